Context: an optimization exercise on an open-source flow, tuned for small area and a short achievable clock period. The choices shown serve that exercise and are no tape-out recipe.
RTL that was checked went through simulation tests only; none was proved equivalent to the original.
The runs stand in the order in which they began. Some may have run side by side, so a run need not build on the results above it, and the first need not be the original design.
The series may have gaps, and a smaller design here may also do less where the tests do not look.
Function not checked in runs 2 to 17, 22 to 28, 38, 39, 41 and 42: the RTL went through the layout flow alone.
The clock port is modelled as an ideal driver; clocking choices that lean on that would not hold on a real chip.
Power and IR drop assume default switching activity.

## config.mk

```make
export PLATFORM = sky130hd
export DESIGN_NAME = pe
export DESIGN_NICKNAME = pe
export VERILOG_FILES = /design/flow/design.v
export SDC_FILE = /design/flow/constraint.sdc
export NUM_CORES = 4
export LEC_CHECK = 0
export CAP_MARGIN = 20
export CORE_MARGIN = 2
export CORE_UTILIZATION = 40
export SLEW_MARGIN = 20
```

## design.v

```verilog
`default_nettype none
`timescale 1ns / 1ps
module pe #(
    parameter IN_PRECISION = 16,
    parameter OUT_PRECISION = 32,       
    parameter REG_SIZE = 4
) (
    input wire clk,                     
    input wire rst,                     
    input wire [IN_PRECISION-1:0] act,  
    input wire [IN_PRECISION-1:0] wgt,  
    input wire store,                   
    input wire reuse,                   
    input wire [REG_SIZE-1:0] addr,     
    input wire update_out,              
    output reg [OUT_PRECISION-1:0] out  
);
    reg [OUT_PRECISION-1:0] regfile [REG_SIZE-1:0];
    reg start_new_dot_product; 
    wire addr_ok = (addr < REG_SIZE);
    wire [OUT_PRECISION-1:0] reg_wgt = addr_ok ? regfile[addr] : {OUT_PRECISION{1'b0}};
    always @(posedge clk) begin
        if (rst) begin
            for (int i=0; i<REG_SIZE; i=i+1) begin
                regfile[i] <= 0;
            end
            out <= 0;
            start_new_dot_product <= 0;
        end 
        else begin
            if (store && addr_ok) begin
                regfile[addr] <= wgt;
            end 
            if (start_new_dot_product) begin
                if (reuse) begin                                 
                    regfile[0] <= act * reg_wgt;
                end else begin                                   
                    regfile[0] <= act * wgt;    
                end
                start_new_dot_product <= 0;
            end 
            else begin
                if (reuse) begin                                     
                    regfile[0] <= regfile[0] + act * reg_wgt;
                end else begin                                       
                    regfile[0] <= regfile[0] + act * wgt;
                end
            end
            if (update_out) begin
                out <= regfile[0];
                start_new_dot_product <= 1;  
            end
        end
    end
endmodule
```

## run.sh

```bash
#!/bin/bash
# synth_recipe.tcl (not shown) runs the flow's synth.tcl, then flattens the netlist and writes it again
# the make line also repeats each setting of config.mk as NAME=value (left out here)
make -C /OpenROAD-flow-scripts/flow DESIGN_CONFIG=/design/flow/config.mk WORK_HOME=/design/flow/orfs CLKGATE_MAP_FILE= SYNTH_SCRIPT=/design/flow/synth_recipe.tcl finish
```

## constraint.sdc

```tcl
create_clock -name core_clock -period 11.0 [get_ports {clk}]
set_input_delay 2.2000 -clock core_clock [delete_from_list [all_inputs] [get_ports {clk}]]
set_output_delay 2.2000 -clock core_clock [all_outputs]
set_load 0.01 [all_outputs]
```

==> flow_summary_export.csv, run 1 <==
group,metric,value,unit
outcome,status,"finished clean",
critical_path,critPathMaxFanout,21,
synthesis,synthDistinctLibCells,73,
floorplanning,design.core.area,70000,µm²
placement,hpwl,71000,µm
global_routing,overflow,0,
sta,fin_skew,0.0103,ns
critical_path,setup.worst_path.start_class,"input pin",
synthesis,avgSynthCellArea,8.82,µm²
critical_path,crit_required,11.17,ns
detailed_routing,drt_iter0_drc,1494,
layout,nets,4239,
detailed_routing,viasPerCell,5.16,
synthesis,synth_area_leaders,"fa_1 (35%), ha_1 (10%), edfxtp_1 (8.5%)",
critical_path,cp.arrival,10.66,ns
global_routing,grt_max_degree,50,
critical_path,cpPeakStageDelay,0.54,ns
clock_tree,root_buffer,"clkbuf_16",
clock_tree,cts.sinks,113,
sta,drv_slew,0,
clock_tree,cts_made_buffers,17,
sta,fin_crit_sh,95.4,%
synthesis,netlist_area,28300,µm²
global_routing,antenna_found_initial,4,
synthesis,synth_enable_flop_cells,80,
synthesis,synth.most_common_cell,"inv_1",
sta,fin_setup_tns,0,ns
sta,setup_viol,0,
floorplanning,ios,73,
floorplanning,dieArea,72800,µm²
detailed_routing,drt_wl_total,86100,µm
floorplanning,initial_core_util,40.4,%
detailed_routing,routedWlPerCell,19.5,µm
floorplanning,die_x,270,µm
floorplanning,die_h,270,µm
placement,dpl.cell_count,4382,
placement,place.gp.congestion,0.884,
synthesis,syn_inst,3205,
layout,area_growth,15.8,%
clock_tree,cts_hold_buf,0,
clock_tree,cts_buffer_depth,2,
placement,numPortBuffers,72,
global_routing,grt_pass1_wl,138000,µm
sta,period_needed,10.49,ns
clock_tree,h-tree-depth,4,
synthesis,yosysTopAreaCellShare,35.4,%
sta,worst_pin_slew,1.11,ns
flow_run,drv_cap,0,
clock_tree,cts_tree,"yes",
synthesis,synth_async_sr_flop_share,0,%
critical_path,reg2reg_to,"regfile[0][28]$_SDFFCE_PP0P_",
detailed_routing,remaining_drc_errors,0,
sta,max_freq,95.3,MHz
sta,fin_ws,0.509,ns
layout,instances_no_fill,4422,
critical_path,crit_slowest_cell,"fa_1",
placement,place_ws,-0.543,ns
critical_path,worstSetupPathType,"in -> reg",
synthesis,ys_seq_area_share,10.8,%
critical_path,reg2reg_depth,32,
floorplanning,num_rows,97,
global_routing,first_global_vias,24000,
min_path,worst_hold_path.endpoint,"out[12]$_SDFFE_PP0P_",
sta,hold_viol,0,
detailed_routing,dr.pass1.iters,6,
sta,rsz0062_at_grt,"no",
min_path,min_from,"out[12]$_SDFFE_PP0P_",
min_path,min_path_cells,2,
synthesis,ys_ff_latch,113,
clock_tree,insertion_delay,0.46,ns
critical_path,r2r_slack,2.11,ns
layout,nFillCells,6806,
min_path,min_path_type,"reg -> reg",
critical_path,worst_path_most_repeated_cell,"fa_1",
critical_path,cp-end-kind,"register",
clock_tree,clkTransAtPathRegs,0.06,ns
synthesis,synth_commonest_cells,"inv_1 (601), fa_1 (500), nand2_1 (476)",
layout,drive_gt1_share,11.9,%
critical_path,regToRegStartpoint,"regfile[0][3]$_DFFE_PP_",
synthesis,synth_top_flop_cell,"edfxtp_1",
synthesis,yosysWarnings,1,
global_routing,grt_usage,24.5,%
detailed_routing,dr_total_vias,22800,
detailed_routing,ant_nets,0,
synthesis,synth_area_leader_cell,"fa_1",
sta,max_slew_margin,26.3,%
[worst max-delay path, delay by kind of cell]
family | cells | cell delay (ns)
AND/OR/NAND/NOR | 7 | 1.48
buffers and inverters | 8 | 1.36
AO/OA/AOI/OAI | 10 | 1.96
adder cells (fa/ha/maj) | 8 | 3.66
[logic make-up after synthesis]
family	synth area share, %
adder cells (fa/ha/maj)	45.7
AND/OR/NAND/NOR	17.1
multiplexers	3.59
XOR/XNOR	3.72
AO/OA/AOI/OAI	8.70
flip-flops	10.8
other	0.0133
buffers and inverters	10.3
[flip-flops by register name, summed over array words and instances (netlist names)]
register / count
start_new_dot_product: 1
out: 32
regfile: 80
[area by class of cell]
type / instances / area [µm²] / share of cell area [%]
multi-input cells: 2347 / 22500 / 68.7
inverters: 602 / 2260 / 6.91
flip-flops and latches: 113 / 3060 / 9.36
clock buffers: 18 / 439 / 1.34
clock inverters: 14 / 104 / 0.317
well taps: 940 / 1180 / 3.59
repair buffers: 385 / 3200 / 9.77
diodes: 3 / 7.51 / 0.0229
[cells in the final DEF (no fill, tap or decap), types with 7 or more instances in the layout]
master / count
a211o_1: 7
nand2b_1: 21
o31ai_1: 11
xnor2_1: 93
conb_1: 32
o211ai_1: 11
o22ai_1: 9
and2_1: 139
clkdlybuf4s50_1: 58
o21bai_1: 11
nand3_1: 35
dfxtp_1: 33
nor3_1: 20
edfxtp_1: 80
o21ai_0: 60
buf_2: 12
a21o_1: 45
nor2b_1: 13
clkbuf_16: 18
a211oi_1: 23
ha_1: 232
nor2_1: 138
mux4_2: 25
mux2i_1: 43
inv_1: 601
or3_1: 12
buf_12: 13
o21a_1: 23
xor2_1: 27
nand2_1: 476
fa_1: 497
a21oi_1: 90
buf_4: 299
and3_1: 150
[per-stage QoR]
step | utilization (%) | hold slack (ns) | cell area [µm²]
final | 46.7 | 0.489 | 32700
after global routing | 46.7 | 0.513 | 32700
after CTS | 46.6 | 0.495 | 32600
after detailed placement | 45.8 | 0.481 | 32100
after global placement | 45.8 | 0.474 | 32100
after floorplan | - | 0.531 | 28400
[metal layers]
layer	vias up	GRT usage [%]	part of all wire [%]
met2	676	39.3	46
li1	10600	-	-
met3	94	5.96	8.3
met1	11400	33.3	44
met5	-	0	0.015
met4	2	5.98	2.1
[how the worst max path moves through the flow]
| stage | start | endpoint | slack [ns] | cells after the start |
|---|---|---|---|---|
| 6_report | addr[3] | regfile[0][28]$_SDFFCE_PP0P_ | 0.51 | 33 |
| 5_1_grt | addr[3] | regfile[0][31]$_SDFFCE_PP0P_ | 0.09 | 35 |
| 4_1_cts | addr[1] | regfile[0][29]$_SDFFCE_PP0P_ | 0.009 | 35 |
| 3_5_place_dp | addr[1] | regfile[0][29]$_SDFFCE_PP0P_ | -0.54 | 35 |
| 3_3_place_gp | addr[1] | regfile[0][29]$_SDFFCE_PP0P_ | -0.46 | 35 |
| 2_1_floorplan | addr[0] | regfile[0][29]$_SDFFCE_PP0P_ | 0.04 | 36 |
[what timing repair did]
| action | CTS | global route |
|---|---|---|
| cloned | 0 | 1 |
| setup endpoints to repair | 3 | 11 |
| resized for setup | 3 | 17 |
| pin swaps | 0 | 6 |
| setup buffers | 0 | 4 |
Power of run 1 is left out: the tool's default activity adds up to more than one toggle a clock period on the data nets, which glitch-free logic cannot reach.
==> run 2: changes to the inputs <==
==> design.v (replaced) <==
`default_nettype none
`timescale 1ns / 1ps
module pe (
    input wire clk,
    input wire rst,
    input wire [15:0] act,
    input wire [15:0] wgt,
    input wire store,
    input wire reuse,
    input wire [3:0] addr,
    input wire update_out,
    output reg [31:0] out
);
    reg [31:0] acc_s;             
    reg [15:0] r1, r2, r3;        
    reg start;
    wire [31:0] acc = acc_s;
    wire a0 = addr == 4'd0;
    wire a1 = addr == 4'd1;
    wire a2 = addr == 4'd2;
    wire a3 = addr == 4'd3;
    wire sw = ~rst & ~reuse;
    wire s0 = ~rst & reuse & a0;
    wire s1 = ~rst & reuse & a1;
    wire s2 = ~rst & reuse & a2;
    wire s3 = ~rst & reuse & a3;
    wire [31:0] B;
    assign B[15:0] = ({16{sw}} & wgt) | ({16{s0}} & acc[15:0]) | ({16{s1}} & r1)
                   | ({16{s2}} & r2) | ({16{s3}} & r3);
    assign B[31:16] = {16{s0}} & acc[31:16];
    wire keep = ~rst & ~start;
    wire [31:0] acc_s_g = {32{keep}} & acc_s;
    wire [17:0] ax = {1'b0, act, 1'b0};
    wire [7:0] one, two, neg;
    genvar g;
    generate for (g = 0; g < 8; g = g + 1) begin : enc
        assign one[g] = ax[2*g+1] ^ ax[2*g];
        assign two[g] = (ax[2*g+2] & ~ax[2*g+1] & ~ax[2*g]) | (~ax[2*g+2] & ax[2*g+1] & ax[2*g]);
        assign neg[g] = ax[2*g+2];
    end endgenerate
    wire [32:0] Bx = {B, 1'b0};
    wire [31:0] pp0;
    wire [29:0] pp1;
    wire [27:0] pp2;
    wire [25:0] pp3;
    wire [23:0] pp4;
    wire [21:0] pp5;
    wire [19:0] pp6;
    wire [17:0] pp7;
    generate for (g = 0; g < 32; g = g + 1) begin : pp
        if (g < 32) pe_bsel b0 (.one(one[0]), .two(two[0]), .neg(neg[0]), .b1(Bx[g+1]), .b0(Bx[g]), .p(pp0[g]));
        if (g < 30) pe_bsel b1 (.one(one[1]), .two(two[1]), .neg(neg[1]), .b1(Bx[g+1]), .b0(Bx[g]), .p(pp1[g]));
        if (g < 28) pe_bsel b2 (.one(one[2]), .two(two[2]), .neg(neg[2]), .b1(Bx[g+1]), .b0(Bx[g]), .p(pp2[g]));
        if (g < 26) pe_bsel b3 (.one(one[3]), .two(two[3]), .neg(neg[3]), .b1(Bx[g+1]), .b0(Bx[g]), .p(pp3[g]));
        if (g < 24) pe_bsel b4 (.one(one[4]), .two(two[4]), .neg(neg[4]), .b1(Bx[g+1]), .b0(Bx[g]), .p(pp4[g]));
        if (g < 22) pe_bsel b5 (.one(one[5]), .two(two[5]), .neg(neg[5]), .b1(Bx[g+1]), .b0(Bx[g]), .p(pp5[g]));
        if (g < 20) pe_bsel b6 (.one(one[6]), .two(two[6]), .neg(neg[6]), .b1(Bx[g+1]), .b0(Bx[g]), .p(pp6[g]));
        if (g < 18) pe_bsel b7 (.one(one[7]), .two(two[7]), .neg(neg[7]), .b1(Bx[g+1]), .b0(Bx[g]), .p(pp7[g]));
    end endgenerate
    wire [15:0] pp8 = {16{act[15]}} & B[15:0];
    wire fs1, fc1;
    pe_fa u0 (.a(acc_s_g[0]), .b(neg[0]), .c(pp0[0]), .s(fs1), .co(fc1));
    wire fs2, fc2;
    pe_fa u1 (.a(acc_s_g[1]), .b(pp0[1]), .c(fc1), .s(fs2), .co(fc2));
    wire fs3, fc3;
    pe_fa u2 (.a(acc_s_g[2]), .b(neg[1]), .c(pp0[2]), .s(fs3), .co(fc3));
    wire fs4, fc4;
    pe_fa u3 (.a(pp1[0]), .b(fs3), .c(fc2), .s(fs4), .co(fc4));
    wire fs5, fc5;
    pe_fa u4 (.a(acc_s_g[3]), .b(pp0[3]), .c(pp1[1]), .s(fs5), .co(fc5));
    wire fs6, fc6;
    pe_fa u5 (.a(fc3), .b(fs5), .c(fc4), .s(fs6), .co(fc6));
    wire fs7, fc7;
    pe_fa u6 (.a(acc_s_g[4]), .b(neg[2]), .c(pp0[4]), .s(fs7), .co(fc7));
    wire fs8, fc8;
    pe_fa u7 (.a(pp1[2]), .b(pp2[0]), .c(fc5), .s(fs8), .co(fc8));
    wire hs1, hc1;
    pe_ha u8 (.a(fs7), .b(fs8), .s(hs1), .co(hc1));
    wire fs9, fc9;
    pe_fa u9 (.a(acc_s_g[5]), .b(pp0[5]), .c(pp1[3]), .s(fs9), .co(fc9));
    wire fs10, fc10;
    pe_fa u10 (.a(pp2[1]), .b(fc7), .c(fs9), .s(fs10), .co(fc10));
    wire fs11, fc11;
    pe_fa u11 (.a(fc8), .b(fs10), .c(hc1), .s(fs11), .co(fc11));
    wire fs12, fc12;
    pe_fa u12 (.a(acc_s_g[6]), .b(neg[3]), .c(pp0[6]), .s(fs12), .co(fc12));
    wire fs13, fc13;
    pe_fa u13 (.a(pp1[4]), .b(pp2[2]), .c(pp3[0]), .s(fs13), .co(fc13));
    wire fs14, fc14;
    pe_fa u14 (.a(fc9), .b(fs12), .c(fs13), .s(fs14), .co(fc14));
    wire hs2, hc2;
    pe_ha u15 (.a(fc10), .b(fs14), .s(hs2), .co(hc2));
    wire fs15, fc15;
    pe_fa u16 (.a(acc_s_g[7]), .b(pp0[7]), .c(pp1[5]), .s(fs15), .co(fc15));
    wire fs16, fc16;
    pe_fa u17 (.a(pp2[3]), .b(pp3[1]), .c(fc12), .s(fs16), .co(fc16));
    wire fs17, fc17;
    pe_fa u18 (.a(fc13), .b(fs15), .c(fc14), .s(fs17), .co(fc17));
    wire fs18, fc18;
    pe_fa u19 (.a(fs16), .b(hc2), .c(fs17), .s(fs18), .co(fc18));
    wire fs19, fc19;
    pe_fa u20 (.a(acc_s_g[8]), .b(neg[4]), .c(pp0[8]), .s(fs19), .co(fc19));
    wire fs20, fc20;
    pe_fa u21 (.a(pp1[6]), .b(pp2[4]), .c(pp3[2]), .s(fs20), .co(fc20));
    wire fs21, fc21;
    pe_fa u22 (.a(pp4[0]), .b(fc15), .c(fs19), .s(fs21), .co(fc21));
    wire fs22, fc22;
    pe_fa u23 (.a(fs20), .b(fc16), .c(fs21), .s(fs22), .co(fc22));
    wire hs3, hc3;
    pe_ha u24 (.a(fc17), .b(fs22), .s(hs3), .co(hc3));
    wire fs23, fc23;
    pe_fa u25 (.a(acc_s_g[9]), .b(pp0[9]), .c(pp1[7]), .s(fs23), .co(fc23));
    wire fs24, fc24;
    pe_fa u26 (.a(pp2[5]), .b(pp3[3]), .c(pp4[1]), .s(fs24), .co(fc24));
    wire fs25, fc25;
    pe_fa u27 (.a(fc19), .b(fc20), .c(fs23), .s(fs25), .co(fc25));
    wire fs26, fc26;
    pe_fa u28 (.a(fs24), .b(fc21), .c(fs25), .s(fs26), .co(fc26));
    wire hs4, hc4;
    pe_ha u29 (.a(fc22), .b(fs26), .s(hs4), .co(hc4));
    wire fs27, fc27;
    pe_fa u30 (.a(acc_s_g[10]), .b(neg[5]), .c(pp0[10]), .s(fs27), .co(fc27));
    wire fs28, fc28;
    pe_fa u31 (.a(pp1[8]), .b(pp2[6]), .c(pp3[4]), .s(fs28), .co(fc28));
    wire fs29, fc29;
    pe_fa u32 (.a(pp4[2]), .b(pp5[0]), .c(fc23), .s(fs29), .co(fc29));
    wire fs30, fc30;
    pe_fa u33 (.a(fc24), .b(fs27), .c(fs28), .s(fs30), .co(fc30));
    wire fs31, fc31;
    pe_fa u34 (.a(fc25), .b(fs29), .c(fs30), .s(fs31), .co(fc31));
    wire hs5, hc5;
    pe_ha u35 (.a(fc26), .b(fs31), .s(hs5), .co(hc5));
    wire fs32, fc32;
    pe_fa u36 (.a(acc_s_g[11]), .b(pp0[11]), .c(pp1[9]), .s(fs32), .co(fc32));
    wire fs33, fc33;
    pe_fa u37 (.a(pp2[7]), .b(pp3[5]), .c(pp4[3]), .s(fs33), .co(fc33));
    wire fs34, fc34;
    pe_fa u38 (.a(pp5[1]), .b(fc27), .c(fc28), .s(fs34), .co(fc34));
    wire fs35, fc35;
    pe_fa u39 (.a(fs32), .b(fs33), .c(fc29), .s(fs35), .co(fc35));
    wire fs36, fc36;
    pe_fa u40 (.a(fc30), .b(fs34), .c(fs35), .s(fs36), .co(fc36));
    wire hs6, hc6;
    pe_ha u41 (.a(fc31), .b(hc5), .s(hs6), .co(hc6));
    wire fs37, fc37;
    pe_fa u42 (.a(acc_s_g[12]), .b(neg[6]), .c(pp0[12]), .s(fs37), .co(fc37));
    wire fs38, fc38;
    pe_fa u43 (.a(pp1[10]), .b(pp2[8]), .c(pp3[6]), .s(fs38), .co(fc38));
    wire fs39, fc39;
    pe_fa u44 (.a(pp4[4]), .b(pp5[2]), .c(pp6[0]), .s(fs39), .co(fc39));
    wire fs40, fc40;
    pe_fa u45 (.a(fc32), .b(fc33), .c(fs37), .s(fs40), .co(fc40));
    wire fs41, fc41;
    pe_fa u46 (.a(fs38), .b(fs39), .c(fc34), .s(fs41), .co(fc41));
    wire fs42, fc42;
    pe_fa u47 (.a(fs40), .b(fc35), .c(fs41), .s(fs42), .co(fc42));
    wire hs7, hc7;
    pe_ha u48 (.a(fc36), .b(fs42), .s(hs7), .co(hc7));
    wire fs43, fc43;
    pe_fa u49 (.a(acc_s_g[13]), .b(pp0[13]), .c(pp1[11]), .s(fs43), .co(fc43));
    wire fs44, fc44;
    pe_fa u50 (.a(pp2[9]), .b(pp3[7]), .c(pp4[5]), .s(fs44), .co(fc44));
    wire fs45, fc45;
    pe_fa u51 (.a(pp5[3]), .b(pp6[1]), .c(fc37), .s(fs45), .co(fc45));
    wire fs46, fc46;
    pe_fa u52 (.a(fc38), .b(fc39), .c(fs43), .s(fs46), .co(fc46));
    wire fs47, fc47;
    pe_fa u53 (.a(fs44), .b(fc40), .c(fs45), .s(fs47), .co(fc47));
    wire fs48, fc48;
    pe_fa u54 (.a(fs46), .b(fc41), .c(fs47), .s(fs48), .co(fc48));
    wire hs8, hc8;
    pe_ha u55 (.a(fc42), .b(fs48), .s(hs8), .co(hc8));
    wire fs49, fc49;
    pe_fa u56 (.a(acc_s_g[14]), .b(neg[7]), .c(pp0[14]), .s(fs49), .co(fc49));
    wire fs50, fc50;
    pe_fa u57 (.a(pp1[12]), .b(pp2[10]), .c(pp3[8]), .s(fs50), .co(fc50));
    wire fs51, fc51;
    pe_fa u58 (.a(pp4[6]), .b(pp5[4]), .c(pp6[2]), .s(fs51), .co(fc51));
    wire fs52, fc52;
    pe_fa u59 (.a(pp7[0]), .b(fc43), .c(fc44), .s(fs52), .co(fc52));
    wire fs53, fc53;
    pe_fa u60 (.a(fs49), .b(fs50), .c(fs51), .s(fs53), .co(fc53));
    wire fs54, fc54;
    pe_fa u61 (.a(fc45), .b(fc46), .c(fs52), .s(fs54), .co(fc54));
    wire fs55, fc55;
    pe_fa u62 (.a(fs53), .b(fc47), .c(fs54), .s(fs55), .co(fc55));
    wire hs9, hc9;
    pe_ha u63 (.a(fc48), .b(fs55), .s(hs9), .co(hc9));
    wire fs56, fc56;
    pe_fa u64 (.a(acc_s_g[15]), .b(pp0[15]), .c(pp1[13]), .s(fs56), .co(fc56));
    wire fs57, fc57;
    pe_fa u65 (.a(pp2[11]), .b(pp3[9]), .c(pp4[7]), .s(fs57), .co(fc57));
    wire fs58, fc58;
    pe_fa u66 (.a(pp5[5]), .b(pp6[3]), .c(pp7[1]), .s(fs58), .co(fc58));
    wire fs59, fc59;
    pe_fa u67 (.a(fc49), .b(fc50), .c(fc51), .s(fs59), .co(fc59));
    wire fs60, fc60;
    pe_fa u68 (.a(fs56), .b(fs57), .c(fs58), .s(fs60), .co(fc60));
    wire fs61, fc61;
    pe_fa u69 (.a(fc52), .b(fc53), .c(fs59), .s(fs61), .co(fc61));
    wire fs62, fc62;
    pe_fa u70 (.a(fs60), .b(fc54), .c(fs61), .s(fs62), .co(fc62));
    wire hs10, hc10;
    pe_ha u71 (.a(fc55), .b(fs62), .s(hs10), .co(hc10));
    wire fs63, fc63;
    pe_fa u72 (.a(acc_s_g[16]), .b(pp8[0]), .c(pp0[16]), .s(fs63), .co(fc63));
    wire fs64, fc64;
    pe_fa u73 (.a(pp1[14]), .b(pp2[12]), .c(pp3[10]), .s(fs64), .co(fc64));
    wire fs65, fc65;
    pe_fa u74 (.a(pp4[8]), .b(pp5[6]), .c(pp6[4]), .s(fs65), .co(fc65));
    wire fs66, fc66;
    pe_fa u75 (.a(pp7[2]), .b(fc56), .c(fc57), .s(fs66), .co(fc66));
    wire fs67, fc67;
    pe_fa u76 (.a(fc58), .b(fs63), .c(fs64), .s(fs67), .co(fc67));
    wire fs68, fc68;
    pe_fa u77 (.a(fs65), .b(fc59), .c(fc60), .s(fs68), .co(fc68));
    wire fs69, fc69;
    pe_fa u78 (.a(fs66), .b(fs67), .c(fc61), .s(fs69), .co(fc69));
    wire fs70, fc70;
    pe_fa u79 (.a(fs68), .b(fc62), .c(fs69), .s(fs70), .co(fc70));
    wire fs71, fc71;
    pe_fa u80 (.a(acc_s_g[17]), .b(pp8[1]), .c(pp0[17]), .s(fs71), .co(fc71));
    wire fs72, fc72;
    pe_fa u81 (.a(pp1[15]), .b(pp2[13]), .c(pp3[11]), .s(fs72), .co(fc72));
    wire fs73, fc73;
    pe_fa u82 (.a(pp4[9]), .b(pp5[7]), .c(pp6[5]), .s(fs73), .co(fc73));
    wire fs74, fc74;
    pe_fa u83 (.a(pp7[3]), .b(fc63), .c(fc64), .s(fs74), .co(fc74));
    wire fs75, fc75;
    pe_fa u84 (.a(fc65), .b(fs71), .c(fs72), .s(fs75), .co(fc75));
    wire fs76, fc76;
    pe_fa u85 (.a(fs73), .b(fc66), .c(fc67), .s(fs76), .co(fc76));
    wire fs77, fc77;
    pe_fa u86 (.a(fs74), .b(fs75), .c(fc68), .s(fs77), .co(fc77));
    wire fs78, fc78;
    pe_fa u87 (.a(fs76), .b(fc69), .c(fs77), .s(fs78), .co(fc78));
    wire fs79, fc79;
    pe_fa u88 (.a(acc_s_g[18]), .b(pp8[2]), .c(pp0[18]), .s(fs79), .co(fc79));
    wire fs80, fc80;
    pe_fa u89 (.a(pp1[16]), .b(pp2[14]), .c(pp3[12]), .s(fs80), .co(fc80));
    wire fs81, fc81;
    pe_fa u90 (.a(pp4[10]), .b(pp5[8]), .c(pp6[6]), .s(fs81), .co(fc81));
    wire fs82, fc82;
    pe_fa u91 (.a(pp7[4]), .b(fc71), .c(fc72), .s(fs82), .co(fc82));
    wire fs83, fc83;
    pe_fa u92 (.a(fc73), .b(fs79), .c(fs80), .s(fs83), .co(fc83));
    wire fs84, fc84;
    pe_fa u93 (.a(fs81), .b(fc74), .c(fc75), .s(fs84), .co(fc84));
    wire fs85, fc85;
    pe_fa u94 (.a(fs82), .b(fs83), .c(fc76), .s(fs85), .co(fc85));
    wire fs86, fc86;
    pe_fa u95 (.a(fs84), .b(fc77), .c(fs85), .s(fs86), .co(fc86));
    wire fs87, fc87;
    pe_fa u96 (.a(acc_s_g[19]), .b(pp8[3]), .c(pp0[19]), .s(fs87), .co(fc87));
    wire fs88, fc88;
    pe_fa u97 (.a(pp1[17]), .b(pp2[15]), .c(pp3[13]), .s(fs88), .co(fc88));
    wire fs89, fc89;
    pe_fa u98 (.a(pp4[11]), .b(pp5[9]), .c(pp6[7]), .s(fs89), .co(fc89));
    wire fs90, fc90;
    pe_fa u99 (.a(pp7[5]), .b(fc79), .c(fc80), .s(fs90), .co(fc90));
    wire fs91, fc91;
    pe_fa u100 (.a(fc81), .b(fs87), .c(fs88), .s(fs91), .co(fc91));
    wire fs92, fc92;
    pe_fa u101 (.a(fs89), .b(fc82), .c(fc83), .s(fs92), .co(fc92));
    wire fs93, fc93;
    pe_fa u102 (.a(fs90), .b(fs91), .c(fc84), .s(fs93), .co(fc93));
    wire fs94, fc94;
    pe_fa u103 (.a(fs92), .b(fc85), .c(fs93), .s(fs94), .co(fc94));
    wire fs95, fc95;
    pe_fa u104 (.a(acc_s_g[20]), .b(pp8[4]), .c(pp0[20]), .s(fs95), .co(fc95));
    wire fs96, fc96;
    pe_fa u105 (.a(pp1[18]), .b(pp2[16]), .c(pp3[14]), .s(fs96), .co(fc96));
    wire fs97, fc97;
    pe_fa u106 (.a(pp4[12]), .b(pp5[10]), .c(pp6[8]), .s(fs97), .co(fc97));
    wire fs98, fc98;
    pe_fa u107 (.a(pp7[6]), .b(fc87), .c(fc88), .s(fs98), .co(fc98));
    wire fs99, fc99;
    pe_fa u108 (.a(fc89), .b(fs95), .c(fs96), .s(fs99), .co(fc99));
    wire fs100, fc100;
    pe_fa u109 (.a(fs97), .b(fc90), .c(fc91), .s(fs100), .co(fc100));
    wire fs101, fc101;
    pe_fa u110 (.a(fs98), .b(fs99), .c(fc92), .s(fs101), .co(fc101));
    wire fs102, fc102;
    pe_fa u111 (.a(fs100), .b(fc93), .c(fs101), .s(fs102), .co(fc102));
    wire fs103, fc103;
    pe_fa u112 (.a(acc_s_g[21]), .b(pp8[5]), .c(pp0[21]), .s(fs103), .co(fc103));
    wire fs104, fc104;
    pe_fa u113 (.a(pp1[19]), .b(pp2[17]), .c(pp3[15]), .s(fs104), .co(fc104));
    wire fs105, fc105;
    pe_fa u114 (.a(pp4[13]), .b(pp5[11]), .c(pp6[9]), .s(fs105), .co(fc105));
    wire fs106, fc106;
    pe_fa u115 (.a(pp7[7]), .b(fc95), .c(fc96), .s(fs106), .co(fc106));
    wire fs107, fc107;
    pe_fa u116 (.a(fc97), .b(fs103), .c(fs104), .s(fs107), .co(fc107));
    wire fs108, fc108;
    pe_fa u117 (.a(fs105), .b(fc98), .c(fc99), .s(fs108), .co(fc108));
    wire fs109, fc109;
    pe_fa u118 (.a(fs106), .b(fs107), .c(fc100), .s(fs109), .co(fc109));
    wire fs110, fc110;
    pe_fa u119 (.a(fs108), .b(fc101), .c(fs109), .s(fs110), .co(fc110));
    wire fs111, fc111;
    pe_fa u120 (.a(acc_s_g[22]), .b(pp8[6]), .c(pp0[22]), .s(fs111), .co(fc111));
    wire fs112, fc112;
    pe_fa u121 (.a(pp1[20]), .b(pp2[18]), .c(pp3[16]), .s(fs112), .co(fc112));
    wire fs113, fc113;
    pe_fa u122 (.a(pp4[14]), .b(pp5[12]), .c(pp6[10]), .s(fs113), .co(fc113));
    wire fs114, fc114;
    pe_fa u123 (.a(pp7[8]), .b(fc103), .c(fc104), .s(fs114), .co(fc114));
    wire fs115, fc115;
    pe_fa u124 (.a(fc105), .b(fs111), .c(fs112), .s(fs115), .co(fc115));
    wire fs116, fc116;
    pe_fa u125 (.a(fs113), .b(fc106), .c(fc107), .s(fs116), .co(fc116));
    wire fs117, fc117;
    pe_fa u126 (.a(fs114), .b(fs115), .c(fc108), .s(fs117), .co(fc117));
    wire fs118, fc118;
    pe_fa u127 (.a(fs116), .b(fc109), .c(fs117), .s(fs118), .co(fc118));
    wire fs119, fc119;
    pe_fa u128 (.a(acc_s_g[23]), .b(pp8[7]), .c(pp0[23]), .s(fs119), .co(fc119));
    wire fs120, fc120;
    pe_fa u129 (.a(pp1[21]), .b(pp2[19]), .c(pp3[17]), .s(fs120), .co(fc120));
    wire fs121, fc121;
    pe_fa u130 (.a(pp4[15]), .b(pp5[13]), .c(pp6[11]), .s(fs121), .co(fc121));
    wire fs122, fc122;
    pe_fa u131 (.a(pp7[9]), .b(fc111), .c(fc112), .s(fs122), .co(fc122));
    wire fs123, fc123;
    pe_fa u132 (.a(fc113), .b(fs119), .c(fs120), .s(fs123), .co(fc123));
    wire fs124, fc124;
    pe_fa u133 (.a(fs121), .b(fc114), .c(fc115), .s(fs124), .co(fc124));
    wire fs125, fc125;
    pe_fa u134 (.a(fs122), .b(fs123), .c(fc116), .s(fs125), .co(fc125));
    wire fs126, fc126;
    pe_fa u135 (.a(fs124), .b(fc117), .c(fs125), .s(fs126), .co(fc126));
    wire fs127, fc127;
    pe_fa u136 (.a(acc_s_g[24]), .b(pp8[8]), .c(pp0[24]), .s(fs127), .co(fc127));
    wire fs128, fc128;
    pe_fa u137 (.a(pp1[22]), .b(pp2[20]), .c(pp3[18]), .s(fs128), .co(fc128));
    wire fs129, fc129;
    pe_fa u138 (.a(pp4[16]), .b(pp5[14]), .c(pp6[12]), .s(fs129), .co(fc129));
    wire fs130, fc130;
    pe_fa u139 (.a(pp7[10]), .b(fc119), .c(fc120), .s(fs130), .co(fc130));
    wire fs131, fc131;
    pe_fa u140 (.a(fc121), .b(fs127), .c(fs128), .s(fs131), .co(fc131));
    wire fs132, fc132;
    pe_fa u141 (.a(fs129), .b(fc122), .c(fc123), .s(fs132), .co(fc132));
    wire fs133, fc133;
    pe_fa u142 (.a(fs130), .b(fs131), .c(fc124), .s(fs133), .co(fc133));
    wire fs134, fc134;
    pe_fa u143 (.a(fs132), .b(fc125), .c(fs133), .s(fs134), .co(fc134));
    wire fs135, fc135;
    pe_fa u144 (.a(acc_s_g[25]), .b(pp8[9]), .c(pp0[25]), .s(fs135), .co(fc135));
    wire fs136, fc136;
    pe_fa u145 (.a(pp1[23]), .b(pp2[21]), .c(pp3[19]), .s(fs136), .co(fc136));
    wire fs137, fc137;
    pe_fa u146 (.a(pp4[17]), .b(pp5[15]), .c(pp6[13]), .s(fs137), .co(fc137));
    wire fs138, fc138;
    pe_fa u147 (.a(pp7[11]), .b(fc127), .c(fc128), .s(fs138), .co(fc138));
    wire fs139, fc139;
    pe_fa u148 (.a(fc129), .b(fs135), .c(fs136), .s(fs139), .co(fc139));
    wire fs140, fc140;
    pe_fa u149 (.a(fs137), .b(fc130), .c(fc131), .s(fs140), .co(fc140));
    wire fs141, fc141;
    pe_fa u150 (.a(fs138), .b(fs139), .c(fc132), .s(fs141), .co(fc141));
    wire fs142, fc142;
    pe_fa u151 (.a(fs140), .b(fc133), .c(fs141), .s(fs142), .co(fc142));
    wire fs143, fc143;
    pe_fa u152 (.a(acc_s_g[26]), .b(pp8[10]), .c(pp0[26]), .s(fs143), .co(fc143));
    wire fs144, fc144;
    pe_fa u153 (.a(pp1[24]), .b(pp2[22]), .c(pp3[20]), .s(fs144), .co(fc144));
    wire fs145, fc145;
    pe_fa u154 (.a(pp4[18]), .b(pp5[16]), .c(pp6[14]), .s(fs145), .co(fc145));
    wire fs146, fc146;
    pe_fa u155 (.a(pp7[12]), .b(fc135), .c(fc136), .s(fs146), .co(fc146));
    wire fs147, fc147;
    pe_fa u156 (.a(fc137), .b(fs143), .c(fs144), .s(fs147), .co(fc147));
    wire fs148, fc148;
    pe_fa u157 (.a(fs145), .b(fc138), .c(fc139), .s(fs148), .co(fc148));
    wire fs149, fc149;
    pe_fa u158 (.a(fs146), .b(fs147), .c(fc140), .s(fs149), .co(fc149));
    wire fs150, fc150;
    pe_fa u159 (.a(fs148), .b(fc141), .c(fs149), .s(fs150), .co(fc150));
    wire fs151, fc151;
    pe_fa u160 (.a(acc_s_g[27]), .b(pp8[11]), .c(pp0[27]), .s(fs151), .co(fc151));
    wire fs152, fc152;
    pe_fa u161 (.a(pp1[25]), .b(pp2[23]), .c(pp3[21]), .s(fs152), .co(fc152));
    wire fs153, fc153;
    pe_fa u162 (.a(pp4[19]), .b(pp5[17]), .c(pp6[15]), .s(fs153), .co(fc153));
    wire fs154, fc154;
    pe_fa u163 (.a(pp7[13]), .b(fc143), .c(fc144), .s(fs154), .co(fc154));
    wire fs155, fc155;
    pe_fa u164 (.a(fc145), .b(fs151), .c(fs152), .s(fs155), .co(fc155));
    wire fs156, fc156;
    pe_fa u165 (.a(fs153), .b(fc146), .c(fc147), .s(fs156), .co(fc156));
    wire fs157, fc157;
    pe_fa u166 (.a(fs154), .b(fs155), .c(fc148), .s(fs157), .co(fc157));
    wire fs158, fc158;
    pe_fa u167 (.a(fs156), .b(fc149), .c(fs157), .s(fs158), .co(fc158));
    wire fs159, fc159;
    pe_fa u168 (.a(acc_s_g[28]), .b(pp8[12]), .c(pp0[28]), .s(fs159), .co(fc159));
    wire fs160, fc160;
    pe_fa u169 (.a(pp1[26]), .b(pp2[24]), .c(pp3[22]), .s(fs160), .co(fc160));
    wire fs161, fc161;
    pe_fa u170 (.a(pp4[20]), .b(pp5[18]), .c(pp6[16]), .s(fs161), .co(fc161));
    wire fs162, fc162;
    pe_fa u171 (.a(pp7[14]), .b(fc151), .c(fc152), .s(fs162), .co(fc162));
    wire fs163, fc163;
    pe_fa u172 (.a(fc153), .b(fs159), .c(fs160), .s(fs163), .co(fc163));
    wire fs164, fc164;
    pe_fa u173 (.a(fs161), .b(fc154), .c(fc155), .s(fs164), .co(fc164));
    wire fs165, fc165;
    pe_fa u174 (.a(fs162), .b(fs163), .c(fc156), .s(fs165), .co(fc165));
    wire fs166, fc166;
    pe_fa u175 (.a(fs164), .b(fc157), .c(fs165), .s(fs166), .co(fc166));
    wire fs167, fc167;
    pe_fa u176 (.a(acc_s_g[29]), .b(pp8[13]), .c(pp0[29]), .s(fs167), .co(fc167));
    wire fs168, fc168;
    pe_fa u177 (.a(pp1[27]), .b(pp2[25]), .c(pp3[23]), .s(fs168), .co(fc168));
    wire fs169, fc169;
    pe_fa u178 (.a(pp4[21]), .b(pp5[19]), .c(pp6[17]), .s(fs169), .co(fc169));
    wire fs170, fc170;
    pe_fa u179 (.a(pp7[15]), .b(fc159), .c(fc160), .s(fs170), .co(fc170));
    wire fs171, fc171;
    pe_fa u180 (.a(fc161), .b(fs167), .c(fs168), .s(fs171), .co(fc171));
    wire fs172, fc172;
    pe_fa u181 (.a(fs169), .b(fc162), .c(fc163), .s(fs172), .co(fc172));
    wire fs173, fc173;
    pe_fa u182 (.a(fs170), .b(fs171), .c(fc164), .s(fs173), .co(fc173));
    wire fs174, fc174;
    pe_fa u183 (.a(fs172), .b(fc165), .c(fs173), .s(fs174), .co(fc174));
    wire fs175, fc175;
    pe_fa u184 (.a(acc_s_g[30]), .b(pp8[14]), .c(pp0[30]), .s(fs175), .co(fc175));
    wire fs176, fc176;
    pe_fa u185 (.a(pp1[28]), .b(pp2[26]), .c(pp3[24]), .s(fs176), .co(fc176));
    wire fs177, fc177;
    pe_fa u186 (.a(pp4[22]), .b(pp5[20]), .c(pp6[18]), .s(fs177), .co(fc177));
    wire fs178, fc178;
    pe_fa u187 (.a(pp7[16]), .b(fc167), .c(fc168), .s(fs178), .co(fc178));
    wire fs179, fc179;
    pe_fa u188 (.a(fc169), .b(fs175), .c(fs176), .s(fs179), .co(fc179));
    wire fs180, fc180;
    pe_fa u189 (.a(fs177), .b(fc170), .c(fc171), .s(fs180), .co(fc180));
    wire fs181, fc181;
    pe_fa u190 (.a(fs178), .b(fs179), .c(fc172), .s(fs181), .co(fc181));
    wire fs182, fc182;
    pe_fa u191 (.a(fs180), .b(fc173), .c(fs181), .s(fs182), .co(fc182));
    wire fs183, fc183;
    pe_fa u192 (.a(acc_s_g[31]), .b(pp8[15]), .c(pp0[31]), .s(fs183), .co(fc183));
    wire fs184, fc184;
    pe_fa u193 (.a(pp1[29]), .b(pp2[27]), .c(pp3[25]), .s(fs184), .co(fc184));
    wire fs185, fc185;
    pe_fa u194 (.a(pp4[23]), .b(pp5[21]), .c(pp6[19]), .s(fs185), .co(fc185));
    wire fs186, fc186;
    pe_fa u195 (.a(pp7[17]), .b(fc175), .c(fc176), .s(fs186), .co(fc186));
    wire fs187, fc187;
    pe_fa u196 (.a(fc177), .b(fs183), .c(fs184), .s(fs187), .co(fc187));
    wire fs188, fc188;
    pe_fa u197 (.a(fs185), .b(fc178), .c(fc179), .s(fs188), .co(fc188));
    wire fs189, fc189;
    pe_fa u198 (.a(fs186), .b(fs187), .c(fc180), .s(fs189), .co(fc189));
    wire fs190, fc190;
    pe_fa u199 (.a(fs188), .b(fc181), .c(fs189), .s(fs190), .co(fc190));
    wire [31:0] row_a = {fc182, fc174, fc166, fc158, fc150, fc142, fc134, fc126, fc118, fc110, fc102, fc94, fc86, fc78, fc70, hc10, hc9, hc8, hc7, hc6, fs36, hc4, hc3, hs3, fs18, hs2, fs11, hs1, fs6, fs4, fs2, fs1};
    wire [31:0] row_b = {fs190, fs182, fs174, fs166, fs158, fs150, fs142, fs134, fs126, fs118, fs110, fs102, fs94, fs86, fs78, fs70, hs10, hs9, hs8, hs7, hs6, hs5, hs4, fc18, 1'b0, fc11, 1'b0, fc6, 1'b0, 1'b0, 1'b0, 1'b0};
    always @(posedge clk) begin
        acc_s <= row_a + row_b;
        if (rst) begin
            r1 <= 16'd0;
            r2 <= 16'd0;
            r3 <= 16'd0;
            out <= 32'd0;
            start <= 1'b0;
        end else begin
            if (store && a1) r1 <= wgt;
            if (store && a2) r2 <= wgt;
            if (store && a3) r3 <= wgt;
            if (update_out) out <= acc;
            start <= update_out;
        end
    end
endmodule
module pe_bsel (input wire one, input wire two, input wire neg, input wire b1, input wire b0, output wire p);
    assign p = ((one & b1) | (two & b0)) ^ neg;
endmodule
module pe_fa (input wire a, input wire b, input wire c, output wire s, output wire co);
    assign s = a ^ b ^ c;
    assign co = (a & b) | (a & c) | (b & c);
endmodule
module pe_ha (input wire a, input wire b, output wire s, output wire co);
    assign s = a ^ b;
    assign co = a & b;
endmodule
--- a/config.mk
+++ b/config.mk
@@ -9,3 +9,4 @@
 export CORE_MARGIN = 2
 export CORE_UTILIZATION = 40
 export SLEW_MARGIN = 20
+export SYNTH_HIERARCHICAL = 1
==> run 2 against run 1 <==
Against the previous run: still clean on timing, DRC and antenna; first-iteration DRC count decreased by 38%; setup slack gained 1.1 ns; die area shrank 49%; area after synthesis down 49%; clock-buffer cell count increased by 2; critical endpoint is now acc_s[30]$_DFF_P_; largest cell class unchanged.
==> flow_summary_export.csv, run 2 <==
group,metric,value,unit
floorplanning,design.core.area,35400,µm²
min_path,min_path_cells,2,
min_path,min_path_type,"reg -> reg",
critical_path,cp-end-kind,"register",
synthesis,synth_area_leaders,"fa_1 (27%), a22oi_2 (17%), dfxtp_1 (16%)",
detailed_routing,dr.pass1.iters,8,
clock_tree,cts_made_buffers,17,
critical_path,reg2reg_depth,18,
layout,nets,1716,
detailed_routing,viasPerCell,5.77,
global_routing,first_global_vias,11900,
floorplanning,die_h,193,µm
flow_run,drv_cap,0,
placement,numPortBuffers,72,
global_routing,antenna_found_initial,0,
synthesis,synth_area_leader_cell,"fa_1",
clock_tree,cts.sinks,113,
synthesis,synth_async_sr_flop_share,0,%
critical_path,crit_required,11.29,ns
synthesis,synth_enable_flop_cells,0,
clock_tree,h-tree-depth,4,
detailed_routing,drt_wl_total,44800,µm
sta,fin_crit_sh,85.1,%
placement,place.gp.congestion,0.939,
critical_path,worst_path_most_repeated_cell,"fa_1",
global_routing,grt_usage,24.5,%
clock_tree,cts_hold_buf,0,
clock_tree,insertion_delay,0.41,ns
synthesis,synth.most_common_cell,"xnor2_1",
floorplanning,ios,73,
critical_path,crit_slowest_cell,"inv_1",
synthesis,avgSynthCellArea,10.6,µm²
floorplanning,die_x,193,µm
clock_tree,cts_buffer_depth,2,
critical_path,cp_num_cells,20,
synthesis,synth_commonest_cells,"xnor2_1 (217), a22oi_2 (200), fa_1 (190)",
critical_path,critPathBufInv,3,
global_routing,overflow,0,
synthesis,yosysWarnings,7,
floorplanning,num_rows,69,
critical_path,critPathMaxFanout,18,
sta,rsz0062_at_grt,"no",
synthesis,yosysTopAreaCellShare,26.5,%
layout,final_cell_mix,"xnor2_1 (217), a22oi_2 (200), fa_1 (190)",
sta,drv_slew,0,
critical_path,cp.arrival,9.66,ns
critical_path,worstSetupPathType,"in -> reg",
sta,max_slew_margin,23.7,%
detailed_routing,routedWlPerCell,23.3,µm
sta,setup_viol,0,
global_routing,grt_pass1_wl,71600,µm
detailed_routing,ant_nets,0,
critical_path,path_delay_family,"adder cells",
synthesis,ys_seq_area_share,15.8,%
layout,drive_gt1_share,21.4,%
layout,reg.largest.list,"acc_s (32), out (32)",
layout,diodes,0,
sta,fin_setup_tns,0,ns
detailed_routing,remaining_drc_errors,0,
sta,worst_pin_slew,1.14,ns
floorplanning,initial_core_util,40.5,%
global_routing,grt_max_degree,83,
clock_tree,clkTransAtPathRegs,0.05,ns
detailed_routing,drt_iter0_drc,929,
detailed_routing,dr_total_vias,11100,
synthesis,netlist_area,14300,µm²
critical_path,cpPeakStageDelay,0.81,ns
synthesis,syn_inst,1353,
clock_tree,cts_tree,"yes",
clock_tree,cts_setup_buffers,0,
clock_tree,root_buffer,"clkbuf_16",
clock_tree,cts_resized,0,
critical_path,setup.worst_path.start_class,"input pin",
layout,area_growth,14.9,%
synthesis,ys_ff_latch,113,
critical_path,path_cells,"clkdlybuf4s50_1 > nor4b_4 > buf_4 > and3b_1 > a222oi_1 > inv_1 > a22oi_2 > xnor2_1 > fa_1 > fa_1 > fa_1 > fa_1 > fa_1 > ha_1 > nand4_1 > a211oi_1 > nor3_1 > a21oi_1 > nor4b_1 > a311oi_1",
sta,fin_skew,0.0112,ns
layout,final_common_cell,"xnor2_1",
sta,holdWs,0.454,ns
synthesis,synth_top_flop_cell,"dfxtp_1",
synthesis,synthDistinctLibCells,57,
sta,period_needed,9.37,ns
outcome,status,"finished clean",
sta,hold_viol,0,
sta,max_freq,107,MHz
placement,hpwl,33500,µm
floorplanning,dieArea,37400,µm²
## run 2: cells by family (layout without fill, tap and decap cells)
logic type                 Yosys count  after routing  synth area share (%)
xor gates and xnor gates           231            231                  14.1
and+or+nand+nor                    310            310                  10.5
AOI/OAI and AO/OA                  356            356                  24.6
adders and majority gates          226            226                  29.7
muxes                               49             49                  3.42
DFF                                113            113                  15.8
buffers and inverters               67            167                  1.95
other                                1              8                0.0261
## run 2: final timing paths
check / startpoint / endpoint / slack, ns
worst max-delay path: addr[3] / acc_s[30]$_DFF_P_ / 1.63
worst min-delay path: r1[6]$_SDFFE_PP0P_ / r1[6]$_SDFFE_PP0P_ / 0.45
worst max register to register: acc_s[14]$_DFF_P_ / acc_s[30]$_DFF_P_ / 4.35
worst min register to register: r1[6]$_SDFFE_PP0P_ / r1[6]$_SDFFE_PP0P_ / 0.45
## run 2: area by class of cell
type | count | area, µm²
clock inverter | 10 | 87.6
tap | 461 | 577
clock buffer | 20 | 467
fill | 3379 | 18900
multi-input combinational | 1180 | 12000
sequential | 113 | 2260
inverter | 22 | 82.6
timing repair buffer | 115 | 1010
## run 2: metrics by stage
stage               setup slack, ns  cell area (µm²)  std cells  util [%]
finish                         1.63            16500       1921      46.6
global route                   1.44            16500       1921      46.6
CTS                            1.76            16400       1920      46.5
detailed placement             1.36            15900       1890      44.9
global placement               1.44            15900       1890      44.9
floorplan                      1.55            14400       1360         -
## run 2: worst reg2reg max path, delay by kind of cell (launching register included)
kind | cells | cell delay, ns
adders and majority gates | 6 | 2.74
xor gates and xnor gates | 1 | 0.20
buffers and inverters | 1 | 0.54
muxes | 1 | 0.15
AOI/OAI and AO/OA | 6 | 2.17
and+or+nand+nor | 3 | 0.35
DFF | 1 | 0.38
## run 2: per-layer routing
metal  up-vias  GRT usage [%]  part of all wire, %
li1       4970              -                    -
met1      5673           32.9                   44
met2       369           41.3                   49
met3        76           2.49                  4.4
met4         0           8.06                  2.9
met5         -              0                    0
## run 2: Yosys stat by module, one instance, submodules excluded
module | cells | times used
pe_bsel | 2 | 200
pe_fa | 1 | 190
pe_ha | 1 | 10
pe | 753 | 1
Power of run 2 is not shown: the default activity estimate is doubtful for this run.
## Run 3: large edit since run 2, in outline
design.v: 490 -> 525 lines; modules unchanged: 3
  pe: edited, 477 -> 512 lines, shown in part
==> module pe, changes in run 3, first 27 of 678 lines <==
@@ -9,10 +9,11 @@
     input wire update_out,
     output reg [31:0] out
 );
-    reg [31:0] acc_s;             
+    reg [31:0] acc_s;
+    reg [31:0] acc_c;
     reg [15:0] r1, r2, r3;        
     reg start;
-    wire [31:0] acc = acc_s;
+    wire [31:0] acc = acc_s + acc_c;
     wire a0 = addr == 4'd0;
     wire a1 = addr == 4'd1;
     wire a2 = addr == 4'd2;
@@ -28,6 +29,7 @@
     assign B[31:16] = {16{s0}} & acc[31:16];
     wire keep = ~rst & ~start;
     wire [31:0] acc_s_g = {32{keep}} & acc_s;
+    wire [31:0] acc_c_g = {32{keep}} & acc_c;
     wire [17:0] ax = {1'b0, act, 1'b0};
     wire [7:0] one, two, neg;
     genvar g;
@@ -57,409 +59,442 @@
     end endgenerate
     wire [15:0] pp8 = {16{act[15]}} & B[15:0];
     wire fs1, fc1;
-    pe_fa u0 (.a(acc_s_g[0]), .b(neg[0]), .c(pp0[0]), .s(fs1), .co(fc1));
==> run 3 against run 2 <==
Against the previous run: still clean on timing, DRC and antenna; register-to-register slack improved by 0.21 ns; first-iteration DRC count rose by 15%; clock skew rose by 0.0064 ns; clock-buffer cell count fell by 3; fmax rose by 27%; cell count rose by 9.6%; utilization fell by 0.15 points; largest cell class unchanged.
==> flow_summary_export.csv, run 3 <==
group,metric,value,unit
synthesis,synth_area_leader_cell,"fa_1",
layout,final_common_cell,"xnor2_1",
detailed_routing,remaining_drc_errors,0,
critical_path,cp-end-kind,"register",
global_routing,first_global_vias,12700,
synthesis,yosysTopAreaCellShare,27.7,%
clock_tree,clkTransAtPathRegs,0.07,ns
clock_tree,cts_resized,0,
clock_tree,cts_buffer_depth,2,
floorplanning,initial_core_util,40.5,%
placement,place_ws,3.23,ns
sta,max_slew_margin,23.3,%
sta,setup_viol,0,
floorplanning,design.core.area,38600,µm²
min_path,min_path_type,"reg -> reg",
detailed_routing,dr_total_vias,12100,
synthesis,synth.most_common_cell,"xnor2_1",
critical_path,critPathMaxFanout,15,
layout,final_cell_mix,"xnor2_1 (217), fa_1 (216), a22oi_2 (200)",
global_routing,antenna_found_initial,0,
sta,worst_pin_slew,1.15,ns
placement,hpwl,34800,µm
global_routing,grt_max_degree,90,
detailed_routing,routedWlPerCell,23.9,µm
pwr,ir_drop,103,µV
detailed_routing,drt_iter0_drc,1069,
placement,place.gp.congestion,0.889,
layout,nets,1863,
critical_path,worst_path_most_repeated_cell,"fa_1",
detailed_routing,ant_nets,0,
synthesis,synth_top_flop_cell,"dfxtp_1",
sta,fin_ws,3.64,ns
clock_tree,cts_setup_buffers,0,
pwr,cellPowerDensity,248,nW/µm²
synthesis,ys_ff_latch,145,
synthesis,synth_area_leaders,"fa_1 (28%), dfxtp_1 (19%), a22oi_2 (16%)",
critical_path,crit_required,11.34,ns
sta,fin_skew,0.0177,ns
sta,fin_setup_tns,0,ns
global_routing,grt_usage,25.4,%
critical_path,worstSetupPathType,"in -> reg",
sta,fin_crit_sh,66.9,%
detailed_routing,dr.pass1.iters,5,
floorplanning,ios,73,
critical_path,path_delay_family,"adder cells",
sta,rsz0062_at_grt,"no",
synthesis,synth_enable_flop_cells,0,
layout,reg.largest.list,"acc_c (32), acc_s (32), out (32)",
outcome,status,"finished clean",
critical_path,path_cells,"clkdlybuf4s50_1 > nor2b_1 > nor2b_1 > buf_4 > a222oi_1 > nand3_1 > buf_4 > and2_1 > fa_1 > fa_1 > fa_1 > fa_1 > fa_1 > fa_1",
global_routing,grt_pass1_wl,77900,µm
critical_path,critPathBufInv,3,
synthesis,synth_commonest_cells,"xnor2_1 (217), fa_1 (216), a22oi_2 (200)",
synthesis,ys_seq_area_share,18.6,%
detailed_routing,drt_wl_total,50400,µm
sta,hold_viol,0,
pwr,p_leak,6.11,nW
clock_tree,cts_tree,"yes",
floorplanning,dieArea,40700,µm²
sta,drv_slew,0,
placement,numPortBuffers,72,
clock_tree,cts.sinks,145,
clock_tree,insertion_delay,0.46,ns
detailed_routing,viasPerCell,5.76,
clock_tree,h-tree-depth,4,
floorplanning,die_h,202,µm
critical_path,cpPeakStageDelay,0.60,ns
global_routing,overflow,0,
clock_tree,cts_hold_buf,0,
layout,final_util,46.4,%
critical_path,setup.worst_path.start_class,"input pin",
synthesis,avgSynthCellArea,10.6,µm²
layout,drive_gt1_share,20.7,%
sta,max_freq,136,MHz
critical_path,cp.arrival,7.70,ns
layout,area_growth,14.7,%
floorplanning,num_rows,72,
floorplanning,die_x,202,µm
synthesis,synthDistinctLibCells,60,
clock_tree,root_buffer,"clkbuf_16",
synthesis,yosysWarnings,7,
clock_tree,cts_made_buffers,17,
synthesis,synth_async_sr_flop_share,0,%
flow_run,drv_cap,0,
synthesis,syn_inst,1470,
sta,period_needed,7.36,ns
synthesis,netlist_area,15600,µm²
critical_path,crit_slowest_cell,"clkdlybuf4s50_1",
## run 3: modules after synthesis (local to each module, per instance)
module | flip-flops and latches | times used | cells inside
pe_ha | 0 | 1 | 1
pe_fa | 0 | 215 | 1
pe | 145 | 1 | 854
pe_bsel | 0 | 200 | 2
## run 3: path summary, 6_finish.rpt
check                 startpoint                  end  slack, ns  cells past startpoint
max                      addr[1]    acc_c[31]$_DFF_P_       3.64                     14
min          r3[12]$_SDFFE_PP0P_  r3[12]$_SDFFE_PP0P_       0.46                      2
max reg2reg    acc_s[10]$_DFF_P_    acc_c[24]$_DFF_P_       4.56                     16
min reg2reg  r3[12]$_SDFFE_PP0P_  r3[12]$_SDFFE_PP0P_       0.46                      2
## run 3: layout make-up
cell class | instances | area, µm²
Antenna cell | 1 | 2.50
Clock buffer | 17 | 425
Clock inverter | 15 | 148
Fill cell | 3581 | 20700
Inverter | 22 | 82.6
Multi-Input combinational cell | 1263 | 12700
Sequential cell | 145 | 2900
Tap cell | 518 | 648
Timing Repair Buffer | 125 | 1070
## run 3: kinds of logic (layout without fill, tap and decap cells)
family / Yosys count / in the layout / share of synthesized area (%)
AOI/OAI and AO/OA: 382 / 382 / 23.5
and+or+nand+nor: 367 / 367 / 11.3
adders and majority gates: 248 / 248 / 30.2
xor gates and xnor gates: 236 / 236 / 13.2
DFF: 145 / 145 / 18.6
buffers and inverters: 69 / 179 / 1.69
muxes: 22 / 22 / 1.45
other: 1 / 9 / 0.0240
## run 3: through the flow
stage               std cells  hold WS (ns)  instance area, µm²  power (mW)
floorplan                1477         0.433               15700        2.89
global placement         2073         0.441               17400        3.77
detailed placement       2073         0.446               17400        3.84
CTS                      2105         0.456               17900        4.47
global route             2105         0.477               17900        4.86
finish                   2106         0.457               17900        4.45
## run 3: worst register-to-register path: stages (launching register included)
cell and delay (ns):
dfxtp_1 0.33, ha_1 0.41, nand3_2 0.14, or3_4 0.40, o31ai_2 0.44, o21bai_1 0.20, nor3_1 0.40, a31oi_1 0.18
xor2_1 0.21, nor2_1 0.89, a22oi_2 0.20, xnor2_1 0.25, fa_1 0.48, fa_1 0.42, fa_1 0.42, fa_1 0.53
fa_1 0.41
## run 3: routing by layer
| metal | share of wire (%) | track usage, % |
|---|---|---|
| met1 | 45 | 35.9 |
| met4 | 2.8 | 9.48 |
| met2 | 45 | 38.5 |
| met5 | 0 | 0 |
| met3 | 7.3 | 5.13 |
## run 3: where the power goes
part           leakage (nW)  internal, mW  total (mW)  switching [mW]
Combinational          4.64          1.27        3.01            1.74
Sequential             1.20         0.738       0.846           0.108
Clock                 0.272         0.318       0.596           0.278
==> run 4: changes to the inputs <==
--- a/config.mk
+++ b/config.mk
@@ -7,6 +7,7 @@
 export LEC_CHECK = 0
 export CAP_MARGIN = 20
 export CORE_MARGIN = 2
-export CORE_UTILIZATION = 40
+export CORE_UTILIZATION = 55
+export SETUP_SLACK_MARGIN = 3
 export SLEW_MARGIN = 20
 export SYNTH_HIERARCHICAL = 1
==> run 4 against run 3 <==
Against the previous run: setup slack improved by 0.0081 ns; sequential share of layout area rose by 0.12 points; cell count decreased by 6.8%; clock power up 3.4%; global-route usage increased by 7.3 points; sequential power barely moved; flip-flop and latch count did not move; highest routed layer unchanged.
==> flow_summary_export.csv, run 4 <==
group,metric,value,unit
critical_path,cp.arrival,7.66,ns
floorplanning,dieArea,29800,µm²
synthesis,yosysWarnings,7,
global_routing,grt_usage,32.7,%
detailed_routing,drt_iter0_drc,954,
critical_path,crit_required,11.31,ns
sta,period_needed,7.35,ns
synthesis,netlist_area,15600,µm²
clock_tree,cts_hold_buf,0,
sta,holdWs,0.456,ns
global_routing,antenna_found_initial,1,
sta,hold_viol,0,
layout,nets,1859,
synthesis,ys_seq_area_share,18.6,%
detailed_routing,dr_total_vias,12100,
pwr,p_leak,6.12,nW
min_path,min_path_type,"reg -> reg",
floorplanning,die_h,173,µm
sta,fin_skew,0.0181,ns
synthesis,synth_area_leaders,"fa_1 (28%), dfxtp_1 (19%), a22oi_2 (16%)",
detailed_routing,routedWlPerCell,24.3,µm
min_path,min_path_cells,2,
layout,final_common_cell,"xnor2_1",
floorplanning,ios,73,
clock_tree,cts_setup_buffers,0,
placement,numPortBuffers,72,
clock_tree,cts_made_buffers,17,
floorplanning,initial_core_util,56.1,%
clock_tree,clkTransAtPathRegs,0.06,ns
sta,setup_viol,0,
sta,worst_pin_slew,1.16,ns
layout,register_area,2900,µm²
critical_path,path_cells,"clkdlybuf4s50_1 > nor2_1 > nand3b_1 > nand2b_1 > nor2_1 > a221o_1 > a221o_1 > buf_4 > and2_1 > fa_1 > fa_1 > fa_1 > fa_1 > fa_1 > fa_1",
global_routing,grt_pass1_wl,75400,µm
clock_tree,h-tree-depth,4,
detailed_routing,ant_nets,0,
clock_tree,cts.sinks,145,
detailed_routing,remaining_drc_errors,0,
global_routing,grt_max_degree,72,
synthesis,synthDistinctLibCells,60,
clock_tree,cts_tree,"yes",
sta,rsz0062_at_grt,"no",
clock_tree,cts_resized,0,
synthesis,synth_area_leader_cell,"fa_1",
layout,nFillCells,2375,
synthesis,yosysTopAreaCellShare,27.7,%
sta,fin_crit_sh,66.8,%
critical_path,reg2reg_depth,17,
sta,max_freq,136,MHz
global_routing,first_global_vias,12800,
synthesis,ys_ff_latch,145,
clock_tree,cts_buffer_depth,2,
synthesis,synth_enable_flop_cells,0,
critical_path,path_delay_family,"adder cells",
clock_tree,insertion_delay,0.44,ns
critical_path,cp-end-kind,"register",
placement,place_ws,3.21,ns
critical_path,critPathBufInv,2,
detailed_routing,drt_wl_total,47800,µm
detailed_routing,viasPerCell,6.18,
sta,max_slew_margin,22.5,%
floorplanning,die_x,173,µm
outcome,status,"finished clean",
placement,place.gp.congestion,0.899,
synthesis,synth_commonest_cells,"xnor2_1 (217), fa_1 (216), a22oi_2 (200)",
layout,area_growth,13.8,%
floorplanning,design.core.area,27900,µm²
placement,hpwl,33500,µm
sta,drv_slew,0,
synthesis,synth_top_flop_cell,"dfxtp_1",
synthesis,avgSynthCellArea,10.6,µm²
sta,fin_ws,3.65,ns
critical_path,crit_slowest_cell,"nand2b_1",
sta,fin_setup_tns,0,ns
flow_run,drv_cap,0,
clock_tree,root_buffer,"clkbuf_16",
layout,multiInputGateArea,12700,µm²
layout,final_util,63.9,%
pwr,cellPowerDensity,247,nW/µm²
layout,final_cell_mix,"xnor2_1 (217), fa_1 (216), a22oi_2 (200)",
critical_path,worstSetupPathType,"in -> reg",
synthesis,synth.most_common_cell,"xnor2_1",
critical_path,critPathMaxFanout,20,
global_routing,overflow,0,
floorplanning,num_rows,61,
pwr,finalPower,4.39,mW
detailed_routing,dr.pass1.iters,5,
critical_path,cp_num_cells,15,
critical_path,setup.worst_path.start_class,"input pin",
pwr,ir_drop,110,µV
layout,drive_gt1_share,20.5,%
layout,reg.largest.list,"acc_c (32), acc_s (32), out (32)",
critical_path,cpPeakStageDelay,0.83,ns
synthesis,synth_async_sr_flop_share,0,%
synthesis,syn_inst,1470,
critical_path,worst_path_most_repeated_cell,"fa_1",
## run 4: metal layers
metal | vias to the layer above | global-route usage, % | wire, µm
met2 | 435 | 53.8 | 23100
met4 | 0 | 9.54 | 1130
met3 | 68 | 5.39 | 2890
met5 | - | 0 | 0
met1 | 6278 | 44.7 | 20700
li1 | 5348 | - | -
## run 4: power breakdown
| group | total (mW) | internal (mW) | switching [mW] |
|---|---|---|---|
| Sequential | 0.849 | 0.739 | 0.110 |
| Combinational | 2.93 | 1.27 | 1.66 |
| Clock | 0.616 | 0.350 | 0.266 |
## run 4: per-module statistics from Yosys (local to each module, per instance)
module	times used	cell area, µm²
pe	1	7070
pe_ha	1	12.5
pe_fa	215	20.0
pe_bsel	200	21.3
## run 4: cell families after synthesis
group	after synthesis	synth area share, %
compound gates	382	23.5
simple gates	367	11.3
fa+ha+maj	248	30.2
xor+xnor	236	13.2
flops	145	18.6
buf+inv	69	1.69
mux	22	1.45
other cells	1	0.0240
## run 4: through the flow
stage / area, µm² / cells
2_1_floorplan: 15700 / 1477
3_3_place_gp: 17100 / 1927
3_5_place_dp: 17200 / 1928
4_1_cts: 17800 / 1960
5_1_grt: 17800 / 1961
6_report: 17800 / 1962
## run 4: final timing paths
check | start | endpoint | slack, ns
worst max-delay path | addr[2] | acc_c[22]$_DFF_P_ | 3.65
worst min-delay path | r1[7]$_SDFFE_PP0P_ | r1[7]$_SDFFE_PP0P_ | 0.46
worst max register to register | acc_s[9]$_DFF_P_ | acc_c[25]$_DFF_P_ | 4.63
worst min register to register | r1[7]$_SDFFE_PP0P_ | r1[7]$_SDFFE_PP0P_ | 0.46
## run 4: final cells by class
type | count | area share, %
Timing Repair Buffer | 121 | 5.96
Multi-Input combinational cell | 1263 | 71.2
Antenna cell | 1 | 0.0141
Clock inverter | 13 | 0.914
Tap cell | 378 | 2.66
Clock buffer | 19 | 2.49
Sequential cell | 145 | 16.3
Inverter | 22 | 0.464
## run 4: worst min-delay path, cell delays in order, from the launching register on
cell and delay (ns):
dfxtp_1 0.31, nand2_1 0.05, a21oi_1 0.05
==> run 5: changes to the inputs <==
--- a/config.mk
+++ b/config.mk
@@ -8,6 +8,6 @@
 export CAP_MARGIN = 20
 export CORE_MARGIN = 2
 export CORE_UTILIZATION = 55
-export SETUP_SLACK_MARGIN = 3
+export SETUP_SLACK_MARGIN = 5
 export SLEW_MARGIN = 20
 export SYNTH_HIERARCHICAL = 1
==> run 5 against run 4 <==
Against the previous run: sequential share of layout area fell by 1.5 points; global-route usage is 4.5 points higher; non-clock buffer count up 91; via count up 7.0%; wire length increased by 15%; highest routed layer is now met5.
==> flow_summary_export.csv, run 5 <==
group,metric,value,unit
outcome,status,"finished clean",
synthesis,netlist_area,15600,µm²
clock_tree,cts.sinks,145,
layout,final_common_cell,"a22oi_2",
sta,holdWs,0.455,ns
sta,rsz0062_at_grt,"yes",
detailed_routing,remaining_drc_errors,0,
synthesis,synth_commonest_cells,"xnor2_1 (217), fa_1 (216), a22oi_2 (200)",
detailed_routing,ant_nets,0,
sta,setup_viol,0,
synthesis,synth_area_leader_cell,"fa_1",
placement,hpwl,34200,µm
critical_path,setup.worst_path.start_class,"input pin",
synthesis,avgSynthCellArea,10.6,µm²
synthesis,ys_seq_area_share,18.6,%
critical_path,worst_path_most_repeated_cell,"fa_2",
synthesis,synth_area_leaders,"fa_1 (28%), dfxtp_1 (19%), a22oi_2 (16%)",
global_routing,grt_max_degree,65,
pwr,p_leak,6.85,nW
floorplanning,ios,73,
floorplanning,die_x,173,µm
synthesis,ys_ff_latch,145,
global_routing,first_global_vias,13300,
pwr,seqPwrFrac,17.9,%
global_routing,antenna_found_initial,1,
detailed_routing,dr.pass1.iters,6,
min_path,worst_hold_path.endpoint,"r1[4]$_SDFFE_PP0P_",
critical_path,reg2reg_depth,17,
layout,nets,1951,
pwr,finalPower,4.72,mW
floorplanning,die_h,173,µm
min_path,min_path_type,"reg -> reg",
sta,max_freq,164,MHz
critical_path,cp.arrival,6.44,ns
sta,worst_pin_slew,0.833,ns
detailed_routing,drt_iter0_drc,1476,
synthesis,syn_inst,1470,
synthesis,synth_enable_flop_cells,0,
critical_path,worstSetupPathType,"in -> reg",
min_path,min_path_cells,2,
critical_path,reg2reg_to,"acc_c[31]$_DFF_P_",
sta,hold_viol,0,
layout,reg.largest.list,"acc_c (32), acc_s (32), out (32)",
synthesis,synthDistinctLibCells,60,
synthesis,yosysTopAreaCellShare,27.7,%
pwr,p_sw,2.26,mW
detailed_routing,dr_total_vias,13000,
synthesis,yosysWarnings,7,
critical_path,crit_slowest_cell,"fa_2",
pwr,p_clk_share,12.4,%
critical_path,r2r_slack,5.09,ns
sta,fin_crit_sh,55.6,%
detailed_routing,routedWlPerCell,26.6,µm
critical_path,regToRegStartpoint,"acc_s[9]$_DFF_P_",
synthesis,synth.most_common_cell,"xnor2_1",
floorplanning,design.core.area,27900,µm²
global_routing,grt_pass1_wl,83300,µm
pwr,ir_drop,119,µV
critical_path,crit_required,11.33,ns
critical_path,critPathMaxFanout,9,
clock_tree,cts_buffer_depth,2,
layout,area_growth,25.0,%
critical_path,cp-end-kind,"register",
sta,max_slew_margin,44.3,%
clock_tree,insertion_delay,0.44,ns
placement,dpl.cell_count,1928,
pwr,cellPowerDensity,242,nW/µm²
min_path,min_from,"r1[4]$_SDFFE_PP0P_",
placement,place.gp.congestion,0.869,
layout,diodes,0,
synthesis,synth_top_flop_cell,"dfxtp_1",
pwr,power_switching_share,47.9,%
detailed_routing,viasPerCell,6.32,
sta,period_needed,6.11,ns
pwr,p_comb_share,69.7,%
placement,numPortBuffers,72,
layout,drive_gt1_share,34.3,%
critical_path,cpPeakStageDelay,0.57,ns
detailed_routing,drt_wl_total,54700,µm
clock_tree,cts_hold_buf,0,
layout,instances_no_fill,2053,
clock_tree,cts_made_buffers,17,
flow_run,drv_cap,0,
critical_path,path_cells,"buf_16 > nand3b_1 > buf_6 > nor2b_4 > buf_6 > a222oi_1 > nand3_4 > buf_12 > buf_4 > a22oi_2 > xnor2_2 > fa_1 > fa_2 > fa_2 > fa_2 > fa_2",
global_routing,grt_usage,37.2,%
floorplanning,num_rows,61,
global_routing,overflow,0,
synthesis,synth_async_sr_flop_share,0,%
sta,fin_setup_tns,0,ns
clock_tree,cts_tree,"yes",
floorplanning,initial_core_util,56.1,%
sta,fin_skew,0.0116,ns
floorplanning,dieArea,29800,µm²
clock_tree,root_buffer,"clkbuf_16",
sta,drv_slew,0,
clock_tree,h-tree-depth,4,
layout,final_cell_mix,"a22oi_2 (201), xnor2_1 (199), dfxtp_1 (145)",
pwr,p_int,2.46,mW
clock_tree,clkTransAtPathRegs,0.07,ns
==> run 5: cell count changes in the layout (fill, tap and decap cells not counted), moves of 8 or more <==
cell,change
buf_12,+18
buf_4,+41
buf_6,+32
fa_1,-101
fa_2,+101
nor2_1,-8
xnor2_1,-18
xnor2_2,+18
==> run 5: how the worst max path moves through the flow <==
stage	to	startpoint	depth (start not counted)
3_3_place_gp	acc_c[31]$_DFF_P_	addr[1]	13
6_report	acc_c[20]$_DFF_P_	rst	16
2_1_floorplan	acc_c[18]$_DFF_P_	rst	12
5_1_grt	acc_c[20]$_DFF_P_	addr[2]	17
3_5_place_dp	acc_c[31]$_DFF_P_	addr[1]	13
4_1_cts	acc_c[17]$_DFF_P_	rst	16
==> run 5: through the flow <==
stage / instance area, µm² / setup WS (ns) / utilization, %
final: 19500 / 4.89 / 70.2
after global routing: 19500 / 4.80 / 70.2
after CTS: 19000 / 5.00 / 68.2
after detailed placement: 17400 / 3.37 / 62.3
after global placement: 17400 / 3.41 / 62.3
after floorplan: 15900 / 4.27 / -
==> run 5: cells by family (layout without fill, tap and decap cells) <==
group	count (synthesis)	count (layout)	share of synthesized area, %
compound gates	382	382	23.5
buf+inv	69	266	1.69
xor+xnor	236	236	13.2
simple gates	367	368	11.3
other cells	1	8	0.0240
flops	145	145	18.6
fa+ha+maj	248	248	30.2
mux	22	22	1.45
==> run 5: layer usage <==
metal	wire, µm	share of wire (%)	global-route usage, %
met5	12	0.022	0.641
met1	23000	42	51.3
met4	1980	3.6	13.0
met3	5150	9.4	10.0
met2	24600	45	56.8
==> run 5: area by class of cell <==
cell class	count	area [µm²]
clock buffers	17	425
clock inverters	15	144
repair buffers	212	2200
inverters	22	82.6
flip-flops and latches	145	2900
multi-input cells	1264	13300
fillers	2054	8310
well taps	378	473
==> run 5: power by group through the flow <==
stage	clock (mW)	sequential, mW	combinational [mW]
after CTS	0.589	0.845	3.18
after global placement	0	0.854	2.96
after floorplan	0	0.828	2.13
final	0.587	0.845	3.29
after detailed placement	0	0.854	3.06
after global routing	0.613	0.861	3.64
==> run 5: Yosys stat by module, one instance, submodules excluded <==
| module | flops+latches | cells |
|---|---|---|
| pe_fa | 0 | 1 |
| pe_ha | 0 | 1 |
| pe | 145 | 854 |
| pe_bsel | 0 | 2 |
==> run 5: repair_timing <==
| action | CTS | global route |
|---|---|---|
| resized for setup | 125 | 57 |
| setup buffers | 56 | 30 |
| pin swaps | 60 | 61 |
| setup endpoints to repair | 46 | 32 |
| cloned | 7 | 0 |
==> run 5: critical path: cells and delay by family <==
family	cells	cell delay, ns
fa+ha+maj	5	2.23
compound gates	2	0.73
buf+inv	5	0.70
simple gates	3	0.42
xor+xnor	1	0.15
## Run 6: large edit since run 5, in outline
design.v: 525 -> 491 lines; modules unchanged: 3
  pe: edited, 512 -> 478 lines, shown in part
==> module pe, changes in run 6, first 21 of 709 lines <==
@@ -9,28 +9,22 @@
     input wire update_out,
     output reg [31:0] out
 );
-    reg [31:0] acc_s;
-    reg [31:0] acc_c;
+    reg [31:0] acc;               
     reg [15:0] r1, r2, r3;        
     reg start;
-    wire [31:0] acc = acc_s + acc_c;
+    reg [15:0] act_r;
+    reg [15:0] bm_r;              
+    reg s0_r;                     
+    reg keep_r;                   
     wire a0 = addr == 4'd0;
     wire a1 = addr == 4'd1;
     wire a2 = addr == 4'd2;
     wire a3 = addr == 4'd3;
-    wire sw = ~rst & ~reuse;
-    wire s0 = ~rst & reuse & a0;
-    wire s1 = ~rst & reuse & a1;
--- a/config.mk
+++ b/config.mk
@@ -8,6 +8,6 @@
 export CAP_MARGIN = 20
 export CORE_MARGIN = 2
 export CORE_UTILIZATION = 55
-export SETUP_SLACK_MARGIN = 5
+export SETUP_SLACK_MARGIN = 0
 export SLEW_MARGIN = 20
 export SYNTH_HIERARCHICAL = 1
==> run 6 against run 5 <==
Against the previous run: fmax is 11% lower; area after synthesis is 4.9% lower; register-to-register slack worse by 0.99 ns.
==> flow_summary_export.csv, run 6 <==
group,metric,value,unit
outcome,status,"finished clean",
synthesis,netlist_area,14900,µm²
critical_path,critPathMaxFanout,30,
sta,max_freq,145,MHz
critical_path,cpPeakStageDelay,0.70,ns
synthesis,synth_xor_area_share,13.5,%
layout,instances_no_fill,1803,
global_routing,overflow,0,
floorplanning,dieArea,28400,µm²
detailed_routing,dr.pass1.iters,5,
clock_tree,clkTransAtPathRegs,0.08,ns
placement,dpl.cell_count,1770,
critical_path,r2r_slack,4.10,ns
detailed_routing,viasPerCell,6.20,
clock_tree,cts_made_buffers,17,
floorplanning,num_rows,60,
critical_path,critPathBufInv,2,
clock_tree,cts.sinks,147,
clock_tree,h-tree-depth,4,
detailed_routing,routedWlPerCell,23.5,µm
synthesis,synthDistinctLibCells,58,
detailed_routing,drt_iter0_drc,1046,
global_routing,grt_usage,31.1,%
critical_path,crit_slowest_cell,"dfxtp_2",
critical_path,worstSetupPathType,"reg -> reg",
synthesis,synth_area_leader_cell,"fa_1",
clock_tree,insertion_delay,0.45,ns
global_routing,grt_pass1_wl,67600,µm
sta,drv_slew,0,
clock_tree,root_buffer,"clkbuf_16",
flow_run,drv_cap,0,
synthesis,synth_mux_area_share,2.42,%
clock_tree,cts_resized,0,
synthesis,syn_inst,1363,
critical_path,cp.arrival,7.22,ns
clock_tree,cts_hold_buf,0,
sta,holdWs,0.393,ns
floorplanning,design.core.area,26700,µm²
clock_tree,cts_buffer_depth,2,
placement,numPortBuffers,72,
floorplanning,ios,73,
synthesis,synth.most_common_cell,"xnor2_1",
critical_path,path_delay_family,"adder cells",
clock_tree,cts_tree,"yes",
clock_tree,cts_setup_buffers,0,
detailed_routing,drt_wl_total,42400,µm
synthesis,synth_top_flop_cell,"dfxtp_1",
detailed_routing,ant_nets,0,
synthesis,synth_async_sr_flop_share,0,%
critical_path,cp-end-kind,"register",
synthesis,synth-simple-area-share,10.5,%
sta,max_slew_margin,27.3,%
synthesis,ys_ff_latch,147,
layout,final_cell_mix,"xnor2_1 (212), a22oi_2 (200), fa_1 (193)",
global_routing,antenna_found_initial,0,
layout,nets,1712,
synthesis,avgSynthCellArea,10.9,µm²
sta,fin_crit_sh,62.7,%
sta,fin_setup_tns,0,ns
layout,nFillCells,2259,
floorplanning,die_x,168,µm
global_routing,first_global_vias,11200,
sta,setup_viol,0,
layout,multiInputGateArea,11900,µm²
critical_path,crit_required,11.33,ns
sta,fin_skew,0.0346,ns
critical_path,startpoint,"act_r[1]$_DFF_P_",
layout,drive_gt1_share,21.5,%
sta,worst_pin_slew,1.09,ns
placement,place.gp.congestion,0.900,
floorplanning,die_h,168,µm
layout,reg.largest.list,"acc (32), out (32)",
synthesis,yosysWarnings,7,
synthesis,ys_seq_area_share,19.8,%
sta,rsz0062_at_grt,"no",
synthesis,synth_enable_flop_cells,0,
synthesis,synth_compound_area_share,24.0,%
floorplanning,initial_core_util,55.6,%
synthesis,synth_top_family_by_area,"adder cells",
layout,final_common_cell,"xnor2_1",
critical_path,worst_path_most_repeated_cell,"fa_1",
synthesis,synth-adder-area-share,28.5,%
critical_path,path_cells,"buf_4 > nand3b_1 > o21ai_4 > buf_4 > a22oi_2 > xnor2_1 > fa_1 > fa_1 > fa_1 > fa_1 > fa_1 > ha_1 > a21oi_1 > o21ai_0 > nor3_1 > o21ai_0 > a31o_2 > a211o_1",
global_routing,grt_max_degree,99,
min_path,min_from,"start$_SDFF_PP0_",
min_path,min_path_type,"reg -> reg",
synthesis,yosysTopAreaCellShare,26.0,%
synthesis,synth_commonest_cells,"xnor2_1 (212), a22oi_2 (200), fa_1 (193)",
placement,hpwl,30300,µm
detailed_routing,dr_total_vias,11200,
layout,area_growth,13.3,%
critical_path,setup.worst_path.start_class,"register",
detailed_routing,remaining_drc_errors,0,
sta,period_needed,6.90,ns
sta,hold_viol,0,
layout,register_area,2950,µm²
critical_path,regToRegStartpoint,"act_r[1]$_DFF_P_",
synthesis,synth_area_leaders,"fa_1 (26%), dfxtp_1 (20%), a22oi_2 (17%)",
run 6: cell types whose count changed after synthesis, sizes merged, moves of 8 or more:
cell    change
buf         +8
nor2b       -8
nor2       -32
mux2       +11
clkbuf     -14
nand2       -9
a21o        -8
inv        -16
and2       -12
a21oi       +8
fa         -23
nor3b      +11
run 6: kinds of logic after synthesis:
kind of cell | after synthesis
fa+ha+maj | 223
mux | 34
simple gates | 316
other cells | 1
flops | 147
compound gates | 365
xor+xnor | 230
buf+inv | 47
run 6: worst paths after layout:
kind | to | cells after the start
max | out[29]$_SDFFE_PP0P_ | 18
min | keep_r$_DFF_P_ | 1
max reg2reg | out[29]$_SDFFE_PP0P_ | 18
min reg2reg | keep_r$_DFF_P_ | 1
run 6: layer usage:
layer	GRT usage, %	part of all wire [%]	wire length, µm	up-vias
met3	6.14	7.3	3090	39
met4	6.41	1.5	632	0
met1	47.8	48	20300	5674
met2	45.5	43	18400	436
li1	-	-	-	5031
met5	0	0	0	-
run 6: Yosys stat by module (local to each module, per instance):
module | cells | flops+latches
pe | 763 | 147
pe_bsel | 2 | 0
pe_fa | 1 | 0
pe_ha | 1 | 0
run 6: cell type report:
type	instances	area share, %
multi-input combinational	1176	70.7
timing repair buffer	100	5.48
clock inverter	15	1.09
antenna	1	0.0148
tap	341	2.53
sequential	147	17.5
inverter	6	0.134
clock buffer	17	2.52
run 6: metrics by stage:
step / cell area [µm²] / setup slack, ns / util (%)
after detailed placement: 16200 / 4.16 / 60.8
final: 16900 / 4.10 / 63.1
after global placement: 16200 / 4.26 / 60.7
after floorplan: 14900 / 2.22 / -
after global routing: 16900 / 3.83 / 63.1
after CTS: 16900 / 4.11 / 63.1
Power of run 6 is not shown: the default activity estimate is doubtful for this run.
==> run 7: changes to the inputs <==
--- a/config.mk
+++ b/config.mk
@@ -8,6 +8,6 @@
 export CAP_MARGIN = 20
 export CORE_MARGIN = 2
 export CORE_UTILIZATION = 55
-export SETUP_SLACK_MARGIN = 0
+export SETUP_SLACK_MARGIN = 5
 export SLEW_MARGIN = 20
 export SYNTH_HIERARCHICAL = 1
==> run 7 against run 6 <==
Against the previous run: die area did not move; flip-flop and latch count did not move; largest cell class unchanged; hold slack got worse by 0.0027 ns; critical path type unchanged; highest routed layer unchanged; register-to-register slack improved by 1.0 ns; synthesized cell count did not move.
==> flow_summary_export.csv, run 7 <==
group,metric,value,unit
floorplanning,ios,73,
sta,fin_setup_tns,0,ns
synthesis,avgSynthCellArea,10.9,µm²
outcome,status,"finished clean",
synthesis,synth.most_common_cell,"xnor2_1",
clock_tree,cts_tree,"yes",
layout,final_cell_mix,"xnor2_1 (211), a22oi_2 (200), fa_1 (193)",
sta,setup_viol,0,
critical_path,path_delay_family,"adder cells",
critical_path,crit_required,11.33,ns
critical_path,critPathMaxFanout,32,
layout,drive_gt1_share,25.4,%
detailed_routing,dr_total_vias,11600,
detailed_routing,viasPerCell,6.27,
synthesis,netlist_area,14900,µm²
synthesis,ys_seq_area_share,19.8,%
clock_tree,insertion_delay,0.44,ns
layout,diodes,0,
sta,fin_crit_sh,53.3,%
min_path,min_path_type,"reg -> reg",
critical_path,worstSetupPathType,"reg -> reg",
global_routing,first_global_vias,11500,
sta,rsz0062_at_grt,"yes",
floorplanning,initial_core_util,55.6,%
critical_path,cp.arrival,6.19,ns
clock_tree,clkTransAtPathRegs,0.07,ns
synthesis,syn_inst,1363,
flow_run,drv_cap,0,
critical_path,path_cells,"buf_12 > mux2_4 > buf_4 > a22oi_2 > xnor2_1 > fa_1 > fa_1 > fa_1 > fa_1 > fa_1 > ha_1 > a21oi_1 > o211ai_1 > a221oi_1 > o21ai_1 > a31o_2 > a211o_1",
sta,period_needed,5.86,ns
global_routing,grt_max_degree,94,
floorplanning,die_h,168,µm
sta,fin_skew,0.0181,ns
synthesis,synth_area_leader_cell,"fa_1",
layout,area_growth,18.8,%
layout,multiInputGateArea,12200,µm²
clock_tree,cts_hold_buf,0,
synthesis,synthDistinctLibCells,58,
placement,place.gp.congestion,0.889,
synthesis,synth_top_flop_cell,"dfxtp_1",
critical_path,setup.worst_path.start_class,"register",
detailed_routing,drt_wl_total,45000,µm
floorplanning,die_x,168,µm
sta,worst_pin_slew,0.950,ns
placement,hpwl,30400,µm
synthesis,synth_async_sr_flop_share,0,%
critical_path,critPathBufInv,2,
synthesis,synth_commonest_cells,"xnor2_1 (212), a22oi_2 (200), fa_1 (193)",
critical_path,cpPeakStageDelay,0.51,ns
layout,register_area,2970,µm²
detailed_routing,drt_iter0_drc,1126,
sta,max_freq,171,MHz
synthesis,ys_ff_latch,147,
global_routing,antenna_found_initial,0,
floorplanning,num_rows,60,
synthesis,synth_enable_flop_cells,0,
floorplanning,dieArea,28400,µm²
sta,drv_slew,0,
clock_tree,cts_made_buffers,17,
clock_tree,cts_buffer_depth,2,
sta,max_slew_margin,36.7,%
clock_tree,cts.sinks,147,
detailed_routing,routedWlPerCell,24.3,µm
critical_path,cp-end-kind,"register",
synthesis,yosysWarnings,7,
layout,nets,1760,
critical_path,crit_slowest_cell,"fa_1",
detailed_routing,dr.pass1.iters,6,
synthesis,synth_area_leaders,"fa_1 (26%), dfxtp_1 (20%), a22oi_2 (17%)",
layout,final_common_cell,"xnor2_1",
detailed_routing,ant_nets,0,
global_routing,overflow,0,
sta,hold_viol,0,
synthesis,yosysTopAreaCellShare,26.0,%
layout,reg.largest.list,"acc (32), out (32)",
clock_tree,h-tree-depth,4,
critical_path,worst_path_most_repeated_cell,"fa_1",
floorplanning,design.core.area,26700,µm²
global_routing,grt_pass1_wl,70500,µm
clock_tree,root_buffer,"clkbuf_16",
layout,nFillCells,2128,
global_routing,grt_usage,32.5,%
detailed_routing,remaining_drc_errors,0,
placement,numPortBuffers,72,
run 7: cell counts after synthesis:
No cell type changed its count.
run 7: worst paths after layout:
| kind | start | end | slack [ns] | depth (start not counted) |
|---|---|---|---|---|
| worst max register to register | s0_r$_DFF_P_ | out[29]$_SDFFE_PP0P_ | 5.14 | 17 |
| worst max-delay path | s0_r$_DFF_P_ | out[29]$_SDFFE_PP0P_ | 5.14 | 17 |
| worst min register to register | start$_SDFF_PP0_ | keep_r$_DFF_P_ | 0.39 | 1 |
| worst min-delay path | start$_SDFF_PP0_ | keep_r$_DFF_P_ | 0.39 | 1 |
run 7: kinds of logic (layout without fill, tap and decap cells):
kind of cell               after synthesis  in the layout  share of synthesized area, %
adders and majority gates              223            223                          28.5
xor gates and xnor gates               230            232                          13.5
DFF                                    147            147                          19.8
buffers and inverters                   47            182                          1.20
muxes                                   34             34                          2.42
AOI/OAI and AO/OA                      365            367                          24.0
and+or+nand+nor                        316            316                          10.5
other                                    1              8                        0.0252
run 7: per-stage QoR:
stage	hold slack (ns)	instances	util, %	cell area [µm²]	setup slack [ns]
2_1_floorplan	0.363	1370	-	15100	5.03
3_3_place_gp	0.372	1761	60.7	16200	4.24
3_5_place_dp	0.378	1762	60.8	16200	4.17
4_1_cts	0.391	1816	64.5	17200	4.99
5_1_grt	0.406	1850	66.1	17700	4.95
6_report	0.390	1850	66.1	17700	5.14
run 7: cell type report:
class,instances,share of cell area (%)
Tap cell,341,2.42
Clock inverter,15,1.06
Multi-Input combinational cell,1180,69.0
Timing Repair Buffer,144,8.25
Clock buffer,17,2.41
Inverter,6,0.128
Sequential cell,147,16.8
run 7: repair_timing:
item,4_1_cts,5_1_grt
setup endpoints to repair,28,21
pin swaps,4,5
gates cloned,4,1
buffers inserted,18,33
resized for setup,42,25
run 7: per-layer routing:
metal	wire length [µm]	up-vias	GRT usage (%)
met4	990	0	7.72
li1	-	5127	-
met5	0	-	0
met2	19800	476	47.5
met3	3180	70	5.50
met1	21000	5921	50.2
run 7: Yosys stat by module (local to each module, per instance):
module | area (µm²) | cells | copies in the design
pe_ha | 12.5 | 1 | 7
pe_fa | 20.0 | 1 | 193
pe_bsel | 21.3 | 2 | 200
pe | 6670 | 763 | 1
Power of run 7 is not shown: the default activity estimate is doubtful for this run.
==> run 8: changes to the inputs <==
--- a/design.v
+++ b/design.v
@@ -11,30 +11,29 @@
     input wire update_out,
     output reg [31:0] out
 );
-    reg [31:0] acc;               
+    reg [31:0] accg;              
+    reg [31:0] bm_r;              
+    reg [15:0] pp8_r;             
+    reg [7:0] one, two, neg;      
     reg [15:0] r1, r2, r3;        
     reg start;
-    reg [15:0] act_r;
-    reg [15:0] bm_r;              
-    reg s0_r;                     
-    reg keep_r;                   
+    wire [31:0] acc_next;
     wire a0 = addr == 4'd0;
     wire a1 = addr == 4'd1;
     wire a2 = addr == 4'd2;
     wire a3 = addr == 4'd3;
     wire [15:0] bm = ({16{~reuse}} & wgt) | ({16{reuse & a1}} & r1)
                    | ({16{reuse & a2}} & r2) | ({16{reuse & a3}} & r3);
-    wire [31:0] B = s0_r ? acc : {16'd0, bm_r};
-    wire [31:0] acc_s_g = {32{keep_r}} & acc;
-    wire [17:0] ax = {1'b0, act_r, 1'b0};
-    wire [7:0] one, two, neg;
+    wire [31:0] bsel = rst ? 32'd0 : (reuse & a0) ? acc_next : {16'd0, bm};
+    wire keep = ~rst & ~start;
+    wire [17:0] ax = {1'b0, act, 1'b0};
+    wire [7:0] one_d, two_d;
     genvar g;
     generate for (g = 0; g < 8; g = g + 1) begin : enc
-        assign one[g] = ax[2*g+1] ^ ax[2*g];
-        assign two[g] = (ax[2*g+2] & ~ax[2*g+1] & ~ax[2*g]) | (~ax[2*g+2] & ax[2*g+1] & ax[2*g]);
-        assign neg[g] = ax[2*g+2];
+        assign one_d[g] = ax[2*g+1] ^ ax[2*g];
+        assign two_d[g] = (ax[2*g+2] & ~ax[2*g+1] & ~ax[2*g]) | (~ax[2*g+2] & ax[2*g+1] & ax[2*g]);
     end endgenerate
-    wire [32:0] Bx = {B, 1'b0};
+    wire [32:0] Bx = {bm_r, 1'b0};
     wire [31:0] pp0;
     wire [29:0] pp1;
     wire [27:0] pp2;
@@ -53,7 +52,8 @@
         if (g < 20) pe_bsel b6 (.one(one[6]), .two(two[6]), .neg(neg[6]), .b1(Bx[g+1]), .b0(Bx[g]), .p(pp6[g]));
         if (g < 18) pe_bsel b7 (.one(one[7]), .two(two[7]), .neg(neg[7]), .b1(Bx[g+1]), .b0(Bx[g]), .p(pp7[g]));
     end endgenerate
-    wire [15:0] pp8 = {16{act_r[15]}} & B[15:0];
+    wire [31:0] acc_s_g = accg;
+    wire [15:0] pp8 = pp8_r;
     wire fs1, fc1;
     pe_fa u0 (.a(neg[0]), .b(acc_s_g[0]), .c(pp0[0]), .s(fs1), .co(fc1));
     wire fs2, fc2;
@@ -199,7 +199,7 @@
     wire hs7, hc7;
     pe_ha u71 (.a(fc58), .b(fs65), .s(hs7), .co(hc7));
     wire fs66, fc66;
-    pe_fa u72 (.a(acc_s_g[16]), .b(pp8[0]), .c(pp0[16]), .s(fs66), .co(fc66));
+    pe_fa u72 (.a(pp8[0]), .b(acc_s_g[16]), .c(pp0[16]), .s(fs66), .co(fc66));
     wire fs67, fc67;
     pe_fa u73 (.a(pp1[14]), .b(pp2[12]), .c(pp3[10]), .s(fs67), .co(fc67));
     wire fs68, fc68;
@@ -215,7 +215,7 @@
     wire fs73, fc73;
     pe_fa u79 (.a(fs71), .b(fs72), .c(fc65), .s(fs73), .co(fc73));
     wire fs74, fc74;
-    pe_fa u80 (.a(acc_s_g[17]), .b(pp8[1]), .c(pp0[17]), .s(fs74), .co(fc74));
+    pe_fa u80 (.a(pp8[1]), .b(acc_s_g[17]), .c(pp0[17]), .s(fs74), .co(fc74));
     wire fs75, fc75;
     pe_fa u81 (.a(pp1[15]), .b(pp2[13]), .c(pp3[11]), .s(fs75), .co(fc75));
     wire fs76, fc76;
@@ -231,7 +231,7 @@
     wire fs81, fc81;
     pe_fa u87 (.a(fs79), .b(fs80), .c(fc72), .s(fs81), .co(fc81));
     wire fs82, fc82;
-    pe_fa u88 (.a(acc_s_g[18]), .b(pp8[2]), .c(pp0[18]), .s(fs82), .co(fc82));
+    pe_fa u88 (.a(pp8[2]), .b(acc_s_g[18]), .c(pp0[18]), .s(fs82), .co(fc82));
     wire fs83, fc83;
     pe_fa u89 (.a(pp1[16]), .b(pp2[14]), .c(pp3[12]), .s(fs83), .co(fc83));
     wire fs84, fc84;
@@ -247,7 +247,7 @@
     wire fs89, fc89;
     pe_fa u95 (.a(fs87), .b(fc80), .c(fs88), .s(fs89), .co(fc89));
     wire fs90, fc90;
-    pe_fa u96 (.a(acc_s_g[19]), .b(pp8[3]), .c(pp0[19]), .s(fs90), .co(fc90));
+    pe_fa u96 (.a(pp8[3]), .b(acc_s_g[19]), .c(pp0[19]), .s(fs90), .co(fc90));
     wire fs91, fc91;
     pe_fa u97 (.a(pp1[17]), .b(pp2[15]), .c(pp3[13]), .s(fs91), .co(fc91));
     wire fs92, fc92;
@@ -263,7 +263,7 @@
     wire fs97, fc97;
     pe_fa u103 (.a(fs95), .b(fc88), .c(fs96), .s(fs97), .co(fc97));
     wire fs98, fc98;
-    pe_fa u104 (.a(acc_s_g[20]), .b(pp8[4]), .c(pp0[20]), .s(fs98), .co(fc98));
+    pe_fa u104 (.a(pp8[4]), .b(acc_s_g[20]), .c(pp0[20]), .s(fs98), .co(fc98));
     wire fs99, fc99;
     pe_fa u105 (.a(pp1[18]), .b(pp2[16]), .c(pp3[14]), .s(fs99), .co(fc99));
     wire fs100, fc100;
@@ -279,7 +279,7 @@
     wire fs105, fc105;
     pe_fa u111 (.a(fs103), .b(fc96), .c(fs104), .s(fs105), .co(fc105));
     wire fs106, fc106;
-    pe_fa u112 (.a(acc_s_g[21]), .b(pp8[5]), .c(pp0[21]), .s(fs106), .co(fc106));
+    pe_fa u112 (.a(pp8[5]), .b(acc_s_g[21]), .c(pp0[21]), .s(fs106), .co(fc106));
     wire fs107, fc107;
     pe_fa u113 (.a(pp1[19]), .b(pp2[17]), .c(pp3[15]), .s(fs107), .co(fc107));
     wire fs108, fc108;
@@ -295,7 +295,7 @@
     wire fs113, fc113;
     pe_fa u119 (.a(fs111), .b(fc104), .c(fs112), .s(fs113), .co(fc113));
     wire fs114, fc114;
-    pe_fa u120 (.a(acc_s_g[22]), .b(pp8[6]), .c(pp0[22]), .s(fs114), .co(fc114));
+    pe_fa u120 (.a(pp8[6]), .b(acc_s_g[22]), .c(pp0[22]), .s(fs114), .co(fc114));
     wire fs115, fc115;
     pe_fa u121 (.a(pp1[20]), .b(pp2[18]), .c(pp3[16]), .s(fs115), .co(fc115));
     wire fs116, fc116;
@@ -311,7 +311,7 @@
     wire fs121, fc121;
     pe_fa u127 (.a(fs119), .b(fc112), .c(fs120), .s(fs121), .co(fc121));
     wire fs122, fc122;
-    pe_fa u128 (.a(acc_s_g[23]), .b(pp8[7]), .c(pp0[23]), .s(fs122), .co(fc122));
+    pe_fa u128 (.a(pp8[7]), .b(acc_s_g[23]), .c(pp0[23]), .s(fs122), .co(fc122));
     wire fs123, fc123;
     pe_fa u129 (.a(pp1[21]), .b(pp2[19]), .c(pp3[17]), .s(fs123), .co(fc123));
     wire fs124, fc124;
@@ -327,7 +327,7 @@
     wire fs129, fc129;
     pe_fa u135 (.a(fs127), .b(fc120), .c(fs128), .s(fs129), .co(fc129));
     wire fs130, fc130;
-    pe_fa u136 (.a(acc_s_g[24]), .b(pp8[8]), .c(pp0[24]), .s(fs130), .co(fc130));
+    pe_fa u136 (.a(pp8[8]), .b(acc_s_g[24]), .c(pp0[24]), .s(fs130), .co(fc130));
     wire fs131, fc131;
     pe_fa u137 (.a(pp1[22]), .b(pp2[20]), .c(pp3[18]), .s(fs131), .co(fc131));
     wire fs132, fc132;
@@ -343,7 +343,7 @@
     wire fs137, fc137;
     pe_fa u143 (.a(fs135), .b(fc128), .c(fs136), .s(fs137), .co(fc137));
     wire fs138, fc138;
-    pe_fa u144 (.a(acc_s_g[25]), .b(pp8[9]), .c(pp0[25]), .s(fs138), .co(fc138));
+    pe_fa u144 (.a(pp8[9]), .b(acc_s_g[25]), .c(pp0[25]), .s(fs138), .co(fc138));
     wire fs139, fc139;
     pe_fa u145 (.a(pp1[23]), .b(pp2[21]), .c(pp3[19]), .s(fs139), .co(fc139));
     wire fs140, fc140;
@@ -359,7 +359,7 @@
     wire fs145, fc145;
     pe_fa u151 (.a(fs143), .b(fc136), .c(fs144), .s(fs145), .co(fc145));
     wire fs146, fc146;
-    pe_fa u152 (.a(acc_s_g[26]), .b(pp8[10]), .c(pp0[26]), .s(fs146), .co(fc146));
+    pe_fa u152 (.a(pp8[10]), .b(acc_s_g[26]), .c(pp0[26]), .s(fs146), .co(fc146));
     wire fs147, fc147;
     pe_fa u153 (.a(pp1[24]), .b(pp2[22]), .c(pp3[20]), .s(fs147), .co(fc147));
     wire fs148, fc148;
@@ -375,7 +375,7 @@
     wire fs153, fc153;
     pe_fa u159 (.a(fs151), .b(fc144), .c(fs152), .s(fs153), .co(fc153));
     wire fs154, fc154;
-    pe_fa u160 (.a(acc_s_g[27]), .b(pp8[11]), .c(pp0[27]), .s(fs154), .co(fc154));
+    pe_fa u160 (.a(pp8[11]), .b(acc_s_g[27]), .c(pp0[27]), .s(fs154), .co(fc154));
     wire fs155, fc155;
     pe_fa u161 (.a(pp1[25]), .b(pp2[23]), .c(pp3[21]), .s(fs155), .co(fc155));
     wire fs156, fc156;
@@ -391,7 +391,7 @@
     wire fs161, fc161;
     pe_fa u167 (.a(fs159), .b(fc152), .c(fs160), .s(fs161), .co(fc161));
     wire fs162, fc162;
-    pe_fa u168 (.a(acc_s_g[28]), .b(pp8[12]), .c(pp0[28]), .s(fs162), .co(fc162));
+    pe_fa u168 (.a(pp8[12]), .b(acc_s_g[28]), .c(pp0[28]), .s(fs162), .co(fc162));
     wire fs163, fc163;
     pe_fa u169 (.a(pp1[26]), .b(pp2[24]), .c(pp3[22]), .s(fs163), .co(fc163));
     wire fs164, fc164;
@@ -407,7 +407,7 @@
     wire fs169, fc169;
     pe_fa u175 (.a(fs167), .b(fc160), .c(fs168), .s(fs169), .co(fc169));
     wire fs170, fc170;
-    pe_fa u176 (.a(acc_s_g[29]), .b(pp8[13]), .c(pp0[29]), .s(fs170), .co(fc170));
+    pe_fa u176 (.a(pp8[13]), .b(acc_s_g[29]), .c(pp0[29]), .s(fs170), .co(fc170));
     wire fs171, fc171;
     pe_fa u177 (.a(pp1[27]), .b(pp2[25]), .c(pp3[23]), .s(fs171), .co(fc171));
     wire fs172, fc172;
@@ -423,7 +423,7 @@
     wire fs177, fc177;
     pe_fa u183 (.a(fs175), .b(fc168), .c(fs176), .s(fs177), .co(fc177));
     wire fs178, fc178;
-    pe_fa u184 (.a(acc_s_g[30]), .b(pp8[14]), .c(pp0[30]), .s(fs178), .co(fc178));
+    pe_fa u184 (.a(pp8[14]), .b(acc_s_g[30]), .c(pp0[30]), .s(fs178), .co(fc178));
     wire fs179, fc179;
     pe_fa u185 (.a(pp1[28]), .b(pp2[26]), .c(pp3[24]), .s(fs179), .co(fc179));
     wire fs180, fc180;
@@ -439,7 +439,7 @@
     wire fs185, fc185;
     pe_fa u191 (.a(fs183), .b(fc176), .c(fs184), .s(fs185), .co(fc185));
     wire fs186, fc186;
-    pe_fa u192 (.a(acc_s_g[31]), .b(pp8[15]), .c(pp0[31]), .s(fs186), .co(fc186));
+    pe_fa u192 (.a(pp8[15]), .b(acc_s_g[31]), .c(pp0[31]), .s(fs186), .co(fc186));
     wire fs187, fc187;
     pe_fa u193 (.a(pp1[29]), .b(pp2[27]), .c(pp3[25]), .s(fs187), .co(fc187));
     wire fs188, fc188;
@@ -456,13 +456,14 @@
     pe_fa u199 (.a(fs191), .b(fc184), .c(fs192), .s(fs193), .co(fc193));
     wire [31:0] row_a = {fc185, fc177, fc169, fc161, fc153, fc145, fc137, fc129, fc121, fc113, fc105, fc97, fc89, fc81, fs81, hc7, hc6, hc5, hc4, hs4, fs39, hs3, fs28, hs2, fs19, fs15, hs1, fs9, fs6, fs4, fs2, fs1};
     wire [31:0] row_b = {fs193, fs185, fs177, fs169, fs161, fs153, fs145, fs137, fs129, fs121, fs113, fs105, fs97, fs89, fc73, fs73, hs7, hs6, hs5, fc39, 1'b0, fc28, 1'b0, fc19, 1'b0, 1'b0, fc9, 1'b0, 1'b0, 1'b0, 1'b0, 1'b0};
-    wire [31:0] acc_next = row_a + row_b;
+    assign acc_next = row_a + row_b;
     always @(posedge clk) begin
-        act_r <= act;
-        bm_r <= rst ? 16'd0 : bm;
-        s0_r <= ~rst & reuse & a0;
-        keep_r <= ~rst & ~start;
-        acc <= acc_next;
+        bm_r <= bsel;
+        pp8_r <= {16{act[15]}} & bsel[15:0];
+        one <= one_d;
+        two <= two_d;
+        neg <= {act[15], act[13], act[11], act[9], act[7], act[5], act[3], act[1]};
+        accg <= {32{keep}} & acc_next;
         if (rst) begin
             r1 <= 16'd0;
             r2 <= 16'd0;
==> run 8 against run 7 <==
Against the previous run: fmax grew 0.74%; critical path depth fell by 2; non-clock buffer count down 29; synthesized cell count up 7.3%; hold slack better by 0.063 ns; cell area is 1.0% higher; clock-buffer cell count is 2 higher; first-iteration DRC count fell by 7.0%; cell count rose by 5.7%.
==> flow_summary_export.csv, run 8 <==
group,metric,value,unit
outcome,status,"finished clean",
detailed_routing,drt_iter0_drc,1047,
critical_path,worstSetupPathType,"reg -> reg",
synthesis,synth.most_common_cell,"xnor2_1",
layout,reg.largest.list,"accg (32), bm_r (32), out (32)",
critical_path,cp-end-kind,"register",
global_routing,grt_pass1_wl,75500,µm
layout,final_cell_mix,"xnor2_1 (212), a22oi_2 (200), fa_1 (193)",
clock_tree,h-tree-depth,4,
critical_path,reg2reg_depth,15,
sta,worst_pin_slew,0.969,ns
synthesis,syn_inst,1463,
sta,hold_viol,0,
layout,nets,1822,
sta,holdWs,0.453,ns
critical_path,worst_path_most_repeated_cell,"fa_1",
placement,place.gp.congestion,0.914,
sta,rsz0062_at_grt,"yes",
critical_path,endpoint,"out[31]$_SDFFE_PP0P_",
global_routing,grt_usage,33.1,%
floorplanning,ios,73,
sta,setup_viol,0,
sta,fin_setup_tns,0,ns
critical_path,crit_slowest_cell,"nor4_1",
critical_path,startpoint,"two[0]$_DFF_P_",
synthesis,yosysTopAreaCellShare,24.4,%
global_routing,antenna_found_initial,0,
min_path,min_path_type,"reg -> reg",
floorplanning,design.core.area,28500,µm²
synthesis,synth_area_leaders,"fa_1 (24%), dfxtp_1 (23%), a22oi_2 (16%)",
placement,hpwl,34700,µm
clock_tree,cts_buffer_depth,2,
critical_path,regToRegStartpoint,"two[0]$_DFF_P_",
sta,max_slew_margin,35.4,%
floorplanning,die_h,174,µm
sta,fin_skew,0.0180,ns
clock_tree,cts.sinks,185,
clock_tree,clkTransAtPathRegs,0.08,ns
sta,fin_ws,5.18,ns
synthesis,synth_async_sr_flop_share,0,%
synthesis,netlist_area,15800,µm²
layout,final_util,62.5,%
critical_path,critPathBufInv,1,
critical_path,cp_num_cells,15,
global_routing,overflow,0,
synthesis,ys_seq_area_share,23.4,%
floorplanning,num_rows,62,
clock_tree,root_buffer,"clkbuf_16",
synthesis,synth_top_flop_cell,"dfxtp_1",
detailed_routing,routedWlPerCell,25.0,µm
critical_path,critPathMaxFanout,32,
clock_tree,insertion_delay,0.45,ns
flow_run,drv_cap,0,
detailed_routing,viasPerCell,6.25,
critical_path,setup.worst_path.start_class,"register",
floorplanning,initial_core_util,55.4,%
critical_path,path_delay_family,"adder cells",
critical_path,cpPeakStageDelay,0.53,ns
synthesis,avgSynthCellArea,10.8,µm²
critical_path,cp.arrival,6.17,ns
synthesis,synth_commonest_cells,"xnor2_1 (212), a22oi_2 (200), fa_1 (193)",
placement,numPortBuffers,72,
critical_path,reg2reg_to,"out[31]$_SDFFE_PP0P_",
critical_path,path_cells,"buf_4 > a22oi_2 > xnor2_1 > fa_1 > fa_1 > fa_1 > fa_1 > fa_1 > ha_1 > nand2_1 > nor4_1 > o21ai_1 > a211oi_1 > nor3_1 > o31ai_1",
layout,drive_gt1_share,19.7,%
synthesis,ys_ff_latch,185,
layout,area_growth,12.8,%
sta,drv_slew,0,
critical_path,r2r_slack,5.18,ns
detailed_routing,dr.pass1.iters,5,
detailed_routing,dr_total_vias,12200,
sta,max_freq,172,MHz
sta,period_needed,5.82,ns
synthesis,yosysWarnings,7,
clock_tree,cts_setup_buffers,0,
layout,final_common_cell,"xnor2_1",
floorplanning,die_x,174,µm
global_routing,first_global_vias,12200,
floorplanning,dieArea,30100,µm²
synthesis,synthDistinctLibCells,67,
critical_path,crit_required,11.35,ns
min_path,min_path_cells,2,
clock_tree,cts_tree,"yes",
clock_tree,cts_made_buffers,17,
synthesis,synth_area_leader_cell,"fa_1",
detailed_routing,ant_nets,0,
placement,place_ws,5.14,ns
sta,fin_crit_sh,52.9,%
detailed_routing,remaining_drc_errors,0,
synthesis,synth_enable_flop_cells,0,
detailed_routing,drt_wl_total,48800,µm
global_routing,grt_max_degree,83,
-- run 8: changes by cell type after synthesis, sizes merged, moves of 9 or more --
cell and delta:
a221oi +10, a222oi -16, o21ai +12, o22ai +9, a21oi -13, nor3 +17
nand2b +18, mux2 -14, a22oi +14, nor2 +40, and2 -48, inv +13
dfxtp +38, a31oi +9
-- run 8: final cells by class --
type	count	area, µm²
tap	384	480
clock inverter	13	195
clock buffer	19	433
antenna	1	2.50
timing repair buffer	115	1050
fill	2442	10700
multi-input combinational	1219	11900
sequential	185	3720
inverter	20	75.1
-- run 8: per-module statistics from Yosys (local to each module, per instance) --
module / cells inside / copies in the design
pe: 863 / 1
pe_bsel: 2 / 200
pe_fa: 1 / 193
pe_ha: 1 / 7
-- run 8: timing repair --
action | 4_1_cts | 5_1_grt
resized for setup | 0 | 12
setup endpoints to repair | 0 | 12
hold buffers | 0 | 0
-- run 8: kinds of logic (layout without fill, tap and decap cells) --
family	Yosys count	count (layout)	synth area share [%]
DFF	185	185	23.4
muxes	17	17	1.12
and+or+nand+nor	350	350	10.6
other	1	9	0.0237
xor gates and xnor gates	225	225	12.5
buffers and inverters	66	167	1.65
AOI/OAI and AO/OA	396	396	23.9
adders and majority gates	223	223	26.8
-- run 8: worst min-delay path by stage --
stage	start	to	slack, ns
after global placement	r2[6]$_SDFFE_PP0P_	r2[6]$_SDFFE_PP0P_	0.44
final	r2[2]$_SDFFE_PP0P_	r2[2]$_SDFFE_PP0P_	0.45
after floorplan	r2[1]$_SDFFE_PP0P_	r2[1]$_SDFFE_PP0P_	0.43
after global routing	r2[11]$_SDFFE_PP0P_	r2[11]$_SDFFE_PP0P_	0.47
after CTS	r2[8]$_SDFFE_PP0P_	r2[8]$_SDFFE_PP0P_	0.45
after detailed placement	r2[8]$_SDFFE_PP0P_	r2[8]$_SDFFE_PP0P_	0.44
-- run 8: per-layer routing --
layer / global-route usage (%) / wire, µm / vias up
li1: - / - / 5409
met1: 50.3 / 22800 / 6257
met2: 48.6 / 21300 / 510
met3: 6.78 / 3860 / 56
met4: 7.88 / 852 / 0
met5: 0 / 0 / -
-- run 8: per-stage QoR --
step,cells,cell area (µm²)
floorplan,1470,15800
global placement,1922,17200
detailed placement,1922,17200
CTS,1954,17800
global route,1955,17800
finish,1956,17800
-- run 8: tightest hold or removal path, stage by stage, from the launching register on --
cell and delay [ns]:
dfxtp_1 0.31, nand2_1 0.05, a21oi_1 0.05
Power of run 8 is not shown: default switching activity piles up to over one toggle a cycle in this logic, so the estimate is an artifact.
==> run 9: changes to the inputs <==
--- a/config.mk
+++ b/config.mk
@@ -8,6 +8,6 @@
 export CAP_MARGIN = 20
 export CORE_MARGIN = 2
 export CORE_UTILIZATION = 55
-export SETUP_SLACK_MARGIN = 5
+export SETUP_SLACK_MARGIN = 0
 export SLEW_MARGIN = 20
 export SYNTH_HIERARCHICAL = 1
==> run 9 against run 8 <==
Against the previous run: global-route usage is the same; synthesized cell count is the same; via count is essentially flat; die area is the same; non-clock buffer count is the same; hold slack is essentially flat; setup slack lost 0.22 ns; clock-buffer cell count is the same; cell area shrank 0.19%; cell count is essentially flat; sequential share of layout area is essentially flat; wire length shrank 0.14%; critical endpoint is now accg[30]$_DFF_P_; largest cell class unchanged.
==> flow_summary_export.csv, run 9 <==
group,metric,value,unit
sta,fin_skew,0.0139,ns
sta,fin_crit_sh,54.9,%
synthesis,yosysTopAreaCellShare,24.4,%
global_routing,overflow,0,
detailed_routing,drt_wl_total,48800,µm
critical_path,endpoint,"accg[30]$_DFF_P_",
synthesis,ys_seq_area_share,23.4,%
layout,nets,1822,
sta,max_freq,166,MHz
clock_tree,cts_tree,"yes",
detailed_routing,remaining_drc_errors,0,
clock_tree,cts.sinks,185,
synthesis,netlist_area,15800,µm²
clock_tree,cts_setup_buffers,0,
global_routing,antenna_found_initial,0,
synthesis,synth.most_common_cell,"xnor2_1",
clock_tree,root_buffer,"clkbuf_16",
detailed_routing,dr_total_vias,12200,
critical_path,reg2reg_to,"accg[30]$_DFF_P_",
clock_tree,insertion_delay,0.44,ns
synthesis,synth_area_leader_cell,"fa_1",
floorplanning,initial_core_util,55.4,%
global_routing,grt_usage,33.1,%
sta,period_needed,6.03,ns
synthesis,synth_compound_area_share,23.9,%
clock_tree,cts_buffer_depth,2,
sta,fin_setup_tns,0,ns
critical_path,cp-end-kind,"register",
synthesis,synth_mux_area_share,1.12,%
layout,final_util,62.4,%
synthesis,syn_inst,1463,
synthesis,ys_ff_latch,185,
layout,drive_gt1_share,19.4,%
critical_path,r2r_slack,4.97,ns
clock_tree,clkTransAtPathRegs,0.08,ns
sta,max_slew_margin,23.2,%
sta,rsz0062_at_grt,"no",
detailed_routing,viasPerCell,6.26,
critical_path,setup.worst_path.start_class,"register",
layout,final_cell_mix,"xnor2_1 (212), a22oi_2 (200), fa_1 (193)",
synthesis,synth_commonest_cells,"xnor2_1 (212), a22oi_2 (200), fa_1 (193)",
layout,instances_no_fill,1955,
critical_path,regToRegStartpoint,"two[1]$_DFF_P_",
flow_run,drv_cap,0,
layout,final_common_cell,"xnor2_1",
floorplanning,dieArea,30100,µm²
outcome,status,"finished clean",
synthesis,synthDistinctLibCells,67,
floorplanning,design.core.area,28500,µm²
layout,reg.largest.list,"accg (32), bm_r (32), out (32)",
critical_path,cp.arrival,6.32,ns
synthesis,avgSynthCellArea,10.8,µm²
floorplanning,die_x,174,µm
floorplanning,num_rows,62,
synthesis,yosysWarnings,7,
synthesis,synth_top_flop_cell,"dfxtp_1",
min_path,min_from,"r2[2]$_SDFFE_PP0P_",
critical_path,critPathMaxFanout,30,
synthesis,synth-simple-area-share,10.6,%
placement,dpl.cell_count,1922,
clock_tree,cts_hold_buf,0,
sta,hold_viol,0,
critical_path,startpoint,"two[1]$_DFF_P_",
synthesis,synth_area_leaders,"fa_1 (24%), dfxtp_1 (23%), a22oi_2 (16%)",
clock_tree,cts_made_buffers,17,
global_routing,grt_max_degree,83,
global_routing,grt_pass1_wl,75500,µm
floorplanning,die_h,174,µm
floorplanning,ios,73,
clock_tree,cts_resized,0,
detailed_routing,ant_nets,0,
critical_path,worstSetupPathType,"reg -> reg",
detailed_routing,routedWlPerCell,24.9,µm
synthesis,synth-adder-area-share,26.8,%
layout,diodes,0,
sta,worst_pin_slew,1.15,ns
global_routing,first_global_vias,12200,
critical_path,reg2reg_depth,14,
sta,setup_viol,0,
min_path,min_path_type,"reg -> reg",
layout,area_growth,12.6,%
detailed_routing,drt_iter0_drc,968,
synthesis,synth_async_sr_flop_share,0,%
placement,place.gp.congestion,0.914,
critical_path,crit_required,11.29,ns
synthesis,synth_top_family_by_area,"adder cells",
synthesis,synth_xor_area_share,12.5,%
synthesis,synth_enable_flop_cells,0,
placement,hpwl,34700,µm
placement,numPortBuffers,72,
clock_tree,h-tree-depth,4,
detailed_routing,dr.pass1.iters,5,
sta,drv_slew,0,
## run 9: worst min path at each step
stage	endpoint	cells after the start	slack (ns)
after detailed placement	r2[8]$_SDFFE_PP0P_	2	0.44
after global routing	r2[11]$_SDFFE_PP0P_	2	0.47
after global placement	r2[6]$_SDFFE_PP0P_	2	0.44
after CTS	r2[8]$_SDFFE_PP0P_	2	0.45
after floorplan	r2[1]$_SDFFE_PP0P_	2	0.43
final	r2[2]$_SDFFE_PP0P_	2	0.45
## run 9: layout make-up
| class | instances | area, µm² |
|---|---|---|
| inverters | 20 | 75.1 |
| multi-input cells | 1219 | 11900 |
| well taps | 384 | 480 |
| fillers | 2448 | 10700 |
| repair buffers | 115 | 1040 |
| flip-flops and latches | 185 | 3710 |
| clock inverters | 13 | 195 |
| clock buffers | 19 | 433 |
## run 9: metrics by stage
| stage | hold WS, ns | cell area [µm²] | setup WS, ns |
|---|---|---|---|
| finish | 0.453 | 17800 | 4.97 |
| floorplan | 0.431 | 15800 | 5.35 |
| detailed placement | 0.443 | 17200 | 5.14 |
| global route | 0.470 | 17800 | 4.76 |
| global placement | 0.438 | 17200 | 5.17 |
| CTS | 0.454 | 17800 | 5.11 |
## run 9: modules after synthesis, one instance, submodules excluded
module | area [µm²] | cells
pe | 7610 | 863
pe_bsel | 21.3 | 2
pe_ha | 12.5 | 1
pe_fa | 20.0 | 1
## run 9: layer usage
| metal | routed length [µm] | GRT usage, % |
|---|---|---|
| met1 | 22600 | 50.3 |
| met2 | 21300 | 48.6 |
| met3 | 4070 | 6.78 |
| met4 | 815 | 7.88 |
| met5 | 0 | 0 |
## run 9: worst max-delay path, cell delays in order, from the launching register on
cell and delay (ns):
dfxtp_2 1.09, a22oi_2 0.14, xnor2_1 0.31, fa_1 0.46, fa_1 0.41, fa_1 0.40
fa_1 0.51, fa_1 0.42, ha_1 0.48, nand2_1 0.16, o21ai_0 0.49, a31oi_1 0.15
o21ai_0 0.55, o21a_1 0.24, nor3_1 0.05
## run 9: cells by family after synthesis
logic type | Yosys count
AOI/OAI and AO/OA | 396
and+or+nand+nor | 350
adders and majority gates | 223
other | 1
DFF | 185
xor gates and xnor gates | 225
muxes | 17
buffers and inverters | 66
Power of run 9 is left out for the same reason.
==> run 10: changes to the inputs <==
==> flow/run.sh (new file) <==
#!/bin/bash
# Layout flow: the standard synthesis unchanged, then the standard layout with a
# tighter timing-repair target (repair_timing -setup_margin) and small port buffers.
set -euo pipefail
bash standard.sh synth > synth.log 2>&1
bash standard.sh SETUP_SLACK_MARGIN=9  finish > layout.log 2>&1
==> standard.sh (new file) <==
#!/bin/bash
# synth_recipe.tcl (not shown) runs the flow's synth.tcl, then flattens the netlist and writes it again
# the make line also repeats each setting of config.mk as NAME=value (left out here)
make -C /OpenROAD-flow-scripts/flow DESIGN_CONFIG=/design/flow/config.mk WORK_HOME=/design/flow/orfs CLKGATE_MAP_FILE= SYNTH_SCRIPT=/design/flow/synth_recipe.tcl "${@:-finish}"
--- a/config.mk
+++ b/config.mk
@@ -8,6 +8,6 @@
 export CAP_MARGIN = 20
 export CORE_MARGIN = 2
 export CORE_UTILIZATION = 55
-export SETUP_SLACK_MARGIN = 0
+export SETUP_SLACK_MARGIN = 5
 export SLEW_MARGIN = 20
 export SYNTH_HIERARCHICAL = 1
removed: run.sh
==> run 10 against run 9 <==
Against the previous run: global-route usage up 5.5 points; synthesized cell count unchanged; utilization up 19 points; sequential share of layout area down 3.9 points; clock-buffer cell count down 1; area after synthesis unchanged; flip-flop and latch count unchanged; setup slack better by 1.0 ns; via count up 14%; non-clock buffer count up 224; hold slack better by 0.0059 ns; wire length up 25%; largest cell class unchanged.
==> flow_summary_export.csv, run 10 <==
group,metric,value,unit
clock_tree,cts_buffer_depth,2,
sta,drv_slew,0,
synthesis,netlist_area,15800,µm²
detailed_routing,drt-met1-wl,24900,µm
flow_run,drv_cap,0,
sta,hold_viol,0,
floorplanning,num_rows,62,
detailed_routing,routedWlPerCell,28.0,µm
sta,period_needed,5.03,ns
global_routing,grt_max_degree,39,
synthesis,synth_commonest_cells,"xnor2_1 (212), a22oi_2 (200), fa_1 (193)",
sta,rsz0062_at_grt,"yes",
detailed_routing,wl_met3,4880,µm
synthesis,yosysWarnings,7,
clock_tree,root_buffer,"clkbuf_16",
synthesis,ys_ff_latch,185,
detailed_routing,dr_total_vias,14000,
critical_path,cp.arrival,5.37,ns
sta,setup_viol,0,
clock_tree,h-tree-depth,4,
layout,reg.largest.list,"accg (32), bm_r (32), out (32)",
clock_tree,cts_made_buffers,17,
detailed_routing,ant_nets,0,
min_path,min_path_cells,2,
layout,diodes,0,
floorplanning,ios,73,
detailed_routing,route.met2.wl,28100,µm
detailed_routing,remaining_drc_errors,0,
clock_tree,cts.sinks,185,
critical_path,r2r_slack,5.97,ns
clock_tree,cts_tree,"yes",
clock_tree,clkTransAtPathRegs,0.08,ns
min_path,worst_hold_path.endpoint,"r2[5]$_SDFFE_PP0P_",
layout,nets,2048,
detailed_routing,routed.top_layer,"met4",
outcome,status,"finished clean",
detailed_routing,viasPerCell,6.41,
synthesis,synth_async_sr_flop_share,0,%
synthesis,ys_seq_area_share,23.4,%
detailed_routing,dr.pass1.iters,5,
synthesis,syn_inst,1463,
synthesis,synth.most_common_cell,"xnor2_1",
synthesis,synth_area_leaders,"fa_1 (24%), dfxtp_1 (23%), a22oi_2 (16%)",
synthesis,avgSynthCellArea,10.8,µm²
clock_tree,insertion_delay,0.47,ns
critical_path,worstSetupPathType,"reg -> reg",
sta,fin_setup_tns,0,ns
global_routing,overflow,0,
critical_path,regToRegStartpoint,"one[0]$_DFF_P_",
sta,max_freq,199,MHz
detailed_routing,drt_iter0_drc,1488,
global_routing,first_global_vias,13700,
floorplanning,dieArea,30100,µm²
sta,max_slew_margin,27.5,%
global_routing,grt_pass1_wl,87700,µm
synthesis,yosysTopAreaCellShare,24.4,%
placement,place.gp.congestion,0.882,
global_routing,grt_usage,38.6,%
layout,final_common_cell,"a22oi_2",
sta,worst_pin_slew,1.09,ns
critical_path,critPathMaxFanout,6,
layout,area_growth,46.3,%
synthesis,synth_enable_flop_cells,0,
floorplanning,die_x,174,µm
floorplanning,design.core.area,28500,µm²
min_path,min_path_type,"reg -> reg",
critical_path,reg2reg_depth,16,
critical_path,cp-end-kind,"register",
critical_path,setup.worst_path.start_class,"register",
detailed_routing,drt_wl_total,61000,µm
layout,final_cell_mix,"a22oi_2 (200), xnor2_1 (182), buf_4 (160)",
critical_path,reg2reg_to,"out[21]$_SDFFE_PP0P_",
floorplanning,die_h,174,µm
sta,holdWs,0.459,ns
min_path,min_from,"r2[5]$_SDFFE_PP0P_",
synthesis,synth_top_flop_cell,"dfxtp_1",
layout,drive_gt1_share,53.5,%
global_routing,antenna_found_initial,0,
sta,fin_skew,0.0194,ns
clock_tree,cts_hold_buf,0,
synthesis,synth_area_leader_cell,"fa_1",
placement,numPortBuffers,72,
synthesis,synthDistinctLibCells,67,
placement,hpwl,34900,µm
floorplanning,initial_core_util,55.4,%
critical_path,crit_required,11.34,ns
sta,fin_crit_sh,45.7,%
run 10: cell counts after synthesis:
Identical to the previous run, type by type.
run 10: routing by layer:
layer	track usage [%]	up-vias
met5	0	-
li1	-	5880
met4	15.1	0
met3	6.27	194
met1	54.3	7116
met2	60.2	793
run 10: kinds of logic (layout without fill, tap and decap cells):
group / after synthesis / count (layout) / share of synthesized area [%]
buf+inv: 66 / 391 / 1.65
other cells: 1 / 8 / 0.0237
mux: 17 / 17 / 1.12
compound gates: 396 / 396 / 23.9
simple gates: 350 / 352 / 10.6
xor+xnor: 225 / 225 / 12.5
fa+ha+maj: 223 / 223 / 26.8
flops: 185 / 185 / 23.4
run 10: worst max-delay path by stage:
stage	start	cells after the start	to	slack [ns]
global placement	one[0]$_DFF_P_	14	out[31]$_SDFFE_PP0P_	5.55
CTS	one[0]$_DFF_P_	14	out[31]$_SDFFE_PP0P_	6.01
detailed placement	neg[4]$_DFF_P_	12	out[28]$_SDFFE_PP0P_	5.54
floorplan	one[1]$_DFF_P_	14	out[28]$_SDFFE_PP0P_	6.20
global route	one[0]$_DFF_P_	15	accg[29]$_DFF_P_	5.85
finish	one[0]$_DFF_P_	16	out[21]$_SDFFE_PP0P_	5.97
run 10: per-module statistics from Yosys, one instance, submodules excluded:
module   cells  flops+latches  area (µm²)
pe_bsel      2              0        21.3
pe_ha        1              0        12.5
pe         863            185        7610
pe_fa        1              0        20.0
run 10: area by class of cell:
cell class | instances | area [µm²]
Multi-Input combinational cell | 1221 | 14100
Fill cell | 1690 | 5410
Sequential cell | 185 | 3920
Timing Repair Buffer | 339 | 3910
Tap cell | 384 | 480
Clock buffer | 18 | 439
Clock inverter | 14 | 148
Inverter | 20 | 104
run 10: through the flow:
step / util, % / setup slack, ns / area (µm²) / instances
2_1_floorplan: - / 6.20 / 16900 / 1470
3_3_place_gp: 62.0 / 5.55 / 17700 / 1881
3_5_place_dp: 62.0 / 5.54 / 17700 / 1881
4_1_cts: 75.4 / 6.01 / 21500 / 2081
5_1_grt: 81.1 / 5.85 / 23100 / 2181
6_report: 81.1 / 5.97 / 23100 / 2181
run 10: repair_timing:
item,in CTS,in global routing
pin swaps,117,96
setup endpoints to repair,217,208
gates cloned,9,3
resized for setup,558,166
buffers inserted,159,97
run 10: worst max-delay path, stage by stage (launching register included):
cell	delay [ns]
dfxtp_4	0.41
buf_8	0.16
buf_6	0.11
a22oi_2	0.20
xnor2_2	0.14
fa_2	0.48
fa_2	0.38
fa_2	0.36
fa_1	0.49
fa_1	0.53
ha_4	0.34
nand4_1	0.20
buf_4	0.21
nor4_4	0.36
or3_4	0.25
xnor2_4	0.17
o22ai_1	0.12
Power of run 10 is left out for the same reason.
==> run 11: changes to the inputs <==
==> flow/run.sh (replaced) <==
#!/bin/bash
# Layout flow: the standard synthesis unchanged, then the standard layout with a
# tighter timing-repair target (repair_timing -setup_margin) and small port buffers.
set -euo pipefail
bash standard.sh synth > synth.log 2>&1
bash standard.sh SETUP_SLACK_MARGIN=7  finish > layout.log 2>&1
==> run 11 against run 10 <==
Against the previous run: still clean; area after synthesis stayed put; critical path depth is 1 lower; cell area down 5.5%; fmax up 0.42%; clock skew is 0.0073 ns lower; critical path type unchanged; highest routed layer unchanged.
==> flow_summary_export.csv, run 11 <==
group,metric,value,unit
outcome,status,"finished clean",
layout,nFillCells,1883,
detailed_routing,ant_nets,0,
synthesis,synth_area_leaders,"fa_1 (24%), dfxtp_1 (23%), a22oi_2 (16%)",
critical_path,cp.arrival,5.30,ns
sta,worst_pin_slew,1.18,ns
floorplanning,die_h,174,µm
clock_tree,clkTransAtPathRegs,0.07,ns
sta,fin_skew,0.0121,ns
clock_tree,cts_made_buffers,17,
sta,max_slew_margin,21.0,%
global_routing,overflow,0,
placement,numPortBuffers,72,
detailed_routing,drt_iter0_drc,1594,
synthesis,syn_inst,1463,
layout,drive_gt1_share,43.0,%
global_routing,first_global_vias,13500,
synthesis,synth_commonest_cells,"xnor2_1 (212), a22oi_2 (200), fa_1 (193)",
synthesis,synth_enable_flop_cells,0,
global_routing,antenna_found_initial,0,
placement,hpwl,35000,µm
synthesis,synthDistinctLibCells,67,
floorplanning,initial_core_util,55.4,%
clock_tree,insertion_delay,0.46,ns
detailed_routing,dr_total_vias,13700,
synthesis,synth_area_leader_cell,"fa_1",
sta,drv_slew,0,
floorplanning,design.core.area,28500,µm²
clock_tree,cts_buffer_depth,2,
layout,diodes,0,
layout,multiInputGateArea,13500,µm²
sta,fin_crit_sh,45.5,%
sta,max_freq,200,MHz
layout,nets,2021,
sta,setup_viol,0,
clock_tree,cts_tree,"yes",
global_routing,grt_max_degree,87,
synthesis,avgSynthCellArea,10.8,µm²
synthesis,ys_ff_latch,185,
synthesis,yosysWarnings,7,
placement,dpl_cell_area,17500,µm²
layout,register_area,3880,µm²
layout,final_cell_area,21900,µm²
clock_tree,root_buffer,"clkbuf_16",
sta,hold_viol,0,
critical_path,cp-end-kind,"register",
critical_path,critPathMaxFanout,5,
sta,period_needed,5.01,ns
synthesis,synth_async_sr_flop_share,0,%
placement,place.gp.congestion,0.914,
sta,rsz0062_at_grt,"yes",
clock_tree,cts.sinks,185,
clock_tree,cts_hold_buf,0,
layout,reg.largest.list,"accg (32), bm_r (32), out (32)",
synthesis,ys_seq_area_share,23.4,%
detailed_routing,routedWlPerCell,27.0,µm
global_routing,grt_pass1_wl,85700,µm
floorplanning,ios,73,
layout,final_cell_mix,"a22oi_2 (200), xnor2_1 (188), buf_4 (156)",
floorplanning,die_x,174,µm
critical_path,crit_required,11.29,ns
detailed_routing,drt_wl_total,58200,µm
layout,final_common_cell,"a22oi_2",
sta,fin_setup_tns,0,ns
flow_run,drv_cap,0,
min_path,min_path_type,"reg -> reg",
synthesis,yosysTopAreaCellShare,24.4,%
clock_tree,h-tree-depth,4,
synthesis,synth.most_common_cell,"xnor2_1",
global_routing,grt_usage,38.0,%
detailed_routing,dr.pass1.iters,6,
detailed_routing,viasPerCell,6.37,
floorplanning,dieArea,30100,µm²
synthesis,netlist_area,15800,µm²
floorplanning,num_rows,62,
critical_path,worstSetupPathType,"reg -> reg",
layout,area_growth,38.2,%
critical_path,setup.worst_path.start_class,"register",
synthesis,synth_top_flop_cell,"dfxtp_1",
detailed_routing,remaining_drc_errors,0,
## run 11: cell counts after synthesis
Identical to the previous run, type by type.
## run 11: layout make-up
type	instances	share of cell area (%)
clock buffers	17	1.95
flip-flops and latches	185	17.7
inverters	20	0.360
well taps	384	2.20
clock inverters	15	0.956
repair buffers	314	15.2
multi-input cells	1219	61.6
## run 11: what timing repair did
item	in CTS	in global routing
gates resized for setup	202	73
setup endpoints to repair	97	93
pin swaps	70	30
endpoints found under the hold margin	0	0
buffers inserted	172	65
cloned	0	1
## run 11: metal layers
metal  vias to the layer above  global-route usage (%)  routed length, µm
met3                       154                    6.56               4970
met1                      6914                    55.0              24600
li1                       5815                       -                  -
met5                         -                       0                  0
met2                       848                    56.4              26000
met4                         0                    16.4               2730
## run 11: final timing paths
path                                    startpoint  cells past startpoint  slack [ns]            endpoint
worst min-delay path            r2[5]$_SDFFE_PP0P_                      2        0.45  r2[5]$_SDFFE_PP0P_
worst max register to register      one[0]$_DFF_P_                     15        5.99    accg[30]$_DFF_P_
worst max-delay path                one[0]$_DFF_P_                     15        5.99    accg[30]$_DFF_P_
worst min register to register  r2[5]$_SDFFE_PP0P_                      2        0.45  r2[5]$_SDFFE_PP0P_
## run 11: critical path, cell delays in order (launching register included)
cell	delay [ns]
dfxtp_4	0.39
buf_6	0.15
buf_6	0.12
a22oi_2	0.23
xnor2_2	0.15
fa_2	0.47
fa_2	0.35
fa_1	0.46
fa_1	0.50
fa_2	0.70
nand4_1	0.27
nor2_4	0.25
o311ai_4	0.13
a311oi_2	0.40
o21a_1	0.21
nor3_1	0.05
## run 11: logic make-up (layout without fill, tap and decap cells)
| family | count (synthesis) | count (layout) | synth area share (%) |
|---|---|---|---|
| other cells | 1 | 8 | 0.0237 |
| xor+xnor | 225 | 225 | 12.5 |
| fa+ha+maj | 223 | 223 | 26.8 |
| flops | 185 | 185 | 23.4 |
| buf+inv | 66 | 366 | 1.65 |
| compound gates | 396 | 396 | 23.9 |
| mux | 17 | 17 | 1.12 |
| simple gates | 350 | 350 | 10.6 |
## run 11: per-module statistics from Yosys (local to each module, per instance)
module / cells inside / area (µm²) / flops+latches / times used
pe: 863 / 7610 / 185 / 1
pe_bsel: 2 / 21.3 / 0 / 200
pe_fa: 1 / 20.0 / 0 / 193
pe_ha: 1 / 12.5 / 0 / 7
## run 11: per-stage QoR
stage / hold WS, ns / util (%) / cells / setup WS (ns)
after floorplan: 0.431 / - / 1470 / 6.19
after global placement: 0.437 / 61.2 / 1884 / 5.55
after detailed placement: 0.443 / 61.2 / 1884 / 5.50
after CTS: 0.454 / 73.4 / 2088 / 6.05
after global routing: 0.471 / 76.6 / 2154 / 5.88
final: 0.449 / 76.6 / 2154 / 5.99
Power of run 11 is left out for the same reason.
==> run 12: changes to the inputs <==
==> flow/run.sh (replaced) <==
#!/bin/bash
# Layout flow: the standard synthesis unchanged; after the floorplan every
# combinational cell is set to its smallest drive strength (downsize.tcl), then the standard flow's
# standard layout continues, with timing repair upsizing what the timing needs.
set -euo pipefail
here=$(pwd)
bash standard.sh synth > synth.log 2>&1
bash standard.sh floorplan > floorplan.log 2>&1
odb=$(ls $here/orfs/results/*/pe/base/2_floorplan.odb)
DS_ODB=$odb openroad -no_init -exit flow/downsize.tcl > downsize.log 2>&1
bash standard.sh  finish > layout.log 2>&1
==> flow/downsize.tcl (new file) <==
# Set every combinational standard cell to the smallest drive strength of the same
# function; timing repair later in the flow upsizes the cells that need it.
# Flip-flops, tap cells and port buffers are left alone.
set odb_file $::env(DS_ODB)
read_db $odb_file
set db [ord::get_db]
set block [ord::get_db_block]
set skip {dfxtp dfxbp dfrtp dfrbp dfstp dfsbp edfxtp sdfxtp tapvpwrvgnd conb clkbuf clkinv}
set n 0
foreach inst [$block getInsts] {
  set m [$inst getMaster]
  set name [$m getName]
  if {![regexp {^sky130_fd_sc_hd__(\w+)_(\d+)$} $name -> base drive]} { continue }
  if {[lsearch -exact $skip $base] >= 0} { continue }
  set best ""
  set best_area [expr {[$m getWidth] * [$m getHeight]}]
  foreach d {0 1 2} {
    if {$d >= $drive} { break }
    set cand [$db findMaster "sky130_fd_sc_hd__${base}_$d"]
    if {$cand eq "NULL" || $cand eq ""} { continue }
    set a [expr {[$cand getWidth] * [$cand getHeight]}]
    if {$a < $best_area} { set best $cand; set best_area $a }
  }
  if {$best ne ""} {
    $inst swapMaster $best
    incr n
  }
}
puts "downsized $n instances"
write_db $odb_file
==> run 12 against run 11 <==
Against the previous run: critical path depth rose by 1; global-route usage shrank 6.2 points; flip-flop and latch count did not move; cell count decreased by 10%; clock-buffer cell count is the same; non-clock buffer count shrank 220; critical endpoint is now accg[29]$_DFF_P_; largest cell class unchanged; highest routed layer unchanged.
==> flow_summary_export.csv, run 12 <==
group,metric,value,unit
outcome,status,"finished clean",
min_path,min_path_cells,2,
placement,numPortBuffers,72,
clock_tree,cts_tree,"yes",
placement,place_ws,4.72,ns
sta,fin_ws,5.31,ns
synthesis,synth_top_flop_cell,"dfxtp_1",
detailed_routing,dr_total_vias,12000,
detailed_routing,routedWlPerCell,24.0,µm
critical_path,r2r_slack,5.31,ns
layout,drive_gt1_share,5.74,%
floorplanning,design.core.area,28500,µm²
sta,fin_crit_sh,51.8,%
critical_path,reg2reg_to,"accg[29]$_DFF_P_",
clock_tree,root_buffer,"clkbuf_16",
layout,final_util,57.9,%
sta,fin_skew,0.0194,ns
floorplanning,die_h,174,µm
placement,hpwl,33700,µm
placement,place.gp.congestion,0.905,
global_routing,grt_max_degree,94,
sta,fin_setup_tns,0,ns
global_routing,grt_usage,31.8,%
synthesis,synth_area_leaders,"fa_1 (24%), dfxtp_1 (23%), a22oi_2 (16%)",
synthesis,netlist_area,15800,µm²
global_routing,overflow,0,
sta,hold_viol,0,
sta,max_slew_margin,33.0,%
critical_path,regToRegStartpoint,"one[0]$_DFF_P_",
clock_tree,h-tree-depth,4,
sta,max_freq,176,MHz
sta,holdWs,0.451,ns
synthesis,yosysWarnings,7,
sta,setup_viol,0,
synthesis,ys_ff_latch,185,
min_path,worst_hold_path.endpoint,"r2[1]$_SDFFE_PP0P_",
sta,worst_pin_slew,1.01,ns
critical_path,reg2reg_depth,16,
detailed_routing,dr.pass1.iters,8,
clock_tree,cts.sinks,185,
floorplanning,ios,73,
synthesis,synthDistinctLibCells,67,
floorplanning,dieArea,30100,µm²
layout,reg.largest.list,"accg (32), bm_r (32), out (32)",
detailed_routing,ant_nets,0,
clock_tree,insertion_delay,0.46,ns
layout,final_common_cell,"a22oi_1",
critical_path,crit_required,11.30,ns
clock_tree,cts_hold_buf,0,
synthesis,yosysTopAreaCellShare,24.4,%
floorplanning,initial_core_util,55.4,%
critical_path,cp-end-kind,"register",
layout,nets,1801,
sta,drv_slew,0,
synthesis,ys_seq_area_share,23.4,%
synthesis,synth_async_sr_flop_share,0,%
synthesis,avgSynthCellArea,10.8,µm²
synthesis,synth.most_common_cell,"xnor2_1",
detailed_routing,remaining_drc_errors,0,
synthesis,synth_commonest_cells,"xnor2_1 (212), a22oi_2 (200), fa_1 (193)",
global_routing,grt_pass1_wl,73600,µm
sta,period_needed,5.69,ns
sta,rsz0062_at_grt,"no",
detailed_routing,viasPerCell,6.20,
clock_tree,cts_buffer_depth,2,
layout,final_cell_mix,"a22oi_1 (214), xnor2_1 (212), fa_1 (193)",
synthesis,synth_enable_flop_cells,0,
detailed_routing,drt_wl_total,46500,µm
flow_run,drv_cap,0,
layout,diodes,0,
min_path,min_from,"r2[1]$_SDFFE_PP0P_",
critical_path,worstSetupPathType,"reg -> reg",
synthesis,synth_area_leader_cell,"fa_1",
floorplanning,num_rows,62,
floorplanning,die_x,174,µm
synthesis,syn_inst,1463,
global_routing,first_global_vias,12000,
critical_path,setup.worst_path.start_class,"register",
min_path,min_path_type,"reg -> reg",
layout,area_growth,4.48,%
clock_tree,clkTransAtPathRegs,0.07,ns
detailed_routing,drt_iter0_drc,1459,
critical_path,critPathMaxFanout,32,
critical_path,cp.arrival,5.99,ns
clock_tree,cts_made_buffers,17,
global_routing,antenna_found_initial,0,
run 12: layout make-up:
cell class	instances	area [µm²]
fill	2555	12000
multi-input combinational	1219	10800
sequential	185	3740
timing repair buffer	94	878
tap	384	480
clock buffer	17	425
clock inverter	15	138
inverter	20	75.1
run 12: worst max-delay path: stages, from the launching register on:
cell,delay (ns)
dfxtp_1,0.31
buf_4,0.39
a22oi_1,0.19
xnor2_1,0.17
fa_1,0.40
fa_1,0.42
fa_1,0.39
fa_1,0.41
fa_1,0.39
ha_1,0.28
ha_1,0.25
a311oi_1,0.46
o31a_1,0.29
nor4_1,0.12
o31ai_1,0.65
nand3_1,0.19
nor3b_1,0.19
run 12: logic make-up (layout without fill, tap and decap cells):
group | Yosys count | after routing | share of synthesized area [%]
buffers and inverters | 66 | 146 | 1.65
AND/OR/NAND/NOR | 350 | 350 | 10.6
other | 1 | 8 | 0.0237
XOR/XNOR | 225 | 225 | 12.5
adder cells (fa/ha/maj) | 223 | 223 | 26.8
multiplexers | 17 | 17 | 1.12
AO/OA/AOI/OAI | 396 | 396 | 23.9
flip-flops | 185 | 185 | 23.4
run 12: Yosys stat by module (local to each module, per instance):
module | flip-flops and latches | copies in the design | area (µm²)
pe_ha | 0 | 7 | 12.5
pe_fa | 0 | 193 | 20.0
pe | 185 | 1 | 7610
pe_bsel | 0 | 200 | 21.3
run 12: how the worst max path moves through the flow:
stage,from,end,slack [ns],cells past startpoint
floorplan,one[0]$_DFF_P_,out[28]$_SDFFE_PP0P_,5.35,15
global placement,one[2]$_DFF_P_,out[25]$_SDFFE_PP0P_,4.82,13
detailed placement,one[2]$_DFF_P_,out[25]$_SDFFE_PP0P_,4.72,14
CTS,bm_r[11]$_DFF_P_,out[28]$_SDFFE_PP0P_,5.00,14
global route,one[0]$_DFF_P_,out[28]$_SDFFE_PP0P_,5.06,15
finish,one[0]$_DFF_P_,accg[29]$_DFF_P_,5.31,16
run 12: metal layers:
layer,vias to the layer above,track usage [%],part of all wire [%]
li1,5362,-,-
met1,6029,47.7,46
met2,556,47.1,44
met3,39,7.46,8.7
met4,0,6.72,1.2
met5,-,0,0
run 12: per-stage QoR:
step	std cells	instance area, µm²
2_1_floorplan	1470	15800
3_3_place_gp	1902	15900
6_report	1934	16500
3_5_place_dp	1902	15900
4_1_cts	1934	16500
5_1_grt	1934	16500
run 12: what timing repair did:
action | CTS | global route
pin swaps | 0 | 0
hold endpoints to repair | 0 | 0
endpoints found under the setup margin | 13 | 24
buffers inserted | 0 | 0
resized for setup | 7 | 23
Power of run 12 is left out for the same reason.
==> run 13: changes to the inputs <==
--- a/flow/run.sh
+++ b/flow/run.sh
@@ -8,4 +8,4 @@
 bash standard.sh floorplan > floorplan.log 2>&1
 odb=$(ls $here/orfs/results/*/pe/base/2_floorplan.odb)
 DS_ODB=$odb openroad -no_init -exit flow/downsize.tcl > downsize.log 2>&1
-bash standard.sh  finish > layout.log 2>&1
+bash standard.sh 'BUFFER_PORTS_ARGS=-buffer_cell sky130_fd_sc_hd__buf_2' finish > layout.log 2>&1
==> run 13 against run 12 <==
Against the previous run: largest cell class unchanged; critical path depth decreased by 3; sequential share of layout area rose by 0.40 points; critical endpoint is now out[25]$_SDFFE_PP0P_; clock skew shrank 0.0042 ns; global-route usage shrank 0.50 points; area after synthesis stayed put; clock-buffer cell count stayed put.
==> flow_summary_export.csv, run 13 <==
group,metric,value,unit
detailed_routing,drt_wl_total,46000,µm
critical_path,crit_required,11.31,ns
critical_path,critPathMaxFanout,16,
detailed_routing,dr.pass1.iters,6,
critical_path,cp.arrival,6.12,ns
floorplanning,design.core.area,28500,µm²
clock_tree,cts_setup_buffers,0,
global_routing,grt_usage,31.3,%
global_routing,antenna_found_initial,0,
synthesis,synth_commonest_cells,"xnor2_1 (212), a22oi_2 (200), fa_1 (193)",
detailed_routing,dr_total_vias,11900,
critical_path,cp-end-kind,"register",
detailed_routing,ant_nets,0,
sta,hold_viol,0,
critical_path,reg2reg_to,"out[25]$_SDFFE_PP0P_",
outcome,status,"finished clean",
floorplanning,ios,73,
clock_tree,cts_hold_buf,0,
synthesis,synth_enable_flop_cells,0,
min_path,min_from,"r2[1]$_SDFFE_PP0P_",
clock_tree,clkTransAtPathRegs,0.07,ns
global_routing,overflow,0,
synthesis,synthDistinctLibCells,67,
global_routing,first_global_vias,12000,
detailed_routing,routedWlPerCell,23.8,µm
clock_tree,cts_made_buffers,17,
sta,fin_crit_sh,52.8,%
sta,max_slew_margin,37.4,%
layout,final_common_cell,"a22oi_1",
synthesis,yosysWarnings,7,
layout,nFillCells,2627,
placement,place.gp.congestion,0.928,
placement,dpl.cell_count,1902,
synthesis,ys_seq_area_share,23.4,%
sta,worst_pin_slew,0.940,ns
sta,period_needed,5.81,ns
synthesis,synth_async_sr_flop_share,0,%
synthesis,avgSynthCellArea,10.8,µm²
layout,reg.largest.list,"accg (32), bm_r (32), out (32)",
synthesis,synth_area_leader_cell,"fa_1",
clock_tree,cts.sinks,185,
sta,rsz0062_at_grt,"yes",
sta,drv_slew,0,
sta,fin_setup_tns,0,ns
layout,diodes,0,
floorplanning,dieArea,30100,µm²
layout,drive_gt1_share,9.87,%
synthesis,netlist_area,15800,µm²
floorplanning,die_h,174,µm
detailed_routing,drt_iter0_drc,1281,
flow_run,drv_cap,0,
detailed_routing,viasPerCell,6.15,
critical_path,setup.worst_path.start_class,"register",
layout,area_growth,2.47,%
clock_tree,cts_buffer_depth,2,
floorplanning,die_x,174,µm
synthesis,ys_ff_latch,185,
layout,final_cell_mix,"a22oi_1 (214), xnor2_1 (212), fa_1 (193)",
critical_path,r2r_slack,5.19,ns
detailed_routing,remaining_drc_errors,0,
sta,setup_viol,0,
layout,instances_no_fill,1934,
placement,numPortBuffers,72,
clock_tree,root_buffer,"clkbuf_16",
clock_tree,cts_tree,"yes",
min_path,min_path_cells,2,
placement,hpwl,33500,µm
clock_tree,h-tree-depth,4,
sta,fin_skew,0.0152,ns
floorplanning,initial_core_util,55.4,%
layout,nets,1801,
min_path,worst_hold_path.endpoint,"r2[1]$_SDFFE_PP0P_",
critical_path,regToRegStartpoint,"bm_r[1]$_DFF_P_",
global_routing,grt_max_degree,63,
floorplanning,num_rows,62,
clock_tree,insertion_delay,0.45,ns
synthesis,yosysTopAreaCellShare,24.4,%
synthesis,synth_top_flop_cell,"dfxtp_1",
critical_path,worstSetupPathType,"reg -> reg",
synthesis,synth.most_common_cell,"xnor2_1",
min_path,min_path_type,"reg -> reg",
synthesis,synth_area_leaders,"fa_1 (24%), dfxtp_1 (23%), a22oi_2 (16%)",
synthesis,syn_inst,1463,
critical_path,reg2reg_depth,13,
global_routing,grt_pass1_wl,72200,µm
sta,max_freq,172,MHz
[run 13: cell type report]
type | instances | area, µm² | area share (%)
multi-input combinational | 1219 | 10800 | 66.5
tap | 384 | 480 | 2.96
clock inverter | 15 | 181 | 1.12
timing repair buffer | 94 | 528 | 3.26
inverter | 20 | 75.1 | 0.463
sequential | 185 | 3730 | 23.0
clock buffer | 17 | 425 | 2.62
[run 13: what timing repair did]
item / 4_1_cts / 5_1_grt
endpoints found under the setup margin: 14 / 25
gates resized for setup: 7 / 16
pin swaps: 0 / 0
hold endpoints to repair: 0 / 0
[run 13: metal layers]
| layer | share of wire, % | track usage [%] |
|---|---|---|
| met1 | 45 | 45.5 |
| met4 | 2.0 | 8.40 |
| met5 | 0 | 0 |
| met2 | 44 | 45.9 |
| met3 | 8.9 | 9.04 |
[run 13: critical path, cell delays in order, from the launching register on]
cell and delay (ns):
dfxtp_1 0.93, a22oi_1 0.24, xnor2_1 0.19, fa_1 0.41, fa_1 0.41, fa_1 0.39, fa_1 0.54, fa_1 0.44
ha_1 0.39, a21oi_1 0.26, o21ai_0 0.20, or3_1 0.45, o311ai_1 0.62, o22ai_1 0.18
[run 13: cell families (layout without fill, tap and decap cells)]
logic type	count (synthesis)	after routing	share of synthesized area, %
buffers and inverters	66	146	1.65
other	1	8	0.0237
DFF	185	185	23.4
adders and majority gates	223	223	26.8
and+or+nand+nor	350	350	10.6
AOI/OAI and AO/OA	396	396	23.9
muxes	17	17	1.12
xor gates and xnor gates	225	225	12.5
[run 13: metrics by stage]
step / hold slack [ns] / setup slack [ns] / util [%] / instance area, µm²
2_1_floorplan: 0.431 / 5.35 / - / 15800
3_3_place_gp: 0.432 / 4.75 / 54.5 / 15600
3_5_place_dp: 0.442 / 4.71 / 54.6 / 15600
4_1_cts: 0.453 / 5.02 / 56.7 / 16200
5_1_grt: 0.470 / 4.95 / 56.8 / 16200
6_report: 0.450 / 5.19 / 56.8 / 16200
[run 13: Yosys stat by module, one instance, submodules excluded]
module | cell area (µm²) | copies in the design
pe_ha | 12.5 | 7
pe | 7610 | 1
pe_fa | 20.0 | 193
pe_bsel | 21.3 | 200
[run 13: how the worst max path moves through the flow]
stage	slack [ns]	startpoint	endpoint	depth (start not counted)
2_1_floorplan	5.35	one[0]$_DFF_P_	out[28]$_SDFFE_PP0P_	15
6_report	5.19	bm_r[1]$_DFF_P_	out[25]$_SDFFE_PP0P_	13
3_3_place_gp	4.75	one[1]$_DFF_P_	out[25]$_SDFFE_PP0P_	13
3_5_place_dp	4.71	one[1]$_DFF_P_	out[25]$_SDFFE_PP0P_	13
5_1_grt	4.95	one[1]$_DFF_P_	out[28]$_SDFFE_PP0P_	14
4_1_cts	5.02	bm_r[13]$_DFF_P_	out[28]$_SDFFE_PP0P_	14
Power of run 13 is left out for the same reason.
==> run 14: changes to the inputs <==
--- a/flow/run.sh
+++ b/flow/run.sh
@@ -8,4 +8,4 @@
 bash standard.sh floorplan > floorplan.log 2>&1
 odb=$(ls $here/orfs/results/*/pe/base/2_floorplan.odb)
 DS_ODB=$odb openroad -no_init -exit flow/downsize.tcl > downsize.log 2>&1
-bash standard.sh 'BUFFER_PORTS_ARGS=-buffer_cell sky130_fd_sc_hd__buf_2' finish > layout.log 2>&1
+bash standard.sh 'BUFFER_PORTS_ARGS=-buffer_cell sky130_fd_sc_hd__buf_2' SETUP_SLACK_MARGIN=7 finish > layout.log 2>&1
==> run 14 against run 13 <==
Against the previous run: still clean on timing, DRC and antenna; non-clock buffer count rose by 102; clock-buffer cell count did not move; setup slack improved by 0.78 ns; area after synthesis did not move; via count rose by 7.9%; clock skew rose by 0.00068 ns; largest cell class unchanged.
==> flow_summary_export.csv, run 14 <==
group,metric,value,unit
outcome,status,"finished clean",
global_routing,first_global_vias,12600,
layout,register_area,3830,µm²
synthesis,avgSynthCellArea,10.8,µm²
layout,drive_gt1_share,30.5,%
synthesis,synth.most_common_cell,"xnor2_1",
detailed_routing,routedWlPerCell,25.2,µm
placement,numPortBuffers,72,
clock_tree,root_buffer,"clkbuf_16",
clock_tree,cts_tree,"yes",
floorplanning,initial_core_util,55.4,%
global_routing,grt_usage,34.0,%
sta,setup_viol,0,
sta,drv_slew,0,
global_routing,antenna_found_initial,1,
synthesis,synth_async_sr_flop_share,0,%
layout,final_cell_area,19000,µm²
floorplanning,dieArea,30100,µm²
floorplanning,die_h,174,µm
floorplanning,design.core.area,28500,µm²
flow_run,drv_cap,0,
critical_path,cp.arrival,5.34,ns
detailed_routing,drt_iter0_drc,1457,
layout,reg.largest.list,"accg (32), bm_r (32), out (32)",
sta,holdWs,0.451,ns
clock_tree,h-tree-depth,4,
sta,rsz0062_at_grt,"yes",
synthesis,ys_seq_area_share,23.4,%
layout,final_common_cell,"xnor2_1",
global_routing,grt_pass1_wl,77500,µm
critical_path,path_delay_family,"adder cells",
sta,fin_setup_tns,0,ns
clock_tree,insertion_delay,0.46,ns
global_routing,overflow,0,
synthesis,yosysTopAreaCellShare,24.4,%
layout,final_util,66.5,%
placement,hpwl,33500,µm
layout,diodes,0,
sta,hold_viol,0,
detailed_routing,dr.pass1.iters,8,
critical_path,cpPeakStageDelay,0.58,ns
global_routing,grt_max_degree,63,
critical_path,worstSetupPathType,"reg -> reg",
layout,area_growth,20.0,%
floorplanning,die_x,174,µm
synthesis,syn_inst,1463,
synthesis,synth_enable_flop_cells,0,
sta,fin_skew,0.0158,ns
layout,nFillCells,2260,
synthesis,synth_area_leader_cell,"fa_1",
sta,worst_pin_slew,1.09,ns
critical_path,worst_path_most_repeated_cell,"fa_1",
detailed_routing,remaining_drc_errors,0,
detailed_routing,ant_nets,0,
clock_tree,cts_buffer_depth,2,
clock_tree,cts_made_buffers,17,
synthesis,synth_top_flop_cell,"dfxtp_1",
synthesis,synth_area_leaders,"fa_1 (24%), dfxtp_1 (23%), a22oi_2 (16%)",
synthesis,ys_ff_latch,185,
detailed_routing,dr_total_vias,12800,
critical_path,critPathMaxFanout,13,
critical_path,cp-end-kind,"register",
clock_tree,clkTransAtPathRegs,0.08,ns
floorplanning,ios,73,
critical_path,crit_slowest_cell,"fa_1",
clock_tree,cts.sinks,185,
layout,multiInputGateArea,12300,µm²
synthesis,netlist_area,15800,µm²
floorplanning,num_rows,62,
synthesis,synth_commonest_cells,"xnor2_1 (212), a22oi_2 (200), fa_1 (193)",
layout,nets,1903,
placement,dpl_cell_area,15600,µm²
critical_path,path_cells,"buf_12 > a22oi_2 > xnor2_2 > fa_2 > fa_2 > fa_1 > fa_1 > fa_1 > ha_4 > a21oi_4 > o21a_1 > nor2_1 > or3_4 > o311ai_4 > o22ai_1",
min_path,min_path_type,"reg -> reg",
synthesis,synthDistinctLibCells,67,
synthesis,yosysWarnings,7,
critical_path,crit_required,11.31,ns
critical_path,critPathBufInv,1,
critical_path,setup.worst_path.start_class,"register",
clock_tree,cts_hold_buf,0,
detailed_routing,viasPerCell,6.30,
placement,place.gp.congestion,0.928,
sta,fin_crit_sh,45.7,%
layout,final_cell_mix,"xnor2_1 (188), a22oi_1 (184), dfxtp_1 (146)",
detailed_routing,drt_wl_total,51400,µm
sta,period_needed,5.03,ns
sta,max_slew_margin,27.1,%
sta,max_freq,199,MHz
[run 14: cell counts after synthesis]
No cell type changed its count.
[run 14: final timing paths]
path / startpoint / end / slack, ns / cells past startpoint
hold reg to reg: r2[1]$_SDFFE_PP0P_ / r2[1]$_SDFFE_PP0P_ / 0.45 / 2
hold / removal: r2[1]$_SDFFE_PP0P_ / r2[1]$_SDFFE_PP0P_ / 0.45 / 2
setup / recovery: one[3]$_DFF_P_ / out[25]$_SDFFE_PP0P_ / 5.97 / 15
setup reg to reg: one[3]$_DFF_P_ / out[25]$_SDFFE_PP0P_ / 5.97 / 15
[run 14: layout make-up]
class,count,area share (%)
Clock buffer,17,2.24
Clock inverter,15,0.956
Timing Repair Buffer,196,8.76
Multi-Input combinational cell,1219,65.0
Tap cell,384,2.53
Inverter,20,0.396
Sequential cell,185,20.2
[run 14: worst min-delay path, stage by stage, from the launching register on]
cell and delay [ns]:
dfxtp_1 0.31, nand2_1 0.05, a21oi_1 0.05
[run 14: stage by stage]
| step | cells | setup slack [ns] |
|---|---|---|
| 2_1_floorplan | 1470 | 5.35 |
| 3_3_place_gp | 1902 | 4.75 |
| 3_5_place_dp | 1902 | 4.71 |
| 4_1_cts | 1994 | 5.98 |
| 5_1_grt | 2036 | 5.83 |
| 6_report | 2036 | 5.97 |
[run 14: layer usage]
| metal | GRT usage, % | share of wire [%] |
|---|---|---|
| met2 | 50.1 | 45 |
| met5 | 0 | 0.025 |
| met4 | 12.3 | 3.3 |
| met1 | 47.4 | 42 |
| met3 | 10.5 | 10 |
[run 14: repair_timing]
item / CTS / global route
gates resized for setup: 344 / 84
gates cloned: 5 / 0
endpoints found under the setup margin: 92 / 85
buffers inserted: 55 / 42
pin swaps: 102 / 64
[run 14: kinds of logic (layout without fill, tap and decap cells)]
family | after synthesis | in the layout | share of synthesized area [%]
AOI/OAI and AO/OA | 396 | 396 | 23.9
xor gates and xnor gates | 225 | 225 | 12.5
adders and majority gates | 223 | 223 | 26.8
buffers and inverters | 66 | 248 | 1.65
DFF | 185 | 185 | 23.4
muxes | 17 | 17 | 1.12
other | 1 | 8 | 0.0237
and+or+nand+nor | 350 | 350 | 10.6
[run 14: Yosys stat by module (local to each module, per instance)]
module	cells	copies in the design	flops+latches
pe	863	1	185
pe_bsel	2	200	0
pe_fa	1	193	0
pe_ha	1	7	0
Power of run 14 is left out for the same reason.
==> run 15: changes to the inputs <==
--- a/flow/run.sh
+++ b/flow/run.sh
@@ -8,4 +8,4 @@
 bash standard.sh floorplan > floorplan.log 2>&1
 odb=$(ls $here/orfs/results/*/pe/base/2_floorplan.odb)
 DS_ODB=$odb openroad -no_init -exit flow/downsize.tcl > downsize.log 2>&1
-bash standard.sh 'BUFFER_PORTS_ARGS=-buffer_cell sky130_fd_sc_hd__buf_2' SETUP_SLACK_MARGIN=7 finish > layout.log 2>&1
+bash standard.sh 'BUFFER_PORTS_ARGS=-buffer_cell sky130_fd_sc_hd__buf_2' SETUP_SLACK_MARGIN=6 finish > layout.log 2>&1
==> run 15 against run 14 <==
Against the previous run: wire length down 2.0%; clock-buffer cell count unchanged; area after synthesis unchanged; still clean on timing, DRC and antenna; flip-flop and latch count unchanged; setup slack worse by 0.0077 ns; non-clock buffer count down 44.
==> flow_summary_export.csv, run 15 <==
group,metric,value,unit
detailed_routing,remaining_drc_errors,0,
min_path,min_path_type,"reg -> reg",
synthesis,yosysWarnings,7,
sta,hold_viol,0,
sta,fin_skew,0.0146,ns
critical_path,cpPeakStageDelay,0.52,ns
critical_path,setup.worst_path.start_class,"register",
layout,final_cell_mix,"xnor2_1 (203), a22oi_1 (190), dfxtp_1 (146)",
critical_path,critPathMaxFanout,16,
synthesis,ys_ff_latch,185,
floorplanning,num_rows,62,
sta,rsz0062_at_grt,"yes",
global_routing,antenna_found_initial,0,
clock_tree,clkTransAtPathRegs,0.08,ns
layout,diodes,0,
global_routing,first_global_vias,12400,
layout,nets,1859,
detailed_routing,ant_nets,0,
sta,max_slew_margin,34.6,%
critical_path,crit_required,11.36,ns
detailed_routing,dr.pass1.iters,7,
clock_tree,cts_made_buffers,17,
synthesis,synth_async_sr_flop_share,0,%
critical_path,cp.arrival,5.40,ns
sta,drv_slew,0,
placement,place_ws,4.71,ns
critical_path,path_cells,"buf_6 > a22oi_1 > xnor2_1 > fa_1 > fa_1 > fa_1 > fa_1 > ha_1 > ha_4 > nand2_2 > o31a_1 > buf_4 > o31ai_4 > a31oi_1 > xor2_1 > buf_4 > o22ai_1",
floorplanning,design.core.area,28500,µm²
floorplanning,ios,73,
synthesis,synthDistinctLibCells,67,
critical_path,reg2reg_depth,17,
detailed_routing,routedWlPerCell,25.3,µm
layout,drive_gt1_share,24.8,%
synthesis,ys_seq_area_share,23.4,%
clock_tree,cts_tree,"yes",
outcome,status,"finished clean",
sta,period_needed,5.04,ns
placement,numPortBuffers,72,
min_path,min_path_cells,2,
detailed_routing,drt_wl_total,50300,µm
critical_path,worst_path_most_repeated_cell,"fa_1",
layout,final_util,63.4,%
sta,fin_ws,5.96,ns
synthesis,synth_area_leaders,"fa_1 (24%), dfxtp_1 (23%), a22oi_2 (16%)",
critical_path,cp-end-kind,"register",
synthesis,synth.most_common_cell,"xnor2_1",
sta,setup_viol,0,
clock_tree,root_buffer,"clkbuf_16",
placement,hpwl,33500,µm
detailed_routing,drt_iter0_drc,1488,
synthesis,yosysTopAreaCellShare,24.4,%
clock_tree,insertion_delay,0.45,ns
clock_tree,cts_buffer_depth,2,
synthesis,synth_top_flop_cell,"dfxtp_1",
synthesis,synth_enable_flop_cells,0,
sta,worst_pin_slew,0.982,ns
global_routing,grt_pass1_wl,76200,µm
floorplanning,die_h,174,µm
sta,holdWs,0.451,ns
synthesis,syn_inst,1463,
layout,reg.largest.list,"accg (32), bm_r (32), out (32)",
detailed_routing,dr_total_vias,12600,
global_routing,grt_usage,33.4,%
clock_tree,cts_hold_buf,0,
layout,area_growth,14.5,%
global_routing,grt_max_degree,63,
clock_tree,h-tree-depth,4,
critical_path,worstSetupPathType,"reg -> reg",
synthesis,synth_commonest_cells,"xnor2_1 (212), a22oi_2 (200), fa_1 (193)",
synthesis,netlist_area,15800,µm²
sta,fin_crit_sh,45.8,%
flow_run,drv_cap,0,
placement,place.gp.congestion,0.928,
layout,final_common_cell,"xnor2_1",
floorplanning,initial_core_util,55.4,%
synthesis,avgSynthCellArea,10.8,µm²
clock_tree,cts.sinks,185,
sta,fin_setup_tns,0,ns
sta,max_freq,199,MHz
global_routing,overflow,0,
synthesis,synth_area_leader_cell,"fa_1",
critical_path,crit_slowest_cell,"fa_1",
detailed_routing,viasPerCell,6.30,
floorplanning,die_x,174,µm
floorplanning,dieArea,30100,µm²
[run 15: changes by cell type in the layout (fill, tap and decap cells not counted), moves of 5 or more]
| cell | before | now |
|---|---|---|
| a22oi_1 | 184 | 190 |
| xnor2_2 | 18 | 7 |
| nor2_2 | 11 | 3 |
| a22oi_2 | 30 | 24 |
| nor2_1 | 64 | 73 |
| buf_6 | 21 | 9 |
| buf_4 | 83 | 53 |
| nand2_1 | 119 | 124 |
| xnor2_1 | 188 | 203 |
[run 15: modules after synthesis (local to each module, per instance)]
module / area [µm²] / cells inside / flops+latches
pe: 7610 / 863 / 185
pe_bsel: 21.3 / 2 / 0
pe_fa: 20.0 / 1 / 0
pe_ha: 12.5 / 1 / 0
[run 15: final timing paths]
kind	slack, ns	endpoint	start
max reg2reg	5.96	out[19]$_SDFFE_PP0P_	two[1]$_DFF_P_
max	5.96	out[19]$_SDFFE_PP0P_	two[1]$_DFF_P_
min	0.45	r2[1]$_SDFFE_PP0P_	r2[1]$_SDFFE_PP0P_
min reg2reg	0.45	r2[1]$_SDFFE_PP0P_	r2[1]$_SDFFE_PP0P_
[run 15: cell type report]
| class | instances | area [µm²] |
|---|---|---|
| clock buffer | 17 | 425 |
| clock inverter | 15 | 181 |
| fill | 2410 | 10400 |
| inverter | 20 | 75.1 |
| multi-input combinational | 1219 | 11900 |
| sequential | 185 | 3830 |
| tap | 384 | 480 |
| timing repair buffer | 152 | 1260 |
[run 15: what timing repair did]
action,CTS,global route
cloned,5,1
pin swaps,64,85
resized for setup,233,88
buffers inserted,27,25
endpoints found under the hold margin,0,0
setup endpoints to repair,75,51
[run 15: routing by layer]
metal	global-route usage [%]	share of wire, %	wire length, µm	up-vias
met5	0	0	0	-
met4	10.6	3.2	1610	0
met3	10.2	10	5200	93
met2	49.5	45	22600	665
met1	46.9	42	21000	6320
li1	-	-	-	5479
[run 15: cell families (layout without fill, tap and decap cells)]
family                   Yosys count  in the layout  synth area share [%]
AO/OA/AOI/OAI                    396            396                  23.9
AND/OR/NAND/NOR                  350            350                  10.6
XOR/XNOR                         225            225                  12.5
adder cells (fa/ha/maj)          223            223                  26.8
flip-flops                       185            185                  23.4
buffers and inverters             66            204                  1.65
multiplexers                      17             17                  1.12
other                              1              8                0.0237
[run 15: per-stage QoR]
step	cells	instance area, µm²
floorplan	1470	15800
global placement	1902	15600
detailed placement	1902	15600
CTS	1966	17500
global route	1992	18100
finish	1992	18100
[run 15: worst max-delay path, delay by kind of cell (launching register included)]
family / cells / cell delay (ns)
flip-flops: 1 / 0.50
buffers and inverters: 3 / 0.57
AND/OR/NAND/NOR: 1 / 0.10
adder cells (fa/ha/maj): 6 / 2.44
XOR/XNOR: 2 / 0.33
AO/OA/AOI/OAI: 5 / 0.99
Power of run 15 is left out for the same reason.
==> run 16: too many edits to list; what changed since run 15 <==
design.v: 492 -> 657 lines; modules unchanged: 3
  pe: edited, 479 -> 644 lines, shown in part
==> module pe, changes in run 16, first 22 of 340 lines <==
@@ -11,7 +11,6 @@
 );
     reg [31:0] accg;              
     reg [31:0] bm_r;              
-    reg [15:0] pp8_r;             
     reg [7:0] one, two, neg;      
     reg [15:0] r1, r2, r3;        
     reg start;
@@ -51,7 +50,7 @@
         if (g < 18) pe_bsel b7 (.one(one[7]), .two(two[7]), .neg(neg[7]), .b1(Bx[g+1]), .b0(Bx[g]), .p(pp7[g]));
     end endgenerate
     wire [31:0] acc_s_g = accg;
-    wire [15:0] pp8 = pp8_r;
+    wire [15:0] pp8 = {16{neg[7]}} & bm_r[15:0];      
     wire fs1, fc1;
     pe_fa u0 (.a(neg[0]), .b(acc_s_g[0]), .c(pp0[0]), .s(fs1), .co(fc1));
     wire fs2, fc2;
@@ -197,7 +196,7 @@
     wire hs7, hc7;
     pe_ha u71 (.a(fc58), .b(fs65), .s(hs7), .co(hc7));
     wire fs66, fc66;
-    pe_fa u72 (.a(pp8[0]), .b(acc_s_g[16]), .c(pp0[16]), .s(fs66), .co(fc66));
==> run 16 against run 15 <==
Against the previous run: via count down 1.7%; largest cell class unchanged; cell area up 0.95%; critical path type unchanged; area after synthesis down 5.0%; clock skew up 0.0026 ns; fmax down 5.5%; cell count down 4.4%; register-to-register slack worse by 0.29 ns; flip-flop and latch count down 16; global-route usage up 0.80 points; still clean on timing, DRC and antenna; non-clock buffer count up 58; critical path depth down 2; wire length down 0.42%.
==> flow_summary_export.csv, run 16 <==
group,metric,value,unit
sta,max_slew_margin,27.6,%
sta,hold_viol,0,
critical_path,regToRegStartpoint,"bm_r[17]$_SDFF_PP0_",
synthesis,synth_top_flop_cell,"dfxtp_1",
detailed_routing,dr_total_vias,12300,
global_routing,grt_pass1_wl,73700,µm
sta,fin_skew,0.0172,ns
layout,instances_no_fill,1905,
floorplanning,ios,73,
synthesis,synth_commonest_cells,"xnor2_1 (206), a22oi_2 (200), fa_1 (195)",
critical_path,reg2reg_to,"out[31]$_SDFFE_PP0P_",
critical_path,cpPeakStageDelay,0.55,ns
synthesis,synth_enable_flop_cells,0,
clock_tree,h-tree-depth,4,
critical_path,crit_required,11.35,ns
clock_tree,root_buffer,"clkbuf_16",
sta,worst_pin_slew,1.09,ns
sta,setup_viol,0,
layout,diodes,0,
floorplanning,num_rows,60,
critical_path,setup.worst_path.start_class,"register",
clock_tree,cts_hold_buf,0,
layout,final_cell_mix,"xnor2_1 (194), a22oi_1 (169), fa_1 (139)",
synthesis,synth_area_leader_cell,"fa_1",
placement,dpl.cell_count,1755,
critical_path,cp.arrival,5.67,ns
min_path,min_from,"r2[11]$_SDFFE_PP0P_",
placement,place.gp.congestion,0.864,
layout,final_common_cell,"xnor2_1",
synthesis,ys_ff_latch,169,
critical_path,worst_path_most_repeated_cell,"fa_1",
clock_tree,insertion_delay,0.45,ns
detailed_routing,drt_wl_total,50100,µm
synthesis,avgSynthCellArea,11.1,µm²
critical_path,reg2reg_depth,15,
flow_run,drv_cap,0,
detailed_routing,dr.pass1.iters,6,
floorplanning,initial_core_util,55.9,%
layout,nFillCells,2024,
layout,final_cell_area,18300,µm²
floorplanning,die_h,169,µm
detailed_routing,ant_nets,0,
clock_tree,cts_made_buffers,17,
layout,final_util,68.0,%
global_routing,overflow,0,
sta,drv_slew,0,
sta,period_needed,5.33,ns
critical_path,cp-end-kind,"register",
critical_path,r2r_slack,5.67,ns
placement,numPortBuffers,72,
sta,rsz0062_at_grt,"yes",
min_path,min_path_cells,2,
sta,fin_crit_sh,48.4,%
detailed_routing,remaining_drc_errors,0,
synthesis,ys_seq_area_share,22.5,%
synthesis,yosysTopAreaCellShare,26.0,%
clock_tree,cts_tree,"yes",
clock_tree,cts_buffer_depth,2,
synthesis,synth_async_sr_flop_share,0,%
critical_path,critPathMaxFanout,9,
sta,max_freq,188,MHz
layout,nets,1817,
synthesis,syn_inst,1355,
floorplanning,design.core.area,26900,µm²
global_routing,grt_usage,34.2,%
sta,fin_setup_tns,0,ns
layout,drive_gt1_share,32.3,%
clock_tree,clkTransAtPathRegs,0.09,ns
detailed_routing,routedWlPerCell,26.3,µm
global_routing,grt_max_degree,101,
critical_path,path_cells,"buf_12 > a22oi_1 > xnor2_1 > fa_1 > fa_1 > fa_1 > fa_1 > fa_1 > ha_4 > and3_4 > a221o_1 > a221o_1 > a21o_1 > or3_4 > a32o_1",
min_path,min_path_type,"reg -> reg",
synthesis,netlist_area,15000,µm²
detailed_routing,viasPerCell,6.48,
synthesis,synthDistinctLibCells,56,
floorplanning,dieArea,28700,µm²
global_routing,antenna_found_initial,0,
layout,area_growth,21.7,%
placement,dpl_cell_area,14800,µm²
floorplanning,die_x,169,µm
synthesis,yosysWarnings,7,
synthesis,synth_area_leaders,"fa_1 (26%), dfxtp_1 (23%), a22oi_2 (17%)",
critical_path,worstSetupPathType,"reg -> reg",
layout,reg.largest.list,"accg (32), bm_r (32), out (32)",
clock_tree,cts.sinks,169,
detailed_routing,drt_iter0_drc,1412,
min_path,worst_hold_path.endpoint,"r2[11]$_SDFFE_PP0P_",
global_routing,first_global_vias,11900,
placement,hpwl,29900,µm
critical_path,crit_slowest_cell,"fa_1",
synthesis,synth.most_common_cell,"xnor2_1",
outcome,status,"finished clean",
run 16: repair_timing:
action | in CTS | in global routing
cloned | 8 | 0
pin swaps | 87 | 85
resized for setup | 251 | 130
endpoints found under the setup margin | 63 | 49
setup buffers | 42 | 68
run 16: logic make-up after synthesis:
kind of cell | after synthesis | share of synthesized area [%]
XOR/XNOR | 219 | 12.8
AO/OA/AOI/OAI | 379 | 24.8
buffers and inverters | 49 | 1.27
other | 1 | 0.0250
AND/OR/NAND/NOR | 301 | 9.38
flip-flops | 169 | 22.5
adder cells (fa/ha/maj) | 225 | 28.5
multiplexers | 12 | 0.800
run 16: Yosys stat by module, one instance, submodules excluded:
module,cells inside,flops+latches,times used
pe_ha,1,0,7
pe_bsel,2,0,200
pe,755,169,1
pe_fa,1,0,193
run 16: area by class of cell:
type | instances | area [µm²] | area share (%)
clock inverters | 15 | 228 | 1.25
flip-flops and latches | 169 | 3520 | 19.3
multi-input cells | 1144 | 11700 | 64.3
well taps | 341 | 427 | 2.33
inverters | 9 | 33.8 | 0.185
repair buffers | 210 | 1890 | 10.3
clock buffers | 17 | 425 | 2.33
run 16: worst max-delay path, delay by kind of cell, from the launching register on:
family	cells	cell delay, ns
compound gates	5	1.43
xor+xnor	1	0.14
fa+ha+maj	6	2.58
flops	1	0.38
simple gates	2	0.54
buf+inv	1	0.15
run 16: metrics by stage:
step / hold slack, ns / setup slack [ns]
floorplan: 0.436 / 5.03
global placement: 0.441 / 4.90
detailed placement: 0.447 / 4.85
CTS: 0.458 / 5.82
global route: 0.473 / 5.61
finish: 0.459 / 5.67
run 16: worst max-delay path by stage:
stage	start	to	slack [ns]	cells past startpoint
6_report	bm_r[17]$_SDFF_PP0_	out[31]$_SDFFE_PP0P_	5.67	15
5_1_grt	one[0]$_DFF_P_	out[31]$_SDFFE_PP0P_	5.61	15
4_1_cts	one[0]$_DFF_P_	out[31]$_SDFFE_PP0P_	5.82	15
3_5_place_dp	one[3]$_DFF_P_	out[21]$_SDFFE_PP0P_	4.85	14
3_3_place_gp	bm_r[9]$_SDFF_PP0_	out[21]$_SDFFE_PP0P_	4.90	14
2_1_floorplan	one[0]$_DFF_P_	out[31]$_SDFFE_PP0P_	5.03	14
run 16: layer usage:
metal | GRT usage [%] | wire, µm | up-vias
li1 | - | - | 5273
met1 | 50.2 | 21100 | 6246
met2 | 50.7 | 22600 | 702
met3 | 6.46 | 4650 | 122
met4 | 11.6 | 1770 | 0
met5 | 0 | 0 | -
Power of run 16 is left out for the same reason.
==> run 17: changes to the inputs <==
--- a/design.v
+++ b/design.v
@@ -455,174 +455,7 @@
     pe_fa u199 (.a(fs191), .b(fc184), .c(fs192), .s(fs193), .co(fc193));
     wire [31:0] row_a = {fc185, fc177, fc169, fc161, fc153, fc145, fc137, fc129, fc121, fc113, fc105, fc97, fc89, fc81, fs81, hc7, hc6, hc5, hc4, hs4, fs39, hs3, fs28, hs2, fs19, fs15, hs1, fs9, fs6, fs4, fs2, fs1};
     wire [31:0] row_b = {fs193, fs185, fs177, fs169, fs161, fs153, fs145, fs137, fs129, fs121, fs113, fs105, fs97, fs89, fc73, fs73, hs7, hs6, hs5, fc39, 1'b0, fc28, 1'b0, fc19, 1'b0, 1'b0, fc9, 1'b0, 1'b0, 1'b0, 1'b0, 1'b0};
-    wire [31:0] cg0 = row_a & row_b;
-    wire [31:0] cp0 = row_a ^ row_b;
-    wire [31:0] cg1, cp1;
-    assign cg1[0] = cg0[0]; assign cp1[0] = cp0[0];
-    assign cg1[1] = cg0[1] | (cp0[1] & cg0[0]); assign cp1[1] = cp0[1] & cp0[0];
-    assign cg1[2] = cg0[2]; assign cp1[2] = cp0[2];
-    assign cg1[3] = cg0[3] | (cp0[3] & cg0[2]); assign cp1[3] = cp0[3] & cp0[2];
-    assign cg1[4] = cg0[4]; assign cp1[4] = cp0[4];
-    assign cg1[5] = cg0[5] | (cp0[5] & cg0[4]); assign cp1[5] = cp0[5] & cp0[4];
-    assign cg1[6] = cg0[6]; assign cp1[6] = cp0[6];
-    assign cg1[7] = cg0[7] | (cp0[7] & cg0[6]); assign cp1[7] = cp0[7] & cp0[6];
-    assign cg1[8] = cg0[8]; assign cp1[8] = cp0[8];
-    assign cg1[9] = cg0[9] | (cp0[9] & cg0[8]); assign cp1[9] = cp0[9] & cp0[8];
-    assign cg1[10] = cg0[10]; assign cp1[10] = cp0[10];
-    assign cg1[11] = cg0[11] | (cp0[11] & cg0[10]); assign cp1[11] = cp0[11] & cp0[10];
-    assign cg1[12] = cg0[12]; assign cp1[12] = cp0[12];
-    assign cg1[13] = cg0[13] | (cp0[13] & cg0[12]); assign cp1[13] = cp0[13] & cp0[12];
-    assign cg1[14] = cg0[14]; assign cp1[14] = cp0[14];
-    assign cg1[15] = cg0[15] | (cp0[15] & cg0[14]); assign cp1[15] = cp0[15] & cp0[14];
-    assign cg1[16] = cg0[16]; assign cp1[16] = cp0[16];
-    assign cg1[17] = cg0[17] | (cp0[17] & cg0[16]); assign cp1[17] = cp0[17] & cp0[16];
-    assign cg1[18] = cg0[18]; assign cp1[18] = cp0[18];
-    assign cg1[19] = cg0[19] | (cp0[19] & cg0[18]); assign cp1[19] = cp0[19] & cp0[18];
-    assign cg1[20] = cg0[20]; assign cp1[20] = cp0[20];
-    assign cg1[21] = cg0[21] | (cp0[21] & cg0[20]); assign cp1[21] = cp0[21] & cp0[20];
-    assign cg1[22] = cg0[22]; assign cp1[22] = cp0[22];
-    assign cg1[23] = cg0[23] | (cp0[23] & cg0[22]); assign cp1[23] = cp0[23] & cp0[22];
-    assign cg1[24] = cg0[24]; assign cp1[24] = cp0[24];
-    assign cg1[25] = cg0[25] | (cp0[25] & cg0[24]); assign cp1[25] = cp0[25] & cp0[24];
-    assign cg1[26] = cg0[26]; assign cp1[26] = cp0[26];
-    assign cg1[27] = cg0[27] | (cp0[27] & cg0[26]); assign cp1[27] = cp0[27] & cp0[26];
-    assign cg1[28] = cg0[28]; assign cp1[28] = cp0[28];
-    assign cg1[29] = cg0[29] | (cp0[29] & cg0[28]); assign cp1[29] = cp0[29] & cp0[28];
-    assign cg1[30] = cg0[30]; assign cp1[30] = cp0[30];
-    assign cg1[31] = cg0[31] | (cp0[31] & cg0[30]); assign cp1[31] = cp0[31] & cp0[30];
-    wire [31:0] cg2, cp2;
-    assign cg2[0] = cg1[0]; assign cp2[0] = cp1[0];
-    assign cg2[1] = cg1[1]; assign cp2[1] = cp1[1];
-    assign cg2[2] = cg1[2] | (cp1[2] & cg1[1]); assign cp2[2] = cp1[2] & cp1[1];
-    assign cg2[3] = cg1[3] | (cp1[3] & cg1[1]); assign cp2[3] = cp1[3] & cp1[1];
-    assign cg2[4] = cg1[4]; assign cp2[4] = cp1[4];
-    assign cg2[5] = cg1[5]; assign cp2[5] = cp1[5];
-    assign cg2[6] = cg1[6] | (cp1[6] & cg1[5]); assign cp2[6] = cp1[6] & cp1[5];
-    assign cg2[7] = cg1[7] | (cp1[7] & cg1[5]); assign cp2[7] = cp1[7] & cp1[5];
-    assign cg2[8] = cg1[8]; assign cp2[8] = cp1[8];
-    assign cg2[9] = cg1[9]; assign cp2[9] = cp1[9];
-    assign cg2[10] = cg1[10] | (cp1[10] & cg1[9]); assign cp2[10] = cp1[10] & cp1[9];
-    assign cg2[11] = cg1[11] | (cp1[11] & cg1[9]); assign cp2[11] = cp1[11] & cp1[9];
-    assign cg2[12] = cg1[12]; assign cp2[12] = cp1[12];
-    assign cg2[13] = cg1[13]; assign cp2[13] = cp1[13];
-    assign cg2[14] = cg1[14] | (cp1[14] & cg1[13]); assign cp2[14] = cp1[14] & cp1[13];
-    assign cg2[15] = cg1[15] | (cp1[15] & cg1[13]); assign cp2[15] = cp1[15] & cp1[13];
-    assign cg2[16] = cg1[16]; assign cp2[16] = cp1[16];
-    assign cg2[17] = cg1[17]; assign cp2[17] = cp1[17];
-    assign cg2[18] = cg1[18] | (cp1[18] & cg1[17]); assign cp2[18] = cp1[18] & cp1[17];
-    assign cg2[19] = cg1[19] | (cp1[19] & cg1[17]); assign cp2[19] = cp1[19] & cp1[17];
-    assign cg2[20] = cg1[20]; assign cp2[20] = cp1[20];
-    assign cg2[21] = cg1[21]; assign cp2[21] = cp1[21];
-    assign cg2[22] = cg1[22] | (cp1[22] & cg1[21]); assign cp2[22] = cp1[22] & cp1[21];
-    assign cg2[23] = cg1[23] | (cp1[23] & cg1[21]); assign cp2[23] = cp1[23] & cp1[21];
-    assign cg2[24] = cg1[24]; assign cp2[24] = cp1[24];
-    assign cg2[25] = cg1[25]; assign cp2[25] = cp1[25];
-    assign cg2[26] = cg1[26] | (cp1[26] & cg1[25]); assign cp2[26] = cp1[26] & cp1[25];
-    assign cg2[27] = cg1[27] | (cp1[27] & cg1[25]); assign cp2[27] = cp1[27] & cp1[25];
-    assign cg2[28] = cg1[28]; assign cp2[28] = cp1[28];
-    assign cg2[29] = cg1[29]; assign cp2[29] = cp1[29];
-    assign cg2[30] = cg1[30] | (cp1[30] & cg1[29]); assign cp2[30] = cp1[30] & cp1[29];
-    assign cg2[31] = cg1[31] | (cp1[31] & cg1[29]); assign cp2[31] = cp1[31] & cp1[29];
-    wire [31:0] cg3, cp3;
-    assign cg3[0] = cg2[0]; assign cp3[0] = cp2[0];
-    assign cg3[1] = cg2[1]; assign cp3[1] = cp2[1];
-    assign cg3[2] = cg2[2]; assign cp3[2] = cp2[2];
-    assign cg3[3] = cg2[3]; assign cp3[3] = cp2[3];
-    assign cg3[4] = cg2[4] | (cp2[4] & cg2[3]); assign cp3[4] = cp2[4] & cp2[3];
-    assign cg3[5] = cg2[5] | (cp2[5] & cg2[3]); assign cp3[5] = cp2[5] & cp2[3];
-    assign cg3[6] = cg2[6] | (cp2[6] & cg2[3]); assign cp3[6] = cp2[6] & cp2[3];
-    assign cg3[7] = cg2[7] | (cp2[7] & cg2[3]); assign cp3[7] = cp2[7] & cp2[3];
-    assign cg3[8] = cg2[8]; assign cp3[8] = cp2[8];
-    assign cg3[9] = cg2[9]; assign cp3[9] = cp2[9];
-    assign cg3[10] = cg2[10]; assign cp3[10] = cp2[10];
-    assign cg3[11] = cg2[11]; assign cp3[11] = cp2[11];
-    assign cg3[12] = cg2[12] | (cp2[12] & cg2[11]); assign cp3[12] = cp2[12] & cp2[11];
-    assign cg3[13] = cg2[13] | (cp2[13] & cg2[11]); assign cp3[13] = cp2[13] & cp2[11];
-    assign cg3[14] = cg2[14] | (cp2[14] & cg2[11]); assign cp3[14] = cp2[14] & cp2[11];
-    assign cg3[15] = cg2[15] | (cp2[15] & cg2[11]); assign cp3[15] = cp2[15] & cp2[11];
-    assign cg3[16] = cg2[16]; assign cp3[16] = cp2[16];
-    assign cg3[17] = cg2[17]; assign cp3[17] = cp2[17];
-    assign cg3[18] = cg2[18]; assign cp3[18] = cp2[18];
-    assign cg3[19] = cg2[19]; assign cp3[19] = cp2[19];
-    assign cg3[20] = cg2[20] | (cp2[20] & cg2[19]); assign cp3[20] = cp2[20] & cp2[19];
-    assign cg3[21] = cg2[21] | (cp2[21] & cg2[19]); assign cp3[21] = cp2[21] & cp2[19];
-    assign cg3[22] = cg2[22] | (cp2[22] & cg2[19]); assign cp3[22] = cp2[22] & cp2[19];
-    assign cg3[23] = cg2[23] | (cp2[23] & cg2[19]); assign cp3[23] = cp2[23] & cp2[19];
-    assign cg3[24] = cg2[24]; assign cp3[24] = cp2[24];
-    assign cg3[25] = cg2[25]; assign cp3[25] = cp2[25];
-    assign cg3[26] = cg2[26]; assign cp3[26] = cp2[26];
-    assign cg3[27] = cg2[27]; assign cp3[27] = cp2[27];
-    assign cg3[28] = cg2[28] | (cp2[28] & cg2[27]); assign cp3[28] = cp2[28] & cp2[27];
-    assign cg3[29] = cg2[29] | (cp2[29] & cg2[27]); assign cp3[29] = cp2[29] & cp2[27];
-    assign cg3[30] = cg2[30] | (cp2[30] & cg2[27]); assign cp3[30] = cp2[30] & cp2[27];
-    assign cg3[31] = cg2[31] | (cp2[31] & cg2[27]); assign cp3[31] = cp2[31] & cp2[27];
-    wire [31:0] cg4, cp4;
-    assign cg4[0] = cg3[0]; assign cp4[0] = cp3[0];
-    assign cg4[1] = cg3[1]; assign cp4[1] = cp3[1];
-    assign cg4[2] = cg3[2]; assign cp4[2] = cp3[2];
-    assign cg4[3] = cg3[3]; assign cp4[3] = cp3[3];
-    assign cg4[4] = cg3[4]; assign cp4[4] = cp3[4];
-    assign cg4[5] = cg3[5]; assign cp4[5] = cp3[5];
-    assign cg4[6] = cg3[6]; assign cp4[6] = cp3[6];
-    assign cg4[7] = cg3[7]; assign cp4[7] = cp3[7];
-    assign cg4[8] = cg3[8] | (cp3[8] & cg3[7]); assign cp4[8] = cp3[8] & cp3[7];
-    assign cg4[9] = cg3[9] | (cp3[9] & cg3[7]); assign cp4[9] = cp3[9] & cp3[7];
-    assign cg4[10] = cg3[10] | (cp3[10] & cg3[7]); assign cp4[10] = cp3[10] & cp3[7];
-    assign cg4[11] = cg3[11] | (cp3[11] & cg3[7]); assign cp4[11] = cp3[11] & cp3[7];
-    assign cg4[12] = cg3[12] | (cp3[12] & cg3[7]); assign cp4[12] = cp3[12] & cp3[7];
-    assign cg4[13] = cg3[13] | (cp3[13] & cg3[7]); assign cp4[13] = cp3[13] & cp3[7];
-    assign cg4[14] = cg3[14] | (cp3[14] & cg3[7]); assign cp4[14] = cp3[14] & cp3[7];
-    assign cg4[15] = cg3[15] | (cp3[15] & cg3[7]); assign cp4[15] = cp3[15] & cp3[7];
-    assign cg4[16] = cg3[16]; assign cp4[16] = cp3[16];
-    assign cg4[17] = cg3[17]; assign cp4[17] = cp3[17];
-    assign cg4[18] = cg3[18]; assign cp4[18] = cp3[18];
-    assign cg4[19] = cg3[19]; assign cp4[19] = cp3[19];
-    assign cg4[20] = cg3[20]; assign cp4[20] = cp3[20];
-    assign cg4[21] = cg3[21]; assign cp4[21] = cp3[21];
-    assign cg4[22] = cg3[22]; assign cp4[22] = cp3[22];
-    assign cg4[23] = cg3[23]; assign cp4[23] = cp3[23];
-    assign cg4[24] = cg3[24] | (cp3[24] & cg3[23]); assign cp4[24] = cp3[24] & cp3[23];
-    assign cg4[25] = cg3[25] | (cp3[25] & cg3[23]); assign cp4[25] = cp3[25] & cp3[23];
-    assign cg4[26] = cg3[26] | (cp3[26] & cg3[23]); assign cp4[26] = cp3[26] & cp3[23];
-    assign cg4[27] = cg3[27] | (cp3[27] & cg3[23]); assign cp4[27] = cp3[27] & cp3[23];
-    assign cg4[28] = cg3[28] | (cp3[28] & cg3[23]); assign cp4[28] = cp3[28] & cp3[23];
-    assign cg4[29] = cg3[29] | (cp3[29] & cg3[23]); assign cp4[29] = cp3[29] & cp3[23];
-    assign cg4[30] = cg3[30] | (cp3[30] & cg3[23]); assign cp4[30] = cp3[30] & cp3[23];
-    assign cg4[31] = cg3[31] | (cp3[31] & cg3[23]); assign cp4[31] = cp3[31] & cp3[23];
-    wire [31:0] cg5, cp5;
-    assign cg5[0] = cg4[0]; assign cp5[0] = cp4[0];
-    assign cg5[1] = cg4[1]; assign cp5[1] = cp4[1];
-    assign cg5[2] = cg4[2]; assign cp5[2] = cp4[2];
-    assign cg5[3] = cg4[3]; assign cp5[3] = cp4[3];
-    assign cg5[4] = cg4[4]; assign cp5[4] = cp4[4];
-    assign cg5[5] = cg4[5]; assign cp5[5] = cp4[5];
-    assign cg5[6] = cg4[6]; assign cp5[6] = cp4[6];
-    assign cg5[7] = cg4[7]; assign cp5[7] = cp4[7];
-    assign cg5[8] = cg4[8]; assign cp5[8] = cp4[8];
-    assign cg5[9] = cg4[9]; assign cp5[9] = cp4[9];
-    assign cg5[10] = cg4[10]; assign cp5[10] = cp4[10];
-    assign cg5[11] = cg4[11]; assign cp5[11] = cp4[11];
-    assign cg5[12] = cg4[12]; assign cp5[12] = cp4[12];
-    assign cg5[13] = cg4[13]; assign cp5[13] = cp4[13];
-    assign cg5[14] = cg4[14]; assign cp5[14] = cp4[14];
-    assign cg5[15] = cg4[15]; assign cp5[15] = cp4[15];
-    assign cg5[16] = cg4[16] | (cp4[16] & cg4[15]); assign cp5[16] = cp4[16] & cp4[15];
-    assign cg5[17] = cg4[17] | (cp4[17] & cg4[15]); assign cp5[17] = cp4[17] & cp4[15];
-    assign cg5[18] = cg4[18] | (cp4[18] & cg4[15]); assign cp5[18] = cp4[18] & cp4[15];
-    assign cg5[19] = cg4[19] | (cp4[19] & cg4[15]); assign cp5[19] = cp4[19] & cp4[15];
-    assign cg5[20] = cg4[20] | (cp4[20] & cg4[15]); assign cp5[20] = cp4[20] & cp4[15];
-    assign cg5[21] = cg4[21] | (cp4[21] & cg4[15]); assign cp5[21] = cp4[21] & cp4[15];
-    assign cg5[22] = cg4[22] | (cp4[22] & cg4[15]); assign cp5[22] = cp4[22] & cp4[15];
-    assign cg5[23] = cg4[23] | (cp4[23] & cg4[15]); assign cp5[23] = cp4[23] & cp4[15];
-    assign cg5[24] = cg4[24] | (cp4[24] & cg4[15]); assign cp5[24] = cp4[24] & cp4[15];
-    assign cg5[25] = cg4[25] | (cp4[25] & cg4[15]); assign cp5[25] = cp4[25] & cp4[15];
-    assign cg5[26] = cg4[26] | (cp4[26] & cg4[15]); assign cp5[26] = cp4[26] & cp4[15];
-    assign cg5[27] = cg4[27] | (cp4[27] & cg4[15]); assign cp5[27] = cp4[27] & cp4[15];
-    assign cg5[28] = cg4[28] | (cp4[28] & cg4[15]); assign cp5[28] = cp4[28] & cp4[15];
-    assign cg5[29] = cg4[29] | (cp4[29] & cg4[15]); assign cp5[29] = cp4[29] & cp4[15];
-    assign cg5[30] = cg4[30] | (cp4[30] & cg4[15]); assign cp5[30] = cp4[30] & cp4[15];
-    assign cg5[31] = cg4[31] | (cp4[31] & cg4[15]); assign cp5[31] = cp4[31] & cp4[15];
-    assign acc_next = cp0 ^ {cg5[30:0], 1'b0};
+    assign acc_next = row_a + row_b;
     always @(posedge clk) begin
         bm_r <= bsel;
         one <= one_d;
==> run 17 against run 16 <==
Against the previous run: still clean on timing, DRC and antenna; highest routed layer unchanged; fmax up 4.7%; setup slack better by 0.24 ns; clock skew hardly changed; cell area down 2.7%; sequential share of layout area up 0.52 points; register-to-register slack better by 0.24 ns.
==> flow_summary_export.csv, run 17 <==
group,metric,value,unit
outcome,status,"finished clean",
global_routing,antenna_found_initial,0,
global_routing,grt_max_degree,83,
layout,nFillCells,2278,
critical_path,crit_required,11.30,ns
synthesis,synth_area_leader_cell,"fa_1",
floorplanning,dieArea,29300,µm²
detailed_routing,viasPerCell,6.40,
layout,final_cell_mix,"xnor2_1 (205), a22oi_1 (184), fa_1 (141)",
critical_path,r2r_slack,5.91,ns
clock_tree,root_buffer,"clkbuf_16",
floorplanning,die_h,171,µm
min_path,min_path_cells,2,
synthesis,synth_enable_flop_cells,0,
layout,reg.largest.list,"accg (32), bm_r (32), out (32)",
placement,dpl.cell_count,1860,
layout,area_growth,15.8,%
synthesis,syn_inst,1426,
synthesis,yosysTopAreaCellShare,25.2,%
critical_path,cp.arrival,5.38,ns
clock_tree,cts_hold_buf,0,
detailed_routing,ant_nets,0,
floorplanning,design.core.area,27600,µm²
global_routing,grt-busiest-layer,"met2",
sta,fin_ws,5.91,ns
critical_path,reg2reg_to,"accg[27]$_DFF_P_",
global_routing,grtUsageMet3,5.37,%
sta,setup_viol,0,
detailed_routing,drt_wl_total,50600,µm
critical_path,cp-end-kind,"register",
critical_path,worst_path_most_repeated_cell,"fa_2",
synthesis,yosysWarnings,7,
critical_path,critPathBufInv,3,
sta,max_freq,197,MHz
critical_path,crit_slowest_cell,"fa_2",
placement,hpwl,31900,µm
clock_tree,cts_tree,"yes",
layout,diodes,0,
clock_tree,cts.sinks,169,
synthesis,synth.most_common_cell,"xnor2_1",
floorplanning,num_rows,61,
clock_tree,clkTransAtPathRegs,0.07,ns
floorplanning,ios,73,
global_routing,first_global_vias,12200,
layout,final_common_cell,"xnor2_1",
floorplanning,initial_core_util,55.6,%
sta,period_needed,5.09,ns
global_routing,grt_usage,34.1,%
sta,rsz0062_at_grt,"yes",
sta,max_slew_margin,38.5,%
synthesis,synth_top_flop_cell,"dfxtp_1",
critical_path,path_cells,"bufbuf_16 > a22oi_2 > xnor2_1 > fa_1 > fa_2 > fa_2 > fa_1 > fa_2 > ha_4 > nand4_1 > buf_4 > buf_4 > nor3_2 > o311ai_2 > a21o_1 > nand2_1 > nor2_1",
sta,hold_viol,0,
critical_path,critPathMaxFanout,14,
floorplanning,die_x,171,µm
synthesis,avgSynthCellArea,10.8,µm²
critical_path,path_delay_family,"adder cells",
synthesis,synth_area_leaders,"fa_1 (25%), dfxtp_1 (22%), a22oi_2 (16%)",
global_routing,overflow,0,
critical_path,reg2reg_depth,17,
critical_path,setup.worst_path.start_class,"register",
min_path,worst_hold_path.endpoint,"r1[3]$_SDFFE_PP0P_",
sta,fin_setup_tns,0,ns
synthesis,synthDistinctLibCells,64,
sta,drv_slew,0,
clock_tree,cts_made_buffers,17,
sta,fin_skew,0.0170,ns
synthesis,ys_seq_area_share,22.0,%
detailed_routing,dr.pass1.iters,6,
synthesis,synth_commonest_cells,"xnor2_1 (215), a22oi_2 (200), fa_1 (193)",
global_routing,grt_pass1_wl,74600,µm
detailed_routing,remaining_drc_errors,0,
layout,nets,1825,
layout,drive_gt1_share,25.3,%
critical_path,worstSetupPathType,"reg -> reg",
min_path,min_path_type,"reg -> reg",
sta,holdWs,0.455,ns
sta,fin_crit_sh,46.2,%
clock_tree,h-tree-depth,4,
placement,place_ws,4.63,ns
detailed_routing,drt_iter0_drc,1476,
flow_run,drv_cap,0,
placement,place.gp.congestion,0.942,
global_routing,met1_usage,45.2,%
synthesis,netlist_area,15400,µm²
global_routing,grtUsageMet2,56.3,%
min_path,min_from,"r1[3]$_SDFFE_PP0P_",
critical_path,cpPeakStageDelay,0.55,ns
clock_tree,cts_buffer_depth,2,
placement,numPortBuffers,72,
detailed_routing,routedWlPerCell,25.9,µm
synthesis,ys_ff_latch,169,
sta,worst_pin_slew,0.920,ns
detailed_routing,dr_total_vias,12500,
synthesis,synth_async_sr_flop_share,0,%
critical_path,regToRegStartpoint,"one[2]$_DFF_P_",
clock_tree,insertion_delay,0.45,ns
layout,instances_no_fill,1952,
[run 17: changes by cell type after synthesis, moves of 5 or more]
cell | before | now
o21ai_0 | 16 | 24
buf_2 | 0 | 5
inv_1 | 9 | 14
a221o_1 | 13 | 1
nand4_1 | 2 | 9
a211oi_1 | 8 | 17
nand2_1 | 123 | 143
nor2_1 | 63 | 78
clkbuf_1 | 31 | 37
nor3_1 | 34 | 22
xnor2_1 | 206 | 215
nand3_1 | 8 | 13
[run 17: how the worst max path moves through the flow]
| stage | endpoint | cells past startpoint | slack, ns | from |
|---|---|---|---|---|
| 2_1_floorplan | out[23]$_SDFFE_PP0P_ | 15 | 5.29 | one[0]$_DFF_P_ |
| 4_1_cts | out[31]$_SDFFE_PP0P_ | 16 | 5.93 | one[0]$_DFF_P_ |
| 5_1_grt | accg[27]$_DFF_P_ | 17 | 5.77 | two[3]$_DFF_P_ |
| 3_5_place_dp | out[24]$_SDFFE_PP0P_ | 14 | 4.63 | bm_r[12]$_SDFF_PP0_ |
| 3_3_place_gp | out[24]$_SDFFE_PP0P_ | 14 | 4.59 | bm_r[12]$_SDFF_PP0_ |
| 6_report | accg[27]$_DFF_P_ | 17 | 5.91 | one[2]$_DFF_P_ |
[run 17: cell families (layout without fill, tap and decap cells)]
kind of cell             after synthesis  in the layout  share of synthesized area, %
AO/OA/AOI/OAI                        402            402                          25.2
XOR/XNOR                             227            227                          12.9
adder cells (fa/ha/maj)              223            223                          27.6
buffers and inverters                 60            201                          1.51
flip-flops                           169            169                          22.0
multiplexers                          12             12                         0.782
other                                  1              8                        0.0244
AND/OR/NAND/NOR                      332            332                          9.92
[run 17: area by class of cell]
class / count / area, µm² / share of cell area [%]
tap: 378 / 473 / 2.66
timing repair buffer: 155 / 1390 / 7.84
clock buffer: 17 / 425 / 2.39
clock inverter: 15 / 196 / 1.11
inverter: 14 / 52.6 / 0.296
multi-input combinational: 1204 / 11700 / 65.9
sequential: 169 / 3520 / 19.8
[run 17: worst min-delay path, stage by stage, from the launching register on]
cell and delay, ns:
dfxtp_1 0.31, nand2_1 0.05, a21oi_1 0.05
[run 17: layer usage]
metal | part of all wire, % | vias to the layer above
met2 | 48 | 669
met4 | 4.7 | 0
met1 | 40 | 6276
met3 | 8.0 | 151
li1 | - | 5394
met5 | 0 | -
[run 17: what timing repair did]
item | 4_1_cts | 5_1_grt
buffers inserted | 24 | 28
cloned | 6 | 2
pin swaps | 44 | 71
endpoints found under the setup margin | 60 | 48
resized for setup | 218 | 110
[run 17: per-module statistics from Yosys (local to each module, per instance)]
| module | cell area [µm²] | cells | copies in the design |
|---|---|---|---|
| pe | 7150 | 826 | 1 |
| pe_bsel | 21.3 | 2 | 200 |
| pe_fa | 20.0 | 1 | 193 |
| pe_ha | 12.5 | 1 | 7 |
[run 17: through the flow]
| step | cell area [µm²] | utilization (%) |
|---|---|---|
| global route | 17800 | 64.3 |
| floorplan | 15400 | - |
| CTS | 17000 | 61.5 |
| global placement | 15200 | 54.9 |
| detailed placement | 15200 | 54.9 |
| finish | 17800 | 64.3 |
Power of run 17 is left out for the same reason.
==> run 18: changes to the inputs <==
--- a/design.v
+++ b/design.v
@@ -455,7 +455,174 @@
     pe_fa u199 (.a(fs191), .b(fc184), .c(fs192), .s(fs193), .co(fc193));
     wire [31:0] row_a = {fc185, fc177, fc169, fc161, fc153, fc145, fc137, fc129, fc121, fc113, fc105, fc97, fc89, fc81, fs81, hc7, hc6, hc5, hc4, hs4, fs39, hs3, fs28, hs2, fs19, fs15, hs1, fs9, fs6, fs4, fs2, fs1};
     wire [31:0] row_b = {fs193, fs185, fs177, fs169, fs161, fs153, fs145, fs137, fs129, fs121, fs113, fs105, fs97, fs89, fc73, fs73, hs7, hs6, hs5, fc39, 1'b0, fc28, 1'b0, fc19, 1'b0, 1'b0, fc9, 1'b0, 1'b0, 1'b0, 1'b0, 1'b0};
-    assign acc_next = row_a + row_b;
+    wire [31:0] cg0 = row_a & row_b;
+    wire [31:0] cp0 = row_a ^ row_b;
+    wire [31:0] cg1, cp1;
+    assign cg1[0] = cg0[0]; assign cp1[0] = cp0[0];
+    assign cg1[1] = cg0[1] | (cp0[1] & cg0[0]); assign cp1[1] = cp0[1] & cp0[0];
+    assign cg1[2] = cg0[2] | (cp0[2] & cg0[1]); assign cp1[2] = cp0[2] & cp0[1];
+    assign cg1[3] = cg0[3] | (cp0[3] & cg0[2]); assign cp1[3] = cp0[3] & cp0[2];
+    assign cg1[4] = cg0[4] | (cp0[4] & cg0[3]); assign cp1[4] = cp0[4] & cp0[3];
+    assign cg1[5] = cg0[5] | (cp0[5] & cg0[4]); assign cp1[5] = cp0[5] & cp0[4];
+    assign cg1[6] = cg0[6] | (cp0[6] & cg0[5]); assign cp1[6] = cp0[6] & cp0[5];
+    assign cg1[7] = cg0[7] | (cp0[7] & cg0[6]); assign cp1[7] = cp0[7] & cp0[6];
+    assign cg1[8] = cg0[8] | (cp0[8] & cg0[7]); assign cp1[8] = cp0[8] & cp0[7];
+    assign cg1[9] = cg0[9] | (cp0[9] & cg0[8]); assign cp1[9] = cp0[9] & cp0[8];
+    assign cg1[10] = cg0[10] | (cp0[10] & cg0[9]); assign cp1[10] = cp0[10] & cp0[9];
+    assign cg1[11] = cg0[11] | (cp0[11] & cg0[10]); assign cp1[11] = cp0[11] & cp0[10];
+    assign cg1[12] = cg0[12] | (cp0[12] & cg0[11]); assign cp1[12] = cp0[12] & cp0[11];
+    assign cg1[13] = cg0[13] | (cp0[13] & cg0[12]); assign cp1[13] = cp0[13] & cp0[12];
+    assign cg1[14] = cg0[14] | (cp0[14] & cg0[13]); assign cp1[14] = cp0[14] & cp0[13];
+    assign cg1[15] = cg0[15] | (cp0[15] & cg0[14]); assign cp1[15] = cp0[15] & cp0[14];
+    assign cg1[16] = cg0[16] | (cp0[16] & cg0[15]); assign cp1[16] = cp0[16] & cp0[15];
+    assign cg1[17] = cg0[17] | (cp0[17] & cg0[16]); assign cp1[17] = cp0[17] & cp0[16];
+    assign cg1[18] = cg0[18] | (cp0[18] & cg0[17]); assign cp1[18] = cp0[18] & cp0[17];
+    assign cg1[19] = cg0[19] | (cp0[19] & cg0[18]); assign cp1[19] = cp0[19] & cp0[18];
+    assign cg1[20] = cg0[20] | (cp0[20] & cg0[19]); assign cp1[20] = cp0[20] & cp0[19];
+    assign cg1[21] = cg0[21] | (cp0[21] & cg0[20]); assign cp1[21] = cp0[21] & cp0[20];
+    assign cg1[22] = cg0[22] | (cp0[22] & cg0[21]); assign cp1[22] = cp0[22] & cp0[21];
+    assign cg1[23] = cg0[23] | (cp0[23] & cg0[22]); assign cp1[23] = cp0[23] & cp0[22];
+    assign cg1[24] = cg0[24] | (cp0[24] & cg0[23]); assign cp1[24] = cp0[24] & cp0[23];
+    assign cg1[25] = cg0[25] | (cp0[25] & cg0[24]); assign cp1[25] = cp0[25] & cp0[24];
+    assign cg1[26] = cg0[26] | (cp0[26] & cg0[25]); assign cp1[26] = cp0[26] & cp0[25];
+    assign cg1[27] = cg0[27] | (cp0[27] & cg0[26]); assign cp1[27] = cp0[27] & cp0[26];
+    assign cg1[28] = cg0[28] | (cp0[28] & cg0[27]); assign cp1[28] = cp0[28] & cp0[27];
+    assign cg1[29] = cg0[29] | (cp0[29] & cg0[28]); assign cp1[29] = cp0[29] & cp0[28];
+    assign cg1[30] = cg0[30] | (cp0[30] & cg0[29]); assign cp1[30] = cp0[30] & cp0[29];
+    assign cg1[31] = cg0[31] | (cp0[31] & cg0[30]); assign cp1[31] = cp0[31] & cp0[30];
+    wire [31:0] cg2, cp2;
+    assign cg2[0] = cg1[0]; assign cp2[0] = cp1[0];
+    assign cg2[1] = cg1[1]; assign cp2[1] = cp1[1];
+    assign cg2[2] = cg1[2] | (cp1[2] & cg1[0]); assign cp2[2] = cp1[2] & cp1[0];
+    assign cg2[3] = cg1[3] | (cp1[3] & cg1[1]); assign cp2[3] = cp1[3] & cp1[1];
+    assign cg2[4] = cg1[4] | (cp1[4] & cg1[2]); assign cp2[4] = cp1[4] & cp1[2];
+    assign cg2[5] = cg1[5] | (cp1[5] & cg1[3]); assign cp2[5] = cp1[5] & cp1[3];
+    assign cg2[6] = cg1[6] | (cp1[6] & cg1[4]); assign cp2[6] = cp1[6] & cp1[4];
+    assign cg2[7] = cg1[7] | (cp1[7] & cg1[5]); assign cp2[7] = cp1[7] & cp1[5];
+    assign cg2[8] = cg1[8] | (cp1[8] & cg1[6]); assign cp2[8] = cp1[8] & cp1[6];
+    assign cg2[9] = cg1[9] | (cp1[9] & cg1[7]); assign cp2[9] = cp1[9] & cp1[7];
+    assign cg2[10] = cg1[10] | (cp1[10] & cg1[8]); assign cp2[10] = cp1[10] & cp1[8];
+    assign cg2[11] = cg1[11] | (cp1[11] & cg1[9]); assign cp2[11] = cp1[11] & cp1[9];
+    assign cg2[12] = cg1[12] | (cp1[12] & cg1[10]); assign cp2[12] = cp1[12] & cp1[10];
+    assign cg2[13] = cg1[13] | (cp1[13] & cg1[11]); assign cp2[13] = cp1[13] & cp1[11];
+    assign cg2[14] = cg1[14] | (cp1[14] & cg1[12]); assign cp2[14] = cp1[14] & cp1[12];
+    assign cg2[15] = cg1[15] | (cp1[15] & cg1[13]); assign cp2[15] = cp1[15] & cp1[13];
+    assign cg2[16] = cg1[16] | (cp1[16] & cg1[14]); assign cp2[16] = cp1[16] & cp1[14];
+    assign cg2[17] = cg1[17] | (cp1[17] & cg1[15]); assign cp2[17] = cp1[17] & cp1[15];
+    assign cg2[18] = cg1[18] | (cp1[18] & cg1[16]); assign cp2[18] = cp1[18] & cp1[16];
+    assign cg2[19] = cg1[19] | (cp1[19] & cg1[17]); assign cp2[19] = cp1[19] & cp1[17];
+    assign cg2[20] = cg1[20] | (cp1[20] & cg1[18]); assign cp2[20] = cp1[20] & cp1[18];
+    assign cg2[21] = cg1[21] | (cp1[21] & cg1[19]); assign cp2[21] = cp1[21] & cp1[19];
+    assign cg2[22] = cg1[22] | (cp1[22] & cg1[20]); assign cp2[22] = cp1[22] & cp1[20];
+    assign cg2[23] = cg1[23] | (cp1[23] & cg1[21]); assign cp2[23] = cp1[23] & cp1[21];
+    assign cg2[24] = cg1[24] | (cp1[24] & cg1[22]); assign cp2[24] = cp1[24] & cp1[22];
+    assign cg2[25] = cg1[25] | (cp1[25] & cg1[23]); assign cp2[25] = cp1[25] & cp1[23];
+    assign cg2[26] = cg1[26] | (cp1[26] & cg1[24]); assign cp2[26] = cp1[26] & cp1[24];
+    assign cg2[27] = cg1[27] | (cp1[27] & cg1[25]); assign cp2[27] = cp1[27] & cp1[25];
+    assign cg2[28] = cg1[28] | (cp1[28] & cg1[26]); assign cp2[28] = cp1[28] & cp1[26];
+    assign cg2[29] = cg1[29] | (cp1[29] & cg1[27]); assign cp2[29] = cp1[29] & cp1[27];
+    assign cg2[30] = cg1[30] | (cp1[30] & cg1[28]); assign cp2[30] = cp1[30] & cp1[28];
+    assign cg2[31] = cg1[31] | (cp1[31] & cg1[29]); assign cp2[31] = cp1[31] & cp1[29];
+    wire [31:0] cg3, cp3;
+    assign cg3[0] = cg2[0]; assign cp3[0] = cp2[0];
+    assign cg3[1] = cg2[1]; assign cp3[1] = cp2[1];
+    assign cg3[2] = cg2[2]; assign cp3[2] = cp2[2];
+    assign cg3[3] = cg2[3]; assign cp3[3] = cp2[3];
+    assign cg3[4] = cg2[4] | (cp2[4] & cg2[0]); assign cp3[4] = cp2[4] & cp2[0];
+    assign cg3[5] = cg2[5] | (cp2[5] & cg2[1]); assign cp3[5] = cp2[5] & cp2[1];
+    assign cg3[6] = cg2[6] | (cp2[6] & cg2[2]); assign cp3[6] = cp2[6] & cp2[2];
+    assign cg3[7] = cg2[7] | (cp2[7] & cg2[3]); assign cp3[7] = cp2[7] & cp2[3];
+    assign cg3[8] = cg2[8] | (cp2[8] & cg2[4]); assign cp3[8] = cp2[8] & cp2[4];
+    assign cg3[9] = cg2[9] | (cp2[9] & cg2[5]); assign cp3[9] = cp2[9] & cp2[5];
+    assign cg3[10] = cg2[10] | (cp2[10] & cg2[6]); assign cp3[10] = cp2[10] & cp2[6];
+    assign cg3[11] = cg2[11] | (cp2[11] & cg2[7]); assign cp3[11] = cp2[11] & cp2[7];
+    assign cg3[12] = cg2[12] | (cp2[12] & cg2[8]); assign cp3[12] = cp2[12] & cp2[8];
+    assign cg3[13] = cg2[13] | (cp2[13] & cg2[9]); assign cp3[13] = cp2[13] & cp2[9];
+    assign cg3[14] = cg2[14] | (cp2[14] & cg2[10]); assign cp3[14] = cp2[14] & cp2[10];
+    assign cg3[15] = cg2[15] | (cp2[15] & cg2[11]); assign cp3[15] = cp2[15] & cp2[11];
+    assign cg3[16] = cg2[16] | (cp2[16] & cg2[12]); assign cp3[16] = cp2[16] & cp2[12];
+    assign cg3[17] = cg2[17] | (cp2[17] & cg2[13]); assign cp3[17] = cp2[17] & cp2[13];
+    assign cg3[18] = cg2[18] | (cp2[18] & cg2[14]); assign cp3[18] = cp2[18] & cp2[14];
+    assign cg3[19] = cg2[19] | (cp2[19] & cg2[15]); assign cp3[19] = cp2[19] & cp2[15];
+    assign cg3[20] = cg2[20] | (cp2[20] & cg2[16]); assign cp3[20] = cp2[20] & cp2[16];
+    assign cg3[21] = cg2[21] | (cp2[21] & cg2[17]); assign cp3[21] = cp2[21] & cp2[17];
+    assign cg3[22] = cg2[22] | (cp2[22] & cg2[18]); assign cp3[22] = cp2[22] & cp2[18];
+    assign cg3[23] = cg2[23] | (cp2[23] & cg2[19]); assign cp3[23] = cp2[23] & cp2[19];
+    assign cg3[24] = cg2[24] | (cp2[24] & cg2[20]); assign cp3[24] = cp2[24] & cp2[20];
+    assign cg3[25] = cg2[25] | (cp2[25] & cg2[21]); assign cp3[25] = cp2[25] & cp2[21];
+    assign cg3[26] = cg2[26] | (cp2[26] & cg2[22]); assign cp3[26] = cp2[26] & cp2[22];
+    assign cg3[27] = cg2[27] | (cp2[27] & cg2[23]); assign cp3[27] = cp2[27] & cp2[23];
+    assign cg3[28] = cg2[28] | (cp2[28] & cg2[24]); assign cp3[28] = cp2[28] & cp2[24];
+    assign cg3[29] = cg2[29] | (cp2[29] & cg2[25]); assign cp3[29] = cp2[29] & cp2[25];
+    assign cg3[30] = cg2[30] | (cp2[30] & cg2[26]); assign cp3[30] = cp2[30] & cp2[26];
+    assign cg3[31] = cg2[31] | (cp2[31] & cg2[27]); assign cp3[31] = cp2[31] & cp2[27];
+    wire [31:0] cg4, cp4;
+    assign cg4[0] = cg3[0]; assign cp4[0] = cp3[0];
+    assign cg4[1] = cg3[1]; assign cp4[1] = cp3[1];
+    assign cg4[2] = cg3[2]; assign cp4[2] = cp3[2];
+    assign cg4[3] = cg3[3]; assign cp4[3] = cp3[3];
+    assign cg4[4] = cg3[4]; assign cp4[4] = cp3[4];
+    assign cg4[5] = cg3[5]; assign cp4[5] = cp3[5];
+    assign cg4[6] = cg3[6]; assign cp4[6] = cp3[6];
+    assign cg4[7] = cg3[7]; assign cp4[7] = cp3[7];
+    assign cg4[8] = cg3[8] | (cp3[8] & cg3[0]); assign cp4[8] = cp3[8] & cp3[0];
+    assign cg4[9] = cg3[9] | (cp3[9] & cg3[1]); assign cp4[9] = cp3[9] & cp3[1];
+    assign cg4[10] = cg3[10] | (cp3[10] & cg3[2]); assign cp4[10] = cp3[10] & cp3[2];
+    assign cg4[11] = cg3[11] | (cp3[11] & cg3[3]); assign cp4[11] = cp3[11] & cp3[3];
+    assign cg4[12] = cg3[12] | (cp3[12] & cg3[4]); assign cp4[12] = cp3[12] & cp3[4];
+    assign cg4[13] = cg3[13] | (cp3[13] & cg3[5]); assign cp4[13] = cp3[13] & cp3[5];
+    assign cg4[14] = cg3[14] | (cp3[14] & cg3[6]); assign cp4[14] = cp3[14] & cp3[6];
+    assign cg4[15] = cg3[15] | (cp3[15] & cg3[7]); assign cp4[15] = cp3[15] & cp3[7];
+    assign cg4[16] = cg3[16] | (cp3[16] & cg3[8]); assign cp4[16] = cp3[16] & cp3[8];
+    assign cg4[17] = cg3[17] | (cp3[17] & cg3[9]); assign cp4[17] = cp3[17] & cp3[9];
+    assign cg4[18] = cg3[18] | (cp3[18] & cg3[10]); assign cp4[18] = cp3[18] & cp3[10];
+    assign cg4[19] = cg3[19] | (cp3[19] & cg3[11]); assign cp4[19] = cp3[19] & cp3[11];
+    assign cg4[20] = cg3[20] | (cp3[20] & cg3[12]); assign cp4[20] = cp3[20] & cp3[12];
+    assign cg4[21] = cg3[21] | (cp3[21] & cg3[13]); assign cp4[21] = cp3[21] & cp3[13];
+    assign cg4[22] = cg3[22] | (cp3[22] & cg3[14]); assign cp4[22] = cp3[22] & cp3[14];
+    assign cg4[23] = cg3[23] | (cp3[23] & cg3[15]); assign cp4[23] = cp3[23] & cp3[15];
+    assign cg4[24] = cg3[24] | (cp3[24] & cg3[16]); assign cp4[24] = cp3[24] & cp3[16];
+    assign cg4[25] = cg3[25] | (cp3[25] & cg3[17]); assign cp4[25] = cp3[25] & cp3[17];
+    assign cg4[26] = cg3[26] | (cp3[26] & cg3[18]); assign cp4[26] = cp3[26] & cp3[18];
+    assign cg4[27] = cg3[27] | (cp3[27] & cg3[19]); assign cp4[27] = cp3[27] & cp3[19];
+    assign cg4[28] = cg3[28] | (cp3[28] & cg3[20]); assign cp4[28] = cp3[28] & cp3[20];
+    assign cg4[29] = cg3[29] | (cp3[29] & cg3[21]); assign cp4[29] = cp3[29] & cp3[21];
+    assign cg4[30] = cg3[30] | (cp3[30] & cg3[22]); assign cp4[30] = cp3[30] & cp3[22];
+    assign cg4[31] = cg3[31] | (cp3[31] & cg3[23]); assign cp4[31] = cp3[31] & cp3[23];
+    wire [31:0] cg5, cp5;
+    assign cg5[0] = cg4[0]; assign cp5[0] = cp4[0];
+    assign cg5[1] = cg4[1]; assign cp5[1] = cp4[1];
+    assign cg5[2] = cg4[2]; assign cp5[2] = cp4[2];
+    assign cg5[3] = cg4[3]; assign cp5[3] = cp4[3];
+    assign cg5[4] = cg4[4]; assign cp5[4] = cp4[4];
+    assign cg5[5] = cg4[5]; assign cp5[5] = cp4[5];
+    assign cg5[6] = cg4[6]; assign cp5[6] = cp4[6];
+    assign cg5[7] = cg4[7]; assign cp5[7] = cp4[7];
+    assign cg5[8] = cg4[8]; assign cp5[8] = cp4[8];
+    assign cg5[9] = cg4[9]; assign cp5[9] = cp4[9];
+    assign cg5[10] = cg4[10]; assign cp5[10] = cp4[10];
+    assign cg5[11] = cg4[11]; assign cp5[11] = cp4[11];
+    assign cg5[12] = cg4[12]; assign cp5[12] = cp4[12];
+    assign cg5[13] = cg4[13]; assign cp5[13] = cp4[13];
+    assign cg5[14] = cg4[14]; assign cp5[14] = cp4[14];
+    assign cg5[15] = cg4[15]; assign cp5[15] = cp4[15];
+    assign cg5[16] = cg4[16] | (cp4[16] & cg4[0]); assign cp5[16] = cp4[16] & cp4[0];
+    assign cg5[17] = cg4[17] | (cp4[17] & cg4[1]); assign cp5[17] = cp4[17] & cp4[1];
+    assign cg5[18] = cg4[18] | (cp4[18] & cg4[2]); assign cp5[18] = cp4[18] & cp4[2];
+    assign cg5[19] = cg4[19] | (cp4[19] & cg4[3]); assign cp5[19] = cp4[19] & cp4[3];
+    assign cg5[20] = cg4[20] | (cp4[20] & cg4[4]); assign cp5[20] = cp4[20] & cp4[4];
+    assign cg5[21] = cg4[21] | (cp4[21] & cg4[5]); assign cp5[21] = cp4[21] & cp4[5];
+    assign cg5[22] = cg4[22] | (cp4[22] & cg4[6]); assign cp5[22] = cp4[22] & cp4[6];
+    assign cg5[23] = cg4[23] | (cp4[23] & cg4[7]); assign cp5[23] = cp4[23] & cp4[7];
+    assign cg5[24] = cg4[24] | (cp4[24] & cg4[8]); assign cp5[24] = cp4[24] & cp4[8];
+    assign cg5[25] = cg4[25] | (cp4[25] & cg4[9]); assign cp5[25] = cp4[25] & cp4[9];
+    assign cg5[26] = cg4[26] | (cp4[26] & cg4[10]); assign cp5[26] = cp4[26] & cp4[10];
+    assign cg5[27] = cg4[27] | (cp4[27] & cg4[11]); assign cp5[27] = cp4[27] & cp4[11];
+    assign cg5[28] = cg4[28] | (cp4[28] & cg4[12]); assign cp5[28] = cp4[28] & cp4[12];
+    assign cg5[29] = cg4[29] | (cp4[29] & cg4[13]); assign cp5[29] = cp4[29] & cp4[13];
+    assign cg5[30] = cg4[30] | (cp4[30] & cg4[14]); assign cp5[30] = cp4[30] & cp4[14];
+    assign cg5[31] = cg4[31] | (cp4[31] & cg4[15]); assign cp5[31] = cp4[31] & cp4[15];
+    assign acc_next = cp0 ^ {cg5[30:0], 1'b0};
     always @(posedge clk) begin
         bm_r <= bsel;
         one <= one_d;
==> run 18 against run 17 <==
Against the previous run: area after synthesis fell by 1.0%; fmax fell by 0.26%; cell area fell by 0.56%; cell count fell by 2.7%; die area fell by 1.0%; global-route usage fell by 1.7 points; flip-flop and latch count did not move; clock-buffer cell count did not move; non-clock buffer count rose by 16; largest cell class unchanged; highest routed layer unchanged.
==> flow_summary_export.csv, run 18 <==
group,metric,value,unit
outcome,status,"finished clean",
layout,final_common_cell,"xnor2_1",
floorplanning,die_x,170,µm
placement,hpwl,30100,µm
floorplanning,initial_core_util,56.2,%
sta,worst_pin_slew,1.04,ns
global_routing,overflow,0,
layout,drive_gt1_share,26.1,%
clock_tree,h-tree-depth,4,
sta,setup_viol,0,
synthesis,syn_inst,1390,
critical_path,crit_required,11.30,ns
synthesis,avgSynthCellArea,10.9,µm²
detailed_routing,remaining_drc_errors,0,
clock_tree,cts_buffer_depth,2,
critical_path,cpPeakStageDelay,0.52,ns
sta,drv_slew,0,
critical_path,cp-end-kind,"register",
critical_path,worst_path_most_repeated_cell,"fa_2",
synthesis,synth_async_sr_flop_share,0,%
critical_path,r2r_slack,5.90,ns
clock_tree,root_buffer,"clkbuf_16",
critical_path,path_cells,"buf_12 > a22oi_1 > xnor2_1 > fa_2 > fa_2 > fa_1 > fa_1 > fa_2 > ha_4 > nand4_1 > o221ai_2 > a21oi_4 > o21ai_4 > mux2i_2 > a221o_1 > nor2_1",
global_routing,grt_pass1_wl,70400,µm
layout,area_growth,16.3,%
placement,place.gp.congestion,0.952,
sta,fin_skew,0.0137,ns
detailed_routing,viasPerCell,6.42,
synthesis,yosysTopAreaCellShare,25.4,%
layout,reg.largest.list,"accg (32), bm_r (32), out (32)",
placement,numPortBuffers,72,
detailed_routing,drt_wl_total,48900,µm
detailed_routing,drt_iter0_drc,1482,
detailed_routing,dr.pass1.iters,5,
synthesis,yosysWarnings,7,
synthesis,ys_seq_area_share,22.3,%
sta,max_freq,196,MHz
detailed_routing,ant_nets,0,
critical_path,startpoint,"one[1]$_DFF_P_",
sta,period_needed,5.10,ns
clock_tree,cts_made_buffers,17,
global_routing,grtUsageMet3,7.47,%
clock_tree,clkTransAtPathRegs,0.08,ns
floorplanning,dieArea,29000,µm²
clock_tree,cts.sinks,169,
critical_path,path_delay_family,"adder cells",
floorplanning,num_rows,60,
critical_path,worstSetupPathType,"reg -> reg",
synthesis,ys_ff_latch,169,
detailed_routing,dr_total_vias,12200,
clock_tree,cts_hold_buf,0,
critical_path,critPathMaxFanout,14,
synthesis,synth_top_flop_cell,"dfxtp_1",
global_routing,grt_usage,32.4,%
floorplanning,design.core.area,27000,µm²
detailed_routing,routedWlPerCell,25.7,µm
critical_path,cp.arrival,5.40,ns
floorplanning,die_h,170,µm
floorplanning,ios,73,
critical_path,setup.worst_path.start_class,"register",
clock_tree,cts_tree,"yes",
synthesis,synth.most_common_cell,"xnor2_1",
clock_tree,insertion_delay,0.45,ns
synthesis,synth_commonest_cells,"xnor2_1 (213), a22oi_2 (200), fa_1 (193)",
global_routing,grtUsageMet2,48.8,%
synthesis,synth_area_leaders,"fa_1 (25%), dfxtp_1 (22%), a22oi_2 (16%)",
synthesis,synth_area_leader_cell,"fa_1",
critical_path,regToRegStartpoint,"one[1]$_DFF_P_",
min_path,min_path_type,"reg -> reg",
global_routing,first_global_vias,11800,
synthesis,synth_enable_flop_cells,0,
global_routing,met1_usage,46.7,%
min_path,min_from,"r1[11]$_SDFFE_PP0P_",
critical_path,crit_slowest_cell,"fa_1",
global_routing,antenna_found_initial,0,
layout,final_cell_mix,"xnor2_1 (199), a22oi_1 (186), fa_1 (149)",
global_routing,grt_max_degree,64,
sta,fin_crit_sh,46.4,%
layout,diodes,0,
layout,nFillCells,2155,
layout,nets,1809,
synthesis,netlist_area,15200,µm²
flow_run,drv_cap,0,
sta,fin_setup_tns,0,ns
sta,hold_viol,0,
critical_path,critPathBufInv,1,
synthesis,synthDistinctLibCells,65,
sta,rsz0062_at_grt,"yes",
sta,max_slew_margin,30.6,%
global_routing,grt-busiest-layer,"met2",
run 18: per-stage QoR:
stage | instance area (µm²) | cells | setup WS, ns | util (%) | hold WS [ns]
floorplan | 15200 | 1397 | 5.32 | - | 0.436
global placement | 14900 | 1787 | 5.09 | 55.1 | 0.442
detailed placement | 14900 | 1787 | 4.96 | 55.1 | 0.448
CTS | 16500 | 1838 | 5.95 | 60.9 | 0.459
global route | 17700 | 1899 | 5.80 | 65.4 | 0.471
finish | 17700 | 1899 | 5.90 | 65.4 | 0.457
run 18: final timing paths:
kind	end	cells after the start
worst min-delay path	r1[11]$_SDFFE_PP0P_	2
worst max-delay path	accg[30]$_DFF_P_	16
worst max register to register	accg[30]$_DFF_P_	16
worst min register to register	r1[11]$_SDFFE_PP0P_	2
run 18: worst register-to-register path: stages, from the launching register on:
cell and delay, ns:
dfxtp_4 0.37, buf_12 0.15, a22oi_1 0.24, xnor2_1 0.20, fa_2 0.50, fa_2 0.38
fa_1 0.41, fa_1 0.52, fa_2 0.48, ha_4 0.36, nand4_1 0.15, o221ai_2 0.30
a21oi_4 0.10, o21ai_4 0.25, mux2i_2 0.30, a221o_1 0.19, nor2_1 0.05
run 18: logic make-up (layout without fill, tap and decap cells):
group | Yosys count | count (layout) | share of synthesized area (%)
other cells | 1 | 8 | 0.0247
mux | 10 | 10 | 0.659
xor+xnor | 230 | 230 | 13.3
simple gates | 310 | 310 | 9.23
fa+ha+maj | 223 | 223 | 27.9
flops | 169 | 169 | 22.3
buf+inv | 54 | 215 | 1.74
compound gates | 393 | 393 | 24.9
run 18: layout make-up:
cell class | count | area [µm²] | area share (%)
sequential | 169 | 3520 | 19.9
timing repair buffer | 171 | 1500 | 8.46
clock buffer | 17 | 425 | 2.41
clock inverter | 15 | 236 | 1.34
inverter | 12 | 45.0 | 0.255
tap | 341 | 427 | 2.41
multi-input combinational | 1174 | 11500 | 65.2
run 18: timing repair:
action                                  in CTS  in global routing
endpoints found under the setup margin      57                 46
setup buffers                               15                 57
pin swaps                                   31                 77
cloned                                       4                  4
gates resized for setup                    171                128
run 18: routing by layer:
| layer | routed length [µm] | vias up |
|---|---|---|
| li1 | - | 5262 |
| met1 | 20600 | 6161 |
| met2 | 21900 | 668 |
| met3 | 4800 | 95 |
| met4 | 1620 | 0 |
| met5 | 0 | - |
run 18: per-module statistics from Yosys, one instance, submodules excluded:
module / area (µm²) / flip-flops and latches / times used / cells
pe_fa: 20.0 / 0 / 193 / 1
pe_bsel: 21.3 / 0 / 200 / 2
pe_ha: 12.5 / 0 / 7 / 1
pe: 6990 / 169 / 1 / 790
Power of run 18 is left out for the same reason.
==> run 19: changes to the inputs <==
--- a/config.mk
+++ b/config.mk
@@ -7,7 +7,7 @@
 export LEC_CHECK = 0
 export CAP_MARGIN = 20
 export CORE_MARGIN = 2
-export CORE_UTILIZATION = 55
+export CORE_UTILIZATION = 70
 export SETUP_SLACK_MARGIN = 5
 export SLEW_MARGIN = 20
 export SYNTH_HIERARCHICAL = 1
==> run 19 against run 18 <==
Against the previous run: cell count fell by 3.7%; sequential share of layout area about the same; via count increased by 6.9%; die area is 21% lower; still clean on timing, DRC and antenna; wire length grew 6.8%; area after synthesis is the same; register-to-register slack worse by 0.18 ns; clock-buffer cell count is the same; critical path depth unchanged.
==> flow_summary_export.csv, run 19 <==
group,metric,value,unit
layout,final_cell_mix,"xnor2_1 (186), a22oi_1 (178), fa_1 (142)",
synthesis,synth.most_common_cell,"xnor2_1",
min_path,min_path_type,"reg -> reg",
detailed_routing,routedWlPerCell,28.5,µm
detailed_routing,ant_nets,0,
sta,period_needed,5.28,ns
global_routing,antenna_found_initial,2,
global_routing,first_global_vias,12300,
layout,area_growth,16.1,%
synthesis,ys_ff_latch,169,
flow_run,drv_cap,0,
layout,final_common_cell,"xnor2_1",
clock_tree,cts.sinks,169,
synthesis,syn_inst,1390,
critical_path,critPathMaxFanout,14,
global_routing,grt_pass1_wl,70000,µm
layout,register_area,3520,µm²
layout,drive_gt1_share,28.1,%
synthesis,synth_area_leaders,"fa_1 (25%), dfxtp_1 (22%), a22oi_2 (16%)",
sta,drv_slew,0,
placement,place.gp.congestion,1.01,
sta,fin_ws,5.72,ns
sta,rsz0062_at_grt,"yes",
clock_tree,cts_made_buffers,17,
synthesis,netlist_area,15200,µm²
synthesis,synth_async_sr_flop_share,0,%
detailed_routing,drt_iter0_drc,1523,
layout,nets,1804,
critical_path,cp.arrival,5.58,ns
sta,setup_viol,0,
critical_path,cp-end-kind,"register",
synthesis,yosysTopAreaCellShare,25.4,%
layout,multiInputGateArea,11700,µm²
floorplanning,num_rows,53,
synthesis,synthDistinctLibCells,65,
clock_tree,cts_tree,"yes",
sta,hold_viol,0,
synthesis,avgSynthCellArea,10.9,µm²
clock_tree,root_buffer,"clkbuf_16",
synthesis,synth_enable_flop_cells,0,
detailed_routing,dr_total_vias,13000,
floorplanning,die_x,151,µm
sta,fin_setup_tns,0,ns
critical_path,worstSetupPathType,"reg -> reg",
placement,dpl.cell_count,1723,
critical_path,setup.worst_path.start_class,"register",
sta,max_slew_margin,25.3,%
clock_tree,clkTransAtPathRegs,0.08,ns
placement,place_ws,4.99,ns
clock_tree,cts_hold_buf,0,
detailed_routing,viasPerCell,7.12,
synthesis,ys_seq_area_share,22.3,%
global_routing,grt_max_degree,63,
clock_tree,h-tree-depth,4,
layout,instances_no_fill,1829,
global_routing,grt_usage,41.1,%
floorplanning,dieArea,22900,µm²
detailed_routing,remaining_drc_errors,0,
floorplanning,ios,73,
synthesis,synth_top_flop_cell,"dfxtp_1",
sta,worst_pin_slew,1.12,ns
global_routing,overflow,0,
outcome,status,"finished clean",
sta,max_freq,190,MHz
synthesis,yosysWarnings,7,
synthesis,synth_area_leader_cell,"fa_1",
floorplanning,die_h,151,µm
sta,fin_crit_sh,48.0,%
clock_tree,cts_buffer_depth,2,
synthesis,synth_commonest_cells,"xnor2_1 (213), a22oi_2 (200), fa_1 (193)",
floorplanning,initial_core_util,71.8,%
clock_tree,insertion_delay,0.45,ns
floorplanning,design.core.area,21200,µm²
sta,fin_skew,0.0218,ns
detailed_routing,dr.pass1.iters,6,
layout,reg.largest.list,"accg (32), bm_r (32), out (32)",
critical_path,crit_required,11.31,ns
placement,numPortBuffers,72,
detailed_routing,drt_wl_total,52200,µm
layout,nFillCells,1176,
layout,final_util,83.4,%
placement,hpwl,29100,µm
==> run 19: cell count changes in the layout (fill, tap and decap cells not counted), sizes merged <==
cell,change
clkinvlp,+1
bufbuf,+2
diode,+1
buf,-6
clkbuf,-1
clkinv,+1
inv,-2
==> run 19: worst paths after layout <==
path | start | cells after the start | slack [ns] | end
max | one[2]$_DFF_P_ | 16 | 5.72 | out[31]$_SDFFE_PP0P_
min | r1[14]$_SDFFE_PP0P_ | 2 | 0.46 | r1[14]$_SDFFE_PP0P_
min reg2reg | r1[14]$_SDFFE_PP0P_ | 2 | 0.46 | r1[14]$_SDFFE_PP0P_
max reg2reg | one[2]$_DFF_P_ | 16 | 5.72 | out[31]$_SDFFE_PP0P_
==> run 19: area by class of cell <==
type	instances	share of cell area, %
antenna	1	0.0142
clock buffer	17	2.41
clock inverter	15	0.972
inverter	12	0.255
multi-input combinational	1174	66.3
sequential	169	19.9
tap	275	1.95
timing repair buffer	166	8.17
==> run 19: Yosys stat by module (local to each module, per instance) <==
module | times used | flip-flops and latches | area (µm²) | cells inside
pe_bsel | 200 | 0 | 21.3 | 2
pe_fa | 193 | 0 | 20.0 | 1
pe | 1 | 169 | 6990 | 790
pe_ha | 7 | 0 | 12.5 | 1
==> run 19: metrics by stage <==
step | instance area (µm²) | hold WS [ns]
after floorplan | 15200 | 0.436
after global placement | 14800 | 0.441
after detailed placement | 14800 | 0.446
after CTS | 16400 | 0.457
after global routing | 17600 | 0.472
final | 17600 | 0.455
==> run 19: kinds of logic (layout without fill, tap and decap cells) <==
| group | Yosys count | in the layout | synth area share [%] |
|---|---|---|---|
| AOI/OAI and AO/OA | 393 | 393 | 24.9 |
| xor gates and xnor gates | 230 | 230 | 13.3 |
| adders and majority gates | 223 | 223 | 27.9 |
| buffers and inverters | 54 | 210 | 1.74 |
| DFF | 169 | 169 | 22.3 |
| muxes | 10 | 10 | 0.659 |
| other | 1 | 9 | 0.0247 |
| and+or+nand+nor | 310 | 310 | 9.23 |
==> run 19: what timing repair did <==
item                       CTS  global route
setup endpoints to repair   56            49
buffers inserted            18            47
cloned                       5             3
pin swaps                   68           113
resized for setup          194           142
==> run 19: worst max-delay path, stage by stage, from the launching register on <==
cell,delay [ns]
dfxtp_4,0.39
buf_12,0.16
a22oi_1,0.28
xnor2_1,0.21
fa_1,0.49
fa_1,0.41
fa_1,0.42
fa_1,0.50
fa_2,0.62
ha_4,0.25
and3_4,0.18
a221o_1,0.32
a21o_1,0.21
a31oi_2,0.15
o22ai_2,0.14
xnor2_2,0.27
a211oi_2,0.10
==> run 19: metal layers <==
metal | global-route usage (%) | up-vias | part of all wire, %
met5 | 0 | - | 0.084
met4 | 17.9 | 2 | 6.6
met3 | 10.6 | 332 | 14
met2 | 62.1 | 1110 | 44
met1 | 56.2 | 6333 | 35
li1 | - | 5254 | -
Power of run 19 is left out for the same reason.
==> run 20: changes to the inputs <==
--- a/config.mk
+++ b/config.mk
@@ -7,7 +7,7 @@
 export LEC_CHECK = 0
 export CAP_MARGIN = 20
 export CORE_MARGIN = 2
-export CORE_UTILIZATION = 70
+export CORE_UTILIZATION = 45
 export SETUP_SLACK_MARGIN = 5
 export SLEW_MARGIN = 20
 export SYNTH_HIERARCHICAL = 1
==> run 20 against run 19 <==
Against the previous run: highest routed layer unchanged; hold slack improved by 0.0015 ns; cell count increased by 11%; global-route usage decreased by 14 points; still clean on timing, DRC and antenna; clock-buffer cell count did not move; wire length fell by 3.5%; critical endpoint is now accg[25]$_DFF_P_; largest cell class unchanged.
==> flow_summary_export.csv, run 20 <==
group,metric,value,unit
outcome,status,"finished clean",
sta,period_needed,5.09,ns
critical_path,worst_path_most_repeated_cell,"fa_2",
synthesis,synth_compound_area_share,24.9,%
min_path,min_path_type,"reg -> reg",
synthesis,synth.most_common_cell,"xnor2_1",
synthesis,synth_area_leader_cell,"fa_1",
synthesis,synth_top_family_by_area,"adder cells",
layout,nets,1834,
layout,nFillCells,2903,
synthesis,synth_commonest_cells,"xnor2_1 (213), a22oi_2 (200), fa_1 (193)",
placement,hpwl,30400,µm
clock_tree,root_buffer,"clkbuf_16",
synthesis,syn_inst,1390,
global_routing,overflow,0,
layout,diodes,0,
synthesis,synth-simple-area-share,9.23,%
layout,drive_gt1_share,30.4,%
synthesis,synth_async_sr_flop_share,0,%
clock_tree,h-tree-depth,4,
clock_tree,clkTransAtPathRegs,0.09,ns
layout,final_common_cell,"xnor2_1",
detailed_routing,routedWlPerCell,24.8,µm
sta,rsz0062_at_grt,"yes",
synthesis,ys_ff_latch,169,
synthesis,synth_enable_flop_cells,0,
floorplanning,design.core.area,33400,µm²
synthesis,ys_seq_area_share,22.3,%
floorplanning,num_rows,67,
synthesis,avgSynthCellArea,10.9,µm²
placement,place.gp.congestion,0.911,
synthesis,synth_area_leaders,"fa_1 (25%), dfxtp_1 (22%), a22oi_2 (16%)",
critical_path,worstSetupPathType,"reg -> reg",
floorplanning,initial_core_util,45.5,%
global_routing,antenna_found_initial,1,
detailed_routing,drt_wl_total,50400,µm
sta,drv_slew,0,
sta,fin_skew,0.0186,ns
sta,setup_viol,0,
placement,numPortBuffers,72,
synthesis,synthDistinctLibCells,65,
critical_path,cp.arrival,5.38,ns
critical_path,critPathMaxFanout,8,
global_routing,grt_usage,27.3,%
clock_tree,cts_hold_buf,0,
sta,worst_pin_slew,0.939,ns
detailed_routing,remaining_drc_errors,0,
synthesis,yosysTopAreaCellShare,25.4,%
floorplanning,dieArea,35300,µm²
detailed_routing,drt_iter0_drc,1498,
flow_run,drv_cap,0,
sta,hold_viol,0,
global_routing,grt_pass1_wl,73800,µm
critical_path,cpPeakStageDelay,0.61,ns
detailed_routing,dr.pass1.iters,6,
clock_tree,cts.sinks,169,
synthesis,yosysWarnings,7,
synthesis,netlist_area,15200,µm²
layout,area_growth,19.8,%
critical_path,crit_slowest_cell,"fa_2",
global_routing,grt_max_degree,80,
critical_path,crit_required,11.30,ns
sta,max_freq,197,MHz
clock_tree,cts_buffer_depth,2,
detailed_routing,viasPerCell,6.12,
detailed_routing,ant_nets,0,
layout,final_cell_mix,"xnor2_1 (190), a22oi_1 (164), fa_1 (132)",
synthesis,synth_xor_area_share,13.3,%
sta,fin_setup_tns,0,ns
critical_path,setup.worst_path.start_class,"register",
clock_tree,insertion_delay,0.45,ns
floorplanning,die_h,188,µm
floorplanning,ios,73,
synthesis,synth_mux_area_share,0.659,%
layout,reg.largest.list,"accg (32), bm_r (32), out (32)",
synthesis,synth-adder-area-share,27.9,%
global_routing,first_global_vias,12000,
critical_path,path_cells,"buf_12 > a22oi_2 > xnor2_2 > fa_2 > fa_2 > fa_2 > fa_1 > fa_2 > ha_4 > a21oi_4 > o21ai_2 > a211oi_2 > nand2_1 > a31oi_2 > xor2_1 > buf_4 > nor2_1",
sta,max_slew_margin,37.4,%
synthesis,synth_top_flop_cell,"dfxtp_1",
detailed_routing,dr_total_vias,12400,
critical_path,cp-end-kind,"register",
sta,fin_crit_sh,46.3,%
clock_tree,cts_made_buffers,17,
clock_tree,cts_tree,"yes",
floorplanning,die_x,188,µm
run 20: cell types whose count changed in the layout (fill, tap and decap cells not counted), moves of 6 or more:
cell | previous run | this run
dfxtp_2 | 11 | 5
dfxtp_4 | 32 | 38
buf_4 | 63 | 87
a22oi_2 | 32 | 46
a22oi_1 | 178 | 164
fa_2 | 51 | 61
fa_1 | 142 | 132
run 20: metrics by stage:
step                util (%)  worst slack, ns  cells  cell area [µm²]  hold WS, ns
floorplan                  -             5.32   1397            15200        0.436
global placement        45.1             5.08   1897            15000        0.441
detailed placement      45.1             5.09   1897            15000        0.447
CTS                     50.4             5.98   1958            16800        0.456
global route            54.6             5.81   2031            18200        0.470
finish                  54.6             5.91   2031            18200        0.457
run 20: kinds of logic (layout without fill, tap and decap cells):
| logic type | count (synthesis) | after routing |
|---|---|---|
| AOI/OAI and AO/OA | 393 | 393 |
| xor gates and xnor gates | 230 | 230 |
| adders and majority gates | 223 | 223 |
| buffers and inverters | 54 | 240 |
| DFF | 169 | 169 |
| muxes | 10 | 10 |
| other | 1 | 8 |
| and+or+nand+nor | 310 | 310 |
run 20: Yosys stat by module (local to each module, per instance):
| module | flops+latches | cell area [µm²] |
|---|---|---|
| pe | 169 | 6990 |
| pe_bsel | 0 | 21.3 |
| pe_ha | 0 | 12.5 |
| pe_fa | 0 | 20.0 |
run 20: cell type report:
class                      count  area, µm²  area share (%)
clock buffer                  17        425            2.34
clock inverter                15        216            1.19
inverter                      12       45.0           0.247
multi-input combinational   1174      11700            64.0
sequential                   169       3530            19.4
tap                          448        561            3.08
timing repair buffer         196       1770            9.72
run 20: worst max-delay path, delay by kind of cell, from the launching register on:
family          cells  cell delay (ns)
buf+inv             2             0.32
xor+xnor            2             0.36
fa+ha+maj           6             2.61
simple gates        2             0.19
flops               1             0.41
compound gates      5             1.01
run 20: routing by layer:
layer	track usage [%]	part of all wire (%)
met1	38.1	41
met2	41.8	46
met3	6.49	9.4
met4	9.18	3.9
met5	0	0.022
run 20: repair_timing:
| action | 4_1_cts | 5_1_grt |
|---|---|---|
| pin swaps | 76 | 105 |
| buffers inserted | 22 | 68 |
| gates resized for setup | 199 | 150 |
| setup endpoints to repair | 55 | 44 |
| cloned | 7 | 5 |
| hold endpoints to repair | 0 | 0 |
run 20: final timing paths:
check	slack, ns	depth (start not counted)	from	endpoint
min	0.46	2	r2[8]$_SDFFE_PP0P_	r2[8]$_SDFFE_PP0P_
max reg2reg	5.91	17	one[0]$_DFF_P_	accg[25]$_DFF_P_
max	5.91	17	one[0]$_DFF_P_	accg[25]$_DFF_P_
min reg2reg	0.46	2	r2[8]$_SDFFE_PP0P_	r2[8]$_SDFFE_PP0P_
Power of run 20 is left out for the same reason.
==> run 21: changes to the inputs <==
--- a/flow/run.sh
+++ b/flow/run.sh
@@ -8,4 +8,4 @@
 bash standard.sh floorplan > floorplan.log 2>&1
 odb=$(ls $here/orfs/results/*/pe/base/2_floorplan.odb)
 DS_ODB=$odb openroad -no_init -exit flow/downsize.tcl > downsize.log 2>&1
-bash standard.sh 'BUFFER_PORTS_ARGS=-buffer_cell sky130_fd_sc_hd__buf_2' SETUP_SLACK_MARGIN=6 finish > layout.log 2>&1
+bash standard.sh 'BUFFER_PORTS_ARGS=-buffer_cell sky130_fd_sc_hd__buf_2' SETUP_SLACK_MARGIN=6 'CTS_ARGS=-sink_clustering_enable -repair_clock_nets -dont_use_dummy_load' finish > layout.log 2>&1
--- a/config.mk
+++ b/config.mk
@@ -7,7 +7,7 @@
 export LEC_CHECK = 0
 export CAP_MARGIN = 20
 export CORE_MARGIN = 2
-export CORE_UTILIZATION = 45
+export CORE_UTILIZATION = 55
 export SETUP_SLACK_MARGIN = 5
 export SLEW_MARGIN = 20
 export SYNTH_HIERARCHICAL = 1
==> run 21 against run 20 <==
Against the previous run: still clean; first-iteration DRC count is 3.6% higher; clock-buffer cell count stayed put; fmax shrank 0.20%; cell count shrank 5.3%; critical endpoint is now out[29]$_SDFFE_PP0P_; largest cell class unchanged.
==> flow_summary_export.csv, run 21 <==
group,metric,value,unit
floorplanning,num_rows,60,
sta,hold_viol,0,
global_routing,antenna_found_initial,1,
clock_tree,cts_hold_buf,0,
clock_tree,cts_made_buffers,17,
critical_path,cp-end-kind,"register",
synthesis,synth_area_leaders,"fa_1 (25%), dfxtp_1 (22%), a22oi_2 (16%)",
synthesis,syn_inst,1390,
placement,hpwl,30100,µm
sta,max_freq,196,MHz
layout,final_cell_mix,"xnor2_1 (194), a22oi_1 (177), fa_1 (140)",
clock_tree,clkTransAtPathRegs,0.06,ns
global_routing,grt_usage,32.6,%
sta,setup_viol,0,
floorplanning,die_x,170,µm
detailed_routing,drt_wl_total,49700,µm
synthesis,avgSynthCellArea,10.9,µm²
layout,area_growth,17.9,%
global_routing,grt_max_degree,64,
critical_path,setup.worst_path.start_class,"register",
synthesis,synth_commonest_cells,"xnor2_1 (213), a22oi_2 (200), fa_1 (193)",
sta,period_needed,5.10,ns
sta,max_slew_margin,36.7,%
floorplanning,initial_core_util,56.2,%
global_routing,first_global_vias,11700,
outcome,status,"finished clean",
floorplanning,dieArea,29000,µm²
sta,fin_setup_tns,0,ns
detailed_routing,drt_iter0_drc,1552,
flow_run,drv_cap,0,
synthesis,yosysTopAreaCellShare,25.4,%
clock_tree,insertion_delay,0.45,ns
synthesis,synth_async_sr_flop_share,0,%
clock_tree,cts.sinks,169,
synthesis,synth_enable_flop_cells,0,
layout,reg.largest.list,"accg (32), bm_r (32), out (32)",
synthesis,synth.most_common_cell,"xnor2_1",
synthesis,synth_area_leader_cell,"fa_1",
global_routing,grt_pass1_wl,70600,µm
detailed_routing,routedWlPerCell,25.8,µm
placement,numPortBuffers,72,
sta,fin_crit_sh,46.3,%
floorplanning,ios,73,
clock_tree,root_buffer,"clkbuf_16",
sta,rsz0062_at_grt,"yes",
critical_path,r2r_slack,5.90,ns
synthesis,ys_ff_latch,169,
critical_path,crit_required,11.27,ns
min_path,min_path_type,"reg -> reg",
critical_path,critPathMaxFanout,7,
sta,drv_slew,0,
synthesis,ys_seq_area_share,22.3,%
layout,nets,1847,
layout,nFillCells,2139,
detailed_routing,dr.pass1.iters,5,
synthesis,synth_top_flop_cell,"dfxtp_1",
layout,final_common_cell,"xnor2_1",
detailed_routing,ant_nets,0,
synthesis,netlist_area,15200,µm²
floorplanning,die_h,170,µm
clock_tree,h-tree-depth,4,
clock_tree,cts_buffer_depth,2,
layout,drive_gt1_share,29.0,%
synthesis,yosysWarnings,7,
floorplanning,design.core.area,27000,µm²
critical_path,cp.arrival,5.37,ns
detailed_routing,remaining_drc_errors,0,
detailed_routing,dr_total_vias,12400,
placement,place.gp.congestion,0.952,
clock_tree,cts_tree,"yes",
global_routing,overflow,0,
detailed_routing,viasPerCell,6.44,
synthesis,synthDistinctLibCells,65,
sta,fin_skew,0.0317,ns
sta,worst_pin_slew,0.949,ns
critical_path,worstSetupPathType,"reg -> reg",
## run 21: cell types whose count changed in the layout (fill, tap and decap cells not counted), moves of 4 or more
cell,before,now
a21oi_4,4,8
a22oi_1,164,177
a22oi_2,46,33
buf_4,87,98
clkinv_8,7,0
dfxtp_2,5,9
dfxtp_4,38,34
fa_1,132,140
fa_2,61,53
xnor2_1,190,194
xnor2_2,22,17
## run 21: area by class of cell
cell class | instances | area, µm² | share of cell area (%)
Timing Repair Buffer | 209 | 1820 | 10.2
Sequential cell | 169 | 3520 | 19.7
Multi-Input combinational cell | 1174 | 11700 | 65.1
Tap cell | 341 | 427 | 2.38
Inverter | 12 | 45.0 | 0.251
Antenna cell | 1 | 2.50 | 0.0140
Clock buffer | 17 | 425 | 2.38
## run 21: logic make-up (layout without fill, tap and decap cells)
family                   Yosys count  in the layout  synth area share (%)
AO/OA/AOI/OAI                    393            393                  24.9
XOR/XNOR                         230            230                  13.3
adder cells (fa/ha/maj)          223            223                  27.9
buffers and inverters             54            238                  1.74
flip-flops                       169            169                  22.3
multiplexers                      10             10                 0.659
other                              1              9                0.0247
AND/OR/NAND/NOR                  310            310                  9.23
## run 21: path summary, 6_finish.rpt
kind | start | end | cells past startpoint
worst max-delay path | one[2]$_DFF_P_ | out[29]$_SDFFE_PP0P_ | 17
worst min-delay path | r1[11]$_SDFFE_PP0P_ | r1[11]$_SDFFE_PP0P_ | 2
worst max register to register | one[2]$_DFF_P_ | out[29]$_SDFFE_PP0P_ | 17
worst min register to register | r1[11]$_SDFFE_PP0P_ | r1[11]$_SDFFE_PP0P_ | 2
## run 21: metal layers
| metal | track usage (%) | share of wire (%) | up-vias |
|---|---|---|---|
| met5 | 0 | 0 | - |
| met4 | 10.6 | 3.6 | 0 |
| met3 | 6.63 | 9.1 | 107 |
| met2 | 48.3 | 45 | 672 |
| met1 | 47.8 | 42 | 6280 |
| li1 | - | - | 5325 |
## run 21: per-stage QoR
| stage | hold slack, ns | std cells | setup slack, ns | utilization, % | area (µm²) |
|---|---|---|---|---|---|
| 3_5_place_dp | 0.448 | 1787 | 4.96 | 55.1 | 14900 |
| 3_3_place_gp | 0.442 | 1787 | 5.09 | 55.1 | 14900 |
| 5_1_grt | 0.471 | 1923 | 5.78 | 66.3 | 17900 |
| 4_1_cts | 0.456 | 1829 | 5.97 | 60.3 | 16300 |
| 2_1_floorplan | 0.436 | 1397 | 5.32 | - | 15200 |
| 6_report | 0.455 | 1923 | 5.90 | 66.3 | 17900 |
## run 21: repair_timing
action                     in CTS  in global routing
setup endpoints to repair      57                 45
setup buffers                  21                 87
gates resized for setup       169                171
pin swaps                      35                 77
gates cloned                    4                  6
## run 21: per-module statistics from Yosys, one instance, submodules excluded
module | cells inside | flops+latches | cell area (µm²)
pe_bsel | 2 | 0 | 21.3
pe_ha | 1 | 0 | 12.5
pe | 790 | 169 | 6990
pe_fa | 1 | 0 | 20.0
## run 21: worst max-delay path, stage by stage (launching register included)
cell	delay (ns)
dfxtp_4	0.39
buf_12	0.16
a22oi_2	0.22
xnor2_2	0.13
fa_2	0.42
fa_1	0.50
fa_2	0.41
fa_1	0.50
fa_2	0.61
ha_4	0.26
a21oi_4	0.18
o21ai_2	0.08
a211oi_2	0.30
buf_4	0.16
a21bo_1	0.15
a21oi_2	0.08
xnor2_2	0.27
a211oi_1	0.12
Power of run 21 is left out for the same reason.
==> run 22: changes to the inputs <==
--- a/design.v
+++ b/design.v
@@ -42,15 +42,23 @@
     wire [19:0] pp6;
     wire [17:0] pp7;
     generate for (g = 0; g < 32; g = g + 1) begin : pp
-        if (g < 32) pe_bsel b0 (.one(one[0]), .two(two[0]), .neg(neg[0]), .b1(Bx[g+1]), .b0(Bx[g]), .p(pp0[g]));
-        if (g < 30) pe_bsel b1 (.one(one[1]), .two(two[1]), .neg(neg[1]), .b1(Bx[g+1]), .b0(Bx[g]), .p(pp1[g]));
-        if (g < 28) pe_bsel b2 (.one(one[2]), .two(two[2]), .neg(neg[2]), .b1(Bx[g+1]), .b0(Bx[g]), .p(pp2[g]));
-        if (g < 26) pe_bsel b3 (.one(one[3]), .two(two[3]), .neg(neg[3]), .b1(Bx[g+1]), .b0(Bx[g]), .p(pp3[g]));
-        if (g < 24) pe_bsel b4 (.one(one[4]), .two(two[4]), .neg(neg[4]), .b1(Bx[g+1]), .b0(Bx[g]), .p(pp4[g]));
-        if (g < 22) pe_bsel b5 (.one(one[5]), .two(two[5]), .neg(neg[5]), .b1(Bx[g+1]), .b0(Bx[g]), .p(pp5[g]));
-        if (g < 20) pe_bsel b6 (.one(one[6]), .two(two[6]), .neg(neg[6]), .b1(Bx[g+1]), .b0(Bx[g]), .p(pp6[g]));
-        if (g < 18) pe_bsel b7 (.one(one[7]), .two(two[7]), .neg(neg[7]), .b1(Bx[g+1]), .b0(Bx[g]), .p(pp7[g]));
+        if (g > 0 && g < 32) pe_bsel b0 (.one(one[0]), .two(two[0]), .neg(neg[0]), .b1(Bx[g+1]), .b0(Bx[g]), .p(pp0[g]));
+        if (g > 0 && g < 30) pe_bsel b1 (.one(one[1]), .two(two[1]), .neg(neg[1]), .b1(Bx[g+1]), .b0(Bx[g]), .p(pp1[g]));
+        if (g > 0 && g < 28) pe_bsel b2 (.one(one[2]), .two(two[2]), .neg(neg[2]), .b1(Bx[g+1]), .b0(Bx[g]), .p(pp2[g]));
+        if (g > 0 && g < 26) pe_bsel b3 (.one(one[3]), .two(two[3]), .neg(neg[3]), .b1(Bx[g+1]), .b0(Bx[g]), .p(pp3[g]));
+        if (g > 0 && g < 24) pe_bsel b4 (.one(one[4]), .two(two[4]), .neg(neg[4]), .b1(Bx[g+1]), .b0(Bx[g]), .p(pp4[g]));
+        if (g > 0 && g < 22) pe_bsel b5 (.one(one[5]), .two(two[5]), .neg(neg[5]), .b1(Bx[g+1]), .b0(Bx[g]), .p(pp5[g]));
+        if (g > 0 && g < 20) pe_bsel b6 (.one(one[6]), .two(two[6]), .neg(neg[6]), .b1(Bx[g+1]), .b0(Bx[g]), .p(pp6[g]));
+        if (g > 0 && g < 18) pe_bsel b7 (.one(one[7]), .two(two[7]), .neg(neg[7]), .b1(Bx[g+1]), .b0(Bx[g]), .p(pp7[g]));
     end endgenerate
+    assign pp0[0] = (one[0] & bm_r[0]) ^ neg[0];
+    assign pp1[0] = (one[1] & bm_r[0]) ^ neg[1];
+    assign pp2[0] = (one[2] & bm_r[0]) ^ neg[2];
+    assign pp3[0] = (one[3] & bm_r[0]) ^ neg[3];
+    assign pp4[0] = (one[4] & bm_r[0]) ^ neg[4];
+    assign pp5[0] = (one[5] & bm_r[0]) ^ neg[5];
+    assign pp6[0] = (one[6] & bm_r[0]) ^ neg[6];
+    assign pp7[0] = (one[7] & bm_r[0]) ^ neg[7];
     wire [31:0] acc_s_g = accg;
     wire [15:0] pp8 = {16{neg[7]}} & bm_r[15:0];      
     wire fs1, fc1;
--- a/flow/run.sh
+++ b/flow/run.sh
@@ -8,4 +8,4 @@
 bash standard.sh floorplan > floorplan.log 2>&1
 odb=$(ls $here/orfs/results/*/pe/base/2_floorplan.odb)
 DS_ODB=$odb openroad -no_init -exit flow/downsize.tcl > downsize.log 2>&1
-bash standard.sh 'BUFFER_PORTS_ARGS=-buffer_cell sky130_fd_sc_hd__buf_2' SETUP_SLACK_MARGIN=6 'CTS_ARGS=-sink_clustering_enable -repair_clock_nets -dont_use_dummy_load' finish > layout.log 2>&1
+bash standard.sh 'BUFFER_PORTS_ARGS=-buffer_cell sky130_fd_sc_hd__buf_2' SETUP_SLACK_MARGIN=6 finish > layout.log 2>&1
==> run 22 against run 21 <==
Against the previous run: cell area is 3.5% lower; die area is 1.4% lower; non-clock buffer count is 66 lower; global-route usage is 0.51 points higher; wire length is 4.0% lower; first-iteration DRC count is 6.0% lower; sequential share of layout area is 0.64 points higher; register-to-register slack worse by 0.13 ns; flip-flop and latch count stayed put; via count is 4.6% lower; clock skew is 0.0069 ns lower; largest cell class unchanged.
==> flow_summary_export.csv, run 22 <==
group,metric,value,unit
outcome,status,"finished clean",
synthesis,synth_compound_area_share,24.3,%
global_routing,overflow,0,
layout,reg.largest.list,"accg (32), bm_r (32), out (32)",
critical_path,critPathMaxFanout,13,
critical_path,regToRegStartpoint,"one[4]$_DFF_P_",
clock_tree,cts_buffer_depth,2,
sta,hold_viol,0,
synthesis,ys_seq_area_share,22.6,%
critical_path,startpoint,"one[4]$_DFF_P_",
critical_path,reg2reg_depth,17,
critical_path,cp_num_cells,17,
critical_path,worst_path_most_repeated_cell,"fa_2",
layout,area_growth,15.3,%
clock_tree,h-tree-depth,4,
detailed_routing,drt_wl_total,47700,µm
floorplanning,die_x,169,µm
min_path,min_path_type,"reg -> reg",
clock_tree,cts.sinks,169,
synthesis,synth_top_flop_cell,"dfxtp_1",
floorplanning,num_rows,60,
clock_tree,root_buffer,"clkbuf_16",
detailed_routing,ant_nets,0,
detailed_routing,dr_total_vias,11800,
layout,nets,1759,
synthesis,yosysTopAreaCellShare,25.8,%
synthesis,synth_commonest_cells,"xnor2_1 (211), fa_1 (193), a22oi_2 (192)",
floorplanning,initial_core_util,55.7,%
synthesis,yosysWarnings,7,
detailed_routing,drt_iter0_drc,1459,
detailed_routing,remaining_drc_errors,0,
global_routing,first_global_vias,11600,
synthesis,synth_mux_area_share,0.534,%
global_routing,grt_max_degree,87,
critical_path,cpPeakStageDelay,0.56,ns
clock_tree,insertion_delay,0.45,ns
critical_path,worstSetupPathType,"reg -> reg",
synthesis,netlist_area,15000,µm²
critical_path,path_cells,"a22oi_1 > xnor2_2 > fa_1 > fa_2 > fa_2 > fa_2 > fa_1 > ha_4 > buf_4 > buf_4 > nand2_1 > o21ai_1 > nand3_1 > a31oi_4 > a31oi_2 > xor2_2 > o21ai_1",
synthesis,synth_xor_area_share,13.4,%
floorplanning,die_h,169,µm
clock_tree,cts_hold_buf,0,
detailed_routing,routedWlPerCell,25.8,µm
floorplanning,design.core.area,26900,µm²
sta,period_needed,5.23,ns
critical_path,crit_slowest_cell,"fa_2",
placement,place.gp.congestion,0.868,
placement,dpl_cell_area,14800,µm²
critical_path,cp.arrival,5.55,ns
sta,setup_viol,0,
layout,final_cell_area,17300,µm²
clock_tree,cts_tree,"yes",
sta,fin_setup_tns,0,ns
global_routing,grt_usage,33.1,%
global_routing,grt_pass1_wl,71800,µm
synthesis,synth.most_common_cell,"xnor2_1",
floorplanning,ios,73,
synthesis,synth_area_leader_cell,"fa_1",
synthesis,synth-adder-area-share,28.3,%
layout,nFillCells,2128,
placement,numPortBuffers,72,
critical_path,reg2reg_to,"out[27]$_SDFFE_PP0P_",
global_routing,antenna_found_initial,0,
critical_path,critPathBufInv,2,
sta,worst_pin_slew,0.920,ns
synthesis,avgSynthCellArea,10.9,µm²
critical_path,crit_required,11.32,ns
layout,final_common_cell,"xnor2_1",
placement,hpwl,29700,µm
sta,holdWs,0.457,ns
sta,max_freq,191,MHz
synthesis,synth-simple-area-share,9.57,%
sta,rsz0062_at_grt,"yes",
sta,fin_skew,0.0248,ns
sta,fin_crit_sh,47.5,%
synthesis,synthDistinctLibCells,56,
layout,final_cell_mix,"xnor2_1 (197), a22oi_1 (180), fa_1 (153)",
synthesis,ys_ff_latch,169,
critical_path,path_delay_family,"adder cells",
synthesis,synth_top_family_by_area,"adder cells",
critical_path,r2r_slack,5.77,ns
clock_tree,clkTransAtPathRegs,0.08,ns
detailed_routing,viasPerCell,6.39,
sta,drv_slew,0,
synthesis,synth_enable_flop_cells,0,
critical_path,setup.worst_path.start_class,"register",
synthesis,synth_area_leaders,"fa_1 (26%), dfxtp_1 (23%), a22oi_2 (16%)",
layout,drive_gt1_share,24.3,%
critical_path,cp-end-kind,"register",
floorplanning,dieArea,28600,µm²
synthesis,synth_async_sr_flop_share,0,%
synthesis,syn_inst,1376,
layout,diodes,0,
sta,max_slew_margin,38.5,%
critical_path,endpoint,"out[27]$_SDFFE_PP0P_",
detailed_routing,dr.pass1.iters,8,
clock_tree,cts_made_buffers,17,
flow_run,drv_cap,0,
## run 22: changes by cell type in the layout (fill, tap and decap cells not counted), sizes merged, moves of 6 or more
cell,delta
clkinv,+6
conb,-8
buf,-60
a221oi,+10
nand2b,-7
clkbuf,-7
nand2,+12
a22oi,-10
## run 22: logic make-up after synthesis
family | after synthesis
AOI/OAI and AO/OA | 379
xor gates and xnor gates | 230
adders and majority gates | 223
buffers and inverters | 50
DFF | 169
muxes | 8
and+or+nand+nor | 317
## run 22: layer usage
metal / track usage [%] / vias to the layer above / share of wire, % / wire length, µm
met5: 0 / - / 0 / 0
met3: 6.73 / 80 / 9.4 / 4500
met1: 48.6 / 5966 / 42 / 20200
li1: - / 5132 / - / -
met2: 50.3 / 641 / 46 / 21800
met4: 8.47 / 0 / 2.5 / 1170
## run 22: modules after synthesis (local to each module, per instance)
module	cells	area, µm²	flip-flops and latches	copies in the design
pe_fa	1	20.0	0	193
pe_bsel	2	21.3	0	192
pe_ha	1	12.5	0	7
pe	792	6950	169	1
## run 22: worst min-delay path by stage
stage | slack, ns | to | cells past startpoint | start
finish | 0.46 | r2[4]$_SDFFE_PP0P_ | 2 | r2[4]$_SDFFE_PP0P_
global route | 0.47 | r2[4]$_SDFFE_PP0P_ | 2 | r2[4]$_SDFFE_PP0P_
detailed placement | 0.44 | out[30]$_SDFFE_PP0P_ | 2 | out[30]$_SDFFE_PP0P_
global placement | 0.44 | out[30]$_SDFFE_PP0P_ | 2 | out[30]$_SDFFE_PP0P_
floorplan | 0.44 | r1[10]$_SDFFE_PP0P_ | 2 | r1[10]$_SDFFE_PP0P_
CTS | 0.46 | r3[6]$_SDFFE_PP0P_ | 2 | r3[6]$_SDFFE_PP0P_
## run 22: per-stage QoR
step                      instances  setup slack (ns)  util (%)
after floorplan                1376              5.27         -
after global placement         1763              5.06      54.9
after detailed placement       1763              4.95      54.9
after CTS                      1817              5.93      61.7
after global routing           1849              5.66      64.3
final                          1849              5.77      64.3
## run 22: area by class of cell
| class | count | area, µm² | area share [%] |
|---|---|---|---|
| repair buffers | 143 | 1230 | 7.13 |
| clock inverters | 15 | 215 | 1.25 |
| multi-input cells | 1157 | 11400 | 66.2 |
| clock buffers | 17 | 425 | 2.46 |
| flip-flops and latches | 169 | 3510 | 20.3 |
| inverters | 7 | 26.3 | 0.152 |
| well taps | 341 | 427 | 2.47 |
## run 22: timing repair
action                     CTS  global route
setup buffers               18            32
gates cloned                 4             0
setup endpoints to repair   61            49
hold endpoints to repair     0             0
gates resized for setup    220            69
pin swaps                   71            55
## run 22: worst register-to-register path, cell delays in order, from the launching register on
cell and delay [ns]:
dfxtp_4 0.42, a22oi_1 0.38, xnor2_2 0.13, fa_1 0.48, fa_2 0.56, fa_2 0.45
fa_2 0.36, fa_1 0.49, ha_4 0.31, buf_4 0.11, buf_4 0.11, nand2_1 0.06
o21ai_1 0.20, nand3_1 0.23, a31oi_4 0.32, a31oi_2 0.18, xor2_2 0.23, o21ai_1 0.08
Power of run 22 is left out for the same reason.
==> run 23: changes to the inputs <==
--- a/flow/run.sh
+++ b/flow/run.sh
@@ -8,4 +8,4 @@
 bash standard.sh floorplan > floorplan.log 2>&1
 odb=$(ls $here/orfs/results/*/pe/base/2_floorplan.odb)
 DS_ODB=$odb openroad -no_init -exit flow/downsize.tcl > downsize.log 2>&1
-bash standard.sh 'BUFFER_PORTS_ARGS=-buffer_cell sky130_fd_sc_hd__buf_2' SETUP_SLACK_MARGIN=6 finish > layout.log 2>&1
+bash standard.sh 'BUFFER_PORTS_ARGS=-buffer_cell sky130_fd_sc_hd__buf_2' SETUP_SLACK_MARGIN=6.4 finish > layout.log 2>&1
==> run 23 against run 22 <==
Against the previous run: clock skew rose by 0.0040 ns; first-iteration DRC count is 8.7% higher; critical path depth unchanged; fmax increased by 0.16%; hold slack got worse by 0.0014 ns; flip-flop and latch count is the same; wire length is 3.7% higher; die area is the same; clock-buffer cell count did not move; non-clock buffer count grew 32; area after synthesis did not move.
==> flow_summary_export.csv, run 23 <==
group,metric,value,unit
critical_path,worstSetupPathType,"reg -> reg",
detailed_routing,remaining_drc_errors,0,
outcome,status,"finished clean",
global_routing,first_global_vias,11800,
critical_path,endpoint,"out[24]$_SDFFE_PP0P_",
synthesis,synth_area_leader_cell,"fa_1",
sta,worst_pin_slew,0.951,ns
synthesis,synth_commonest_cells,"xnor2_1 (211), fa_1 (193), a22oi_2 (192)",
clock_tree,insertion_delay,0.45,ns
sta,max_slew_margin,36.4,%
critical_path,path_delay_family,"adder cells",
critical_path,startpoint,"one[0]$_DFF_P_",
critical_path,path_cells,"buf_12 > a22oi_2 > xnor2_2 > fa_2 > fa_2 > fa_2 > fa_1 > ha_2 > ha_4 > a21o_1 > buf_4 > a21oi_2 > a311oi_4 > or4_1 > o21ai_1 > xor2_1 > a211oi_1",
floorplanning,design.core.area,26900,µm²
critical_path,critPathBufInv,2,
synthesis,yosysWarnings,7,
floorplanning,ios,73,
synthesis,synth_area_leaders,"fa_1 (26%), dfxtp_1 (23%), a22oi_2 (16%)",
flow_run,drv_cap,0,
clock_tree,root_buffer,"clkbuf_16",
detailed_routing,viasPerCell,6.48,
placement,hpwl,29700,µm
synthesis,avgSynthCellArea,10.9,µm²
sta,fin_setup_tns,0,ns
critical_path,worst_path_most_repeated_cell,"fa_2",
layout,final_common_cell,"xnor2_1",
critical_path,reg2reg_to,"out[24]$_SDFFE_PP0P_",
critical_path,cp.arrival,5.50,ns
clock_tree,cts_made_buffers,17,
critical_path,crit_required,11.28,ns
global_routing,antenna_found_initial,0,
layout,reg.largest.list,"accg (32), bm_r (32), out (32)",
synthesis,syn_inst,1376,
clock_tree,cts.sinks,169,
critical_path,setup.worst_path.start_class,"register",
critical_path,reg2reg_depth,17,
synthesis,synth_top_flop_cell,"dfxtp_1",
min_path,min_path_type,"reg -> reg",
floorplanning,initial_core_util,55.7,%
critical_path,cp-end-kind,"register",
sta,fin_crit_sh,47.5,%
clock_tree,cts_tree,"yes",
detailed_routing,drt_iter0_drc,1586,
layout,diodes,0,
layout,area_growth,18.7,%
global_routing,grt_max_degree,87,
critical_path,critPathMaxFanout,8,
synthesis,synth.most_common_cell,"xnor2_1",
synthesis,ys_ff_latch,169,
floorplanning,num_rows,60,
critical_path,cpPeakStageDelay,0.56,ns
layout,nets,1791,
critical_path,cp_num_cells,17,
critical_path,r2r_slack,5.78,ns
synthesis,synth_async_sr_flop_share,0,%
layout,instances_no_fill,1881,
detailed_routing,ant_nets,0,
synthesis,netlist_area,15000,µm²
clock_tree,cts_buffer_depth,2,
synthesis,ys_seq_area_share,22.6,%
sta,fin_ws,5.78,ns
critical_path,crit_slowest_cell,"fa_2",
floorplanning,die_x,169,µm
sta,setup_viol,0,
sta,max_freq,192,MHz
floorplanning,dieArea,28600,µm²
synthesis,yosysTopAreaCellShare,25.8,%
placement,place_ws,4.95,ns
floorplanning,die_h,169,µm
detailed_routing,routedWlPerCell,26.3,µm
layout,final_cell_mix,"xnor2_1 (194), a22oi_1 (180), fa_1 (149)",
placement,numPortBuffers,72,
critical_path,regToRegStartpoint,"one[0]$_DFF_P_",
detailed_routing,drt_wl_total,49500,µm
synthesis,synth_enable_flop_cells,0,
clock_tree,h-tree-depth,4,
sta,rsz0062_at_grt,"yes",
synthesis,synthDistinctLibCells,56,
detailed_routing,dr_total_vias,12200,
detailed_routing,dr.pass1.iters,7,
sta,hold_viol,0,
clock_tree,cts_hold_buf,0,
layout,drive_gt1_share,28.0,%
global_routing,grt_usage,33.9,%
global_routing,grt_pass1_wl,73100,µm
clock_tree,clkTransAtPathRegs,0.08,ns
global_routing,overflow,0,
sta,fin_skew,0.0289,ns
sta,drv_slew,0,
sta,period_needed,5.22,ns
placement,dpl.cell_count,1763,
placement,place.gp.congestion,0.868,
-- run 23: Yosys stat by module (local to each module, per instance) --
module | cell area [µm²] | cells
pe_bsel | 21.3 | 2
pe | 6950 | 792
pe_ha | 12.5 | 1
pe_fa | 20.0 | 1
-- run 23: worst min path at each step --
stage / from / endpoint / slack (ns) / cells after the start
2_1_floorplan: r1[10]$_SDFFE_PP0P_ / r1[10]$_SDFFE_PP0P_ / 0.44 / 2
4_1_cts: r3[6]$_SDFFE_PP0P_ / r3[6]$_SDFFE_PP0P_ / 0.46 / 2
5_1_grt: r2[4]$_SDFFE_PP0P_ / r2[4]$_SDFFE_PP0P_ / 0.47 / 2
6_report: r3[6]$_SDFFE_PP0P_ / r3[6]$_SDFFE_PP0P_ / 0.46 / 2
3_5_place_dp: out[30]$_SDFFE_PP0P_ / out[30]$_SDFFE_PP0P_ / 0.44 / 2
3_3_place_gp: out[30]$_SDFFE_PP0P_ / out[30]$_SDFFE_PP0P_ / 0.44 / 2
-- run 23: kinds of logic after synthesis --
logic type,Yosys count,share of synthesized area (%)
xor+xnor,230,13.4
simple gates,317,9.57
flops,169,22.6
mux,8,0.534
fa+ha+maj,223,28.3
compound gates,379,24.3
buf+inv,50,1.29
-- run 23: through the flow --
step	util (%)	hold slack [ns]	cell area (µm²)
2_1_floorplan	-	0.436	15000
4_1_cts	63.1	0.457	17000
3_5_place_dp	54.9	0.443	14800
5_1_grt	66.1	0.472	17800
3_3_place_gp	54.9	0.442	14700
6_report	66.1	0.456	17800
-- run 23: repair_timing --
item | 4_1_cts | 5_1_grt
gates resized for setup | 260 | 75
cloned | 6 | 1
endpoints found under the setup margin | 66 | 63
pin swaps | 94 | 50
endpoints found under the hold margin | 0 | 0
buffers inserted | 33 | 46
-- run 23: cell type report --
class,instances,area [µm²]
tap,341,427
inverter,7,26.3
timing repair buffer,175,1560
clock buffer,17,425
fill,2053,9100
sequential,169,3520
multi-input combinational,1157,11600
clock inverter,15,215
-- run 23: per-layer routing --
layer | global-route usage, % | up-vias | wire length, µm
li1 | - | 5194 | -
met1 | 48.8 | 6115 | 20400
met2 | 51.4 | 745 | 22100
met3 | 8.30 | 140 | 5200
met4 | 8.84 | 0 | 1800
met5 | 0 | - | 0
-- run 23: worst reg2reg max path: cells and delay by family (launching register included) --
kind,cells,cell delay (ns)
buffers and inverters,2,0.31
DFF,1,0.37
adders and majority gates,6,2.50
and+or+nand+nor,1,0.42
AOI/OAI and AO/OA,6,0.99
xor gates and xnor gates,2,0.46
Power of run 23 is left out for the same reason.
## Run 24: large edit since run 23, in outline
design.v: 665 -> 604 lines; modules unchanged: 3
  pe: edited, 652 -> 591 lines, not shown
--- a/flow/run.sh
+++ b/flow/run.sh
@@ -8,4 +8,4 @@
 bash standard.sh floorplan > floorplan.log 2>&1
 odb=$(ls $here/orfs/results/*/pe/base/2_floorplan.odb)
 DS_ODB=$odb openroad -no_init -exit flow/downsize.tcl > downsize.log 2>&1
-bash standard.sh 'BUFFER_PORTS_ARGS=-buffer_cell sky130_fd_sc_hd__buf_2' SETUP_SLACK_MARGIN=6.4 finish > layout.log 2>&1
+bash standard.sh 'BUFFER_PORTS_ARGS=-buffer_cell sky130_fd_sc_hd__buf_2' SETUP_SLACK_MARGIN=6 finish > layout.log 2>&1
==> run 24 against run 23 <==
Against the previous run: critical path type unchanged; wire length increased by 17%; synthesized cell count increased by 25%; die area increased by 12%; clock-buffer cell count increased by 1.
==> flow_summary_export.csv, run 24 <==
group,metric,value,unit
synthesis,synth_enable_flop_cells,0,
synthesis,synth_area_leader_cell,"dfxtp_1",
sta,hold_viol,0,
synthesis,synth.most_common_cell,"xnor2_1",
clock_tree,insertion_delay,0.47,ns
sta,drv_slew,0,
critical_path,crit_slowest_cell,"fa_2",
floorplanning,design.core.area,29900,µm²
synthesis,synthDistinctLibCells,72,
floorplanning,ios,73,
synthesis,avgSynthCellArea,9.77,µm²
min_path,min_from,"r1[2]$_SDFFE_PP0P_",
layout,reg.largest.list,"accg (32), bm_r (32), out (32)",
sta,setup_viol,0,
flow_run,drv_cap,0,
sta,max_slew_margin,35.2,%
layout,final_common_cell,"xnor2_1",
global_routing,grt_max_degree,89,
synthesis,synth_async_sr_flop_share,0,%
synthesis,netlist_area,16800,µm²
sta,fin_ws,5.07,ns
placement,place_ws,4.28,ns
detailed_routing,remaining_drc_errors,0,
critical_path,cp.arrival,6.29,ns
layout,nets,2144,
detailed_routing,drt_wl_total,57900,µm
synthesis,ys_ff_latch,169,
floorplanning,num_rows,63,
critical_path,setup.worst_path.start_class,"register",
critical_path,reg2reg_depth,19,
floorplanning,dieArea,31900,µm²
synthesis,syn_inst,1717,
placement,hpwl,40200,µm
sta,worst_pin_slew,0.972,ns
placement,numPortBuffers,72,
global_routing,overflow,0,
critical_path,cpPeakStageDelay,0.59,ns
critical_path,cp_num_cells,19,
critical_path,cp-end-kind,"register",
min_path,min_path_cells,2,
placement,place.gp.congestion,0.931,
layout,area_growth,17.8,%
detailed_routing,ant_nets,0,
layout,drive_gt1_share,25.2,%
sta,fin_setup_tns,0,ns
critical_path,critPathMaxFanout,6,
detailed_routing,viasPerCell,6.47,
layout,final_cell_mix,"xnor2_1 (219), a22oi_1 (192), nand2_1 (176)",
global_routing,antenna_found_initial,2,
global_routing,grt_pass1_wl,86600,µm
global_routing,first_global_vias,14200,
clock_tree,cts_buffer_depth,2,
global_routing,grt_usage,36.5,%
synthesis,synth_commonest_cells,"xnor2_1 (226), a22oi_2 (192), nand2_1 (187)",
sta,fin_skew,0.0142,ns
sta,max_freq,169,MHz
critical_path,worstSetupPathType,"reg -> reg",
min_path,min_path_type,"reg -> reg",
clock_tree,cts.sinks,169,
global_routing,grt-busiest-layer,"met2",
critical_path,path_delay_family,"adder cells",
global_routing,grtUsageMet3,13.1,%
outcome,status,"finished clean",
detailed_routing,drt_iter0_drc,1612,
critical_path,critPathBufInv,2,
clock_tree,root_buffer,"clkbuf_16",
sta,period_needed,5.93,ns
sta,fin_crit_sh,53.9,%
critical_path,reg2reg_to,"out[28]$_SDFFE_PP0P_",
clock_tree,cts_made_buffers,17,
critical_path,path_cells,"buf_12 > ha_4 > nand4_1 > nor4_4 > nor4b_2 > buf_4 > nor3b_2 > xor2_1 > fa_1 > fa_2 > fa_1 > fa_2 > ha_4 > a21o_4 > a21o_1 > a21o_4 > o311a_1 > or3_4 > a32o_1",
layout,nFillCells,2425,
synthesis,yosysTopAreaCellShare,20.2,%
critical_path,endpoint,"out[28]$_SDFFE_PP0P_",
global_routing,met1_usage,51.2,%
detailed_routing,routedWlPerCell,25.4,µm
floorplanning,die_x,179,µm
detailed_routing,dr.pass1.iters,7,
floorplanning,die_h,179,µm
clock_tree,cts_tree,"yes",
clock_tree,h-tree-depth,4,
synthesis,synth_top_flop_cell,"dfxtp_1",
critical_path,r2r_slack,5.07,ns
critical_path,regToRegStartpoint,"neg[4]$_DFF_P_",
critical_path,startpoint,"neg[4]$_DFF_P_",
critical_path,crit_required,11.36,ns
synthesis,ys_seq_area_share,20.2,%
synthesis,yosysWarnings,7,
clock_tree,cts_hold_buf,0,
detailed_routing,dr_total_vias,14800,
synthesis,synth_area_leaders,"dfxtp_1 (20%), fa_1 (19%), a22oi_2 (14%)",
clock_tree,clkTransAtPathRegs,0.07,ns
global_routing,grtUsageMet2,52.5,%
sta,rsz0062_at_grt,"yes",
floorplanning,initial_core_util,56.2,%
## run 24: changes by cell type after synthesis, sizes merged, moves of 13 or more
cell	previous run	this run
xnor2	211	226
a211oi	10	33
o21ai	25	45
nand2	139	187
ha	30	62
nand4	1	14
a21oi	73	113
nor3	11	31
inv	6	19
fa	193	162
a21o	7	29
## run 24: final cells by class
| class | count | area [µm²] | area share (%) |
|---|---|---|---|
| Clock inverter | 14 | 154 | 0.779 |
| Timing Repair Buffer | 204 | 1590 | 8.04 |
| Multi-Input combinational cell | 1467 | 13600 | 68.8 |
| Sequential cell | 169 | 3410 | 17.3 |
| Antenna cell | 1 | 2.50 | 0.0127 |
| Clock buffer | 18 | 439 | 2.22 |
| Inverter | 20 | 77.6 | 0.392 |
| Tap cell | 390 | 488 | 2.47 |
## run 24: repair_timing
action,in CTS,in global routing
gates resized for setup,205,151
cloned,3,0
pin swaps,77,114
buffers inserted,52,37
setup endpoints to repair,57,62
## run 24: routing by layer
layer	part of all wire (%)	routed length (µm)
met4	2.8	1640
met1	42	24600
met5	0	0
met2	43	25200
met3	11	6520
## run 24: modules after synthesis, one instance, submodules excluded
module	flops+latches	copies in the design
pe	169	1
pe_bsel	0	192
pe_ha	0	7
pe_fa	0	161
## run 24: logic make-up (layout without fill, tap and decap cells)
kind of cell / count (synthesis) / count (layout) / synth area share [%]
AND/OR/NAND/NOR: 454 / 454 / 12.7
XOR/XNOR: 257 / 257 / 13.4
AO/OA/AOI/OAI: 524 / 524 / 27.4
buffers and inverters: 81 / 256 / 1.89
flip-flops: 169 / 169 / 20.2
adder cells (fa/ha/maj): 224 / 224 / 24.0
multiplexers: 8 / 8 / 0.477
other: 0 / 1 / 0
## run 24: worst min-delay path by stage
stage               slack (ns)                  end
CTS                       0.45  r1[13]$_SDFFE_PP0P_
floorplan                 0.43  r1[11]$_SDFFE_PP0P_
detailed placement        0.44  r1[13]$_SDFFE_PP0P_
global placement          0.44   r1[2]$_SDFFE_PP0P_
finish                    0.45   r1[2]$_SDFFE_PP0P_
global route              0.47   r3[3]$_SDFFE_PP0P_
## run 24: metrics by stage
| step | std cells | util [%] | hold slack (ns) | area, µm² |
|---|---|---|---|---|
| 5_1_grt | 2282 | 66.2 | 0.471 | 19800 |
| 3_5_place_dp | 2158 | 55.8 | 0.443 | 16700 |
| 3_3_place_gp | 2158 | 55.8 | 0.439 | 16700 |
| 4_1_cts | 2245 | 62.9 | 0.454 | 18800 |
| 2_1_floorplan | 1717 | - | 0.433 | 16800 |
| 6_report | 2283 | 66.2 | 0.452 | 19800 |
## run 24: tightest hold or removal path, stage by stage (launching register included)
cell	delay, ns
dfxtp_1	0.31
nand2_1	0.05
a21oi_1	0.05
Power of run 24 is left out for the same reason.
--- run 25: outline of the changes from run 24 ---
design.v: 604 -> 665 lines; modules unchanged: 3
  pe: edited, 591 -> 652 lines, not shown
==> run 25 against run 24 <==
Against the previous run: non-clock buffer count shrank 47; setup slack improved by 0.82 ns; utilization down 3.1 points; via count decreased by 14%; synthesized cell count fell by 13%; hold slack gained 0.0051 ns; cell area fell by 11%; flip-flop and latch count unchanged; area after synthesis fell by 6.1%; critical path depth decreased by 4; highest routed layer unchanged.
==> flow_summary_export.csv, run 25 <==
group,metric,value,unit
layout,reg.largest.list,"accg (32), bm_r (32), out (32)",
critical_path,cp.arrival,5.42,ns
synthesis,synthDistinctLibCells,73,
sta,hold_viol,0,
synthesis,synth_area_leader_cell,"fa_1",
global_routing,antenna_found_initial,0,
critical_path,worstSetupPathType,"reg -> reg",
floorplanning,design.core.area,28000,µm²
layout,instances_no_fill,1993,
floorplanning,initial_core_util,56.2,%
flow_run,drv_cap,0,
synthesis,yosysTopAreaCellShare,23.5,%
global_routing,grt_usage,33.2,%
critical_path,r2r_slack,5.89,ns
synthesis,synth_enable_flop_cells,0,
sta,max_freq,196,MHz
global_routing,grt_max_degree,52,
floorplanning,die_h,173,µm
sta,holdWs,0.458,ns
critical_path,reg2reg_to,"bm_r[31]$_SDFF_PP0_",
placement,hpwl,34000,µm
floorplanning,die_x,173,µm
synthesis,synth.most_common_cell,"xnor2_1",
critical_path,cp-end-kind,"register",
sta,period_needed,5.11,ns
synthesis,netlist_area,15700,µm²
layout,drive_gt1_share,21.5,%
global_routing,grt_pass1_wl,76700,µm
floorplanning,ios,73,
outcome,status,"finished clean",
floorplanning,num_rows,61,
sta,rsz0062_at_grt,"yes",
clock_tree,cts_hold_buf,0,
sta,drv_slew,0,
critical_path,setup.worst_path.start_class,"register",
synthesis,yosysWarnings,7,
sta,fin_skew,0.0164,ns
synthesis,synth_top_flop_cell,"dfxtp_1",
synthesis,avgSynthCellArea,10.6,µm²
synthesis,ys_seq_area_share,21.5,%
clock_tree,cts_made_buffers,17,
layout,nets,1875,
detailed_routing,dr.pass1.iters,6,
detailed_routing,routedWlPerCell,24.9,µm
sta,setup_viol,0,
synthesis,synth_async_sr_flop_share,0,%
synthesis,synth_area_leaders,"fa_1 (24%), dfxtp_1 (21%), a22oi_2 (15%)",
min_path,min_path_type,"reg -> reg",
critical_path,regToRegStartpoint,"one[0]$_DFF_P_",
layout,diodes,0,
detailed_routing,viasPerCell,6.36,
placement,dpl.cell_count,1905,
detailed_routing,dr_total_vias,12700,
clock_tree,insertion_delay,0.45,ns
sta,worst_pin_slew,0.907,ns
detailed_routing,ant_nets,0,
clock_tree,cts_buffer_depth,2,
clock_tree,root_buffer,"clkbuf_16",
detailed_routing,remaining_drc_errors,0,
detailed_routing,drt_wl_total,49600,µm
critical_path,reg2reg_depth,15,
clock_tree,clkTransAtPathRegs,0.07,ns
detailed_routing,drt_iter0_drc,1656,
critical_path,startpoint,"one[0]$_DFF_P_",
placement,numPortBuffers,72,
global_routing,overflow,0,
layout,nFillCells,2333,
sta,fin_crit_sh,46.4,%
critical_path,endpoint,"bm_r[31]$_SDFF_PP0_",
global_routing,first_global_vias,12600,
critical_path,critPathMaxFanout,8,
floorplanning,dieArea,30000,µm²
synthesis,syn_inst,1486,
sta,fin_setup_tns,0,ns
synthesis,synth_commonest_cells,"xnor2_1 (215), a22oi_2 (192), fa_1 (185)",
layout,final_common_cell,"xnor2_1",
layout,final_cell_mix,"xnor2_1 (206), a22oi_1 (200), fa_1 (166)",
clock_tree,cts.sinks,169,
clock_tree,cts_tree,"yes",
layout,area_growth,12.3,%
critical_path,crit_required,11.31,ns
clock_tree,h-tree-depth,4,
synthesis,ys_ff_latch,169,
placement,place.gp.congestion,0.932,
sta,max_slew_margin,39.5,%
[run 25: changes by cell type in the layout (fill, tap and decap cells not counted), sizes merged, moves of 17 or more]
cell    previous run  this run
a22oi            193       210
a21oi            113        73
a211oi            33         7
buf              201       157
fa               162       185
a21o              29        11
nand2            187       151
nor2             102        85
[run 25: cells by family after synthesis]
kind of cell | after synthesis | synth area share (%)
fa+ha+maj | 232 | 27.3
simple gates | 345 | 10.1
buf+inv | 72 | 2.17
flops | 169 | 21.5
compound gates | 422 | 25.2
mux | 9 | 0.572
xor+xnor | 237 | 13.2
[run 25: repair_timing]
item | in CTS | in global routing
setup buffers | 18 | 35
resized for setup | 145 | 95
endpoints found under the setup margin | 64 | 53
gates cloned | 3 | 0
pin swaps | 48 | 60
[run 25: Yosys stat by module, one instance, submodules excluded]
module | cells inside | times used
pe_ha | 1 | 16
pe_bsel | 2 | 192
pe_fa | 1 | 184
pe | 902 | 1
[run 25: worst min-delay path by stage]
stage,slack [ns],cells past startpoint,endpoint,from
3_5_place_dp,0.45,2,r1[15]$_SDFFE_PP0P_,r1[15]$_SDFFE_PP0P_
5_1_grt,0.48,2,r3[5]$_SDFFE_PP0P_,r3[5]$_SDFFE_PP0P_
6_report,0.46,2,r1[5]$_SDFFE_PP0P_,r1[5]$_SDFFE_PP0P_
4_1_cts,0.46,2,r1[15]$_SDFFE_PP0P_,r1[15]$_SDFFE_PP0P_
3_3_place_gp,0.44,2,out[25]$_SDFFE_PP0P_,out[25]$_SDFFE_PP0P_
2_1_floorplan,0.44,2,r2[0]$_SDFFE_PP0P_,r2[0]$_SDFFE_PP0P_
[run 25: per-stage QoR]
| stage | worst slack (ns) | util, % | cell area, µm² |
|---|---|---|---|
| finish | 5.89 | 63.1 | 17700 |
| global route | 5.78 | 63.1 | 17700 |
| CTS | 5.85 | 60.6 | 17000 |
| detailed placement | 4.95 | 55.3 | 15500 |
| global placement | 4.92 | 55.3 | 15500 |
| floorplan | 5.15 | - | 15700 |
[run 25: worst max-delay path, stage by stage (launching register included)]
cell	delay [ns]
dfxtp_4	0.36
buf_12	0.14
a22oi_2	0.16
xnor2_1	0.10
fa_1	0.57
fa_2	0.47
fa_2	0.36
fa_2	0.58
fa_1	0.46
ha_4	0.26
a211o_1	0.34
o32ai_4	0.37
a41oi_2	0.20
a311oi_2	0.32
xnor2_1	0.18
nor2_1	0.07
[run 25: area by class of cell]
cell class | count | area (µm²) | area share, %
inverter | 12 | 45.0 | 0.255
multi-input combinational | 1245 | 11900 | 67.5
clock inverter | 15 | 178 | 1.01
timing repair buffer | 157 | 1170 | 6.65
tap | 378 | 473 | 2.68
clock buffer | 17 | 425 | 2.41
sequential | 169 | 3450 | 19.5
[run 25: layer usage]
layer  vias to the layer above  routed length (µm)  global-route usage, %
li1                       5549                   -                      -
met1                      6389               22300                   49.4
met2                       663               21300                   47.0
met3                        74                4970                   9.30
met4                         0                 954                   9.43
met5                         -                   0                      0
Power of run 25 is left out for the same reason.
==> run 26: changes to the inputs <==
--- a/config.mk
+++ b/config.mk
@@ -7,7 +7,8 @@
 export LEC_CHECK = 0
 export CAP_MARGIN = 20
 export CORE_MARGIN = 2
-export CORE_UTILIZATION = 55
+export CORE_UTILIZATION = 60
+export PLACE_DENSITY = 0.75
 export SETUP_SLACK_MARGIN = 5
 export SLEW_MARGIN = 20
 export SYNTH_HIERARCHICAL = 1
==> run 26 against run 25 <==
Against the previous run: sequential share of layout area rose by 0.61 points; clock-buffer cell count did not move; critical path depth rose by 1; critical path type unchanged; area after synthesis did not move; cell area fell by 3.0%; register-to-register slack got worse by 0.08 ns; hold slack barely moved; first-iteration DRC count rose by 19%; utilization rose by 3.1 points; critical endpoint is now out[23]$_SDFFE_PP0P_; flip-flop and latch count did not move.
==> flow_summary_export.csv, run 26 <==
group,metric,value,unit
outcome,status,"finished clean",
critical_path,crit_slowest_cell,"fa_1",
synthesis,synth_area_leader_cell,"fa_1",
placement,hpwl,32100,µm
global_routing,grt_max_degree,93,
floorplanning,die_x,166,µm
sta,fin_crit_sh,47.1,%
synthesis,synth_compound_area_share,25.2,%
detailed_routing,ant_nets,0,
global_routing,grt-busiest-layer,"met1",
synthesis,synthDistinctLibCells,73,
floorplanning,initial_core_util,60.8,%
sta,hold_viol,0,
layout,reg.largest.list,"accg (32), bm_r (32), out (32)",
placement,numPortBuffers,72,
global_routing,overflow,0,
sta,worst_pin_slew,0.949,ns
global_routing,grtUsageMet3,8.79,%
detailed_routing,drt_iter0_drc,1973,
sta,setup_viol,0,
synthesis,synth_mux_area_share,0.572,%
placement,dpl_cell_area,15400,µm²
synthesis,synth_async_sr_flop_share,0,%
layout,drive_gt1_share,18.2,%
synthesis,synth.most_common_cell,"xnor2_1",
sta,drv_slew,0,
critical_path,startpoint,"one[0]$_DFF_P_",
synthesis,ys_ff_latch,169,
synthesis,yosysTopAreaCellShare,23.5,%
clock_tree,cts_made_buffers,17,
critical_path,reg2reg_depth,16,
global_routing,first_global_vias,12400,
floorplanning,design.core.area,25900,µm²
floorplanning,num_rows,59,
critical_path,r2r_slack,5.82,ns
detailed_routing,viasPerCell,6.75,
sta,fin_setup_tns,0,ns
synthesis,avgSynthCellArea,10.6,µm²
synthesis,synth_area_leaders,"fa_1 (24%), dfxtp_1 (21%), a22oi_2 (15%)",
detailed_routing,routedWlPerCell,25.0,µm
layout,area_growth,8.87,%
critical_path,path_cells,"buf_12 > a22oi_2 > xnor2_2 > fa_1 > fa_1 > fa_2 > fa_1 > fa_1 > ha_4 > a21o_1 > a211o_1 > o32ai_4 > buf_4 > a21boi_4 > nor4_1 > a311o_1",
min_path,min_path_type,"reg -> reg",
layout,nets,1845,
global_routing,met1_usage,50.6,%
clock_tree,cts_hold_buf,0,
critical_path,cp.arrival,5.52,ns
synthesis,yosysWarnings,7,
detailed_routing,dr.pass1.iters,6,
synthesis,synth_top_family_by_area,"adder cells",
critical_path,critPathMaxFanout,8,
placement,place.gp.congestion,1.01,
sta,max_freq,193,MHz
sta,holdWs,0.458,ns
layout,final_cell_area,17100,µm²
sta,rsz0062_at_grt,"yes",
synthesis,synth-adder-area-share,27.3,%
synthesis,netlist_area,15700,µm²
synthesis,ys_seq_area_share,21.5,%
clock_tree,cts.sinks,169,
detailed_routing,remaining_drc_errors,0,
sta,fin_skew,0.0191,ns
sta,period_needed,5.18,ns
global_routing,grt_usage,34.2,%
global_routing,antenna_found_initial,0,
layout,instances_no_fill,1920,
global_routing,grtUsageMet2,50.2,%
critical_path,cp-end-kind,"register",
critical_path,worst_path_most_repeated_cell,"fa_1",
clock_tree,cts_tree,"yes",
synthesis,synth_enable_flop_cells,0,
flow_run,drv_cap,0,
critical_path,crit_required,11.33,ns
clock_tree,root_buffer,"clkbuf_16",
clock_tree,clkTransAtPathRegs,0.09,ns
placement,dpl.cell_count,1860,
clock_tree,insertion_delay,0.45,ns
critical_path,reg2reg_to,"out[23]$_SDFFE_PP0P_",
detailed_routing,drt_wl_total,48100,µm
critical_path,cpPeakStageDelay,0.55,ns
floorplanning,ios,73,
critical_path,critPathBufInv,2,
critical_path,worstSetupPathType,"reg -> reg",
clock_tree,cts_buffer_depth,2,
layout,final_cell_mix,"xnor2_1 (210), a22oi_1 (203), fa_1 (173)",
synthesis,synth_top_flop_cell,"dfxtp_1",
synthesis,synth_commonest_cells,"xnor2_1 (215), a22oi_2 (192), fa_1 (185)",
synthesis,syn_inst,1486,
critical_path,cp_num_cells,16,
critical_path,regToRegStartpoint,"one[0]$_DFF_P_",
synthesis,synth-simple-area-share,10.1,%
layout,diodes,0,
synthesis,synth_xor_area_share,13.2,%
critical_path,path_delay_family,"adder cells",
global_routing,grt_pass1_wl,74100,µm
critical_path,setup.worst_path.start_class,"register",
layout,final_common_cell,"xnor2_1",
clock_tree,h-tree-depth,4,
detailed_routing,dr_total_vias,13000,
sta,max_slew_margin,36.7,%
floorplanning,dieArea,27600,µm²
floorplanning,die_h,166,µm
critical_path,endpoint,"out[23]$_SDFFE_PP0P_",
-- run 26: cell counts after synthesis --
Identical to the previous run, type by type.
-- run 26: per-module statistics from Yosys, one instance, submodules excluded --
| module | area [µm²] | cells inside | copies in the design |
|---|---|---|---|
| pe_bsel | 21.3 | 2 | 192 |
| pe | 7780 | 902 | 1 |
| pe_ha | 12.5 | 1 | 16 |
| pe_fa | 20.0 | 1 | 184 |
-- run 26: tightest hold or removal path, stage by stage, from the launching register on --
cell     delay, ns
dfxtp_1       0.31
nand2_1       0.05
a21oi_1       0.05
-- run 26: cells by family after synthesis --
| family | Yosys count |
|---|---|
| AOI/OAI and AO/OA | 422 |
| and+or+nand+nor | 345 |
| xor gates and xnor gates | 237 |
| adders and majority gates | 232 |
| DFF | 169 |
| buffers and inverters | 72 |
| muxes | 9 |
-- run 26: layout make-up --
type / instances / area, µm²
fillers: 1969 / 8770
flip-flops and latches: 169 / 3450
multi-input cells: 1245 / 11700
clock inverters: 15 / 211
well taps: 335 / 419
clock buffers: 17 / 425
repair buffers: 127 / 923
inverters: 12 / 45.0
-- run 26: how the worst min path moves through the flow --
| stage | end | cells past startpoint | startpoint |
|---|---|---|---|
| 2_1_floorplan | r2[0]$_SDFFE_PP0P_ | 2 | r2[0]$_SDFFE_PP0P_ |
| 3_3_place_gp | out[25]$_SDFFE_PP0P_ | 2 | out[25]$_SDFFE_PP0P_ |
| 3_5_place_dp | r2[13]$_SDFFE_PP0P_ | 2 | r2[13]$_SDFFE_PP0P_ |
| 4_1_cts | r2[13]$_SDFFE_PP0P_ | 2 | r2[13]$_SDFFE_PP0P_ |
| 5_1_grt | out[30]$_SDFFE_PP0P_ | 2 | out[30]$_SDFFE_PP0P_ |
| 6_report | r2[13]$_SDFFE_PP0P_ | 2 | r2[13]$_SDFFE_PP0P_ |
-- run 26: timing repair --
item / CTS / global route
setup buffers: 11 / 14
gates cloned: 1 / 2
endpoints found under the setup margin: 57 / 57
gates resized for setup: 108 / 85
pin swaps: 20 / 50
hold endpoints to repair: 0 / 0
-- run 26: routing by layer --
metal  vias to the layer above  routed length (µm)
met2                       928               21200
met1                      6401               19400
met5                         -                   0
met4                         0                1270
li1                       5496                   -
met3                       132                6170
-- run 26: stage by stage --
step,utilization [%],setup slack (ns)
2_1_floorplan,-,5.15
3_3_place_gp,59.5,5.09
3_5_place_dp,59.5,5.07
4_1_cts,64.0,5.81
5_1_grt,66.2,5.66
6_report,66.2,5.82
Power of run 26 is left out for the same reason.
==> run 27: changes to the inputs <==
--- a/config.mk
+++ b/config.mk
@@ -7,8 +7,8 @@
 export LEC_CHECK = 0
 export CAP_MARGIN = 20
 export CORE_MARGIN = 2
-export CORE_UTILIZATION = 60
-export PLACE_DENSITY = 0.75
+export CORE_UTILIZATION = 55
+export GPL_TIMING_DRIVEN = 0
 export SETUP_SLACK_MARGIN = 5
 export SLEW_MARGIN = 20
 export SYNTH_HIERARCHICAL = 1
==> run 27 against run 26 <==
Against the previous run: fmax down 3.0%; critical path type unchanged; sequential share of layout area down 0.24 points; highest routed layer unchanged; hold slack worse by 0.0055 ns; still clean.
==> flow_summary_export.csv, run 27 <==
group,metric,value,unit
detailed_routing,drt_iter0_drc,1575,
critical_path,startpoint,"one[0]$_DFF_P_",
synthesis,synth_commonest_cells,"xnor2_1 (215), a22oi_2 (192), fa_1 (185)",
layout,diodes,0,
synthesis,synth-simple-area-share,10.1,%
layout,final_cell_area,17800,µm²
layout,area_growth,13.1,%
sta,max_freq,187,MHz
floorplanning,design.core.area,28000,µm²
synthesis,netlist_area,15700,µm²
sta,fin_skew,0.0292,ns
placement,place_ws,4.50,ns
clock_tree,cts_made_buffers,17,
clock_tree,clkTransAtPathRegs,0.08,ns
sta,fin_crit_sh,48.6,%
floorplanning,die_h,173,µm
critical_path,cp-end-kind,"register",
layout,final_util,63.6,%
critical_path,cp.arrival,5.66,ns
detailed_routing,viasPerCell,6.41,
clock_tree,cts_buffer_depth,2,
sta,max_slew_margin,44.4,%
synthesis,synth_xor_area_share,13.2,%
sta,period_needed,5.35,ns
global_routing,grt_usage,34.7,%
sta,drv_slew,0,
sta,fin_ws,5.65,ns
sta,hold_viol,0,
synthesis,avgSynthCellArea,10.6,µm²
sta,fin_setup_tns,0,ns
synthesis,syn_inst,1486,
floorplanning,num_rows,61,
placement,dpl_cell_area,15700,µm²
synthesis,synth_compound_area_share,25.2,%
global_routing,grt_max_degree,30,
detailed_routing,ant_nets,0,
sta,rsz0062_at_grt,"yes",
critical_path,critPathMaxFanout,11,
global_routing,grt_pass1_wl,79800,µm
clock_tree,root_buffer,"clkbuf_16",
detailed_routing,routedWlPerCell,25.8,µm
detailed_routing,drt_wl_total,52400,µm
global_routing,first_global_vias,13200,
global_routing,grtUsageMet2,51.4,%
synthesis,synth_mux_area_share,0.572,%
floorplanning,initial_core_util,56.2,%
layout,reg.largest.list,"accg (32), bm_r (32), out (32)",
detailed_routing,dr.pass1.iters,6,
placement,place.gp.congestion,0.986,
synthesis,synth_top_family_by_area,"adder cells",
synthesis,synth_async_sr_flop_share,0,%
global_routing,antenna_found_initial,0,
global_routing,overflow,0,
clock_tree,insertion_delay,0.47,ns
global_routing,met1_usage,49.4,%
synthesis,synthDistinctLibCells,73,
synthesis,ys_seq_area_share,21.5,%
global_routing,grt-busiest-layer,"met2",
synthesis,yosysTopAreaCellShare,23.5,%
flow_run,drv_cap,0,
outcome,status,"finished clean",
floorplanning,ios,73,
clock_tree,cts.sinks,169,
synthesis,synth_enable_flop_cells,0,
detailed_routing,remaining_drc_errors,0,
layout,final_common_cell,"xnor2_1",
floorplanning,dieArea,30000,µm²
placement,hpwl,35300,µm
min_path,min_from,"out[22]$_SDFFE_PP0P_",
sta,worst_pin_slew,0.825,ns
critical_path,regToRegStartpoint,"one[0]$_DFF_P_",
detailed_routing,dr_total_vias,13000,
global_routing,grtUsageMet3,7.76,%
synthesis,synth-adder-area-share,27.3,%
placement,numPortBuffers,68,
critical_path,setup.worst_path.start_class,"register",
critical_path,crit_required,11.31,ns
sta,setup_viol,0,
synthesis,ys_ff_latch,169,
clock_tree,cts_tree,"yes",
layout,nets,1911,
synthesis,synth_area_leaders,"fa_1 (24%), dfxtp_1 (21%), a22oi_2 (15%)",
floorplanning,die_x,173,µm
min_path,min_path_type,"reg -> reg",
synthesis,synth_area_leader_cell,"fa_1",
layout,final_cell_mix,"xnor2_1 (204), a22oi_1 (199), fa_1 (175)",
synthesis,yosysWarnings,7,
synthesis,synth.most_common_cell,"xnor2_1",
synthesis,synth_top_flop_cell,"dfxtp_1",
critical_path,worstSetupPathType,"reg -> reg",
clock_tree,h-tree-depth,4,
clock_tree,cts_hold_buf,0,
layout,drive_gt1_share,20.7,%
-- run 27: cell count changes in the layout (fill, tap and decap cells not counted), moves of 9 or more --
cell	change
buf_16	+9
dfxtp_4	+27
ha_1	+11
buf_4	+9
clkbuf_1	+41
dfxtp_1	-19
-- run 27: timing repair --
item	4_1_cts	5_1_grt
setup buffers	37	19
gates resized for setup	167	79
endpoints found under the hold margin	0	0
pin swaps	46	40
setup endpoints to repair	57	54
gates cloned	1	0
-- run 27: path summary, 6_finish.rpt --
kind | cells past startpoint | to | slack (ns)
setup / recovery | 16 | accg[31]$_DFF_P_ | 5.65
setup reg to reg | 16 | accg[31]$_DFF_P_ | 5.65
hold reg to reg | 2 | out[22]$_SDFFE_PP0P_ | 0.45
hold / removal | 2 | out[22]$_SDFFE_PP0P_ | 0.45
-- run 27: layer usage --
metal	share of wire (%)	up-vias
met1	42	6528
li1	-	5626
met4	3.9	0
met3	9.9	130
met5	0	-
met2	44	722
-- run 27: per-stage QoR --
step | instances | hold WS (ns)
finish | 2029 | 0.452
global route | 2029 | 0.474
CTS | 2010 | 0.455
detailed placement | 1940 | 0.442
global placement | 1932 | 0.440
floorplan | 1486 | 0.436
-- run 27: worst max-delay path: stages (launching register included) --
cell and delay [ns]:
dfxtp_4 0.36, buf_12 0.15, a22oi_2 0.24, xnor2_2 0.12, fa_1 0.55, fa_2 0.45, fa_2 0.36, fa_2 0.56
fa_1 0.43, ha_1 0.29, a21o_1 0.22, a211o_1 0.35, o32ai_4 0.30, a41oi_2 0.23, a311oi_2 0.35, xnor2_1 0.19
nor2_1 0.07
-- run 27: final cells by class --
| class | count | area, µm² |
|---|---|---|
| tap | 378 | 473 |
| inverter | 12 | 45.0 |
| clock buffer | 18 | 439 |
| sequential | 169 | 3540 |
| timing repair buffer | 133 | 1110 |
| multi-input combinational | 1245 | 11700 |
| buffer | 60 | 320 |
| clock inverter | 14 | 155 |
| fill | 2398 | 10200 |
-- run 27: per-module statistics from Yosys, one instance, submodules excluded --
module,times used,cell area (µm²),flops+latches
pe,1,7780,169
pe_bsel,192,21.3,0
pe_fa,184,20.0,0
pe_ha,16,12.5,0
-- run 27: logic make-up (layout without fill, tap and decap cells) --
family | after synthesis | in the layout
xor+xnor | 237 | 237
simple gates | 345 | 345
fa+ha+maj | 232 | 232
compound gates | 422 | 422
flops | 169 | 169
buf+inv | 72 | 237
mux | 9 | 9
Power of run 27 is left out for the same reason.
==> run 28: changes to the inputs <==
--- a/design.v
+++ b/design.v
@@ -463,8 +463,31 @@
     pe_fa u199 (.a(fs126), .b(fc153), .c(fs154), .s(fs184), .co(fc184));
     wire [31:0] row_a = {fc183, fc182, fc181, fc180, fc179, fc178, fc177, fc176, fc175, fc174, fc173, fc172, fc171, fc170, fc169, fc168, fc167, fc166, fc165, fc164, fc163, fc162, fc161, fc160, fc159, fc158, fc157, fc156, fc155, hc16, hc15, hs15};
     wire [31:0] row_b = {fs184, fs183, fs182, fs181, fs180, fs179, fs178, fs177, fs176, fs175, fs174, fs173, fs172, fs171, fs170, fs169, fs168, fs167, fs166, fs165, fs164, fs163, fs162, fs161, fs160, fs159, fs158, fs157, fs156, fs155, hs16, pp0[0]};
-    wire [31:0] cg0 = row_a & row_b;
-    wire [31:0] cp0 = row_a ^ row_b;
+    pe_cpa cpa (.a(row_a), .b(row_b), .s(acc_next));
+    always @(posedge clk) begin
+        bm_r <= bsel;
+        one <= one_d;
+        two <= two_d;
+        neg <= {act[15], act[13], act[11], act[9], act[7], act[5], act[3], act[1]};
+        accg <= {32{keep}} & acc_next;
+        if (rst) begin
+            r1 <= 16'd0;
+            r2 <= 16'd0;
+            r3 <= 16'd0;
+            out <= 32'd0;
+            start <= 1'b0;
+        end else begin
+            if (store && a1) r1 <= wgt;
+            if (store && a2) r2 <= wgt;
+            if (store && a3) r3 <= wgt;
+            if (update_out) out <= acc_next;
+            start <= update_out;
+        end
+    end
+endmodule
+module pe_cpa (input wire [31:0] a, input wire [31:0] b, output wire [31:0] s);
+    wire [31:0] cg0 = a & b;
+    wire [31:0] cp0 = a ^ b;
     wire [31:0] cg1, cp1;
     assign cg1[0] = cg0[0]; assign cp1[0] = cp0[0];
     assign cg1[1] = cg0[1] | (cp0[1] & cg0[0]); assign cp1[1] = cp0[1] & cp0[0];
@@ -630,27 +653,7 @@
     assign cg5[29] = cg4[29] | (cp4[29] & cg4[13]); assign cp5[29] = cp4[29] & cp4[13];
     assign cg5[30] = cg4[30] | (cp4[30] & cg4[14]); assign cp5[30] = cp4[30] & cp4[14];
     assign cg5[31] = cg4[31] | (cp4[31] & cg4[15]); assign cp5[31] = cp4[31] & cp4[15];
-    assign acc_next = cp0 ^ {cg5[30:0], 1'b0};
-    always @(posedge clk) begin
-        bm_r <= bsel;
-        one <= one_d;
-        two <= two_d;
-        neg <= {act[15], act[13], act[11], act[9], act[7], act[5], act[3], act[1]};
-        accg <= {32{keep}} & acc_next;
-        if (rst) begin
-            r1 <= 16'd0;
-            r2 <= 16'd0;
-            r3 <= 16'd0;
-            out <= 32'd0;
-            start <= 1'b0;
-        end else begin
-            if (store && a1) r1 <= wgt;
-            if (store && a2) r2 <= wgt;
-            if (store && a3) r3 <= wgt;
-            if (update_out) out <= acc_next;
-            start <= update_out;
-        end
-    end
+    assign s = cp0 ^ {cg5[30:0], 1'b0};
 endmodule
 module pe_bsel (input wire one, input wire two, input wire neg, input wire b1, input wire b0, output wire p);
     assign p = ((one & b1) | (two & b0)) ^ neg;
--- a/config.mk
+++ b/config.mk
@@ -7,8 +7,8 @@
 export LEC_CHECK = 0
 export CAP_MARGIN = 20
 export CORE_MARGIN = 2
-export CORE_UTILIZATION = 55
-export GPL_TIMING_DRIVEN = 0
+export CORE_UTILIZATION = 60
+export PLACE_DENSITY = 0.75
 export SETUP_SLACK_MARGIN = 5
 export SLEW_MARGIN = 20
 export SYNTH_HIERARCHICAL = 1
==> run 28 against run 27 <==
Against the previous run: still clean; clock skew is 0.011 ns lower; sequential share of layout area is 0.060 points lower; flip-flop and latch count stayed put; area after synthesis is 1.3% higher; largest cell class unchanged; highest routed layer unchanged.
==> flow_summary_export.csv, run 28 <==
group,metric,value,unit
clock_tree,cts_tree,"yes",
sta,fin_skew,0.0181,ns
synthesis,synth_area_leader_cell,"fa_1",
synthesis,netlist_area,16000,µm²
clock_tree,h-tree-depth,4,
sta,setup_viol,0,
synthesis,synth_commonest_cells,"xnor2_1 (217), a22oi_2 (192), fa_1 (185)",
floorplanning,die_x,167,µm
sta,rsz0062_at_grt,"yes",
detailed_routing,dr.pass1.iters,8,
global_routing,grt_usage,32.7,%
sta,fin_crit_sh,48.5,%
layout,nets,1801,
clock_tree,clkTransAtPathRegs,0.09,ns
synthesis,ys_seq_area_share,21.2,%
synthesis,ys_ff_latch,169,
critical_path,crit_required,11.40,ns
sta,worst_pin_slew,1.14,ns
layout,final_common_cell,"xnor2_1",
sta,period_needed,5.33,ns
outcome,status,"finished clean",
min_path,min_path_cells,2,
critical_path,regToRegStartpoint,"one[0]$_DFF_P_",
layout,area_growth,10.2,%
critical_path,cp.arrival,5.73,ns
placement,numPortBuffers,72,
clock_tree,cts_buffer_depth,2,
sta,fin_setup_tns,0,ns
critical_path,worstSetupPathType,"reg -> reg",
detailed_routing,viasPerCell,6.68,
placement,hpwl,29600,µm
floorplanning,dieArea,27900,µm²
synthesis,synth_enable_flop_cells,0,
clock_tree,root_buffer,"clkbuf_16",
detailed_routing,remaining_drc_errors,0,
min_path,min_from,"r2[10]$_SDFFE_PP0P_",
floorplanning,design.core.area,26100,µm²
detailed_routing,dr_total_vias,12500,
placement,place.gp.congestion,0.952,
sta,max_slew_margin,23.9,%
layout,final_cell_mix,"xnor2_1 (205), a22oi_1 (183), fa_1 (176)",
floorplanning,ios,73,
synthesis,synth_area_leaders,"fa_1 (23%), dfxtp_1 (21%), a22oi_2 (15%)",
critical_path,cp-end-kind,"register",
critical_path,r2r_slack,5.67,ns
global_routing,grt_pass1_wl,71400,µm
clock_tree,cts.sinks,169,
synthesis,syn_inst,1428,
min_path,min_path_type,"reg -> reg",
floorplanning,die_h,167,µm
global_routing,antenna_found_initial,0,
detailed_routing,drt_iter0_drc,1617,
flow_run,drv_cap,0,
layout,diodes,0,
sta,drv_slew,0,
critical_path,reg2reg_depth,21,
critical_path,critPathMaxFanout,11,
synthesis,synthDistinctLibCells,59,
clock_tree,insertion_delay,0.45,ns
clock_tree,cts_made_buffers,17,
synthesis,yosysTopAreaCellShare,23.2,%
synthesis,synth_top_flop_cell,"dfxtp_1",
floorplanning,num_rows,59,
synthesis,synth.most_common_cell,"xnor2_1",
detailed_routing,drt_wl_total,46000,µm
detailed_routing,routedWlPerCell,24.5,µm
global_routing,overflow,0,
global_routing,first_global_vias,12800,
layout,reg.largest.list,"accg (32), bm_r (32), out (32)",
critical_path,reg2reg_to,"accg[30]$_DFF_P_",
floorplanning,initial_core_util,61.2,%
critical_path,setup.worst_path.start_class,"register",
global_routing,grt_max_degree,116,
sta,max_freq,188,MHz
min_path,worst_hold_path.endpoint,"r2[10]$_SDFFE_PP0P_",
synthesis,synth_async_sr_flop_share,0,%
sta,hold_viol,0,
detailed_routing,ant_nets,0,
synthesis,avgSynthCellArea,11.2,µm²
synthesis,yosysWarnings,7,
layout,drive_gt1_share,20.0,%
==> run 28: changes by cell type in the layout (fill, tap and decap cells not counted), sizes merged, moves of 19 or more <==
cell	before	now
nor3	16	37
nand2b	7	75
and2	25	67
nand3	7	26
mux2i	9	64
nand2	151	28
nor2	85	51
clkbuf	69	17
a21oi	73	44
a221oi	29	4
==> run 28: stage by stage <==
stage          instance area, µm²  utilization [%]  worst slack [ns]  hold slack, ns  std cells
2_1_floorplan               16000                -              5.02           0.445       1428
3_3_place_gp                15700             60.1              4.89           0.456       1806
3_5_place_dp                15700             60.1              4.79           0.461       1807
4_1_cts                     17100             65.7              5.82           0.478       1860
5_1_grt                     17600             67.5              5.46           0.500       1876
6_report                    17600             67.5              5.67           0.477       1876
==> run 28: final cells by class <==
| cell class | count | area (µm²) |
|---|---|---|
| inverter | 9 | 33.8 |
| timing repair buffer | 131 | 1010 |
| clock buffer | 17 | 425 |
| multi-input combinational | 1200 | 12000 |
| fill | 1931 | 8480 |
| tap | 335 | 419 |
| sequential | 169 | 3480 |
| clock inverter | 15 | 220 |
==> run 28: kinds of logic (layout without fill, tap and decap cells) <==
group	Yosys count	after routing	share of synthesized area, %
muxes	80	80	5.14
adders and majority gates	232	232	26.9
and+or+nand+nor	320	320	11.3
AOI/OAI and AO/OA	335	335	21.0
xor gates and xnor gates	233	233	12.8
buffers and inverters	59	172	1.65
DFF	169	169	21.2
==> run 28: worst max-delay path by stage <==
stage	from	end	slack, ns	cells past startpoint
after detailed placement	two[3]$_DFF_P_	out[28]$_SDFFE_PP0P_	4.79	16
after global routing	one[0]$_DFF_P_	out[29]$_SDFFE_PP0P_	5.46	19
final	one[0]$_DFF_P_	accg[30]$_DFF_P_	5.67	21
after global placement	two[3]$_DFF_P_	out[28]$_SDFFE_PP0P_	4.89	16
after floorplan	one[0]$_DFF_P_	out[29]$_SDFFE_PP0P_	5.02	18
after CTS	one[0]$_DFF_P_	out[29]$_SDFFE_PP0P_	5.82	19
==> run 28: modules after synthesis (local to each module, per instance) <==
module	area, µm²	cells	copies in the design	flops+latches
pe	6300	606	1	169
pe_cpa	1690	238	1	0
pe_bsel	21.3	2	192	0
pe_fa	20.0	1	184	0
pe_ha	12.5	1	16	0
==> run 28: per-layer routing <==
layer	wire length (µm)	share of wire [%]	track usage, %
met5	0	0	0
met4	2460	5.3	15.5
met3	4470	9.7	5.99
met2	20900	45	51.1
met1	18200	40	44.2
==> run 28: timing repair <==
item / 4_1_cts / 5_1_grt
gates cloned: 2 / 0
buffers inserted: 19 / 16
hold buffers: 0 / 0
resized for setup: 149 / 59
setup endpoints to repair: 57 / 46
hold endpoints to repair: 0 / 0
pin swaps: 27 / 48
==> run 28: critical path, cell delays in order, from the launching register on <==
cell and delay (ns):
dfxtp_4 0.37, buf_12 0.16, buf_6 0.14, a22oi_2 0.20, xnor2_2 0.11, fa_1 0.51, fa_2 0.38, fa_1 0.50
fa_1 0.53, ha_4 0.31, and4_1 0.20, nand3_1 0.08, or3_4 0.43, nand3_4 0.10, a221oi_2 0.06, buf_4 0.18
buf_12 0.13, o21ai_4 0.19, a41oi_4 0.16, xnor2_2 0.28, buf_4 0.16, and2_1 0.10
Power of run 28 is left out for the same reason.
## Run 29: large edit since run 28, in outline
design.v: 668 -> 668 lines; modules unchanged: 4
  pe_cpa: edited, 170 -> 170 lines, shown in part
==> module pe_cpa, changes in run 29, first 4 of 252 lines <==
@@ -4,101 +4,101 @@
     wire [31:0] cg1, cp1;
     assign cg1[0] = cg0[0]; assign cp1[0] = cp0[0];
     assign cg1[1] = cg0[1] | (cp0[1] & cg0[0]); assign cp1[1] = cp0[1] & cp0[0];
--- a/flow/run.sh
+++ b/flow/run.sh
@@ -8,4 +8,4 @@
 bash standard.sh floorplan > floorplan.log 2>&1
 odb=$(ls $here/orfs/results/*/pe/base/2_floorplan.odb)
 DS_ODB=$odb openroad -no_init -exit flow/downsize.tcl > downsize.log 2>&1
-bash standard.sh 'BUFFER_PORTS_ARGS=-buffer_cell sky130_fd_sc_hd__buf_2' SETUP_SLACK_MARGIN=6 finish > layout.log 2>&1
+bash standard.sh 'BUFFER_PORTS_ARGS=-buffer_cell sky130_fd_sc_hd__buf_2' SETUP_SLACK_MARGIN=6 'CTS_ARGS=-sink_clustering_enable -repair_clock_nets -dont_use_dummy_load -buf_list sky130_fd_sc_hd__clkbuf_8 -sink_buffer_max_cap_derate 0.5' finish > layout.log 2>&1
==> run 29 against run 28 <==
Against the previous run: still clean; register-to-register slack improved by 0.02 ns; via count decreased by 4.2%; cell area decreased by 3.5%; critical endpoint is now out[30]$_SDFFE_PP0P_.
==> flow_summary_export.csv, run 29 <==
group,metric,value,unit
clock_tree,cts_buffer_depth,2,
synthesis,ys_seq_area_share,21.5,%
layout,reg.largest.list,"accg (32), bm_r (32), out (32)",
synthesis,synth-adder-area-share,27.7,%
synthesis,synth_top_family_by_area,"adder cells",
sta,period_needed,5.31,ns
sta,max_slew_margin,33.4,%
detailed_routing,ant_nets,0,
floorplanning,die_h,166,µm
critical_path,crit_required,11.34,ns
detailed_routing,drt-met1-wl,16900,µm
clock_tree,root_buffer,"clkbuf_8",
global_routing,grt_max_degree,98,
critical_path,cp.arrival,5.65,ns
synthesis,ys_ff_latch,169,
critical_path,critPathMaxFanout,8,
clock_tree,insertion_delay,0.48,ns
critical_path,reg2reg_depth,20,
min_path,worst_hold_path.endpoint,"r3[10]$_SDFFE_PP0P_",
detailed_routing,route.met2.wl,20600,µm
detailed_routing,drt_iter0_drc,1411,
layout,final_common_cell,"xnor2_1",
placement,place.gp.congestion,0.891,
floorplanning,num_rows,59,
sta,max_freq,188,MHz
detailed_routing,dr_total_vias,12000,
critical_path,reg2reg_to,"out[30]$_SDFFE_PP0P_",
layout,diodes,0,
synthesis,synth_xor_area_share,12.8,%
outcome,status,"finished clean",
synthesis,synth_async_sr_flop_share,0,%
clock_tree,clkTransAtPathRegs,0.10,ns
synthesis,synth-simple-area-share,10.4,%
sta,fin_setup_tns,0,ns
placement,place_ws,4.95,ns
synthesis,synth_compound_area_share,20.5,%
layout,drive_gt1_share,20.0,%
critical_path,cp-end-kind,"register",
layout,nets,1761,
sta,worst_pin_slew,0.993,ns
synthesis,synth_enable_flop_cells,0,
synthesis,synth_area_leaders,"fa_1 (24%), dfxtp_1 (22%), a22oi_2 (15%)",
global_routing,grt_usage,31.9,%
layout,area_growth,7.84,%
synthesis,synth_top_flop_cell,"dfxtp_1",
sta,hold_viol,0,
critical_path,r2r_slack,5.69,ns
critical_path,worstSetupPathType,"reg -> reg",
global_routing,overflow,0,
global_routing,first_global_vias,12300,
synthesis,synthDistinctLibCells,60,
synthesis,synth_area_leader_cell,"fa_1",
detailed_routing,drt_wl_total,44300,µm
detailed_routing,routedWlPerCell,24.4,µm
synthesis,synth.most_common_cell,"xnor2_1",
placement,hpwl,27800,µm
synthesis,synth_commonest_cells,"xnor2_1 (216), a22oi_2 (192), fa_1 (189)",
flow_run,drv_cap,0,
synthesis,syn_inst,1370,
floorplanning,initial_core_util,60.7,%
synthesis,yosysTopAreaCellShare,24.1,%
sta,fin_skew,0.0473,ns
min_path,min_path_type,"reg -> reg",
clock_tree,cts.sinks,169,
layout,final_cell_mix,"xnor2_1 (208), a22oi_1 (179), fa_1 (175)",
floorplanning,dieArea,27500,µm²
clock_tree,cts_made_buffers,17,
global_routing,antenna_found_initial,0,
detailed_routing,dr.pass1.iters,7,
detailed_routing,routed.top_layer,"met5",
critical_path,regToRegStartpoint,"two[0]$_DFF_P_",
synthesis,yosysWarnings,7,
floorplanning,design.core.area,25900,µm²
synthesis,avgSynthCellArea,11.5,µm²
detailed_routing,viasPerCell,6.61,
global_routing,grt_pass1_wl,69500,µm
sta,fin_ws,5.69,ns
sta,rsz0062_at_grt,"yes",
sta,drv_slew,0,
critical_path,setup.worst_path.start_class,"register",
synthesis,synth_mux_area_share,5.41,%
sta,setup_viol,0,
synthesis,netlist_area,15700,µm²
detailed_routing,remaining_drc_errors,0,
floorplanning,die_x,166,µm
min_path,min_from,"r3[10]$_SDFFE_PP0P_",
detailed_routing,wl_met3,5060,µm
floorplanning,ios,73,
clock_tree,h-tree-depth,4,
min_path,min_path_cells,2,
placement,numPortBuffers,72,
sta,fin_crit_sh,48.3,%
clock_tree,cts_tree,"yes",
-- run 29: cell types whose count changed after synthesis, moves of 4 or more --
cell | before | now
nor3_1 | 36 | 40
nor2_1 | 51 | 42
fa_1 | 185 | 189
nand2_1 | 28 | 20
inv_1 | 9 | 16
a21o_1 | 13 | 6
a211oi_2 | 0 | 4
nand4_1 | 6 | 1
o21bai_1 | 5 | 1
a21oi_1 | 44 | 32
o21ai_0 | 36 | 28
nand3_1 | 25 | 20
clkbuf_1 | 33 | 29
-- run 29: how the worst max path moves through the flow --
stage	slack [ns]	end	depth (start not counted)	start
detailed placement	4.95	out[22]$_SDFFE_PP0P_	16	two[2]$_DFF_P_
floorplan	5.31	out[30]$_SDFFE_PP0P_	16	one[0]$_DFF_P_
finish	5.69	out[30]$_SDFFE_PP0P_	20	two[0]$_DFF_P_
global placement	5.10	out[23]$_SDFFE_PP0P_	16	two[2]$_DFF_P_
CTS	5.88	out[31]$_SDFFE_PP0P_	19	two[0]$_DFF_P_
global route	5.53	out[30]$_SDFFE_PP0P_	19	two[0]$_DFF_P_
-- run 29: cell families after synthesis --
kind of cell	after synthesis
AOI/OAI and AO/OA	305
and+or+nand+nor	289
adders and majority gates	235
xor gates and xnor gates	230
DFF	169
muxes	83
buffers and inverters	59
-- run 29: timing repair --
item,CTS,global route
hold endpoints to repair,0,0
hold buffers,0,0
cloned,3,0
gates resized for setup,152,52
pin swaps,35,13
setup buffers,19,15
setup endpoints to repair,49,45
-- run 29: Yosys stat by module, one instance, submodules excluded --
module / copies in the design / flops+latches
pe: 1 / 169
pe_fa: 184 / 0
pe_cpa: 1 / 0
pe_bsel: 192 / 0
pe_ha: 16 / 0
-- run 29: through the flow --
step	area, µm²	util [%]	instances	hold slack, ns
after floorplan	15700	-	1370	0.445
after global placement	15500	59.8	1764	0.455
after detailed placement	15500	59.8	1764	0.460
after CTS	16600	64.1	1803	0.478
after global routing	17000	65.4	1818	0.496
final	17000	65.4	1818	0.478
-- run 29: cell type report --
class / instances / area, µm²
clock buffer: 17 / 234
inverter: 16 / 60.1
multi-input combinational: 1142 / 11600
fill: 1934 / 8950
timing repair buffer: 139 / 1130
tap: 335 / 419
sequential: 169 / 3470
-- run 29: critical path: stages (launching register included) --
cell and delay [ns]:
dfxtp_4 0.37, buf_12 0.15, buf_12 0.15, a22oi_2 0.16, xnor2_1 0.11, fa_2 0.55, fa_2 0.44, fa_2 0.36
fa_1 0.50, fa_1 0.45, ha_4 0.27, o21ai_4 0.20, o21bai_4 0.13, a211oi_4 0.23, buf_6 0.16, a211oi_2 0.06
buf_4 0.17, o41ai_4 0.29, xnor2_2 0.16, mux2i_1 0.20, nor2_1 0.05
-- run 29: layer usage --
metal	vias up	track usage (%)
met5	-	0
met4	2	13.8
met3	159	8.63
met2	792	49.5
met1	5959	42.4
li1	5097	-
Power of run 29 is left out for the same reason.
==> run 30: changes to the inputs <==
--- a/flow/run.sh
+++ b/flow/run.sh
@@ -8,4 +8,4 @@
 bash standard.sh floorplan > floorplan.log 2>&1
 odb=$(ls $here/orfs/results/*/pe/base/2_floorplan.odb)
 DS_ODB=$odb openroad -no_init -exit flow/downsize.tcl > downsize.log 2>&1
-bash standard.sh 'BUFFER_PORTS_ARGS=-buffer_cell sky130_fd_sc_hd__buf_2' SETUP_SLACK_MARGIN=6 'CTS_ARGS=-sink_clustering_enable -repair_clock_nets -dont_use_dummy_load -buf_list sky130_fd_sc_hd__clkbuf_8 -sink_buffer_max_cap_derate 0.5' finish > layout.log 2>&1
+bash standard.sh 'BUFFER_PORTS_ARGS=-buffer_cell sky130_fd_sc_hd__buf_2' SETUP_SLACK_MARGIN=6 'CTS_ARGS=-sink_clustering_enable -repair_clock_nets -dont_use_dummy_load -buf_list sky130_fd_sc_hd__clkbuf_8 -sink_buffer_max_cap_derate 0.3 -sink_clustering_size 10 -sink_clustering_max_diameter 50' finish > layout.log 2>&1
==> run 30 against run 29 <==
Against the previous run: fmax stayed put; critical path depth stayed put; sequential share of layout area stayed put; via count stayed put; non-clock buffer count stayed put; flip-flop and latch count stayed put; area after synthesis stayed put; synthesized cell count stayed put; first-iteration DRC count stayed put; utilization stayed put; hold slack stayed put; largest cell class unchanged.
==> flow_summary_export.csv, run 30 <==
group,metric,value,unit
outcome,status,"finished clean",
synthesis,ys_seq_area_share,21.5,%
clock_tree,root_buffer,"clkbuf_8",
sta,max_freq,188,MHz
critical_path,setup.worst_path.start_class,"register",
layout,drive_gt1_share,20.0,%
critical_path,worstSetupPathType,"reg -> reg",
global_routing,overflow,0,
critical_path,cp-end-kind,"register",
critical_path,cp.arrival,5.65,ns
sta,hold_viol,0,
placement,numPortBuffers,72,
synthesis,synth_xor_area_share,12.8,%
synthesis,synth_top_flop_cell,"dfxtp_1",
floorplanning,die_h,166,µm
floorplanning,ios,73,
critical_path,crit_required,11.34,ns
sta,setup_viol,0,
detailed_routing,dr_total_vias,12000,
flow_run,drv_cap,0,
critical_path,cpPeakStageDelay,0.55,ns
clock_tree,cts.sinks,169,
floorplanning,dieArea,27500,µm²
sta,period_needed,5.31,ns
min_path,min_path_type,"reg -> reg",
sta,fin_setup_tns,0,ns
detailed_routing,remaining_drc_errors,0,
layout,nets,1761,
floorplanning,die_x,166,µm
global_routing,grt_usage,31.9,%
layout,diodes,0,
global_routing,antenna_found_initial,0,
detailed_routing,routedWlPerCell,24.4,µm
sta,drv_slew,0,
synthesis,synth_async_sr_flop_share,0,%
sta,fin_skew,0.0473,ns
detailed_routing,drt_iter0_drc,1411,
floorplanning,initial_core_util,60.7,%
synthesis,yosysWarnings,7,
sta,holdWs,0.478,ns
synthesis,synth_top_family_by_area,"adder cells",
synthesis,ys_ff_latch,169,
sta,rsz0062_at_grt,"yes",
synthesis,netlist_area,15700,µm²
synthesis,syn_inst,1370,
layout,final_cell_mix,"xnor2_1 (208), a22oi_1 (179), fa_1 (175)",
synthesis,synth_area_leaders,"fa_1 (24%), dfxtp_1 (22%), a22oi_2 (15%)",
detailed_routing,dr.pass1.iters,7,
clock_tree,clkTransAtPathRegs,0.10,ns
synthesis,synth_area_leader_cell,"fa_1",
layout,instances_no_fill,1818,
critical_path,crit_slowest_cell,"fa_2",
sta,max_slew_margin,33.4,%
detailed_routing,drt_wl_total,44300,µm
placement,dpl.cell_count,1764,
layout,area_growth,7.84,%
clock_tree,cts_made_buffers,17,
detailed_routing,ant_nets,0,
detailed_routing,viasPerCell,6.61,
floorplanning,design.core.area,25900,µm²
sta,fin_crit_sh,48.3,%
clock_tree,cts_hold_buf,0,
synthesis,synth_commonest_cells,"xnor2_1 (216), a22oi_2 (192), fa_1 (189)",
placement,hpwl,27800,µm
layout,final_common_cell,"xnor2_1",
synthesis,synth-adder-area-share,27.7,%
global_routing,grt_max_degree,98,
synthesis,yosysTopAreaCellShare,24.1,%
global_routing,grt_pass1_wl,69500,µm
clock_tree,cts_tree,"yes",
clock_tree,insertion_delay,0.48,ns
critical_path,critPathMaxFanout,8,
sta,worst_pin_slew,0.993,ns
layout,reg.largest.list,"accg (32), bm_r (32), out (32)",
layout,final_util,65.4,%
synthesis,avgSynthCellArea,11.5,µm²
synthesis,synth_compound_area_share,20.5,%
clock_tree,h-tree-depth,4,
placement,place.gp.congestion,0.891,
layout,nFillCells,1934,
critical_path,path_cells,"buf_12 > buf_12 > a22oi_2 > xnor2_1 > fa_2 > fa_2 > fa_2 > fa_1 > fa_1 > ha_4 > o21ai_4 > o21bai_4 > a211oi_4 > buf_6 > a211oi_2 > buf_4 > o41ai_4 > xnor2_2 > mux2i_1 > nor2_1",
global_routing,first_global_vias,12300,
synthesis,synth.most_common_cell,"xnor2_1",
synthesis,synth_enable_flop_cells,0,
synthesis,synth_mux_area_share,5.41,%
synthesis,synth-simple-area-share,10.4,%
floorplanning,num_rows,59,
clock_tree,cts_buffer_depth,2,
critical_path,worst_path_most_repeated_cell,"fa_2",
synthesis,synthDistinctLibCells,60,
[run 30: final timing paths]
check | start | to | depth (start not counted) | slack, ns
worst max-delay path | two[0]$_DFF_P_ | out[30]$_SDFFE_PP0P_ | 20 | 5.69
worst max register to register | two[0]$_DFF_P_ | out[30]$_SDFFE_PP0P_ | 20 | 5.69
worst min register to register | r3[10]$_SDFFE_PP0P_ | r3[10]$_SDFFE_PP0P_ | 2 | 0.48
worst min-delay path | r3[10]$_SDFFE_PP0P_ | r3[10]$_SDFFE_PP0P_ | 2 | 0.48
[run 30: area by class of cell]
type | instances | area [µm²] | area share, %
clock buffer | 17 | 234 | 1.38
tap | 335 | 419 | 2.47
timing repair buffer | 139 | 1130 | 6.68
multi-input combinational | 1142 | 11600 | 68.7
sequential | 169 | 3470 | 20.5
inverter | 16 | 60.1 | 0.354
[run 30: worst max-delay path: cells and delay by family, from the launching register on]
kind	cells	cell delay [ns]
adders and majority gates	6	2.57
buffers and inverters	4	0.63
xor gates and xnor gates	2	0.27
and+or+nand+nor	1	0.05
AOI/OAI and AO/OA	6	1.07
muxes	1	0.20
DFF	1	0.37
[run 30: per-module statistics from Yosys (local to each module, per instance)]
module | cell area [µm²] | cells inside | flip-flops and latches
pe | 6300 | 606 | 169
pe_bsel | 21.3 | 2 | 0
pe_cpa | 1460 | 180 | 0
pe_fa | 20.0 | 1 | 0
pe_ha | 12.5 | 1 | 0
[run 30: metrics by stage]
stage / cell area [µm²] / worst slack (ns)
2_1_floorplan: 15700 / 5.31
3_3_place_gp: 15500 / 5.10
3_5_place_dp: 15500 / 4.95
4_1_cts: 16600 / 5.88
5_1_grt: 17000 / 5.53
6_report: 17000 / 5.69
[run 30: per-layer routing]
layer / track usage (%) / up-vias / share of wire [%]
met5: 0 / - / 0.079
met2: 49.5 / 792 / 46
met4: 13.8 / 2 / 4.1
li1: - / 5097 / -
met1: 42.4 / 5959 / 38
met3: 8.63 / 159 / 11
[run 30: cell families after synthesis]
kind of cell	count (synthesis)
compound gates	305
flops	169
fa+ha+maj	235
simple gates	289
mux	83
buf+inv	59
xor+xnor	230
[run 30: repair_timing]
action	CTS	global route
setup endpoints to repair	49	45
pin swaps	35	13
gates cloned	3	0
resized for setup	152	52
buffers inserted	19	15
Power of run 30 is left out for the same reason.
==> run 31: changes to the inputs <==
==> flow/run.sh (replaced) <==
#!/bin/bash
# Layout flow: the standard synthesis unchanged; after the floorplan every
# combinational cell is set to its smallest drive strength (downsize.tcl), then the standard flow's
# standard layout continues, with timing repair upsizing what the timing needs.
set -euo pipefail
here=$(pwd)
bash standard.sh synth > synth.log 2>&1
bash standard.sh floorplan > floorplan.log 2>&1
odb=$(ls $here/orfs/results/*/pe/base/2_floorplan.odb)
DS_ODB=$odb openroad -no_init -exit flow/downsize.tcl > downsize.log 2>&1
bash standard.sh 'BUFFER_PORTS_ARGS=-buffer_cell sky130_fd_sc_hd__buf_2' SETUP_SLACK_MARGIN=6 finish > layout.log 2>&1
==> run 31 against run 30 <==
Against the previous run: still clean on timing, DRC and antenna; area after synthesis stayed put; sequential share of layout area fell by 0.40 points; non-clock buffer count fell by 6; largest cell class unchanged; highest routed layer is now met4.
==> flow_summary_export.csv, run 31 <==
group,metric,value,unit
sta,fin_setup_tns,0,ns
critical_path,worstSetupPathType,"reg -> reg",
synthesis,synth.most_common_cell,"xnor2_1",
detailed_routing,dr_total_vias,12200,
synthesis,synthDistinctLibCells,60,
synthesis,synth_enable_flop_cells,0,
detailed_routing,drt_wl_total,45100,µm
layout,final_common_cell,"xnor2_1",
detailed_routing,ant_nets,0,
sta,fin_skew,0.0139,ns
global_routing,antenna_found_initial,0,
clock_tree,cts.sinks,169,
critical_path,r2r_slack,5.89,ns
synthesis,synth_top_flop_cell,"dfxtp_1",
synthesis,yosysWarnings,7,
layout,instances_no_fill,1827,
layout,area_growth,10.5,%
detailed_routing,remaining_drc_errors,0,
layout,diodes,0,
critical_path,cp-end-kind,"register",
layout,drive_gt1_share,20.7,%
min_path,min_path_cells,2,
layout,final_cell_mix,"xnor2_1 (206), a22oi_1 (179), fa_1 (172)",
critical_path,startpoint,"two[0]$_DFF_P_",
placement,dpl.cell_count,1764,
critical_path,regToRegStartpoint,"two[0]$_DFF_P_",
clock_tree,cts_made_buffers,17,
min_path,worst_hold_path.endpoint,"r3[10]$_SDFFE_PP0P_",
global_routing,overflow,0,
clock_tree,cts_buffer_depth,2,
detailed_routing,viasPerCell,6.67,
min_path,min_path_type,"reg -> reg",
critical_path,crit_required,11.33,ns
sta,drv_slew,0,
synthesis,ys_seq_area_share,21.5,%
synthesis,avgSynthCellArea,11.5,µm²
detailed_routing,drt_iter0_drc,1542,
floorplanning,die_x,166,µm
sta,period_needed,5.11,ns
layout,final_util,67.1,%
global_routing,grt_max_degree,98,
floorplanning,initial_core_util,60.7,%
placement,hpwl,27800,µm
clock_tree,h-tree-depth,4,
critical_path,reg2reg_depth,19,
floorplanning,design.core.area,25900,µm²
clock_tree,root_buffer,"clkbuf_16",
floorplanning,dieArea,27500,µm²
synthesis,synth_area_leaders,"fa_1 (24%), dfxtp_1 (22%), a22oi_2 (15%)",
global_routing,grt_pass1_wl,70400,µm
layout,nets,1755,
sta,hold_viol,0,
placement,numPortBuffers,72,
layout,reg.largest.list,"accg (32), bm_r (32), out (32)",
sta,max_freq,196,MHz
sta,rsz0062_at_grt,"yes",
placement,place.gp.congestion,0.891,
critical_path,cp.arrival,5.44,ns
clock_tree,insertion_delay,0.45,ns
global_routing,grt_usage,32.5,%
floorplanning,die_h,166,µm
sta,fin_crit_sh,46.5,%
synthesis,synth_async_sr_flop_share,0,%
min_path,min_from,"r3[10]$_SDFFE_PP0P_",
critical_path,reg2reg_to,"out[29]$_SDFFE_PP0P_",
clock_tree,cts_hold_buf,0,
synthesis,synth_area_leader_cell,"fa_1",
outcome,status,"finished clean",
layout,nFillCells,1863,
clock_tree,clkTransAtPathRegs,0.08,ns
floorplanning,ios,73,
clock_tree,cts_tree,"yes",
detailed_routing,routedWlPerCell,24.7,µm
synthesis,netlist_area,15700,µm²
critical_path,critPathMaxFanout,16,
sta,worst_pin_slew,1.04,ns
synthesis,synth_commonest_cells,"xnor2_1 (216), a22oi_2 (192), fa_1 (189)",
sta,setup_viol,0,
floorplanning,num_rows,59,
global_routing,first_global_vias,12500,
detailed_routing,dr.pass1.iters,7,
critical_path,setup.worst_path.start_class,"register",
sta,max_slew_margin,30.6,%
synthesis,yosysTopAreaCellShare,24.1,%
flow_run,drv_cap,0,
synthesis,ys_ff_latch,169,
synthesis,syn_inst,1370,
-- run 31: cell counts after synthesis --
No cell type changed its count.
-- run 31: critical path: stages (launching register included) --
cell and delay [ns]:
dfxtp_4 0.36, buf_12 0.16, a22oi_2 0.20, xnor2_2 0.16, fa_1 0.46, fa_1 0.46
fa_2 0.37, fa_1 0.47, fa_1 0.54, ha_4 0.33, and4_4 0.24, and2_1 0.15
a22oi_2 0.06, buf_6 0.15, a211oi_4 0.26, a21oi_2 0.12, buf_4 0.15, xnor2_2 0.13
mux2i_1 0.14, nor2_1 0.05
-- run 31: how the worst max path moves through the flow --
stage                           end  slack, ns  cells past startpoint
3_3_place_gp   out[23]$_SDFFE_PP0P_       5.10                     16
3_5_place_dp   out[22]$_SDFFE_PP0P_       4.95                     16
2_1_floorplan  out[30]$_SDFFE_PP0P_       5.31                     16
6_report       out[29]$_SDFFE_PP0P_       5.89                     19
5_1_grt        out[23]$_SDFFE_PP0P_       5.71                     19
4_1_cts        out[31]$_SDFFE_PP0P_       5.89                     17
-- run 31: logic make-up (layout without fill, tap and decap cells) --
family / after synthesis / after routing / share of synthesized area (%)
XOR/XNOR: 230 / 230 / 12.8
adder cells (fa/ha/maj): 235 / 235 / 27.7
multiplexers: 83 / 83 / 5.41
AO/OA/AOI/OAI: 305 / 305 / 20.5
AND/OR/NAND/NOR: 289 / 289 / 10.4
flip-flops: 169 / 169 / 21.5
buffers and inverters: 59 / 181 / 1.65
-- run 31: modules after synthesis, one instance, submodules excluded --
module,area [µm²],copies in the design,flops+latches,cells inside
pe_fa,20.0,184,0,1
pe_cpa,1460,1,0,180
pe,6300,1,169,606
pe_bsel,21.3,192,0,2
pe_ha,12.5,16,0,1
-- run 31: final cells by class --
type                       count  area (µm²)  share of cell area, %
clock buffer                  18         439                   2.53
tap                          335         419                   2.41
inverter                      16        60.1                  0.346
sequential                   169        3490                   20.1
multi-input combinational   1142       11700                   67.1
clock inverter                14         195                   1.12
timing repair buffer         133        1130                   6.49
-- run 31: what timing repair did --
| item | in CTS | in global routing |
|---|---|---|
| pin swaps | 25 | 37 |
| gates cloned | 5 | 0 |
| endpoints found under the hold margin | 0 | 0 |
| resized for setup | 140 | 70 |
| endpoints found under the setup margin | 49 | 45 |
| setup buffers | 15 | 11 |
-- run 31: per-layer routing --
metal | track usage (%) | part of all wire [%]
met2 | 51.6 | 47
met4 | 13.7 | 4.1
met5 | 0 | 0
met1 | 42.6 | 38
met3 | 8.03 | 11
-- run 31: metrics by stage --
step	instance area [µm²]	setup WS, ns	hold slack, ns
floorplan	15700	5.31	0.445
global placement	15500	5.10	0.455
detailed placement	15500	4.95	0.460
CTS	16900	5.89	0.477
global route	17400	5.71	0.491
finish	17400	5.89	0.475
Power of run 31 is left out for the same reason.
==> run 32: changes to the inputs <==
--- a/design.v
+++ b/design.v
@@ -468,7 +468,7 @@
         bm_r <= bsel;
         one <= one_d;
         two <= two_d;
-        neg <= {act[15], act[13], act[11], act[9], act[7], act[5], act[3], act[1]};
+        neg <= {8{~rst}} & {act[15], act[13], act[11], act[9], act[7], act[5], act[3], act[1]};
         accg <= {32{keep}} & acc_next;
         if (rst) begin
             r1 <= 16'd0;
==> flow/run.sh (replaced) <==
#!/bin/bash
# Layout flow. Synthesis is the standard synthesis, unchanged. After the floorplan,
# every combinational cell is set to its smallest drive strength (downsize.tcl); the rest
# is the standard layout, with the ports buffered by buf_2 cells and timing repair
# aiming at 6 ns of setup slack, so that it upsizes only the cells the timing needs.
# Each step's full output goes to its own log file in this folder.
set -euo pipefail
here=$(pwd)
bash standard.sh synth > synth.log 2>&1
bash standard.sh floorplan > floorplan.log 2>&1
odb=$(ls $here/orfs/results/*/pe/base/2_floorplan.odb)
DS_ODB=$odb openroad -no_init -exit flow/downsize.tcl > downsize.log 2>&1
bash standard.sh 'BUFFER_PORTS_ARGS=-buffer_cell sky130_fd_sc_hd__buf_2' SETUP_SLACK_MARGIN=6 finish > layout.log 2>&1
==> run 32 against run 31 <==
Against the previous run: wire length is 0.82% higher; setup slack worse by 0.075 ns; flip-flop and latch count stayed put; cell count is 0.99% higher; via count is 1.1% lower; first-iteration DRC count is 2.4% higher.
==> flow_summary_export.csv, run 32 <==
group,metric,value,unit
detailed_routing,routed.top_layer,"met4",
floorplanning,design.core.area,25900,µm²
detailed_routing,route.met2.wl,20800,µm
layout,instances_no_fill,1845,
synthesis,synth_area_leaders,"fa_1 (24%), dfxtp_1 (21%), a22oi_2 (15%)",
sta,period_needed,5.19,ns
outcome,status,"finished clean",
synthesis,synth_commonest_cells,"xnor2_1 (216), a22oi_2 (192), fa_1 (189)",
detailed_routing,remaining_drc_errors,0,
layout,final_cell_mix,"xnor2_1 (205), a22oi_1 (182), fa_1 (180)",
layout,area_growth,9.58,%
floorplanning,dieArea,27600,µm²
layout,reg.largest.list,"accg (32), bm_r (32), out (32)",
detailed_routing,ant_nets,0,
detailed_routing,dr.pass1.iters,7,
sta,max_slew_margin,21.3,%
sta,max_freq,193,MHz
global_routing,antenna_found_initial,0,
min_path,min_path_type,"reg -> reg",
sta,rsz0062_at_grt,"yes",
sta,fin_setup_tns,0,ns
floorplanning,die_x,166,µm
detailed_routing,drt_iter0_drc,1579,
critical_path,cp.arrival,5.51,ns
layout,final_common_cell,"xnor2_1",
global_routing,grt_pass1_wl,70700,µm
floorplanning,ios,73,
sta,fin_crit_sh,47.1,%
sta,worst_pin_slew,1.18,ns
clock_tree,insertion_delay,0.45,ns
critical_path,setup.worst_path.start_class,"register",
critical_path,crit_required,11.32,ns
flow_run,drv_cap,0,
detailed_routing,viasPerCell,6.53,
layout,diodes,0,
synthesis,synth_area_leader_cell,"fa_1",
layout,drive_gt1_share,20.1,%
placement,hpwl,28500,µm
clock_tree,clkTransAtPathRegs,0.08,ns
detailed_routing,drt-met1-wl,17700,µm
clock_tree,h-tree-depth,4,
critical_path,cp-end-kind,"register",
synthesis,syn_inst,1385,
clock_tree,cts_tree,"yes",
sta,setup_viol,0,
detailed_routing,drt_wl_total,45400,µm
synthesis,synth.most_common_cell,"xnor2_1",
placement,dpl.cell_count,1772,
synthesis,synth_async_sr_flop_share,0,%
clock_tree,cts_made_buffers,17,
floorplanning,die_h,166,µm
floorplanning,initial_core_util,60.8,%
synthesis,netlist_area,15800,µm²
clock_tree,cts.sinks,169,
sta,hold_viol,0,
layout,nets,1773,
critical_path,critPathMaxFanout,14,
synthesis,ys_seq_area_share,21.5,%
clock_tree,cts_buffer_depth,2,
critical_path,worstSetupPathType,"reg -> reg",
sta,fin_skew,0.0172,ns
synthesis,yosysWarnings,7,
global_routing,first_global_vias,12600,
detailed_routing,wl_met3,5030,µm
sta,drv_slew,0,
synthesis,ys_ff_latch,169,
synthesis,synthDistinctLibCells,60,
floorplanning,num_rows,59,
global_routing,overflow,0,
synthesis,yosysTopAreaCellShare,24.0,%
synthesis,synth_top_flop_cell,"dfxtp_1",
detailed_routing,routedWlPerCell,24.6,µm
placement,place.gp.congestion,0.898,
layout,final_util,66.7,%
placement,numPortBuffers,72,
synthesis,avgSynthCellArea,11.4,µm²
global_routing,grt_max_degree,93,
synthesis,synth_enable_flop_cells,0,
global_routing,grt_usage,32.5,%
clock_tree,root_buffer,"clkbuf_16",
detailed_routing,dr_total_vias,12000,
==> run 32: final cells by class <==
cell class                      count  area [µm²]
Clock inverter                     13         168
Timing Repair Buffer              137        1040
Multi-Input combinational cell   1156       11600
Inverter                           16        60.1
Sequential cell                   169        3500
Tap cell                          335         419
Clock buffer                       19         453
Fill cell                        1865        8630
==> run 32: Yosys stat by module (local to each module, per instance) <==
| module | cells inside | flip-flops and latches | copies in the design | cell area, µm² |
|---|---|---|---|---|
| pe | 621 | 169 | 1 | 6340 |
| pe_bsel | 2 | 0 | 192 | 21.3 |
| pe_cpa | 180 | 0 | 1 | 1460 |
| pe_fa | 1 | 0 | 184 | 20.0 |
| pe_ha | 1 | 0 | 16 | 12.5 |
==> run 32: cells by family after synthesis <==
| logic type | count (synthesis) | share of synthesized area (%) |
|---|---|---|
| AO/OA/AOI/OAI | 305 | 20.5 |
| multiplexers | 83 | 5.40 |
| adder cells (fa/ha/maj) | 235 | 27.6 |
| AND/OR/NAND/NOR | 303 | 10.6 |
| flip-flops | 169 | 21.5 |
| buffers and inverters | 60 | 1.67 |
| XOR/XNOR | 230 | 12.8 |
==> run 32: metrics by stage <==
stage	hold WS (ns)	setup WS, ns	instance area (µm²)
floorplan	0.445	5.31	15800
global placement	0.456	4.91	15500
detailed placement	0.461	4.84	15500
CTS	0.477	5.83	17000
global route	0.494	5.68	17300
finish	0.475	5.81	17300
==> run 32: final timing paths <==
check | from | end | slack [ns] | cells after the start
max | one[0]$_DFF_P_ | out[17]$_SDFFE_PP0P_ | 5.81 | 19
min | r1[15]$_SDFFE_PP0P_ | r1[15]$_SDFFE_PP0P_ | 0.48 | 2
max reg2reg | one[0]$_DFF_P_ | out[17]$_SDFFE_PP0P_ | 5.81 | 19
min reg2reg | r1[15]$_SDFFE_PP0P_ | r1[15]$_SDFFE_PP0P_ | 0.48 | 2
==> run 32: timing repair <==
item	in CTS	in global routing
cloned	3	0
pin swaps	37	33
setup buffers	29	9
resized for setup	146	43
endpoints found under the setup margin	53	48
endpoints found under the hold margin	0	0
hold buffers	0	0
==> run 32: critical path, stage by stage, from the launching register on <==
cell     delay [ns]
dfxtp_2        0.34
buf_12         0.15
buf_4          0.15
a22oi_2        0.21
xnor2_2        0.15
fa_2           0.49
fa_2           0.40
fa_1           0.53
fa_2           0.48
ha_4           0.30
nand4_1        0.20
buf_4          0.20
buf_4          0.12
o221a_4        0.34
nand2_1        0.15
inv_1          0.07
fa_1           0.41
xnor2_2        0.17
mux2i_1        0.13
nor2_1         0.05
==> run 32: layer usage <==
layer	GRT usage [%]	up-vias
met5	0	-
met4	15.4	0
met3	8.25	171
met2	49.9	833
met1	43.2	5901
li1	-	5144
Power of run 32 is left out for the same reason.
==> run 33: changes to the inputs <==
==> flow/run.sh (replaced) <==
#!/bin/bash
# Layout flow. Synthesis is the standard synthesis, unchanged. After the floorplan,
# every combinational cell is set to its smallest drive strength (downsize.tcl); the rest
# is the standard layout, with the ports buffered by buf_2 cells and timing repair
# aiming at 6 ns of setup slack, so that it upsizes only the cells the timing needs.
# After the global-route repair, recover.tcl sets cells back to smaller drive strengths
# where that does not lower the worst setup slack (recover_hook.tcl).
# Each step's full output goes to its own log file in this folder.
set -euo pipefail
here=$(pwd)
bash standard.sh synth > synth.log 2>&1
bash standard.sh floorplan > floorplan.log 2>&1
odb=$(ls $here/orfs/results/*/pe/base/2_floorplan.odb)
DS_ODB=$odb openroad -no_init -exit flow/downsize.tcl > downsize.log 2>&1
bash standard.sh 'BUFFER_PORTS_ARGS=-buffer_cell sky130_fd_sc_hd__buf_2' SETUP_SLACK_MARGIN=6 POST_GLOBAL_ROUTE_TCL=$here/flow/recover_hook.tcl finish > layout.log 2>&1
==> flow/recover.tcl (new file) <==
# Area recovery after timing repair: try each combinational cell at a smaller drive
# strength, least critical first, and keep the change only if the worst setup slack
# does not drop below what repair reached.
proc pe_recover_area {} {
  set db [ord::get_db]
  set block [ord::get_db_block]
  set wns0 [sta::worst_slack_cmd max]
  set floor [expr {$wns0 - 0.005e-9}]
  set cands {}
  foreach inst [$block getInsts] {
    set name [[$inst getMaster] getName]
    if {![regexp {^sky130_fd_sc_hd__(\w+)_(\d+)$} $name -> base drive]} { continue }
    if {[regexp {^(dfxtp|dfxbp|dfrtp|dfrbp|dfstp|dfsbp|edfxtp|sdfxtp|tapvpwrvgnd|conb|clkbuf|clkinv|clkdlybuf4s50|decap|fill)} $base]} { continue }
    if {$drive <= 1} { continue }
    set pin_slack 1.0
    foreach it [$inst getITerms] {
      if {[$it isOutputSignal]} {
        set p [get_pins -quiet [$inst getName]/[[$it getMTerm] getName]]
        if {$p ne ""} { set pin_slack [get_property $p slack_max] }
      }
    }
    lappend cands [list $pin_slack $inst $base $drive]
  }
  set cands [lsort -real -decreasing -index 0 $cands]
  set n 0
  foreach c $cands {
    lassign $c s inst base drive
    set orig [[$inst getMaster] getName]
    foreach d {0 1 2 4 6 8} {
      if {$d >= $drive} { break }
      set m [$db findMaster "sky130_fd_sc_hd__${base}_$d"]
      if {$m eq "NULL" || $m eq ""} { continue }
      replace_cell [$inst getName] "sky130_fd_sc_hd__${base}_$d"
      estimate_parasitics -placement
      if {[sta::worst_slack_cmd max] >= $floor} { incr n; break }
      replace_cell [$inst getName] $orig
      estimate_parasitics -placement
    }
  }
  puts "area recovery: downsized $n of [llength $cands] cells, worst slack [sta::worst_slack_cmd max] (was $wns0)"
}
==> flow/recover_hook.tcl (new file) <==
# POST_GLOBAL_ROUTE hook: area recovery (recover.tcl) after the global-route timing
# repair, with the nets of resized cells routed again incrementally.
source [file join [file dirname [info script]] recover.tcl]
global_route -start_incremental
pe_recover_area
global_route -end_incremental
estimate_parasitics -global_routing
report_worst_slack -max -digits 3
write_guides $::env(RESULTS_DIR)/route.guide
==> run 33 against run 32 <==
Against the previous run: fmax down 4.6%; global-route usage unchanged; critical endpoint is now out[23]$_SDFFE_PP0P_; highest routed layer unchanged; flip-flop and latch count unchanged; register-to-register slack got worse by 0.25 ns; utilization decreased by 3.4 points; the layout now fails its checks (max-capacitance violations, max-slew violations); cell area down 5.0%.
==> flow_summary_export.csv, run 33 <==
group,metric,value,unit
sta,max_freq,184,MHz
critical_path,regToRegStartpoint,"neg[7]$_DFF_P_",
placement,dpl_cell_area,15500,µm²
critical_path,path_delay_family,"adder cells",
critical_path,crit_slowest_cell,"fa_1",
floorplanning,die_x,166,µm
synthesis,yosysTopAreaCellShare,24.0,%
sta,fin_setup_tns,0,ns
sta,fin_crit_sh,49.4,%
synthesis,ys_ff_latch,169,
global_routing,grt_max_degree,93,
global_routing,grt_pass1_wl,70700,µm
critical_path,path_cells,"buf_8 > and2_0 > fa_1 > fa_1 > fa_1 > fa_1 > fa_1 > ha_2 > o21ai_1 > o21bai_2 > buf_4 > buf_2 > nor3_2 > a211oi_1 > buf_2 > mux2i_1 > nand3_1 > mux2i_1 > nor2_1",
sta,hold_viol,0,
placement,place.gp.congestion,0.898,
critical_path,worst_path_most_repeated_cell,"fa_1",
sta,worst_pin_slew,3.02,ns
layout,nFillCells,2059,
placement,place_ws,4.84,ns
floorplanning,ios,73,
detailed_routing,dr_total_vias,12200,
synthesis,synthDistinctLibCells,60,
layout,final_cell_mix,"xnor2_1 (212), a22oi_1 (190), fa_1 (188)",
floorplanning,initial_core_util,60.8,%
synthesis,synth.most_common_cell,"xnor2_1",
synthesis,netlist_area,15800,µm²
clock_tree,root_buffer,"clkbuf_16",
synthesis,synth_top_flop_cell,"dfxtp_1",
critical_path,worstSetupPathType,"reg -> reg",
synthesis,synth_commonest_cells,"xnor2_1 (216), a22oi_2 (192), fa_1 (189)",
layout,nets,1773,
critical_path,cp.arrival,5.68,ns
placement,hpwl,28500,µm
min_path,min_path_type,"reg -> reg",
layout,reg.largest.list,"accg (32), bm_r (32), out (32)",
critical_path,critPathMaxFanout,18,
sta,setup_viol,0,
detailed_routing,routedWlPerCell,24.6,µm
clock_tree,clkTransAtPathRegs,0.08,ns
clock_tree,cts_resized,146,
synthesis,synth_enable_flop_cells,0,
floorplanning,design.core.area,25900,µm²
flow_run,drv_cap,5,
synthesis,avgSynthCellArea,11.4,µm²
detailed_routing,viasPerCell,6.60,
clock_tree,cts_setup_buffers,29,
global_routing,overflow,0,
synthesis,synth_area_leader_cell,"fa_1",
global_routing,first_global_vias,12600,
min_path,min_from,"r1[15]$_SDFFE_PP0P_",
critical_path,cpPeakStageDelay,0.51,ns
sta,fin_skew,0.0261,ns
sta,fin_ws,5.56,ns
clock_tree,cts.sinks,169,
synthesis,ys_seq_area_share,21.5,%
layout,final_cell_area,16400,µm²
synthesis,synth_area_leaders,"fa_1 (24%), dfxtp_1 (21%), a22oi_2 (15%)",
critical_path,critPathBufInv,4,
detailed_routing,ant_nets,0,
layout,area_growth,4.07,%
detailed_routing,remaining_drc_errors,0,
detailed_routing,drt_wl_total,45400,µm
clock_tree,insertion_delay,0.45,ns
critical_path,cp-end-kind,"register",
critical_path,crit_required,11.25,ns
floorplanning,num_rows,59,
critical_path,startpoint,"neg[7]$_DFF_P_",
layout,final_common_cell,"xnor2_1",
outcome,status,"failed layout checks",
global_routing,antenna_found_initial,0,
synthesis,synth_async_sr_flop_share,0,%
global_routing,grt_usage,32.5,%
floorplanning,dieArea,27600,µm²
clock_tree,cts_tree,"yes",
layout,diodes,0,
synthesis,syn_inst,1385,
placement,numPortBuffers,72,
clock_tree,h-tree-depth,4,
clock_tree,cts_buffer_depth,2,
floorplanning,die_h,166,µm
clock_tree,cts_made_buffers,17,
layout,multiInputGateArea,11200,µm²
sta,period_needed,5.44,ns
clock_tree,cts_hold_buf,0,
outcome,check.faults,"max-capacitance violations, max-slew violations",
detailed_routing,drt_iter0_drc,1616,
layout,drive_gt1_share,7.75,%
detailed_routing,dr.pass1.iters,14,
synthesis,yosysWarnings,7,
layout,register_area,3500,µm²
critical_path,setup.worst_path.start_class,"register",
sta,drv_slew,155,
sta,max_slew_margin,-102,%
## run 33: cell count changes in the layout (fill, tap and decap cells not counted), moves of 9 or more
cell | before | now
buf_1 | 0 | 108
buf_2 | 70 | 6
buf_4 | 49 | 14
ha_4 | 13 | 4
inv_1 | 15 | 24
mux2_1 | 0 | 16
mux2_2 | 16 | 0
## run 33: worst register-to-register path: stages (launching register included)
cell,delay (ns)
dfxtp_4,0.41
buf_8,0.22
and2_0,0.36
fa_1,0.50
fa_1,0.40
fa_1,0.42
fa_1,0.51
fa_1,0.43
ha_2,0.39
o21ai_1,0.12
o21bai_2,0.20
buf_4,0.15
buf_2,0.12
nor3_2,0.05
a211oi_1,0.20
buf_2,0.20
mux2i_1,0.19
nand3_1,0.14
mux2i_1,0.16
nor2_1,0.07
## run 33: metal layers
layer / share of wire [%] / routed length [µm] / track usage (%)
met1: 39 / 17700 / 43.2
met2: 45 / 20400 / 49.9
met3: 11 / 5070 / 8.25
met4: 4.9 / 2210 / 15.4
met5: 0 / 0 / 0
## run 33: final cells by class
class | count | share of cell area (%)
Multi-Input combinational cell | 1156 | 68.4
Clock inverter | 13 | 0.564
Inverter | 16 | 0.366
Timing Repair Buffer | 137 | 4.07
Sequential cell | 169 | 21.3
Clock buffer | 19 | 2.76
Tap cell | 335 | 2.55
## run 33: modules after synthesis, one instance, submodules excluded
module | cells inside | flops+latches | cell area (µm²)
pe | 621 | 169 | 6340
pe_bsel | 2 | 0 | 21.3
pe_fa | 1 | 0 | 20.0
pe_cpa | 180 | 0 | 1460
pe_ha | 1 | 0 | 12.5
## run 33: worst paths after layout
check	endpoint	slack [ns]	depth (start not counted)
min reg2reg	r1[15]$_SDFFE_PP0P_	0.48	2
min	r1[15]$_SDFFE_PP0P_	0.48	2
max reg2reg	out[23]$_SDFFE_PP0P_	5.56	19
max	out[23]$_SDFFE_PP0P_	5.56	19
## run 33: cells by family (layout without fill, tap and decap cells)
logic type / Yosys count / count (layout) / share of synthesized area [%]
AO/OA/AOI/OAI: 305 / 305 / 20.5
multiplexers: 83 / 83 / 5.40
adder cells (fa/ha/maj): 235 / 235 / 27.6
buffers and inverters: 60 / 185 / 1.67
XOR/XNOR: 230 / 230 / 12.8
flip-flops: 169 / 169 / 21.5
AND/OR/NAND/NOR: 303 / 303 / 10.6
## run 33: through the flow
stage	util (%)	hold slack, ns	instances
2_1_floorplan	-	0.445	1385
3_5_place_dp	59.7	0.461	1772
6_report	63.3	0.476	1845
4_1_cts	65.5	0.477	1836
3_3_place_gp	59.7	0.456	1772
Power of run 33 is left out for the same reason.
==> run 34: changes to the inputs <==
--- a/flow/recover.tcl
+++ b/flow/recover.tcl
@@ -1,11 +1,21 @@
 # Area recovery after timing repair: try each combinational cell at a smaller drive
-# strength, least critical first, and keep the change only if the worst setup slack
-# does not drop below what repair reached.
-proc pe_recover_area {} {
+# strength, least critical first, and keep the change only if the worst setup slack does
+# not drop (by more than 5 ps in all) and the max-slew and max-capacitance checks keep a
+# 20% margin (or what they had).
+# est is the estimate_parasitics mode in use at this point of the flow.
+proc pe_recover_est {est} {
+  estimate_parasitics $est
+}
+proc pe_recover_area {est} {
   set db [ord::get_db]
   set block [ord::get_db_block]
+  pe_recover_est $est
   set wns0 [sta::worst_slack_cmd max]
   set floor [expr {$wns0 - 0.005e-9}]
+  set slew0 [sta::max_slew_violation_count]
+  set cap0 [sta::max_capacitance_violation_count]
+  set slewlim [expr {min(0.2, [sta::max_slew_check_slack_limit])}]
+  set caplim [expr {min(0.2, [sta::max_capacitance_check_slack_limit])}]
   set cands {}
   foreach inst [$block getInsts] {
     set name [[$inst getMaster] getName]
@@ -31,10 +41,16 @@
       set m [$db findMaster "sky130_fd_sc_hd__${base}_$d"]
       if {$m eq "NULL" || $m eq ""} { continue }
       replace_cell [$inst getName] "sky130_fd_sc_hd__${base}_$d"
-      estimate_parasitics -placement
-      if {[sta::worst_slack_cmd max] >= $floor} { incr n; break }
+      pe_recover_est $est
+      if {[sta::worst_slack_cmd max] >= $floor && [sta::max_slew_violation_count] <= $slew0
+          && [sta::max_capacitance_violation_count] <= $cap0
+          && [sta::max_slew_check_slack_limit] >= $slewlim
+          && [sta::max_capacitance_check_slack_limit] >= $caplim} {
+        incr n
+        break
+      }
       replace_cell [$inst getName] $orig
-      estimate_parasitics -placement
+      pe_recover_est $est
     }
   }
   puts "area recovery: downsized $n of [llength $cands] cells, worst slack [sta::worst_slack_cmd max] (was $wns0)"
--- a/flow/recover_hook.tcl
+++ b/flow/recover_hook.tcl
@@ -2,7 +2,7 @@
 # repair, with the nets of resized cells routed again incrementally.
 source [file join [file dirname [info script]] recover.tcl]
 global_route -start_incremental
-pe_recover_area
+pe_recover_area -global_routing
 global_route -end_incremental
 estimate_parasitics -global_routing
 report_worst_slack -max -digits 3
==> run 34 against run 33 <==
Against the previous run: now clean on timing, DRC and antenna; utilization up 0.91 points; first-iteration DRC count increased by 0.25%; global-route usage unchanged; flip-flop and latch count did not move; hold slack worse by 0.0013 ns; non-clock buffer count unchanged; via count down 1.2%; register-to-register slack improved by 0.19 ns; critical endpoint is now bm_r[17]$_SDFF_PP0_; largest cell class unchanged; highest routed layer unchanged.
==> flow_summary_export.csv, run 34 <==
group,metric,value,unit
clock_tree,cts_resized,146,
detailed_routing,viasPerCell,6.52,
critical_path,cp.arrival,5.58,ns
critical_path,reg2reg_depth,18,
min_path,min_path_cells,2,
synthesis,yosysTopAreaCellShare,24.0,%
layout,diodes,0,
min_path,min_from,"r3[11]$_SDFFE_PP0P_",
global_routing,overflow,0,
floorplanning,num_rows,59,
global_routing,grt_usage,32.5,%
sta,max_freq,191,MHz
critical_path,crit_slowest_cell,"fa_1",
layout,drive_gt1_share,10.1,%
floorplanning,ios,73,
critical_path,reg2reg_to,"bm_r[17]$_SDFF_PP0_",
critical_path,setup.worst_path.start_class,"register",
clock_tree,insertion_delay,0.45,ns
layout,reg.largest.list,"accg (32), bm_r (32), out (32)",
layout,nFillCells,2007,
sta,worst_pin_slew,1.19,ns
synthesis,synth_async_sr_flop_share,0,%
layout,final_common_cell,"xnor2_1",
critical_path,path_delay_family,"adder cells",
clock_tree,clkTransAtPathRegs,0.08,ns
sta,hold_viol,0,
floorplanning,die_h,166,µm
detailed_routing,remaining_drc_errors,0,
clock_tree,cts.sinks,169,
min_path,worst_hold_path.endpoint,"r3[11]$_SDFFE_PP0P_",
critical_path,regToRegStartpoint,"one[0]$_DFF_P_",
placement,place.gp.congestion,0.898,
synthesis,synth_commonest_cells,"xnor2_1 (216), a22oi_2 (192), fa_1 (189)",
detailed_routing,dr_total_vias,12000,
placement,hpwl,28500,µm
global_routing,grt_pass1_wl,70700,µm
outcome,status,"finished clean",
sta,setup_viol,0,
synthesis,synth_area_leader_cell,"fa_1",
critical_path,path_cells,"buf_8 > buf_1 > a22oi_2 > xnor2_1 > fa_2 > fa_2 > fa_1 > fa_1 > ha_4 > nand4_1 > buf_1 > buf_1 > o221a_4 > nand2_1 > inv_1 > fa_1 > xnor2_1 > and2_0",
global_routing,grt_max_degree,93,
synthesis,yosysWarnings,7,
sta,fin_crit_sh,47.7,%
clock_tree,cts_tree,"yes",
floorplanning,die_x,166,µm
clock_tree,cts_buffer_depth,2,
synthesis,ys_ff_latch,169,
min_path,min_path_type,"reg -> reg",
clock_tree,h-tree-depth,4,
synthesis,synth_top_flop_cell,"dfxtp_1",
synthesis,synth.most_common_cell,"xnor2_1",
critical_path,critPathBufInv,5,
layout,nets,1773,
placement,numPortBuffers,72,
clock_tree,cts_hold_buf,0,
layout,final_cell_mix,"xnor2_1 (210), a22oi_1 (186), fa_1 (183)",
sta,max_slew_margin,20.4,%
critical_path,cp-end-kind,"register",
flow_run,drv_cap,0,
critical_path,r2r_slack,5.76,ns
detailed_routing,routedWlPerCell,24.6,µm
clock_tree,cts_setup_buffers,29,
global_routing,antenna_found_initial,0,
synthesis,ys_seq_area_share,21.5,%
critical_path,startpoint,"one[0]$_DFF_P_",
detailed_routing,drt_wl_total,45400,µm
detailed_routing,ant_nets,0,
critical_path,crit_required,11.33,ns
synthesis,syn_inst,1385,
global_routing,first_global_vias,12600,
sta,fin_skew,0.0254,ns
floorplanning,initial_core_util,60.8,%
layout,area_growth,5.57,%
synthesis,netlist_area,15800,µm²
critical_path,worstSetupPathType,"reg -> reg",
synthesis,synth_enable_flop_cells,0,
synthesis,synth_area_leaders,"fa_1 (24%), dfxtp_1 (21%), a22oi_2 (15%)",
sta,drv_slew,0,
critical_path,cpPeakStageDelay,0.53,ns
synthesis,synthDistinctLibCells,60,
sta,fin_setup_tns,0,ns
floorplanning,design.core.area,25900,µm²
clock_tree,root_buffer,"clkbuf_16",
critical_path,critPathMaxFanout,14,
detailed_routing,dr.pass1.iters,7,
sta,period_needed,5.24,ns
synthesis,avgSynthCellArea,11.4,µm²
clock_tree,cts_made_buffers,17,
floorplanning,dieArea,27600,µm²
detailed_routing,drt_iter0_drc,1620,
==> run 34: worst register-to-register path, delay by kind of cell, from the launching register on <==
| family | cells | cell delay, ns |
|---|---|---|
| XOR/XNOR | 2 | 0.48 |
| adder cells (fa/ha/maj) | 6 | 2.61 |
| flip-flops | 1 | 0.35 |
| AND/OR/NAND/NOR | 3 | 0.60 |
| AO/OA/AOI/OAI | 2 | 0.43 |
| buffers and inverters | 5 | 0.66 |
==> run 34: routing by layer <==
layer	up-vias	global-route usage, %	wire length (µm)
li1	5142	-	-
met1	5899	43.2	17700
met2	796	49.9	20600
met3	197	8.25	4990
met4	0	15.4	2070
met5	-	0	0
==> run 34: modules after synthesis (local to each module, per instance) <==
module / cells / copies in the design / cell area [µm²] / flip-flops and latches
pe: 621 / 1 / 6340 / 169
pe_cpa: 180 / 1 / 1460 / 0
pe_fa: 1 / 184 / 20.0 / 0
pe_ha: 1 / 16 / 12.5 / 0
pe_bsel: 2 / 192 / 21.3 / 0
==> run 34: area by class of cell <==
cell class / instances / area (µm²) / area share (%)
clock buffers: 19 / 453 / 2.72
clock inverters: 13 / 92.6 / 0.556
inverters: 16 / 60.1 / 0.361
multi-input cells: 1156 / 11400 / 68.5
flip-flops and latches: 169 / 3500 / 21.0
well taps: 335 / 419 / 2.52
repair buffers: 137 / 726 / 4.36
==> run 34: cell families after synthesis <==
group	count (synthesis)	synth area share [%]
AND/OR/NAND/NOR	303	10.6
multiplexers	83	5.40
adder cells (fa/ha/maj)	235	27.6
buffers and inverters	60	1.67
flip-flops	169	21.5
XOR/XNOR	230	12.8
AO/OA/AOI/OAI	305	20.5
==> run 34: how the worst max path moves through the flow <==
stage / end / slack (ns) / cells after the start
floorplan: out[30]$_SDFFE_PP0P_ / 5.31 / 16
CTS: out[31]$_SDFFE_PP0P_ / 5.83 / 19
detailed placement: out[31]$_SDFFE_PP0P_ / 4.84 / 16
global placement: out[29]$_SDFFE_PP0P_ / 4.91 / 16
finish: bm_r[17]$_SDFF_PP0_ / 5.76 / 18
==> run 34: metrics by stage <==
step	hold slack, ns	std cells	util, %	cell area [µm²]	setup slack (ns)
finish	0.474	1845	64.2	16600	5.76
floorplan	0.445	1385	-	15800	5.31
detailed placement	0.461	1772	59.7	15500	4.84
global placement	0.456	1772	59.7	15500	4.91
CTS	0.477	1836	65.5	17000	5.83
Power of run 34 is left out for the same reason.
==> run 35: changes to the inputs <==
--- a/flow/run.sh
+++ b/flow/run.sh
@@ -12,4 +12,4 @@
 bash standard.sh floorplan > floorplan.log 2>&1
 odb=$(ls $here/orfs/results/*/pe/base/2_floorplan.odb)
 DS_ODB=$odb openroad -no_init -exit flow/downsize.tcl > downsize.log 2>&1
-bash standard.sh 'BUFFER_PORTS_ARGS=-buffer_cell sky130_fd_sc_hd__buf_2' SETUP_SLACK_MARGIN=6 POST_GLOBAL_ROUTE_TCL=$here/flow/recover_hook.tcl finish > layout.log 2>&1
+bash standard.sh 'BUFFER_PORTS_ARGS=-buffer_cell sky130_fd_sc_hd__buf_2' SETUP_SLACK_MARGIN=6 POST_CTS_TCL=$here/flow/recover_cts.tcl POST_GLOBAL_ROUTE_TCL=$here/flow/recover_hook.tcl finish > layout.log 2>&1
==> flow/recover_cts.tcl (new file) <==
# POST_CTS hook: area recovery (recover.tcl) after the CTS timing repair.
source [file join [file dirname [info script]] recover.tcl]
pe_recover_area -placement
==> run 35 against run 34 <==
Against the previous run: still clean on timing, DRC and antenna; via count up 1.4%; fmax is 0.54% lower; global-route usage hardly changed; sequential share of layout area is 0.12 points lower; clock-buffer cell count stayed put; cell area grew 0.96%; wire length increased by 1.4%; register-to-register slack worse by 0.03 ns; utilization rose by 0.62 points; die area is the same; hold slack about the same; area after synthesis unchanged; critical path type unchanged.
==> flow_summary_export.csv, run 35 <==
group,metric,value,unit
clock_tree,insertion_delay,0.45,ns
global_routing,grt_pass1_wl,70600,µm
synthesis,ys_ff_latch,169,
critical_path,setup.worst_path.start_class,"register",
sta,max_slew_margin,22.7,%
floorplanning,initial_core_util,60.8,%
detailed_routing,dr_total_vias,12200,
synthesis,avgSynthCellArea,11.4,µm²
layout,reg.largest.list,"accg (32), bm_r (32), out (32)",
critical_path,crit_required,11.33,ns
layout,instances_no_fill,1859,
global_routing,antenna_found_initial,0,
global_routing,first_global_vias,12500,
synthesis,synth_top_flop_cell,"dfxtp_1",
synthesis,synth_commonest_cells,"xnor2_1 (216), a22oi_2 (192), fa_1 (189)",
floorplanning,dieArea,27600,µm²
detailed_routing,ant_nets,0,
detailed_routing,drt_iter0_drc,1728,
layout,diodes,0,
detailed_routing,routedWlPerCell,24.7,µm
placement,place.gp.congestion,0.898,
synthesis,ys_seq_area_share,21.5,%
layout,final_common_cell,"xnor2_1",
sta,max_freq,190,MHz
global_routing,grt_usage,32.5,%
critical_path,worstSetupPathType,"reg -> reg",
layout,drive_gt1_share,10.6,%
detailed_routing,viasPerCell,6.57,
sta,fin_crit_sh,47.9,%
global_routing,grt_max_degree,93,
synthesis,synthDistinctLibCells,60,
layout,area_growth,6.59,%
sta,period_needed,5.27,ns
critical_path,cp-end-kind,"register",
sta,fin_setup_tns,0,ns
synthesis,syn_inst,1385,
flow_run,drv_cap,0,
sta,drv_slew,0,
placement,hpwl,28500,µm
detailed_routing,remaining_drc_errors,0,
synthesis,synth_area_leader_cell,"fa_1",
synthesis,netlist_area,15800,µm²
floorplanning,num_rows,59,
clock_tree,cts_tree,"yes",
min_path,min_path_type,"reg -> reg",
clock_tree,cts.sinks,169,
synthesis,synth.most_common_cell,"xnor2_1",
detailed_routing,dr.pass1.iters,9,
floorplanning,ios,73,
detailed_routing,drt_wl_total,46000,µm
sta,hold_viol,0,
floorplanning,design.core.area,25900,µm²
sta,setup_viol,0,
critical_path,cp.arrival,5.61,ns
layout,final_cell_mix,"xnor2_1 (207), fa_1 (184), a22oi_1 (184)",
sta,fin_skew,0.0260,ns
synthesis,synth_enable_flop_cells,0,
synthesis,yosysWarnings,7,
sta,fin_ws,5.73,ns
floorplanning,die_x,166,µm
sta,worst_pin_slew,1.16,ns
synthesis,yosysTopAreaCellShare,24.0,%
placement,dpl.cell_count,1772,
outcome,status,"finished clean",
floorplanning,die_h,166,µm
critical_path,critPathMaxFanout,14,
synthesis,synth_area_leaders,"fa_1 (24%), dfxtp_1 (21%), a22oi_2 (15%)",
layout,nets,1787,
placement,numPortBuffers,72,
global_routing,overflow,0,
synthesis,synth_async_sr_flop_share,0,%
placement,place_ws,4.84,ns
clock_tree,clkTransAtPathRegs,0.08,ns
run 35: cell count changes in the layout (fill, tap and decap cells not counted), moves of 3 or more:
cell	before	now
xnor2_2	6	9
dfxtp_1	132	129
xnor2_1	210	207
buf_12	0	3
buf_2	19	12
dfxtp_4	28	32
clkbuf_2	0	7
buf_1	94	104
clkbuf_16	17	20
buf_8	4	1
run 35: metal layers:
layer,up-vias,global-route usage [%],wire (µm),share of wire [%]
met5,-,0,0,0
met4,0,15.2,2290,5.0
li1,5170,-,-,-
met2,840,49.8,20800,45
met3,201,7.77,5020,11
met1,5997,43.7,17900,39
run 35: path summary, 6_finish.rpt:
kind / startpoint / endpoint / slack [ns] / depth (start not counted)
worst max-delay path: one[0]$_DFF_P_ / bm_r[17]$_SDFF_PP0_ / 5.73 / 18
worst min register to register: r1[15]$_SDFFE_PP0P_ / r1[15]$_SDFFE_PP0P_ / 0.47 / 2
worst max register to register: one[0]$_DFF_P_ / bm_r[17]$_SDFF_PP0_ / 5.73 / 18
worst min-delay path: r1[15]$_SDFFE_PP0P_ / r1[15]$_SDFFE_PP0P_ / 0.47 / 2
run 35: per-stage QoR:
stage / util (%) / hold slack, ns / cell area, µm²
2_1_floorplan: - / 0.445 / 15800
6_report: 64.9 / 0.475 / 16800
3_5_place_dp: 59.7 / 0.461 / 15500
3_3_place_gp: 59.7 / 0.456 / 15500
run 35: layout make-up:
| type | instances | area (µm²) |
|---|---|---|
| fillers | 1993 | 9110 |
| flip-flops and latches | 169 | 3510 |
| clock inverters | 13 | 92.6 |
| inverters | 16 | 60.1 |
| clock buffers | 19 | 453 |
| well taps | 335 | 419 |
| multi-input cells | 1156 | 11400 |
| repair buffers | 151 | 871 |
run 35: Yosys stat by module (local to each module, per instance):
module	cells inside	area [µm²]	copies in the design
pe	621	6340	1
pe_cpa	180	1460	1
pe_bsel	2	21.3	192
pe_fa	1	20.0	184
pe_ha	1	12.5	16
run 35: cells by family (layout without fill, tap and decap cells):
| logic type | Yosys count | count (layout) | synth area share [%] |
|---|---|---|---|
| AOI/OAI and AO/OA | 305 | 305 | 20.5 |
| xor gates and xnor gates | 230 | 230 | 12.8 |
| adders and majority gates | 235 | 235 | 27.6 |
| buffers and inverters | 60 | 199 | 1.67 |
| DFF | 169 | 169 | 21.5 |
| muxes | 83 | 83 | 5.40 |
| and+or+nand+nor | 303 | 303 | 10.6 |
run 35: critical path: stages, from the launching register on:
cell	delay (ns)
dfxtp_2	0.33
buf_8	0.15
clkbuf_2	0.13
a22oi_2	0.20
xnor2_2	0.15
fa_2	0.47
fa_1	0.44
fa_1	0.46
fa_1	0.55
ha_4	0.30
nand4_1	0.20
a2111oi_4	0.38
buf_6	0.19
nand2_1	0.07
nand2_1	0.14
inv_1	0.07
fa_1	0.38
xnor2_1	0.26
and2_0	0.26
Power of run 35 is left out for the same reason.
==> run 36: changes to the inputs <==
--- a/flow/run.sh
+++ b/flow/run.sh
@@ -12,4 +12,4 @@
 bash standard.sh floorplan > floorplan.log 2>&1
 odb=$(ls $here/orfs/results/*/pe/base/2_floorplan.odb)
 DS_ODB=$odb openroad -no_init -exit flow/downsize.tcl > downsize.log 2>&1
-bash standard.sh 'BUFFER_PORTS_ARGS=-buffer_cell sky130_fd_sc_hd__buf_2' SETUP_SLACK_MARGIN=6 POST_CTS_TCL=$here/flow/recover_cts.tcl POST_GLOBAL_ROUTE_TCL=$here/flow/recover_hook.tcl finish > layout.log 2>&1
+bash standard.sh 'BUFFER_PORTS_ARGS=-buffer_cell sky130_fd_sc_hd__buf_2' SETUP_SLACK_MARGIN=6 POST_GLOBAL_ROUTE_TCL=$here/flow/recover_hook.tcl finish > layout.log 2>&1
--- a/config.mk
+++ b/config.mk
@@ -7,8 +7,7 @@
 export LEC_CHECK = 0
 export CAP_MARGIN = 20
 export CORE_MARGIN = 2
-export CORE_UTILIZATION = 60
-export PLACE_DENSITY = 0.75
+export CORE_UTILIZATION = 55
 export SETUP_SLACK_MARGIN = 5
 export SLEW_MARGIN = 20
 export SYNTH_HIERARCHICAL = 1
removed: flow/recover_cts.tcl
==> run 36 against run 35 <==
Against the previous run: critical path depth unchanged; largest cell class unchanged; utilization down 4.1 points; setup slack better by 0.025 ns; flip-flop and latch count unchanged; wire length up 1.1%; global-route usage down 2.2 points; clock-buffer cell count up 2; area after synthesis unchanged; register-to-register slack better by 0.02 ns; non-clock buffer count up 6; hold slack about the same; first-iteration DRC count down 30%.
==> flow_summary_export.csv, run 36 <==
group,metric,value,unit
placement,hpwl,29900,µm
placement,numPortBuffers,72,
synthesis,netlist_area,15800,µm²
outcome,status,"finished clean",
synthesis,yosysWarnings,7,
critical_path,setup.worst_path.start_class,"register",
sta,hold_viol,0,
clock_tree,cts_buffer_depth,2,
critical_path,crit_required,11.38,ns
synthesis,synth_async_sr_flop_share,0,%
layout,final_common_cell,"xnor2_1",
critical_path,reg2reg_depth,18,
synthesis,avgSynthCellArea,11.4,µm²
layout,final_cell_area,17000,µm²
global_routing,first_global_vias,11800,
layout,area_growth,7.86,%
detailed_routing,dr.pass1.iters,8,
layout,final_util,60.7,%
clock_tree,root_buffer,"clkbuf_16",
detailed_routing,routedWlPerCell,24.4,µm
detailed_routing,viasPerCell,6.20,
sta,drv_slew,0,
layout,nets,1793,
min_path,min_path_type,"reg -> reg",
synthesis,yosysTopAreaCellShare,24.0,%
global_routing,overflow,0,
sta,worst_pin_slew,1.13,ns
clock_tree,clkTransAtPathRegs,0.07,ns
sta,max_freq,191,MHz
sta,period_needed,5.25,ns
clock_tree,cts_made_buffers,17,
layout,drive_gt1_share,11.1,%
layout,instances_no_fill,1908,
global_routing,grt_max_degree,83,
flow_run,drv_cap,0,
clock_tree,cts_resized,134,
global_routing,grt_pass1_wl,70200,µm
floorplanning,initial_core_util,56.3,%
floorplanning,dieArea,30000,µm²
critical_path,critPathMaxFanout,7,
detailed_routing,dr_total_vias,11800,
synthesis,ys_ff_latch,169,
critical_path,path_cells,"buf_12 > a22oi_1 > xnor2_1 > fa_1 > fa_1 > fa_1 > fa_1 > fa_1 > ha_2 > and4_1 > and2_0 > a22oi_2 > buf_2 > a21oi_4 > or4_1 > nand3_2 > mux2i_1 > nor2_1",
critical_path,crit_slowest_cell,"fa_1",
critical_path,critPathBufInv,2,
floorplanning,num_rows,61,
critical_path,cp-end-kind,"register",
global_routing,antenna_found_initial,0,
critical_path,path_delay_family,"adder cells",
sta,max_slew_margin,24.8,%
synthesis,synth_commonest_cells,"xnor2_1 (216), a22oi_2 (192), fa_1 (189)",
synthesis,ys_seq_area_share,21.5,%
sta,fin_setup_tns,0,ns
detailed_routing,drt_wl_total,46500,µm
layout,final_cell_mix,"xnor2_1 (212), fa_1 (181), a22oi_1 (181)",
clock_tree,cts_hold_buf,0,
synthesis,synth.most_common_cell,"xnor2_1",
synthesis,syn_inst,1385,
synthesis,synthDistinctLibCells,60,
critical_path,cpPeakStageDelay,0.51,ns
sta,fin_skew,0.0265,ns
floorplanning,die_h,173,µm
layout,reg.largest.list,"accg (32), bm_r (32), out (32)",
synthesis,synth_area_leader_cell,"fa_1",
clock_tree,insertion_delay,0.45,ns
sta,fin_crit_sh,47.7,%
detailed_routing,ant_nets,0,
clock_tree,cts_tree,"yes",
critical_path,r2r_slack,5.75,ns
global_routing,grt_usage,30.3,%
clock_tree,cts_setup_buffers,12,
clock_tree,h-tree-depth,4,
placement,dpl.cell_count,1824,
critical_path,cp_num_cells,18,
critical_path,worst_path_most_repeated_cell,"fa_1",
detailed_routing,drt_iter0_drc,1218,
placement,dpl_cell_area,15600,µm²
synthesis,synth_area_leaders,"fa_1 (24%), dfxtp_1 (21%), a22oi_2 (15%)",
floorplanning,design.core.area,28000,µm²
floorplanning,die_x,173,µm
clock_tree,cts.sinks,169,
min_path,min_path_cells,2,
floorplanning,ios,73,
sta,setup_viol,0,
critical_path,cp.arrival,5.63,ns
synthesis,synth_enable_flop_cells,0,
critical_path,worstSetupPathType,"reg -> reg",
synthesis,synth_top_flop_cell,"dfxtp_1",
placement,place.gp.congestion,0.904,
detailed_routing,remaining_drc_errors,0,
[run 36: cell counts after synthesis]
Identical to the previous run, type by type.
[run 36: through the flow]
stage / setup WS [ns] / hold WS [ns]
after CTS: 5.86 / 0.475
after global placement: 4.84 / 0.456
final: 5.75 / 0.475
after floorplan: 5.31 / 0.445
after detailed placement: 4.80 / 0.460
[run 36: metal layers]
metal / up-vias / share of wire, % / wire length [µm] / track usage, %
met5: - / 0 / 0 / 0
met4: 0 / 1.5 / 703 / 7.49
met3: 53 / 8.2 / 3840 / 6.51
met2: 586 / 45 / 21100 / 45.5
met1: 6012 / 45 / 20800 / 44.5
li1: 5188 / - / - / -
[run 36: cell type report]
class,instances,area [µm²]
Clock inverter,10,87.6
Antenna cell,1,2.50
Inverter,16,60.1
Timing Repair Buffer,157,1050
Clock buffer,21,450
Fill cell,2433,11000
Multi-Input combinational cell,1156,11400
Sequential cell,169,3510
Tap cell,378,473
[run 36: logic make-up after synthesis]
family          Yosys count  synth area share (%)
compound gates          305                  20.5
xor+xnor                230                  12.8
fa+ha+maj               235                  27.6
buf+inv                  60                  1.67
flops                   169                  21.5
mux                      83                  5.40
simple gates            303                  10.6
[run 36: worst register-to-register path: stages, from the launching register on]
cell     delay, ns
dfxtp_4       0.38
buf_12        0.16
a22oi_1       0.23
xnor2_1       0.22
fa_1          0.49
fa_1          0.47
fa_1          0.39
fa_1          0.46
fa_1          0.51
ha_2          0.31
and4_1        0.23
and2_0        0.17
a22oi_2       0.20
buf_2         0.18
a21oi_4       0.07
or4_1         0.45
nand3_2       0.12
mux2i_1       0.08
nor2_1        0.10
[run 36: Yosys stat by module, one instance, submodules excluded]
module | flops+latches | area (µm²) | copies in the design | cells
pe | 169 | 6340 | 1 | 621
pe_bsel | 0 | 21.3 | 192 | 2
pe_cpa | 0 | 1460 | 1 | 180
pe_fa | 0 | 20.0 | 184 | 1
pe_ha | 0 | 12.5 | 16 | 1
[run 36: worst paths after layout]
check,startpoint,to
setup / recovery,one[0]$_DFF_P_,out[26]$_SDFFE_PP0P_
hold / removal,r1[2]$_SDFFE_PP0P_,r1[2]$_SDFFE_PP0P_
setup reg to reg,one[0]$_DFF_P_,out[26]$_SDFFE_PP0P_
hold reg to reg,r1[2]$_SDFFE_PP0P_,r1[2]$_SDFFE_PP0P_
Power of run 36 is left out for the same reason.
==> run 37: changes to the inputs <==
--- a/flow/run.sh
+++ b/flow/run.sh
@@ -12,4 +12,4 @@
 bash standard.sh floorplan > floorplan.log 2>&1
 odb=$(ls $here/orfs/results/*/pe/base/2_floorplan.odb)
 DS_ODB=$odb openroad -no_init -exit flow/downsize.tcl > downsize.log 2>&1
-bash standard.sh 'BUFFER_PORTS_ARGS=-buffer_cell sky130_fd_sc_hd__buf_2' SETUP_SLACK_MARGIN=6 POST_GLOBAL_ROUTE_TCL=$here/flow/recover_hook.tcl finish > layout.log 2>&1
+bash standard.sh 'BUFFER_PORTS_ARGS=-buffer_cell sky130_fd_sc_hd__buf_2' SETUP_SLACK_MARGIN=6.5 POST_GLOBAL_ROUTE_TCL=$here/flow/recover_hook.tcl finish > layout.log 2>&1
--- a/config.mk
+++ b/config.mk
@@ -7,7 +7,8 @@
 export LEC_CHECK = 0
 export CAP_MARGIN = 20
 export CORE_MARGIN = 2
-export CORE_UTILIZATION = 55
+export CORE_UTILIZATION = 60
+export PLACE_DENSITY = 0.75
 export SETUP_SLACK_MARGIN = 5
 export SLEW_MARGIN = 20
 export SYNTH_HIERARCHICAL = 1
==> run 37 against run 36 <==
Against the previous run: still clean on timing, DRC and antenna; area after synthesis unchanged; non-clock buffer count decreased by 5; global-route usage increased by 2.3 points; cell area decreased by 1.2%; hold slack improved by 0.0015 ns; fmax decreased by 2.1%; register-to-register slack got worse by 0.11 ns; wire length increased by 0.42%; first-iteration DRC count increased by 48%; die area decreased by 8.1%; utilization increased by 4.1 points.
==> flow_summary_export.csv, run 37 <==
group,metric,value,unit
global_routing,grtUsageMet2,50.4,%
layout,multiInputGateArea,11400,µm²
synthesis,ys_seq_area_share,21.5,%
global_routing,antenna_found_initial,0,
sta,setup_viol,0,
sta,holdWs,0.476,ns
critical_path,reg2reg_depth,15,
sta,fin_crit_sh,48.7,%
sta,hold_viol,0,
synthesis,syn_inst,1385,
detailed_routing,ant_nets,0,
critical_path,cp-end-kind,"register",
floorplanning,dieArea,27600,µm²
clock_tree,cts_made_buffers,17,
clock_tree,cts_setup_buffers,33,
synthesis,synth_enable_flop_cells,0,
detailed_routing,drt_iter0_drc,1805,
floorplanning,design.core.area,25900,µm²
layout,register_area,3510,µm²
synthesis,avgSynthCellArea,11.4,µm²
synthesis,synth_commonest_cells,"xnor2_1 (216), a22oi_2 (192), fa_1 (189)",
layout,nets,1788,
synthesis,synth_top_flop_cell,"dfxtp_1",
min_path,min_path_type,"reg -> reg",
sta,fin_setup_tns,0,ns
clock_tree,cts.sinks,169,
layout,reg.largest.list,"accg (32), bm_r (32), out (32)",
global_routing,grt_max_degree,93,
detailed_routing,viasPerCell,6.62,
global_routing,grtUsageMet3,8.01,%
critical_path,worstSetupPathType,"reg -> reg",
global_routing,grt_pass1_wl,71000,µm
critical_path,crit_required,11.29,ns
placement,place.gp.congestion,0.898,
synthesis,synth_area_leader_cell,"fa_1",
synthesis,synthDistinctLibCells,60,
placement,dpl_cell_area,15500,µm²
sta,max_slew_margin,21.8,%
global_routing,grt-busiest-layer,"met2",
floorplanning,ios,73,
sta,max_freq,187,MHz
flow_run,drv_cap,0,
critical_path,critPathMaxFanout,15,
clock_tree,cts_hold_buf,0,
detailed_routing,dr.pass1.iters,9,
sta,period_needed,5.36,ns
detailed_routing,dr_total_vias,12300,
sta,worst_pin_slew,1.17,ns
clock_tree,cts_resized,166,
min_path,min_path_cells,2,
critical_path,setup.worst_path.start_class,"register",
global_routing,met1_usage,43.5,%
clock_tree,insertion_delay,0.45,ns
layout,final_cell_mix,"xnor2_1 (209), a22oi_1 (185), fa_1 (184)",
layout,diodes,0,
floorplanning,die_h,166,µm
detailed_routing,routedWlPerCell,25.1,µm
global_routing,grt_usage,32.6,%
critical_path,cp.arrival,5.65,ns
synthesis,yosysWarnings,7,
outcome,status,"finished clean",
global_routing,first_global_vias,12600,
detailed_routing,remaining_drc_errors,0,
synthesis,synth_async_sr_flop_share,0,%
clock_tree,cts_tree,"yes",
layout,final_cell_area,16800,µm²
synthesis,ys_ff_latch,169,
layout,final_common_cell,"xnor2_1",
synthesis,synth_area_leaders,"fa_1 (24%), dfxtp_1 (21%), a22oi_2 (15%)",
clock_tree,h-tree-depth,4,
clock_tree,root_buffer,"clkbuf_16",
clock_tree,clkTransAtPathRegs,0.08,ns
synthesis,synth.most_common_cell,"xnor2_1",
detailed_routing,drt_wl_total,46700,µm
layout,drive_gt1_share,10.8,%
placement,hpwl,28500,µm
floorplanning,initial_core_util,60.8,%
placement,numPortBuffers,72,
synthesis,netlist_area,15800,µm²
clock_tree,cts_buffer_depth,2,
layout,area_growth,6.59,%
global_routing,overflow,0,
floorplanning,die_x,166,µm
synthesis,yosysTopAreaCellShare,24.0,%
sta,drv_slew,0,
sta,fin_skew,0.0272,ns
layout,nFillCells,2005,
floorplanning,num_rows,59,
-- run 37: final cells by class --
class	count	share of cell area, %
Timing Repair Buffer	152	5.03
Inverter	16	0.380
Sequential cell	169	20.9
Multi-Input combinational cell	1156	68.0
Clock inverter	13	0.551
Clock buffer	19	2.70
Tap cell	335	2.49
-- run 37: per-module statistics from Yosys, one instance, submodules excluded --
module / cells / area, µm² / flops+latches / copies in the design
pe_cpa: 180 / 1460 / 0 / 1
pe: 621 / 6340 / 169 / 1
pe_ha: 1 / 12.5 / 0 / 16
pe_bsel: 2 / 21.3 / 0 / 192
pe_fa: 1 / 20.0 / 0 / 184
-- run 37: cells by family (layout without fill, tap and decap cells) --
family	Yosys count	in the layout	synth area share, %
compound gates	305	305	20.5
xor+xnor	230	230	12.8
fa+ha+maj	235	235	27.6
buf+inv	60	200	1.67
flops	169	169	21.5
mux	83	83	5.40
simple gates	303	303	10.6
-- run 37: critical path, stage by stage, from the launching register on --
cell	delay, ns
dfxtp_4	0.48
buf_2	0.36
a22oi_1	0.16
xnor2_1	0.27
fa_1	0.50
fa_1	0.54
fa_1	0.49
ha_4	0.32
nand2_1	0.10
a21oi_1	0.17
a21boi_0	0.23
o21ai_0	0.51
a21oi_1	0.17
xnor2_1	0.44
nor3_1	0.12
nor3_1	0.36
-- run 37: final timing paths --
check        slack [ns]          startpoint             endpoint
min                0.48  r2[2]$_SDFFE_PP0P_   r2[2]$_SDFFE_PP0P_
max                5.64      one[2]$_DFF_P_  bm_r[14]$_SDFF_PP0_
max reg2reg        5.64      one[2]$_DFF_P_  bm_r[14]$_SDFF_PP0_
min reg2reg        0.48  r2[2]$_SDFFE_PP0P_   r2[2]$_SDFFE_PP0P_
-- run 37: per-stage QoR --
step                      instances  util [%]  worst slack (ns)
after floorplan                1385         -              5.31
after global placement         1772      59.7              4.91
after detailed placement       1772      59.7              4.84
after CTS                      1840      65.9              5.83
final                          1860      64.9              5.64
-- run 37: metal layers --
layer  vias to the layer above  wire, µm
li1                       5168         -
met1                      6045     18000
met2                       885     21100
met3                       210      5230
met4                         0      2380
met5                         -         0
Power of run 37 is left out for the same reason.
==> run 38: changes to the inputs <==
--- a/design.v
+++ b/design.v
@@ -15,14 +15,15 @@
     reg [31:0] bm_r;              
     reg [7:0] one, two, neg;      
     reg [15:0] r1, r2, r3;        
+    reg [3:1] rv;                 
     reg start;
     wire [31:0] acc_next;
     wire a0 = addr == 4'd0;
     wire a1 = addr == 4'd1;
     wire a2 = addr == 4'd2;
     wire a3 = addr == 4'd3;
-    wire [15:0] bm = ({16{~reuse}} & wgt) | ({16{reuse & a1}} & r1)
-                   | ({16{reuse & a2}} & r2) | ({16{reuse & a3}} & r3);
+    wire [15:0] bm = ({16{~reuse}} & wgt) | ({16{reuse & a1 & rv[1]}} & r1)
+                   | ({16{reuse & a2 & rv[2]}} & r2) | ({16{reuse & a3 & rv[3]}} & r3);
     wire [31:0] bsel = rst ? 32'd0 : (reuse & a0) ? acc_next : {16'd0, bm};
     wire keep = ~rst & ~start;
     wire [17:0] ax = {1'b0, act, 1'b0};
@@ -470,16 +471,17 @@
         two <= two_d;
         neg <= {8{~rst}} & {act[15], act[13], act[11], act[9], act[7], act[5], act[3], act[1]};
         accg <= {32{keep}} & acc_next;
+        if (store && a1) r1 <= wgt;    
+        if (store && a2) r2 <= wgt;
+        if (store && a3) r3 <= wgt;
         if (rst) begin
-            r1 <= 16'd0;
-            r2 <= 16'd0;
-            r3 <= 16'd0;
+            rv <= 3'b000;
             out <= 32'd0;
             start <= 1'b0;
         end else begin
-            if (store && a1) r1 <= wgt;
-            if (store && a2) r2 <= wgt;
-            if (store && a3) r3 <= wgt;
+            if (store && a1) rv[1] <= 1'b1;
+            if (store && a2) rv[2] <= 1'b1;
+            if (store && a3) rv[3] <= 1'b1;
             if (update_out) out <= acc_next;
             start <= update_out;
         end
--- a/flow/run.sh
+++ b/flow/run.sh
@@ -12,4 +12,4 @@
 bash standard.sh floorplan > floorplan.log 2>&1
 odb=$(ls $here/orfs/results/*/pe/base/2_floorplan.odb)
 DS_ODB=$odb openroad -no_init -exit flow/downsize.tcl > downsize.log 2>&1
-bash standard.sh 'BUFFER_PORTS_ARGS=-buffer_cell sky130_fd_sc_hd__buf_2' SETUP_SLACK_MARGIN=6.5 POST_GLOBAL_ROUTE_TCL=$here/flow/recover_hook.tcl finish > layout.log 2>&1
+bash standard.sh 'BUFFER_PORTS_ARGS=-buffer_cell sky130_fd_sc_hd__buf_2' SETUP_SLACK_MARGIN=6 POST_GLOBAL_ROUTE_TCL=$here/flow/recover_hook.tcl finish > layout.log 2>&1
==> run 38 against run 37 <==
Against the previous run: non-clock buffer count stayed put; sequential share of layout area rose by 3.3 points; fmax increased by 0.40%; critical path depth down 2; clock-buffer cell count shrank 2; largest cell class unchanged; global-route usage increased by 0.47 points; wire length is 4.2% lower; cell count down 5.6%.
==> flow_summary_export.csv, run 38 <==
group,metric,value,unit
sta,fin_skew,0.0242,ns
clock_tree,clkTransAtPathRegs,0.08,ns
floorplanning,initial_core_util,61.4,%
floorplanning,design.core.area,25300,µm²
sta,fin_setup_tns,0,ns
synthesis,synth_top_flop_cell,"dfxtp_1",
clock_tree,cts_setup_buffers,27,
synthesis,ys_ff_latch,172,
critical_path,critPathMaxFanout,14,
synthesis,synth_commonest_cells,"xnor2_1 (216), a22oi_2 (192), fa_1 (189)",
critical_path,cp-end-kind,"register",
layout,drive_gt1_share,13.0,%
sta,hold_viol,0,
sta,max_slew_margin,29.0,%
global_routing,antenna_found_initial,0,
floorplanning,ios,73,
min_path,min_path_type,"reg -> reg",
critical_path,path_cells,"buf_2 > a22oi_1 > xnor2_1 > fa_1 > fa_1 > fa_1 > ha_1 > a21oi_1 > a21boi_0 > o21ai_2 > o311ai_4 > o31ai_1 > a41oi_1",
placement,numPortBuffers,72,
detailed_routing,routedWlPerCell,25.5,µm
detailed_routing,dr.pass1.iters,7,
synthesis,netlist_area,15500,µm²
synthesis,synth_area_leader_cell,"fa_1",
floorplanning,dieArea,27100,µm²
clock_tree,cts_resized,149,
critical_path,reg2reg_to,"bm_r[15]$_SDFF_PP0_",
min_path,min_from,"rv[3]$_SDFFE_PP0P_",
layout,final_common_cell,"xnor2_1",
global_routing,first_global_vias,11600,
floorplanning,die_x,165,µm
placement,place.gp.congestion,0.924,
critical_path,critPathBufInv,1,
synthesis,yosysWarnings,7,
clock_tree,cts.sinks,172,
clock_tree,h-tree-depth,4,
critical_path,worstSetupPathType,"reg -> reg",
layout,nets,1689,
synthesis,synth_area_leaders,"fa_1 (24%), dfxtp_1 (16%), a22oi_2 (15%)",
placement,hpwl,27700,µm
critical_path,r2r_slack,5.66,ns
critical_path,reg2reg_depth,13,
sta,max_freq,187,MHz
detailed_routing,dr_total_vias,11700,
global_routing,grt_max_degree,49,
synthesis,synth_async_sr_flop_share,0,%
critical_path,cpPeakStageDelay,0.69,ns
clock_tree,cts_buffer_depth,2,
critical_path,worst_path_most_repeated_cell,"fa_1",
critical_path,cp.arrival,5.63,ns
global_routing,overflow,0,
sta,worst_pin_slew,1.07,ns
sta,setup_viol,0,
layout,final_util,66.2,%
layout,reg.largest.list,"accg (32), bm_r (32), out (32)",
detailed_routing,drt_wl_total,44700,µm
detailed_routing,drt_iter0_drc,1722,
flow_run,drv_cap,0,
critical_path,setup.worst_path.start_class,"register",
synthesis,yosysTopAreaCellShare,24.4,%
layout,area_growth,7.80,%
layout,final_cell_mix,"xnor2_1 (209), a22oi_1 (179), fa_1 (178)",
outcome,status,"finished clean",
sta,fin_crit_sh,48.5,%
sta,drv_slew,0,
detailed_routing,viasPerCell,6.67,
detailed_routing,remaining_drc_errors,0,
synthesis,synth.most_common_cell,"xnor2_1",
synthesis,synth_enable_flop_cells,48,
synthesis,syn_inst,1277,
floorplanning,num_rows,58,
clock_tree,cts_tree,"yes",
detailed_routing,ant_nets,0,
clock_tree,insertion_delay,0.45,ns
min_path,worst_hold_path.endpoint,"rv[3]$_SDFFE_PP0P_",
clock_tree,root_buffer,"clkbuf_16",
clock_tree,cts_made_buffers,17,
global_routing,grt_usage,33.1,%
global_routing,grt_pass1_wl,67400,µm
critical_path,cp_num_cells,13,
critical_path,crit_slowest_cell,"a21boi_0",
synthesis,ys_seq_area_share,25.3,%
floorplanning,die_h,165,µm
critical_path,path_delay_family,"compound AO/OA/AOI/OAI gates",
min_path,min_path_cells,2,
synthesis,avgSynthCellArea,12.1,µm²
clock_tree,cts_hold_buf,0,
sta,period_needed,5.34,ns
critical_path,crit_required,11.29,ns
layout,diodes,0,
synthesis,synthDistinctLibCells,61,
critical_path,regToRegStartpoint,"two[3]$_DFF_P_",
==> run 38: cell count changes in the layout (fill, tap and decap cells not counted), moves of 17 or more <==
cell	delta
nand2b_1	-65
edfxtp_1	+48
nor3_1	-28
dfxtp_1	-45
a21oi_1	-17
o21ai_0	-17
nand3_1	+32
a41oi_1	+19
==> run 38: logic make-up after synthesis <==
| group | Yosys count | synth area share (%) |
|---|---|---|
| flops | 172 | 25.3 |
| fa+ha+maj | 235 | 28.1 |
| mux | 51 | 3.29 |
| simple gates | 244 | 8.25 |
| xor+xnor | 230 | 13.0 |
| buf+inv | 53 | 1.48 |
| compound gates | 292 | 20.6 |
==> run 38: per-module statistics from Yosys, one instance, submodules excluded <==
module / flip-flops and latches / cell area, µm² / cells inside / times used
pe_ha: 0 / 12.5 / 1 / 16
pe: 172 / 6080 / 513 / 1
pe_bsel: 0 / 21.3 / 2 / 192
pe_fa: 0 / 20.0 / 1 / 184
pe_cpa: 0 / 1460 / 180 / 1
==> run 38: cell type report <==
type,instances,area [µm²]
Fill cell,1944,8540
Clock buffer,17,425
Inverter,18,67.6
Sequential cell,172,4050
Clock inverter,15,130
Timing Repair Buffer,152,896
Tap cell,330,413
Multi-Input combinational cell,1052,10700
==> run 38: routing by layer <==
layer / vias up / routed length (µm) / track usage, %
li1: 4872 / - / -
met1: 5805 / 17300 / 45.5
met2: 869 / 20700 / 52.1
met3: 173 / 4610 / 5.25
met4: 0 / 2120 / 14.5
met5: - / 0 / 0
==> run 38: worst max-delay path by stage <==
stage / startpoint / to / slack, ns
after floorplan: one[0]$_DFF_P_ / out[30]$_SDFFE_PP0P_ / 5.31
after global placement: two[2]$_DFF_P_ / out[29]$_SDFFE_PP0P_ / 4.55
after detailed placement: two[2]$_DFF_P_ / out[29]$_SDFFE_PP0P_ / 4.40
after CTS: two[0]$_DFF_P_ / out[30]$_SDFFE_PP0P_ / 5.83
final: two[3]$_DFF_P_ / bm_r[15]$_SDFF_PP0_ / 5.66
==> run 38: per-stage QoR <==
step	instance area, µm²	worst slack (ns)	cells	hold WS, ns
2_1_floorplan	15500	5.31	1277	0.432
4_1_cts	16800	5.83	1731	0.475
3_3_place_gp	15300	4.55	1669	0.446
3_5_place_dp	15300	4.40	1669	0.454
6_report	16700	5.66	1756	0.474
==> run 38: worst register-to-register path: cells and delay by family, from the launching register on <==
kind	cells	cell delay, ns
AOI/OAI and AO/OA	7	2.44
xor gates and xnor gates	1	0.17
adders and majority gates	4	1.78
buffers and inverters	1	0.34
DFF	1	0.47
Power of run 38 is left out for the same reason.
--- run 39: outline of the changes from run 38 ---
design.v: 670 -> 808 lines; modules unchanged: 3
  pe: edited, 487 -> 786 lines, shown in part
  pe_gc: new, 3 lines
  pe_and2: new, 3 lines
  pe_xor2: new, 3 lines
  removed: pe_cpa
==> module pe, changes in run 39, first 12 of 351 lines <==
@@ -13,15 +13,14 @@
     reg [31:0] bm_r;              
     reg [7:0] one, two, neg;      
     reg [15:0] r1, r2, r3;        
-    reg [3:1] rv;                 
     reg start;
     wire [31:0] acc_next;
     wire a0 = addr == 4'd0;
     wire a1 = addr == 4'd1;
     wire a2 = addr == 4'd2;
     wire a3 = addr == 4'd3;
-    wire [15:0] bm = ({16{~reuse}} & wgt) | ({16{reuse & a1 & rv[1]}} & r1)
==> module pe_gc as of run 39 <==
module pe_gc (input wire g1, input wire p1, input wire g0, output wire g);
    assign g = g1 | (p1 & g0);
endmodule
==> module pe_and2 as of run 39 <==
module pe_and2 (input wire a, input wire b, output wire y);
    assign y = a & b;
endmodule
==> module pe_xor2 as of run 39 <==
module pe_xor2 (input wire a, input wire b, output wire y);
    assign y = a ^ b;
endmodule
==> run 39 against run 38 <==
Against the previous run: still clean on timing, DRC and antenna; clock-buffer cell count rose by 1; register-to-register slack gained 0.25 ns; non-clock buffer count shrank 35; setup slack better by 0.25 ns; largest cell class unchanged.
==> flow_summary_export.csv, run 39 <==
group,metric,value,unit
min_path,min_path_type,"reg -> reg",
sta,max_slew_margin,23.7,%
layout,area_growth,5.64,%
min_path,min_path_cells,2,
critical_path,crit_required,11.35,ns
clock_tree,cts_resized,74,
sta,max_freq,196,MHz
global_routing,antenna_found_initial,0,
layout,reg.largest.list,"accg (32), bm_r (32), out (32)",
global_routing,grt_pass1_wl,75100,µm
placement,numPortBuffers,72,
synthesis,synth.most_common_cell,"xnor2_1",
synthesis,synthDistinctLibCells,34,
floorplanning,ios,73,
global_routing,grt_max_degree,78,
clock_tree,cts_setup_buffers,4,
floorplanning,design.core.area,27000,µm²
detailed_routing,drt-met1-wl,19900,µm
synthesis,syn_inst,1488,
detailed_routing,wl_met3,4460,µm
synthesis,yosysTopAreaCellShare,22.3,%
detailed_routing,routedWlPerCell,24.7,µm
critical_path,critPathMaxFanout,15,
layout,final_cell_mix,"xnor2_1 (199), a22oi_1 (180), fa_1 (178)",
floorplanning,die_x,170,µm
sta,fin_skew,0.0239,ns
sta,hold_viol,0,
synthesis,yosysWarnings,7,
detailed_routing,ant_nets,0,
global_routing,overflow,0,
clock_tree,root_buffer,"clkbuf_16",
floorplanning,initial_core_util,61.3,%
sta,fin_crit_sh,46.3,%
clock_tree,cts_made_buffers,17,
layout,nets,1853,
critical_path,cp-end-kind,"register",
clock_tree,cts_buffer_depth,2,
clock_tree,cts_hold_buf,0,
synthesis,ys_seq_area_share,20.5,%
synthesis,synth_top_flop_cell,"dfxtp_1",
layout,drive_gt1_share,9.54,%
synthesis,netlist_area,16500,µm²
critical_path,reg2reg_depth,17,
detailed_routing,route.met2.wl,22300,µm
global_routing,first_global_vias,13300,
clock_tree,insertion_delay,0.43,ns
synthesis,ys_ff_latch,169,
floorplanning,num_rows,60,
synthesis,avgSynthCellArea,11.1,µm²
critical_path,setup.worst_path.start_class,"register",
flow_run,drv_cap,0,
outcome,status,"finished clean",
clock_tree,cts.sinks,169,
floorplanning,die_h,170,µm
detailed_routing,routed.top_layer,"met4",
synthesis,synth_area_leaders,"fa_1 (22%), dfxtp_1 (20%), a22oi_2 (15%)",
layout,final_common_cell,"xnor2_1",
global_routing,grt_usage,33.9,%
clock_tree,clkTransAtPathRegs,0.08,ns
layout,final_util,64.7,%
clock_tree,cts_tree,"yes",
detailed_routing,dr.pass1.iters,6,
clock_tree,h-tree-depth,4,
sta,fin_setup_tns,0,ns
synthesis,synth_enable_flop_cells,0,
synthesis,synth_async_sr_flop_share,0,%
detailed_routing,remaining_drc_errors,0,
synthesis,synth_commonest_cells,"xnor2_1 (200), a22oi_2 (192), fa_1 (184)",
synthesis,synth_area_leader_cell,"fa_1",
sta,drv_slew,0,
sta,setup_viol,0,
detailed_routing,drt_iter0_drc,1326,
critical_path,worstSetupPathType,"reg -> reg",
detailed_routing,dr_total_vias,12600,
detailed_routing,drt_wl_total,47800,µm
placement,place.gp.congestion,0.994,
floorplanning,dieArea,28900,µm²
critical_path,cp.arrival,5.44,ns
detailed_routing,viasPerCell,6.53,
placement,hpwl,32800,µm
sta,holdWs,0.474,ns
sta,worst_pin_slew,1.14,ns
sta,period_needed,5.09,ns
run 39: cell types whose count changed after synthesis, moves of 20 or more:
cell	before	now
a21o_1	6	124
and2_1	64	158
nand2b_1	3	66
edfxtp_1	48	0
dfxtp_1	124	169
nand3_1	52	16
xor2_1	14	39
nor3_1	11	32
a41oi_1	20	0
run 39: modules after synthesis, one instance, submodules excluded:
module	cell area, µm²	cells	flops+latches
pe	6340	622	169
pe_and2	6.26	1	0
pe_bsel	21.3	2	0
pe_fa	20.0	1	0
pe_gc	7.51	1	0
pe_ha	12.5	1	0
pe_xor2	8.76	1	0
run 39: layout make-up:
cell class,count,area [µm²]
diodes,1,2.50
clock buffers,18,429
clock inverters,14,115
fillers,2165,9510
inverters,1,3.75
multi-input cells,1274,12400
flip-flops and latches,169,3430
well taps,341,427
repair buffers,117,652
run 39: path summary, 6_finish.rpt:
kind	endpoint	start	slack, ns
max	bm_r[19]$_SDFF_PP0_	bm_r[17]$_SDFF_PP0_	5.91
min	r2[4]$_SDFFE_PP0P_	r2[4]$_SDFFE_PP0P_	0.47
max reg2reg	bm_r[19]$_SDFF_PP0_	bm_r[17]$_SDFF_PP0_	5.91
min reg2reg	r2[4]$_SDFFE_PP0P_	r2[4]$_SDFFE_PP0P_	0.47
run 39: cell families (layout without fill, tap and decap cells):
kind of cell	Yosys count	after routing	synth area share (%)
buffers and inverters	45	150	1.27
AOI/OAI and AO/OA	371	371	22.3
other	1	2	0.0227
xor gates and xnor gates	239	239	12.7
muxes	80	80	4.97
adders and majority gates	232	232	25.9
DFF	169	169	20.5
and+or+nand+nor	351	351	12.3
run 39: worst max-delay path, stage by stage (launching register included):
cell and delay, ns:
dfxtp_1 0.31, buf_4 0.26, a22oi_2 0.14, xnor2_2 0.17, fa_1 0.53, fa_2 0.47
fa_2 0.35, fa_1 0.45, fa_1 0.59, ha_4 0.24, a21o_1 0.21, a21o_1 0.19
a21o_1 0.18, a21o_1 0.16, a21o_4 0.21, xor2_4 0.26, buf_1 0.16, and2_1 0.12
run 39: metal layers:
metal | track usage, % | vias to the layer above
met5 | 0 | -
met2 | 53.0 | 759
li1 | - | 5416
met4 | 11.2 | 0
met3 | 6.70 | 112
met1 | 47.6 | 6339
run 39: per-stage QoR:
stage	cell area (µm²)	setup slack, ns	cells
6_report	17400	5.91	1935
3_3_place_gp	16400	5.38	1893
2_1_floorplan	16500	5.57	1488
4_1_cts	17500	5.95	1931
3_5_place_dp	16400	5.41	1893
Power of run 39 is left out for the same reason.
## Run 40: large edit since run 39, in outline
design.v: 808 -> 759 lines; modules unchanged: 6
  pe: edited, 786 -> 737 lines, not shown
==> run 40 against run 39 <==
Against the previous run: first-iteration DRC count decreased by 3.6%; cell count down 6.0%; non-clock buffer count down 13.
==> flow_summary_export.csv, run 40 <==
group,metric,value,unit
floorplanning,ios,73,
detailed_routing,remaining_drc_errors,0,
clock_tree,clkTransAtPathRegs,0.08,ns
synthesis,syn_inst,1390,
critical_path,critPathMaxFanout,20,
layout,reg.largest.list,"accg (32), bm_r (32), out (32)",
clock_tree,cts_setup_buffers,0,
layout,diodes,0,
clock_tree,h-tree-depth,4,
global_routing,first_global_vias,12000,
critical_path,crit_required,11.28,ns
layout,nFillCells,2133,
layout,drive_gt1_share,8.23,%
clock_tree,insertion_delay,0.45,ns
floorplanning,dieArea,27700,µm²
clock_tree,cts_hold_buf,0,
layout,final_cell_mix,"xnor2_1 (199), a22oi_1 (187), fa_1 (181)",
synthesis,synth_async_sr_flop_share,0,%
clock_tree,cts_resized,54,
flow_run,drv_cap,0,
sta,fin_skew,0.0408,ns
clock_tree,cts_buffer_depth,2,
clock_tree,cts_made_buffers,17,
detailed_routing,drt_iter0_drc,1278,
outcome,status,"finished clean",
detailed_routing,dr_total_vias,11600,
placement,hpwl,27700,µm
synthesis,avgSynthCellArea,11.4,µm²
placement,dpl_cell_area,15600,µm²
synthesis,synth_area_leader_cell,"fa_1",
sta,fin_ws,6.04,ns
detailed_routing,dr.pass1.iters,7,
clock_tree,root_buffer,"clkbuf_16",
critical_path,setup.worst_path.start_class,"register",
synthesis,ys_seq_area_share,21.4,%
detailed_routing,ant_nets,0,
detailed_routing,routedWlPerCell,23.0,µm
sta,holdWs,0.473,ns
sta,fin_setup_tns,0,ns
layout,final_common_cell,"xnor2_1",
synthesis,synth_top_flop_cell,"dfxtp_1",
min_path,min_path_type,"reg -> reg",
synthesis,synth.most_common_cell,"xnor2_1",
sta,setup_viol,0,
synthesis,synthDistinctLibCells,34,
floorplanning,num_rows,59,
placement,place_ws,5.65,ns
synthesis,synth_commonest_cells,"xnor2_1 (200), a22oi_2 (192), fa_1 (184)",
clock_tree,cts.sinks,169,
sta,max_slew_margin,24.9,%
synthesis,synth_enable_flop_cells,0,
floorplanning,initial_core_util,60.9,%
sta,period_needed,4.96,ns
floorplanning,die_x,166,µm
global_routing,grt_max_degree,73,
synthesis,netlist_area,15800,µm²
synthesis,yosysTopAreaCellShare,23.3,%
global_routing,grt_usage,30.1,%
sta,fin_crit_sh,45.1,%
sta,worst_pin_slew,1.13,ns
floorplanning,design.core.area,26000,µm²
layout,final_cell_area,16500,µm²
detailed_routing,viasPerCell,6.36,
clock_tree,cts_tree,"yes",
critical_path,cp-end-kind,"register",
layout,nets,1743,
critical_path,worstSetupPathType,"reg -> reg",
floorplanning,die_h,166,µm
sta,drv_slew,0,
global_routing,antenna_found_initial,0,
synthesis,synth_area_leaders,"fa_1 (23%), dfxtp_1 (21%), a22oi_2 (15%)",
critical_path,cp.arrival,5.24,ns
placement,numPortBuffers,72,
layout,area_growth,4.01,%
global_routing,overflow,0,
global_routing,grt_pass1_wl,66600,µm
synthesis,ys_ff_latch,169,
synthesis,yosysWarnings,7,
detailed_routing,drt_wl_total,41800,µm
sta,max_freq,202,MHz
sta,hold_viol,0,
placement,place.gp.congestion,0.885,
[run 40: critical path: stages (launching register included)]
cell and delay, ns:
dfxtp_1 0.39, buf_2 0.59, xnor2_1 0.20, fa_1 0.50, fa_1 0.40, fa_1 0.48, fa_1 0.55, ha_4 0.22
and2_4 0.16, and2_4 0.15, and2_1 0.23, a21o_4 0.32, a21o_1 0.24, xor2_2 0.19, mux2i_1 0.14, nor2_1 0.05
[run 40: path summary, 6_finish.rpt]
path                                              to  depth (start not counted)           startpoint  slack, ns
worst max-delay path            out[24]$_SDFFE_PP0P_                         15       neg[6]$_DFF_P_       6.04
worst min-delay path             r2[11]$_SDFFE_PP0P_                          2  r2[11]$_SDFFE_PP0P_       0.47
worst max register to register  out[24]$_SDFFE_PP0P_                         15       neg[6]$_DFF_P_       6.04
worst min register to register   r2[11]$_SDFFE_PP0P_                          2  r2[11]$_SDFFE_PP0P_       0.47
[run 40: final cells by class]
type                            instances  area (µm²)  share of cell area [%]
Clock buffer                           17         425                    2.58
Timing Repair Buffer                  104         536                    3.25
Clock inverter                         15         131                   0.798
Inverter                                1        3.75                  0.0228
Tap cell                              335         419                    2.54
Sequential cell                       169        3450                    20.9
Multi-Input combinational cell       1177       11500                    69.9
[run 40: metal layers]
| layer | vias up | part of all wire [%] | wire length [µm] | GRT usage [%] |
|---|---|---|---|---|
| met5 | - | 0 | 0 | 0 |
| met4 | 0 | 2.8 | 1180 | 10.0 |
| met3 | 103 | 9.3 | 3900 | 6.35 |
| met2 | 662 | 47 | 19700 | 47.6 |
| li1 | 5057 | - | - | - |
| met1 | 5742 | 41 | 17100 | 41.6 |
[run 40: cell families after synthesis]
group / synth area share (%)
other: 0.0237
and+or+nand+nor: 10.9
AOI/OAI and AO/OA: 21.0
buffers and inverters: 1.33
muxes: 5.18
xor gates and xnor gates: 13.2
DFF: 21.4
adders and majority gates: 27.1
[run 40: stage by stage]
step / std cells / util, %
2_1_floorplan: 1390 / -
3_3_place_gp: 1777 / 60.2
3_5_place_dp: 1777 / 60.2
6_report: 1818 / 63.4
4_1_cts: 1811 / 63.5
[run 40: modules after synthesis, one instance, submodules excluded]
module   cell area [µm²]  times used  cells  flip-flops and latches
pe_xor2             8.76          32      1                       0
pe                  6340           1    622                     169
pe_ha               12.5          48      1                       0
pe_fa               20.0         184      1                       0
pe_gc               7.51          75      1                       0
pe_and2             6.26          45      1                       0
pe_bsel             21.3         192      2                       0
Power of run 40 is left out for the same reason.
==> run 41: changes to the inputs <==
--- a/design.v
+++ b/design.v
@@ -465,7 +465,8 @@
     wire [31:0] row_b = {fs184, fs183, fs182, fs181, fs180, fs179, fs178, fs177, fs176, fs175, fs174, fs173, fs172, fs171, fs170, fs169, fs168, fs167, fs166, fs165, fs164, fs163, fs162, fs161, fs160, fs159, fs158, fs157, fs156, fs155, hs16, pp0[0]};
     wire [31:0] cg0, cp0;
     generate for (g = 0; g < 32; g = g + 1) begin : cpg
-        pe_ha h (.a(row_a[g]), .b(row_b[g]), .s(cp0[g]), .co(cg0[g]));
+        pe_and2 ag (.a(row_a[g]), .b(row_b[g]), .y(cg0[g]));
+        pe_xor2 xp (.a(row_a[g]), .b(row_b[g]), .y(cp0[g]));
     end endgenerate
     wire [31:0] cg1, cp1;
     assign cg1[0] = cg0[0]; assign cp1[0] = cp0[0];
==> run 41 against run 40 <==
Against the previous run: synthesized cell count increased by 2.2%; critical path depth increased by 2; setup slack lost 0.022 ns; via count about the same; register-to-register slack worse by 0.02 ns; critical endpoint is now out[31]$_SDFFE_PP0P_; highest routed layer unchanged.
==> flow_summary_export.csv, run 41 <==
group,metric,value,unit
critical_path,worst_path_most_repeated_cell,"fa_1",
layout,area_growth,3.99,%
critical_path,cp-end-kind,"register",
clock_tree,insertion_delay,0.45,ns
global_routing,grt-busiest-layer,"met2",
global_routing,grt_max_degree,92,
synthesis,synth_commonest_cells,"xnor2_1 (200), a22oi_2 (192), fa_1 (184)",
floorplanning,ios,73,
synthesis,synth_area_leaders,"fa_1 (23%), dfxtp_1 (21%), a22oi_2 (15%)",
clock_tree,cts_made_buffers,17,
global_routing,grtUsageMet2,46.0,%
detailed_routing,remaining_drc_errors,0,
critical_path,cp.arrival,5.28,ns
flow_run,drv_cap,0,
floorplanning,num_rows,59,
clock_tree,cts_setup_buffers,0,
placement,dpl_cell_area,15800,µm²
layout,diodes,0,
synthesis,ys_ff_latch,169,
synthesis,synth_async_sr_flop_share,0,%
critical_path,crit_slowest_cell,"fa_1",
sta,max_freq,201,MHz
synthesis,synth_enable_flop_cells,0,
synthesis,syn_inst,1421,
critical_path,cpPeakStageDelay,0.51,ns
synthesis,avgSynthCellArea,11.2,µm²
detailed_routing,dr_total_vias,11600,
synthesis,ys_seq_area_share,21.3,%
layout,reg.largest.list,"accg (32), bm_r (32), out (32)",
synthesis,synth_area_leader_cell,"fa_1",
placement,place.gp.congestion,0.891,
global_routing,grt_pass1_wl,64400,µm
clock_tree,cts.sinks,169,
detailed_routing,ant_nets,0,
clock_tree,cts_resized,41,
layout,final_common_cell,"xnor2_1",
floorplanning,design.core.area,26100,µm²
sta,setup_viol,0,
synthesis,synthDistinctLibCells,34,
layout,final_util,63.5,%
sta,max_slew_margin,27.3,%
critical_path,worstSetupPathType,"reg -> reg",
sta,fin_skew,0.0317,ns
floorplanning,dieArea,27800,µm²
global_routing,grt_usage,28.9,%
sta,fin_crit_sh,45.3,%
layout,drive_gt1_share,7.96,%
synthesis,netlist_area,15900,µm²
synthesis,yosysTopAreaCellShare,23.2,%
synthesis,synth_top_flop_cell,"dfxtp_1",
clock_tree,cts_hold_buf,0,
global_routing,overflow,0,
floorplanning,die_x,167,µm
global_routing,antenna_found_initial,0,
detailed_routing,dr.pass1.iters,8,
layout,nets,1748,
critical_path,path_delay_family,"adder cells",
detailed_routing,viasPerCell,6.23,
clock_tree,root_buffer,"clkbuf_16",
synthesis,yosysWarnings,7,
detailed_routing,drt_wl_total,40200,µm
floorplanning,initial_core_util,61.1,%
placement,numPortBuffers,72,
sta,fin_setup_tns,0,ns
sta,drv_slew,0,
sta,hold_viol,0,
placement,hpwl,27200,µm
synthesis,synth.most_common_cell,"xnor2_1",
clock_tree,cts_buffer_depth,2,
clock_tree,h-tree-depth,4,
outcome,status,"finished clean",
critical_path,critPathBufInv,1,
critical_path,critPathMaxFanout,16,
clock_tree,clkTransAtPathRegs,0.08,ns
critical_path,crit_required,11.30,ns
clock_tree,cts_tree,"yes",
detailed_routing,drt_iter0_drc,1305,
detailed_routing,routedWlPerCell,21.7,µm
floorplanning,die_h,167,µm
layout,final_cell_area,16500,µm²
layout,final_cell_mix,"xnor2_1 (198), a22oi_1 (188), fa_1 (183)",
global_routing,first_global_vias,11800,
sta,worst_pin_slew,1.09,ns
global_routing,met1_usage,40.9,%
min_path,min_path_type,"reg -> reg",
global_routing,grtUsageMet3,4.75,%
critical_path,path_cells,"buf_12 > a22oi_2 > xnor2_1 > fa_1 > fa_1 > fa_1 > fa_1 > fa_1 > xor2_2 > a21o_1 > a21o_4 > a21o_4 > a21o_1 > a21o_1 > xor2_2 > mux2i_1 > nor2_1",
sta,period_needed,4.98,ns
critical_path,setup.worst_path.start_class,"register",
run 41: changes by cell type in the layout (fill, tap and decap cells not counted), moves of 5 or more:
cell / before / now
and2_1: 105 / 135
ha_1: 36 / 16
xor2_1: 37 / 57
ha_4: 9 / 0
buf_1: 74 / 79
buf_6: 8 / 1
dfxtp_1: 134 / 141
xor2_2: 2 / 14
run 41: stage by stage:
| stage | setup slack, ns | hold slack (ns) | std cells |
|---|---|---|---|
| 3_5_place_dp | 5.59 | 0.461 | 1815 |
| 4_1_cts | 6.00 | 0.472 | 1847 |
| 2_1_floorplan | 5.55 | 0.445 | 1421 |
| 3_3_place_gp | 5.64 | 0.455 | 1814 |
| 6_report | 6.02 | 0.472 | 1855 |
run 41: cells by family (layout without fill, tap and decap cells):
group | after synthesis | count (layout) | share of synthesized area (%)
other cells | 1 | 1 | 0.0236
flops | 169 | 169 | 21.3
xor+xnor | 271 | 271 | 14.9
simple gates | 333 | 333 | 12.0
fa+ha+maj | 200 | 200 | 24.4
mux | 80 | 80 | 5.16
compound gates | 322 | 322 | 20.9
buf+inv | 45 | 144 | 1.32
run 41: Yosys stat by module (local to each module, per instance):
module   copies in the design  flops+latches
pe                          1            169
pe_ha                      16              0
pe_gc                      75              0
pe_and2                    76              0
pe_fa                     184              0
pe_bsel                   192              0
pe_xor2                    64              0
run 41: worst paths after layout:
path | start | to | slack (ns) | depth (start not counted)
setup / recovery | one[0]$_DFF_P_ | out[31]$_SDFFE_PP0P_ | 6.02 | 17
hold / removal | r2[9]$_SDFFE_PP0P_ | r2[9]$_SDFFE_PP0P_ | 0.47 | 2
setup reg to reg | one[0]$_DFF_P_ | out[31]$_SDFFE_PP0P_ | 6.02 | 17
hold reg to reg | r2[9]$_SDFFE_PP0P_ | r2[9]$_SDFFE_PP0P_ | 0.47 | 2
run 41: tightest hold or removal path, stage by stage, from the launching register on:
cell,delay [ns]
dfxtp_1,0.31
o21ai_0,0.06
a21oi_1,0.06
run 41: cell type report:
type                    count  area (µm²)
clock buffers              17         425
clock inverters            15         151
fillers                  2124        9510
inverters                   1        3.75
multi-input cells        1207       11500
flip-flops and latches    169        3430
well taps                 335         419
repair buffers            111         573
run 41: routing by layer:
metal | up-vias | share of wire (%)
met5 | - | 0
met4 | 0 | 2.5
met3 | 90 | 8.6
met2 | 628 | 47
met1 | 5714 | 42
li1 | 5124 | -
Power of run 41 is left out for the same reason.
--- run 42: outline of the changes from run 41 ---
design.v: 760 -> 858 lines; modules unchanged: 5
  pe: edited, 738 -> 821 lines, shown in part
  pe_aoi21: new, 3 lines, not shown
  pe_oai21: new, 3 lines, not shown
  pe_nand2: new, 3 lines
  pe_nor2: new, 3 lines
  pe_xnor2: new, 3 lines, not shown
  pe_inv: new, 3 lines
  removed: pe_gc
==> module pe as of run 42, first 14 of 821 lines <==
module pe (
    input wire clk,
    input wire rst,
    input wire [15:0] act,
    input wire [15:0] wgt,
    input wire store,
    input wire reuse,
    input wire [3:0] addr,
    input wire update_out,
    output reg [31:0] out
);
    reg [31:0] accg;              
    reg [31:0] bm_r;              
    reg [7:0] one, two, neg;      
==> module pe_nand2 as of run 42 <==
module pe_nand2 (input wire a, input wire b, output wire y);
    assign y = ~(a & b);
endmodule
==> module pe_nor2 as of run 42 <==
module pe_nor2 (input wire a, input wire b, output wire y);
    assign y = ~(a | b);
endmodule
==> module pe_inv as of run 42 <==
module pe_inv (input wire a, output wire y);
    assign y = ~a;
endmodule
==> run 42 against run 41 <==
Against the previous run: wire length increased by 4.1%; cell count up 2.0%; synthesized cell count grew 1.7%; global-route usage increased by 0.83 points; via count up 2.4%; cell area down 0.36%.
==> flow_summary_export.csv, run 42 <==
group,metric,value,unit
synthesis,synth_top_family_by_area,"adder cells",
floorplanning,die_h,167,µm
clock_tree,cts_hold_buf,0,
detailed_routing,viasPerCell,6.25,
clock_tree,clkTransAtPathRegs,0.08,ns
synthesis,synth.most_common_cell,"xnor2_1",
layout,nets,1787,
floorplanning,num_rows,59,
clock_tree,insertion_delay,0.45,ns
synthesis,synth_async_sr_flop_share,0,%
floorplanning,dieArea,27800,µm²
layout,diodes,0,
layout,final_common_cell,"xnor2_1",
clock_tree,cts.sinks,169,
layout,register_area,3490,µm²
critical_path,worstSetupPathType,"reg -> reg",
clock_tree,cts_buffer_depth,2,
detailed_routing,drt_iter0_drc,1217,
synthesis,synth_area_leader_cell,"fa_1",
sta,hold_viol,0,
synthesis,ys_seq_area_share,21.3,%
sta,worst_pin_slew,0.968,ns
detailed_routing,routedWlPerCell,22.1,µm
synthesis,yosysTopAreaCellShare,23.2,%
synthesis,synth_enable_flop_cells,0,
critical_path,critPathMaxFanout,16,
synthesis,ys_ff_latch,169,
floorplanning,die_x,167,µm
layout,multiInputGateArea,11300,µm²
layout,area_growth,3.91,%
sta,fin_skew,0.0275,ns
critical_path,setup.worst_path.start_class,"register",
critical_path,crit_required,11.36,ns
sta,max_freq,202,MHz
global_routing,grtUsageMet3,5.61,%
sta,drv_slew,0,
synthesis,synth-simple-area-share,11.4,%
synthesis,synth_xor_area_share,14.9,%
layout,nFillCells,2159,
floorplanning,ios,73,
synthesis,synth_commonest_cells,"xnor2_1 (215), a22oi_2 (192), fa_1 (184)",
sta,fin_crit_sh,45.0,%
placement,dpl.cell_count,1835,
floorplanning,initial_core_util,61.1,%
synthesis,synth_area_leaders,"fa_1 (23%), dfxtp_1 (21%), a22oi_2 (15%)",
global_routing,grt_usage,29.7,%
global_routing,overflow,0,
layout,reg.largest.list,"accg (32), bm_r (32), out (32)",
detailed_routing,dr.pass1.iters,7,
min_path,min_path_type,"reg -> reg",
global_routing,antenna_found_initial,0,
synthesis,synth_top_flop_cell,"dfxtp_1",
global_routing,first_global_vias,11900,
placement,hpwl,27500,µm
synthesis,synth_compound_area_share,20.8,%
synthesis,netlist_area,15900,µm²
synthesis,synthDistinctLibCells,34,
layout,final_cell_mix,"xnor2_1 (212), a22oi_1 (186), fa_1 (178)",
placement,place.gp.congestion,0.865,
global_routing,grt_max_degree,90,
layout,instances_no_fill,1893,
clock_tree,root_buffer,"clkbuf_16",
clock_tree,h-tree-depth,4,
placement,dpl_cell_area,15500,µm²
sta,setup_viol,0,
flow_run,drv_cap,0,
synthesis,avgSynthCellArea,11.0,µm²
global_routing,met1_usage,41.5,%
layout,final_util,63.4,%
synthesis,yosysWarnings,7,
global_routing,grtUsageMet2,47.2,%
critical_path,cp.arrival,5.31,ns
detailed_routing,dr_total_vias,11800,
layout,drive_gt1_share,8.92,%
clock_tree,cts_setup_buffers,2,
global_routing,grt-busiest-layer,"met2",
synthesis,syn_inst,1445,
global_routing,grt_pass1_wl,65600,µm
clock_tree,cts_resized,56,
clock_tree,cts_tree,"yes",
synthesis,synth_mux_area_share,5.17,%
synthesis,synth-adder-area-share,24.5,%
clock_tree,cts_made_buffers,17,
sta,max_slew_margin,35.2,%
critical_path,cp-end-kind,"register",
sta,fin_setup_tns,0,ns
detailed_routing,ant_nets,0,
sta,period_needed,4.95,ns
detailed_routing,remaining_drc_errors,0,
layout,final_cell_area,16500,µm²
floorplanning,design.core.area,26000,µm²
detailed_routing,drt_wl_total,41800,µm
outcome,status,"finished clean",
placement,numPortBuffers,72,
## run 42: changes by cell type after synthesis, sizes merged, moves of 16 or more
cell | before | now
nand2 | 20 | 50
inv | 1 | 27
and2 | 140 | 95
xor2 | 71 | 55
o21ai | 23 | 53
a21o | 75 | 0
a21oi | 16 | 61
## run 42: kinds of logic (layout without fill, tap and decap cells)
kind of cell / count (synthesis) / in the layout
xor gates and xnor gates: 270 / 270
muxes: 80 / 80
DFF: 169 / 169
adders and majority gates: 200 / 200
buffers and inverters: 71 / 184
AOI/OAI and AO/OA: 322 / 322
and+or+nand+nor: 333 / 333
## run 42: area by class of cell
cell class / instances / area share, %
Clock inverter: 13 / 0.478
Timing Repair Buffer: 126 / 3.99
Inverter: 27 / 0.638
Multi-Input combinational cell: 1205 / 68.6
Clock buffer: 18 / 2.60
Tap cell: 335 / 2.54
Sequential cell: 169 / 21.2
## run 42: through the flow
step	hold WS, ns	worst slack, ns
after global placement	0.454	5.54
after detailed placement	0.461	5.43
final	0.474	6.05
after floorplan	0.445	5.39
after CTS	0.472	6.00
## run 42: path summary, 6_finish.rpt
kind / start / end / slack [ns] / depth (start not counted)
max: two[0]$_DFF_P_ / out[23]$_SDFFE_PP0P_ / 6.05 / 17
min: r2[6]$_SDFFE_PP0P_ / r2[6]$_SDFFE_PP0P_ / 0.47 / 2
max reg2reg: two[0]$_DFF_P_ / out[23]$_SDFFE_PP0P_ / 6.05 / 17
min reg2reg: r2[6]$_SDFFE_PP0P_ / r2[6]$_SDFFE_PP0P_ / 0.47 / 2
## run 42: per-layer routing
metal	up-vias	routed length [µm]
met1	5896	17500
met3	99	3500
met2	628	19700
met5	-	0
met4	0	1150
li1	5215	-
## run 42: Yosys stat by module, one instance, submodules excluded, a selection
module    cell area [µm²]  times used
pe                   6340           1
pe_and2              6.26          31
pe_aoi21             8.76          45
pe_fa                20.0         184
pe_ha                12.5          16
pe_inv               3.75          26
pe_xnor2             8.76          15
pe_xor2              8.76          48
## run 42: critical path, cell delays in order (launching register included)
cell	delay (ns)
dfxtp_4	0.38
buf_12	0.16
a22oi_1	0.21
xnor2_1	0.11
fa_1	0.52
fa_2	0.44
fa_1	0.39
fa_1	0.48
fa_2	0.61
xor2_4	0.20
nand2_1	0.14
nor2_2	0.28
inv_1	0.09
nor2_1	0.11
a21oi_1	0.09
xnor2_1	0.39
mux2i_1	0.13
nor2_1	0.10
Power of run 42 is left out for the same reason.
==> run 43: changes to the inputs <==
==> design.v: back to that of run 40 <==
==> flow/run.sh (replaced) <==
#!/bin/bash
# Layout flow. Synthesis is the standard synthesis, unchanged. After the floorplan,
# every combinational cell is set to its smallest drive strength (downsize.tcl); the rest
# is the standard layout, with the ports buffered by buf_2 cells and timing repair
# aiming at 7.2 ns of setup slack, so that it upsizes only the cells the timing needs.
# After the global-route repair, recover.tcl sets cells back to smaller drive strengths
# where that does not lower the worst setup slack (recover_hook.tcl).
# Each step's full output goes to its own log file in this folder.
set -euo pipefail
here=$(pwd)
bash standard.sh synth > synth.log 2>&1
bash standard.sh floorplan > floorplan.log 2>&1
odb=$(ls $here/orfs/results/*/pe/base/2_floorplan.odb)
DS_ODB=$odb openroad -no_init -exit flow/downsize.tcl > downsize.log 2>&1
bash standard.sh 'BUFFER_PORTS_ARGS=-buffer_cell sky130_fd_sc_hd__buf_2' SETUP_SLACK_MARGIN=7.2 POST_GLOBAL_ROUTE_TCL=$here/flow/recover_hook.tcl finish > layout.log 2>&1
==> run 43 against run 42 <==
Against the previous run: setup slack lost 0.071 ns; area after synthesis shrank 0.17%; cell count shrank 3.4%; fmax shrank 1.4%; still clean; clock skew grew 0.013 ns; die area shrank 0.17%; critical endpoint is now out[28]$_SDFFE_PP0P_; utilization grew 0.30 points.
==> flow_summary_export.csv, run 43 <==
group,metric,value,unit
outcome,status,"finished clean",
global_routing,grt-busiest-layer,"met2",
layout,final_common_cell,"xnor2_1",
min_path,min_path_cells,2,
detailed_routing,drt_wl_total,43200,µm
layout,reg.largest.list,"accg (32), bm_r (32), out (32)",
clock_tree,clkTransAtPathRegs,0.09,ns
detailed_routing,dr.pass1.iters,7,
critical_path,critPathMaxFanout,16,
clock_tree,h-tree-depth,4,
sta,setup_viol,0,
detailed_routing,viasPerCell,6.43,
sta,max_slew_margin,26.1,%
synthesis,netlist_area,15800,µm²
critical_path,setup.worst_path.start_class,"register",
placement,hpwl,27700,µm
layout,diodes,0,
synthesis,synth_area_leaders,"fa_1 (23%), dfxtp_1 (21%), a22oi_2 (15%)",
synthesis,ys_ff_latch,169,
floorplanning,ios,73,
global_routing,antenna_found_initial,0,
global_routing,grt_pass1_wl,69300,µm
critical_path,crit_required,11.32,ns
synthesis,synth_area_leader_cell,"fa_1",
critical_path,cp-end-kind,"register",
synthesis,avgSynthCellArea,11.4,µm²
flow_run,drv_cap,0,
critical_path,cpPeakStageDelay,0.55,ns
synthesis,yosysTopAreaCellShare,23.3,%
critical_path,cp.arrival,5.34,ns
placement,numPortBuffers,72,
layout,drive_gt1_share,8.43,%
clock_tree,root_buffer,"clkbuf_16",
critical_path,regToRegStartpoint,"two[0]$_DFF_P_",
global_routing,overflow,0,
global_routing,grtUsageMet2,50.2,%
global_routing,met1_usage,42.9,%
sta,worst_pin_slew,1.11,ns
min_path,min_path_type,"reg -> reg",
synthesis,synth_enable_flop_cells,0,
critical_path,startpoint,"two[0]$_DFF_P_",
critical_path,crit_slowest_cell,"fa_1",
detailed_routing,routedWlPerCell,23.6,µm
critical_path,path_cells,"buf_12 > a22oi_1 > xnor2_1 > fa_1 > fa_1 > fa_1 > fa_1 > fa_1 > ha_4 > a21o_1 > a21o_4 > a21o_4 > a21o_1 > a21o_1 > xor2_2 > mux2i_1 > nor2_1",
sta,hold_viol,0,
sta,max_freq,199,MHz
layout,nFillCells,2130,
critical_path,worstSetupPathType,"reg -> reg",
floorplanning,initial_core_util,60.9,%
min_path,worst_hold_path.endpoint,"r2[11]$_SDFFE_PP0P_",
clock_tree,cts_tree,"yes",
global_routing,grt_max_degree,73,
clock_tree,cts_resized,146,
critical_path,worst_path_most_repeated_cell,"fa_1",
min_path,min_from,"r2[11]$_SDFFE_PP0P_",
floorplanning,die_x,166,µm
sta,fin_skew,0.0406,ns
sta,drv_slew,0,
detailed_routing,ant_nets,0,
floorplanning,die_h,166,µm
layout,area_growth,4.58,%
sta,fin_setup_tns,0,ns
synthesis,synth.most_common_cell,"xnor2_1",
clock_tree,cts_hold_buf,0,
clock_tree,cts.sinks,169,
synthesis,yosysWarnings,7,
clock_tree,insertion_delay,0.45,ns
synthesis,synth_commonest_cells,"xnor2_1 (200), a22oi_2 (192), fa_1 (184)",
layout,nets,1754,
synthesis,ys_seq_area_share,21.4,%
synthesis,synthDistinctLibCells,34,
detailed_routing,remaining_drc_errors,0,
synthesis,synth_async_sr_flop_share,0,%
synthesis,synth_top_flop_cell,"dfxtp_1",
detailed_routing,dr_total_vias,11800,
sta,fin_crit_sh,45.6,%
floorplanning,design.core.area,26000,µm²
global_routing,grt_usage,31.5,%
detailed_routing,drt_iter0_drc,1251,
clock_tree,cts_setup_buffers,12,
sta,period_needed,5.02,ns
global_routing,first_global_vias,12300,
critical_path,r2r_slack,5.98,ns
floorplanning,dieArea,27700,µm²
critical_path,reg2reg_to,"out[28]$_SDFFE_PP0P_",
critical_path,reg2reg_depth,17,
clock_tree,cts_made_buffers,17,
placement,place.gp.congestion,0.885,
floorplanning,num_rows,59,
global_routing,grtUsageMet3,6.18,%
clock_tree,cts_buffer_depth,2,
synthesis,syn_inst,1390,
layout,final_cell_mix,"xnor2_1 (198), a22oi_1 (187), fa_1 (183)",
## run 43: cell types whose count changed after synthesis
cell / previous run / this run
a21o_1: 0 / 75
ha_1: 16 / 48
nand2_1: 50 / 20
and2_1: 95 / 109
conb_1: 0 / 1
inv_1: 27 / 1
xnor2_1: 215 / 200
nor2_1: 54 / 39
a21oi_2: 45 / 0
o21ai_1: 30 / 0
xor2_1: 55 / 39
## run 43: stage by stage
stage          hold WS, ns  cell area, µm²  setup WS (ns)  std cells  util [%]
2_1_floorplan        0.445           15800           5.46       1390         -
3_3_place_gp         0.454           15600           5.75       1777      60.2
3_5_place_dp         0.461           15600           5.65       1777      60.2
4_1_cts              0.474           17200           6.09       1825      66.1
6_report             0.471           16600           5.98       1829      63.7
## run 43: worst max-delay path: cells and delay by family, from the launching register on
kind	cells	cell delay [ns]
AND/OR/NAND/NOR	1	0.05
adder cells (fa/ha/maj)	6	2.59
buffers and inverters	1	0.16
flip-flops	1	0.38
AO/OA/AOI/OAI	6	1.18
XOR/XNOR	2	0.36
multiplexers	1	0.14
## run 43: cell type report
type / instances / area [µm²] / share of cell area [%]
Clock inverter: 15 / 134 / 0.808
Inverter: 1 / 3.75 / 0.0227
Multi-Input combinational cell: 1177 / 11500 / 69.4
Clock buffer: 17 / 425 / 2.57
Timing Repair Buffer: 115 / 627 / 3.78
Tap cell: 335 / 419 / 2.53
Sequential cell: 169 / 3460 / 20.9
## run 43: worst max-delay path by stage
| stage | endpoint | slack (ns) | depth (start not counted) |
|---|---|---|---|
| floorplan | out[26]$_SDFFE_PP0P_ | 5.46 | 16 |
| global placement | out[31]$_SDFFE_PP0P_ | 5.75 | 16 |
| detailed placement | out[30]$_SDFFE_PP0P_ | 5.65 | 16 |
| CTS | out[25]$_SDFFE_PP0P_ | 6.09 | 17 |
| finish | out[28]$_SDFFE_PP0P_ | 5.98 | 17 |
## run 43: cell families after synthesis
group,share of synthesized area [%]
AOI/OAI and AO/OA,21.0
and+or+nand+nor,10.9
xor gates and xnor gates,13.2
adders and majority gates,27.1
DFF,21.4
muxes,5.18
buffers and inverters,1.33
other,0.0237
## run 43: per-module statistics from Yosys, one instance, submodules excluded
module | cells | flip-flops and latches | area, µm²
pe | 622 | 169 | 6340
pe_and2 | 1 | 0 | 6.26
pe_bsel | 2 | 0 | 21.3
pe_fa | 1 | 0 | 20.0
pe_gc | 1 | 0 | 7.51
pe_ha | 1 | 0 | 12.5
pe_xor2 | 1 | 0 | 8.76
## run 43: layer usage
metal,wire (µm),up-vias
li1,-,5078
met4,1670,0
met1,17400,5839
met5,0,-
met2,20100,694
met3,4000,143
Power of run 43 is left out for the same reason.
==> run 44: changes to the inputs <==
==> flow/run.sh (replaced) <==
#!/bin/bash
# Layout flow. Synthesis is the standard synthesis, unchanged. After the floorplan,
# every combinational cell is set to its smallest drive strength (downsize.tcl); the rest
# is the standard layout, with the ports buffered by buf_2 cells and timing repair
# aiming at 6.6 ns of setup slack, so that it upsizes only the cells the timing needs.
# After the global-route repair, recover.tcl sets cells back to smaller drive strengths
# where that does not lower the worst setup slack (recover_hook.tcl).
# Each step's full output goes to its own log file in this folder.
set -euo pipefail
here=$(pwd)
bash standard.sh synth > synth.log 2>&1
bash standard.sh floorplan > floorplan.log 2>&1
odb=$(ls $here/orfs/results/*/pe/base/2_floorplan.odb)
DS_ODB=$odb openroad -no_init -exit flow/downsize.tcl > downsize.log 2>&1
bash standard.sh 'BUFFER_PORTS_ARGS=-buffer_cell sky130_fd_sc_hd__buf_2' SETUP_SLACK_MARGIN=6.6 POST_GLOBAL_ROUTE_TCL=$here/flow/recover_hook.tcl finish > layout.log 2>&1
==> run 44 against run 43 <==
Against the previous run: still clean; die area did not move; via count fell by 0.94%; utilization rose by 0.25 points; area after synthesis did not move; flip-flop and latch count did not move; clock skew fell by 0.0023 ns; clock-buffer cell count did not move; wire length fell by 0.17%; hold slack improved by 0.0016 ns; cell area rose by 0.39%; highest routed layer unchanged.
==> flow_summary_export.csv, run 44 <==
group,metric,value,unit
global_routing,grt_usage,31.3,%
layout,area_growth,4.99,%
layout,final_common_cell,"xnor2_1",
synthesis,syn_inst,1390,
floorplanning,dieArea,27700,µm²
floorplanning,die_x,166,µm
floorplanning,num_rows,59,
global_routing,first_global_vias,12200,
synthesis,netlist_area,15800,µm²
synthesis,synthDistinctLibCells,34,
global_routing,antenna_found_initial,0,
critical_path,r2r_slack,5.96,ns
critical_path,reg2reg_to,"out[28]$_SDFFE_PP0P_",
detailed_routing,dr_total_vias,11600,
global_routing,grt_max_degree,73,
global_routing,grt_pass1_wl,68700,µm
critical_path,cp.arrival,5.33,ns
layout,reg.largest.list,"accg (32), bm_r (32), out (32)",
detailed_routing,ant_nets,0,
sta,hold_viol,0,
synthesis,synth_area_leader_cell,"fa_1",
critical_path,worstSetupPathType,"reg -> reg",
critical_path,crit_required,11.29,ns
min_path,worst_hold_path.endpoint,"r2[11]$_SDFFE_PP0P_",
placement,place.gp.congestion,0.885,
floorplanning,initial_core_util,60.9,%
critical_path,crit_slowest_cell,"fa_1",
clock_tree,cts_resized,125,
clock_tree,cts_setup_buffers,6,
layout,nets,1753,
detailed_routing,remaining_drc_errors,0,
synthesis,ys_seq_area_share,21.4,%
global_routing,met1_usage,42.6,%
sta,fin_skew,0.0382,ns
synthesis,avgSynthCellArea,11.4,µm²
synthesis,synth_area_leaders,"fa_1 (23%), dfxtp_1 (21%), a22oi_2 (15%)",
sta,fin_setup_tns,0,ns
layout,drive_gt1_share,8.64,%
layout,diodes,0,
layout,register_area,3480,µm²
clock_tree,cts_hold_buf,0,
synthesis,yosysTopAreaCellShare,23.3,%
synthesis,synth_async_sr_flop_share,0,%
sta,drv_slew,0,
placement,hpwl,27700,µm
detailed_routing,viasPerCell,6.37,
layout,nFillCells,2120,
critical_path,cpPeakStageDelay,0.51,ns
sta,max_freq,198,MHz
clock_tree,cts_buffer_depth,2,
clock_tree,clkTransAtPathRegs,0.09,ns
layout,final_cell_mix,"xnor2_1 (197), a22oi_1 (183), fa_1 (183)",
critical_path,setup.worst_path.start_class,"register",
synthesis,synth_top_flop_cell,"dfxtp_1",
min_path,min_from,"r2[11]$_SDFFE_PP0P_",
critical_path,cp-end-kind,"register",
critical_path,reg2reg_depth,17,
sta,setup_viol,0,
min_path,min_path_cells,2,
sta,fin_crit_sh,45.9,%
synthesis,synth_commonest_cells,"xnor2_1 (200), a22oi_2 (192), fa_1 (184)",
synthesis,synth.most_common_cell,"xnor2_1",
layout,multiInputGateArea,11500,µm²
detailed_routing,drt_iter0_drc,1306,
global_routing,overflow,0,
clock_tree,insertion_delay,0.45,ns
sta,period_needed,5.04,ns
sta,worst_pin_slew,1.14,ns
placement,dpl.cell_count,1777,
synthesis,ys_ff_latch,169,
flow_run,drv_cap,0,
global_routing,grtUsageMet3,6.25,%
clock_tree,cts_made_buffers,17,
critical_path,critPathMaxFanout,16,
clock_tree,h-tree-depth,4,
sta,max_slew_margin,24.0,%
detailed_routing,dr.pass1.iters,7,
floorplanning,die_h,166,µm
clock_tree,cts.sinks,169,
global_routing,grt-busiest-layer,"met2",
floorplanning,design.core.area,26000,µm²
clock_tree,cts_tree,"yes",
detailed_routing,routedWlPerCell,23.6,µm
global_routing,grtUsageMet2,49.4,%
min_path,min_path_type,"reg -> reg",
floorplanning,ios,73,
synthesis,synth_enable_flop_cells,0,
synthesis,yosysWarnings,7,
detailed_routing,drt_wl_total,43100,µm
critical_path,path_cells,"buf_12 > a22oi_2 > xnor2_1 > fa_1 > fa_1 > fa_1 > fa_1 > fa_1 > ha_2 > a21o_1 > a21o_4 > a21o_4 > a21o_1 > a21o_1 > xor2_2 > mux2i_1 > nor2_1",
placement,numPortBuffers,72,
critical_path,regToRegStartpoint,"two[0]$_DFF_P_",
layout,instances_no_fill,1828,
critical_path,worst_path_most_repeated_cell,"fa_1",
clock_tree,root_buffer,"clkbuf_16",
outcome,status,"finished clean",
run 44: worst max path at each step:
stage	from	end	slack, ns
4_1_cts	one[0]$_DFF_P_	out[25]$_SDFFE_PP0P_	6.09
6_report	two[0]$_DFF_P_	out[28]$_SDFFE_PP0P_	5.96
3_5_place_dp	bm_r[15]$_SDFF_PP0_	out[30]$_SDFFE_PP0P_	5.65
2_1_floorplan	one[0]$_DFF_P_	out[26]$_SDFFE_PP0P_	5.46
3_3_place_gp	bm_r[17]$_SDFF_PP0_	out[31]$_SDFFE_PP0P_	5.75
run 44: kinds of logic (layout without fill, tap and decap cells):
kind of cell | count (synthesis) | in the layout | share of synthesized area, %
AOI/OAI and AO/OA | 322 | 323 | 21.0
xor gates and xnor gates | 239 | 239 | 13.2
adders and majority gates | 232 | 232 | 27.1
buffers and inverters | 45 | 147 | 1.33
DFF | 169 | 169 | 21.4
muxes | 80 | 80 | 5.18
other | 1 | 1 | 0.0237
and+or+nand+nor | 302 | 302 | 10.9
run 44: critical path, delay by kind of cell, from the launching register on:
family	cells	cell delay (ns)
simple gates	1	0.05
fa+ha+maj	6	2.62
buf+inv	1	0.18
flops	1	0.40
mux	1	0.14
compound gates	6	1.07
xor+xnor	2	0.41
run 44: modules after synthesis, one instance, submodules excluded:
module / times used / cells inside / flops+latches
pe_fa: 184 / 1 / 0
pe_xor2: 32 / 1 / 0
pe: 1 / 622 / 169
pe_bsel: 192 / 2 / 0
pe_ha: 48 / 1 / 0
pe_and2: 45 / 1 / 0
pe_gc: 75 / 1 / 0
run 44: routing by layer:
layer | routed length, µm | vias to the layer above
met3 | 3570 | 118
met2 | 20300 | 645
met5 | 0 | -
li1 | - | 5081
met4 | 1510 | 0
met1 | 17800 | 5799
run 44: layout make-up:
class                   instances  area share (%)
multi-input cells            1177            69.2
flip-flops and latches        169            20.9
repair buffers                114            3.98
clock buffers                  17            2.56
well taps                     335            2.52
clock inverters                15           0.790
inverters                       1          0.0226
run 44: per-stage QoR:
step           hold WS [ns]  cell area (µm²)  setup WS, ns  util [%]
2_1_floorplan         0.445            15800          5.46         -
3_3_place_gp          0.454            15600          5.75      60.2
3_5_place_dp          0.461            15600          5.65      60.2
4_1_cts               0.474            17000          6.09      65.5
6_report              0.473            16600          5.96      64.0
Power of run 44 is left out for the same reason.

==> re-timing with driven ports <==
How much do the figures lean on ideal ports? The routed layouts below were timed once more, with nothing changed but the port constraints. Step 1 assumes that a clkbuf_16 drives the clock port and a buf_2 every other input. Step 2 times the ports against the registers' clock, not the clock port: input delays grow and output delays shrink by t, the midpoint of the rising clock arrivals with the driver on. Slacks: ideal ports / drivers / drivers and shift; pairs: ideal ports / drivers.
run | shift t [ns] | setup slack, ns | latest minus earliest clock arrival (ns) | cell pins on the clock port's net
run 1 | 0.501 | 0.509 / 0.536 / 0.035 | 0.011 / 0.010 | 1
run 2 | 0.445 | 1.634 / 1.650 / 1.205 | 0.011 / 0.011 | 1
run 3 | 0.505 | 3.640 / 3.664 / 3.159 | 0.018 / 0.018 | 1
run 4 | 0.475 | 3.648 / 3.664 / 3.189 | 0.018 / 0.018 | 1
run 5 | 0.491 | 4.889 / 4.826 / 4.335 | 0.013 / 0.012 | 1
run 6 | 0.485 | 4.104 / 4.104 / 4.104 | 0.035 / 0.035 | 1
run 7 | 0.480 | 5.140 / 5.140 / 5.140 | 0.019 / 0.019 | 1
run 8 | 0.488 | 5.183 / 5.183 / 5.183 | 0.019 / 0.019 | 1
run 9 | 0.487 | 4.966 / 4.966 / 4.966 | 0.014 / 0.014 | 1
run 10 | 0.510 | 5.974 / 5.974 / 5.974 | 0.021 / 0.021 | 1
run 11 | 0.508 | 5.995 / 5.995 / 5.995 | 0.013 / 0.013 | 1
run 12 | 0.502 | 5.306 / 5.306 / 5.306 | 0.019 / 0.019 | 1
run 13 | 0.495 | 5.193 / 5.193 / 5.193 | 0.015 / 0.016 | 1
run 14 | 0.502 | 5.970 / 5.970 / 5.970 | 0.016 / 0.016 | 1
run 15 | 0.494 | 5.962 / 5.962 / 5.962 | 0.015 / 0.015 | 1
run 16 | 0.497 | 5.672 / 5.672 / 5.672 | 0.019 / 0.019 | 1
run 17 | 0.497 | 5.913 / 5.913 / 5.913 | 0.022 / 0.022 | 1
run 18 | 0.498 | 5.900 / 5.900 / 5.900 | 0.021 / 0.021 | 1
run 19 | 0.488 | 5.724 / 5.724 / 5.724 | 0.022 / 0.021 | 1
run 20 | 0.497 | 5.912 / 5.912 / 5.912 | 0.021 / 0.021 | 1
run 21 | 0.485 | 5.902 / 5.902 / 5.902 | 0.050 / 0.051 | 1
run 22 | 0.486 | 5.770 / 5.770 / 5.770 | 0.024 / 0.024 | 1
run 23 | 0.494 | 5.778 / 5.778 / 5.778 | 0.028 / 0.029 | 1
run 24 | 0.520 | 5.069 / 5.069 / 5.069 | 0.015 / 0.014 | 1
run 25 | 0.495 | 5.891 / 5.891 / 5.891 | 0.016 / 0.016 | 1
run 26 | 0.490 | 5.816 / 5.816 / 5.816 | 0.020 / 0.020 | 1
run 27 | 0.508 | 5.655 / 5.655 / 5.655 | 0.029 / 0.029 | 1
run 28 | 0.496 | 5.668 / 5.668 / 5.668 | 0.019 / 0.019 | 1
run 29 | 0.507 | 5.688 / 5.688 / 5.688 | 0.050 / 0.050 | 1
run 30 | 0.507 | 5.688 / 5.688 / 5.688 | 0.050 / 0.050 | 1
run 31 | 0.492 | 5.888 / 5.888 / 5.888 | 0.015 / 0.015 | 1
run 32 | 0.487 | 5.814 / 5.814 / 5.814 | 0.018 / 0.018 | 1
run 33 | 0.482 | 5.565 / 5.564 / 5.564 | 0.026 / 0.026 | 1
run 34 | 0.482 | 5.755 / 5.755 / 5.755 | 0.026 / 0.026 | 1
run 35 | 0.481 | 5.727 / 5.727 / 5.727 | 0.026 / 0.026 | 1
run 36 | 0.493 | 5.751 / 5.751 / 5.751 | 0.027 / 0.026 | 1
run 37 | 0.481 | 5.639 / 5.639 / 5.639 | 0.028 / 0.027 | 1
run 38 | 0.484 | 5.661 / 5.661 / 5.661 | 0.025 / 0.025 | 1
run 39 | 0.472 | 5.906 / 5.906 / 5.906 | 0.025 / 0.025 | 1
run 40 | 0.481 | 6.041 / 6.041 / 6.041 | 0.043 / 0.043 | 1
run 41 | 0.489 | 6.019 / 6.019 / 6.019 | 0.034 / 0.035 | 1
run 42 | 0.485 | 6.051 / 6.051 / 6.051 | 0.027 / 0.028 | 1
run 43 | 0.482 | 5.980 / 5.980 / 5.980 | 0.044 / 0.044 | 1
run 44 | 0.483 | 5.955 / 5.955 / 5.955 | 0.042 / 0.042 | 1
The setup slack of run 5, which loses most, moves by -0.063 ns with the drivers and by -0.554 ns with both steps.
